This is an optimization exercise on Yosys and OpenROAD, whose aim is a short achievable clock period and few clock cycles, not a production implementation. At most, simulation tests tie the RTL to the original design; equivalence was not proved. The runs stand in the order in which they began. Some may have run side by side, so a run need not build on the results above it, and the first need not be the original design. Not every run is shown, and edits may drop behaviour that the tests do not exercise. No functional check of the RTL was part of runs 2, 4 and 5.

### flow/run.sh
#!/bin/bash
# synth_recipe.tcl (not shown) runs the flow's synth.tcl, then flattens the netlist and writes it again
# the make line also repeats each setting of config.mk as NAME=value (left out here)
make -C /OpenROAD-flow-scripts/flow DESIGN_CONFIG=/design/flow/config.mk WORK_HOME=/design/flow/orfs CLKGATE_MAP_FILE= SYNTH_SCRIPT=/design/flow/synth_recipe.tcl finish
### flow/config.mk
export PLATFORM = sky130hd
export DESIGN_NAME = ulsoc_core
export DESIGN_NICKNAME = ulsoc_core
export VERILOG_FILES = /design/flow/design.v
export SDC_FILE = /design/flow/constraint.sdc
export NUM_CORES = 8
export LEC_CHECK = 0
export CAP_MARGIN = 30
export CORE_MARGIN = 2
export CORE_UTILIZATION = 50
export SLEW_MARGIN = 30
### flow/constraint.sdc
create_clock -name core_clock -period 9.0 [get_ports {clk}]
set_input_delay 1.8000 -clock core_clock [delete_from_list [all_inputs] [get_ports {clk}]]
set_output_delay 1.8000 -clock core_clock [all_outputs]
set_load 0.01 [all_outputs]
### flow/design.v
module ifu_fetch
(
    input       wire    [32-1:0]     pc_i,
    input       wire    [32-1:0]      rd_data_i,
    input       wire                        busy_,
    output      wire    [32-1:0]      inst_o,  
    output      wire    [32-1:0]     pc_o,
    output      wire                        wait_
);
assign inst_o = rd_data_i;
assign pc_o = pc_i;
assign wait_ = busy_;
endmodule
module ifu_reg
(
    input       wire    [32-1:0]      inst_i,  
    input       wire                        clk,
    input       wire                        reset,
    input       wire    [32-1:0]     pc_i,
    input       wire                        flush,
    input       wire                        stall,
    input       wire    [32-1:0]     jmp_addr,
    output      reg     [32-1:0]     pc_o,
    output      reg     [32-1:0]      inst_o,
    output      reg     [32-1:0]     pc_next_o
);
always @(posedge clk or negedge reset) begin
    if(reset == 1'b0)begin
        pc_o <= 0;
        pc_next_o <= 0;
        inst_o <= 32'b0000_0000_0000_0000_0000_0000_0001_0011;
    end
    else if(flush == 1'b1)begin
        pc_o <= jmp_addr;
        pc_next_o <= jmp_addr;
        inst_o <= 32'b0000_0000_0000_0000_0000_0000_0001_0011;
    end
    else if(stall == 1'b1)begin
        pc_o <= pc_o;
        pc_next_o <= pc_o;
        inst_o <= inst_o;
    end
    else begin
        pc_o <= pc_i;
        pc_next_o <= pc_i + 4;
        inst_o <= inst_i;
    end
end
endmodule
module ifu
(
    input       wire                        clk,
    input       wire                        reset,
    input       wire                        flush,
    input       wire                        stall,
    input       wire    [32-1:0]     jmp_addr_i,
    input       wire    [32-1:0]      rd_data_i,
    input       wire                        busy_,
    output      wire    [32-1:0]      inst_o, 
    output      wire    [32-1:0]     pc_o,
    output      wire    [32-1:0]     fetch_addr_o,
    output      wire                        wait_
);
wire [32-1:0] pc;
wire [32-1:0] pc_next;
wire [32-1:0]  inst;
assign fetch_addr_o = pc_next;
ifu_fetch ifu_fetch
(
    .pc_i(pc_next),
    .rd_data_i(rd_data_i),
    .busy_(busy_),
    .inst_o(inst),  
    .pc_o(pc),
    .wait_(wait_)
);
ifu_reg ifu_reg
(
    .clk(clk),
    .reset(reset),
    .inst_i(inst),  
    .pc_i(pc),
    .flush(flush),
    .stall(stall),
    .jmp_addr(jmp_addr_i),
    .pc_o(pc_o),
    .inst_o(inst_o),
    .pc_next_o(pc_next)
);
endmodule
module idu_dec
(
    input       wire    [32-1:0]      inst_i, 
    input       wire    [32-1:0]     pc_i,  
    input      wire     [32-1:0]    rd_data_0,
    input      wire     [32-1:0]    rd_data_1,
    output     reg      [4:0]                    rd_addr_0,
    output     reg      [4:0]                    rd_addr_1,
    output     reg     [32-1:0]         op_1_o,
    output     reg     [32-1:0]         op_2_o,
    output     reg     [32-1:0]         jmp_1_o,
    output     reg     [32-1:0]         jmp_2_o,
    output     wire     [32-1:0]         inst_o, 
    output     wire    [32-1:0]         pc_o,  
    output     reg                             jmp_o,
    output     reg                             wr_en_,
    output     wire     [4:0]                  wb_addr_o, 
    output     reg                             mem_rw,  
    output     reg                             mem_req_
);
wire [6:0] opcode = inst_i[6:0];
wire [4:0] rd = inst_i[11:7];
wire [2:0] funct3 = inst_i[14:12];
wire [4:0] rs1 = inst_i[19:15];
wire [4:0] rs2 = inst_i[24:20];
wire [7:0] funct7 = inst_i[31:25];
assign wb_addr_o = rd;
assign pc_o = pc_i;
assign inst_o = inst_i;
always @(*) begin
    rd_addr_0 = 0;
    rd_addr_1 = 0;
    op_1_o = 0;
    op_2_o = 0;
    jmp_o = 1'b0;
    jmp_1_o = 0;
    jmp_2_o = 0;
    wr_en_ = 1'b1;
    mem_rw = 1'b0;
    mem_req_ = 1'b1;
    case(opcode)
        7'b0010011:begin  
            case(funct3)
                3'b000,3'b010,3'b011,3'b100,3'b110,3'b111,3'b001,3'b101,3'b101:begin
                    rd_addr_0 = rs1;
                    rd_addr_1 = 0;
                    op_1_o = rd_data_0;
                    op_2_o = {{20{inst_i[31]}}, inst_i[31:20]};
                    jmp_o = 1'b0;
                    jmp_1_o = 0;
                    jmp_2_o = 0;
                    wr_en_ = 1'b0;
                end
                default:begin
                    rd_addr_0 = 0;
                    rd_addr_1 = 0;
                    op_1_o = 0;
                    op_2_o = 0;
                    jmp_o = 1'b0;
                    jmp_1_o = 0;
                    jmp_2_o = 0;
                    wr_en_ = 1'b1;
                end
            endcase
        end
        7'b0110011:begin
            case(funct3) 
                3'b000,3'b000,3'b001,3'b010,3'b011,3'b100,3'b101,3'b101,3'b110,3'b111:begin
                    rd_addr_0 = rs1;
                    rd_addr_1 = rs2;
                    op_1_o = rd_data_0;
                    op_2_o = rd_data_1;
                    jmp_o = 1'b0;
                    jmp_1_o = 0;
                    jmp_2_o = 0;
                    wr_en_ = 1'b0;
                end
                default:begin
                    rd_addr_0 = 0;
                    rd_addr_1 = 0;
                    op_1_o = 0;
                    op_2_o = 0;
                    jmp_o = 1'b0;
                    jmp_1_o = 0;
                    jmp_2_o = 0;
                    wr_en_ = 1'b1;
                end
            endcase
        end
        7'b0110111:begin
            rd_addr_0 = rs1;
            rd_addr_1 = 0;
            op_1_o = {inst_i[31:12], 12'b0};
            op_2_o = 0;
            jmp_o = 1'b0;
            jmp_1_o = 0;
            jmp_2_o = 0;
            wr_en_ = 1'b0;
        end
        7'b0010111:begin
            rd_addr_0 = 0;
            rd_addr_1 = 0;
            op_1_o = pc_i;
            op_2_o = {inst_i[31:12], 12'b0};
            wr_en_ = 1'b0;
        end
        7'b1101111:begin  
            rd_addr_0 = 0;
            rd_addr_1 = 0;
            op_1_o = pc_i;
            op_2_o = 4;
            jmp_o = 1'b1;
            jmp_1_o = pc_i;
            jmp_2_o = {{12{inst_i[31]}}, inst_i[19:12], inst_i[20], inst_i[30:21], 1'b0};
            wr_en_ = 1'b0;
        end
        7'b1100111:begin
            rd_addr_0 = rs1;
            rd_addr_1 = 0;
            op_1_o = pc_i;
            op_2_o = 4;
            jmp_o = 1'b1;
            jmp_1_o = rd_data_0;
            jmp_2_o = {{20{inst_i[31]}}, inst_i[31:20]};
            wr_en_ = 1'b0;
        end
        7'b1100011:begin  
            case (funct3)
                3'b000,3'b001,3'b100,3'b101,3'b110,3'b111:begin
                    rd_addr_0 = rs1;
                    rd_addr_1 = rs2;
                    op_1_o = rd_data_0;
                    op_2_o = rd_data_1;
                    jmp_o = 1'b1;
                    jmp_1_o = pc_i;
                    jmp_2_o = {{20{inst_i[31]}}, inst_i[7], inst_i[30:25], inst_i[11:8], 1'b0};
                    wr_en_ = 1'b1;
                end
                default:begin
                    rd_addr_0 = 0;
                    rd_addr_1 = 0;
                    op_1_o = 0;
                    op_2_o = 0;
                    jmp_o = 1'b0;
                    jmp_1_o = 0;
                    jmp_2_o = 0;
                    wr_en_ = 1'b1;
                end
            endcase
        end
        7'b0000011:begin
            case(funct3)
                3'b000,3'b001,3'b010,3'b100,3'b101:begin
                    rd_addr_0 = rs1;
                    rd_addr_1 = 0;
                    op_1_o = rd_data_0;
                    op_2_o = {{20{inst_i[31]}}, inst_i[31:20]};
                    jmp_o = 1'b0;
                    jmp_1_o = 0;
                    jmp_2_o = 0;
                    wr_en_ = 1'b0;
                end
                default:begin
                    rd_addr_0 = 0;
                    rd_addr_1 = 0;
                    op_1_o = 0;
                    op_2_o = 0;
                    jmp_o = 1'b0;
                    jmp_1_o = 0;
                    jmp_2_o = 0;
                    wr_en_ = 1'b1;
                end
            endcase
        end
        7'b0100011:begin
            case(funct3)
                3'b000,3'b001,3'b010:begin
                    rd_addr_0 = rs1;
                    rd_addr_1 = rs2;
                    op_1_o = rd_data_0;
                    op_2_o = {{20{inst_i[31]}}, inst_i[31:25], inst_i[11:7]};
                    jmp_o = 1'b0;
                    jmp_1_o = rd_data_1;
                    jmp_2_o = 0;
                    wr_en_ = 1'b1;
                end
                default:begin
                    rd_addr_0 = 0;
                    rd_addr_1 = 0;
                    op_1_o = 0;
                    op_2_o = 0;
                    jmp_o = 1'b0;
                    jmp_1_o = 0;
                    jmp_2_o = 0;
                    wr_en_ = 1'b1;
                end
            endcase
        end
        7'b0001111:begin
            case(funct3)
                3'b000:begin
                    rd_addr_0 = rs1;
                    rd_addr_1 = rs2;
                    op_1_o = inst_i;
                    op_2_o = 32'h4;
                end
            endcase
        end
        default:begin
            rd_addr_0 = 0;
            rd_addr_1 = 0;
            op_1_o = 0;
            op_2_o = 0;
            jmp_o = 1'b0;
            jmp_1_o = 0;
            jmp_2_o = 0;
            wr_en_ = 1'b1;
        end
    endcase
end
endmodule
module idu_reg
(
    input      wire    [32-1:0]         op_1_i,
    input      wire    [32-1:0]         op_2_i,
    input      wire    [32-1:0]         jmp_1_i,
    input      wire    [32-1:0]         jmp_2_i,
    input      wire    [32-1:0]          inst_i, 
    input      wire    [32-1:0]         pc_i,  
    input      wire                            jmp_i,
    input      wire    [4:0]                   wb_addr_i, 
    input      wire                            dec_wr_en_,
    output     reg     [32-1:0]         op_1_o,
    output     reg     [32-1:0]         op_2_o,
    output     reg     [32-1:0]         jmp_1_o,
    output     reg     [32-1:0]         jmp_2_o,
    output     reg     [32-1:0]          inst_o, 
    output     reg     [32-1:0]         pc_o,  
    output     reg                             jmp_o,
    output     reg      [4:0]                  wb_addr_o, 
    output     reg                             wr_en_,
    input      wire                            clk,
    input      wire                            reset,
    input      wire                            flush,
    input      wire                            stall
);
always @(posedge clk or negedge reset) begin
    if(reset == 1'b0)begin
        inst_o <= 32'b0000_0000_0000_0000_0000_0000_0001_0011;
        op_1_o <= 0;
        op_2_o <= 0;
        jmp_1_o <= 0;
        jmp_2_o <= 0;
        pc_o <= 0;
        jmp_o <= 0;
        wb_addr_o <= 0;
        wr_en_ <= 1'b1;
    end
    else if(flush == 1'b1)begin
        inst_o <= 32'b0000_0000_0000_0000_0000_0000_0001_0011;
        op_1_o <= 0;
        op_2_o <= 0;
        jmp_1_o <= 0;
        jmp_2_o <= 0;
        pc_o <= pc_o;
        jmp_o <= 0;
        wb_addr_o <= wb_addr_o;
        wr_en_ <= 1'b1;
    end
    else if (stall == 1'b1)begin
        op_1_o <= op_1_o;
        op_2_o <= op_2_o;
        jmp_1_o <= jmp_1_o;
        jmp_2_o <= jmp_2_o;
        inst_o <= inst_o;
        pc_o <= pc_o;
        jmp_o <= jmp_o;
        wb_addr_o <= wb_addr_o;
        wr_en_ <= wr_en_;
    end
    else begin
        op_1_o <= op_1_i;
        op_2_o <= op_2_i;
        jmp_1_o <= jmp_1_i;
        jmp_2_o <= jmp_2_i;
        inst_o <= inst_i;
        pc_o <= pc_i;
        jmp_o <= jmp_i;
        wb_addr_o <= wb_addr_i;
        wr_en_ <= dec_wr_en_;
    end
end
endmodule
module idu  
(
    input       wire                        clk,
    input       wire                        reset,
    input       wire                        flush,
    input       wire                        stall,  
    input       wire    [32-1:0]      inst_i, 
    input       wire    [32-1:0]     pc_i,
    output     wire     [32-1:0]         op_1_o,
    output     wire     [32-1:0]         op_2_o,
    output     wire     [32-1:0]         jmp_1_o,
    output     wire     [32-1:0]         jmp_2_o,
    output     wire     [32-1:0]          inst_o, 
    output     wire     [32-1:0]         pc_o,  
    output     wire                             jmp_o,
    output     wire                             wr_en_,
    output     wire     [4:0]                   wb_addr_o, 
    input      wire     [32-1:0]    rd_data_0,
    input      wire     [32-1:0]    rd_data_1,
    output     wire      [4:0]                   rd_addr_0,
    output     wire      [4:0]                   rd_addr_1,
    output     wire                              mem_rw,
    output     wire                              mem_req_
);
wire    [32-1:0]         op_1;
wire    [32-1:0]         op_2;
wire    [32-1:0]         jmp_1;
wire    [32-1:0]         jmp_2;
wire    [32-1:0]          inst; 
wire    [32-1:0]         pc;  
wire                            jmp;
wire    [4:0]                   wb_addr; 
wire                            dec_wr_en_;
idu_reg idu_reg
(
    .op_1_i(op_1),
    .op_2_i(op_2),
    .jmp_1_i(jmp_1),
    .jmp_2_i(jmp_2),
    .inst_i(inst), 
    .pc_i(pc),  
    .jmp_i(jmp),
    .wb_addr_i(wb_addr), 
    .dec_wr_en_(dec_wr_en_),
    .op_1_o(op_1_o),
    .op_2_o(op_2_o),
    .jmp_1_o(jmp_1_o),
    .jmp_2_o(jmp_2_o),
    .inst_o(inst_o), 
    .pc_o(pc_o),  
    .jmp_o(jmp_o),
    .wb_addr_o(wb_addr_o), 
    .wr_en_(wr_en_),
    .clk(clk),
    .reset(reset),
    .flush(flush),
    .stall(stall)
);
idu_dec idu_dec
(
    .inst_i(inst_i), 
    .pc_i(pc_i),  
    .rd_data_0(rd_data_0),
    .rd_data_1(rd_data_1),
    .rd_addr_0(rd_addr_0),
    .rd_addr_1(rd_addr_1),
    .op_1_o(op_1),
    .op_2_o(op_2),
    .jmp_1_o(jmp_1),
    .jmp_2_o(jmp_2),
    .inst_o(inst), 
    .pc_o(pc),  
    .jmp_o(jmp),
    .wr_en_(dec_wr_en_),
    .wb_addr_o(wb_addr), 
    .mem_rw(mem_rw),  
    .mem_req_(mem_req_)
);
endmodule
module regs_32I
(
    input       wire            [4:0]                    rd_addr_0,
    input       wire            [4:0]                    rd_addr_1,
    input       wire            [4:0]                    wr_addr,
    input       wire            [32-1:0]    wr_data,
    input       wire                                     reset,
    input       wire                                     clk,
    input       wire                                     wr_en_,
    output      wire            [32-1:0]    rd_data_0,
    output      wire            [32-1:0]    rd_data_1
);
reg [32-1:0] regs [0:32-1];
assign rd_data_0 = (rd_addr_0 == wr_addr && wr_en_ == 1'b0 && wr_addr != 0) ? wr_data:
                    (rd_addr_0 == 0)?0:regs[rd_addr_0];
assign rd_data_1 = (rd_addr_1 == wr_addr && wr_en_ == 1'b0 && wr_addr != 0) ? wr_data:
                    (rd_addr_1 == 0)?0:regs[rd_addr_1];
integer i;
always @(posedge clk or negedge reset) begin
    if(reset == 1'b0)begin
        for(i = 0;i < 32 ;i = i+1)begin
            regs[i] <= 0;
        end
    end
    else if(wr_en_ == 1'b0 && wr_addr != 0)begin
            regs[wr_addr] <= wr_data;
    end
end
endmodule
module exu_alu
(
    input      wire    [32-1:0]         op_1_i,
    input      wire    [32-1:0]         op_2_i,
    input      wire    [32-1:0]         jmp_1_i,
    input      wire    [32-1:0]         jmp_2_i,
    input      wire    [32-1:0]          inst_i,
    input      wire    [32-1:0]         pc_i,
    input      wire                            wr_en_,
    input      wire     [4:0]                  wb_addr_i,
    output     reg      [32-1:0]        jmp_addr_o,
    output     reg                             jmp_o,
    input      wire    [32-1:0]         mem_rd_data_i,
    output     reg                             mem_we_o,
    output     reg     [3:0]                   mem_wstrb_o,
    output     reg     [32-1:0]         mem_wr_data_o,
    output     wire    [32-1:0]         mem_addr_o,
    output      wire            [4:0]                    wr_addr_o,
    output      wire            [32-1:0]    wr_data_o,
    output      wire                                     reg_wr_en_
);
wire [6:0] opcode = inst_i[6:0];
wire [2:0] funct3 = inst_i[14:12];
wire [6:0] funct7 = inst_i[31:25];
wire  [32-1:0] ops_sll = op_1_i << op_2_i[4:0];
wire  [32-1:0] ops_srl = op_1_i >> op_2_i[4:0];
wire  [32-1:0] ops_sra = ($signed(op_1_i)) >>> op_2_i[4:0];
wire  [32-1:0] ops_add = op_1_i + op_2_i;
wire  [32-1:0] ops_sub = op_1_i - op_2_i;
wire  [32-1:0] ops_and = op_1_i & op_2_i;
wire  [32-1:0] ops_or  = op_1_i | op_2_i;
wire  [32-1:0] ops_xor = op_1_i ^ op_2_i;
wire                  ops_ge  = $signed(op_1_i) >= $signed(op_2_i);
wire                  ops_geu = op_1_i >= op_2_i;
wire                  ops_eq  = op_1_i == op_2_i;
wire  [32-1:0] jmps_add = jmp_1_i + jmp_2_i;
wire  [7:0]  ld_byte = mem_rd_data_i >> {ops_add[1:0], 3'b000};
wire  [15:0] ld_half = ops_add[1] ? mem_rd_data_i[31:16] : mem_rd_data_i[15:0];
reg    [32-1:0]  wb_data;
assign      mem_addr_o = ops_add;
assign      reg_wr_en_ = wr_en_;
assign      wr_addr_o  = wb_addr_i;
assign      wr_data_o  = wb_data;
always @(*) begin
    wb_data = ops_add;
    jmp_o = 1'b0;
    jmp_addr_o = jmps_add;
    mem_we_o = 1'b0;
    mem_wstrb_o = 4'b0000;
    mem_wr_data_o = jmp_1_i;
    case(opcode)
        7'b0010011:begin
            case(funct3)
                3'b000:  wb_data = ops_add;
                3'b010:  wb_data = {31'b0, ~ops_ge};
                3'b011: wb_data = {31'b0, ~ops_geu};
                3'b100:  wb_data = ops_xor;
                3'b110:   wb_data = ops_or;
                3'b111:  wb_data = ops_and;
                3'b001:  wb_data = ops_sll;
                default:      wb_data = (funct7 == 0) ? ops_srl : ops_sra;
            endcase
        end
        7'b0110011:begin
            case(funct3)
                3'b000:   wb_data = (funct7 == 0) ? ops_add : ops_sub;
                3'b010:   wb_data = {31'b0, ~ops_ge};
                3'b011:  wb_data = {31'b0, ~ops_geu};
                3'b100:   wb_data = ops_xor;
                3'b110:    wb_data = ops_or;
                3'b111:   wb_data = ops_and;
                3'b001:   wb_data = ops_sll;
                default:      wb_data = (funct7 == 0) ? ops_srl : ops_sra;
            endcase
        end
        7'b0110111, 7'b0010111:begin
            wb_data = ops_add;
        end
        7'b1101111:begin  
            jmp_o = 1'b1;
            wb_data = ops_add;
        end
        7'b1100111:begin
            jmp_o = 1'b1;
            wb_data = ops_add;
            jmp_addr_o = {jmps_add[31:1], 1'b0};
        end
        7'b1100011:begin
            case (funct3)
                3'b000:  jmp_o = ops_eq;
                3'b001:  jmp_o = ~ops_eq;
                3'b100:  jmp_o = ~ops_ge;
                3'b101:  jmp_o = ops_ge;
                3'b110: jmp_o = ~ops_geu;
                3'b111: jmp_o = ops_geu;
                default:     jmp_o = 1'b0;
            endcase
        end
        7'b0000011:begin
            case(funct3)
                3'b000:  wb_data = {{24{ld_byte[7]}}, ld_byte};
                3'b100: wb_data = {24'b0, ld_byte};
                3'b001:  wb_data = {{16{ld_half[15]}}, ld_half};
                3'b101: wb_data = {16'b0, ld_half};
                default:    wb_data = mem_rd_data_i;
            endcase
        end
        7'b0100011:begin
            case(funct3)
                3'b000:begin
                    mem_we_o = 1'b1;
                    mem_wstrb_o = 4'b0001 << ops_add[1:0];
                    mem_wr_data_o = {4{jmp_1_i[7:0]}};
                end
                3'b001:begin
                    mem_we_o = 1'b1;
                    mem_wstrb_o = ops_add[1] ? 4'b1100 : 4'b0011;
                    mem_wr_data_o = {2{jmp_1_i[15:0]}};
                end
                3'b010:begin
                    mem_we_o = 1'b1;
                    mem_wstrb_o = 4'b1111;
                end
                default:begin
                end
            endcase
        end
        default:begin
        end
    endcase
end
endmodule
module ulsoc_core
(
    input       wire                        clk,
    input       wire                        rst_n,
    output      wire    [32-1:0]     imem_addr,
    input       wire    [32-1:0]      imem_rdata,
    output      wire    [32-1:0]     dmem_addr,
    input       wire    [32-1:0]     dmem_rdata,
    output      wire                        dmem_we,
    output      wire    [3:0]               dmem_wstrb,
    output      wire    [32-1:0]     dmem_wdata,
    output      wire                        wb_valid,
    output      wire    [4:0]               wb_rd,
    output      wire    [32-1:0] wb_data
);
wire                        flush;
wire    [32-1:0]     jmp_addr;
wire    [32-1:0]      if_inst;
wire    [32-1:0]     if_pc;
wire    [32-1:0]     id_op_1;
wire    [32-1:0]     id_op_2;
wire    [32-1:0]     id_jmp_1;
wire    [32-1:0]     id_jmp_2;
wire    [32-1:0]      id_inst;
wire    [32-1:0]     id_pc;
wire                        id_jmp;
wire                        id_wr_en_;
wire    [4:0]               id_wb_addr;
wire    [32-1:0] rd_data_0;
wire    [32-1:0] rd_data_1;
wire    [4:0]               rd_addr_0;
wire    [4:0]               rd_addr_1;
wire    [4:0]               wr_addr;
wire    [32-1:0] wr_data;
wire                        wr_en_;
ifu ifu
(
    .clk(clk),
    .reset(rst_n),
    .flush(flush),
    .stall(1'b0),
    .jmp_addr_i(jmp_addr),
    .rd_data_i(imem_rdata),
    .busy_(1'b1),
    .inst_o(if_inst),
    .pc_o(if_pc),
    .fetch_addr_o(imem_addr),
    .wait_()
);
idu idu
(
    .clk(clk),
    .reset(rst_n),
    .flush(flush),
    .stall(1'b0),
    .inst_i(if_inst),
    .pc_i(if_pc),
    .op_1_o(id_op_1),
    .op_2_o(id_op_2),
    .jmp_1_o(id_jmp_1),
    .jmp_2_o(id_jmp_2),
    .inst_o(id_inst),
    .pc_o(id_pc),
    .jmp_o(id_jmp),
    .wr_en_(id_wr_en_),
    .wb_addr_o(id_wb_addr),
    .rd_data_0(rd_data_0),
    .rd_data_1(rd_data_1),
    .rd_addr_0(rd_addr_0),
    .rd_addr_1(rd_addr_1),
    .mem_rw(),
    .mem_req_()
);
regs_32I regs_32I
(
    .rd_addr_0(rd_addr_0),
    .rd_addr_1(rd_addr_1),
    .wr_addr(wr_addr),
    .wr_data(wr_data),
    .reset(rst_n),
    .clk(clk),
    .wr_en_(wr_en_),
    .rd_data_0(rd_data_0),
    .rd_data_1(rd_data_1)
);
exu_alu exu_alu
(
    .op_1_i(id_op_1),
    .op_2_i(id_op_2),
    .jmp_1_i(id_jmp_1),
    .jmp_2_i(id_jmp_2),
    .inst_i(id_inst),
    .pc_i(id_pc),
    .wr_en_(id_wr_en_),
    .wb_addr_i(id_wb_addr),
    .jmp_addr_o(jmp_addr),
    .jmp_o(flush),
    .mem_rd_data_i(dmem_rdata),
    .mem_we_o(dmem_we),
    .mem_wstrb_o(dmem_wstrb),
    .mem_wr_data_o(dmem_wdata),
    .mem_addr_o(dmem_addr),
    .wr_addr_o(wr_addr),
    .wr_data_o(wr_data),
    .reg_wr_en_(wr_en_)
);
assign wb_valid = (wr_en_ == 1'b0) && (wr_addr != 0);
assign wb_rd    = wr_addr;
assign wb_data  = wr_data;
endmodule
==> run notes, run 1 <==
OUTCOME
-------------------------------------------------------------------------------------
Run status .............................................................  no timing/DRC/antenna violations

YOSYS
-------------------------------------------------------------------------------------
Number of enable flip-flop cells after synthesis .......................            0
Sequential fraction of the synthesis area ..............................        42.9%
Post-synth cell types ..................................................           98
Async set-or-reset flop fraction in the synthesized netlist ............         100%
Yosys warning total ....................................................            6
Post-synthesis cell area ...............................................  0.0716 mm^2
Post-synth top flop .................................................... sky130_fd_sc_hd__dfrtp_1
Number of register bits inferred by synthesis ..........................        1,228
Gate Count Post-Synth ..................................................        8,191
Average cell area after synthesis ......................................    8.74 um^2

CLOCK TREE
-------------------------------------------------------------------------------------
# resized after CTS ....................................................            0
TritonCTS Sinks ........................................................        1,228
Clock transition at path regs ..........................................      0.07 ns
Post-CTS Hold Fix Bufs .................................................            0
Clock buffer depth .....................................................            3
TritonCTS clock tree ...................................................        built
Root Buffer Master ..................................................... sky130_fd_sc_hd__clkbuf_16
Clk Latency, worst-skew pair ...........................................      0.83 ns
Number of buffers inserted during clock tree synthesis .................          136
# Post-CTS Setup Buffers ...............................................            0
Total number of H-tree levels ..........................................            4

HOLD PATH
-------------------------------------------------------------------------------------
Hold Crit Depth ........................................................            2
Hold Startpoint ........................................................ regs_32I.regs[25][23]
Hold endpoint .......................................................... regs_32I.regs[25][23]
Hold Path Class ........................................................ register to register

ROUTE
-------------------------------------------------------------------------------------
Routed Antenna Nets ....................................................            0
Total wire length after detailed routing ...............................   435,000 um
Count of routing violations after the opening detailed-route iteration .       16,811
Average vias per placed instance .......................................         7.83
Routed vias ............................................................       79,596
Number of iterations in the first detailed-routing pass ................           14
Routed WL per cell .....................................................      42.8 um
Number of design rule violations left after detail routing .............            0

STA
-------------------------------------------------------------------------------------
Number of failing hold endpoints at the final stage ....................            0
Layout Skew ............................................................    0.0898 ns
Max Clk Rate ...........................................................      120 MHz
Number of pins exceeding their max-slew limit in the final report ......            0
Final setup violation count ............................................            0
Fin crit share .........................................................        92.4%
Pin slew with the least headroom to its limit ..........................      1.27 ns
RSZ-0062 raised after global routing ...................................        false
Slew margin rel. .......................................................        15.3%
Summed negative setup slack over all endpoints .........................         0 ns
Tmin final .............................................................      8.31 ns

FLOORPLANNING
-------------------------------------------------------------------------------------
Std-Cell Rows ..........................................................          138
Initial Util ...........................................................        50.4%
Full die area ..........................................................   0.146 mm^2
Core region area .......................................................   0.142 mm^2
Num ports ..............................................................          205
Die Wd .................................................................       382 um
Overall die height .....................................................       382 um

PLACE
-------------------------------------------------------------------------------------
Placer's final routability congestion estimate .........................         1.09
IO Port Bufs ...........................................................          204
DP HPWL ................................................................   281,000 um

SETUP PATH
-------------------------------------------------------------------------------------
CP arrival .............................................................      6.51 ns
Worst reg-to-reg setup slack ...........................................      1.97 ns
Kind of critical path .................................................. register to primary output
Worst reg-to-reg path cell count .......................................           16
Startpoint type of the worst setup path ................................     register
Required arrival time at the worst endpoint ............................      7.20 ns
Endpoint of the lowest-slack register-to-register path ................. idu.idu_reg.op_2_o[7]
Critical path capture point type ....................................... primary output
Reg-to-Reg Start ....................................................... idu.idu_reg.op_2_o[0]
Largest fanout on the critical path ....................................           34

LAYOUT
-------------------------------------------------------------------------------------
Layout cell share with drive strength beyond 1 .........................        11.8%
Final net count ........................................................        8,327
Area growth from synthesis to layout ...................................        14.5%
Layout Utilization .....................................................        57.7%
Leading cell types in the layout, fill and taps excluded ............... 1,396 x sky130_fd_sc_hd__nand2_1, 1,209 x sky130_fd_sc_hd__dfrtp_1, 1,123 x sky130_fd_sc_hd__o21ai_0
Most common cell after layout, fill and taps aside ..................... sky130_fd_sc_hd__nand2_1

GLOBAL ROUTING
-------------------------------------------------------------------------------------
Number of antenna violations at the first check in global routing ......           50
Number of global-route vias before repair ..............................       72,398
Global-route wire length before repair .................................   591,000 um
Overall fraction of global-route tracks in use .........................        58.1%
Pin count of the biggest net entering global routing ...................          159
Total global routing overflow ..........................................            0

RUN
-------------------------------------------------------------------------------------
# Max-Cap Violations ...................................................            0

==> synth_stat cells (all sizes together) (19+ instances only) <==
master   instances  share of area (%)
nand2         1430                7.5
dfrtp         1221                 43
o21ai         1145                8.0
a22oi          567                5.9
clkbuf         565                3.0
nor2           366                1.9
a21oi          345                2.4
inv            181               0.95
buf            179                1.2
a221oi         165                2.0
nor3           143                1.1
nand3          137               0.96
mux2i          130                1.8
nand4          130                1.1
ha             129                2.3
mux2           115                1.8
a22o           114                1.4
xnor2           71               0.87
and2            70               0.61
nand2b          64               0.56
a211oi          60               0.72
mux4            60                1.9
a222oi          54               0.75
a31oi           53               0.46
o22ai           47               0.41
and3            46               0.40
o211ai          43               0.46
nor4            33               0.31
o221ai          33               0.40
o21a            31               0.33
or3             30               0.27
a21o            29               0.30
nor2b           27               0.24
xor2            25               0.31
a2111oi         24               0.31
a32oi           24               0.29
o31ai           19               0.20
==> through the flow <==
step / area, um^2 / hold slack, ns / cells / setup WS, ns
2_1_floorplan: 71600 / 0.461 / 8191 / 2.66
3_3_place_gp: 76600 / 0.480 / 9868 / 1.41
3_5_place_dp: 76800 / 0.489 / 9875 / 1.45
4_1_cts: 81600 / 0.502 / 10123 / 0.931
5_1_grt: 81900 / 0.523 / 10135 / 0.460
6_report: 82000 / 0.508 / 10172 / 0.685
==> cell type report <==
cell class / count / area (um^2)
Multi-Input combinational cell: 6036 / 38300
Clock buffer: 194 / 3920
Fill cell: 12903 / 60000
Timing Repair Buffer: 544 / 4890
Sequential cell: 1228 / 30800
Antenna cell: 43 / 108
Tap cell: 1890 / 2360
Inverter: 183 / 687
Clock inverter: 54 / 887
==> layer usage <==
| layer | vias up | global-route usage, % | wire length [um] |
|---|---|---|---|
| met1 | 37900 | 65.8 | 141000 |
| met5 | - | 4.23 | 1250 |
| met3 | 3190 | 32.5 | 74500 |
| li1 | 30009 | - | - |
| met2 | 8441 | 76.4 | 164000 |
| met4 | 56 | 52.9 | 53800 |
==> cells by family (layout without fill, tap and decap cells) <==
| group | after synthesis | after routing | share of synthesized area [%] |
|---|---|---|---|
| xor+xnor | 96 | 96 | 1.17 |
| mux | 305 | 305 | 5.51 |
| flops | 1228 | 1228 | 42.9 |
| buf+inv | 927 | 975 | 5.17 |
| fa+ha+maj | 132 | 132 | 2.34 |
| simple gates | 2554 | 2554 | 15.9 |
| compound gates | 2949 | 2949 | 27.0 |
| other cells | 0 | 43 | 0 |
==> worst max-delay path by stage <==
stage	startpoint	to	slack [ns]	cells past startpoint
6_report	idu.idu_reg.op_2_o[0]	wb_data[24]	0.69	15
5_1_grt	idu.idu_reg.op_2_o[0]	wb_data[24]	0.46	15
4_1_cts	idu.idu_reg.op_2_o[0]	wb_data[25]	0.93	14
3_5_place_dp	dmem_rdata[31]	wb_data[25]	1.45	12
3_3_place_gp	dmem_rdata[31]	wb_data[25]	1.41	12
2_1_floorplan	idu.idu_reg.op_2_o[2]	wb_data[31]	2.66	19
==> registers in the layout, indices dropped and copies added, names as in the netlist <==
signal,count
idu.idu_reg.inst_o,17
idu.idu_reg.jmp_1_o,32
idu.idu_reg.jmp_2_o,21
idu.idu_reg.op_1_o,32
idu.idu_reg.op_2_o,32
idu.idu_reg.wb_addr_o,5
idu.idu_reg.wr_en_,1
ifu.ifu_reg.inst_o,32
ifu.ifu_reg.pc_next_o,32
ifu.ifu_reg.pc_o,32
regs_32I.regs,992
==> critical path, cell delays in order (launching register included) <==
cell	delay, ns
sky130_fd_sc_hd__dfrtp_4	0.69
sky130_fd_sc_hd__buf_4	0.48
sky130_fd_sc_hd__ha_1	0.26
sky130_fd_sc_hd__inv_1	0.06
sky130_fd_sc_hd__fa_1	0.39
sky130_fd_sc_hd__nor3b_1	0.16
sky130_fd_sc_hd__nor3_1	0.43
sky130_fd_sc_hd__nor2b_1	0.14
sky130_fd_sc_hd__o21ai_0	0.73
sky130_fd_sc_hd__nand4b_1	0.38
sky130_fd_sc_hd__and2_1	0.32
sky130_fd_sc_hd__a221oi_1	0.28
sky130_fd_sc_hd__o21a_1	0.26
sky130_fd_sc_hd__buf_4	0.39
sky130_fd_sc_hd__inv_1	0.13
sky130_fd_sc_hd__clkdlybuf4s50_1	0.62
Power of run 1 is not shown: the default activity estimate is doubtful for this run.
==> run 2, diff against run 1 <==
==> flow/design.v (replaced) <==
module ulsoc_core
(
    input  wire         clk,
    input  wire         rst_n,
    output wire [31:0]  imem_addr,
    input  wire [31:0]  imem_rdata,
    output wire [31:0]  dmem_addr,
    input  wire [31:0]  dmem_rdata,
    output wire         dmem_we,
    output wire [3:0]   dmem_wstrb,
    output wire [31:0]  dmem_wdata,
    output wire         wb_valid,
    output wire [4:0]   wb_rd,
    output wire [31:0]  wb_data
);
reg         exr_q;           
reg  [31:0] exr_pc_q;
reg         dr_q;            
reg  [31:0] dr_pc_q;
reg  [31:0] fpc_q;           
reg         d_v;
reg  [31:0] d_inst;
reg  [31:0] d_pc;
reg         d_pred;
reg         ex_v;
reg         ex_wr;           
reg  [4:0]  ex_rd;
reg         ex_early;        
reg  [31:0] ex_a;
reg  [31:0] ex_b;
reg         ex_fa;           
reg         ex_fb;           
reg  [31:0] ex_addr;
reg         ex_st;
reg  [3:0]  ex_wstrb;
reg  [1:0]  ex_sz;           
reg         ex_ld;
reg         ex_ldu;
reg         ex_br;
reg  [2:0]  ex_f3;
reg         ex_sub;          
reg         ex_op;           
reg         ex_pred;
reg  [31:0] ex_alt;
reg         wb_v;
reg  [4:0]  wb_rd_q;
reg  [31:0] wb_d;
reg  [31:0] rf [1:31];
wire [31:0] fpc = exr_q ? exr_pc_q : (dr_q ? dr_pc_q : fpc_q);
assign imem_addr = fpc;
wire [31:0] fi     = imem_rdata;
wire        f_jal  = (fi[6:0] == 7'b1101111);
wire        f_bbk  = (fi[6:0] == 7'b1100011) && fi[31];
wire [31:0] f_immj = {{12{fi[31]}}, fi[19:12], fi[20], fi[30:21], 1'b0};
wire [31:0] f_immb = {{20{fi[31]}}, fi[7], fi[30:25], fi[11:8], 1'b0};
wire [31:0] f_tj   = fpc + f_immj;
wire [31:0] f_tb   = fpc + f_immb;
wire [31:0] f_seq  = fpc + 32'd4;
wire [6:0]  d_opc = d_inst[6:0];
wire [4:0]  d_rd  = d_inst[11:7];
wire [2:0]  d_f3  = d_inst[14:12];
wire [4:0]  d_rs1 = d_inst[19:15];
wire [4:0]  d_rs2 = d_inst[24:20];
wire d_lui   = (d_opc == 7'b0110111);
wire d_auipc = (d_opc == 7'b0010111);
wire d_jal   = (d_opc == 7'b1101111);
wire d_jalr  = (d_opc == 7'b1100111);
wire d_br    = (d_opc == 7'b1100011);
wire d_load  = (d_opc == 7'b0000011);
wire d_store = (d_opc == 7'b0100011);
wire d_opimm = (d_opc == 7'b0010011);
wire d_opr   = (d_opc == 7'b0110011);
wire [31:0] d_immi = {{20{d_inst[31]}}, d_inst[31:20]};
wire [31:0] d_imms = {{20{d_inst[31]}}, d_inst[31:25], d_inst[11:7]};
wire [31:0] d_immb = {{20{d_inst[31]}}, d_inst[7], d_inst[30:25], d_inst[11:8], 1'b0};
wire [31:0] d_immu = {d_inst[31:12], 12'b0};
wire ex_hit1 = ex_v && ex_wr && (ex_rd == d_rs1);
wire ex_hit2 = ex_v && ex_wr && (ex_rd == d_rs2);
wire wb_hit1 = wb_v && (wb_rd_q == d_rs1);
wire wb_hit2 = wb_v && (wb_rd_q == d_rs2);
wire [31:0] rf1 = (d_rs1 == 5'd0) ? 32'd0 : rf[d_rs1];
wire [31:0] rf2 = (d_rs2 == 5'd0) ? 32'd0 : rf[d_rs2];
wire [31:0] d_v1 = (ex_hit1 && ex_early) ? ex_a : (wb_hit1 ? wb_d : rf1);
wire [31:0] d_v2 = (ex_hit2 && ex_early) ? ex_a : (wb_hit2 ? wb_d : rf2);
wire d_fa = ex_hit1 && !ex_early;
wire d_fb = ex_hit2 && !ex_early;
wire d_uses_addr = d_load || d_store || d_jalr;
wire d_stall     = d_v && d_uses_addr && d_fa;
wire [31:0] d_aimm = d_store ? d_imms : d_immi;
wire [31:0] d_sum  = d_v1 + d_aimm;
wire [31:0] d_pc4   = d_pc + 32'd4;
wire [31:0] d_tb    = d_pc + d_immb;
wire [31:0] d_auipv = d_pc + d_immu;
wire d_jr = d_v && d_jalr && !d_stall;       
reg  [3:0]  d_wstrb;
always @(*) begin
    case (d_f3[1:0])
        2'd0:    d_wstrb = 4'b0001 << d_sum[1:0];
        2'd1:    d_wstrb = d_sum[1] ? 4'b1100 : 4'b0011;
        default: d_wstrb = 4'b1111;
    endcase
end
wire [31:0] a = ex_fa ? wb_d : ex_a;
wire [31:0] b = ex_fb ? wb_d : ex_b;
wire [31:0] r_add = a + b;
wire [31:0] r_sub = a - b;
wire        c_eq  = (a == b);
wire        c_lt  = ($signed(a) < $signed(b));
wire        c_ltu = (a < b);
wire [31:0] r_sll = a << b[4:0];
wire [31:0] r_srl = a >> b[4:0];
wire [31:0] r_sra = $signed(a) >>> b[4:0];
reg         taken;
always @(*) begin
    case (ex_f3)
        3'd0:    taken = c_eq;
        3'd1:    taken = !c_eq;
        3'd4:    taken = c_lt;
        3'd5:    taken = !c_lt;
        3'd6:    taken = c_ltu;
        default: taken = !c_ltu;
    endcase
end
wire ex_mis = ex_v && ex_br && (taken != ex_pred);
wire [31:0] ld_sh = dmem_rdata >> {ex_addr[1:0], 3'b000};
reg  [31:0] ld_val;
always @(*) begin
    case (ex_sz)
        2'd0:    ld_val = {{24{ld_sh[7] & !ex_ldu}}, ld_sh[7:0]};
        2'd1:    ld_val = {{16{ld_sh[15] & !ex_ldu}}, ld_sh[15:0]};
        default: ld_val = dmem_rdata;
    endcase
end
reg  [31:0] alu;
always @(*) begin
    case (ex_f3)
        3'd0:    alu = ex_sub ? r_sub : r_add;
        3'd1:    alu = r_sll;
        3'd2:    alu = {31'd0, c_lt};
        3'd3:    alu = {31'd0, c_ltu};
        3'd4:    alu = a ^ b;
        3'd5:    alu = ex_sub ? r_sra : r_srl;
        3'd6:    alu = a | b;
        default: alu = a & b;
    endcase
end
wire [31:0] ex_res = ex_ld ? ld_val : (ex_op ? alu : ex_a);
assign dmem_addr  = ex_addr;
assign dmem_we    = ex_v && ex_st;
assign dmem_wstrb = ex_wstrb;
assign dmem_wdata = (ex_sz == 2'd0) ? {4{b[7:0]}} :
                    (ex_sz == 2'd1) ? {2{b[15:0]}} : b;
assign wb_valid = wb_v;
assign wb_rd    = wb_rd_q;
assign wb_data  = wb_d;
integer i;
always @(posedge clk or negedge rst_n) begin
    if (!rst_n) begin
        exr_q   <= 1'b0;
        exr_pc_q <= 32'd0;
        dr_q    <= 1'b0;
        dr_pc_q <= 32'd0;
        fpc_q   <= 32'd0;
        d_v     <= 1'b0;
        d_inst  <= 32'h00000013;
        d_pc    <= 32'd0;
        d_pred  <= 1'b0;
        ex_v    <= 1'b0;
        ex_wr   <= 1'b0;
        ex_rd   <= 5'd0;
        ex_early <= 1'b0;
        ex_a    <= 32'd0;
        ex_b    <= 32'd0;
        ex_fa   <= 1'b0;
        ex_fb   <= 1'b0;
        ex_addr <= 32'd0;
        ex_st   <= 1'b0;
        ex_wstrb <= 4'd0;
        ex_sz   <= 2'd0;
        ex_ld   <= 1'b0;
        ex_ldu  <= 1'b0;
        ex_br   <= 1'b0;
        ex_f3   <= 3'd0;
        ex_sub  <= 1'b0;
        ex_op   <= 1'b0;
        ex_pred <= 1'b0;
        ex_alt  <= 32'd0;
        wb_v    <= 1'b0;
        wb_rd_q <= 5'd0;
        wb_d    <= 32'd0;
        for (i = 1; i < 32; i = i + 1) rf[i] <= 32'd0;
    end
    else begin
        exr_q    <= ex_mis;
        exr_pc_q <= ex_alt;
        dr_q     <= d_jr && !ex_mis;
        dr_pc_q  <= {d_sum[31:1], 1'b0};
        if (d_stall)
            fpc_q <= fpc;
        else if (f_jal)
            fpc_q <= f_tj;
        else if (f_bbk)
            fpc_q <= f_tb;
        else
            fpc_q <= f_seq;
        if (ex_mis)
            d_v <= 1'b0;
        else if (!d_stall)
            d_v <= !d_jr;
        if (!d_stall) begin
            d_inst <= fi;
            d_pc   <= fpc;
            d_pred <= f_jal || f_bbk;
        end
        ex_v     <= d_v && !d_stall && !ex_mis;
        ex_wr    <= (d_rd != 5'd0) && !d_br && !d_store;
        ex_rd    <= d_rd;
        ex_early <= d_lui || d_auipc || d_jal || d_jalr;
        ex_a     <= d_lui ? d_immu : d_auipc ? d_auipv : (d_jal || d_jalr) ? d_pc4 : d_v1;
        ex_b     <= d_opimm ? d_immi : d_v2;
        ex_fa    <= d_fa && (d_opimm || d_opr || d_br);
        ex_fb    <= d_fb && (d_opr || d_br || d_store);
        ex_addr  <= d_sum;
        ex_st    <= d_store;
        ex_wstrb <= d_wstrb;
        ex_sz    <= d_f3[1:0];
        ex_ld    <= d_load;
        ex_ldu   <= d_f3[2];
        ex_br    <= d_br;
        ex_f3    <= d_f3;
        ex_sub   <= d_inst[30] && (d_opr || (d_opimm && d_f3 == 3'd5));
        ex_op    <= d_opimm || d_opr;
        ex_pred  <= d_pred;
        ex_alt   <= d_pred ? d_pc4 : d_tb;
        wb_v    <= ex_v && ex_wr;
        wb_rd_q <= ex_rd;
        wb_d    <= ex_res;
        if (wb_v)
            rf[wb_rd_q] <= wb_d;
    end
end
endmodule
--- a/flow/config.mk
+++ b/flow/config.mk
@@ -7,2 +7,3 @@
 export LEC_CHECK = 0
+export ABC_CLOCK_PERIOD_IN_PS = 2500
 export CAP_MARGIN = 30
@@ -10,2 +11,3 @@
 export CORE_UTILIZATION = 50
+export SETUP_SLACK_MARGIN = 5
 export SLEW_MARGIN = 30
==> run notes, run 2 <==
PLACE
-------------------------------------------------------------------------------------
DP HPWL ................................................................   269,000 um   was 281,000 um
IO Port Bufs ...........................................................          204   unchanged
Placed cell areas ......................................................  0.0847 mm^2   was 0.0768 mm^2
Placer's final routability congestion estimate .........................         1.05   was 1.09
Number of placed instances, taps included ..............................       10,005   was 9,875

YOSYS
-------------------------------------------------------------------------------------
Post-synth top area share ..............................................        41.2%   was 42.7%
Average cell area after synthesis ......................................    9.77 um^2   was 8.74 um^2
Commonest cells in the synthesized netlist ............................. 1,310 x sky130_fd_sc_hd__dfrtp_1, 1,024 x sky130_fd_sc_hd__mux2_2, 828 x sky130_fd_sc_hd__a22oi_1   was 1,430 x sky130_fd_sc_hd__nand2_1, 1,221 x sky130_fd_sc_hd__dfrtp_1, 1,125 x sky130_fd_sc_hd__o21ai_0
Async set-or-reset flop fraction in the synthesized netlist ............         100%   unchanged
Gate Count Post-Synth ..................................................        8,151   was 8,191
Top-count cell post-synth .............................................. sky130_fd_sc_hd__dfrtp_1   was sky130_fd_sc_hd__nand2_1
Sequential fraction of the synthesis area ..............................        41.3%   was 42.9%
Post-synth top flop .................................................... sky130_fd_sc_hd__dfrtp_1   unchanged
Leading cell types by total area after synthesis ....................... sky130_fd_sc_hd__dfrtp_1 41%, sky130_fd_sc_hd__mux2_2 14%, sky130_fd_sc_hd__a22oi_1 7.8%   was sky130_fd_sc_hd__dfrtp_1 43%, sky130_fd_sc_hd__o21ai_0 7.9%, sky130_fd_sc_hd__nand2_1 7.5%
Number of register bits inferred by synthesis ..........................        1,313   was 1,228
Post-synth cell types ..................................................           96   was 98
Post-synthesis cell type with the largest combined area ................ sky130_fd_sc_hd__dfrtp_1   unchanged
Number of enable flip-flop cells after synthesis .......................            0   unchanged
Post-synthesis cell area ...............................................  0.0796 mm^2   was 0.0716 mm^2
Yosys warning total ....................................................            2   was 6

ROUTE
-------------------------------------------------------------------------------------
Routed vias ............................................................       81,996   was 79,596
Average vias per placed instance .......................................         7.62   was 7.83
Routed Antenna Nets ....................................................            0   unchanged
Routed WL per cell .....................................................      40.8 um   was 42.8 um
Number of design rule violations left after detail routing .............            0   unchanged
Number of iterations in the first detailed-routing pass ................           14   unchanged
Count of routing violations after the opening detailed-route iteration .       17,949   was 16,811
Total wire length after detailed routing ...............................   438,000 um   was 435,000 um

CLOCK TREE
-------------------------------------------------------------------------------------
Clock buffer depth .....................................................            3   unchanged
Clock transition at path regs ..........................................      0.06 ns   was 0.07 ns
Post-CTS Hold Fix Bufs .................................................            0   unchanged
Root Buffer Master ..................................................... sky130_fd_sc_hd__clkbuf_16   unchanged
TritonCTS clock tree ...................................................        built   unchanged
Clk Latency, worst-skew pair ...........................................      0.83 ns   about the same
Total number of H-tree levels ..........................................            4   unchanged
TritonCTS Sinks ........................................................        1,313   was 1,228
Number of buffers inserted during clock tree synthesis .................          148   was 136

GLOBAL ROUTING
-------------------------------------------------------------------------------------
Met1 Track Usage GR ....................................................        66.6%   was 65.8%
Number of global-route vias before repair ..............................       77,398   was 72,398
Met3 usage .............................................................        24.6%   was 32.5%
Number of antenna violations at the first check in global routing ......           30   was 50
Overall fraction of global-route tracks in use .........................        52.4%   was 58.1%
Global-route wire length before repair .................................   603,000 um   was 591,000 um
Pin count of the biggest net entering global routing ...................          174   was 159
Met2 capacity usage during global routing ..............................        70.2%   was 76.4%
GRT Max-Usage Layer ....................................................         met2   unchanged
Total global routing overflow ..........................................            0   unchanged

STA
-------------------------------------------------------------------------------------
Number of pins exceeding their max-slew limit in the final report ......            0   unchanged
Number of failing hold endpoints at the final stage ....................            0   unchanged
Max Clk Rate ...........................................................      186 MHz   was 120 MHz
Layout Skew ............................................................    0.0457 ns   was 0.0898 ns
Fin crit share .........................................................        59.6%   was 92.4%
RSZ-0062 raised after global routing ...................................         true   was false
Post-route worst hold slack ............................................     0.347 ns   was 0.508 ns
Slew margin rel. .......................................................        22.3%   was 15.3%
Tmin final .............................................................      5.37 ns   was 8.31 ns
Pin slew with the least headroom to its limit ..........................      1.17 ns   was 1.27 ns
Summed negative setup slack over all endpoints .........................         0 ns   unchanged
Final setup violation count ............................................            0   unchanged

LAYOUT
-------------------------------------------------------------------------------------
Final net count ........................................................        8,848   was 8,327
Area growth from synthesis to layout ...................................        24.2%   was 14.5%
Leading cell types in the layout, fill and taps excluded ............... 1,290 x sky130_fd_sc_hd__dfrtp_1, 1,017 x sky130_fd_sc_hd__mux2_2, 813 x sky130_fd_sc_hd__a22oi_1   was 1,396 x sky130_fd_sc_hd__nand2_1, 1,209 x sky130_fd_sc_hd__dfrtp_1, 1,123 x sky130_fd_sc_hd__o21ai_0
Finished layout cell area ..............................................  0.0989 mm^2   was 0.0820 mm^2
Most common cell after layout, fill and taps aside ..................... sky130_fd_sc_hd__dfrtp_1   was sky130_fd_sc_hd__nand2_1
Largest register FFs ...................................................          992   unchanged
Layout cell share with drive strength beyond 1 .........................        31.8%   was 11.8%
Register with the highest flop count ...................................           rf   was regs_32I.regs
Non-filler instance count after layout .................................       10,759   was 10,172

OUTCOME
-------------------------------------------------------------------------------------
Run status .............................................................  no timing/DRC/antenna violations   unchanged

FLOORPLANNING
-------------------------------------------------------------------------------------
Std-Cell Rows ..........................................................          146   was 138
Core region area .......................................................   0.158 mm^2   was 0.142 mm^2
Num ports ..............................................................          205   unchanged
Full die area ..........................................................   0.162 mm^2   was 0.146 mm^2
Overall die height .....................................................       403 um   was 382 um
Die Wd .................................................................       403 um   was 382 um
Initial Util ...........................................................        50.3%   was 50.4%

SETUP PATH
-------------------------------------------------------------------------------------
Kind of critical path .................................................. register to register   was register to primary output
Critical path capture point type .......................................     register   was primary output
Required arrival time at the worst endpoint ............................      9.72 ns   was 7.20 ns
Worst reg-to-reg path cell count .......................................           19   was 16
Startpoint type of the worst setup path ................................     register   unchanged
Reg-to-Reg Start .......................................................   d_inst[18]   was idu.idu_reg.op_2_o[0]
Largest fanout on the critical path ....................................           11   was 34
Launch point of the critical path ......................................   d_inst[18]   was idu.idu_reg.op_2_o[0]
CP arrival .............................................................      6.08 ns   was 6.51 ns

HOLD PATH
-------------------------------------------------------------------------------------
Hold Path Class ........................................................ register to register   unchanged
Hold Startpoint ........................................................   ex_alt[13]   was regs_32I.regs[25][23]
Hold Crit Depth ........................................................            0   was 2

RUN
-------------------------------------------------------------------------------------
# Max-Cap Violations ...................................................            0   unchanged

## run 2: cell types whose count changed after synthesis, sizes merged, moves of 76 or more
cell    before   now
nand2     1430   709
a221oi     165    44
ha         129   222
a22o       114    25
a22oi      567   828
a21oi      345   542
mux2       115  1024
mux2i      130   206
nor2       366   458
o21ai     1145   448
dfrtp     1221  1310
## run 2: worst paths after layout
path                                      to  slack, ns
worst min-delay path            exr_pc_q[13]       0.35
max in group asynchronous            wb_d[2]       5.94
worst min register to register  exr_pc_q[13]       0.35
worst max-delay path             dr_pc_q[31]       3.63
worst max register to register   dr_pc_q[31]       3.63
min in group asynchronous         rf[22][15]       0.91
## run 2: layout make-up
cell class | instances | area (um^2)
antenna | 17 | 42.5
clock buffer | 205 | 4270
clock inverter | 62 | 830
fill | 13106 | 59300
inverter | 173 | 736
multi-input combinational | 5982 | 47700
sequential | 1313 | 32900
tap | 2072 | 2590
timing repair buffer | 934 | 9860
timing repair inverter | 1 | 8.76
## run 2: kinds of logic (layout without fill, tap and decap cells)
kind of cell	after synthesis	in the layout	synth area share, %
buffers and inverters	857	1375	4.29
XOR/XNOR	189	189	2.08
AO/OA/AOI/OAI	2480	2480	20.9
adder cells (fa/ha/maj)	229	229	3.66
multiplexers	1233	1233	17.2
other	0	17	0
flip-flops	1313	1313	41.3
AND/OR/NAND/NOR	1850	1851	10.6
## run 2: worst max-delay path, stage by stage, from the launching register on
cell and delay (ns):
sky130_fd_sc_hd__dfrtp_4 0.49, sky130_fd_sc_hd__buf_6 0.17, sky130_fd_sc_hd__nand3b_1 0.17, sky130_fd_sc_hd__buf_4 0.16, sky130_fd_sc_hd__nor2_4 0.04, sky130_fd_sc_hd__buf_4 0.19
sky130_fd_sc_hd__buf_4 0.23, sky130_fd_sc_hd__a2111oi_0 0.41, sky130_fd_sc_hd__nand3_1 0.14, sky130_fd_sc_hd__or4_1 0.66, sky130_fd_sc_hd__a32oi_2 0.37, sky130_fd_sc_hd__o21ai_1 0.18
sky130_fd_sc_hd__ha_1 0.41, sky130_fd_sc_hd__a21o_1 0.25, sky130_fd_sc_hd__a21oi_1 0.24, sky130_fd_sc_hd__o21ai_0 0.30, sky130_fd_sc_hd__o31a_1 0.40, sky130_fd_sc_hd__a21o_1 0.17
sky130_fd_sc_hd__a21oi_2 0.13, sky130_fd_sc_hd__xnor2_1 0.14
## run 2: per-stage QoR
step	util (%)	setup slack (ns)
finish	62.5	3.63
floorplan	-	4.58
detailed placement	53.5	1.77
global placement	53.4	1.89
global route	62.5	3.60
CTS	60.8	3.88
## run 2: metal layers
metal,vias up,part of all wire (%)
li1,31208,-
met5,-,0.091
met1,40237,36
met2,7876,39
met4,34,9.3
met3,2641,16
## run 2: what timing repair did
| action | in CTS | in global routing |
|---|---|---|
| setup buffers | 337 | 104 |
| cloned | 23 | 1 |
| pin swaps | 244 | 233 |
| gates resized for setup | 973 | 388 |
| endpoints found under the setup margin | 214 | 174 |
Power of run 2 is not shown: the default activity estimate is doubtful for this run.
==> run 3, diff against run 2 <==
==> flow/design.v (replaced) <==
module fe_pre
(
    input  wire [31:0] fi,           
    input  wire [8:0]  pc_lo,        
    output wire [8:0]  lo_j,
    output wire        cj,
    output wire [8:0]  lo_b,
    output wire        cb,
    output wire        pj,           
    output wire        pb            
);
wire sg = fi[31];
assign {cj, lo_j} = {1'b0, pc_lo} + {1'b0, fi[28:21], 1'b0};
assign {cb, lo_b} = {1'b0, pc_lo} + {1'b0, fi[28:25], fi[11:8], 1'b0};
wire jnear = (fi[19:12] == {8{sg}}) && (fi[20] == sg) && (fi[30:29] == {2{sg}});
wire bnear = (fi[7] == sg) && (fi[30:29] == {2{sg}});
assign pj = (fi[6:0] == 7'b1101111) && jnear;
assign pb = (fi[6:0] == 7'b1100011) && sg && bnear;
endmodule
module rs_sel
(
    input  wire [4:0]  rs,
    input  wire [4:0]  n_rd,         
    input  wire        n_wr,
    input  wire        n_early,      
    input  wire [4:0]  w_rd,         
    input  wire        w_wr,
    input  wire [31:1] ok,           
    output wire [31:1] sel_rf,
    output wire        sel_wb,
    output wire        sel_ee,
    output wire        fa            
);
wire hn = n_wr && (n_rd == rs);
wire hw = w_wr && (w_rd == rs);
wire [31:0] oh = 32'd1 << rs;
assign sel_rf = oh[31:1] & ok & {31{!hn && !hw}};
assign sel_wb = hw && !hn;
assign sel_ee = hn && n_early;
assign fa     = hn && !n_early;
endmodule
module rf_rd
(
    input  wire [31:1]   sel,
    input  wire          sel_wb,
    input  wire          sel_ee,
    input  wire [991:0]  rf,         
    input  wire [31:0]   wbd,
    input  wire [31:0]   eev,
    output reg  [31:0]   v
);
integer k;
always @(*) begin
    v = ({32{sel_wb}} & wbd) | ({32{sel_ee}} & eev);
    for (k = 1; k < 32; k = k + 1)
        v = v | ({32{sel[k]}} & rf[32*(k-1) +: 32]);
end
endmodule
module alu
(
    input  wire [31:0] a,
    input  wire [31:0] b,
    input  wire        s_add, s_sub, s_sll, s_slt, s_sltu, s_xor, s_srl, s_sra, s_or, s_and,
    output wire [31:0] r
);
wire [31:0] r_add = a + b;
wire [31:0] r_sub = a - b;
wire        lt    = $signed(a) < $signed(b);
wire        ltu   = a < b;
wire [31:0] r_sll = a << b[4:0];
wire [31:0] r_srl = a >> b[4:0];
wire [31:0] r_sra = $signed(a) >>> b[4:0];
assign r = ({32{s_add}} & r_add) |
           ({32{s_sub}} & r_sub) |
           ({32{s_sll}} & r_sll) |
           ({32{s_srl}} & r_srl) |
           ({32{s_sra}} & r_sra) |
           ({32{s_xor}} & (a ^ b)) |
           ({32{s_or}}  & (a | b)) |
           ({32{s_and}} & (a & b)) |
           {31'd0, (s_slt && lt) || (s_sltu && ltu)};
endmodule
module brc
(
    input  wire [31:0] a,
    input  wire [31:0] b,
    input  wire        m_eq1, m_eq0, m_lt1, m_lt0, m_ltu1, m_ltu0,
    output wire        mis
);
wire eq  = (a == b);
wire lt  = $signed(a) < $signed(b);
wire ltu = a < b;
assign mis = (m_eq1 && eq) || (m_eq0 && !eq) ||
             (m_lt1 && lt) || (m_lt0 && !lt) ||
             (m_ltu1 && ltu) || (m_ltu0 && !ltu);
endmodule
module ldal
(
    input  wire [31:0] d,
    input  wire [3:0]  s_b,
    input  wire [1:0]  s_h,
    input  wire        s_w,
    input  wire        s_sx,
    output wire [31:0] v
);
wire [7:0]  bb = ({8{s_b[0]}} & d[7:0])   | ({8{s_b[1]}} & d[15:8]) |
                 ({8{s_b[2]}} & d[23:16]) | ({8{s_b[3]}} & d[31:24]);
wire [15:0] hh = ({16{s_h[0]}} & d[15:0]) | ({16{s_h[1]}} & d[31:16]);
wire        bs = s_sx && bb[7];
wire        hs = s_sx && hh[15];
assign v = ({32{s_w}} & d) | {{24{bs}}, bb} | {{16{hs}}, hh};
endmodule
module ulsoc_core
(
    input  wire         clk,
    input  wire         rst_n,
    output wire [31:0]  imem_addr,
    input  wire [31:0]  imem_rdata,
    output wire [31:0]  dmem_addr,
    input  wire [31:0]  dmem_rdata,
    output wire         dmem_we,
    output wire [3:0]   dmem_wstrb,
    output wire [31:0]  dmem_wdata,
    output wire         wb_valid,
    output wire [4:0]   wb_rd,
    output wire [31:0]  wb_data
);
reg          s_exr, s_dr, s_sq, s_j, s_b, s_h0, s_hp, s_hm;
reg  [31:0]  exr_pc;
reg  [31:0]  dr_pc;
reg  [31:0]  seq_q;
reg  [8:0]   lo_j, lo_b;
reg  [31:9]  hi_q, hip_q, him_q;
reg          d_v;
reg  [31:0]  d_inst;
reg  [31:0]  d_pc;
reg          d_pred;
reg  [31:1]  d_rf1, d_rf2;       
reg          d_wb1, d_wb2;       
reg          d_ee1, d_ee2;       
reg          d_fa1, d_fa2;       
reg          ex_v;
reg          ex_wr;              
reg  [4:0]   ex_rd;
reg  [31:0]  ex_a;
reg  [31:0]  ex_b;
reg  [31:0]  ex_addr;
reg          ex_st;
reg  [3:0]   ex_wstrb;
reg  [1:0]   ex_sz;              
reg  [31:0]  ex_alt;             
reg          m_eq1, m_eq0, m_lt1, m_lt0, m_ltu1, m_ltu0;
reg          s_add, s_sub, s_sll, s_slt, s_sltu, s_xor, s_srl, s_sra, s_or, s_and, s_pass;
reg  [3:0]   s_lb;               
reg  [1:0]   s_lh;               
reg          s_lw;
reg          s_lsx;              
reg          wb_v;
reg  [4:0]   wb_rd_q;
reg  [31:0]  wb_d;
reg  [31:0]  rf [1:31];
reg  [31:1]  rf_ok;
wire [31:0] fpc;
assign fpc[8:0]  = ({9{s_exr}} & exr_pc[8:0]) | ({9{s_dr}} & dr_pc[8:0]) |
                   ({9{s_sq}} & seq_q[8:0])   | ({9{s_j}} & lo_j) | ({9{s_b}} & lo_b);
assign fpc[31:9] = ({23{s_exr}} & exr_pc[31:9]) | ({23{s_dr}} & dr_pc[31:9]) |
                   ({23{s_sq}} & seq_q[31:9])   | ({23{s_h0}} & hi_q) |
                   ({23{s_hp}} & hip_q)         | ({23{s_hm}} & him_q);
assign imem_addr = fpc;
wire [31:0] fi = imem_rdata;
wire [8:0]  f_lo_j, f_lo_b;
wire        f_cj, f_cb, f_pj, f_pb;
fe_pre u_fe_pre (.fi(fi), .pc_lo(fpc[8:0]), .lo_j(f_lo_j), .cj(f_cj), .lo_b(f_lo_b), .cb(f_cb),
                 .pj(f_pj), .pb(f_pb));
wire [6:0]  d_opc = d_inst[6:0];
wire [4:0]  d_rd  = d_inst[11:7];
wire [2:0]  d_f3  = d_inst[14:12];
wire d_lui   = (d_opc == 7'b0110111);
wire d_auipc = (d_opc == 7'b0010111);
wire d_jal   = (d_opc == 7'b1101111);
wire d_jalr  = (d_opc == 7'b1100111);
wire d_br    = (d_opc == 7'b1100011);
wire d_load  = (d_opc == 7'b0000011);
wire d_store = (d_opc == 7'b0100011);
wire d_opimm = (d_opc == 7'b0010011);
wire d_opr   = (d_opc == 7'b0110011);
wire d_op    = d_opimm || d_opr;
wire d_early = d_lui || d_auipc || d_jal || d_jalr;
wire d_wr    = (d_rd != 5'd0) && !d_br && !d_store;
wire [31:0] d_immi = {{20{d_inst[31]}}, d_inst[31:20]};
wire [31:0] d_imms = {{20{d_inst[31]}}, d_inst[31:25], d_inst[11:7]};
wire [31:0] d_immb = {{20{d_inst[31]}}, d_inst[7], d_inst[30:25], d_inst[11:8], 1'b0};
wire [31:0] d_immj = {{12{d_inst[31]}}, d_inst[19:12], d_inst[20], d_inst[30:21], 1'b0};
wire [31:0] d_immu = {d_inst[31:12], 12'b0};
wire [991:0] rf_bus;
genvar gi;
generate
    for (gi = 1; gi < 32; gi = gi + 1) begin : rfb
        assign rf_bus[32*(gi-1) +: 32] = rf[gi];
    end
endgenerate
wire [31:0] d_v1, d_v2;
rf_rd u_rd1 (.sel(d_rf1), .sel_wb(d_wb1), .sel_ee(d_ee1), .rf(rf_bus), .wbd(wb_d), .eev(ex_a), .v(d_v1));
rf_rd u_rd2 (.sel(d_rf2), .sel_wb(d_wb2), .sel_ee(d_ee2), .rf(rf_bus), .wbd(wb_d), .eev(ex_a), .v(d_v2));
wire d_stall = d_v && (d_load || d_store || d_jalr) && d_fa1;
wire d_redir = d_v && (d_stall || d_jalr || (d_jal && !d_pred));
wire [31:0] d_sum = d_v1 + (d_store ? d_imms : d_immi);
wire [31:0] d_pc4 = d_pc + 32'd4;
reg  [3:0]  d_wstrb;
always @(*) begin
    case (d_f3[1:0])
        2'd0:    d_wstrb = 4'b0001 << d_sum[1:0];
        2'd1:    d_wstrb = d_sum[1] ? 4'b1100 : 4'b0011;
        default: d_wstrb = 4'b1111;
    endcase
end
wire [31:0] d_aval = d_lui ? d_immu : d_auipc ? (d_pc + d_immu) : (d_jal || d_jalr) ? d_pc4 : d_v1;
wire [31:0] d_bval = d_opimm ? d_immi : d_v2;
wire [31:0] alu_r, ld_v;
wire        ex_mis_c;
alu u_alu (.a(ex_a), .b(ex_b), .s_add(s_add), .s_sub(s_sub), .s_sll(s_sll), .s_slt(s_slt),
           .s_sltu(s_sltu), .s_xor(s_xor), .s_srl(s_srl), .s_sra(s_sra), .s_or(s_or),
           .s_and(s_and), .r(alu_r));
brc u_brc (.a(ex_a), .b(ex_b), .m_eq1(m_eq1), .m_eq0(m_eq0), .m_lt1(m_lt1), .m_lt0(m_lt0),
           .m_ltu1(m_ltu1), .m_ltu0(m_ltu0), .mis(ex_mis_c));
ldal u_ldal (.d(dmem_rdata), .s_b(s_lb), .s_h(s_lh), .s_w(s_lw), .s_sx(s_lsx), .v(ld_v));
wire        ex_mis = ex_v && ex_mis_c;
wire [31:0] ex_res = alu_r | ld_v | ({32{s_pass}} & ex_a);
assign dmem_addr  = ex_addr;
assign dmem_we    = ex_v && ex_st;
assign dmem_wstrb = ex_wstrb;
assign dmem_wdata = (ex_sz == 2'd0) ? {4{ex_b[7:0]}} :
                    (ex_sz == 2'd1) ? {2{ex_b[15:0]}} : ex_b;
assign wb_valid = wb_v;
assign wb_rd    = wb_rd_q;
assign wb_data  = wb_d;
wire [31:1] rf_ok_nx = rf_ok | ({31{wb_v}} & (31'd1 << (wb_rd_q - 5'd1)));
wire [31:1] f_rf1, f_rf2;
wire        f_wb1, f_wb2, f_ee1, f_ee2, f_fa1, f_fa2;
rs_sel u_rs1 (.rs(fi[19:15]), .n_rd(d_rd), .n_wr(d_v && d_wr), .n_early(d_early),
              .w_rd(ex_rd), .w_wr(ex_v && ex_wr), .ok(rf_ok_nx),
              .sel_rf(f_rf1), .sel_wb(f_wb1), .sel_ee(f_ee1), .fa(f_fa1));
rs_sel u_rs2 (.rs(fi[24:20]), .n_rd(d_rd), .n_wr(d_v && d_wr), .n_early(d_early),
              .w_rd(ex_rd), .w_wr(ex_v && ex_wr), .ok(rf_ok_nx),
              .sel_rf(f_rf2), .sel_wb(f_wb2), .sel_ee(f_ee2), .fa(f_fa2));
wire f_go = !ex_mis && !d_redir;     
always @(posedge clk or negedge rst_n) begin
    if (!rst_n) begin
        s_exr <= 1'b0;
        s_dr  <= 1'b0;
        s_sq  <= 1'b0;
        s_j   <= 1'b0;
        s_b   <= 1'b0;
        s_h0  <= 1'b0;
        s_hp  <= 1'b0;
        s_hm  <= 1'b0;
        d_v   <= 1'b0;
        ex_v  <= 1'b0;
        wb_v  <= 1'b0;
        rf_ok <= 31'd0;
    end
    else begin
        s_exr <= ex_mis;
        s_dr  <= !ex_mis && d_redir;
        s_sq  <= f_go && !f_pj && !f_pb;
        s_j   <= f_go && f_pj;
        s_b   <= f_go && f_pb;
        s_h0  <= f_go && ((f_pj && (f_cj == f_immsg)) || (f_pb && f_cb));
        s_hp  <= f_go && f_pj && f_cj && !f_immsg;
        s_hm  <= f_go && ((f_pj && !f_cj && f_immsg) || (f_pb && !f_cb));
        d_v   <= f_go;
        ex_v  <= d_v && !d_stall && !ex_mis;
        wb_v  <= ex_v && ex_wr;
        rf_ok <= rf_ok_nx;
    end
end
wire f_immsg = fi[31];
wire d_go    = d_v && !d_stall;      
wire [31:0] d_tgt = d_stall ? d_pc : d_jalr ? {d_sum[31:1], 1'b0} : (d_pc + d_immj);
always @(posedge clk) begin
    exr_pc <= ex_alt;
    dr_pc  <= d_tgt;
    seq_q  <= fpc + 32'd4;
    lo_j   <= f_lo_j;
    lo_b   <= f_lo_b;
    hi_q   <= fpc[31:9];
    hip_q  <= fpc[31:9] + 23'd1;
    him_q  <= fpc[31:9] - 23'd1;
    d_inst <= fi;
    d_pc   <= fpc;
    d_pred <= f_pj || f_pb;
    d_rf1  <= f_rf1;
    d_rf2  <= f_rf2;
    d_wb1  <= f_wb1;
    d_wb2  <= f_wb2;
    d_ee1  <= f_ee1;
    d_ee2  <= f_ee2;
    d_fa1  <= f_fa1;
    d_fa2  <= f_fa2;
    ex_wr    <= d_wr;
    ex_rd    <= d_rd;
    ex_a     <= (d_fa1 && (d_op || d_br)) ? ex_res : d_aval;
    ex_b     <= (d_fa2 && (d_opr || d_br || d_store)) ? ex_res : d_bval;
    ex_addr  <= d_sum;
    ex_st    <= d_store;
    ex_wstrb <= d_wstrb;
    ex_sz    <= d_f3[1:0];
    ex_alt   <= d_pred ? d_pc4 : (d_pc + d_immb);
    m_eq1  <= d_go && d_br && (d_f3[2:1] == 2'd0) && !(d_pred ^ d_f3[0]);
    m_eq0  <= d_go && d_br && (d_f3[2:1] == 2'd0) &&  (d_pred ^ d_f3[0]);
    m_lt1  <= d_go && d_br && (d_f3[2:1] == 2'd2) && !(d_pred ^ d_f3[0]);
    m_lt0  <= d_go && d_br && (d_f3[2:1] == 2'd2) &&  (d_pred ^ d_f3[0]);
    m_ltu1 <= d_go && d_br && (d_f3[2:1] == 2'd3) && !(d_pred ^ d_f3[0]);
    m_ltu0 <= d_go && d_br && (d_f3[2:1] == 2'd3) &&  (d_pred ^ d_f3[0]);
    s_add  <= d_op && d_f3 == 3'd0 && !(d_opr && d_inst[30]);
    s_sub  <= d_opr && d_f3 == 3'd0 && d_inst[30];
    s_sll  <= d_op && d_f3 == 3'd1;
    s_slt  <= d_op && d_f3 == 3'd2;
    s_sltu <= d_op && d_f3 == 3'd3;
    s_xor  <= d_op && d_f3 == 3'd4;
    s_srl  <= d_op && d_f3 == 3'd5 && !d_inst[30];
    s_sra  <= d_op && d_f3 == 3'd5 && d_inst[30];
    s_or   <= d_op && d_f3 == 3'd6;
    s_and  <= d_op && d_f3 == 3'd7;
    s_pass <= d_early;
    s_lb   <= {4{d_load && d_f3[1:0] == 2'd0}} & (4'b0001 << d_sum[1:0]);
    s_lh   <= {2{d_load && d_f3[1:0] == 2'd1}} & (d_sum[1] ? 2'b10 : 2'b01);
    s_lw   <= d_load && d_f3[1:0] == 2'd2;
    s_lsx  <= !d_f3[2];
    wb_rd_q <= ex_rd;
    wb_d    <= ex_res;
    if (wb_v)
        rf[wb_rd_q] <= wb_d;
end
endmodule
--- a/flow/config.mk
+++ b/flow/config.mk
@@ -7,3 +7,2 @@
 export LEC_CHECK = 0
-export ABC_CLOCK_PERIOD_IN_PS = 2500
 export CAP_MARGIN = 30
@@ -13 +12,2 @@
 export SLEW_MARGIN = 30
+export SYNTH_HIERARCHICAL = 1
==> run notes, run 3 <==
OUTCOME
-------------------------------------------------------------------------------------
Run status .............................................................  no timing/DRC/antenna violations   unchanged

LAYOUT
-------------------------------------------------------------------------------------
Layout Utilization .....................................................        59.7%   was 62.5%
Area growth from synthesis to layout ...................................        18.6%   was 24.2%
Layout cell share with drive strength beyond 1 .........................        18.5%   was 31.8%
Largest register FFs ...................................................          992   unchanged
Register with the highest flop count ...................................           rf   unchanged
Most common cell after layout, fill and taps aside ..................... sky130_fd_sc_hd__a22oi_1   was sky130_fd_sc_hd__dfrtp_1
Leading cell types in the layout, fill and taps excluded ............... 998 x sky130_fd_sc_hd__a22oi_1, 992 x sky130_fd_sc_hd__edfxtp_1, 452 x sky130_fd_sc_hd__nand2_1   was 1,290 x sky130_fd_sc_hd__dfrtp_1, 1,017 x sky130_fd_sc_hd__mux2_2, 813 x sky130_fd_sc_hd__a22oi_1
Fillers ................................................................       12,266   was 13,106
Final net count ........................................................        7,384   was 8,848
Finished layout cell area ..............................................  0.0894 mm^2   was 0.0989 mm^2

STA
-------------------------------------------------------------------------------------
Final setup violation count ............................................            0   unchanged
Slew margin rel. .......................................................        17.3%   was 22.3%
Number of failing hold endpoints at the final stage ....................            0   unchanged
RSZ-0062 raised after global routing ...................................         true   unchanged
Tmin final .............................................................      4.26 ns   was 5.37 ns
Fin crit share .........................................................        47.3%   was 59.6%
Number of pins exceeding their max-slew limit in the final report ......            0   unchanged
Summed negative setup slack over all endpoints .........................         0 ns   unchanged
Post-route worst hold slack ............................................     0.321 ns   was 0.347 ns
Pin slew with the least headroom to its limit ..........................      1.23 ns   was 1.17 ns
Max Clk Rate ...........................................................      235 MHz   was 186 MHz
Layout Skew ............................................................    0.0474 ns   was 0.0457 ns

YOSYS
-------------------------------------------------------------------------------------
Post-synth top area share ..............................................        39.5%   was 41.2%
Post-synth top flop .................................................... sky130_fd_sc_hd__edfxtp_1   was sky130_fd_sc_hd__dfrtp_1
Yosys warning total ....................................................            8   was 2
Number of enable flip-flop cells after synthesis .......................          992   was 0
Average cell area after synthesis ......................................    11.2 um^2   was 9.77 um^2
Sequential fraction of the synthesis area ..............................        54.0%   was 41.3%
Async set-or-reset flop fraction in the synthesized netlist ............        2.75%   was 100%
Top-count cell post-synth .............................................. sky130_fd_sc_hd__a22oi_1   was sky130_fd_sc_hd__dfrtp_1
Post-synth cell types ..................................................          115   was 96
Gate Count Post-Synth ..................................................        6,745   was 8,151
Commonest cells in the synthesized netlist ............................. 1,051 x sky130_fd_sc_hd__a22oi_1, 992 x sky130_fd_sc_hd__edfxtp_1, 493 x sky130_fd_sc_hd__dfxtp_1   was 1,310 x sky130_fd_sc_hd__dfrtp_1, 1,024 x sky130_fd_sc_hd__mux2_2, 828 x sky130_fd_sc_hd__a22oi_1
Number of register bits inferred by synthesis ..........................        1,527   was 1,313
Post-synthesis cell area ...............................................  0.0754 mm^2   was 0.0796 mm^2
Leading cell types by total area after synthesis ....................... sky130_fd_sc_hd__edfxtp_1 40%, sky130_fd_sc_hd__dfxtp_1 13%, sky130_fd_sc_hd__a22oi_1 10%   was sky130_fd_sc_hd__dfrtp_1 41%, sky130_fd_sc_hd__mux2_2 14%, sky130_fd_sc_hd__a22oi_1 7.8%
Post-synthesis cell type with the largest combined area ................ sky130_fd_sc_hd__edfxtp_1   was sky130_fd_sc_hd__dfrtp_1

GLOBAL ROUTING
-------------------------------------------------------------------------------------
Overall fraction of global-route tracks in use .........................        45.2%   was 52.4%
Met2 capacity usage during global routing ..............................        66.2%   was 70.2%
Number of antenna violations at the first check in global routing ......           18   was 30
Met3 usage .............................................................        15.1%   was 24.6%
Pin count of the biggest net entering global routing ...................           68   was 174
Global-route wire length before repair .................................   486,000 um   was 603,000 um
Met1 Track Usage GR ....................................................        57.2%   was 66.6%
Number of global-route vias before repair ..............................       62,410   was 77,398
GRT Max-Usage Layer ....................................................         met2   unchanged
Total global routing overflow ..........................................            0   unchanged

ROUTE
-------------------------------------------------------------------------------------
Routed vias ............................................................       67,346   was 81,996
Total wire length after detailed routing ...............................   359,000 um   was 438,000 um
Average vias per placed instance .......................................         7.30   was 7.62
Routed Antenna Nets ....................................................            0   unchanged
Count of routing violations after the opening detailed-route iteration .       12,195   was 17,949
Routed WL per cell .....................................................      38.9 um   was 40.8 um
Number of design rule violations left after detail routing .............            0   unchanged
Number of iterations in the first detailed-routing pass ................           10   was 14

CLOCK TREE
-------------------------------------------------------------------------------------
Clock transition at path regs ..........................................      0.06 ns   about the same
Number of buffers inserted during clock tree synthesis .................          158   was 148
Clk Latency, worst-skew pair ...........................................      0.83 ns   about the same
Total number of H-tree levels ..........................................            4   unchanged
Root Buffer Master ..................................................... sky130_fd_sc_hd__clkbuf_16   unchanged
TritonCTS Sinks ........................................................        1,527   was 1,313
TritonCTS clock tree ...................................................        built   unchanged
Post-CTS Hold Fix Bufs .................................................            0   unchanged
Clock buffer depth .....................................................            3   unchanged

SETUP PATH
-------------------------------------------------------------------------------------
Kind of critical path .................................................. register to register   unchanged
Required arrival time at the worst endpoint ............................      9.69 ns   was 9.72 ns
Largest fanout on the critical path ....................................           32   was 11
Reg-to-Reg Start .......................................................    d_rf1[31]   was d_inst[18]
CP arrival .............................................................      4.95 ns   was 6.08 ns
Critical path capture point type .......................................     register   unchanged
Launch point of the critical path ......................................    d_rf1[31]   was d_inst[18]
Startpoint type of the worst setup path ................................     register   unchanged

FLOORPLANNING
-------------------------------------------------------------------------------------
Overall die height .....................................................       392 um   was 403 um
Num ports ..............................................................          205   unchanged
Core region area .......................................................   0.150 mm^2   was 0.158 mm^2
Die Wd .................................................................       392 um   was 403 um
Std-Cell Rows ..........................................................          142   was 146
Full die area ..........................................................   0.154 mm^2   was 0.162 mm^2
Initial Util ...........................................................        50.3%   about the same

RUN
-------------------------------------------------------------------------------------
# Max-Cap Violations ...................................................            0   unchanged

PLACE
-------------------------------------------------------------------------------------
Placed cell areas ......................................................  0.0797 mm^2   was 0.0847 mm^2
IO Port Bufs ...........................................................          204   unchanged
DP HPWL ................................................................   221,000 um   was 269,000 um
Placer's final routability congestion estimate .........................         1.04   was 1.05

HOLD PATH
-------------------------------------------------------------------------------------
Hold Path Class ........................................................ register to register   unchanged
Hold Startpoint ........................................................   ex_alt[19]   was ex_alt[13]

==> run 3: cell count changes after synthesis, moves of 223 or more <==
cell | before | now
sky130_fd_sc_hd__dfrtp_1 | 1310 | 42
sky130_fd_sc_hd__edfxtp_1 | 0 | 992
sky130_fd_sc_hd__mux2_2 | 1024 | 41
sky130_fd_sc_hd__dfxtp_1 | 0 | 493
sky130_fd_sc_hd__clkbuf_1 | 493 | 192
sky130_fd_sc_hd__nand2_1 | 709 | 484
sky130_fd_sc_hd__a21oi_1 | 540 | 317
sky130_fd_sc_hd__a22oi_1 | 828 | 1051
==> run 3: worst paths after layout <==
kind / endpoint / slack [ns] / cells after the start
max: dr_pc[28] / 4.74 / 14
min: exr_pc[19] / 0.32 / 0
max reg2reg: dr_pc[28] / 4.74 / 14
min reg2reg: exr_pc[19] / 0.32 / 0
max in group asynchronous: s_exr / 7.42 / 2
min in group asynchronous: s_h0 / 1.09 / 2
==> run 3: repair_timing <==
| action | 4_1_cts | 5_1_grt |
|---|---|---|
| pin swaps | 106 | 96 |
| setup buffers | 112 | 79 |
| setup endpoints to repair | 195 | 113 |
| resized for setup | 483 | 277 |
| gates cloned | 5 | 9 |
| endpoints found under the hold margin | 0 | 0 |
==> run 3: cells by family (layout without fill, tap and decap cells) <==
kind of cell | count (synthesis) | in the layout | synth area share (%)
multiplexers | 144 | 144 | 2.45
adder cells (fa/ha/maj) | 238 | 238 | 4.03
XOR/XNOR | 241 | 241 | 2.80
AND/OR/NAND/NOR | 1746 | 1746 | 11.8
flip-flops | 1527 | 1527 | 54.0
AO/OA/AOI/OAI | 2190 | 2190 | 20.8
other | 0 | 5 | 0
buffers and inverters | 659 | 1124 | 4.16
==> run 3: cell type report <==
class	instances	area, um^2	area share [%]
sequential	1527	41000	45.8
multi-input combinational	4559	33600	37.6
timing repair buffer	631	6190	6.92
clock buffer	218	4480	5.01
tap	2016	2520	2.82
clock inverter	72	832	0.930
inverter	203	779	0.872
antenna	5	12.5	0.0140
==> run 3: per-layer routing <==
metal  share of wire, %  wire length (um)
met1                 36            128000
met2                 42            150000
met3                 14             51500
met4                8.1             29000
met5              0.075               270
==> run 3: stage by stage <==
stage          cells  worst slack [ns]
5_1_grt         9226              4.70
3_3_place_gp    8731              3.83
2_1_floorplan   6745              5.03
6_report        9231              4.74
3_5_place_dp    8731              3.80
4_1_cts         9138              4.81
==> run 3: worst max-delay path, cell delays in order (launching register included) <==
cell	delay, ns
sky130_fd_sc_hd__dfxtp_2	0.32
sky130_fd_sc_hd__buf_8	0.22
sky130_fd_sc_hd__a22oi_1	0.24
sky130_fd_sc_hd__nand4_1	0.22
sky130_fd_sc_hd__nor4_4	0.61
sky130_fd_sc_hd__nand2_2	0.17
sky130_fd_sc_hd__ha_4	0.34
sky130_fd_sc_hd__nand4_1	0.09
sky130_fd_sc_hd__a211o_1	0.37
sky130_fd_sc_hd__a32oi_4	0.36
sky130_fd_sc_hd__a211oi_4	0.15
sky130_fd_sc_hd__or3_1	0.40
sky130_fd_sc_hd__o21ai_2	0.16
sky130_fd_sc_hd__xnor2_2	0.11
sky130_fd_sc_hd__a221o_1	0.31
==> run 3: modules after synthesis (local to each module, per instance) <==
module | times used | flops+latches | cells inside | area [um^2]
ulsoc_core | 1 | 1527 | 3352 | 52200
alu | 1 | 0 | 1273 | 8470
rf_rd | 2 | 0 | 803 | 5560
brc | 1 | 0 | 125 | 908
rs_sel | 2 | 0 | 110 | 773
fe_pre | 1 | 0 | 88 | 653
ldal | 1 | 0 | 81 | 484
Testbench counts for the RTL of run 3, summed over its fixed seeds: cycles 74,608.
Power of run 3 is not shown: the default activity estimate is doubtful for this run.
==> run 4, diff against run 3 <==
--- a/flow/design.v
+++ b/flow/design.v
@@ -11,9 +11,169 @@
 );
-wire sg = fi[31];
-assign {cj, lo_j} = {1'b0, pc_lo} + {1'b0, fi[28:21], 1'b0};
-assign {cb, lo_b} = {1'b0, pc_lo} + {1'b0, fi[28:25], fi[11:8], 1'b0};
-wire jnear = (fi[19:12] == {8{sg}}) && (fi[20] == sg) && (fi[30:29] == {2{sg}});
-wire bnear = (fi[7] == sg) && (fi[30:29] == {2{sg}});
-assign pj = (fi[6:0] == 7'b1101111) && jnear;
-assign pb = (fi[6:0] == 7'b1100011) && sg && bnear;
+ksa #(9, 0) u_j (.a(pc_lo), .b({fi[28:21], 1'b0}), .s(lo_j), .co(cj));
+ksa #(9, 0) u_b (.a(pc_lo), .b({fi[28:25], fi[11:8], 1'b0}), .s(lo_b), .co(cb));
+fe_dec u_dec (.fi(fi), .pj(pj), .pb(pb));
+endmodule
+module fe_dec
+(
+    input  wire [31:0] fi,
+    output wire        pj,
+    output wire        pb
+);
+assign pj = (fi[6:0] == 7'b1101111);
+assign pb = (fi[6:0] == 7'b1100011) && fi[31];
+endmodule
+module fq_mux
+(
+    input  wire        pj, pb, cj, cb, sg,
+    input  wire [8:0]  lo_j, lo_b,
+    input  wire [31:0] seq,
+    input  wire [31:9] hi, hip, him,
+    output wire [31:0] fq
+);
+wire sq = !pj && !pb;
+wire h0 = (pj && (cj == sg)) || (pb && cb);
+wire hp = pj && cj && !sg;
+wire hm = (pj && !cj && sg) || (pb && !cb);
+assign fq[8:0]  = ({9{pj}} & lo_j) | ({9{pb}} & lo_b) | ({9{sq}} & seq[8:0]);
+assign fq[31:9] = ({23{h0}} & hi) | ({23{hp}} & hip) | ({23{hm}} & him) | ({23{sq}} & seq[31:9]);
+endmodule
+module inc4
+(
+    input  wire [31:0] a,
+    output wire [31:0] s
+);
+assign s = {a[31:2] + 30'd1, a[1:0]};
+endmodule
+module c_inv   (input wire a, output wire y);                 assign y = ~a;                    endmodule
+module c_nand2 (input wire a, input wire b, output wire y);   assign y = ~(a & b);              endmodule
+module c_nor2  (input wire a, input wire b, output wire y);   assign y = ~(a | b);              endmodule
+module c_xor2  (input wire a, input wire b, output wire y);   assign y = a ^ b;                 endmodule
+module c_xnor2 (input wire a, input wire b, output wire y);   assign y = ~(a ^ b);              endmodule
+module c_nand2b(input wire a, input wire b, output wire y);   assign y = ~(a & ~b);             endmodule
+module c_nor2b (input wire a, input wire b, output wire y);   assign y = ~(a | ~b);             endmodule
+module c_aoi21 (input wire a1, input wire a2, input wire b1, output wire y); assign y = ~((a1 & a2) | b1); endmodule
+module c_oai21 (input wire a1, input wire a2, input wire b1, output wire y); assign y = ~((a1 | a2) & b1); endmodule
+module ksa #(parameter W = 32, parameter SUB = 0)
+(
+    input  wire [W-1:0] a,
+    input  wire [W-1:0] b,
+    output wire [W-1:0] s,
+    output wire         co
+);
+localparam L = $clog2(W);
+wire [W-1:0] g [0:L];
+wire [W-1:0] t [0:L];
+wire [W-1:0] p;                  
+genvar l, i;
+generate
+    for (i = 0; i < W; i = i + 1) begin : l0
+        if (SUB) begin : sb
+            c_xnor2 ux (.a(a[i]), .b(b[i]), .y(p[i]));
+            if (i == 0) begin : ci
+                c_nor2b ug (.a(a[i]), .b(b[i]), .y(g[0][i]));
+            end
+            else begin : nci
+                c_nand2b ug (.a(a[i]), .b(b[i]), .y(g[0][i]));
+            end
+            c_nor2b ut (.a(a[i]), .b(b[i]), .y(t[0][i]));
+        end
+        else begin : ad
+            c_xor2  ux (.a(a[i]), .b(b[i]), .y(p[i]));
+            c_nand2 ug (.a(a[i]), .b(b[i]), .y(g[0][i]));
+            c_nor2  ut (.a(a[i]), .b(b[i]), .y(t[0][i]));
+        end
+    end
+    for (l = 1; l <= L; l = l + 1) begin : lv
+        localparam D = 1 << (l - 1);
+        for (i = 0; i < W; i = i + 1) begin : bt
+            if (i >= D) begin : m
+                if (l % 2 == 1) begin : odd
+                    c_oai21 ug (.a1(t[l-1][i]), .a2(g[l-1][i-D]), .b1(g[l-1][i]), .y(g[l][i]));
+                    c_nor2  ut (.a(t[l-1][i]), .b(t[l-1][i-D]), .y(t[l][i]));
+                end
+                else begin : even
+                    c_aoi21 ug (.a1(t[l-1][i]), .a2(g[l-1][i-D]), .b1(g[l-1][i]), .y(g[l][i]));
+                    c_nand2 ut (.a(t[l-1][i]), .b(t[l-1][i-D]), .y(t[l][i]));
+                end
+            end
+            else begin : pass
+                c_inv ug (.a(g[l-1][i]), .y(g[l][i]));
+                assign t[l][i] = 1'b0;
+            end
+        end
+    end
+    if (L % 2 == 1) begin : sp
+        for (i = 1; i < W; i = i + 1) begin : s_
+            c_xor2 us (.a(p[i]), .b(g[L][i-1]), .y(s[i]));
+        end
+        assign co = g[L][W-1];
+    end
+    else begin : sn
+        for (i = 1; i < W; i = i + 1) begin : s_
+            c_xnor2 us (.a(p[i]), .b(g[L][i-1]), .y(s[i]));
+        end
+        c_inv uco (.a(g[L][W-1]), .y(co));
+    end
+    if (SUB) begin : s0s
+        c_inv us0 (.a(p[0]), .y(s[0]));
+    end
+    else begin : s0a
+        assign s[0] = p[0];
+    end
+endgenerate
+endmodule
+module c_aoi22 (input wire a1, input wire a2, input wire b1, input wire b2, output wire y);
+    assign y = ~((a1 & a2) | (b1 & b2));
+endmodule
+module c_nand4 (input wire a, input wire b, input wire c, input wire d, output wire y);
+    assign y = ~(a & b & c & d);
+endmodule
+module c_nand3 (input wire a, input wire b, input wire c, output wire y);
+    assign y = ~(a & b & c);
+endmodule
+module aomux #(parameter N = 33)
+(
+    input  wire [N-1:0]    sel,
+    input  wire [32*N-1:0] d,
+    output wire [31:0]     y
+);
+localparam N1 = (N + 1) / 2;         
+localparam N2 = (N1 + 3) / 4;        
+localparam N3 = (N2 + 1) / 2;        
+genvar j, k;
+generate
+    for (j = 0; j < 32; j = j + 1) begin : bit_
+        wire [4*N2-1:0] l1;
+        wire [2*N3-1:0] l2;
+        wire [2:0]      l3;
+        for (k = 0; k < 4 * N2; k = k + 1) begin : a1
+            if (2 * k + 1 < N) begin : two
+                c_aoi22 u (.a1(sel[2*k]), .a2(d[32*(2*k)+j]), .b1(sel[2*k+1]), .b2(d[32*(2*k+1)+j]), .y(l1[k]));
+            end
+            else if (2 * k < N) begin : one
+                c_nand2 u (.a(sel[2*k]), .b(d[32*(2*k)+j]), .y(l1[k]));
+            end
+            else begin : none
+                assign l1[k] = 1'b1;
+            end
+        end
+        for (k = 0; k < 2 * N3; k = k + 1) begin : a2
+            if (k < N2) begin : g
+                c_nand4 u (.a(l1[4*k]), .b(l1[4*k+1]), .c(l1[4*k+2]), .d(l1[4*k+3]), .y(l2[k]));
+            end
+            else begin : none
+                assign l2[k] = 1'b0;
+            end
+        end
+        for (k = 0; k < 3; k = k + 1) begin : a3
+            if (k < N3) begin : g
+                c_nor2 u (.a(l2[2*k]), .b(l2[2*k+1]), .y(l3[k]));
+            end
+            else begin : none
+                assign l3[k] = 1'b1;
+            end
+        end
+        c_nand3 u4 (.a(l3[0]), .b(l3[1]), .c(l3[2]), .y(y[j]));
+    end
+endgenerate
 endmodule
@@ -33,6 +193,15 @@
 );
+wire [31:1] n_oh = {31{n_wr}} & (31'd1 << (n_rd - 5'd1));
+wire [31:1] w_oh = {31{w_wr}} & (31'd1 << (w_rd - 5'd1));
+wire [31:1] m    = ok & ~n_oh & ~w_oh;
+wire [3:0]  q0 = 4'd1 << rs[1:0];
+wire [7:0]  q1 = 8'd1 << rs[4:2];
+genvar k;
+generate
+    for (k = 1; k < 32; k = k + 1) begin : dk
+        assign sel_rf[k] = q0[k % 4] & q1[k / 4] & m[k];
+    end
+endgenerate
 wire hn = n_wr && (n_rd == rs);
 wire hw = w_wr && (w_rd == rs);
-wire [31:0] oh = 32'd1 << rs;
-assign sel_rf = oh[31:1] & ok & {31{!hn && !hw}};
 assign sel_wb = hw && !hn;
@@ -41,2 +210,27 @@
 endmodule
+module add32
+(
+    input  wire [31:0] a,
+    input  wire [31:0] b,
+    output wire [31:0] s
+);
+ksa #(32, 0) u_k (.a(a), .b(b), .s(s), .co());
+endmodule
+module addc
+(
+    input  wire [31:0] a,
+    input  wire [31:0] b,
+    output wire [31:0] s
+);
+assign s = a + b;
+endmodule
+module incdec23
+(
+    input  wire [22:0] a,
+    output wire [22:0] p,
+    output wire [22:0] m
+);
+assign p = a + 23'd1;
+assign m = a - 23'd1;
+endmodule
 module rf_rd
@@ -49,12 +243,36 @@
     input  wire [31:0]   eev,
-    output reg  [31:0]   v
+    output wire [31:0]   v
 );
-integer k;
-always @(*) begin
-    v = ({32{sel_wb}} & wbd) | ({32{sel_ee}} & eev);
-    for (k = 1; k < 32; k = k + 1)
-        v = v | ({32{sel[k]}} & rf[32*(k-1) +: 32]);
-end
+aomux #(33) u_m (.sel({sel_ee, sel_wb, sel}), .d({eev, wbd, rf}), .y(v));
 endmodule
-module alu
+module shf
+(
+    input  wire [31:0] a,
+    input  wire [4:0]  shn,          
+    output wire [31:0] sll,
+    output wire [31:0] srl,
+    output wire [31:0] sra
+);
+wire [4:0] sh = ~shn;
+assign sll = a << sh;
+assign srl = a >> sh;
+assign sra = $signed(a) >>> sh;
+endmodule
+module cmp
+(
+    input  wire [31:0] a,
+    input  wire [31:0] b,
+    output wire        lt,
+    output wire        ltu,
+    output wire        eq
+);
+wire [31:0] du, ds;
+wire        geu, ges;
+ksa #(32, 1) u_u (.a(a), .b(b), .s(du), .co(geu));
+ksa #(32, 1) u_s (.a({~a[31], a[30:0]}), .b({~b[31], b[30:0]}), .s(ds), .co(ges));
+c_inv u_iu (.a(geu), .y(ltu));
+c_inv u_is (.a(ges), .y(lt));
+eqc u_eq (.a(a), .b(b), .eq(eq));
+endmodule
+module eqc
 (
@@ -62,13 +280,18 @@
     input  wire [31:0] b,
-    input  wire        s_add, s_sub, s_sll, s_slt, s_sltu, s_xor, s_srl, s_sra, s_or, s_and,
+    output wire        eq
+);
+assign eq = (a == b);
+endmodule
+module rmux
+(
+    input  wire [31:0] a,
+    input  wire [31:0] b,
+    input  wire [31:0] r_add, r_sub, r_sll, r_srl, r_sra,
+    input  wire        lt, ltu,
+    input  wire        s_add, s_sub, s_sll, s_slt, s_sltu, s_xor, s_srl, s_sra, s_or, s_and, s_pass,
+    input  wire [31:0] ld_v,         
     output wire [31:0] r
 );
-wire [31:0] r_add = a + b;
-wire [31:0] r_sub = a - b;
-wire        lt    = $signed(a) < $signed(b);
-wire        ltu   = a < b;
-wire [31:0] r_sll = a << b[4:0];
-wire [31:0] r_srl = a >> b[4:0];
-wire [31:0] r_sra = $signed(a) >>> b[4:0];
-assign r = ({32{s_add}} & r_add) |
+assign r = ld_v |
+           ({32{s_add}} & r_add) |
            ({32{s_sub}} & r_sub) |
@@ -80,5 +303,6 @@
            ({32{s_and}} & (a & b)) |
+           ({32{s_pass}} & a) |
            {31'd0, (s_slt && lt) || (s_sltu && ltu)};
 endmodule
-module brc
+module alu
 (
@@ -86,2 +310,36 @@
     input  wire [31:0] b,
+    input  wire [4:0]  shn,
+    input  wire [31:0] ld_v,
+    input  wire        lt, ltu,
+    input  wire        s_add, s_sub, s_sll, s_slt, s_sltu, s_xor, s_srl, s_sra, s_or, s_and, s_pass,
+    output wire [31:0] r
+);
+wire [31:0] r_add, r_sub, r_sll, r_srl, r_sra;
+ksa #(32, 0) u_add (.a(a), .b(b), .s(r_add), .co());
+ksa #(32, 1) u_sub (.a(a), .b(b), .s(r_sub), .co());
+shf u_shf (.a(a), .shn(shn), .sll(r_sll), .srl(r_srl), .sra(r_sra));
+rmux u_rmux (.a(a), .b(b), .r_add(r_add), .r_sub(r_sub), .r_sll(r_sll), .r_srl(r_srl), .r_sra(r_sra),
+             .lt(lt), .ltu(ltu), .s_add(s_add), .s_sub(s_sub), .s_sll(s_sll), .s_slt(s_slt),
+             .s_sltu(s_sltu), .s_xor(s_xor), .s_srl(s_srl), .s_sra(s_sra), .s_or(s_or),
+             .s_and(s_and), .s_pass(s_pass), .ld_v(ld_v), .r(r));
+endmodule
+module exfin
+(
+    input  wire [31:0] r,
+    input  wire        fa,
+    input  wire        fbw,          
+    input  wire        fbh,          
+    input  wire        fbb,          
+    input  wire [31:0] d_a,
+    input  wire [31:0] d_b,
+    output wire [31:0] a_nx,
+    output wire [31:0] b_nx
+);
+assign a_nx = fa ? r : d_a;
+assign b_nx = ({32{fbw}} & r) | ({32{fbh}} & {2{r[15:0]}}) | ({32{fbb}} & {4{r[7:0]}}) |
+              ({32{!(fbw || fbh || fbb)}} & d_b);
+endmodule
+module brc
+(
+    input  wire        eq, lt, ltu,
     input  wire        m_eq1, m_eq0, m_lt1, m_lt0, m_ltu1, m_ltu0,
@@ -89,5 +347,2 @@
 );
-wire eq  = (a == b);
-wire lt  = $signed(a) < $signed(b);
-wire ltu = a < b;
 assign mis = (m_eq1 && eq) || (m_eq0 && !eq) ||
@@ -127,8 +382,6 @@
 );
-reg          s_exr, s_dr, s_sq, s_j, s_b, s_h0, s_hp, s_hm;
+reg          s_exr, s_dr, s_fq;
 reg  [31:0]  exr_pc;
 reg  [31:0]  dr_pc;
-reg  [31:0]  seq_q;
-reg  [8:0]   lo_j, lo_b;
-reg  [31:9]  hi_q, hip_q, him_q;
+reg  [31:0]  fq;
 reg          d_v;
@@ -141,2 +394,5 @@
 reg          d_fa1, d_fa2;       
+reg          d_lui, d_auipc, d_jal, d_jalr, d_br, d_load, d_store, d_opimm, d_opr;
+reg          d_wr, d_early;
+reg  [31:0]  d_aimm;             
 reg          ex_v;
@@ -149,3 +405,3 @@
 reg  [3:0]   ex_wstrb;
-reg  [1:0]   ex_sz;              
+reg  [4:0]   ex_shn;             
 reg  [31:0]  ex_alt;             
@@ -162,8 +418,3 @@
 reg  [31:1]  rf_ok;
-wire [31:0] fpc;
-assign fpc[8:0]  = ({9{s_exr}} & exr_pc[8:0]) | ({9{s_dr}} & dr_pc[8:0]) |
-                   ({9{s_sq}} & seq_q[8:0])   | ({9{s_j}} & lo_j) | ({9{s_b}} & lo_b);
-assign fpc[31:9] = ({23{s_exr}} & exr_pc[31:9]) | ({23{s_dr}} & dr_pc[31:9]) |
-                   ({23{s_sq}} & seq_q[31:9])   | ({23{s_h0}} & hi_q) |
-                   ({23{s_hp}} & hip_q)         | ({23{s_hm}} & him_q);
+wire [31:0] fpc = ({32{s_exr}} & exr_pc) | ({32{s_dr}} & dr_pc) | ({32{s_fq}} & fq);
 assign imem_addr = fpc;
@@ -174,19 +425,23 @@
                  .pj(f_pj), .pb(f_pb));
-wire [6:0]  d_opc = d_inst[6:0];
+wire        f_immsg = fi[31];
+wire [31:0] f_seq, f_fq;
+wire [22:0] f_hip, f_him;
+inc4     u_seq (.a(fpc), .s(f_seq));
+incdec23 u_hid (.a(fpc[31:9]), .p(f_hip), .m(f_him));
+fq_mux   u_fq  (.pj(f_pj), .pb(f_pb), .cj(f_cj), .cb(f_cb), .sg(f_immsg), .lo_j(f_lo_j), .lo_b(f_lo_b),
+                .seq(f_seq), .hi(fpc[31:9]), .hip(f_hip), .him(f_him), .fq(f_fq));
+wire [6:0] f_opc   = fi[6:0];
+wire       f_lui   = (f_opc == 7'b0110111);
+wire       f_auipc = (f_opc == 7'b0010111);
+wire       f_jal   = (f_opc == 7'b1101111);
+wire       f_jalr  = (f_opc == 7'b1100111);
+wire       f_br    = (f_opc == 7'b1100011);
+wire       f_load  = (f_opc == 7'b0000011);
+wire       f_store = (f_opc == 7'b0100011);
+wire       f_opimm = (f_opc == 7'b0010011);
+wire       f_opr   = (f_opc == 7'b0110011);
 wire [4:0]  d_rd  = d_inst[11:7];
 wire [2:0]  d_f3  = d_inst[14:12];
-wire d_lui   = (d_opc == 7'b0110111);
-wire d_auipc = (d_opc == 7'b0010111);
-wire d_jal   = (d_opc == 7'b1101111);
-wire d_jalr  = (d_opc == 7'b1100111);
-wire d_br    = (d_opc == 7'b1100011);
-wire d_load  = (d_opc == 7'b0000011);
-wire d_store = (d_opc == 7'b0100011);
-wire d_opimm = (d_opc == 7'b0010011);
-wire d_opr   = (d_opc == 7'b0110011);
-wire d_op    = d_opimm || d_opr;
-wire d_early = d_lui || d_auipc || d_jal || d_jalr;
-wire d_wr    = (d_rd != 5'd0) && !d_br && !d_store;
+wire        d_op  = d_opimm || d_opr;
 wire [31:0] d_immi = {{20{d_inst[31]}}, d_inst[31:20]};
-wire [31:0] d_imms = {{20{d_inst[31]}}, d_inst[31:25], d_inst[11:7]};
 wire [31:0] d_immb = {{20{d_inst[31]}}, d_inst[7], d_inst[30:25], d_inst[11:8], 1'b0};
@@ -205,5 +460,14 @@
 wire d_stall = d_v && (d_load || d_store || d_jalr) && d_fa1;
-wire d_redir = d_v && (d_stall || d_jalr || (d_jal && !d_pred));
-wire [31:0] d_sum = d_v1 + (d_store ? d_imms : d_immi);
-wire [31:0] d_pc4 = d_pc + 32'd4;
+wire d_jnear = (d_inst[19:12] == {8{d_inst[31]}}) && (d_inst[20] == d_inst[31]) &&
+               (d_inst[30:29] == {2{d_inst[31]}});
+wire d_bnear = (d_inst[7] == d_inst[31]) && (d_inst[30:29] == {2{d_inst[31]}});
+wire d_far   = d_pred && (d_jal ? !d_jnear : !d_bnear);
+wire d_redir = d_v && (d_stall || d_jalr || d_far);
+wire [31:0] d_sum;
+add32 u_dsum (.a(d_v1), .b(d_aimm), .s(d_sum));
+wire [31:0] d_pc4, d_auipv, d_tb, d_tj;
+addc u_pc4 (.a(d_pc), .b(32'd4),  .s(d_pc4));
+addc u_aui (.a(d_pc), .b(d_immu), .s(d_auipv));
+addc u_tb  (.a(d_pc), .b(d_immb), .s(d_tb));
+addc u_tj  (.a(d_pc), .b(d_immj), .s(d_tj));
 reg  [3:0]  d_wstrb;
@@ -216,14 +480,23 @@
 end
-wire [31:0] d_aval = d_lui ? d_immu : d_auipc ? (d_pc + d_immu) : (d_jal || d_jalr) ? d_pc4 : d_v1;
-wire [31:0] d_bval = d_opimm ? d_immi : d_v2;
-wire [31:0] alu_r, ld_v;
-wire        ex_mis_c;
-alu u_alu (.a(ex_a), .b(ex_b), .s_add(s_add), .s_sub(s_sub), .s_sll(s_sll), .s_slt(s_slt),
-           .s_sltu(s_sltu), .s_xor(s_xor), .s_srl(s_srl), .s_sra(s_sra), .s_or(s_or),
-           .s_and(s_and), .r(alu_r));
-brc u_brc (.a(ex_a), .b(ex_b), .m_eq1(m_eq1), .m_eq0(m_eq0), .m_lt1(m_lt1), .m_lt0(m_lt0),
-           .m_ltu1(m_ltu1), .m_ltu0(m_ltu0), .mis(ex_mis_c));
+wire [31:0] d_aval = d_lui ? d_immu : d_auipc ? d_auipv : (d_jal || d_jalr) ? d_pc4 : d_v1;
+wire [31:0] d_bval = d_opimm ? d_immi :
+                     !d_store ? d_v2 :
+                     (d_f3[1:0] == 2'd0) ? {4{d_v2[7:0]}} :
+                     (d_f3[1:0] == 2'd1) ? {2{d_v2[15:0]}} : d_v2;
+wire        c_lt, c_ltu, c_eq, ex_mis_c;
+wire [31:0] ld_v, ex_res, ex_a_nx, ex_b_nx;
+cmp  u_cmp (.a(ex_a), .b(ex_b), .lt(c_lt), .ltu(c_ltu), .eq(c_eq));
 ldal u_ldal (.d(dmem_rdata), .s_b(s_lb), .s_h(s_lh), .s_w(s_lw), .s_sx(s_lsx), .v(ld_v));
+alu  u_alu (.a(ex_a), .b(ex_b), .shn(ex_shn), .ld_v(ld_v), .lt(c_lt), .ltu(c_ltu),
+            .s_add(s_add), .s_sub(s_sub), .s_sll(s_sll), .s_slt(s_slt), .s_sltu(s_sltu),
+            .s_xor(s_xor), .s_srl(s_srl), .s_sra(s_sra), .s_or(s_or), .s_and(s_and),
+            .s_pass(s_pass), .r(ex_res));
+brc  u_brc (.eq(c_eq), .lt(c_lt), .ltu(c_ltu), .m_eq1(m_eq1), .m_eq0(m_eq0), .m_lt1(m_lt1),
+            .m_lt0(m_lt0), .m_ltu1(m_ltu1), .m_ltu0(m_ltu0), .mis(ex_mis_c));
+wire d_fbx = d_fa2 && d_store;
+exfin u_exfin (.r(ex_res), .fa(d_fa1 && (d_op || d_br)),
+               .fbw(d_fa2 && (d_opr || d_br || (d_store && d_f3[1:0] == 2'd2))),
+               .fbh(d_fbx && d_f3[1:0] == 2'd1), .fbb(d_fbx && d_f3[1:0] == 2'd0),
+               .d_a(d_aval), .d_b(d_bval), .a_nx(ex_a_nx), .b_nx(ex_b_nx));
 wire        ex_mis = ex_v && ex_mis_c;
-wire [31:0] ex_res = alu_r | ld_v | ({32{s_pass}} & ex_a);
 assign dmem_addr  = ex_addr;
@@ -231,4 +504,3 @@
 assign dmem_wstrb = ex_wstrb;
-assign dmem_wdata = (ex_sz == 2'd0) ? {4{ex_b[7:0]}} :
-                    (ex_sz == 2'd1) ? {2{ex_b[15:0]}} : ex_b;
+assign dmem_wdata = ex_b;
 assign wb_valid = wb_v;
@@ -250,8 +522,3 @@
         s_dr  <= 1'b0;
-        s_sq  <= 1'b0;
-        s_j   <= 1'b0;
-        s_b   <= 1'b0;
-        s_h0  <= 1'b0;
-        s_hp  <= 1'b0;
-        s_hm  <= 1'b0;
+        s_fq  <= 1'b0;
         d_v   <= 1'b0;
@@ -264,8 +531,3 @@
         s_dr  <= !ex_mis && d_redir;
-        s_sq  <= f_go && !f_pj && !f_pb;
-        s_j   <= f_go && f_pj;
-        s_b   <= f_go && f_pb;
-        s_h0  <= f_go && ((f_pj && (f_cj == f_immsg)) || (f_pb && f_cb));
-        s_hp  <= f_go && f_pj && f_cj && !f_immsg;
-        s_hm  <= f_go && ((f_pj && !f_cj && f_immsg) || (f_pb && !f_cb));
+        s_fq  <= f_go;
         d_v   <= f_go;
@@ -276,5 +538,4 @@
 end
-wire f_immsg = fi[31];
-wire d_go    = d_v && !d_stall;      
-wire [31:0] d_tgt = d_stall ? d_pc : d_jalr ? {d_sum[31:1], 1'b0} : (d_pc + d_immj);
+wire d_go = d_v && !d_stall;         
+wire [31:0] d_tgt = d_stall ? d_pc : d_jalr ? {d_sum[31:1], 1'b0} : d_jal ? d_tj : d_tb;
 always @(posedge clk) begin
@@ -282,23 +543,30 @@
     dr_pc  <= d_tgt;
-    seq_q  <= fpc + 32'd4;
-    lo_j   <= f_lo_j;
-    lo_b   <= f_lo_b;
-    hi_q   <= fpc[31:9];
-    hip_q  <= fpc[31:9] + 23'd1;
-    him_q  <= fpc[31:9] - 23'd1;
-    d_inst <= fi;
-    d_pc   <= fpc;
-    d_pred <= f_pj || f_pb;
-    d_rf1  <= f_rf1;
-    d_rf2  <= f_rf2;
-    d_wb1  <= f_wb1;
-    d_wb2  <= f_wb2;
-    d_ee1  <= f_ee1;
-    d_ee2  <= f_ee2;
-    d_fa1  <= f_fa1;
-    d_fa2  <= f_fa2;
+    fq     <= f_fq;
+    d_inst  <= fi;
+    d_pc    <= fpc;
+    d_pred  <= f_pj || f_pb;
+    d_rf1   <= f_rf1;
+    d_rf2   <= f_rf2;
+    d_wb1   <= f_wb1;
+    d_wb2   <= f_wb2;
+    d_ee1   <= f_ee1;
+    d_ee2   <= f_ee2;
+    d_fa1   <= f_fa1;
+    d_fa2   <= f_fa2;
+    d_lui   <= f_lui;
+    d_auipc <= f_auipc;
+    d_jal   <= f_jal;
+    d_jalr  <= f_jalr;
+    d_br    <= f_br;
+    d_load  <= f_load;
+    d_store <= f_store;
+    d_opimm <= f_opimm;
+    d_opr   <= f_opr;
+    d_wr    <= (fi[11:7] != 5'd0) && !f_br && !f_store;
+    d_early <= f_lui || f_auipc || f_jal || f_jalr;
+    d_aimm  <= {{20{fi[31]}}, fi[31:25], f_store ? fi[11:7] : fi[24:20]};
     ex_wr    <= d_wr;
     ex_rd    <= d_rd;
-    ex_a     <= (d_fa1 && (d_op || d_br)) ? ex_res : d_aval;
-    ex_b     <= (d_fa2 && (d_opr || d_br || d_store)) ? ex_res : d_bval;
+    ex_a     <= ex_a_nx;
+    ex_b     <= ex_b_nx;
     ex_addr  <= d_sum;
@@ -306,4 +574,4 @@
     ex_wstrb <= d_wstrb;
-    ex_sz    <= d_f3[1:0];
-    ex_alt   <= d_pred ? d_pc4 : (d_pc + d_immb);
+    ex_shn   <= ~ex_b_nx[4:0];
+    ex_alt   <= d_pred ? d_pc4 : d_tb;
     m_eq1  <= d_go && d_br && (d_f3[2:1] == 2'd0) && !(d_pred ^ d_f3[0]);
==> flow/flow/run.sh (new file) <==
#!/bin/bash
# Own layout flow: the standard synthesis unchanged, then the standard ORFS
# steps (floorplan to finish) with three repair settings changed:
#  - timing and design repair may resize a cell to any size of its function,
#    not only to sizes with the same footprint (MATCH_CELL_FOOTPRINT=0);
#  - the port buffers are sky130_fd_sc_hd__buf_4;
set -euo pipefail
bash standard.sh synth > synth.log 2>&1
bash standard.sh MATCH_CELL_FOOTPRINT=0 \
    "BUFFER_PORTS_ARGS=-buffer_cell sky130_fd_sc_hd__buf_4" \
    SETUP_SLACK_MARGIN=6 finish > layout.log 2>&1
test -s out/final.def
==> flow/standard.sh (new file) <==
#!/bin/bash
# synth_recipe.tcl (not shown) runs the flow's synth.tcl, then flattens the netlist and writes it again
# the make line also repeats each setting of config.mk as NAME=value (left out here)
make -C /OpenROAD-flow-scripts/flow DESIGN_CONFIG=/design/flow/config.mk WORK_HOME=/design/flow/orfs CLKGATE_MAP_FILE= SYNTH_SCRIPT=/design/flow/synth_recipe.tcl "${@:-finish}"
--- a/flow/config.mk
+++ b/flow/config.mk
@@ -10,3 +10,2 @@
 export CORE_UTILIZATION = 50
-export SETUP_SLACK_MARGIN = 5
 export SLEW_MARGIN = 30
removed: flow/run.sh
==> run notes, run 4 <==
OUTCOME
-------------------------------------------------------------------------------------
Run status .............................................................  no timing/DRC/antenna violations   unchanged

STA
-------------------------------------------------------------------------------------
Summed negative setup slack over all endpoints .........................         0 ns   unchanged
Fin crit share .........................................................        44.5%   was 47.3%
Max Clk Rate ...........................................................      250 MHz   was 235 MHz
Tmin final .............................................................      4.00 ns   was 4.26 ns
Number of pins exceeding their max-slew limit in the final report ......            0   unchanged
Final setup violation count ............................................            0   unchanged
RSZ-0062 raised after global routing ...................................         true   unchanged
Layout Skew ............................................................    0.0807 ns   was 0.0474 ns
Number of failing hold endpoints at the final stage ....................            0   unchanged
Slew margin rel. .......................................................        30.7%   was 17.3%
Pin slew with the least headroom to its limit ..........................      1.03 ns   was 1.23 ns

ROUTE
-------------------------------------------------------------------------------------
Count of routing violations after the opening detailed-route iteration .       13,677   was 12,195
Routed vias ............................................................       85,966   was 67,346
Routed Antenna Nets ....................................................            0   unchanged
Number of iterations in the first detailed-routing pass ................           15   was 10
Routed WL per cell .....................................................      36.5 um   was 38.9 um
Total wire length after detailed routing ...............................   450,000 um   was 359,000 um
Number of design rule violations left after detail routing .............            0   unchanged
Average vias per placed instance .......................................         6.97   was 7.30

CLOCK TREE
-------------------------------------------------------------------------------------
Number of buffers inserted during clock tree synthesis .................          161   was 158
Root Buffer Master ..................................................... sky130_fd_sc_hd__clkbuf_16   unchanged
Clock transition at path regs ..........................................      0.06 ns   about the same
Total number of H-tree levels ..........................................            4   unchanged
Clock buffer depth .....................................................            3   unchanged
Post-CTS Hold Fix Bufs .................................................            0   unchanged
Clk Latency, worst-skew pair ...........................................      0.87 ns   was 0.83 ns
TritonCTS clock tree ...................................................        built   unchanged
TritonCTS Sinks ........................................................        1,472   was 1,527

PLACE
-------------------------------------------------------------------------------------
Placer's final routability congestion estimate .........................         1.07   was 1.04
IO Port Bufs ...........................................................          204   unchanged
Placed cell areas ......................................................  0.0983 mm^2   was 0.0797 mm^2
DP HPWL ................................................................   264,000 um   was 221,000 um
Number of placed instances, taps included ..............................       11,273   was 8,731

FLOORPLANNING
-------------------------------------------------------------------------------------
Overall die height .....................................................       433 um   was 392 um
Initial Util ...........................................................        50.3%   about the same
Full die area ..........................................................   0.187 mm^2   was 0.154 mm^2
Num ports ..............................................................          205   unchanged
Die Wd .................................................................       433 um   was 392 um
Core region area .......................................................   0.183 mm^2   was 0.150 mm^2
Std-Cell Rows ..........................................................          157   was 142

SETUP PATH
-------------------------------------------------------------------------------------
CP arrival .............................................................      2.20 ns   was 4.95 ns
Required arrival time at the worst endpoint ............................      7.20 ns   was 9.69 ns
Kind of critical path .................................................. register to primary output   was register to register
Critical path capture point type ....................................... primary output   was register
Startpoint type of the worst setup path ................................     register   unchanged
Largest fanout on the critical path ....................................           32   unchanged

LAYOUT
-------------------------------------------------------------------------------------
Final net count ........................................................        9,970   was 7,384
Non-filler instance count after layout .................................       12,326   was 9,231
Register with the highest flop count ...................................           rf   unchanged
Most common cell after layout, fill and taps aside ..................... sky130_fd_sc_hd__a22oi_2   was sky130_fd_sc_hd__a22oi_1
Finished layout cell area ..............................................   0.119 mm^2   was 0.0894 mm^2
Largest register FFs ...................................................          992   unchanged
Leading cell types in the layout, fill and taps excluded ............... 1,037 x sky130_fd_sc_hd__a22oi_2, 992 x sky130_fd_sc_hd__edfxtp_1, 687 x sky130_fd_sc_hd__buf_4   was 998 x sky130_fd_sc_hd__a22oi_1, 992 x sky130_fd_sc_hd__edfxtp_1, 452 x sky130_fd_sc_hd__nand2_1
Layout cell share with drive strength beyond 1 .........................        42.3%   was 18.5%
Area growth from synthesis to layout ...................................        29.2%   was 18.6%

RUN
-------------------------------------------------------------------------------------
# Max-Cap Violations ...................................................            0   unchanged

YOSYS
-------------------------------------------------------------------------------------
Average cell area after synthesis ......................................    11.0 um^2   was 11.2 um^2
Post-synthesis cell area ...............................................  0.0920 mm^2   was 0.0754 mm^2
Gate Count Post-Synth ..................................................        8,372   was 6,745
Yosys warning total ....................................................           10   was 8

GLOBAL ROUTING
-------------------------------------------------------------------------------------
Global-route wire length before repair .................................   611,000 um   was 486,000 um
Total global routing overflow ..........................................            0   unchanged
Number of antenna violations at the first check in global routing ......           49   was 18
Number of global-route vias before repair ..............................       79,586   was 62,410
Pin count of the biggest net entering global routing ...................           70   was 68
Overall fraction of global-route tracks in use .........................        46.3%   was 45.2%

HOLD PATH
-------------------------------------------------------------------------------------
Hold Path Class ........................................................ register to register   unchanged

run 4: final timing paths:
check / startpoint / to / slack [ns] / cells past startpoint
min in group asynchronous: rst_n / rf_ok[29] / 0.92 / 1
max: s_exr / imem_addr[10] / 5.00 / 4
min reg2reg: ex_alt[26] / exr_pc[26] / 0.32 / 0
max in group asynchronous: rst_n / wb_v / 7.66 / 1
min: ex_alt[26] / exr_pc[26] / 0.32 / 0
max reg2reg: ex_shn[0] / ex_b[25] / 5.51 / 14
run 4: worst max-delay path, stage by stage (launching register included):
cell and delay [ns]:
sky130_fd_sc_hd__dfrtp_1 0.41, sky130_fd_sc_hd__buf_12 0.18, sky130_fd_sc_hd__a222oi_1 0.45, sky130_fd_sc_hd__inv_2 0.13, sky130_fd_sc_hd__buf_4 0.17
run 4: final cells by class:
class | count | area [um^2]
Antenna cell | 26 | 65.1
Fill cell | 14218 | 64100
Tap cell | 2464 | 3080
Clock buffer | 212 | 4500
Timing Repair inverter | 1 | 7.51
Multi-Input combinational cell | 6592 | 55800
Timing Repair Buffer | 1155 | 12900
Sequential cell | 1472 | 40300
Clock inverter | 82 | 991
Inverter | 322 | 1230
run 4: per-stage QoR:
stage          util, %  hold WS [ns]  setup slack (ns)
2_1_floorplan        -         0.310              5.69
3_3_place_gp      53.7         0.310              4.29
3_5_place_dp      53.8         0.314              4.24
4_1_cts           63.1         0.320              5.03
5_1_grt           64.9         0.329              4.94
6_report          65.0         0.321              5.00
run 4: timing repair:
action | 4_1_cts | 5_1_grt
gates cloned | 69 | 4
endpoints found under the hold margin | 0 | 0
setup endpoints to repair | 356 | 304
pin swaps | 305 | 260
setup buffers | 539 | 121
resized for setup | 1523 | 555
run 4: per-layer routing:
metal | up-vias | wire length, um | track usage [%]
met5 | - | 692 | 2.00
li1 | 34970 | - | -
met2 | 6712 | 179000 | 64.0
met3 | 1899 | 62900 | 17.4
met4 | 30 | 38600 | 31.1
met1 | 42355 | 169000 | 59.7
Power of run 4 is not shown: the default activity estimate is doubtful for this run.
==> run 5, diff against run 4 <==
--- a/flow/design.v
+++ b/flow/design.v
@@ -32,8 +32,19 @@
 );
-wire sq = !pj && !pb;
-wire h0 = (pj && (cj == sg)) || (pb && cb);
-wire hp = pj && cj && !sg;
-wire hm = (pj && !cj && sg) || (pb && !cb);
-assign fq[8:0]  = ({9{pj}} & lo_j) | ({9{pb}} & lo_b) | ({9{sq}} & seq[8:0]);
-assign fq[31:9] = ({23{h0}} & hi) | ({23{hp}} & hip) | ({23{hm}} & him) | ({23{sq}} & seq[31:9]);
+wire sq, h0, hp, hm;
+fq_sel u_sel (.pj(pj), .pb(pb), .cj(cj), .cb(cb), .sg(sg), .sq(sq), .h0(h0), .hp(hp), .hm(hm));
+wire [31:0] lo, hh;
+ao3x32 u_lo (.s0(pj), .s1(pb), .s2(sq), .d0({23'd0, lo_j}), .d1({23'd0, lo_b}), .d2(seq), .y(lo));
+ao4x32 u_hi (.s0(h0), .s1(hp), .s2(hm), .s3(sq), .d0({hi, 9'd0}), .d1({hip, 9'd0}), .d2({him, 9'd0}),
+             .d3(seq), .y(hh));
+assign fq = {hh[31:9], lo[8:0]};
+endmodule
+module fq_sel
+(
+    input  wire pj, pb, cj, cb, sg,
+    output wire sq, h0, hp, hm
+);
+assign sq = !pj && !pb;
+assign h0 = (pj && (cj == sg)) || (pb && cb);
+assign hp = pj && cj && !sg;
+assign hm = (pj && !cj && sg) || (pb && !cb);
 endmodule
@@ -46,2 +57,11 @@
 endmodule
+module fo_mux
+(
+    input  wire        s,
+    input  wire [31:0] a,            
+    input  wire [31:0] b,
+    output wire [31:0] y
+);
+assign y = s ? a : b;
+endmodule
 module c_inv   (input wire a, output wire y);                 assign y = ~a;                    endmodule
@@ -179,2 +199,34 @@
 endmodule
+module ao3x32
+(
+    input  wire        s0, s1, s2,
+    input  wire [31:0] d0, d1, d2,
+    output wire [31:0] y
+);
+genvar j;
+generate
+    for (j = 0; j < 32; j = j + 1) begin : b
+        wire x01, x2;
+        c_aoi22 u0 (.a1(s0), .a2(d0[j]), .b1(s1), .b2(d1[j]), .y(x01));
+        c_nand2 u1 (.a(s2), .b(d2[j]), .y(x2));
+        c_nand2 u2 (.a(x01), .b(x2), .y(y[j]));
+    end
+endgenerate
+endmodule
+module ao4x32
+(
+    input  wire        s0, s1, s2, s3,
+    input  wire [31:0] d0, d1, d2, d3,
+    output wire [31:0] y
+);
+genvar j;
+generate
+    for (j = 0; j < 32; j = j + 1) begin : b
+        wire x01, x23;
+        c_aoi22 u0 (.a1(s0), .a2(d0[j]), .b1(s1), .b2(d1[j]), .y(x01));
+        c_aoi22 u1 (.a1(s2), .a2(d2[j]), .b1(s3), .b2(d3[j]), .y(x23));
+        c_nand2 u2 (.a(x01), .b(x23), .y(y[j]));
+    end
+endgenerate
+endmodule
 module rs_sel
@@ -284,59 +336,2 @@
 endmodule
-module rmux
-(
-    input  wire [31:0] a,
-    input  wire [31:0] b,
-    input  wire [31:0] r_add, r_sub, r_sll, r_srl, r_sra,
-    input  wire        lt, ltu,
-    input  wire        s_add, s_sub, s_sll, s_slt, s_sltu, s_xor, s_srl, s_sra, s_or, s_and, s_pass,
-    input  wire [31:0] ld_v,         
-    output wire [31:0] r
-);
-assign r = ld_v |
-           ({32{s_add}} & r_add) |
-           ({32{s_sub}} & r_sub) |
-           ({32{s_sll}} & r_sll) |
-           ({32{s_srl}} & r_srl) |
-           ({32{s_sra}} & r_sra) |
-           ({32{s_xor}} & (a ^ b)) |
-           ({32{s_or}}  & (a | b)) |
-           ({32{s_and}} & (a & b)) |
-           ({32{s_pass}} & a) |
-           {31'd0, (s_slt && lt) || (s_sltu && ltu)};
-endmodule
-module alu
-(
-    input  wire [31:0] a,
-    input  wire [31:0] b,
-    input  wire [4:0]  shn,
-    input  wire [31:0] ld_v,
-    input  wire        lt, ltu,
-    input  wire        s_add, s_sub, s_sll, s_slt, s_sltu, s_xor, s_srl, s_sra, s_or, s_and, s_pass,
-    output wire [31:0] r
-);
-wire [31:0] r_add, r_sub, r_sll, r_srl, r_sra;
-ksa #(32, 0) u_add (.a(a), .b(b), .s(r_add), .co());
-ksa #(32, 1) u_sub (.a(a), .b(b), .s(r_sub), .co());
-shf u_shf (.a(a), .shn(shn), .sll(r_sll), .srl(r_srl), .sra(r_sra));
-rmux u_rmux (.a(a), .b(b), .r_add(r_add), .r_sub(r_sub), .r_sll(r_sll), .r_srl(r_srl), .r_sra(r_sra),
-             .lt(lt), .ltu(ltu), .s_add(s_add), .s_sub(s_sub), .s_sll(s_sll), .s_slt(s_slt),
-             .s_sltu(s_sltu), .s_xor(s_xor), .s_srl(s_srl), .s_sra(s_sra), .s_or(s_or),
-             .s_and(s_and), .s_pass(s_pass), .ld_v(ld_v), .r(r));
-endmodule
-module exfin
-(
-    input  wire [31:0] r,
-    input  wire        fa,
-    input  wire        fbw,          
-    input  wire        fbh,          
-    input  wire        fbb,          
-    input  wire [31:0] d_a,
-    input  wire [31:0] d_b,
-    output wire [31:0] a_nx,
-    output wire [31:0] b_nx
-);
-assign a_nx = fa ? r : d_a;
-assign b_nx = ({32{fbw}} & r) | ({32{fbh}} & {2{r[15:0]}}) | ({32{fbb}} & {4{r[7:0]}}) |
-              ({32{!(fbw || fbh || fbb)}} & d_b);
-endmodule
 module brc
@@ -367,2 +362,53 @@
 endmodule
+module alu_ops
+(
+    input  wire [31:0] a,
+    input  wire [31:0] b,
+    input  wire [4:0]  shn,
+    output wire [31:0] r_add, r_sub, r_sll, r_srl, r_sra, r_xor, r_or, r_and
+);
+ksa #(32, 0) u_add (.a(a), .b(b), .s(r_add), .co());
+ksa #(32, 1) u_sub (.a(a), .b(b), .s(r_sub), .co());
+shf u_shf (.a(a), .shn(shn), .sll(r_sll), .srl(r_srl), .sra(r_sra));
+lgc u_lgc (.a(a), .b(b), .x(r_xor), .o(r_or), .n(r_and));
+endmodule
+module lgc
+(
+    input  wire [31:0] a,
+    input  wire [31:0] b,
+    output wire [31:0] x, o, n
+);
+assign x = a ^ b;
+assign o = a | b;
+assign n = a & b;
+endmodule
+module exsel
+(
+    input  wire [32*11-1:0] ops,     
+    input  wire [10:0]      s,       
+    input  wire [31:0]      ld_v,    
+    input  wire             fa,
+    input  wire             fbw,     
+    input  wire             fbh,     
+    input  wire             fbb,     
+    input  wire [31:0]      d_a,
+    input  wire [31:0]      d_b,
+    output wire [31:0]      r,
+    output wire [31:0]      a_nx,
+    output wire [31:0]      b_nx
+);
+wire [32*11-1:0] ops_h, ops_b;
+genvar k;
+generate
+    for (k = 0; k < 11; k = k + 1) begin : rp
+        assign ops_h[32*k +: 32] = {2{ops[32*k +: 16]}};
+        assign ops_b[32*k +: 32] = {4{ops[32*k +: 8]}};
+    end
+endgenerate
+wire nfb = !(fbw || fbh || fbb);
+aomux #(12) u_r (.sel({1'b1, s}), .d({ld_v, ops}), .y(r));
+aomux #(13) u_a (.sel({!fa, fa, {11{fa}} & s}), .d({d_a, ld_v, ops}), .y(a_nx));
+aomux #(37) u_b (.sel({nfb, fbb, fbh, fbw, {11{fbb}} & s, {11{fbh}} & s, {11{fbw}} & s}),
+                 .d({d_b, {4{ld_v[7:0]}}, {2{ld_v[15:0]}}, ld_v, ops_b, ops_h, ops}), .y(b_nx));
+endmodule
 module ulsoc_core
@@ -382,6 +428,3 @@
 );
-reg          s_exr, s_dr, s_fq;
-reg  [31:0]  exr_pc;
-reg  [31:0]  dr_pc;
-reg  [31:0]  fq;
+reg  [31:0]  fpc;                
 reg          d_v;
@@ -389,2 +432,3 @@
 reg  [31:0]  d_pc;
+reg  [31:0]  d_pc4;
 reg          d_pred;
@@ -407,2 +451,3 @@
 reg  [31:0]  ex_alt;             
+reg          ex_jalr;            
 reg          m_eq1, m_eq0, m_lt1, m_lt0, m_ltu1, m_ltu0;
@@ -418,3 +463,2 @@
 reg  [31:1]  rf_ok;
-wire [31:0] fpc = ({32{s_exr}} & exr_pc) | ({32{s_dr}} & dr_pc) | ({32{s_fq}} & fq);
 assign imem_addr = fpc;
@@ -464,10 +508,11 @@
 wire d_far   = d_pred && (d_jal ? !d_jnear : !d_bnear);
-wire d_redir = d_v && (d_stall || d_jalr || d_far);
+wire d_redir = d_v && (d_stall || d_far);
 wire [31:0] d_sum;
 add32 u_dsum (.a(d_v1), .b(d_aimm), .s(d_sum));
-wire [31:0] d_pc4, d_auipv, d_tb, d_tj;
-addc u_pc4 (.a(d_pc), .b(32'd4),  .s(d_pc4));
-addc u_aui (.a(d_pc), .b(d_immu), .s(d_auipv));
-addc u_tb  (.a(d_pc), .b(d_immb), .s(d_tb));
-addc u_tj  (.a(d_pc), .b(d_immj), .s(d_tj));
+wire [31:0] d_auipv, d_tb, d_tj;
+wire [19:0] d_auih;
+ksa #(20, 0) u_aui (.a(d_pc[31:12]), .b(d_inst[31:12]), .s(d_auih), .co());
+assign d_auipv = {d_auih, d_pc[11:0]};
+ksa #(32, 0) u_tb  (.a(d_pc), .b(d_immb), .s(d_tb), .co());
+ksa #(32, 0) u_tj  (.a(d_pc), .b(d_immj), .s(d_tj), .co());
 reg  [3:0]  d_wstrb;
@@ -489,13 +534,15 @@
 ldal u_ldal (.d(dmem_rdata), .s_b(s_lb), .s_h(s_lh), .s_w(s_lw), .s_sx(s_lsx), .v(ld_v));
-alu  u_alu (.a(ex_a), .b(ex_b), .shn(ex_shn), .ld_v(ld_v), .lt(c_lt), .ltu(c_ltu),
-            .s_add(s_add), .s_sub(s_sub), .s_sll(s_sll), .s_slt(s_slt), .s_sltu(s_sltu),
-            .s_xor(s_xor), .s_srl(s_srl), .s_sra(s_sra), .s_or(s_or), .s_and(s_and),
-            .s_pass(s_pass), .r(ex_res));
 brc  u_brc (.eq(c_eq), .lt(c_lt), .ltu(c_ltu), .m_eq1(m_eq1), .m_eq0(m_eq0), .m_lt1(m_lt1),
             .m_lt0(m_lt0), .m_ltu1(m_ltu1), .m_ltu0(m_ltu0), .mis(ex_mis_c));
+wire [31:0] r_add, r_sub, r_sll, r_srl, r_sra, r_xor, r_or, r_and;
+alu_ops u_ops (.a(ex_a), .b(ex_b), .shn(ex_shn), .r_add(r_add), .r_sub(r_sub), .r_sll(r_sll),
+               .r_srl(r_srl), .r_sra(r_sra), .r_xor(r_xor), .r_or(r_or), .r_and(r_and));
 wire d_fbx = d_fa2 && d_store;
-exfin u_exfin (.r(ex_res), .fa(d_fa1 && (d_op || d_br)),
+exsel u_exsel (.ops({{31'd0, c_ltu}, {31'd0, c_lt}, ex_a, r_and, r_or, r_xor, r_sra, r_srl, r_sll,
+                     r_sub, r_add}),
+               .s({s_sltu, s_slt, s_pass, s_and, s_or, s_xor, s_sra, s_srl, s_sll, s_sub, s_add}),
+               .ld_v(ld_v), .fa(d_fa1 && (d_op || d_br)),
                .fbw(d_fa2 && (d_opr || d_br || (d_store && d_f3[1:0] == 2'd2))),
                .fbh(d_fbx && d_f3[1:0] == 2'd1), .fbb(d_fbx && d_f3[1:0] == 2'd0),
-               .d_a(d_aval), .d_b(d_bval), .a_nx(ex_a_nx), .b_nx(ex_b_nx));
+               .d_a(d_aval), .d_b(d_bval), .r(ex_res), .a_nx(ex_a_nx), .b_nx(ex_b_nx));
 wire        ex_mis = ex_v && ex_mis_c;
@@ -517,8 +564,10 @@
               .sel_rf(f_rf2), .sel_wb(f_wb2), .sel_ee(f_ee2), .fa(f_fa2));
-wire f_go = !ex_mis && !d_redir;     
+wire ex_redir = ex_v && (ex_mis_c || ex_jalr);   
+wire f_go = !ex_redir && !d_redir;   
+wire [31:0] fpc_o, fpc_n;
+fo_mux  u_fo (.s(d_redir), .a(d_tgt), .b(f_fq), .y(fpc_o));
+fo_mux  u_fn (.s(ex_redir), .a(ex_tgt), .b(fpc_o), .y(fpc_n));
 always @(posedge clk or negedge rst_n) begin
     if (!rst_n) begin
-        s_exr <= 1'b0;
-        s_dr  <= 1'b0;
-        s_fq  <= 1'b0;
+        fpc   <= 32'd0;
         d_v   <= 1'b0;
@@ -529,7 +578,5 @@
     else begin
-        s_exr <= ex_mis;
-        s_dr  <= !ex_mis && d_redir;
-        s_fq  <= f_go;
+        fpc   <= fpc_n;
         d_v   <= f_go;
-        ex_v  <= d_v && !d_stall && !ex_mis;
+        ex_v  <= d_v && !d_stall && !ex_redir;
         wb_v  <= ex_v && ex_wr;
@@ -539,9 +586,8 @@
 wire d_go = d_v && !d_stall;         
-wire [31:0] d_tgt = d_stall ? d_pc : d_jalr ? {d_sum[31:1], 1'b0} : d_jal ? d_tj : d_tb;
+wire [31:0] d_tgt = d_stall ? d_pc : d_jal ? d_tj : d_tb;
+wire [31:0] ex_tgt = ex_jalr ? {ex_addr[31:1], 1'b0} : ex_alt;
 always @(posedge clk) begin
-    exr_pc <= ex_alt;
-    dr_pc  <= d_tgt;
-    fq     <= f_fq;
     d_inst  <= fi;
     d_pc    <= fpc;
+    d_pc4   <= f_seq;
     d_pred  <= f_pj || f_pb;
@@ -576,2 +622,3 @@
     ex_alt   <= d_pred ? d_pc4 : d_tb;
+    ex_jalr  <= d_jalr;
     m_eq1  <= d_go && d_br && (d_f3[2:1] == 2'd0) && !(d_pred ^ d_f3[0]);
==> run notes, run 5 <==
SETUP PATH
-------------------------------------------------------------------------------------
Critical path capture point type ....................................... primary output   unchanged
Largest fanout on the critical path ....................................            2   was 32
Required arrival time at the worst endpoint ............................      7.20 ns   about the same
Worst reg-to-reg setup slack ...........................................      5.56 ns   was 5.51 ns
Kind of critical path .................................................. register to primary output   unchanged
Startpoint type of the worst setup path ................................     register   unchanged
CP arrival .............................................................      1.81 ns   was 2.20 ns

HOLD PATH
-------------------------------------------------------------------------------------
Hold Path Class ........................................................ register to register   unchanged

STA
-------------------------------------------------------------------------------------
Pin slew with the least headroom to its limit ..........................      1.19 ns   was 1.03 ns
Final setup violation count ............................................            0   unchanged
Layout Skew ............................................................    0.0549 ns   was 0.0807 ns
Tmin final .............................................................      3.61 ns   was 4.00 ns
Number of failing hold endpoints at the final stage ....................            0   unchanged
Fin crit share .........................................................        40.1%   was 44.5%
Number of pins exceeding their max-slew limit in the final report ......            0   unchanged
RSZ-0062 raised after global routing ...................................         true   unchanged
Slew margin rel. .......................................................        20.9%   was 30.7%
Max Clk Rate ...........................................................      277 MHz   was 250 MHz
Summed negative setup slack over all endpoints .........................         0 ns   unchanged

FLOORPLANNING
-------------------------------------------------------------------------------------
Overall die height .....................................................       455 um   was 433 um
Die Wd .................................................................       455 um   was 433 um
Num ports ..............................................................          205   unchanged
Initial Util ...........................................................        50.3%   about the same
Full die area ..........................................................   0.207 mm^2   was 0.187 mm^2
Core region area .......................................................   0.202 mm^2   was 0.183 mm^2
Std-Cell Rows ..........................................................          165   was 157

CLOCK TREE
-------------------------------------------------------------------------------------
Post-CTS Hold Fix Bufs .................................................            0   unchanged
TritonCTS clock tree ...................................................        built   unchanged
Total number of H-tree levels ..........................................            4   unchanged
Clock buffer depth .....................................................            3   unchanged
Root Buffer Master ..................................................... sky130_fd_sc_hd__clkbuf_16   unchanged
Clk Latency, worst-skew pair ...........................................      0.88 ns   was 0.87 ns
TritonCTS Sinks ........................................................        1,439   was 1,472
Clock transition at path regs ..........................................      0.06 ns   about the same
Number of buffers inserted during clock tree synthesis .................          161   unchanged

ROUTE
-------------------------------------------------------------------------------------
Count of routing violations after the opening detailed-route iteration .       17,347   was 13,677
Average vias per placed instance .......................................         7.14   was 6.97
Total wire length after detailed routing ...............................   568,000 um   was 450,000 um
Routed Antenna Nets ....................................................            0   unchanged
Routed WL per cell .....................................................      39.7 um   was 36.5 um
Routed vias ............................................................      102,142   was 85,966
Number of iterations in the first detailed-routing pass ................            9   was 15
Number of design rule violations left after detail routing .............            0   unchanged

GLOBAL ROUTING
-------------------------------------------------------------------------------------
Total global routing overflow ..........................................            0   unchanged
Global-route wire length before repair .................................   743,000 um   was 611,000 um
Overall fraction of global-route tracks in use .........................        51.4%   was 46.3%
Number of antenna violations at the first check in global routing ......           51   was 49
Pin count of the biggest net entering global routing ...................           67   was 70
Number of global-route vias before repair ..............................       92,477   was 79,586

YOSYS
-------------------------------------------------------------------------------------
Average cell area after synthesis ......................................    10.8 um^2   was 11.0 um^2
Post-synthesis cell area ...............................................   0.102 mm^2   was 0.0920 mm^2
Yosys warning total ....................................................           11   was 10
Gate Count Post-Synth ..................................................        9,412   was 8,372

RUN
-------------------------------------------------------------------------------------
# Max-Cap Violations ...................................................            0   unchanged

LAYOUT
-------------------------------------------------------------------------------------
Register with the highest flop count ...................................           rf   unchanged
Area of the multi-input gates ..........................................  0.0687 mm^2   was 0.0558 mm^2
Fillers ................................................................       15,661   was 14,218
Leading cell types in the layout, fill and taps excluded ............... 2,046 x sky130_fd_sc_hd__a22oi_2, 992 x sky130_fd_sc_hd__edfxtp_1, 886 x sky130_fd_sc_hd__conb_1   was 1,037 x sky130_fd_sc_hd__a22oi_2, 992 x sky130_fd_sc_hd__edfxtp_1, 687 x sky130_fd_sc_hd__buf_4
Final net count ........................................................       11,605   was 9,970
Most common cell after layout, fill and taps aside ..................... sky130_fd_sc_hd__a22oi_2   unchanged
Sequential cell area ...................................................  0.0398 mm^2   was 0.0403 mm^2
Layout cell share with drive strength beyond 1 .........................        46.5%   was 42.3%
Area growth from synthesis to layout ...................................        30.4%   was 29.2%
Largest register FFs ...................................................          992   unchanged

PLACE
-------------------------------------------------------------------------------------
Placer's final routability congestion estimate .........................         1.05   was 1.07
DP HPWL ................................................................   337,000 um   was 264,000 um
IO Port Bufs ...........................................................          204   unchanged

OUTCOME
-------------------------------------------------------------------------------------
Run status .............................................................  no timing/DRC/antenna violations   unchanged

run 5: metrics by stage:
| stage | instance area (um^2) | util [%] | hold slack [ns] | setup slack, ns | cells |
|---|---|---|---|---|---|
| 2_1_floorplan | 105000 | - | 0.324 | 5.31 | 10287 |
| 3_3_place_gp | 111000 | 55.2 | 0.374 | 4.18 | 13274 |
| 3_5_place_dp | 112000 | 55.3 | 0.378 | 4.17 | 13278 |
| 4_1_cts | 126000 | 62.5 | 0.394 | 5.57 | 13970 |
| 5_1_grt | 133000 | 65.6 | 0.406 | 5.41 | 14281 |
| 6_report | 133000 | 65.6 | 0.392 | 5.39 | 14309 |
run 5: path summary, 6_finish.rpt:
kind,endpoint,depth (start not counted),start
max,wb_data[11],2,wb_d[11]
min,s_pass,0,d_early
max reg2reg,ex_a[13],13,d_rf1[13]
min reg2reg,s_pass,0,d_early
max in group asynchronous,fpc[2],2,rst_n
min in group asynchronous,fpc[29],1,rst_n
run 5: repair_timing:
item	in CTS	in global routing
buffers inserted	326	279
resized for setup	1371	795
endpoints found under the setup margin	330	303
gates cloned	70	24
pin swaps	112	408
run 5: worst max-delay path, stage by stage (launching register included):
cell and delay, ns:
sky130_fd_sc_hd__dfxtp_4 0.59, sky130_fd_sc_hd__buf_12 0.21, sky130_fd_sc_hd__buf_6 0.12
run 5: cell type report:
type	instances	area share (%)
multi-input combinational	8317	51.8
sequential	1439	30.0
timing repair buffer	1202	10.5
clock buffer	200	3.21
tap	2672	2.52
inverter	347	1.00
clock inverter	96	0.881
antenna	36	0.0679
run 5: layer usage:
metal,track usage [%],routed length (um),vias up
met5,1.01,1160,-
met4,34.7,52900,54
met3,25.9,96400,2678
met2,71.4,223000,9236
met1,61.7,194000,49908
li1,-,-,40266
Power of run 5 is not shown: the default activity estimate is doubtful for this run.
==> run 6, diff against run 5 <==
--- a/flow/design.v
+++ b/flow/design.v
@@ -82,3 +82,3 @@
 );
-localparam L = $clog2(W);
+localparam L = (W <= 2) ? 1 : (W <= 4) ? 2 : (W <= 8) ? 3 : (W <= 16) ? 4 : (W <= 32) ? 5 : 6;
 wire [W-1:0] g [0:L];
==> run notes, run 6 <==
ROUTE
----------------------------------------------------------------------------------------
Number of design rule violations left after detail routing ................            0   unchanged
Number of iterations in the first detailed-routing pass ...................            9   unchanged
Routed Antenna Nets .......................................................            0   unchanged
Count of routing violations after the opening detailed-route iteration ....       17,347   unchanged
Total wire length after detailed routing ..................................   568,000 um   unchanged
Routed vias ...............................................................      102,142   unchanged
Routed WL per cell ........................................................      39.7 um   unchanged
Average vias per placed instance ..........................................         7.14   unchanged

SETUP PATH
----------------------------------------------------------------------------------------
Number of logic stages on the critical path including buffering ...........            2   unchanged
Buf/Inv on CP .............................................................            2   unchanged
Endpoint of the lowest-slack register-to-register path ....................     ex_a[13]   unchanged
CP arrival ................................................................      1.81 ns   about the same
Startpoint type of the worst setup path ...................................     register   unchanged
Worst reg-to-reg path cell count ..........................................           13   unchanged
Required arrival time at the worst endpoint ...............................      7.20 ns   about the same
Worst reg-to-reg setup slack ..............................................      5.56 ns   about the same
Critical path capture point type .......................................... primary output   unchanged
Critical path, cell by cell ............................................... buf_12, buf_6   unchanged
Category of cells accounting for the largest share of critical-path delay .   flip-flops   unchanged
Largest fanout on the critical path .......................................            2   unchanged
Max incr delay on CP ......................................................      0.59 ns   about the same
Reg-to-Reg Start ..........................................................    d_rf1[13]   unchanged
Kind of critical path ..................................................... register to primary output   unchanged
Standard cell with the maximum stage delay on the critical path ........... sky130_fd_sc_hd__dfxtp_4   unchanged

STA
----------------------------------------------------------------------------------------
Summed negative setup slack over all endpoints ............................         0 ns   unchanged
Slew margin rel. ..........................................................        20.9%   unchanged
RSZ-0062 raised after global routing ......................................         true   unchanged
Pin slew with the least headroom to its limit .............................      1.19 ns   unchanged
Number of failing hold endpoints at the final stage .......................            0   unchanged
Max Clk Rate ..............................................................      277 MHz   unchanged
Number of pins exceeding their max-slew limit in the final report .........            0   unchanged
Final setup violation count ...............................................            0   unchanged
Layout Skew ...............................................................    0.0549 ns   unchanged
Tmin final ................................................................      3.61 ns   unchanged
Fin crit share ............................................................        40.1%   unchanged

FLOORPLANNING
----------------------------------------------------------------------------------------
Full die area .............................................................   0.207 mm^2   unchanged
Overall die height ........................................................       455 um   unchanged
Num ports .................................................................          205   unchanged
Std-Cell Rows .............................................................          165   unchanged
Die Wd ....................................................................       455 um   unchanged
Initial Util ..............................................................        50.3%   unchanged
Core region area ..........................................................   0.202 mm^2   unchanged

GLOBAL ROUTING
----------------------------------------------------------------------------------------
Total global routing overflow .............................................            0   unchanged
Number of global-route vias before repair .................................       92,477   unchanged
Overall fraction of global-route tracks in use ............................        51.4%   unchanged
Global-route wire length before repair ....................................   743,000 um   unchanged
Number of antenna violations at the first check in global routing .........           51   unchanged
Pin count of the biggest net entering global routing ......................           67   unchanged

CLOCK TREE
----------------------------------------------------------------------------------------
TritonCTS Sinks ...........................................................        1,439   unchanged
Number of buffers inserted during clock tree synthesis ....................          161   unchanged
Clk Latency, worst-skew pair ..............................................      0.88 ns   about the same
Total number of H-tree levels .............................................            4   unchanged
TritonCTS clock tree ......................................................        built   unchanged
Root Buffer Master ........................................................ sky130_fd_sc_hd__clkbuf_16   unchanged
Clock buffer depth ........................................................            3   unchanged
Clock transition at path regs .............................................      0.06 ns   about the same

LAYOUT
----------------------------------------------------------------------------------------
Leading cell types in the layout, fill and taps excluded .................. 2,046 x sky130_fd_sc_hd__a22oi_2, 992 x sky130_fd_sc_hd__edfxtp_1, 886 x sky130_fd_sc_hd__conb_1   unchanged
Layout Utilization ........................................................        65.6%   unchanged
Layout cell share with drive strength beyond 1 ............................        46.5%   unchanged
Area of the multi-input gates .............................................  0.0687 mm^2   unchanged
Register with the highest flop count ......................................           rf   unchanged
Fillers ...................................................................       15,661   unchanged
Largest register FFs ......................................................          992   unchanged
Final net count ...........................................................       11,605   unchanged
Most common cell after layout, fill and taps aside ........................ sky130_fd_sc_hd__a22oi_2   unchanged
Sequential cell area ......................................................  0.0398 mm^2   unchanged
Non-filler instance count after layout ....................................       14,309   unchanged
Area growth from synthesis to layout ......................................        30.4%   unchanged

HOLD PATH
----------------------------------------------------------------------------------------
Hold Startpoint ...........................................................      d_early   unchanged
Hold endpoint .............................................................       s_pass   unchanged
Hold Path Class ........................................................... register to register   unchanged
Hold Crit Depth ...........................................................            0   unchanged

PLACE
----------------------------------------------------------------------------------------
DP HPWL ...................................................................   337,000 um   unchanged
IO Port Bufs ..............................................................          204   unchanged
Number of placed instances, taps included .................................       13,278   unchanged
Placer's final routability congestion estimate ............................         1.05   unchanged

YOSYS
----------------------------------------------------------------------------------------
Gate Count Post-Synth .....................................................        9,412   unchanged
Yosys warning total .......................................................           11   unchanged
Average cell area after synthesis .........................................    10.8 um^2   unchanged
Post-synthesis cell area ..................................................   0.102 mm^2   unchanged

OUTCOME
----------------------------------------------------------------------------------------
Run status ................................................................  no timing/DRC/antenna violations   unchanged

RUN
----------------------------------------------------------------------------------------
# Max-Cap Violations ......................................................            0   unchanged

-- run 6: cell counts in the layout (fill, tap and decap cells not counted) --
Identical to the previous run, type by type.
-- run 6: cell type report --
cell class                 count  area share (%)
sequential                  1439            30.0
timing repair buffer        1202            10.5
inverter                     347            1.00
tap                         2672            2.52
antenna                       36          0.0679
clock inverter                96           0.881
multi-input combinational   8317            51.8
clock buffer                 200            3.21
-- run 6: worst max path at each step --
| stage | startpoint | end | slack, ns |
|---|---|---|---|
| floorplan | imem_rdata[22] | fpc[10] | 5.31 |
| global placement | ex_shn[0] | ex_shn[1] | 4.18 |
| detailed placement | ex_shn[0] | ex_shn[1] | 4.17 |
| CTS | wb_d[18] | wb_data[18] | 5.57 |
| global route | wb_d[11] | wb_data[11] | 5.41 |
| finish | wb_d[11] | wb_data[11] | 5.39 |
-- run 6: stage by stage --
| step | area, um^2 | worst slack (ns) | hold slack, ns |
|---|---|---|---|
| 6_report | 133000 | 5.39 | 0.392 |
| 5_1_grt | 133000 | 5.41 | 0.406 |
| 4_1_cts | 126000 | 5.57 | 0.394 |
| 3_5_place_dp | 112000 | 4.17 | 0.378 |
| 3_3_place_gp | 111000 | 4.18 | 0.374 |
| 2_1_floorplan | 105000 | 5.31 | 0.324 |
-- run 6: repair_timing --
| item | CTS | global route |
|---|---|---|
| hold buffers | 0 | 0 |
| cloned | 70 | 24 |
| gates resized for setup | 1371 | 795 |
| pin swaps | 112 | 408 |
| buffers inserted | 326 | 279 |
| endpoints found under the setup margin | 330 | 303 |
-- run 6: routing by layer --
metal / up-vias / wire length (um) / track usage (%)
li1: 40266 / - / -
met5: - / 1160 / 1.01
met3: 2678 / 96400 / 25.9
met2: 9236 / 223000 / 71.4
met4: 54 / 52900 / 34.7
met1: 49908 / 194000 / 61.7
Testbench counts for the RTL of run 6, summed over its fixed seeds: cycles 75,378.
Power of run 6 is not shown: the default activity estimate is doubtful for this run.
## Run 7: large edit since run 6, in outline
flow/design.v: 650 -> 5006 lines; modules unchanged: 27
  fe_pre: edited, 15 -> 16 lines
  fe_dec: edited, 9 -> 10 lines
  nf_mux: new, 35 lines
  nf_sel: new, 17 lines
  bht_rd: new, 8 lines
  aomuxb: new, 61 lines
  aomux: edited, 46 -> 15 lines
  rs_sel: edited, 31 -> 37 lines
  rf_rd: edited, 12 -> 14 lines
  exsel: edited, 29 -> 4236 lines, shown in part
  ulsoc_core: edited, 237 -> 312 lines
  removed: fq_mux, fq_sel
==> module fe_pre, changes in run 7 <==
@@ -8,2 +8,3 @@
     output wire        cb,
+    input  wire        flip,         
     output wire        pj,           
@@ -13,3 +14,3 @@
 ksa #(9, 0) u_b (.a(pc_lo), .b({fi[28:25], fi[11:8], 1'b0}), .s(lo_b), .co(cb));
-fe_dec u_dec (.fi(fi), .pj(pj), .pb(pb));
+fe_dec u_dec (.fi(fi), .flip(flip), .pj(pj), .pb(pb));
 endmodule
==> module fe_dec as of run 7 <==
module fe_dec
(
    input  wire [31:0] fi,
    input  wire        flip,
    output wire        pj,
    output wire        pb
);
assign pj = fi[6] && fi[5] && !fi[4] && fi[3];
assign pb = fi[6] && fi[5] && !fi[4] && !fi[3] && !fi[2] && (fi[31] ^ flip);
endmodule
==> module nf_mux as of run 7 <==
module nf_mux
(
    input  wire        ex_r, d_r,    
    input  wire        pj, pb, cj, cb, sg,
    input  wire [31:0] ex_t, d_t,    
    input  wire [8:0]  lo_j, lo_b,
    input  wire [31:0] seq,
    input  wire [31:9] hi, hip, him,
    output wire [31:0] y
);
wire [31:0] hi_x  = {hi, 9'd0};
wire [31:0] hip_x = {hip, 9'd0};
wire [31:0] him_x = {him, 9'd0};
genvar j, q;
generate
    for (q = 0; q < 8; q = q + 1) begin : sl
        wire se, sd, sj, sb, ss, h0, hp, hm;
        nf_sel u_sel (.ex_r(ex_r), .d_r(d_r), .pj(pj), .pb(pb), .cj(cj), .cb(cb), .sg(sg),
                      .se(se), .sd(sd), .sj(sj), .sb(sb), .ss(ss), .h0(h0), .hp(hp), .hm(hm));
        for (j = 4 * q; j < 4 * q + 4; j = j + 1) begin : b
            wire x0, x1, x2;
            c_aoi22 u0 (.a1(se), .a2(ex_t[j]), .b1(sd), .b2(d_t[j]), .y(x0));
            if (j < 9) begin : lo
                c_aoi22 u1 (.a1(sj), .a2(lo_j[j]), .b1(sb), .b2(lo_b[j]), .y(x1));
                c_nand2 u2 (.a(ss), .b(seq[j]), .y(x2));
            end
            else begin : hi_
                c_aoi22 u1 (.a1(h0), .a2(hi_x[j]), .b1(hp), .b2(hip_x[j]), .y(x1));
                c_aoi22 u2 (.a1(hm), .a2(him_x[j]), .b1(ss), .b2(seq[j]), .y(x2));
            end
            c_nand3 u3 (.a(x0), .b(x1), .c(x2), .y(y[j]));
        end
    end
endgenerate
endmodule
==> module nf_sel as of run 7 <==
module nf_sel
(
    input  wire ex_r, d_r, pj, pb, cj, cb, sg,
    output wire se, sd, sj, sb, ss, h0, hp, hm
);
wire f = !ex_r && !d_r;
wire p = pj || pb;
wire c = pj ? cj : cb;
assign se = ex_r;
assign sd = !ex_r && d_r;
assign sj = f && pj;
assign sb = f && pb;
assign ss = f && !p;
assign h0 = f && p && (c == sg);
assign hp = f && p && c && !sg;
assign hm = f && p && !c && sg;
endmodule
==> module bht_rd as of run 7 <==
module bht_rd #(parameter N = 64, parameter B = 6)
(
    input  wire [N-1:0]         flip_bits,
    input  wire [B-1:0]         idx,
    output wire                 flip
);
assign flip = flip_bits[idx];
endmodule
==> module aomuxb as of run 7 <==
module aomuxb #(parameter N = 16)
(
    input  wire [32*N-1:0] sel,
    input  wire [32*N-1:0] d,
    output wire [31:0]     y
);
localparam N1 = (N + 1) / 2;         
localparam N2 = (N1 + 3) / 4;        
localparam N3 = (N2 + 1) / 2;        
genvar j, k;
generate
    for (j = 0; j < 32; j = j + 1) begin : bit_
        wire [N1-1:0] l1;
        wire [N2-1:0] l2;
        wire [N3-1:0] l3;
        for (k = 0; k < N1; k = k + 1) begin : a1
            if (2 * k + 1 < N) begin : two
                c_aoi22 u (.a1(sel[32*(2*k)+j]), .a2(d[32*(2*k)+j]), .b1(sel[32*(2*k+1)+j]), .b2(d[32*(2*k+1)+j]), .y(l1[k]));
            end
            else begin : one
                c_nand2 u (.a(sel[32*(2*k)+j]), .b(d[32*(2*k)+j]), .y(l1[k]));
            end
        end
        for (k = 0; k < N2; k = k + 1) begin : a2
            localparam G = (N1 - 4 * k) < 4 ? (N1 - 4 * k) : 4;
            if (G == 4) begin : g4
                c_nand4 u (.a(l1[4*k]), .b(l1[4*k+1]), .c(l1[4*k+2]), .d(l1[4*k+3]), .y(l2[k]));
            end
            else if (G == 3) begin : g3
                c_nand3 u (.a(l1[4*k]), .b(l1[4*k+1]), .c(l1[4*k+2]), .y(l2[k]));
            end
            else if (G == 2) begin : g2
                c_nand2 u (.a(l1[4*k]), .b(l1[4*k+1]), .y(l2[k]));
            end
            else begin : g1
                c_inv u (.a(l1[4*k]), .y(l2[k]));
            end
        end
        for (k = 0; k < N3; k = k + 1) begin : a3
            if (2 * k + 1 < N2) begin : two
                c_nor2 u (.a(l2[2*k]), .b(l2[2*k+1]), .y(l3[k]));
            end
            else begin : one
                c_inv u (.a(l2[2*k]), .y(l3[k]));
            end
        end
        if (N3 == 4) begin : f4
            c_nand4 u4 (.a(l3[0]), .b(l3[1]), .c(l3[2]), .d(l3[3]), .y(y[j]));
        end
        else if (N3 == 3) begin : f3
            c_nand3 u4 (.a(l3[0]), .b(l3[1]), .c(l3[2]), .y(y[j]));
        end
        else if (N3 == 2) begin : f2
            c_nand2 u4 (.a(l3[0]), .b(l3[1]), .y(y[j]));
        end
        else begin : f1
            c_inv u4 (.a(l3[0]), .y(y[j]));
        end
    end
endgenerate
endmodule
==> module aomux as of run 7 <==
module aomux #(parameter N = 33)
(
    input  wire [N-1:0]    sel,
    input  wire [32*N-1:0] d,
    output wire [31:0]     y
);
wire [32*N-1:0] sel32;
genvar k;
generate
    for (k = 0; k < N; k = k + 1) begin : s
        assign sel32[32*k +: 32] = {32{sel[k]}};
    end
endgenerate
aomuxb #(N) u (.sel(sel32), .d(d), .y(y));
endmodule
==> module rs_sel, changes in run 7 <==
@@ -8,2 +8,4 @@
     input  wire        w_wr,
+    input  wire [4:0]  x_rd,         
+    input  wire        x_wr,
     input  wire [31:1] ok,           
@@ -11,2 +13,3 @@
     output wire        sel_wb,
+    output wire        sel_w2,
     output wire        sel_ee,
@@ -16,3 +19,4 @@
 wire [31:1] w_oh = {31{w_wr}} & (31'd1 << (w_rd - 5'd1));
-wire [31:1] m    = ok & ~n_oh & ~w_oh;
+wire [31:1] x_oh = {31{x_wr}} & (31'd1 << (x_rd - 5'd1));
+wire [31:1] m    = ok & ~n_oh & ~w_oh & ~x_oh;
 wire [3:0]  q0 = 4'd1 << rs[1:0];
@@ -27,3 +31,5 @@
 wire hw = w_wr && (w_rd == rs);
+wire hx = x_wr && (x_rd == rs);
 assign sel_wb = hw && !hn;
+assign sel_w2 = hx && !hw && !hn;
 assign sel_ee = hn && n_early;
==> module rf_rd as of run 7 <==
module rf_rd
(
    input  wire [31:1]   sel,
    input  wire          sel_wb,
    input  wire          sel_w2,
    input  wire          sel_ee,
    input  wire [991:0]  rf,         
    input  wire [31:0]   wbd,
    input  wire [31:0]   w2d,
    input  wire [31:0]   eev,
    output wire [31:0]   v
);
aomux #(34) u_m (.sel({sel_ee, sel_wb, sel_w2, sel}), .d({eev, wbd, w2d, rf}), .y(v));
endmodule
==> module exsel, changes in run 7, first 45 of 4261 lines <==
@@ -2,28 +2,4235 @@
 (
-    input  wire [32*11-1:0] ops,     
-    input  wire [10:0]      s,       
-    input  wire [31:0]      ld_v,    
-    input  wire             fa,
-    input  wire             fbw,     
-    input  wire             fbh,     
-    input  wire             fbb,     
-    input  wire [31:0]      d_a,
-    input  wire [31:0]      d_b,
-    output wire [31:0]      r,
-    output wire [31:0]      a_nx,
-    output wire [31:0]      b_nx
+    input  wire [31:0] r_add, r_sub, r_sll, r_srl, r_sra, r_xor, r_or, r_and, r_pass,
+    input  wire        lt, ltu,
+    input  wire        s_add, s_sub, s_sll, s_srl, s_sra, s_xor, s_or, s_and, s_pass, s_slt, s_sltu, lq0, lq1, lq2, lq3, lh0, lh1, lw, sx7, sx15b, sx15, sx23, sx31b, sx31,
+    input  wire [31:0] dm,       
+    input  wire        fa, fb, fsw, fsh, fsb,
+    input  wire [31:0] d_a, d_b, d_s,
+    output wire [31:0] r, a_nx, b_nx, s_nx
 );
-wire [32*11-1:0] ops_h, ops_b;
-genvar k;
-generate
-    for (k = 0; k < 11; k = k + 1) begin : rp
-        assign ops_h[32*k +: 32] = {2{ops[32*k +: 16]}};
-        assign ops_b[32*k +: 32] = {4{ops[32*k +: 8]}};
-    end
-endgenerate
-wire nfb = !(fbw || fbh || fbb);
-aomux #(12) u_r (.sel({1'b1, s}), .d({ld_v, ops}), .y(r));
-aomux #(13) u_a (.sel({!fa, fa, {11{fa}} & s}), .d({d_a, ld_v, ops}), .y(a_nx));
-aomux #(37) u_b (.sel({nfb, fbb, fbh, fbw, {11{fbb}} & s, {11{fbh}} & s, {11{fbw}} & s}),
-                 .d({d_b, {4{ld_v[7:0]}}, {2{ld_v[15:0]}}, ld_v, ops_b, ops_h, ops}), .y(b_nx));
+wire nfa = !fa;
+wire nfb = !fb;
+wire nfs = !(fsw || fsh || fsb);
+wire a_s_add = fa && s_add;
+wire a_s_sub = fa && s_sub;
+wire a_s_sll = fa && s_sll;
+wire a_s_srl = fa && s_srl;
+wire a_s_sra = fa && s_sra;
+wire a_s_xor = fa && s_xor;
+wire a_s_or = fa && s_or;
==> module ulsoc_core as of run 7 <==
module ulsoc_core
(
    input  wire         clk,
    input  wire         rst_n,
    output wire [31:0]  imem_addr,
    input  wire [31:0]  imem_rdata,
    output wire [31:0]  dmem_addr,
    input  wire [31:0]  dmem_rdata,
    output wire         dmem_we,
    output wire [3:0]   dmem_wstrb,
    output wire [31:0]  dmem_wdata,
    output wire         wb_valid,
    output wire [4:0]   wb_rd,
    output wire [31:0]  wb_data
);
reg  [31:0]  fpc;                
reg  [31:0]  fpc_n_q;            
reg          d_v;
reg  [31:0]  d_inst;
reg  [31:0]  d_pc;
reg  [31:0]  d_pc4;
reg          d_pred;
reg  [31:1]  d_rf1, d_rf2;       
reg          d_wb1, d_wb2;       
reg          d_x1, d_x2;         
reg          d_ee1, d_ee2;       
reg          d_fa1, d_fa2;       
reg          d_lui, d_auipc, d_jal, d_jalr, d_br, d_load, d_store, d_opimm, d_opr;
reg          d_wr, d_early;
reg  [31:0]  d_aimm;             
reg          ex_v;
reg          ex_wr;              
reg  [4:0]   ex_rd;
reg  [31:0]  ex_a;
reg  [31:0]  ex_b;
reg  [31:0]  ex_addr;
reg          ex_we;              
reg  [31:0]  ex_wd;              
reg  [3:0]   ex_wstrb;
reg  [4:0]   ex_shn;             
reg  [31:0]  ex_alt;             
reg          ex_jalr;            
reg          m_eq1, m_eq0, m_lt1, m_lt0, m_ltu1, m_ltu0;
reg          s_add, s_sub, s_sll, s_slt, s_sltu, s_xor, s_srl, s_sra, s_or, s_and, s_pass;
reg          lq0, lq1, lq2, lq3, lh0, lh1, lw;    
reg          sx7, sx15b, sx15, sx23, sx31b, sx31;
reg          wb_v;
reg  [4:0]   wb_rd_q;
reg  [31:0]  wb_d;
reg          w2_v;
reg  [4:0]   w2_rd;
reg  [31:0]  w2_d;
localparam BN = 64;
localparam BB = 6;
reg  [1:0]   bht [0:BN-1];
reg  [BB-1:0] d_bidx, ex_bidx, bu_idx;
reg  [BB-1:0] f_bidx;
reg           f_flip;
reg          ex_br, ex_pred, ex_sg, bu_we, bu_mis, bu_pred, bu_sg;
wire         bu_agree = (bu_pred ^ bu_mis) == bu_sg;    
reg  [31:0]  rf [1:31];
reg  [31:1]  rf_ok;
assign imem_addr = ~fpc_n_q;
wire [31:0] fi = imem_rdata;
wire [8:0]  f_lo_j, f_lo_b;
wire        f_cj, f_cb, f_pj, f_pb;
wire [BN-1:0] bht_flip;
genvar bi;
generate
    for (bi = 0; bi < BN; bi = bi + 1) begin : bhf
        assign bht_flip[bi] = bht[bi][1];
    end
endgenerate
wire        f_flip_n;
bht_rd #(BN, BB) u_bhr (.flip_bits(bht_flip), .idx(fpc[BB+1:2]), .flip(f_flip_n));
fe_pre u_fe_pre (.fi(fi), .pc_lo(fpc[8:0]), .flip(f_flip), .lo_j(f_lo_j), .cj(f_cj), .lo_b(f_lo_b), .cb(f_cb),
                 .pj(f_pj), .pb(f_pb));
wire        f_immsg = fi[31];
wire [31:0] f_seq;
wire [22:0] f_hip, f_him;
inc4     u_seq (.a(fpc), .s(f_seq));
incdec23 u_hid (.a(fpc[31:9]), .p(f_hip), .m(f_him));
wire [6:0] f_opc   = fi[6:0];
wire       f_lui   = (f_opc == 7'b0110111);
wire       f_auipc = (f_opc == 7'b0010111);
wire       f_jal   = (f_opc == 7'b1101111);
wire       f_jalr  = (f_opc == 7'b1100111);
wire       f_br    = (f_opc == 7'b1100011);
wire       f_load  = (f_opc == 7'b0000011);
wire       f_store = (f_opc == 7'b0100011);
wire       f_opimm = (f_opc == 7'b0010011);
wire       f_opr   = (f_opc == 7'b0110011);
wire [4:0]  d_rd  = d_inst[11:7];
wire [2:0]  d_f3  = d_inst[14:12];
wire        d_op  = d_opimm || d_opr;
wire [31:0] d_immi = {{20{d_inst[31]}}, d_inst[31:20]};
wire [31:0] d_immb = {{20{d_inst[31]}}, d_inst[7], d_inst[30:25], d_inst[11:8], 1'b0};
wire [31:0] d_immj = {{12{d_inst[31]}}, d_inst[19:12], d_inst[20], d_inst[30:21], 1'b0};
wire [31:0] d_immu = {d_inst[31:12], 12'b0};
wire [991:0] rf_bus;
genvar gi;
generate
    for (gi = 1; gi < 32; gi = gi + 1) begin : rfb
        assign rf_bus[32*(gi-1) +: 32] = rf[gi];
    end
endgenerate
wire [31:0] d_v1, d_v2;
rf_rd u_rd1 (.sel(d_rf1), .sel_wb(d_wb1), .sel_w2(d_x1), .sel_ee(d_ee1), .rf(rf_bus), .wbd(wb_d),
             .w2d(w2_d), .eev(ex_a), .v(d_v1));
rf_rd u_rd2 (.sel(d_rf2), .sel_wb(d_wb2), .sel_w2(d_x2), .sel_ee(d_ee2), .rf(rf_bus), .wbd(wb_d),
             .w2d(w2_d), .eev(ex_a), .v(d_v2));
wire d_stall = d_v && (d_load || d_store || d_jalr) && d_fa1;
wire d_jnear = (d_inst[19:12] == {8{d_inst[31]}}) && (d_inst[20] == d_inst[31]) &&
               (d_inst[30:29] == {2{d_inst[31]}});
wire d_bnear = (d_inst[7] == d_inst[31]) && (d_inst[30:29] == {2{d_inst[31]}});
wire d_far   = d_pred && (d_jal ? !d_jnear : !d_bnear);
wire d_redir = d_v && (d_stall || d_far);
wire [31:0] d_sum;
add32 u_dsum (.a(d_v1), .b(d_aimm), .s(d_sum));
wire [31:0] d_auipv, d_tb, d_tj;
wire [19:0] d_auih;
ksa #(20, 0) u_aui (.a(d_pc[31:12]), .b(d_inst[31:12]), .s(d_auih), .co());
assign d_auipv = {d_auih, d_pc[11:0]};
ksa #(32, 0) u_tb  (.a(d_pc), .b(d_immb), .s(d_tb), .co());
ksa #(32, 0) u_tj  (.a(d_pc), .b(d_immj), .s(d_tj), .co());
reg  [3:0]  d_wstrb;
always @(*) begin
    case (d_f3[1:0])
        2'd0:    d_wstrb = 4'b0001 << d_sum[1:0];
        2'd1:    d_wstrb = d_sum[1] ? 4'b1100 : 4'b0011;
        default: d_wstrb = 4'b1111;
    endcase
end
wire [31:0] d_aval = d_lui ? d_immu : d_auipc ? d_auipv : (d_jal || d_jalr) ? d_pc4 : d_v1;
wire [3:0]  d_lb  = {4{d_load && d_f3[1:0] == 2'd0}} & (4'b0001 << d_sum[1:0]);
wire [1:0]  d_lh  = {2{d_load && d_f3[1:0] == 2'd1}} & (d_sum[1] ? 2'b10 : 2'b01);
wire        d_lw  = d_load && d_f3[1:0] == 2'd2;
wire        d_lsx = !d_f3[2];
wire [31:0] d_bval = d_opimm ? d_immi : d_v2;
wire [31:0] d_sval = (d_f3[1:0] == 2'd0) ? {4{d_v2[7:0]}} :
                     (d_f3[1:0] == 2'd1) ? {2{d_v2[15:0]}} : d_v2;
wire        c_lt, c_ltu, c_eq, ex_mis_c;
wire [31:0] ex_res, ex_a_nx, ex_b_nx;
cmp  u_cmp (.a(ex_a), .b(ex_b), .lt(c_lt), .ltu(c_ltu), .eq(c_eq));
brc  u_brc (.eq(c_eq), .lt(c_lt), .ltu(c_ltu), .m_eq1(m_eq1), .m_eq0(m_eq0), .m_lt1(m_lt1),
            .m_lt0(m_lt0), .m_ltu1(m_ltu1), .m_ltu0(m_ltu0), .mis(ex_mis_c));
wire [31:0] r_add, r_sub, r_sll, r_srl, r_sra, r_xor, r_or, r_and;
alu_ops u_ops (.a(ex_a), .b(ex_b), .shn(ex_shn), .r_add(r_add), .r_sub(r_sub), .r_sll(r_sll),
               .r_srl(r_srl), .r_sra(r_sra), .r_xor(r_xor), .r_or(r_or), .r_and(r_and));
wire d_fsx = d_fa2 && d_store;
wire [31:0] ex_s_nx;
exsel u_exsel (.r_add(r_add), .r_sub(r_sub), .r_sll(r_sll), .r_srl(r_srl), .r_sra(r_sra),
               .r_xor(r_xor), .r_or(r_or), .r_and(r_and), .r_pass(ex_a), .lt(c_lt), .ltu(c_ltu),
               .s_add(s_add), .s_sub(s_sub), .s_sll(s_sll), .s_srl(s_srl), .s_sra(s_sra),
               .s_xor(s_xor), .s_or(s_or), .s_and(s_and), .s_pass(s_pass), .s_slt(s_slt),
               .s_sltu(s_sltu),
               .lq0(lq0), .lq1(lq1), .lq2(lq2), .lq3(lq3), .lh0(lh0), .lh1(lh1), .lw(lw),
               .sx7(sx7), .sx15b(sx15b), .sx15(sx15), .sx23(sx23), .sx31b(sx31b), .sx31(sx31),
               .dm(dmem_rdata),
               .fa(d_fa1 && (d_op || d_br)), .fb(d_fa2 && (d_opr || d_br)),
               .fsw(d_fsx && d_f3[1:0] == 2'd2), .fsh(d_fsx && d_f3[1:0] == 2'd1),
               .fsb(d_fsx && d_f3[1:0] == 2'd0),
               .d_a(d_aval), .d_b(d_bval), .d_s(d_sval),
               .r(ex_res), .a_nx(ex_a_nx), .b_nx(ex_b_nx), .s_nx(ex_s_nx));
wire        ex_mis = ex_v && ex_mis_c;
assign dmem_addr  = ex_addr;
assign dmem_we    = ex_we;
assign dmem_wstrb = ex_wstrb;
assign dmem_wdata = ex_wd;
assign wb_valid = wb_v;
assign wb_rd    = wb_rd_q;
assign wb_data  = wb_d;
wire [31:1] rf_ok_nx = rf_ok | ({31{w2_v}} & (31'd1 << (w2_rd - 5'd1)));
wire [31:1] f_rf1, f_rf2;
wire        f_wb1, f_wb2, f_x1, f_x2, f_ee1, f_ee2, f_fa1, f_fa2;
rs_sel u_rs1 (.rs(fi[19:15]), .n_rd(d_rd), .n_wr(d_v && d_wr), .n_early(d_early),
              .w_rd(ex_rd), .w_wr(ex_v && ex_wr), .x_rd(wb_rd_q), .x_wr(wb_v), .ok(rf_ok_nx),
              .sel_rf(f_rf1), .sel_wb(f_wb1), .sel_w2(f_x1), .sel_ee(f_ee1), .fa(f_fa1));
rs_sel u_rs2 (.rs(fi[24:20]), .n_rd(d_rd), .n_wr(d_v && d_wr), .n_early(d_early),
              .w_rd(ex_rd), .w_wr(ex_v && ex_wr), .x_rd(wb_rd_q), .x_wr(wb_v), .ok(rf_ok_nx),
              .sel_rf(f_rf2), .sel_wb(f_wb2), .sel_w2(f_x2), .sel_ee(f_ee2), .fa(f_fa2));
wire ex_redir = ex_v && (ex_mis_c || ex_jalr);   
wire f_go = !ex_redir && !d_redir;   
wire [31:0] d_tgt = d_stall ? d_pc : d_jal ? d_tj : d_tb;
wire [31:0] ex_tgt = ex_jalr ? {ex_addr[31:1], 1'b0} : ex_alt;
wire [31:0] fpc_n;
nf_mux u_nf (.ex_r(ex_redir), .d_r(d_redir), .pj(f_pj), .pb(f_pb), .cj(f_cj), .cb(f_cb),
             .sg(f_immsg), .ex_t(ex_tgt), .d_t(d_tgt), .lo_j(f_lo_j), .lo_b(f_lo_b),
             .seq(f_seq), .hi(fpc[31:9]), .hip(f_hip), .him(f_him), .y(fpc_n));
integer bk;
always @(posedge clk or negedge rst_n) begin
    if (!rst_n) begin
        fpc   <= 32'd0;
        f_bidx <= {BB{1'b0}};
        f_flip <= 1'b0;
        fpc_n_q <= 32'hffffffff;
        ex_we <= 1'b0;
        w2_v  <= 1'b0;
        bu_we <= 1'b0;
        for (bk = 0; bk < BN; bk = bk + 1) bht[bk] <= 2'd1;
        d_v   <= 1'b0;
        ex_v  <= 1'b0;
        wb_v  <= 1'b0;
        rf_ok <= 31'd0;
    end
    else begin
        fpc   <= fpc_n;
        f_bidx <= fpc[BB+1:2];
        f_flip <= f_flip_n;
        fpc_n_q <= ~fpc_n;
        ex_we <= d_v && !d_stall && !ex_redir && d_store;
        w2_v  <= wb_v;
        bu_we <= ex_v && ex_br;
        for (bk = 0; bk < BN; bk = bk + 1) begin
            if (bu_we && bu_idx == bk) begin
                if (bu_agree && bht[bk] != 2'd0)
                    bht[bk] <= bht[bk] - 2'd1;
                else if (!bu_agree && bht[bk] != 2'd3)
                    bht[bk] <= bht[bk] + 2'd1;
            end
        end
        d_v   <= f_go;
        ex_v  <= d_v && !d_stall && !ex_redir;
        wb_v  <= ex_v && ex_wr;
        rf_ok <= rf_ok_nx;
    end
end
wire d_go = d_v && !d_stall;         
always @(posedge clk) begin
    d_inst  <= fi;
    d_pc    <= fpc;
    d_pc4   <= f_seq;
    d_bidx  <= f_bidx;
    d_pred  <= f_pj || f_pb;
    d_rf1   <= f_rf1;
    d_rf2   <= f_rf2;
    d_wb1   <= f_wb1;
    d_wb2   <= f_wb2;
    d_x1    <= f_x1;
    d_x2    <= f_x2;
    d_ee1   <= f_ee1;
    d_ee2   <= f_ee2;
    d_fa1   <= f_fa1;
    d_fa2   <= f_fa2;
    d_lui   <= f_lui;
    d_auipc <= f_auipc;
    d_jal   <= f_jal;
    d_jalr  <= f_jalr;
    d_br    <= f_br;
    d_load  <= f_load;
    d_store <= f_store;
    d_opimm <= f_opimm;
    d_opr   <= f_opr;
    d_wr    <= (fi[11:7] != 5'd0) && !f_br && !f_store;
    d_early <= f_lui || f_auipc || f_jal || f_jalr;
    d_aimm  <= {{20{fi[31]}}, fi[31:25], f_store ? fi[11:7] : fi[24:20]};
    ex_wr    <= d_wr;
    ex_rd    <= d_rd;
    ex_a     <= ex_a_nx;
    ex_b     <= ex_b_nx;
    ex_addr  <= d_sum;
    ex_wd    <= ex_s_nx;
    ex_wstrb <= d_wstrb;
    ex_shn   <= ~ex_b_nx[4:0];
    ex_alt   <= d_pred ? d_pc4 : d_tb;
    ex_jalr  <= d_jalr;
    ex_br    <= d_br;
    ex_pred  <= d_pred;
    ex_sg    <= d_inst[31];
    ex_bidx  <= d_bidx;
    bu_idx   <= ex_bidx;
    bu_mis   <= ex_mis_c;
    bu_pred  <= ex_pred;
    bu_sg    <= ex_sg;
    m_eq1  <= d_go && d_br && (d_f3[2:1] == 2'd0) && !(d_pred ^ d_f3[0]);
    m_eq0  <= d_go && d_br && (d_f3[2:1] == 2'd0) &&  (d_pred ^ d_f3[0]);
    m_lt1  <= d_go && d_br && (d_f3[2:1] == 2'd2) && !(d_pred ^ d_f3[0]);
    m_lt0  <= d_go && d_br && (d_f3[2:1] == 2'd2) &&  (d_pred ^ d_f3[0]);
    m_ltu1 <= d_go && d_br && (d_f3[2:1] == 2'd3) && !(d_pred ^ d_f3[0]);
    m_ltu0 <= d_go && d_br && (d_f3[2:1] == 2'd3) &&  (d_pred ^ d_f3[0]);
    s_add  <= d_op && d_f3 == 3'd0 && !(d_opr && d_inst[30]);
    s_sub  <= d_opr && d_f3 == 3'd0 && d_inst[30];
    s_sll  <= d_op && d_f3 == 3'd1;
    s_slt  <= d_op && d_f3 == 3'd2;
    s_sltu <= d_op && d_f3 == 3'd3;
    s_xor  <= d_op && d_f3 == 3'd4;
    s_srl  <= d_op && d_f3 == 3'd5 && !d_inst[30];
    s_sra  <= d_op && d_f3 == 3'd5 && d_inst[30];
    s_or   <= d_op && d_f3 == 3'd6;
    s_and  <= d_op && d_f3 == 3'd7;
    s_pass <= d_early;
    lq0    <= d_lw || d_lb[0] || d_lh[0];
    lq1    <= d_lb[1];
    lq2    <= d_lb[2] || d_lh[1];
    lq3    <= d_lb[3];
    lh0    <= d_lw || d_lh[0];
    lh1    <= d_lh[1];
    lw     <= d_lw;
    sx7    <= d_lsx && d_lb[0];
    sx15b  <= d_lsx && d_lb[1];
    sx15   <= d_lsx && (d_lb[1] || d_lh[0]);
    sx23   <= d_lsx && d_lb[2];
    sx31b  <= d_lsx && d_lb[3];
    sx31   <= d_lsx && (d_lb[3] || d_lh[1]);
    wb_rd_q <= ex_rd;
    wb_d    <= ex_res;
    w2_rd   <= wb_rd_q;
    w2_d    <= wb_d;
    if (w2_v)
        rf[w2_rd] <= w2_d;
end
endmodule
==> run notes, run 7 <==
YOSYS
-------------------------------------------------------------------------------------
Average cell area after synthesis ......................................    10.7 um^2   was 10.8 um^2
Yosys warning total ....................................................           12   was 11
Post-synthesis cell area ...............................................   0.119 mm^2   was 0.102 mm^2
Gate Count Post-Synth ..................................................       11,131   was 9,412

HOLD PATH
-------------------------------------------------------------------------------------
Hold endpoint ..........................................................   ex_bidx[4]   was s_pass
Hold Startpoint ........................................................    d_bidx[4]   was d_early
Hold Path Class ........................................................ register to register   unchanged
Hold Crit Depth ........................................................            0   unchanged

STA
-------------------------------------------------------------------------------------
RSZ-0062 raised after global routing ...................................         true   unchanged
Summed negative setup slack over all endpoints .........................         0 ns   unchanged
Final setup violation count ............................................            0   unchanged
Tmin final .............................................................      3.79 ns   was 3.61 ns
Fin crit share .........................................................        42.1%   was 40.1%
Layout Skew ............................................................     0.101 ns   was 0.0549 ns
Pin slew with the least headroom to its limit ..........................      1.15 ns   was 1.19 ns
Number of pins exceeding their max-slew limit in the final report ......            0   unchanged
Number of failing hold endpoints at the final stage ....................            0   unchanged
Max Clk Rate ...........................................................      264 MHz   was 277 MHz
Slew margin rel. .......................................................        22.4%   was 20.9%

CLOCK TREE
-------------------------------------------------------------------------------------
Post-CTS Hold Fix Bufs .................................................            0   unchanged
TritonCTS Sinks ........................................................        1,708   was 1,439
Clock transition at path regs ..........................................      0.07 ns   was 0.06 ns
TritonCTS clock tree ...................................................        built   unchanged
Number of buffers inserted during clock tree synthesis .................          187   was 161
Clk Latency, worst-skew pair ...........................................      0.93 ns   was 0.88 ns
Total number of H-tree levels ..........................................            4   unchanged
Clock buffer depth .....................................................            3   unchanged
Root Buffer Master ..................................................... sky130_fd_sc_hd__clkbuf_16   unchanged

ROUTE
-------------------------------------------------------------------------------------
Highest signal layer in the routed design ..............................         met5   unchanged
Routed vias ............................................................      116,752   was 102,142
Routed WL per cell .....................................................      41.0 um   was 39.7 um
Routed Antenna Nets ....................................................            0   unchanged
Total wire length after detailed routing ...............................   639,000 um   was 568,000 um
Average vias per placed instance .......................................         7.49   was 7.14
WL met3 ................................................................    99,500 um   was 96,400 um
Met1 Wirelength ........................................................   223,000 um   was 194,000 um
Number of iterations in the first detailed-routing pass ................           15   was 9
Routed wl met2 .........................................................   253,000 um   was 223,000 um
Number of design rule violations left after detail routing .............            0   unchanged
Count of routing violations after the opening detailed-route iteration .       19,023   was 17,347

SETUP PATH
-------------------------------------------------------------------------------------
Startpoint type of the worst setup path ................................     register   unchanged
Kind of critical path .................................................. register to register   was register to primary output
Largest fanout on the critical path ....................................            8   was 2
Worst reg-to-reg path cell count .......................................           12   was 13
Worst reg-to-reg setup slack ...........................................      5.21 ns   was 5.56 ns
Required arrival time at the worst endpoint ............................      9.77 ns   was 7.20 ns
Reg-to-Reg Start .......................................................    ex_shn[0]   was d_rf1[13]
Critical path capture point type .......................................     register   was primary output
Endpoint of the lowest-slack register-to-register path .................    ex_wd[19]   was ex_a[13]
CP arrival .............................................................      4.56 ns   was 1.81 ns

RUN
-------------------------------------------------------------------------------------
# Max-Cap Violations ...................................................            0   unchanged

FLOORPLANNING
-------------------------------------------------------------------------------------
Initial Util ...........................................................        50.2%   was 50.3%
Core region area .......................................................   0.237 mm^2   was 0.202 mm^2
Overall die height .....................................................       492 um   was 455 um
Full die area ..........................................................   0.242 mm^2   was 0.207 mm^2
Die Wd .................................................................       492 um   was 455 um
Std-Cell Rows ..........................................................          179   was 165
Num ports ..............................................................          205   unchanged

LAYOUT
-------------------------------------------------------------------------------------
Leading cell types in the layout, fill and taps excluded ............... 2,537 x sky130_fd_sc_hd__a22oi_2, 992 x sky130_fd_sc_hd__edfxtp_1, 712 x sky130_fd_sc_hd__nand2_1   was 2,046 x sky130_fd_sc_hd__a22oi_2, 992 x sky130_fd_sc_hd__edfxtp_1, 886 x sky130_fd_sc_hd__conb_1
Biggest regs ........................................................... rf (992), bht (128)
Area growth from synthesis to layout ...................................        24.2%   was 30.4%
Final net count ........................................................       12,366   was 11,605
Fillers ................................................................       18,767   was 15,661
Largest register FFs ...................................................          992   unchanged
Most common cell after layout, fill and taps aside ..................... sky130_fd_sc_hd__a22oi_2   unchanged
Layout cell share with drive strength beyond 1 .........................        49.3%   was 46.5%
Register with the highest flop count ...................................           rf   unchanged

GLOBAL ROUTING
-------------------------------------------------------------------------------------
Number of antenna violations at the first check in global routing ......           53   was 51
Number of global-route vias before repair ..............................      107,632   was 92,477
Global-route wire length before repair .................................   864,000 um   was 743,000 um
Overall fraction of global-route tracks in use .........................        50.5%   was 51.4%
Pin count of the biggest net entering global routing ...................          153   was 67
Total global routing overflow ..........................................            0   unchanged

PLACE
-------------------------------------------------------------------------------------
Placer's final routability congestion estimate .........................         1.09   was 1.05
IO Port Bufs ...........................................................          204   unchanged
DP HPWL ................................................................   406,000 um   was 337,000 um

OUTCOME
-------------------------------------------------------------------------------------
Run status .............................................................  no timing/DRC/antenna violations   unchanged

run 7: worst max-delay path: stages, from the launching register on:
cell and delay (ns):
sky130_fd_sc_hd__dfxtp_4 0.38, sky130_fd_sc_hd__buf_12 0.10, sky130_fd_sc_hd__buf_12 0.10, sky130_fd_sc_hd__buf_16 0.14, sky130_fd_sc_hd__mux4_2 0.64, sky130_fd_sc_hd__nor2_2 0.16
sky130_fd_sc_hd__nor3_2 0.06, sky130_fd_sc_hd__a21oi_1 0.13, sky130_fd_sc_hd__o211ai_1 0.25, sky130_fd_sc_hd__a22oi_2 0.25, sky130_fd_sc_hd__nand4_1 0.88, sky130_fd_sc_hd__nor2_2 0.42
sky130_fd_sc_hd__nand3_1 0.11
run 7: metrics by stage:
| stage | cell area, um^2 | utilization (%) | setup slack [ns] | hold WS (ns) | cells |
|---|---|---|---|---|---|
| after floorplan | 119000 | - | 5.22 | 0.310 | 11137 |
| after global placement | 126000 | 53.2 | 3.69 | 0.310 | 14573 |
| after detailed placement | 126000 | 53.3 | 3.58 | 0.313 | 14578 |
| after CTS | 144000 | 60.5 | 5.51 | 0.295 | 15333 |
| after global routing | 148000 | 62.3 | 5.37 | 0.310 | 15562 |
| final | 148000 | 62.3 | 5.21 | 0.291 | 15590 |
run 7: what timing repair did:
item / 4_1_cts / 5_1_grt
hold endpoints to repair: 0 / 0
buffers inserted: 358 / 210
pin swaps: 397 / 442
gates resized for setup: 1773 / 501
endpoints found under the setup margin: 408 / 370
cloned: 54 / 7
run 7: area by class of cell:
class | instances | area [um^2] | area share, %
diodes | 40 | 100 | 0.0678
clock buffers | 235 | 5050 | 3.42
clock inverters | 108 | 1220 | 0.827
inverters | 734 | 2800 | 1.90
multi-input cells | 8433 | 75800 | 51.3
flip-flops and latches | 1708 | 46200 | 31.3
well taps | 3167 | 3960 | 2.68
repair buffers | 1165 | 12700 | 8.57
run 7: layer usage:
layer  global-route usage (%)  vias to the layer above
li1                         -                    45613
met2                     69.2                    10123
met1                     60.5                    57891
met4                     36.6                       42
met3                     24.7                     3083
met5                     4.52                        -
run 7: worst max path at each step:
| stage | cells after the start | slack [ns] | from | end |
|---|---|---|---|---|
| 6_report | 12 | 5.21 | ex_shn[0] | ex_wd[19] |
| 3_5_place_dp | 16 | 3.58 | ex_a[7] | fpc_n_q[18] |
| 4_1_cts | 2 | 5.51 | fpc_n_q[4] | imem_addr[4] |
| 5_1_grt | 12 | 5.37 | ex_shn[0] | ex_wd[19] |
| 2_1_floorplan | 7 | 5.22 | imem_rdata[4] | fpc_n_q[12] |
| 3_3_place_gp | 16 | 3.69 | ex_a[7] | fpc_n_q[22] |
Testbench counts for the RTL of run 7, summed over its fixed seeds: cycles 74,458.
Power of run 7 is not shown: the default activity estimate is doubtful for this run.
==> run 8, diff against run 7 <==
==> flow/design.v (replaced) <==
module fe_pre
(
    input  wire [31:0] fi,           
    input  wire [8:0]  pc_lo,        
    output wire [8:0]  lo_j,
    output wire        cj,
    output wire [8:0]  lo_b,
    output wire        cb,
    input  wire        flip,         
    output wire        pj,           
    output wire        pb            
);
ksa #(9, 0) u_j (.a(pc_lo), .b({fi[28:21], 1'b0}), .s(lo_j), .co(cj));
ksa #(9, 0) u_b (.a(pc_lo), .b({fi[28:25], fi[11:8], 1'b0}), .s(lo_b), .co(cb));
fe_dec u_dec (.fi(fi), .flip(flip), .pj(pj), .pb(pb));
endmodule
module fe_dec
(
    input  wire [31:0] fi,
    input  wire        flip,
    output wire        pj,
    output wire        pb
);
assign pj = fi[6] && fi[5] && !fi[4] && fi[3];
assign pb = fi[6] && fi[5] && !fi[4] && !fi[3] && !fi[2] && (fi[31] ^ flip);
endmodule
module fq_mux
(
    input  wire        pj, pb, cj, cb, sg,
    input  wire [8:0]  lo_j, lo_b,
    input  wire [31:0] seq,
    input  wire [31:9] hi, hip, him,
    output wire [31:0] fq
);
wire sq, h0, hp, hm;
fq_sel u_sel (.pj(pj), .pb(pb), .cj(cj), .cb(cb), .sg(sg), .sq(sq), .h0(h0), .hp(hp), .hm(hm));
wire [31:0] lo, hh;
ao3x32 u_lo (.s0(pj), .s1(pb), .s2(sq), .d0({23'd0, lo_j}), .d1({23'd0, lo_b}), .d2(seq), .y(lo));
ao4x32 u_hi (.s0(h0), .s1(hp), .s2(hm), .s3(sq), .d0({hi, 9'd0}), .d1({hip, 9'd0}), .d2({him, 9'd0}),
             .d3(seq), .y(hh));
assign fq = {hh[31:9], lo[8:0]};
endmodule
module fq_sel
(
    input  wire pj, pb, cj, cb, sg,
    output wire sq, h0, hp, hm
);
assign sq = !pj && !pb;
assign h0 = (pj && (cj == sg)) || (pb && (cb == sg));
assign hp = (pj && cj && !sg) || (pb && cb && !sg);
assign hm = (pj && !cj && sg) || (pb && !cb && sg);
endmodule
module inc4
(
    input  wire [31:0] a,
    output wire [31:0] s
);
assign s = {a[31:2] + 30'd1, a[1:0]};
endmodule
module fo_mux
(
    input  wire        s,
    input  wire [31:0] a,            
    input  wire [31:0] b,
    output wire [31:0] y
);
assign y = s ? a : b;
endmodule
module bht_rd #(parameter N = 64, parameter B = 6)
(
    input  wire [N-1:0]         flip_bits,
    input  wire [B-1:0]         idx,
    output wire                 flip
);
assign flip = flip_bits[idx];
endmodule
module c_inv   (input wire a, output wire y);                 assign y = ~a;                    endmodule
module c_nand2 (input wire a, input wire b, output wire y);   assign y = ~(a & b);              endmodule
module c_nor2  (input wire a, input wire b, output wire y);   assign y = ~(a | b);              endmodule
module c_xor2  (input wire a, input wire b, output wire y);   assign y = a ^ b;                 endmodule
module c_xnor2 (input wire a, input wire b, output wire y);   assign y = ~(a ^ b);              endmodule
module c_nand2b(input wire a, input wire b, output wire y);   assign y = ~(a & ~b);             endmodule
module c_nor2b (input wire a, input wire b, output wire y);   assign y = ~(a | ~b);             endmodule
module c_aoi21 (input wire a1, input wire a2, input wire b1, output wire y); assign y = ~((a1 & a2) | b1); endmodule
module c_oai21 (input wire a1, input wire a2, input wire b1, output wire y); assign y = ~((a1 | a2) & b1); endmodule
module ksa #(parameter W = 32, parameter SUB = 0)
(
    input  wire [W-1:0] a,
    input  wire [W-1:0] b,
    output wire [W-1:0] s,
    output wire         co
);
localparam L = (W <= 2) ? 1 : (W <= 4) ? 2 : (W <= 8) ? 3 : (W <= 16) ? 4 : (W <= 32) ? 5 : 6;
wire [W-1:0] g [0:L];
wire [W-1:0] t [0:L];
wire [W-1:0] p;                  
genvar l, i;
generate
    for (i = 0; i < W; i = i + 1) begin : l0
        if (SUB) begin : sb
            c_xnor2 ux (.a(a[i]), .b(b[i]), .y(p[i]));
            if (i == 0) begin : ci
                c_nor2b ug (.a(a[i]), .b(b[i]), .y(g[0][i]));
            end
            else begin : nci
                c_nand2b ug (.a(a[i]), .b(b[i]), .y(g[0][i]));
            end
            c_nor2b ut (.a(a[i]), .b(b[i]), .y(t[0][i]));
        end
        else begin : ad
            c_xor2  ux (.a(a[i]), .b(b[i]), .y(p[i]));
            c_nand2 ug (.a(a[i]), .b(b[i]), .y(g[0][i]));
            c_nor2  ut (.a(a[i]), .b(b[i]), .y(t[0][i]));
        end
    end
    for (l = 1; l <= L; l = l + 1) begin : lv
        localparam D = 1 << (l - 1);
        for (i = 0; i < W; i = i + 1) begin : bt
            if (i >= D) begin : m
                if (l % 2 == 1) begin : odd
                    c_oai21 ug (.a1(t[l-1][i]), .a2(g[l-1][i-D]), .b1(g[l-1][i]), .y(g[l][i]));
                    c_nor2  ut (.a(t[l-1][i]), .b(t[l-1][i-D]), .y(t[l][i]));
                end
                else begin : even
                    c_aoi21 ug (.a1(t[l-1][i]), .a2(g[l-1][i-D]), .b1(g[l-1][i]), .y(g[l][i]));
                    c_nand2 ut (.a(t[l-1][i]), .b(t[l-1][i-D]), .y(t[l][i]));
                end
            end
            else begin : pass
                c_inv ug (.a(g[l-1][i]), .y(g[l][i]));
                assign t[l][i] = 1'b0;
            end
        end
    end
    if (L % 2 == 1) begin : sp
        for (i = 1; i < W; i = i + 1) begin : s_
            c_xor2 us (.a(p[i]), .b(g[L][i-1]), .y(s[i]));
        end
        assign co = g[L][W-1];
    end
    else begin : sn
        for (i = 1; i < W; i = i + 1) begin : s_
            c_xnor2 us (.a(p[i]), .b(g[L][i-1]), .y(s[i]));
        end
        c_inv uco (.a(g[L][W-1]), .y(co));
    end
    if (SUB) begin : s0s
        c_inv us0 (.a(p[0]), .y(s[0]));
    end
    else begin : s0a
        assign s[0] = p[0];
    end
endgenerate
endmodule
module c_aoi22 (input wire a1, input wire a2, input wire b1, input wire b2, output wire y);
    assign y = ~((a1 & a2) | (b1 & b2));
endmodule
module c_nand4 (input wire a, input wire b, input wire c, input wire d, output wire y);
    assign y = ~(a & b & c & d);
endmodule
module c_nand3 (input wire a, input wire b, input wire c, output wire y);
    assign y = ~(a & b & c);
endmodule
module ao3x32
(
    input  wire        s0, s1, s2,
    input  wire [31:0] d0, d1, d2,
    output wire [31:0] y
);
genvar j;
generate
    for (j = 0; j < 32; j = j + 1) begin : b
        wire x01, x2;
        c_aoi22 u0 (.a1(s0), .a2(d0[j]), .b1(s1), .b2(d1[j]), .y(x01));
        c_nand2 u1 (.a(s2), .b(d2[j]), .y(x2));
        c_nand2 u2 (.a(x01), .b(x2), .y(y[j]));
    end
endgenerate
endmodule
module ao4x32
(
    input  wire        s0, s1, s2, s3,
    input  wire [31:0] d0, d1, d2, d3,
    output wire [31:0] y
);
genvar j;
generate
    for (j = 0; j < 32; j = j + 1) begin : b
        wire x01, x23;
        c_aoi22 u0 (.a1(s0), .a2(d0[j]), .b1(s1), .b2(d1[j]), .y(x01));
        c_aoi22 u1 (.a1(s2), .a2(d2[j]), .b1(s3), .b2(d3[j]), .y(x23));
        c_nand2 u2 (.a(x01), .b(x23), .y(y[j]));
    end
endgenerate
endmodule
module aomuxb #(parameter N = 16)
(
    input  wire [32*N-1:0] sel,
    input  wire [32*N-1:0] d,
    output wire [31:0]     y
);
localparam N1 = (N + 1) / 2;         
localparam N2 = (N1 + 3) / 4;        
localparam N3 = (N2 + 1) / 2;        
genvar j, k;
generate
    for (j = 0; j < 32; j = j + 1) begin : bit_
        wire [N1-1:0] l1;
        wire [N2-1:0] l2;
        wire [N3-1:0] l3;
        for (k = 0; k < N1; k = k + 1) begin : a1
            if (2 * k + 1 < N) begin : two
                c_aoi22 u (.a1(sel[32*(2*k)+j]), .a2(d[32*(2*k)+j]), .b1(sel[32*(2*k+1)+j]), .b2(d[32*(2*k+1)+j]), .y(l1[k]));
            end
            else begin : one
                c_nand2 u (.a(sel[32*(2*k)+j]), .b(d[32*(2*k)+j]), .y(l1[k]));
            end
        end
        for (k = 0; k < N2; k = k + 1) begin : a2
            localparam G = (N1 - 4 * k) < 4 ? (N1 - 4 * k) : 4;
            if (G == 4) begin : g4
                c_nand4 u (.a(l1[4*k]), .b(l1[4*k+1]), .c(l1[4*k+2]), .d(l1[4*k+3]), .y(l2[k]));
            end
            else if (G == 3) begin : g3
                c_nand3 u (.a(l1[4*k]), .b(l1[4*k+1]), .c(l1[4*k+2]), .y(l2[k]));
            end
            else if (G == 2) begin : g2
                c_nand2 u (.a(l1[4*k]), .b(l1[4*k+1]), .y(l2[k]));
            end
            else begin : g1
                c_inv u (.a(l1[4*k]), .y(l2[k]));
            end
        end
        for (k = 0; k < N3; k = k + 1) begin : a3
            if (2 * k + 1 < N2) begin : two
                c_nor2 u (.a(l2[2*k]), .b(l2[2*k+1]), .y(l3[k]));
            end
            else begin : one
                c_inv u (.a(l2[2*k]), .y(l3[k]));
            end
        end
        if (N3 == 4) begin : f4
            c_nand4 u4 (.a(l3[0]), .b(l3[1]), .c(l3[2]), .d(l3[3]), .y(y[j]));
        end
        else if (N3 == 3) begin : f3
            c_nand3 u4 (.a(l3[0]), .b(l3[1]), .c(l3[2]), .y(y[j]));
        end
        else if (N3 == 2) begin : f2
            c_nand2 u4 (.a(l3[0]), .b(l3[1]), .y(y[j]));
        end
        else begin : f1
            c_inv u4 (.a(l3[0]), .y(y[j]));
        end
    end
endgenerate
endmodule
module aomux #(parameter N = 33)
(
    input  wire [N-1:0]    sel,
    input  wire [32*N-1:0] d,
    output wire [31:0]     y
);
wire [32*N-1:0] sel32;
genvar k;
generate
    for (k = 0; k < N; k = k + 1) begin : s
        assign sel32[32*k +: 32] = {32{sel[k]}};
    end
endgenerate
aomuxb #(N) u (.sel(sel32), .d(d), .y(y));
endmodule
module rs_sel
(
    input  wire [4:0]  rs,
    input  wire [4:0]  n_rd,         
    input  wire        n_wr,
    input  wire        n_early,      
    input  wire [4:0]  w_rd,         
    input  wire        w_wr,
    input  wire [4:0]  x_rd,         
    input  wire        x_wr,
    input  wire [31:1] ok,           
    output wire [31:1] sel_rf,
    output wire        sel_wb,
    output wire        sel_w2,
    output wire        sel_ee,
    output wire        fa            
);
wire [31:1] n_oh = {31{n_wr}} & (31'd1 << (n_rd - 5'd1));
wire [31:1] w_oh = {31{w_wr}} & (31'd1 << (w_rd - 5'd1));
wire [31:1] x_oh = {31{x_wr}} & (31'd1 << (x_rd - 5'd1));
wire [31:1] m    = ok & ~n_oh & ~w_oh & ~x_oh;
wire [3:0]  q0 = 4'd1 << rs[1:0];
wire [7:0]  q1 = 8'd1 << rs[4:2];
genvar k;
generate
    for (k = 1; k < 32; k = k + 1) begin : dk
        assign sel_rf[k] = q0[k % 4] & q1[k / 4] & m[k];
    end
endgenerate
wire hn = n_wr && (n_rd == rs);
wire hw = w_wr && (w_rd == rs);
wire hx = x_wr && (x_rd == rs);
assign sel_wb = hw && !hn;
assign sel_w2 = hx && !hw && !hn;
assign sel_ee = hn && n_early;
assign fa     = hn && !n_early;
endmodule
module add32
(
    input  wire [31:0] a,
    input  wire [31:0] b,
    output wire [31:0] s
);
ksa #(32, 0) u_k (.a(a), .b(b), .s(s), .co());
endmodule
module addc
(
    input  wire [31:0] a,
    input  wire [31:0] b,
    output wire [31:0] s
);
assign s = a + b;
endmodule
module incdec23
(
    input  wire [22:0] a,
    output wire [22:0] p,
    output wire [22:0] m
);
assign p = a + 23'd1;
assign m = a - 23'd1;
endmodule
module rf_rd
(
    input  wire [31:1]   sel,
    input  wire          sel_wb,
    input  wire          sel_w2,
    input  wire          sel_ee,
    input  wire [991:0]  rf,         
    input  wire [31:0]   wbd,
    input  wire [31:0]   w2d,
    input  wire [31:0]   eev,
    output wire [31:0]   v
);
aomux #(34) u_m (.sel({sel_ee, sel_wb, sel_w2, sel}), .d({eev, wbd, w2d, rf}), .y(v));
endmodule
module shf
(
    input  wire [31:0] a,
    input  wire [4:0]  shn,          
    output wire [31:0] sll,
    output wire [31:0] srl,
    output wire [31:0] sra
);
wire [4:0] sh = ~shn;
assign sll = a << sh;
assign srl = a >> sh;
assign sra = $signed(a) >>> sh;
endmodule
module cmp
(
    input  wire [31:0] a,
    input  wire [31:0] b,
    output wire        lt,
    output wire        ltu,
    output wire        eq
);
wire [31:0] du, ds;
wire        geu, ges;
ksa #(32, 1) u_u (.a(a), .b(b), .s(du), .co(geu));
ksa #(32, 1) u_s (.a({~a[31], a[30:0]}), .b({~b[31], b[30:0]}), .s(ds), .co(ges));
c_inv u_iu (.a(geu), .y(ltu));
c_inv u_is (.a(ges), .y(lt));
eqc u_eq (.a(a), .b(b), .eq(eq));
endmodule
module eqc
(
    input  wire [31:0] a,
    input  wire [31:0] b,
    output wire        eq
);
assign eq = (a == b);
endmodule
module brc
(
    input  wire        eq, lt, ltu,
    input  wire        m_eq1, m_eq0, m_lt1, m_lt0, m_ltu1, m_ltu0,
    output wire        mis
);
assign mis = (m_eq1 && eq) || (m_eq0 && !eq) ||
             (m_lt1 && lt) || (m_lt0 && !lt) ||
             (m_ltu1 && ltu) || (m_ltu0 && !ltu);
endmodule
module ldal
(
    input  wire [31:0] d,
    input  wire [3:0]  s_b,
    input  wire [1:0]  s_h,
    input  wire        s_w,
    input  wire        s_sx,
    output wire [31:0] v
);
wire [7:0]  bb = ({8{s_b[0]}} & d[7:0])   | ({8{s_b[1]}} & d[15:8]) |
                 ({8{s_b[2]}} & d[23:16]) | ({8{s_b[3]}} & d[31:24]);
wire [15:0] hh = ({16{s_h[0]}} & d[15:0]) | ({16{s_h[1]}} & d[31:16]);
wire        bs = s_sx && bb[7];
wire        hs = s_sx && hh[15];
assign v = ({32{s_w}} & d) | {{24{bs}}, bb} | {{16{hs}}, hh};
endmodule
module alu_ops
(
    input  wire [31:0] a,
    input  wire [31:0] b,
    input  wire [4:0]  shn,
    output wire [31:0] r_add, r_sub, r_sll, r_srl, r_sra, r_xor, r_or, r_and
);
ksa #(32, 0) u_add (.a(a), .b(b), .s(r_add), .co());
ksa #(32, 1) u_sub (.a(a), .b(b), .s(r_sub), .co());
shf u_shf (.a(a), .shn(shn), .sll(r_sll), .srl(r_srl), .sra(r_sra));
lgc u_lgc (.a(a), .b(b), .x(r_xor), .o(r_or), .n(r_and));
endmodule
module lgc
(
    input  wire [31:0] a,
    input  wire [31:0] b,
    output wire [31:0] x, o, n
);
assign x = a ^ b;
assign o = a | b;
assign n = a & b;
endmodule
module exsel
(
    input  wire [32*11-1:0] ops,     
    input  wire [10:0]      s,       
    input  wire [31:0]      ld_v,    
    input  wire             fa,
    input  wire             fbw,     
    input  wire             fbh,     
    input  wire             fbb,     
    input  wire [31:0]      d_a,
    input  wire [31:0]      d_b,
    output wire [31:0]      r,
    output wire [31:0]      a_nx,
    output wire [31:0]      b_nx
);
wire [32*11-1:0] ops_h, ops_b;
genvar k;
generate
    for (k = 0; k < 11; k = k + 1) begin : rp
        assign ops_h[32*k +: 32] = {2{ops[32*k +: 16]}};
        assign ops_b[32*k +: 32] = {4{ops[32*k +: 8]}};
    end
endgenerate
wire nfb = !(fbw || fbh || fbb);
aomux #(12) u_r (.sel({1'b1, s}), .d({ld_v, ops}), .y(r));
aomux #(13) u_a (.sel({!fa, fa, {11{fa}} & s}), .d({d_a, ld_v, ops}), .y(a_nx));
aomux #(37) u_b (.sel({nfb, fbb, fbh, fbw, {11{fbb}} & s, {11{fbh}} & s, {11{fbw}} & s}),
                 .d({d_b, {4{ld_v[7:0]}}, {2{ld_v[15:0]}}, ld_v, ops_b, ops_h, ops}), .y(b_nx));
endmodule
module ulsoc_core
(
    input  wire         clk,
    input  wire         rst_n,
    output wire [31:0]  imem_addr,
    input  wire [31:0]  imem_rdata,
    output wire [31:0]  dmem_addr,
    input  wire [31:0]  dmem_rdata,
    output wire         dmem_we,
    output wire [3:0]   dmem_wstrb,
    output wire [31:0]  dmem_wdata,
    output wire         wb_valid,
    output wire [4:0]   wb_rd,
    output wire [31:0]  wb_data
);
reg  [31:0]  fpc;                
reg          d_v;
reg  [31:0]  d_inst;
reg  [31:0]  d_pc;
reg  [31:0]  d_pc4;
reg          d_pred;
reg  [31:1]  d_rf1, d_rf2;       
reg          d_wb1, d_wb2;       
reg          d_x1, d_x2;         
reg          d_ee1, d_ee2;       
reg          d_fa1, d_fa2;       
reg          d_lui, d_auipc, d_jal, d_jalr, d_br, d_load, d_store, d_opimm, d_opr;
reg          d_wr, d_early;
reg  [31:0]  d_aimm;             
reg          ex_v;
reg          ex_wr;              
reg  [4:0]   ex_rd;
reg  [31:0]  ex_a;
reg  [31:0]  ex_b;
reg  [31:0]  ex_addr;
reg          ex_we;              
reg  [3:0]   ex_wstrb;
reg  [4:0]   ex_shn;             
reg  [31:0]  ex_alt;             
reg          ex_jalr;            
reg          m_eq1, m_eq0, m_lt1, m_lt0, m_ltu1, m_ltu0;
reg          s_add, s_sub, s_sll, s_slt, s_sltu, s_xor, s_srl, s_sra, s_or, s_and, s_pass;
reg  [3:0]   s_lb;               
reg  [1:0]   s_lh;               
reg          s_lw;
reg          s_lsx;              
reg          wb_v;
reg  [4:0]   wb_rd_q;
reg  [31:0]  wb_d;
reg          w2_v;
reg  [4:0]   w2_rd;
reg  [31:0]  w2_d;
localparam BN = 64;
localparam BB = 6;
reg  [1:0]   bht [0:BN-1];
reg  [BB-1:0] d_bidx, ex_bidx, bu_idx;
reg  [BB-1:0] f_bidx;
reg           f_flip;
reg          ex_br, ex_pred, ex_sg, bu_we, bu_mis, bu_pred, bu_sg;
wire         bu_agree = (bu_pred ^ bu_mis) == bu_sg;    
reg  [31:0]  rf [1:31];
reg  [31:1]  rf_ok;
assign imem_addr = fpc;
wire [31:0] fi = imem_rdata;
wire [8:0]  f_lo_j, f_lo_b;
wire        f_cj, f_cb, f_pj, f_pb;
wire [BN-1:0] bht_flip;
genvar bi;
generate
    for (bi = 0; bi < BN; bi = bi + 1) begin : bhf
        assign bht_flip[bi] = bht[bi][1];
    end
endgenerate
wire        f_flip_n;
bht_rd #(BN, BB) u_bhr (.flip_bits(bht_flip), .idx(fpc[BB+1:2]), .flip(f_flip_n));
fe_pre u_fe_pre (.fi(fi), .pc_lo(fpc[8:0]), .flip(f_flip), .lo_j(f_lo_j), .cj(f_cj), .lo_b(f_lo_b), .cb(f_cb),
                 .pj(f_pj), .pb(f_pb));
wire        f_immsg = fi[31];
wire [31:0] f_seq, f_fq;
wire [22:0] f_hip, f_him;
inc4     u_seq (.a(fpc), .s(f_seq));
incdec23 u_hid (.a(fpc[31:9]), .p(f_hip), .m(f_him));
fq_mux   u_fq  (.pj(f_pj), .pb(f_pb), .cj(f_cj), .cb(f_cb), .sg(f_immsg), .lo_j(f_lo_j), .lo_b(f_lo_b),
                .seq(f_seq), .hi(fpc[31:9]), .hip(f_hip), .him(f_him), .fq(f_fq));
wire [6:0] f_opc   = fi[6:0];
wire       f_lui   = (f_opc == 7'b0110111);
wire       f_auipc = (f_opc == 7'b0010111);
wire       f_jal   = (f_opc == 7'b1101111);
wire       f_jalr  = (f_opc == 7'b1100111);
wire       f_br    = (f_opc == 7'b1100011);
wire       f_load  = (f_opc == 7'b0000011);
wire       f_store = (f_opc == 7'b0100011);
wire       f_opimm = (f_opc == 7'b0010011);
wire       f_opr   = (f_opc == 7'b0110011);
wire [4:0]  d_rd  = d_inst[11:7];
wire [2:0]  d_f3  = d_inst[14:12];
wire        d_op  = d_opimm || d_opr;
wire [31:0] d_immi = {{20{d_inst[31]}}, d_inst[31:20]};
wire [31:0] d_immb = {{20{d_inst[31]}}, d_inst[7], d_inst[30:25], d_inst[11:8], 1'b0};
wire [31:0] d_immj = {{12{d_inst[31]}}, d_inst[19:12], d_inst[20], d_inst[30:21], 1'b0};
wire [31:0] d_immu = {d_inst[31:12], 12'b0};
wire [991:0] rf_bus;
genvar gi;
generate
    for (gi = 1; gi < 32; gi = gi + 1) begin : rfb
        assign rf_bus[32*(gi-1) +: 32] = rf[gi];
    end
endgenerate
wire [31:0] d_v1, d_v2;
rf_rd u_rd1 (.sel(d_rf1), .sel_wb(d_wb1), .sel_w2(d_x1), .sel_ee(d_ee1), .rf(rf_bus), .wbd(wb_d),
             .w2d(w2_d), .eev(ex_a), .v(d_v1));
rf_rd u_rd2 (.sel(d_rf2), .sel_wb(d_wb2), .sel_w2(d_x2), .sel_ee(d_ee2), .rf(rf_bus), .wbd(wb_d),
             .w2d(w2_d), .eev(ex_a), .v(d_v2));
wire d_stall = d_v && (d_load || d_store || d_jalr) && d_fa1;
wire d_jnear = (d_inst[19:12] == {8{d_inst[31]}}) && (d_inst[20] == d_inst[31]) &&
               (d_inst[30:29] == {2{d_inst[31]}});
wire d_bnear = (d_inst[7] == d_inst[31]) && (d_inst[30:29] == {2{d_inst[31]}});
wire d_far   = d_pred && (d_jal ? !d_jnear : !d_bnear);
wire d_redir = d_v && (d_stall || d_far);
wire [31:0] d_sum;
add32 u_dsum (.a(d_v1), .b(d_aimm), .s(d_sum));
wire [31:0] d_auipv, d_tb, d_tj;
wire [19:0] d_auih;
ksa #(20, 0) u_aui (.a(d_pc[31:12]), .b(d_inst[31:12]), .s(d_auih), .co());
assign d_auipv = {d_auih, d_pc[11:0]};
ksa #(32, 0) u_tb  (.a(d_pc), .b(d_immb), .s(d_tb), .co());
ksa #(32, 0) u_tj  (.a(d_pc), .b(d_immj), .s(d_tj), .co());
reg  [3:0]  d_wstrb;
always @(*) begin
    case (d_f3[1:0])
        2'd0:    d_wstrb = 4'b0001 << d_sum[1:0];
        2'd1:    d_wstrb = d_sum[1] ? 4'b1100 : 4'b0011;
        default: d_wstrb = 4'b1111;
    endcase
end
wire [31:0] d_aval = d_lui ? d_immu : d_auipc ? d_auipv : (d_jal || d_jalr) ? d_pc4 : d_v1;
wire [31:0] d_bval = d_opimm ? d_immi :
                     !d_store ? d_v2 :
                     (d_f3[1:0] == 2'd0) ? {4{d_v2[7:0]}} :
                     (d_f3[1:0] == 2'd1) ? {2{d_v2[15:0]}} : d_v2;
wire        c_lt, c_ltu, c_eq, ex_mis_c;
wire [31:0] ld_v, ex_res, ex_a_nx, ex_b_nx;
cmp  u_cmp (.a(ex_a), .b(ex_b), .lt(c_lt), .ltu(c_ltu), .eq(c_eq));
ldal u_ldal (.d(dmem_rdata), .s_b(s_lb), .s_h(s_lh), .s_w(s_lw), .s_sx(s_lsx), .v(ld_v));
brc  u_brc (.eq(c_eq), .lt(c_lt), .ltu(c_ltu), .m_eq1(m_eq1), .m_eq0(m_eq0), .m_lt1(m_lt1),
            .m_lt0(m_lt0), .m_ltu1(m_ltu1), .m_ltu0(m_ltu0), .mis(ex_mis_c));
wire [31:0] r_add, r_sub, r_sll, r_srl, r_sra, r_xor, r_or, r_and;
alu_ops u_ops (.a(ex_a), .b(ex_b), .shn(ex_shn), .r_add(r_add), .r_sub(r_sub), .r_sll(r_sll),
               .r_srl(r_srl), .r_sra(r_sra), .r_xor(r_xor), .r_or(r_or), .r_and(r_and));
wire d_fbx = d_fa2 && d_store;
exsel u_exsel (.ops({{31'd0, c_ltu}, {31'd0, c_lt}, ex_a, r_and, r_or, r_xor, r_sra, r_srl, r_sll,
                     r_sub, r_add}),
               .s({s_sltu, s_slt, s_pass, s_and, s_or, s_xor, s_sra, s_srl, s_sll, s_sub, s_add}),
               .ld_v(ld_v), .fa(d_fa1 && (d_op || d_br)),
               .fbw(d_fa2 && (d_opr || d_br || (d_store && d_f3[1:0] == 2'd2))),
               .fbh(d_fbx && d_f3[1:0] == 2'd1), .fbb(d_fbx && d_f3[1:0] == 2'd0),
               .d_a(d_aval), .d_b(d_bval), .r(ex_res), .a_nx(ex_a_nx), .b_nx(ex_b_nx));
wire        ex_mis = ex_v && ex_mis_c;
assign dmem_addr  = ex_addr;
assign dmem_we    = ex_we;
assign dmem_wstrb = ex_wstrb;
assign dmem_wdata = ex_b;
assign wb_valid = wb_v;
assign wb_rd    = wb_rd_q;
assign wb_data  = wb_d;
wire [31:1] rf_ok_nx = rf_ok | ({31{w2_v}} & (31'd1 << (w2_rd - 5'd1)));
wire [31:1] f_rf1, f_rf2;
wire        f_wb1, f_wb2, f_x1, f_x2, f_ee1, f_ee2, f_fa1, f_fa2;
rs_sel u_rs1 (.rs(fi[19:15]), .n_rd(d_rd), .n_wr(d_v && d_wr), .n_early(d_early),
              .w_rd(ex_rd), .w_wr(ex_v && ex_wr), .x_rd(wb_rd_q), .x_wr(wb_v), .ok(rf_ok_nx),
              .sel_rf(f_rf1), .sel_wb(f_wb1), .sel_w2(f_x1), .sel_ee(f_ee1), .fa(f_fa1));
rs_sel u_rs2 (.rs(fi[24:20]), .n_rd(d_rd), .n_wr(d_v && d_wr), .n_early(d_early),
              .w_rd(ex_rd), .w_wr(ex_v && ex_wr), .x_rd(wb_rd_q), .x_wr(wb_v), .ok(rf_ok_nx),
              .sel_rf(f_rf2), .sel_wb(f_wb2), .sel_w2(f_x2), .sel_ee(f_ee2), .fa(f_fa2));
wire ex_redir = ex_v && (ex_mis_c || ex_jalr);   
wire f_go = !ex_redir && !d_redir;   
wire [31:0] fpc_o, fpc_n;
fo_mux  u_fo (.s(d_redir), .a(d_tgt), .b(f_fq), .y(fpc_o));
fo_mux  u_fn (.s(ex_redir), .a(ex_tgt), .b(fpc_o), .y(fpc_n));
integer bk;
always @(posedge clk or negedge rst_n) begin
    if (!rst_n) begin
        fpc   <= 32'd0;
        ex_we <= 1'b0;
        w2_v  <= 1'b0;
        f_bidx <= {BB{1'b0}};
        f_flip <= 1'b0;
        bu_we <= 1'b0;
        for (bk = 0; bk < BN; bk = bk + 1) bht[bk] <= 2'd1;
        d_v   <= 1'b0;
        ex_v  <= 1'b0;
        wb_v  <= 1'b0;
        rf_ok <= 31'd0;
    end
    else begin
        fpc   <= fpc_n;
        ex_we <= d_v && !d_stall && !ex_redir && d_store;
        w2_v  <= wb_v;
        f_bidx <= fpc[BB+1:2];
        f_flip <= f_flip_n;
        bu_we <= ex_v && ex_br;
        for (bk = 0; bk < BN; bk = bk + 1) begin
            if (bu_we && bu_idx == bk) begin
                if (bu_agree && bht[bk] != 2'd0)
                    bht[bk] <= bht[bk] - 2'd1;
                else if (!bu_agree && bht[bk] != 2'd3)
                    bht[bk] <= bht[bk] + 2'd1;
            end
        end
        d_v   <= f_go;
        ex_v  <= d_v && !d_stall && !ex_redir;
        wb_v  <= ex_v && ex_wr;
        rf_ok <= rf_ok_nx;
    end
end
wire d_go = d_v && !d_stall;         
wire [31:0] d_tgt = d_stall ? d_pc : d_jal ? d_tj : d_tb;
wire [31:0] ex_tgt = ex_jalr ? {ex_addr[31:1], 1'b0} : ex_alt;
always @(posedge clk) begin
    d_inst  <= fi;
    d_pc    <= fpc;
    d_pc4   <= f_seq;
    d_bidx  <= f_bidx;
    d_pred  <= f_pj || f_pb;
    d_rf1   <= f_rf1;
    d_rf2   <= f_rf2;
    d_wb1   <= f_wb1;
    d_wb2   <= f_wb2;
    d_x1    <= f_x1;
    d_x2    <= f_x2;
    d_ee1   <= f_ee1;
    d_ee2   <= f_ee2;
    d_fa1   <= f_fa1;
    d_fa2   <= f_fa2;
    d_lui   <= f_lui;
    d_auipc <= f_auipc;
    d_jal   <= f_jal;
    d_jalr  <= f_jalr;
    d_br    <= f_br;
    d_load  <= f_load;
    d_store <= f_store;
    d_opimm <= f_opimm;
    d_opr   <= f_opr;
    d_wr    <= (fi[11:7] != 5'd0) && !f_br && !f_store;
    d_early <= f_lui || f_auipc || f_jal || f_jalr;
    d_aimm  <= {{20{fi[31]}}, fi[31:25], f_store ? fi[11:7] : fi[24:20]};
    ex_wr    <= d_wr;
    ex_rd    <= d_rd;
    ex_a     <= ex_a_nx;
    ex_b     <= ex_b_nx;
    ex_addr  <= d_sum;
    ex_wstrb <= d_wstrb;
    ex_shn   <= ~ex_b_nx[4:0];
    ex_alt   <= d_pred ? d_pc4 : d_tb;
    ex_jalr  <= d_jalr;
    ex_br    <= d_br;
    ex_pred  <= d_pred;
    ex_sg    <= d_inst[31];
    ex_bidx  <= d_bidx;
    bu_idx   <= ex_bidx;
    bu_mis   <= ex_mis_c;
    bu_pred  <= ex_pred;
    bu_sg    <= ex_sg;
    m_eq1  <= d_go && d_br && (d_f3[2:1] == 2'd0) && !(d_pred ^ d_f3[0]);
    m_eq0  <= d_go && d_br && (d_f3[2:1] == 2'd0) &&  (d_pred ^ d_f3[0]);
    m_lt1  <= d_go && d_br && (d_f3[2:1] == 2'd2) && !(d_pred ^ d_f3[0]);
    m_lt0  <= d_go && d_br && (d_f3[2:1] == 2'd2) &&  (d_pred ^ d_f3[0]);
    m_ltu1 <= d_go && d_br && (d_f3[2:1] == 2'd3) && !(d_pred ^ d_f3[0]);
    m_ltu0 <= d_go && d_br && (d_f3[2:1] == 2'd3) &&  (d_pred ^ d_f3[0]);
    s_add  <= d_op && d_f3 == 3'd0 && !(d_opr && d_inst[30]);
    s_sub  <= d_opr && d_f3 == 3'd0 && d_inst[30];
    s_sll  <= d_op && d_f3 == 3'd1;
    s_slt  <= d_op && d_f3 == 3'd2;
    s_sltu <= d_op && d_f3 == 3'd3;
    s_xor  <= d_op && d_f3 == 3'd4;
    s_srl  <= d_op && d_f3 == 3'd5 && !d_inst[30];
    s_sra  <= d_op && d_f3 == 3'd5 && d_inst[30];
    s_or   <= d_op && d_f3 == 3'd6;
    s_and  <= d_op && d_f3 == 3'd7;
    s_pass <= d_early;
    s_lb   <= {4{d_load && d_f3[1:0] == 2'd0}} & (4'b0001 << d_sum[1:0]);
    s_lh   <= {2{d_load && d_f3[1:0] == 2'd1}} & (d_sum[1] ? 2'b10 : 2'b01);
    s_lw   <= d_load && d_f3[1:0] == 2'd2;
    s_lsx  <= !d_f3[2];
    wb_rd_q <= ex_rd;
    wb_d    <= ex_res;
    w2_rd   <= wb_rd_q;
    w2_d    <= wb_d;
    if (w2_v)
        rf[w2_rd] <= w2_d;
end
endmodule
==> run notes, run 8 <==
HOLD PATH
----------------------------------------------------------------------------------------
Hold Path Class ........................................................... register to register   unchanged
Hold Startpoint ...........................................................    d_bidx[5]   was d_bidx[4]

GLOBAL ROUTING
----------------------------------------------------------------------------------------
Total global routing overflow .............................................            0   unchanged
Pin count of the biggest net entering global routing ......................          124   was 153
Number of global-route vias before repair .................................       96,948   was 107,632
Met2 capacity usage during global routing .................................        66.0%   was 69.2%
Number of antenna violations at the first check in global routing .........           27   was 53
Global-route wire length before repair ....................................   742,000 um   was 864,000 um
Met1 Track Usage GR .......................................................        56.9%   was 60.5%
GRT Max-Usage Layer .......................................................         met2   unchanged
Overall fraction of global-route tracks in use ............................        45.1%   was 50.5%
Met3 usage ................................................................        14.2%   was 24.7%

SETUP PATH
----------------------------------------------------------------------------------------
Largest fanout on the critical path .......................................            2   was 8
CP arrival ................................................................      1.62 ns   was 4.56 ns
Standard cell with the maximum stage delay on the critical path ........... sky130_fd_sc_hd__dfrtp_4   was sky130_fd_sc_hd__nand4_1
Max incr delay on CP ......................................................      0.56 ns   was 0.88 ns
Critical path capture point type .......................................... primary output   was register
Startpoint type of the worst setup path ...................................     register   unchanged
Category of cells accounting for the largest share of critical-path delay .   flip-flops   was simple AND/OR/NAND/NOR gates
Buf/Inv on CP .............................................................            1   was 3
Launch point of the critical path .........................................      fpc[29]   was ex_shn[0]
Kind of critical path ..................................................... register to primary output   was register to register
Critical path, cell by cell ...............................................        buf_6   was buf_12, buf_12, buf_16, mux4_2, nor2_2, nor3_2, a21oi_1, o211ai_1, a22oi_2, nand4_1, nor2_2, nand3_1
Required arrival time at the worst endpoint ...............................      7.20 ns   was 9.77 ns
Reg-to-Reg Start ..........................................................    d_rf1[23]   was ex_shn[0]

FLOORPLANNING
----------------------------------------------------------------------------------------
Num ports .................................................................          205   unchanged
Die Wd ....................................................................       477 um   was 492 um
Std-Cell Rows .............................................................          173   was 179
Full die area .............................................................   0.227 mm^2   was 0.242 mm^2
Core region area ..........................................................   0.222 mm^2   was 0.237 mm^2
Overall die height ........................................................       477 um   was 492 um
Initial Util ..............................................................        50.3%   was 50.2%

CLOCK TREE
----------------------------------------------------------------------------------------
Clock transition at path regs .............................................      0.07 ns   about the same
Post-CTS Hold Fix Bufs ....................................................            0   unchanged
Root Buffer Master ........................................................ sky130_fd_sc_hd__clkbuf_16   unchanged
Total number of H-tree levels .............................................            4   unchanged
Clock buffer depth ........................................................            3   unchanged
Number of buffers inserted during clock tree synthesis ....................          182   was 187
Clk Latency, worst-skew pair ..............................................      0.92 ns   was 0.93 ns
TritonCTS Sinks ...........................................................        1,639   was 1,708
TritonCTS clock tree ......................................................        built   unchanged

LAYOUT
----------------------------------------------------------------------------------------
Most common cell after layout, fill and taps aside ........................ sky130_fd_sc_hd__a22oi_2   unchanged
Biggest regs .............................................................. rf (992), bht (128)   unchanged
Register with the highest flop count ......................................           rf   unchanged
Non-filler instance count after layout ....................................       14,820   was 15,590
Leading cell types in the layout, fill and taps excluded .................. 2,107 x sky130_fd_sc_hd__a22oi_2, 992 x sky130_fd_sc_hd__edfxtp_1, 727 x sky130_fd_sc_hd__nor2_1   was 2,537 x sky130_fd_sc_hd__a22oi_2, 992 x sky130_fd_sc_hd__edfxtp_1, 712 x sky130_fd_sc_hd__nand2_1
Largest register FFs ......................................................          992   unchanged
Final net count ...........................................................       11,812   was 12,366
Layout cell share with drive strength beyond 1 ............................        45.5%   was 49.3%
Area growth from synthesis to layout ......................................        23.9%   was 24.2%

STA
----------------------------------------------------------------------------------------
Layout Skew ...............................................................    0.0829 ns   was 0.101 ns
RSZ-0062 raised after global routing ......................................         true   unchanged
Number of failing hold endpoints at the final stage .......................            0   unchanged
Tmin final ................................................................      3.42 ns   was 3.79 ns
Post-route worst hold slack ...............................................     0.322 ns   was 0.291 ns
Fin crit share ............................................................        38.0%   was 42.1%
Summed negative setup slack over all endpoints ............................         0 ns   unchanged
Max Clk Rate ..............................................................      293 MHz   was 264 MHz
Final setup violation count ...............................................            0   unchanged
Number of pins exceeding their max-slew limit in the final report .........            0   unchanged
Slew margin rel. ..........................................................        16.0%   was 22.4%
Pin slew with the least headroom to its limit .............................      1.26 ns   was 1.15 ns

YOSYS
----------------------------------------------------------------------------------------
Yosys warning total .......................................................           12   unchanged
Post-synthesis cell area ..................................................   0.112 mm^2   was 0.119 mm^2
Average cell area after synthesis .........................................    10.8 um^2   was 10.7 um^2
Gate Count Post-Synth .....................................................       10,393   was 11,131

ROUTE
----------------------------------------------------------------------------------------
Total wire length after detailed routing ..................................   543,000 um   was 639,000 um
Routed WL per cell ........................................................      36.7 um   was 41.0 um
Number of iterations in the first detailed-routing pass ...................           10   was 15
Count of routing violations after the opening detailed-route iteration ....       14,711   was 19,023
Number of design rule violations left after detail routing ................            0   unchanged
Average vias per placed instance ..........................................         7.01   was 7.49
Routed vias ...............................................................      103,894   was 116,752
Routed Antenna Nets .......................................................            0   unchanged

OUTCOME
----------------------------------------------------------------------------------------
Run status ................................................................  no timing/DRC/antenna violations   unchanged

PLACE
----------------------------------------------------------------------------------------
DP HPWL ...................................................................   354,000 um   was 406,000 um
IO Port Bufs ..............................................................          204   unchanged
Number of placed instances, taps included .................................       13,936   was 14,578
Placer's final routability congestion estimate ............................         1.09   about the same

RUN
----------------------------------------------------------------------------------------
# Max-Cap Violations ......................................................            0   unchanged

[run 8: cell types whose count changed in the layout (fill, tap and decap cells not counted), moves of 83 or more]
cell,previous run,this run
sky130_fd_sc_hd__o21ai_0,152,42
sky130_fd_sc_hd__o31ai_1,3,86
sky130_fd_sc_hd__a22oi_2,2537,2107
sky130_fd_sc_hd__conb_1,8,342
sky130_fd_sc_hd__nand4_1,598,475
sky130_fd_sc_hd__o21ai_1,419,332
[run 8: routing by layer]
layer | vias to the layer above | share of wire, %
li1 | 42567 | -
met1 | 51623 | 37
met2 | 7587 | 42
met3 | 2101 | 12
met4 | 16 | 8.5
met5 | - | 0.062
[run 8: area by class of cell]
type | instances | area [um^2]
fillers | 18147 | 83700
multi-input cells | 8154 | 70500
flip-flops and latches | 1639 | 44600
repair buffers | 1053 | 11100
clock buffers | 233 | 4910
well taps | 2975 | 3720
inverters | 643 | 2470
clock inverters | 102 | 1200
diodes | 19 | 47.5
repair inverters | 2 | 36.3
[run 8: worst paths after layout]
| path | cells after the start | slack (ns) | end |
|---|---|---|---|
| min in group asynchronous | 1 | 0.90 | f_bidx[0] |
| worst max-delay path | 1 | 5.58 | imem_addr[29] |
| worst min register to register | 0 | 0.32 | ex_bidx[5] |
| max in group asynchronous | 2 | 6.70 | fpc[21] |
| worst min-delay path | 0 | 0.32 | ex_bidx[5] |
| worst max register to register | 13 | 5.67 | ex_a[17] |
[run 8: metrics by stage]
step	setup WS, ns	utilization (%)	instance area [um^2]
2_1_floorplan	4.97	-	113000
3_5_place_dp	4.08	53.9	120000
3_3_place_gp	4.49	53.8	120000
6_report	5.58	62.3	139000
4_1_cts	5.57	59.6	132000
5_1_grt	5.56	62.3	139000
[run 8: repair_timing]
action,in CTS,in global routing
pin swaps,72,325
gates resized for setup,1198,846
setup buffers,233,257
setup endpoints to repair,369,344
cloned,25,14
Testbench counts for the RTL of run 8, summed over its fixed seeds: cycles 74,458.
Power of run 8 is not shown: the default activity estimate is doubtful for this run.
==> run 9, diff against run 8 <==
--- a/flow/design.v
+++ b/flow/design.v
@@ -579,3 +579,6 @@
 wire d_far   = d_pred && (d_jal ? !d_jnear : !d_bnear);
-wire d_redir = d_v && (d_stall || d_far);
+wire d_jrf   = d_jalr && d_ee1;
+wire [31:0] d_jrs;
+ksa #(32, 0) u_jrs (.a(ex_a), .b(d_immi), .s(d_jrs), .co());
+wire d_redir = d_v && (d_stall || d_far || d_jrf);
 wire [31:0] d_sum;
@@ -677,3 +680,3 @@
 wire d_go = d_v && !d_stall;         
-wire [31:0] d_tgt = d_stall ? d_pc : d_jal ? d_tj : d_tb;
+wire [31:0] d_tgt = d_stall ? d_pc : d_jrf ? {d_jrs[31:1], 1'b0} : d_jal ? d_tj : d_tb;
 wire [31:0] ex_tgt = ex_jalr ? {ex_addr[31:1], 1'b0} : ex_alt;
@@ -715,3 +718,3 @@
     ex_alt   <= d_pred ? d_pc4 : d_tb;
-    ex_jalr  <= d_jalr;
+    ex_jalr  <= d_jalr && !d_jrf;
     ex_br    <= d_br;
==> run notes, run 9 <==
OUTCOME
-------------------------------------------------------------------------------------
Run status ............................................................. finished with violations   was no timing/DRC/antenna violations
List of failed layout checks ........................................... antenna rules

LAYOUT
-------------------------------------------------------------------------------------
Final net count ........................................................       12,283   was 11,812
Finished layout cell area ..............................................   0.141 mm^2   was 0.139 mm^2
Leading cell types in the layout, fill and taps excluded ............... 2,106 x sky130_fd_sc_hd__a22oi_2, 992 x sky130_fd_sc_hd__edfxtp_1, 842 x sky130_fd_sc_hd__nand2_1   was 2,107 x sky130_fd_sc_hd__a22oi_2, 992 x sky130_fd_sc_hd__edfxtp_1, 727 x sky130_fd_sc_hd__nor2_1
Fillers ................................................................       18,519   was 18,147
Register with the highest flop count ...................................           rf   unchanged
Area of the multi-input gates ..........................................  0.0726 mm^2   was 0.0705 mm^2
Most common cell after layout, fill and taps aside ..................... sky130_fd_sc_hd__a22oi_2   unchanged
Area growth from synthesis to layout ...................................        23.9%   about the same
Layout cell share with drive strength beyond 1 .........................        44.8%   was 45.5%
Sequential cell area ...................................................  0.0445 mm^2   was 0.0446 mm^2
Biggest regs ........................................................... rf (992), bht (128)   unchanged
Largest register FFs ...................................................          992   unchanged

PLACE
-------------------------------------------------------------------------------------
IO Port Bufs ...........................................................          204   unchanged
Placer's final routability congestion estimate .........................         1.08   was 1.09
DP HPWL ................................................................   370,000 um   was 354,000 um
Placed cell areas ......................................................   0.122 mm^2   was 0.120 mm^2

STA
-------------------------------------------------------------------------------------
Tmin final .............................................................      3.44 ns   was 3.42 ns
Number of pins exceeding their max-slew limit in the final report ......            0   unchanged
Max Clk Rate ...........................................................      291 MHz   was 293 MHz
Number of failing hold endpoints at the final stage ....................            0   unchanged
Pin slew with the least headroom to its limit ..........................      1.24 ns   was 1.26 ns
Slew margin rel. .......................................................        16.7%   was 16.0%
Summed negative setup slack over all endpoints .........................         0 ns   unchanged
Fin crit share .........................................................        38.2%   was 38.0%
Final setup violation count ............................................            0   unchanged
RSZ-0062 raised after global routing ...................................         true   unchanged
Layout Skew ............................................................    0.0966 ns   was 0.0829 ns

SETUP PATH
-------------------------------------------------------------------------------------
Required arrival time at the worst endpoint ............................      7.20 ns   about the same
Kind of critical path .................................................. register to primary output   unchanged
Largest fanout on the critical path ....................................            2   unchanged
Critical path capture point type ....................................... primary output   unchanged
CP arrival .............................................................      1.64 ns   was 1.62 ns
Startpoint type of the worst setup path ................................     register   unchanged

FLOORPLANNING
-------------------------------------------------------------------------------------
Overall die height .....................................................       481 um   was 477 um
Std-Cell Rows ..........................................................          175   was 173
Full die area ..........................................................   0.231 mm^2   was 0.227 mm^2
Core region area .......................................................   0.227 mm^2   was 0.222 mm^2
Num ports ..............................................................          205   unchanged
Initial Util ...........................................................        50.1%   was 50.3%
Die Wd .................................................................       481 um   was 477 um

ROUTE
-------------------------------------------------------------------------------------
Number of iterations in the first detailed-routing pass ................           17   was 10
WL met3 ................................................................    83,900 um   was 66,400 um
Routed Antenna Nets ....................................................            1   was 0
Highest signal layer in the routed design ..............................         met5   unchanged
Routed wl met2 .........................................................   233,000 um   was 230,000 um
Number of design rule violations left after detail routing .............            0   unchanged
Count of routing violations after the opening detailed-route iteration .       17,175   was 14,711
Met1 Wirelength ........................................................   214,000 um   was 200,000 um
Total wire length after detailed routing ...............................   584,000 um   was 543,000 um
Routed vias ............................................................      109,002   was 103,894
Average vias per placed instance .......................................         7.10   was 7.01
Routed WL per cell .....................................................      38.0 um   was 36.7 um

YOSYS
-------------------------------------------------------------------------------------
Post-synthesis cell area ...............................................   0.114 mm^2   was 0.112 mm^2
Average cell area after synthesis ......................................    10.5 um^2   was 10.8 um^2
Gate Count Post-Synth ..................................................       10,850   was 10,393
Yosys warning total ....................................................           12   unchanged

GLOBAL ROUTING
-------------------------------------------------------------------------------------
Total global routing overflow ..........................................            0   unchanged
Number of antenna violations at the first check in global routing ......           31   was 27
Global-route wire length before repair .................................   785,000 um   was 742,000 um
Overall fraction of global-route tracks in use .........................        47.8%   was 45.1%
Number of global-route vias before repair ..............................      100,855   was 96,948
Pin count of the biggest net entering global routing ...................          150   was 124

CLOCK TREE
-------------------------------------------------------------------------------------
Post-CTS Hold Fix Bufs .................................................            0   unchanged
Total number of H-tree levels ..........................................            4   unchanged
Number of buffers inserted during clock tree synthesis .................          179   was 182
Root Buffer Master ..................................................... sky130_fd_sc_hd__clkbuf_16   unchanged
Clock buffer depth .....................................................            3   unchanged
Clk Latency, worst-skew pair ...........................................      0.91 ns   was 0.92 ns
TritonCTS Sinks ........................................................        1,639   unchanged
Clock transition at path regs ..........................................      0.06 ns   was 0.07 ns
TritonCTS clock tree ...................................................        built   unchanged

RUN
-------------------------------------------------------------------------------------
# Max-Cap Violations ...................................................            0   unchanged

HOLD PATH
-------------------------------------------------------------------------------------
Hold Path Class ........................................................ register to register   unchanged

==> run 9: cell types whose count changed in the layout (fill, tap and decap cells not counted), moves of 43 or more <==
cell / change
sky130_fd_sc_hd__nand2_1: +143
sky130_fd_sc_hd__o21ai_0: +120
sky130_fd_sc_hd__nor2_1: +95
sky130_fd_sc_hd__o21ai_1: +79
sky130_fd_sc_hd__xor2_1: +71
sky130_fd_sc_hd__nor2_2: +56
sky130_fd_sc_hd__o31ai_1: -55
sky130_fd_sc_hd__a21oi_2: +54
sky130_fd_sc_hd__o211ai_1: -50
sky130_fd_sc_hd__a211oi_1: -44
sky130_fd_sc_hd__nand3_1: +43
==> run 9: path summary, 6_finish.rpt <==
path | startpoint | to | slack [ns] | cells past startpoint
setup / recovery | ex_b[28] | dmem_wdata[28] | 5.56 | 2
hold / removal | ex_bidx[1] | bu_idx[1] | 0.33 | 0
setup reg to reg | ex_b[23] | fpc[7] | 5.59 | 14
hold reg to reg | ex_bidx[1] | bu_idx[1] | 0.33 | 0
max in group asynchronous | rst_n | fpc[25] | 6.78 | 3
min in group asynchronous | rst_n | bht[3][1] | 0.81 | 1
==> run 9: layout make-up <==
class                      instances  area share, %
tap                             3009           2.67
inverter                         637           1.71
multi-input combinational       8650           51.5
timing repair buffer            1039           8.02
antenna                           32         0.0568
clock buffer                     235           3.47
clock inverter                   102          0.955
sequential                      1639           31.6
==> run 9: repair_timing <==
item / in CTS / in global routing
pin swaps: 137 / 271
gates cloned: 37 / 18
gates resized for setup: 1201 / 731
setup buffers: 278 / 179
setup endpoints to repair: 337 / 298
==> run 9: per-layer routing <==
layer  up-vias  GRT usage, %
li1      43983             -
met1     54060          60.6
met2      8622          66.4
met3      2301          18.7
met4        36          32.8
met5         -         0.456
==> run 9: metrics by stage <==
step	setup slack (ns)	instances	hold slack (ns)	utilization, %
after global routing	5.58	15319	0.331	62.1
after floorplan	4.97	11189	0.310	-
final	5.56	15343	0.326	62.1
after detailed placement	4.30	14459	0.312	53.9
after global placement	4.25	14453	0.311	53.8
after CTS	5.57	15111	0.326	59.9
==> run 9: critical path: stages (launching register included) <==
cell and delay, ns:
sky130_fd_sc_hd__dfxtp_4 0.48, sky130_fd_sc_hd__buf_12 0.15, sky130_fd_sc_hd__buf_6 0.09
Testbench counts for the RTL of run 9, summed over its fixed seeds: cycles 73,674.
Power of run 9 is not shown: the default activity estimate is doubtful for this run.
==> run 10, diff against run 9 <==
--- a/flow/design.v
+++ b/flow/design.v
@@ -76,2 +76,32 @@
 endmodule
+module fn_mux
+(
+    input  wire        ex_v, ex_jalr,
+    input  wire        eq, lt, ltu,
+    input  wire        m_eq1, m_eq0, m_lt1, m_lt0, m_ltu1, m_ltu0,
+    input  wire [31:0] ex_t,         
+    input  wire [31:0] other,        
+    output wire [31:0] y
+);
+genvar q;
+generate
+    for (q = 0; q < 8; q = q + 1) begin : sl
+        wire mis;
+        brc u_brc (.eq(eq), .lt(lt), .ltu(ltu), .m_eq1(m_eq1), .m_eq0(m_eq0), .m_lt1(m_lt1),
+                   .m_lt0(m_lt0), .m_ltu1(m_ltu1), .m_ltu0(m_ltu0), .mis(mis));
+        fn_sel u_s (.ex_v(ex_v), .ex_jalr(ex_jalr), .mis(mis), .a(ex_t[4*q +: 4]),
+                    .b(other[4*q +: 4]), .y(y[4*q +: 4]));
+    end
+endgenerate
+endmodule
+module fn_sel
+(
+    input  wire       ex_v, ex_jalr, mis,
+    input  wire [3:0] a,
+    input  wire [3:0] b,
+    output wire [3:0] y
+);
+wire s = ex_v && (mis || ex_jalr);
+assign y = s ? a : b;
+endmodule
 module c_inv   (input wire a, output wire y);                 assign y = ~a;                    endmodule
@@ -640,5 +670,9 @@
 wire f_go = !ex_redir && !d_redir;   
+wire [31:0] d_tgt = d_stall ? d_pc : d_jrf ? {d_jrs[31:1], 1'b0} : d_jal ? d_tj : d_tb;
+wire [31:0] ex_tgt = ex_jalr ? {ex_addr[31:1], 1'b0} : ex_alt;
 wire [31:0] fpc_o, fpc_n;
 fo_mux  u_fo (.s(d_redir), .a(d_tgt), .b(f_fq), .y(fpc_o));
-fo_mux  u_fn (.s(ex_redir), .a(ex_tgt), .b(fpc_o), .y(fpc_n));
+fn_mux  u_fn (.ex_v(ex_v), .ex_jalr(ex_jalr), .eq(c_eq), .lt(c_lt), .ltu(c_ltu),
+              .m_eq1(m_eq1), .m_eq0(m_eq0), .m_lt1(m_lt1), .m_lt0(m_lt0), .m_ltu1(m_ltu1),
+              .m_ltu0(m_ltu0), .ex_t(ex_tgt), .other(fpc_o), .y(fpc_n));
 integer bk;
@@ -680,4 +714,2 @@
 wire d_go = d_v && !d_stall;         
-wire [31:0] d_tgt = d_stall ? d_pc : d_jrf ? {d_jrs[31:1], 1'b0} : d_jal ? d_tj : d_tb;
-wire [31:0] ex_tgt = ex_jalr ? {ex_addr[31:1], 1'b0} : ex_alt;
 always @(posedge clk) begin
==> flow/flow/run.sh (replaced) <==
#!/bin/bash
# Own layout flow: the standard synthesis unchanged, then the standard ORFS
# steps (floorplan to finish) with four repair settings changed:
#  - timing and design repair may resize a cell to any size of its function,
#    not only to sizes with the same footprint (MATCH_CELL_FOOTPRINT=0);
#  - the port buffers are sky130_fd_sc_hd__buf_4;
#  - antenna repair after detailed routing may take up to 10 rounds, not 5.
# Each make run's full output goes to a log file here; ORFS keeps its per-step
# logs under orfs/logs.
set -euo pipefail
bash standard.sh synth > synth.log 2>&1
bash standard.sh MATCH_CELL_FOOTPRINT=0 \
    "BUFFER_PORTS_ARGS=-buffer_cell sky130_fd_sc_hd__buf_4" \
    SETUP_SLACK_MARGIN=6 MAX_REPAIR_ANTENNAS_ITER_DRT=10 finish > layout.log 2>&1
test -s out/final.def
==> run notes, run 10 <==
STA
----------------------------------------------------------------------------------------
Number of pins exceeding their max-slew limit in the final report .........            0   unchanged
Layout Skew ...............................................................     0.127 ns   was 0.0966 ns
Setup ws final ............................................................      5.61 ns   was 5.56 ns
Fin crit share ............................................................        37.7%   was 38.2%
Slew margin rel. ..........................................................        25.7%   was 16.7%
Summed negative setup slack over all endpoints ............................         0 ns   unchanged
Max Clk Rate ..............................................................      295 MHz   was 291 MHz
Tmin final ................................................................      3.39 ns   was 3.44 ns
Number of failing hold endpoints at the final stage .......................            0   unchanged
Pin slew with the least headroom to its limit .............................      1.11 ns   was 1.24 ns
Final setup violation count ...............................................            0   unchanged
RSZ-0062 raised after global routing ......................................         true   unchanged

CLOCK TREE
----------------------------------------------------------------------------------------
TritonCTS clock tree ......................................................        built   unchanged
Post-CTS Hold Fix Bufs ....................................................            0   unchanged
Clock transition at path regs .............................................      0.06 ns   about the same
Clk Latency, worst-skew pair ..............................................      0.94 ns   was 0.91 ns
Clock buffer depth ........................................................            3   unchanged
Number of buffers inserted during clock tree synthesis ....................          182   was 179
Root Buffer Master ........................................................ sky130_fd_sc_hd__clkbuf_16   unchanged
TritonCTS Sinks ...........................................................        1,639   unchanged
Total number of H-tree levels .............................................            4   unchanged

PLACE
----------------------------------------------------------------------------------------
Placer's final routability congestion estimate ............................         1.10   was 1.08
Pre-CTS setup slack .......................................................      4.30 ns   about the same
IO Port Bufs ..............................................................          204   unchanged
DP HPWL ...................................................................   381,000 um   was 370,000 um

ROUTE
----------------------------------------------------------------------------------------
Routed WL per cell ........................................................      38.6 um   was 38.0 um
Routed Antenna Nets .......................................................            0   was 1
Number of design rule violations left after detail routing ................            0   unchanged
Number of iterations in the first detailed-routing pass ...................           17   unchanged
Average vias per placed instance ..........................................         7.17   was 7.10
Count of routing violations after the opening detailed-route iteration ....       17,427   was 17,175
Routed vias ...............................................................      111,381   was 109,002
Total wire length after detailed routing ..................................   600,000 um   was 584,000 um

LAYOUT
----------------------------------------------------------------------------------------
Fillers ...................................................................       18,242   was 18,519
Largest register FFs ......................................................          992   unchanged
Area growth from synthesis to layout ......................................        25.9%   was 23.9%
Layout Utilization ........................................................        63.2%   was 62.1%
Biggest regs .............................................................. rf (992), bht (128)   unchanged
Register with the highest flop count ......................................           rf   unchanged
Final net count ...........................................................       12,472   was 12,283
Leading cell types in the layout, fill and taps excluded .................. 2,109 x sky130_fd_sc_hd__a22oi_2, 992 x sky130_fd_sc_hd__edfxtp_1, 832 x sky130_fd_sc_hd__nand2_1   was 2,106 x sky130_fd_sc_hd__a22oi_2, 992 x sky130_fd_sc_hd__edfxtp_1, 842 x sky130_fd_sc_hd__nand2_1
Most common cell after layout, fill and taps aside ........................ sky130_fd_sc_hd__a22oi_2   unchanged
Layout cell share with drive strength beyond 1 ............................        46.2%   was 44.8%

GLOBAL ROUTING
----------------------------------------------------------------------------------------
Pin count of the biggest net entering global routing ......................          126   was 150
Number of global-route vias before repair .................................      102,111   was 100,855
Overall fraction of global-route tracks in use ............................        48.8%   was 47.8%
Global-route wire length before repair ....................................   801,000 um   was 785,000 um
Total global routing overflow .............................................            0   unchanged
Number of antenna violations at the first check in global routing .........           55   was 31

FLOORPLANNING
----------------------------------------------------------------------------------------
Core region area ..........................................................   0.227 mm^2   about the same
Num ports .................................................................          205   unchanged
Std-Cell Rows .............................................................          175   unchanged
Die Wd ....................................................................       481 um   about the same
Overall die height ........................................................       481 um   about the same
Full die area .............................................................   0.232 mm^2   was 0.231 mm^2
Initial Util ..............................................................        50.2%   was 50.1%

YOSYS
----------------------------------------------------------------------------------------
Post-synthesis cell area ..................................................   0.114 mm^2   about the same
Average cell area after synthesis .........................................    10.5 um^2   about the same
Yosys warning total .......................................................           12   unchanged
Gate Count Post-Synth .....................................................       10,889   was 10,850

HOLD PATH
----------------------------------------------------------------------------------------
Hold endpoint .............................................................    bu_idx[5]   was bu_idx[1]
Hold Startpoint ...........................................................   ex_bidx[5]   was ex_bidx[1]
Hold Path Class ........................................................... register to register   unchanged
Hold Crit Depth ...........................................................            0   unchanged

OUTCOME
----------------------------------------------------------------------------------------
Run status ................................................................  no timing/DRC/antenna violations   was finished with violations

RUN
----------------------------------------------------------------------------------------
# Max-Cap Violations ......................................................            0   unchanged

SETUP PATH
----------------------------------------------------------------------------------------
Launch point of the critical path .........................................        ex_we   was ex_b[28]
Critical path capture point type .......................................... primary output   unchanged
CP arrival ................................................................      1.59 ns   was 1.64 ns
Largest fanout on the critical path .......................................            1   was 2
Worst reg-to-reg path cell count ..........................................           11   was 14
Worst reg-to-reg setup slack ..............................................      5.64 ns   was 5.59 ns
Endpoint of the lowest-slack register-to-register path ....................     wb_d[19]   was fpc[7]
Category of cells accounting for the largest share of critical-path delay .   flip-flops   unchanged
Startpoint type of the worst setup path ...................................     register   unchanged
Required arrival time at the worst endpoint ...............................      7.20 ns   about the same
Critical path, cell by cell ...............................................        buf_6   was buf_12, buf_6
Max incr delay on CP ......................................................      0.54 ns   was 0.48 ns
Buf/Inv on CP .............................................................            1   was 2
Reg-to-Reg Start ..........................................................    ex_shn[0]   was ex_b[23]
Kind of critical path ..................................................... register to primary output   unchanged
Standard cell with the maximum stage delay on the critical path ........... sky130_fd_sc_hd__dfrtp_2   was sky130_fd_sc_hd__dfxtp_4

run 10: what timing repair did:
action,4_1_cts,5_1_grt
pin swaps,236,425
setup endpoints to repair,324,310
resized for setup,1450,890
setup buffers,358,210
cloned,49,27
run 10: routing by layer:
layer	track usage [%]	vias up	routed length, um
li1	-	44494	-
met1	59.5	55092	212000
met2	68.0	9059	241000
met3	21.0	2688	89500
met4	35.8	48	56300
met5	2.63	-	997
run 10: cell type report:
class | count | area, um^2 | area share [%]
Tap cell | 3009 | 3760 | 2.62
Timing Repair Buffer | 1174 | 12900 | 9.02
Sequential cell | 1639 | 44500 | 31.0
Clock buffer | 246 | 4970 | 3.46
Multi-Input combinational cell | 8701 | 73700 | 51.4
Inverter | 637 | 2430 | 1.70
Antenna cell | 48 | 120 | 0.0837
Clock inverter | 85 | 1030 | 0.721
run 10: metrics by stage:
| stage | cells | hold WS, ns | area [um^2] |
|---|---|---|---|
| after global placement | 14508 | 0.312 | 122000 |
| after floorplan | 11228 | 0.310 | 116000 |
| after global routing | 15511 | 0.336 | 143000 |
| after CTS | 15253 | 0.325 | 137000 |
| final | 15539 | 0.326 | 143000 |
| after detailed placement | 14515 | 0.312 | 123000 |
run 10: how the worst max path moves through the flow:
stage,slack [ns],endpoint,cells after the start
finish,5.61,dmem_we,1
global route,5.53,ex_b[20],14
CTS,5.57,dmem_we,1
detailed placement,4.30,fpc[23],9
global placement,4.35,fpc[23],9
floorplan,4.97,fpc[11],8
Testbench counts for the RTL of run 10, summed over its fixed seeds: cycles 73,674.
Power of run 10 is not shown: the default activity estimate is doubtful for this run.
==> run 11, diff against run 10 <==
--- a/flow/design.v
+++ b/flow/design.v
@@ -78,6 +78,10 @@
 (
-    input  wire        ex_v, ex_jalr,
+    input  wire        ex_v, ex_jalr, ex_dres,
     input  wire        eq, lt, ltu,
     input  wire        m_eq1, m_eq0, m_lt1, m_lt0, m_ltu1, m_ltu0,
+    input  wire        dres,
+    input  wire        d_eq, d_lt, d_ltu,
+    input  wire        dm_eq1, dm_eq0, dm_lt1, dm_lt0, dm_ltu1, dm_ltu0,
     input  wire [31:0] ex_t,         
+    input  wire [31:0] d_t,          
     input  wire [31:0] other,        
@@ -88,7 +92,10 @@
     for (q = 0; q < 8; q = q + 1) begin : sl
-        wire mis;
+        wire mis, dmis;
         brc u_brc (.eq(eq), .lt(lt), .ltu(ltu), .m_eq1(m_eq1), .m_eq0(m_eq0), .m_lt1(m_lt1),
                    .m_lt0(m_lt0), .m_ltu1(m_ltu1), .m_ltu0(m_ltu0), .mis(mis));
-        fn_sel u_s (.ex_v(ex_v), .ex_jalr(ex_jalr), .mis(mis), .a(ex_t[4*q +: 4]),
-                    .b(other[4*q +: 4]), .y(y[4*q +: 4]));
+        brc u_dbrc (.eq(d_eq), .lt(d_lt), .ltu(d_ltu), .m_eq1(dm_eq1), .m_eq0(dm_eq0), .m_lt1(dm_lt1),
+                    .m_lt0(dm_lt0), .m_ltu1(dm_ltu1), .m_ltu0(dm_ltu0), .mis(dmis));
+        fn_sel u_s (.ex_v(ex_v), .ex_jalr(ex_jalr), .ex_dres(ex_dres), .mis(mis), .dres(dres),
+                    .dmis(dmis), .a(ex_t[4*q +: 4]), .d(d_t[4*q +: 4]), .b(other[4*q +: 4]),
+                    .y(y[4*q +: 4]));
     end
@@ -98,4 +105,5 @@
 (
-    input  wire       ex_v, ex_jalr, mis,
+    input  wire       ex_v, ex_jalr, ex_dres, mis, dres, dmis,
     input  wire [3:0] a,
+    input  wire [3:0] d,
     input  wire [3:0] b,
@@ -103,4 +111,5 @@
 );
-wire s = ex_v && (mis || ex_jalr);
-assign y = s ? a : b;
+wire se = ex_v && ((mis && !ex_dres) || ex_jalr);
+wire sd = dres && dmis;
+assign y = se ? a : sd ? d : b;
 endmodule
@@ -531,2 +540,3 @@
 reg          ex_jalr;            
+reg          ex_dres;            
 reg          m_eq1, m_eq0, m_lt1, m_lt0, m_ltu1, m_ltu0;
@@ -668,4 +678,20 @@
               .sel_rf(f_rf2), .sel_wb(f_wb2), .sel_w2(f_x2), .sel_ee(f_ee2), .fa(f_fa2));
-wire ex_redir = ex_v && (ex_mis_c || ex_jalr);   
-wire f_go = !ex_redir && !d_redir;   
+wire ex_redir = ex_v && ((ex_mis_c && !ex_dres) || ex_jalr);   
+wire dres = d_v && d_br && !d_far && ex_v && s_lw && (d_fa1 || d_fa2);
+wire [31:0] dr_a = d_fa1 ? dmem_rdata : d_v1;
+wire [31:0] dr_b = d_fa2 ? dmem_rdata : d_v2;
+wire        dc_lt, dc_ltu, dc_eq, dc_mis;
+cmp u_dcmp (.a(dr_a), .b(dr_b), .lt(dc_lt), .ltu(dc_ltu), .eq(dc_eq));
+wire dm_x   = d_pred ^ d_f3[0];
+wire dm_eq1 = (d_f3[2:1] == 2'd0) && !dm_x;
+wire dm_eq0 = (d_f3[2:1] == 2'd0) &&  dm_x;
+wire dm_lt1 = (d_f3[2:1] == 2'd2) && !dm_x;
+wire dm_lt0 = (d_f3[2:1] == 2'd2) &&  dm_x;
+wire dm_ltu1 = (d_f3[2:1] == 2'd3) && !dm_x;
+wire dm_ltu0 = (d_f3[2:1] == 2'd3) &&  dm_x;
+brc  u_dbrc (.eq(dc_eq), .lt(dc_lt), .ltu(dc_ltu), .m_eq1(dm_eq1), .m_eq0(dm_eq0), .m_lt1(dm_lt1),
+             .m_lt0(dm_lt0), .m_ltu1(dm_ltu1), .m_ltu0(dm_ltu0), .mis(dc_mis));
+wire d_bmis = dres && dc_mis;        
+wire [31:0] d_balt = d_pred ? d_pc4 : d_tb;
+wire f_go = !ex_redir && !d_redir && !d_bmis;   
 wire [31:0] d_tgt = d_stall ? d_pc : d_jrf ? {d_jrs[31:1], 1'b0} : d_jal ? d_tj : d_tb;
@@ -674,5 +700,8 @@
 fo_mux  u_fo (.s(d_redir), .a(d_tgt), .b(f_fq), .y(fpc_o));
-fn_mux  u_fn (.ex_v(ex_v), .ex_jalr(ex_jalr), .eq(c_eq), .lt(c_lt), .ltu(c_ltu),
+fn_mux  u_fn (.ex_v(ex_v), .ex_jalr(ex_jalr), .ex_dres(ex_dres), .eq(c_eq), .lt(c_lt), .ltu(c_ltu),
               .m_eq1(m_eq1), .m_eq0(m_eq0), .m_lt1(m_lt1), .m_lt0(m_lt0), .m_ltu1(m_ltu1),
-              .m_ltu0(m_ltu0), .ex_t(ex_tgt), .other(fpc_o), .y(fpc_n));
+              .m_ltu0(m_ltu0), .dres(dres), .d_eq(dc_eq), .d_lt(dc_lt), .d_ltu(dc_ltu),
+              .dm_eq1(dm_eq1), .dm_eq0(dm_eq0), .dm_lt1(dm_lt1), .dm_lt0(dm_lt0),
+              .dm_ltu1(dm_ltu1), .dm_ltu0(dm_ltu0), .ex_t(ex_tgt), .d_t(d_balt),
+              .other(fpc_o), .y(fpc_n));
 integer bk;
@@ -751,2 +780,3 @@
     ex_jalr  <= d_jalr && !d_jrf;
+    ex_dres  <= d_bmis;
     ex_br    <= d_br;
==> run notes, run 11 <==
OUTCOME
----------------------------------------------------------------------------------------
Run status ................................................................  no timing/DRC/antenna violations   unchanged

STA
----------------------------------------------------------------------------------------
Max Clk Rate ..............................................................      223 MHz   was 295 MHz
Summed negative setup slack over all endpoints ............................         0 ns   unchanged
Final setup violation count ...............................................            0   unchanged
Layout Skew ...............................................................     0.129 ns   was 0.127 ns
Tmin final ................................................................      4.49 ns   was 3.39 ns
Pin slew with the least headroom to its limit .............................      1.15 ns   was 1.11 ns
Number of pins exceeding their max-slew limit in the final report .........            0   unchanged
Number of failing hold endpoints at the final stage .......................            0   unchanged
Fin crit share ............................................................        49.9%   was 37.7%
RSZ-0062 raised after global routing ......................................         true   unchanged
Slew margin rel. ..........................................................        23.6%   was 25.7%

CLOCK TREE
----------------------------------------------------------------------------------------
Clock buffer depth ........................................................            3   unchanged
Total number of H-tree levels .............................................            4   unchanged
TritonCTS clock tree ......................................................        built   unchanged
Root Buffer Master ........................................................ sky130_fd_sc_hd__clkbuf_16   unchanged
Number of buffers inserted during clock tree synthesis ....................          179   was 182
Clk Latency, worst-skew pair ..............................................      0.92 ns   was 0.94 ns
Clock transition at path regs .............................................      0.07 ns   was 0.06 ns
Post-CTS Hold Fix Bufs ....................................................            0   unchanged
TritonCTS Sinks ...........................................................        1,640   was 1,639

GLOBAL ROUTING
----------------------------------------------------------------------------------------
Global-route wire length before repair ....................................   827,000 um   was 801,000 um
Number of antenna violations at the first check in global routing .........           53   was 55
Number of global-route vias before repair .................................      105,270   was 102,111
Total global routing overflow .............................................            0   unchanged
Overall fraction of global-route tracks in use ............................        48.9%   was 48.8%
Pin count of the biggest net entering global routing ......................          149   was 126

PLACE
----------------------------------------------------------------------------------------
DP HPWL ...................................................................   387,000 um   was 381,000 um
IO Port Bufs ..............................................................          204   unchanged
Placer's final routability congestion estimate ............................         1.08   was 1.10

YOSYS
----------------------------------------------------------------------------------------
Gate Count Post-Synth .....................................................       11,436   was 10,889
Average cell area after synthesis .........................................    10.3 um^2   was 10.5 um^2
Post-synthesis cell area ..................................................   0.118 mm^2   was 0.114 mm^2
Yosys warning total .......................................................           12   unchanged

FLOORPLANNING
----------------------------------------------------------------------------------------
Initial Util ..............................................................        50.1%   was 50.2%
Std-Cell Rows .............................................................          178   was 175
Full die area .............................................................   0.239 mm^2   was 0.232 mm^2
Overall die height ........................................................       489 um   was 481 um
Die Wd ....................................................................       489 um   was 481 um
Core region area ..........................................................   0.235 mm^2   was 0.227 mm^2
Num ports .................................................................          205   unchanged

SETUP PATH
----------------------------------------------------------------------------------------
Critical path, cell by cell ............................................... buf_12, a22oi_2, nand4_1, nor2_2, nand3_4, mux2_4, buf_4, nor2b_4, nor2_2, nand2_1, nor2_1, nand2_1, o21ai_4, inv_6, mux2i_1, nand3_1, nand2_2, mux2_1, mux2_4   was buf_6
Number of logic stages on the critical path including buffering ...........           19   was 1
Reg-to-Reg Start ..........................................................    d_rf2[21]   was ex_shn[0]
Worst reg-to-reg path cell count ..........................................           19   was 11
Category of cells accounting for the largest share of critical-path delay . simple AND/OR/NAND/NOR gates   was flip-flops
Endpoint of the lowest-slack register-to-register path ....................      fpc[16]   was wb_d[19]
Max incr delay on CP ......................................................      0.47 ns   was 0.54 ns
Worst reg-to-reg setup slack ..............................................      4.51 ns   was 5.64 ns
Standard cell with the maximum stage delay on the critical path ........... sky130_fd_sc_hd__nand4_1   was sky130_fd_sc_hd__dfrtp_2
Critical path capture point type ..........................................     register   was primary output
CP arrival ................................................................      5.25 ns   was 1.59 ns
Startpoint type of the worst setup path ...................................     register   unchanged
Kind of critical path ..................................................... register to register   was register to primary output
Buf/Inv on CP .............................................................            3   was 1
Largest fanout on the critical path .......................................           16   was 1
Required arrival time at the worst endpoint ...............................      9.76 ns   was 7.20 ns

RUN
----------------------------------------------------------------------------------------
# Max-Cap Violations ......................................................            0   unchanged

ROUTE
----------------------------------------------------------------------------------------
Number of iterations in the first detailed-routing pass ...................           12   was 17
Routed WL per cell ........................................................      37.8 um   was 38.6 um
Routed vias ...............................................................      114,086   was 111,381
Average vias per placed instance ..........................................         7.06   was 7.17
Total wire length after detailed routing ..................................   611,000 um   was 600,000 um
Routed Antenna Nets .......................................................            0   unchanged
Count of routing violations after the opening detailed-route iteration ....       17,959   was 17,427
Number of design rule violations left after detail routing ................            0   unchanged

HOLD PATH
----------------------------------------------------------------------------------------
Hold endpoint .............................................................    bu_idx[2]   was bu_idx[5]
Hold Path Class ........................................................... register to register   unchanged
Hold Crit Depth ...........................................................            0   unchanged
Hold Startpoint ...........................................................   ex_bidx[2]   was ex_bidx[5]

LAYOUT
----------------------------------------------------------------------------------------
Area growth from synthesis to layout ......................................        24.6%   was 25.9%
Most common cell after layout, fill and taps aside ........................ sky130_fd_sc_hd__a22oi_2   unchanged
Layout cell share with drive strength beyond 1 ............................        43.9%   was 46.2%
Biggest regs .............................................................. rf (992), bht (128)   unchanged
Register with the highest flop count ......................................           rf   unchanged
Final net count ...........................................................       12,952   was 12,472
Largest register FFs ......................................................          992   unchanged
Leading cell types in the layout, fill and taps excluded .................. 2,109 x sky130_fd_sc_hd__a22oi_2, 992 x sky130_fd_sc_hd__edfxtp_1, 945 x sky130_fd_sc_hd__nand2_1   was 2,109 x sky130_fd_sc_hd__a22oi_2, 992 x sky130_fd_sc_hd__edfxtp_1, 832 x sky130_fd_sc_hd__nand2_1

[run 11: routing by layer]
metal / share of wire (%) / track usage (%) / up-vias
met5: 0.17 / 1.23 / -
met4: 9.1 / 34.1 / 59
met3: 15 / 20.6 / 2524
met2: 39 / 67.2 / 9264
met1: 37 / 61.5 / 56144
li1: - / - / 46095
[run 11: timing repair]
action / CTS / global route
setup buffers: 318 / 169
pin swaps: 232 / 264
resized for setup: 1516 / 525
gates cloned: 68 / 7
setup endpoints to repair: 397 / 349
[run 11: final cells by class]
class	instances	area, um^2
antenna	35	87.6
clock buffer	225	4830
clock inverter	111	1470
fill	19001	88100
inverter	656	2480
multi-input combinational	9223	76700
sequential	1640	44500
tap	3150	3940
timing repair buffer	1114	12400
timing repair inverter	1	7.51
[run 11: worst max path at each step]
stage / startpoint / endpoint / slack (ns)
final: d_rf2[21] / fpc[16] / 4.51
after CTS: d_rf2[17] / fpc[25] / 4.80
after global placement: d_rf1[13] / fpc[28] / 3.58
after global routing: d_rf2[19] / fpc[26] / 4.48
after floorplan: imem_rdata[4] / fpc[15] / 4.77
after detailed placement: d_rf1[13] / fpc[18] / 3.55
[run 11: per-stage QoR]
stage | cells | instance area (um^2) | utilization [%] | setup slack [ns] | hold slack, ns
after floorplan | 11775 | 119000 | - | 4.77 | 0.310
after global placement | 15209 | 126000 | 53.9 | 3.58 | 0.310
after detailed placement | 15219 | 127000 | 54.1 | 3.55 | 0.312
after CTS | 15941 | 143000 | 60.8 | 4.80 | 0.326
after global routing | 16135 | 146000 | 62.4 | 4.48 | 0.330
final | 16155 | 146000 | 62.4 | 4.51 | 0.326
Testbench counts for the RTL of run 11, summed over its fixed seeds: cycles 72,663.
Power of run 11 is not shown: the default activity estimate is doubtful for this run.
==> run 12, diff against run 11 <==
--- a/flow/design.v
+++ b/flow/design.v
@@ -81,4 +81,4 @@
     input  wire        m_eq1, m_eq0, m_lt1, m_lt0, m_ltu1, m_ltu0,
-    input  wire        dres,
-    input  wire        d_eq, d_lt, d_ltu,
+    input  wire        ares,         
+    input  wire        a_eq, a_lt, a_ltu,
     input  wire        dm_eq1, dm_eq0, dm_lt1, dm_lt0, dm_ltu1, dm_ltu0,
@@ -92,9 +92,9 @@
     for (q = 0; q < 8; q = q + 1) begin : sl
-        wire mis, dmis;
+        wire mis, amis;
         brc u_brc (.eq(eq), .lt(lt), .ltu(ltu), .m_eq1(m_eq1), .m_eq0(m_eq0), .m_lt1(m_lt1),
                    .m_lt0(m_lt0), .m_ltu1(m_ltu1), .m_ltu0(m_ltu0), .mis(mis));
-        brc u_dbrc (.eq(d_eq), .lt(d_lt), .ltu(d_ltu), .m_eq1(dm_eq1), .m_eq0(dm_eq0), .m_lt1(dm_lt1),
-                    .m_lt0(dm_lt0), .m_ltu1(dm_ltu1), .m_ltu0(dm_ltu0), .mis(dmis));
-        fn_sel u_s (.ex_v(ex_v), .ex_jalr(ex_jalr), .ex_dres(ex_dres), .mis(mis), .dres(dres),
-                    .dmis(dmis), .a(ex_t[4*q +: 4]), .d(d_t[4*q +: 4]), .b(other[4*q +: 4]),
+        brc u_abrc (.eq(a_eq), .lt(a_lt), .ltu(a_ltu), .m_eq1(dm_eq1), .m_eq0(dm_eq0), .m_lt1(dm_lt1),
+                    .m_lt0(dm_lt0), .m_ltu1(dm_ltu1), .m_ltu0(dm_ltu0), .mis(amis));
+        fn_sel u_s (.ex_v(ex_v), .ex_jalr(ex_jalr), .ex_dres(ex_dres), .mis(mis), .ares(ares),
+                    .amis(amis), .a(ex_t[4*q +: 4]), .d(d_t[4*q +: 4]), .b(other[4*q +: 4]),
                     .y(y[4*q +: 4]));
@@ -105,3 +105,3 @@
 (
-    input  wire       ex_v, ex_jalr, ex_dres, mis, dres, dmis,
+    input  wire       ex_v, ex_jalr, ex_dres, mis, ares, amis,
     input  wire [3:0] a,
@@ -112,3 +112,3 @@
 wire se = ex_v && ((mis && !ex_dres) || ex_jalr);
-wire sd = dres && dmis;
+wire sd = ares && amis;
 assign y = se ? a : sd ? d : b;
@@ -500,2 +500,18 @@
 endmodule
+module zsg
+(
+    input  wire [31:0] a,
+    input  wire [31:0] b,
+    input  wire [31:0] r_add,
+    input  wire [31:0] r_sub,
+    input  wire        eq,           
+    input  wire        s_add, s_sub, s_and,
+    output wire        z,
+    output wire        sg
+);
+wire z_add = ((a ^ b) == {a[30:0] | b[30:0], 1'b0});
+wire z_and = ((a & b) == 32'd0);
+assign z  = (s_add && z_add) || (s_sub && eq) || (s_and && z_and);
+assign sg = (s_add && r_add[31]) || (s_sub && r_sub[31]) || (s_and && a[31] && b[31]);
+endmodule
 module ulsoc_core
@@ -679,7 +695,2 @@
 wire ex_redir = ex_v && ((ex_mis_c && !ex_dres) || ex_jalr);   
-wire dres = d_v && d_br && !d_far && ex_v && s_lw && (d_fa1 || d_fa2);
-wire [31:0] dr_a = d_fa1 ? dmem_rdata : d_v1;
-wire [31:0] dr_b = d_fa2 ? dmem_rdata : d_v2;
-wire        dc_lt, dc_ltu, dc_eq, dc_mis;
-cmp u_dcmp (.a(dr_a), .b(dr_b), .lt(dc_lt), .ltu(dc_ltu), .eq(dc_eq));
 wire dm_x   = d_pred ^ d_f3[0];
@@ -691,6 +702,17 @@
 wire dm_ltu0 = (d_f3[2:1] == 2'd3) &&  dm_x;
-brc  u_dbrc (.eq(dc_eq), .lt(dc_lt), .ltu(dc_ltu), .m_eq1(dm_eq1), .m_eq0(dm_eq0), .m_lt1(dm_lt1),
-             .m_lt0(dm_lt0), .m_ltu1(dm_ltu1), .m_ltu0(dm_ltu0), .mis(dc_mis));
-wire d_bmis = dres && dc_mis;        
 wire [31:0] d_balt = d_pred ? d_pc4 : d_tb;
+wire ex_zs = ex_v && (s_add || s_sub || s_and);
+wire ares1 = d_fa1 && (d_inst[24:20] == 5'd0);      
+wire ares2 = d_fa2 && (d_inst[19:15] == 5'd0);      
+wire ares  = d_v && d_br && !d_far && ex_zs && (ares1 || ares2);
+wire r_z, r_sg;
+zsg  u_zsg (.a(ex_a), .b(ex_b), .r_add(r_add), .r_sub(r_sub), .eq(c_eq), .s_add(s_add),
+            .s_sub(s_sub), .s_and(s_and), .z(r_z), .sg(r_sg));
+wire az_eq  = r_z;
+wire az_lt  = ares1 ? r_sg : (!r_sg && !r_z);
+wire az_ltu = ares1 ? 1'b0 : !r_z;
+wire        da_mis;
+brc  u_abrc (.eq(az_eq), .lt(az_lt), .ltu(az_ltu), .m_eq1(dm_eq1), .m_eq0(dm_eq0), .m_lt1(dm_lt1),
+             .m_lt0(dm_lt0), .m_ltu1(dm_ltu1), .m_ltu0(dm_ltu0), .mis(da_mis));
+wire d_bmis = ares && da_mis;       
 wire f_go = !ex_redir && !d_redir && !d_bmis;   
@@ -702,5 +724,6 @@
               .m_eq1(m_eq1), .m_eq0(m_eq0), .m_lt1(m_lt1), .m_lt0(m_lt0), .m_ltu1(m_ltu1),
-              .m_ltu0(m_ltu0), .dres(dres), .d_eq(dc_eq), .d_lt(dc_lt), .d_ltu(dc_ltu),
+              .m_ltu0(m_ltu0),
               .dm_eq1(dm_eq1), .dm_eq0(dm_eq0), .dm_lt1(dm_lt1), .dm_lt0(dm_lt0),
-              .dm_ltu1(dm_ltu1), .dm_ltu0(dm_ltu0), .ex_t(ex_tgt), .d_t(d_balt),
+              .dm_ltu1(dm_ltu1), .dm_ltu0(dm_ltu0), .ares(ares), .a_eq(az_eq), .a_lt(az_lt),
+              .a_ltu(az_ltu), .ex_t(ex_tgt), .d_t(d_balt),
               .other(fpc_o), .y(fpc_n));
==> run notes, run 12 <==
OUTCOME
-------------------------------------------------------------------------------------
Run status .............................................................  no timing/DRC/antenna violations   unchanged

GLOBAL ROUTING
-------------------------------------------------------------------------------------
Met2 capacity usage during global routing ..............................        67.8%   was 67.2%
Global-route wire length before repair .................................   820,000 um   was 827,000 um
Total global routing overflow ..........................................            0   unchanged
Met3 usage .............................................................        20.2%   was 20.6%
Number of global-route vias before repair ..............................      104,045   was 105,270
Overall fraction of global-route tracks in use .........................        49.0%   was 48.9%
Number of antenna violations at the first check in global routing ......           43   was 53
Met1 Track Usage GR ....................................................        61.6%   was 61.5%
Pin count of the biggest net entering global routing ...................          159   was 149
GRT Max-Usage Layer ....................................................         met2   unchanged

STA
-------------------------------------------------------------------------------------
Number of failing hold endpoints at the final stage ....................            0   unchanged
Fin crit share .........................................................        49.7%   was 49.9%
RSZ-0062 raised after global routing ...................................         true   unchanged
Max Clk Rate ...........................................................      223 MHz   about the same
Final setup violation count ............................................            0   unchanged
Slew margin rel. .......................................................        21.5%   was 23.6%
Tmin final .............................................................      4.48 ns   was 4.49 ns
Number of pins exceeding their max-slew limit in the final report ......            0   unchanged
Pin slew with the least headroom to its limit ..........................      1.17 ns   was 1.15 ns
Summed negative setup slack over all endpoints .........................         0 ns   unchanged
Layout Skew ............................................................     0.137 ns   was 0.129 ns

CLOCK TREE
-------------------------------------------------------------------------------------
Clk Latency, worst-skew pair ...........................................      0.95 ns   was 0.92 ns
Number of buffers inserted during clock tree synthesis .................          181   was 179
Root Buffer Master ..................................................... sky130_fd_sc_hd__clkbuf_16   unchanged
Total number of H-tree levels ..........................................            4   unchanged
Clock buffer depth .....................................................            3   unchanged
TritonCTS Sinks ........................................................        1,640   unchanged
Clock transition at path regs ..........................................      0.07 ns   about the same
TritonCTS clock tree ...................................................        built   unchanged
Post-CTS Hold Fix Bufs .................................................            0   unchanged

SETUP PATH
-------------------------------------------------------------------------------------
Reg-to-Reg Start .......................................................      ex_a[5]   was d_rf2[21]
Worst reg-to-reg setup slack ...........................................      4.52 ns   was 4.51 ns
Required arrival time at the worst endpoint ............................      9.72 ns   was 9.76 ns
Endpoint of the lowest-slack register-to-register path .................       fpc[3]   was fpc[16]
Worst reg-to-reg path cell count .......................................           14   was 19
Kind of critical path .................................................. register to register   unchanged
Critical path capture point type .......................................     register   unchanged
CP arrival .............................................................      5.19 ns   was 5.25 ns
Startpoint type of the worst setup path ................................     register   unchanged
Largest fanout on the critical path ....................................           10   was 16

YOSYS
-------------------------------------------------------------------------------------
Average cell area after synthesis ......................................    10.3 um^2   about the same
Yosys warning total ....................................................           12   unchanged
Post-synthesis cell area ...............................................   0.116 mm^2   was 0.118 mm^2
Gate Count Post-Synth ..................................................       11,265   was 11,436

HOLD PATH
-------------------------------------------------------------------------------------
Hold Crit Depth ........................................................            0   unchanged
Hold Path Class ........................................................ register to register   unchanged
Hold endpoint ..........................................................    bu_idx[2]   unchanged
Hold Startpoint ........................................................   ex_bidx[2]   unchanged

ROUTE
-------------------------------------------------------------------------------------
Total wire length after detailed routing ...............................   612,000 um   was 611,000 um
Routed vias ............................................................      113,490   was 114,086
Count of routing violations after the opening detailed-route iteration .       18,421   was 17,959
Routed Antenna Nets ....................................................            0   unchanged
Average vias per placed instance .......................................         7.15   was 7.06
Number of design rule violations left after detail routing .............            0   unchanged
Number of iterations in the first detailed-routing pass ................           10   was 12
Routed WL per cell .....................................................      38.5 um   was 37.8 um

FLOORPLANNING
-------------------------------------------------------------------------------------
Die Wd .................................................................       486 um   was 489 um
Initial Util ...........................................................        50.4%   was 50.1%
Overall die height .....................................................       486 um   was 489 um
Core region area .......................................................   0.230 mm^2   was 0.235 mm^2
Num ports ..............................................................          205   unchanged
Full die area ..........................................................   0.236 mm^2   was 0.239 mm^2
Std-Cell Rows ..........................................................          176   was 178

LAYOUT
-------------------------------------------------------------------------------------
Layout cell share with drive strength beyond 1 .........................        43.8%   was 43.9%
Most common cell after layout, fill and taps aside ..................... sky130_fd_sc_hd__a22oi_2   unchanged
Register with the highest flop count ...................................           rf   unchanged
Biggest regs ........................................................... rf (992), bht (128)   unchanged
Largest register FFs ...................................................          992   unchanged
Area of the multi-input gates ..........................................  0.0749 mm^2   was 0.0767 mm^2
Sequential cell area ...................................................  0.0445 mm^2   about the same
Fillers ................................................................       18,603   was 19,001
Area growth from synthesis to layout ...................................        24.4%   was 24.6%
Leading cell types in the layout, fill and taps excluded ............... 2,112 x sky130_fd_sc_hd__a22oi_2, 992 x sky130_fd_sc_hd__edfxtp_1, 912 x sky130_fd_sc_hd__nand2_1   was 2,109 x sky130_fd_sc_hd__a22oi_2, 992 x sky130_fd_sc_hd__edfxtp_1, 945 x sky130_fd_sc_hd__nand2_1
Final net count ........................................................       12,861   was 12,952

RUN
-------------------------------------------------------------------------------------
# Max-Cap Violations ...................................................            0   unchanged

PLACE
-------------------------------------------------------------------------------------
Placer's final routability congestion estimate .........................         1.07   was 1.08
DP HPWL ................................................................   395,000 um   was 387,000 um
IO Port Bufs ...........................................................          204   unchanged

## run 12: worst max-delay path by stage
| stage | from | end | depth (start not counted) |
|---|---|---|---|
| after floorplan | imem_rdata[4] | fpc[15] | 9 |
| after global placement | ex_a[28] | fpc[30] | 14 |
| after detailed placement | ex_a[28] | fpc[0] | 14 |
| after CTS | ex_b[29] | fpc[2] | 14 |
| after global routing | ex_b[29] | fpc[9] | 15 |
| final | ex_a[5] | fpc[3] | 14 |
## run 12: critical path: stages (launching register included)
cell and delay [ns]:
sky130_fd_sc_hd__dfxtp_4 0.50, sky130_fd_sc_hd__inv_1 0.08, sky130_fd_sc_hd__ha_1 0.34, sky130_fd_sc_hd__xor2_2 0.22, sky130_fd_sc_hd__nand4_1 0.15, sky130_fd_sc_hd__nor4_2 0.38, sky130_fd_sc_hd__nand4_1 0.68, sky130_fd_sc_hd__nand3_4 0.41
sky130_fd_sc_hd__nor2_4 0.06, sky130_fd_sc_hd__mux2_4 0.37, sky130_fd_sc_hd__mux2i_1 0.19, sky130_fd_sc_hd__nand3_1 0.15, sky130_fd_sc_hd__nand2_4 0.16, sky130_fd_sc_hd__mux2_4 0.32, sky130_fd_sc_hd__mux2_4 0.26
## run 12: layout make-up
| class | instances | area share [%] |
|---|---|---|
| Antenna cell | 25 | 0.0433 |
| Clock buffer | 232 | 3.41 |
| Clock inverter | 108 | 0.857 |
| Inverter | 717 | 1.90 |
| Multi-Input combinational cell | 8996 | 51.8 |
| Sequential cell | 1640 | 30.8 |
| Tap cell | 3026 | 2.62 |
| Timing Repair Buffer | 1125 | 8.49 |
## run 12: timing repair
action | in CTS | in global routing
setup buffers | 323 | 203
cloned | 37 | 23
endpoints found under the hold margin | 0 | 0
resized for setup | 1382 | 656
pin swaps | 164 | 294
setup endpoints to repair | 383 | 326
## run 12: per-stage QoR
stage	instance area, um^2	std cells	util [%]	hold slack [ns]	setup slack [ns]
after global placement	125000	14909	54.1	0.310	3.44
final	144000	15869	62.7	0.301	4.52
after detailed placement	125000	14914	54.2	0.312	3.34
after floorplan	118000	11604	-	0.310	4.77
after CTS	139000	15614	60.5	0.291	4.82
after global routing	144000	15845	62.7	0.313	4.55
## run 12: metal layers
| metal | vias to the layer above | share of wire [%] |
|---|---|---|
| met1 | 55785 | 36 |
| met3 | 2495 | 15 |
| met4 | 32 | 9.0 |
| li1 | 45500 | - |
| met5 | - | 0.090 |
| met2 | 9678 | 40 |
Testbench counts for the RTL of run 12, summed over its fixed seeds: cycles 72,258.
Power of run 12 is not shown: the default activity estimate is doubtful for this run.
==> run 13, diff against run 12 <==
--- a/flow/design.v
+++ b/flow/design.v
@@ -81,2 +81,4 @@
     input  wire        m_eq1, m_eq0, m_lt1, m_lt0, m_ltu1, m_ltu0,
+    input  wire        dres,         
+    input  wire        d_eq, d_lt, d_ltu,
     input  wire        ares,         
@@ -92,9 +94,11 @@
     for (q = 0; q < 8; q = q + 1) begin : sl
-        wire mis, amis;
+        wire mis, dmis, amis;
         brc u_brc (.eq(eq), .lt(lt), .ltu(ltu), .m_eq1(m_eq1), .m_eq0(m_eq0), .m_lt1(m_lt1),
                    .m_lt0(m_lt0), .m_ltu1(m_ltu1), .m_ltu0(m_ltu0), .mis(mis));
+        brc u_dbrc (.eq(d_eq), .lt(d_lt), .ltu(d_ltu), .m_eq1(dm_eq1), .m_eq0(dm_eq0), .m_lt1(dm_lt1),
+                    .m_lt0(dm_lt0), .m_ltu1(dm_ltu1), .m_ltu0(dm_ltu0), .mis(dmis));
         brc u_abrc (.eq(a_eq), .lt(a_lt), .ltu(a_ltu), .m_eq1(dm_eq1), .m_eq0(dm_eq0), .m_lt1(dm_lt1),
                     .m_lt0(dm_lt0), .m_ltu1(dm_ltu1), .m_ltu0(dm_ltu0), .mis(amis));
-        fn_sel u_s (.ex_v(ex_v), .ex_jalr(ex_jalr), .ex_dres(ex_dres), .mis(mis), .ares(ares),
-                    .amis(amis), .a(ex_t[4*q +: 4]), .d(d_t[4*q +: 4]), .b(other[4*q +: 4]),
+        fn_sel u_s (.ex_v(ex_v), .ex_jalr(ex_jalr), .ex_dres(ex_dres), .mis(mis), .dres(dres),
+                    .dmis(dmis), .ares(ares), .amis(amis), .a(ex_t[4*q +: 4]), .d(d_t[4*q +: 4]), .b(other[4*q +: 4]),
                     .y(y[4*q +: 4]));
@@ -105,3 +109,3 @@
 (
-    input  wire       ex_v, ex_jalr, ex_dres, mis, ares, amis,
+    input  wire       ex_v, ex_jalr, ex_dres, mis, dres, dmis, ares, amis,
     input  wire [3:0] a,
@@ -112,3 +116,3 @@
 wire se = ex_v && ((mis && !ex_dres) || ex_jalr);
-wire sd = ares && amis;
+wire sd = (dres && dmis) || (ares && amis);
 assign y = se ? a : sd ? d : b;
@@ -703,2 +707,14 @@
 wire [31:0] d_balt = d_pred ? d_pc4 : d_tb;
+wire dq1 = d_wb1 || d_x1 || (d_inst[19:15] == 5'd0);
+wire dq2 = d_wb2 || d_x2 || (d_inst[24:20] == 5'd0);
+wire dres = d_v && d_br && !d_far && ex_v && s_lw &&
+            ((d_fa1 && (d_fa2 || dq2)) || (d_fa2 && (d_fa1 || dq1)));
+wire [31:0] dq_v1 = ({32{d_wb1}} & wb_d) | ({32{d_x1}} & w2_d);
+wire [31:0] dq_v2 = ({32{d_wb2}} & wb_d) | ({32{d_x2}} & w2_d);
+wire [31:0] dr_a = d_fa1 ? dmem_rdata : dq_v1;
+wire [31:0] dr_b = d_fa2 ? dmem_rdata : dq_v2;
+wire        dc_lt, dc_ltu, dc_eq, dc_mis;
+cmp  u_dcmp (.a(dr_a), .b(dr_b), .lt(dc_lt), .ltu(dc_ltu), .eq(dc_eq));
+brc  u_dbrc (.eq(dc_eq), .lt(dc_lt), .ltu(dc_ltu), .m_eq1(dm_eq1), .m_eq0(dm_eq0), .m_lt1(dm_lt1),
+             .m_lt0(dm_lt0), .m_ltu1(dm_ltu1), .m_ltu0(dm_ltu0), .mis(dc_mis));
 wire ex_zs = ex_v && (s_add || s_sub || s_and);
@@ -706,3 +722,3 @@
 wire ares2 = d_fa2 && (d_inst[19:15] == 5'd0);      
-wire ares  = d_v && d_br && !d_far && ex_zs && (ares1 || ares2);
+wire ares  = d_v && d_br && !d_far && ex_zs && (ares1 || ares2) && !dres;
 wire r_z, r_sg;
@@ -716,3 +732,3 @@
              .m_lt0(dm_lt0), .m_ltu1(dm_ltu1), .m_ltu0(dm_ltu0), .mis(da_mis));
-wire d_bmis = ares && da_mis;       
+wire d_bmis = (dres && dc_mis) || (ares && da_mis);        
 wire f_go = !ex_redir && !d_redir && !d_bmis;   
@@ -724,3 +740,3 @@
               .m_eq1(m_eq1), .m_eq0(m_eq0), .m_lt1(m_lt1), .m_lt0(m_lt0), .m_ltu1(m_ltu1),
-              .m_ltu0(m_ltu0),
+              .m_ltu0(m_ltu0), .dres(dres), .d_eq(dc_eq), .d_lt(dc_lt), .d_ltu(dc_ltu),
               .dm_eq1(dm_eq1), .dm_eq0(dm_eq0), .dm_lt1(dm_lt1), .dm_lt0(dm_lt0),
==> run notes, run 13 <==
LAYOUT
----------------------------------------------------------------------------------------
Area growth from synthesis to layout ......................................        24.1%   was 24.4%
Largest register FFs ......................................................          992   unchanged
Final net count ...........................................................       13,505   was 12,861
Leading cell types in the layout, fill and taps excluded .................. 2,119 x sky130_fd_sc_hd__a22oi_2, 1,008 x sky130_fd_sc_hd__nand2_1, 992 x sky130_fd_sc_hd__edfxtp_1   was 2,112 x sky130_fd_sc_hd__a22oi_2, 992 x sky130_fd_sc_hd__edfxtp_1, 912 x sky130_fd_sc_hd__nand2_1
Biggest regs .............................................................. rf (992), bht (128)   unchanged
Most common cell after layout, fill and taps aside ........................ sky130_fd_sc_hd__a22oi_2   unchanged
Register with the highest flop count ......................................           rf   unchanged
Layout cell share with drive strength beyond 1 ............................        41.9%   was 43.8%

SETUP PATH
----------------------------------------------------------------------------------------
Largest fanout on the critical path .......................................           24   was 10
Launch point of the critical path .........................................    d_inst[7]   was ex_a[5]
Worst reg-to-reg setup slack ..............................................      4.86 ns   was 4.52 ns
Critical path capture point type ..........................................     register   unchanged
Buf/Inv on CP .............................................................            2   was 1
Worst reg-to-reg path cell count ..........................................           15   was 14
Endpoint of the lowest-slack register-to-register path ....................      fpc[16]   was fpc[3]
Reg-to-Reg Start ..........................................................    d_inst[7]   was ex_a[5]
Critical path, cell by cell ............................................... buf_4, nor2_1, nor2_1, nand2_1, nor2_2, a21oi_2, inv_1, xor2_1, mux2i_1, nor2_1, a21oi_2, o21ai_1, mux2_4, mux2_4, mux2_4   was inv_1, ha_1, xor2_2, nand4_1, nor4_2, nand4_1, nand3_4, nor2_4, mux2_4, mux2i_1, nand3_1, nand2_4, mux2_4, mux2_4
CP arrival ................................................................      4.91 ns   was 5.19 ns
Kind of critical path ..................................................... register to register   unchanged
Number of logic stages on the critical path including buffering ...........           15   was 14
Max incr delay on CP ......................................................      0.81 ns   was 0.68 ns
Startpoint type of the worst setup path ...................................     register   unchanged
Worst setup endpoint ......................................................      fpc[16]   was fpc[3]
Required arrival time at the worst endpoint ...............................      9.77 ns   was 9.72 ns
Category of cells accounting for the largest share of critical-path delay . simple AND/OR/NAND/NOR gates   unchanged
Standard cell with the maximum stage delay on the critical path ........... sky130_fd_sc_hd__xor2_1   was sky130_fd_sc_hd__nand4_1

GLOBAL ROUTING
----------------------------------------------------------------------------------------
Total global routing overflow .............................................            0   unchanged
Number of antenna violations at the first check in global routing .........           69   was 43
Global-route wire length before repair ....................................   897,000 um   was 820,000 um
Pin count of the biggest net entering global routing ......................          137   was 159
Overall fraction of global-route tracks in use ............................        52.4%   was 49.0%
Number of global-route vias before repair .................................      110,564   was 104,045

ROUTE
----------------------------------------------------------------------------------------
Average vias per placed instance ..........................................         7.24   was 7.15
Number of iterations in the first detailed-routing pass ...................           31   was 10
Routed vias ...............................................................      120,709   was 113,490
Number of design rule violations left after detail routing ................            0   unchanged
Count of routing violations after the opening detailed-route iteration ....       19,292   was 18,421
Total wire length after detailed routing ..................................   665,000 um   was 612,000 um
Routed WL per cell ........................................................      39.9 um   was 38.5 um
Routed Antenna Nets .......................................................            0   unchanged

STA
----------------------------------------------------------------------------------------
RSZ-0062 raised after global routing ......................................         true   unchanged
Slew margin rel. ..........................................................        19.8%   was 21.5%
Number of pins exceeding their max-slew limit in the final report .........            0   unchanged
Number of failing hold endpoints at the final stage .......................            0   unchanged
Post-route worst hold slack ...............................................     0.315 ns   was 0.301 ns
Layout Skew ...............................................................     0.113 ns   was 0.137 ns
Pin slew with the least headroom to its limit .............................      1.19 ns   was 1.17 ns
Final setup violation count ...............................................            0   unchanged
Summed negative setup slack over all endpoints ............................         0 ns   unchanged
Tmin final ................................................................      4.14 ns   was 4.48 ns
Setup ws final ............................................................      4.86 ns   was 4.52 ns
Fin crit share ............................................................        46.0%   was 49.7%
Max Clk Rate ..............................................................      242 MHz   was 223 MHz

CLOCK TREE
----------------------------------------------------------------------------------------
Total number of H-tree levels .............................................            4   unchanged
Clock transition at path regs .............................................      0.07 ns   about the same
Number of buffers inserted during clock tree synthesis ....................          181   unchanged
TritonCTS clock tree ......................................................        built   unchanged
Clk Latency, worst-skew pair ..............................................      0.94 ns   was 0.95 ns
TritonCTS Sinks ...........................................................        1,640   unchanged
Clock buffer depth ........................................................            3   unchanged
Root Buffer Master ........................................................ sky130_fd_sc_hd__clkbuf_16   unchanged
Post-CTS Hold Fix Bufs ....................................................            0   unchanged

FLOORPLANNING
----------------------------------------------------------------------------------------
Full die area .............................................................   0.243 mm^2   was 0.236 mm^2
Die Wd ....................................................................       493 um   was 486 um
Num ports .................................................................          205   unchanged
Initial Util ..............................................................        50.3%   was 50.4%
Overall die height ........................................................       493 um   was 486 um
Std-Cell Rows .............................................................          179   was 176
Core region area ..........................................................   0.238 mm^2   was 0.230 mm^2

OUTCOME
----------------------------------------------------------------------------------------
Run status ................................................................  no timing/DRC/antenna violations   unchanged

PLACE
----------------------------------------------------------------------------------------
DP HPWL ...................................................................   416,000 um   was 395,000 um
Placer's final routability congestion estimate ............................         1.08   was 1.07
Pre-CTS setup slack .......................................................      3.30 ns   was 3.34 ns
IO Port Bufs ..............................................................          204   unchanged

YOSYS
----------------------------------------------------------------------------------------
Post-synthesis cell area ..................................................   0.120 mm^2   was 0.116 mm^2
Yosys warning total .......................................................           12   unchanged
Average cell area after synthesis .........................................    10.1 um^2   was 10.3 um^2
Gate Count Post-Synth .....................................................       11,814   was 11,265

HOLD PATH
----------------------------------------------------------------------------------------
Hold Path Class ........................................................... register to register   unchanged

RUN
----------------------------------------------------------------------------------------
# Max-Cap Violations ......................................................            0   unchanged

-- run 13: through the flow --
step / cells / utilization, % / cell area, um^2
after detailed placement: 15573 / 54.3 / 129000
after global placement: 15569 / 54.2 / 129000
after global routing: 16644 / 62.4 / 148000
final: 16683 / 62.4 / 148000
after CTS: 16448 / 60.9 / 145000
after floorplan: 12153 / - / 122000
-- run 13: area by class of cell --
cell class,count,area [um^2]
fill,19449,89400
multi-input combinational,9516,77400
sequential,1640,44600
timing repair buffer,1254,13200
clock buffer,241,4990
tap,3167,3960
inverter,711,2700
clock inverter,102,1440
antenna,51,128
timing repair inverter,1,6.26
-- run 13: worst min path at each step --
stage | end | slack [ns] | cells after the start | from
4_1_cts | d_bidx[5] | 0.30 | 0 | f_bidx[5]
6_report | d_bidx[5] | 0.31 | 0 | f_bidx[5]
3_3_place_gp | bu_idx[5] | 0.31 | 0 | ex_bidx[5]
2_1_floorplan | bu_idx[0] | 0.31 | 0 | ex_bidx[0]
3_5_place_dp | bu_idx[5] | 0.31 | 0 | ex_bidx[5]
5_1_grt | d_bidx[5] | 0.32 | 0 | f_bidx[5]
-- run 13: routing by layer --
metal / share of wire [%] / GRT usage (%)
met1: 34 / 61.2
met2: 39 / 71.6
met3: 16 / 27.4
met4: 10 / 40.4
met5: 0.28 / 3.29
-- run 13: what timing repair did --
item	in CTS	in global routing
gates resized for setup	1200	436
cloned	27	5
pin swaps	207	256
endpoints found under the setup margin	393	373
buffers inserted	505	177
Testbench counts for the RTL of run 13, summed over its fixed seeds: cycles 71,248.
Power of run 13 is not shown: the default activity estimate is doubtful for this run.
==> run 14, diff against run 13 <==
--- a/flow/design.v
+++ b/flow/design.v
@@ -81,7 +81,4 @@
     input  wire        m_eq1, m_eq0, m_lt1, m_lt0, m_ltu1, m_ltu0,
-    input  wire        dres,         
-    input  wire        d_eq, d_lt, d_ltu,
-    input  wire        ares,         
-    input  wire        a_eq, a_lt, a_ltu,
-    input  wire        dm_eq1, dm_eq0, dm_lt1, dm_lt0, dm_ltu1, dm_ltu0,
+    input  wire [3:0]  ak,           
+    input  wire        a_z, a_sg,    
     input  wire [31:0] ex_t,         
@@ -94,12 +91,8 @@
     for (q = 0; q < 8; q = q + 1) begin : sl
-        wire mis, dmis, amis;
+        wire mis, amis;
         brc u_brc (.eq(eq), .lt(lt), .ltu(ltu), .m_eq1(m_eq1), .m_eq0(m_eq0), .m_lt1(m_lt1),
                    .m_lt0(m_lt0), .m_ltu1(m_ltu1), .m_ltu0(m_ltu0), .mis(mis));
-        brc u_dbrc (.eq(d_eq), .lt(d_lt), .ltu(d_ltu), .m_eq1(dm_eq1), .m_eq0(dm_eq0), .m_lt1(dm_lt1),
-                    .m_lt0(dm_lt0), .m_ltu1(dm_ltu1), .m_ltu0(dm_ltu0), .mis(dmis));
-        brc u_abrc (.eq(a_eq), .lt(a_lt), .ltu(a_ltu), .m_eq1(dm_eq1), .m_eq0(dm_eq0), .m_lt1(dm_lt1),
-                    .m_lt0(dm_lt0), .m_ltu1(dm_ltu1), .m_ltu0(dm_ltu0), .mis(amis));
-        fn_sel u_s (.ex_v(ex_v), .ex_jalr(ex_jalr), .ex_dres(ex_dres), .mis(mis), .dres(dres),
-                    .dmis(dmis), .ares(ares), .amis(amis), .a(ex_t[4*q +: 4]), .d(d_t[4*q +: 4]), .b(other[4*q +: 4]),
-                    .y(y[4*q +: 4]));
+        amis_m u_amis (.k(ak), .z(a_z), .sg(a_sg), .mis(amis));
+        fn_sel u_s (.ex_v(ex_v), .ex_jalr(ex_jalr), .ex_dres(ex_dres), .mis(mis), .amis(amis),
+                    .a(ex_t[4*q +: 4]), .d(d_t[4*q +: 4]), .b(other[4*q +: 4]), .y(y[4*q +: 4]));
     end
@@ -109,3 +102,3 @@
 (
-    input  wire       ex_v, ex_jalr, ex_dres, mis, dres, dmis, ares, amis,
+    input  wire       ex_v, ex_jalr, ex_dres, mis, amis,
     input  wire [3:0] a,
@@ -116,4 +109,12 @@
 wire se = ex_v && ((mis && !ex_dres) || ex_jalr);
-wire sd = (dres && dmis) || (ares && amis);
-assign y = se ? a : sd ? d : b;
+assign y = se ? a : amis ? d : b;
+endmodule
+module amis_m
+(
+    input  wire [3:0] k,
+    input  wire       z,
+    input  wire       sg,
+    output wire       mis
+);
+assign mis = k[{z, sg}];
 endmodule
@@ -515,6 +516,53 @@
 );
-wire z_add = ((a ^ b) == {a[30:0] | b[30:0], 1'b0});
-wire z_and = ((a & b) == 32'd0);
+wire [31:0] t_add, t_and;            
+genvar i;
+generate
+    for (i = 0; i < 32; i = i + 1) begin : b_
+        wire x;
+        c_xor2 ux (.a(a[i]), .b(b[i]), .y(x));
+        if (i == 0) begin : f
+            c_inv ut (.a(x), .y(t_add[i]));
+        end
+        else begin : n
+            wire on;
+            c_nor2 uo (.a(a[i-1]), .b(b[i-1]), .y(on));
+            c_xor2 ut (.a(x), .b(on), .y(t_add[i]));
+        end
+        c_nand2 un (.a(a[i]), .b(b[i]), .y(t_and[i]));
+    end
+endgenerate
+wire z_add, z_and;
+all32 u_za (.t(t_add), .y(z_add));
+all32 u_zn (.t(t_and), .y(z_and));
+zcomb u_c (.z_add(z_add), .z_and(z_and), .eq(eq), .s31_add(r_add[31]), .s31_sub(r_sub[31]),
+           .a31(a[31]), .b31(b[31]), .s_add(s_add), .s_sub(s_sub), .s_and(s_and), .z(z), .sg(sg));
+endmodule
+module all32
+(
+    input  wire [31:0] t,
+    output wire        y
+);
+wire [7:0] l1;
+wire [3:0] l2;
+wire       l3;
+genvar k;
+generate
+    for (k = 0; k < 8; k = k + 1) begin : a1
+        c_nand4 u (.a(t[4*k]), .b(t[4*k+1]), .c(t[4*k+2]), .d(t[4*k+3]), .y(l1[k]));
+    end
+    for (k = 0; k < 4; k = k + 1) begin : a2
+        c_nor2 u (.a(l1[2*k]), .b(l1[2*k+1]), .y(l2[k]));
+    end
+endgenerate
+c_nand4 u3 (.a(l2[0]), .b(l2[1]), .c(l2[2]), .d(l2[3]), .y(l3));
+c_inv u4 (.a(l3), .y(y));
+endmodule
+module zcomb
+(
+    input  wire z_add, z_and, eq, s31_add, s31_sub, a31, b31, s_add, s_sub, s_and,
+    output wire z,
+    output wire sg
+);
 assign z  = (s_add && z_add) || (s_sub && eq) || (s_and && z_and);
-assign sg = (s_add && r_add[31]) || (s_sub && r_sub[31]) || (s_and && a[31] && b[31]);
+assign sg = (s_add && s31_add) || (s_sub && s31_sub) || (s_and && a31 && b31);
 endmodule
@@ -699,22 +747,3 @@
 wire ex_redir = ex_v && ((ex_mis_c && !ex_dres) || ex_jalr);   
-wire dm_x   = d_pred ^ d_f3[0];
-wire dm_eq1 = (d_f3[2:1] == 2'd0) && !dm_x;
-wire dm_eq0 = (d_f3[2:1] == 2'd0) &&  dm_x;
-wire dm_lt1 = (d_f3[2:1] == 2'd2) && !dm_x;
-wire dm_lt0 = (d_f3[2:1] == 2'd2) &&  dm_x;
-wire dm_ltu1 = (d_f3[2:1] == 2'd3) && !dm_x;
-wire dm_ltu0 = (d_f3[2:1] == 2'd3) &&  dm_x;
 wire [31:0] d_balt = d_pred ? d_pc4 : d_tb;
-wire dq1 = d_wb1 || d_x1 || (d_inst[19:15] == 5'd0);
-wire dq2 = d_wb2 || d_x2 || (d_inst[24:20] == 5'd0);
-wire dres = d_v && d_br && !d_far && ex_v && s_lw &&
-            ((d_fa1 && (d_fa2 || dq2)) || (d_fa2 && (d_fa1 || dq1)));
-wire [31:0] dq_v1 = ({32{d_wb1}} & wb_d) | ({32{d_x1}} & w2_d);
-wire [31:0] dq_v2 = ({32{d_wb2}} & wb_d) | ({32{d_x2}} & w2_d);
-wire [31:0] dr_a = d_fa1 ? dmem_rdata : dq_v1;
-wire [31:0] dr_b = d_fa2 ? dmem_rdata : dq_v2;
-wire        dc_lt, dc_ltu, dc_eq, dc_mis;
-cmp  u_dcmp (.a(dr_a), .b(dr_b), .lt(dc_lt), .ltu(dc_ltu), .eq(dc_eq));
-brc  u_dbrc (.eq(dc_eq), .lt(dc_lt), .ltu(dc_ltu), .m_eq1(dm_eq1), .m_eq0(dm_eq0), .m_lt1(dm_lt1),
-             .m_lt0(dm_lt0), .m_ltu1(dm_ltu1), .m_ltu0(dm_ltu0), .mis(dc_mis));
 wire ex_zs = ex_v && (s_add || s_sub || s_and);
@@ -722,3 +751,3 @@
 wire ares2 = d_fa2 && (d_inst[19:15] == 5'd0);      
-wire ares  = d_v && d_br && !d_far && ex_zs && (ares1 || ares2) && !dres;
+wire ares  = d_v && d_br && !d_far && ex_zs && (ares1 || ares2);
 wire r_z, r_sg;
@@ -726,9 +755,27 @@
             .s_sub(s_sub), .s_and(s_and), .z(r_z), .sg(r_sg));
-wire az_eq  = r_z;
-wire az_lt  = ares1 ? r_sg : (!r_sg && !r_z);
-wire az_ltu = ares1 ? 1'b0 : !r_z;
+function automatic amis_k(input [2:0] f3, input side1, input pred, input zz, input ss);
+    reg eq, lt, ltu, tk;
+    begin
+        eq  = zz;
+        lt  = side1 ? ss : (!ss && !zz);
+        ltu = side1 ? 1'b0 : !zz;
+        case (f3)
+            3'd0:    tk = eq;
+            3'd1:    tk = !eq;
+            3'd4:    tk = lt;
+            3'd5:    tk = !lt;
+            3'd6:    tk = ltu;
+            default: tk = !ltu;
+        endcase
+        amis_k = tk ^ pred;
+    end
+endfunction
+wire [3:0] ak;                       
+assign ak[0] = ares && amis_k(d_f3, ares1, d_pred, 1'b0, 1'b0);
+assign ak[1] = ares && amis_k(d_f3, ares1, d_pred, 1'b0, 1'b1);
+assign ak[2] = ares && amis_k(d_f3, ares1, d_pred, 1'b1, 1'b0);
+assign ak[3] = ares && amis_k(d_f3, ares1, d_pred, 1'b1, 1'b1);
 wire        da_mis;
-brc  u_abrc (.eq(az_eq), .lt(az_lt), .ltu(az_ltu), .m_eq1(dm_eq1), .m_eq0(dm_eq0), .m_lt1(dm_lt1),
-             .m_lt0(dm_lt0), .m_ltu1(dm_ltu1), .m_ltu0(dm_ltu0), .mis(da_mis));
-wire d_bmis = (dres && dc_mis) || (ares && da_mis);        
+amis_m u_amis (.k(ak), .z(r_z), .sg(r_sg), .mis(da_mis));
+wire d_bmis = da_mis;                
 wire f_go = !ex_redir && !d_redir && !d_bmis;   
@@ -740,6 +787,3 @@
               .m_eq1(m_eq1), .m_eq0(m_eq0), .m_lt1(m_lt1), .m_lt0(m_lt0), .m_ltu1(m_ltu1),
-              .m_ltu0(m_ltu0), .dres(dres), .d_eq(dc_eq), .d_lt(dc_lt), .d_ltu(dc_ltu),
-              .dm_eq1(dm_eq1), .dm_eq0(dm_eq0), .dm_lt1(dm_lt1), .dm_lt0(dm_lt0),
-              .dm_ltu1(dm_ltu1), .dm_ltu0(dm_ltu0), .ares(ares), .a_eq(az_eq), .a_lt(az_lt),
-              .a_ltu(az_ltu), .ex_t(ex_tgt), .d_t(d_balt),
+              .m_ltu0(m_ltu0), .ak(ak), .a_z(r_z), .a_sg(r_sg), .ex_t(ex_tgt), .d_t(d_balt),
               .other(fpc_o), .y(fpc_n));
==> run notes, run 14 <==
OUTCOME
----------------------------------------------------------------------------------------
Run status ................................................................  no timing/DRC/antenna violations   unchanged

FLOORPLANNING
----------------------------------------------------------------------------------------
Overall die height ........................................................       484 um   was 493 um
Num ports .................................................................          205   unchanged
Initial Util ..............................................................        50.2%   was 50.3%
Core region area ..........................................................   0.230 mm^2   was 0.238 mm^2
Die Wd ....................................................................       484 um   was 493 um
Full die area .............................................................   0.235 mm^2   was 0.243 mm^2
Std-Cell Rows .............................................................          176   was 179

SETUP PATH
----------------------------------------------------------------------------------------
Buf/Inv on CP .............................................................            6   was 2
Category of cells accounting for the largest share of critical-path delay . multiplexers   was simple AND/OR/NAND/NOR gates
CP arrival ................................................................      4.43 ns   was 4.91 ns
Standard cell with the maximum stage delay on the critical path ........... sky130_fd_sc_hd__a222oi_1   was sky130_fd_sc_hd__xor2_1
Critical path, cell by cell ............................................... buf_12, buf_4, nor2_4, xor2_1, nand4_1, nor2_2, nand4_1, inv_1, a222oi_1, buf_4, clkinvlp_4, buf_12, mux4_2, mux2_2, mux2_4   was buf_4, nor2_1, nor2_1, nand2_1, nor2_2, a21oi_2, inv_1, xor2_1, mux2i_1, nor2_1, a21oi_2, o21ai_1, mux2_4, mux2_4, mux2_4
Kind of critical path ..................................................... register to register   unchanged
Critical path capture point type ..........................................     register   unchanged
Required arrival time at the worst endpoint ...............................      9.70 ns   was 9.77 ns
Startpoint type of the worst setup path ...................................     register   unchanged
Largest fanout on the critical path .......................................            9   was 24
Max incr delay on CP ......................................................      0.48 ns   was 0.81 ns

CLOCK TREE
----------------------------------------------------------------------------------------
Total number of H-tree levels .............................................            4   unchanged
TritonCTS clock tree ......................................................        built   unchanged
Number of buffers inserted during clock tree synthesis ....................          181   unchanged
Clk Latency, worst-skew pair ..............................................      0.92 ns   was 0.94 ns
Clock buffer depth ........................................................            3   unchanged
Root Buffer Master ........................................................ sky130_fd_sc_hd__clkbuf_16   unchanged
Post-CTS Hold Fix Bufs ....................................................            0   unchanged
TritonCTS Sinks ...........................................................        1,640   unchanged
Clock transition at path regs .............................................      0.07 ns   about the same

PLACE
----------------------------------------------------------------------------------------
DP HPWL ...................................................................   385,000 um   was 416,000 um
IO Port Bufs ..............................................................          204   unchanged
Placer's final routability congestion estimate ............................         1.07   was 1.08

LAYOUT
----------------------------------------------------------------------------------------
Register with the highest flop count ......................................           rf   unchanged
Most common cell after layout, fill and taps aside ........................ sky130_fd_sc_hd__a22oi_2   unchanged
Final net count ...........................................................       12,744   was 13,505
Biggest regs .............................................................. rf (992), bht (128)   unchanged
Area growth from synthesis to layout ......................................        24.6%   was 24.1%
Largest register FFs ......................................................          992   unchanged
Leading cell types in the layout, fill and taps excluded .................. 2,110 x sky130_fd_sc_hd__a22oi_2, 992 x sky130_fd_sc_hd__edfxtp_1, 977 x sky130_fd_sc_hd__nand2_1   was 2,119 x sky130_fd_sc_hd__a22oi_2, 1,008 x sky130_fd_sc_hd__nand2_1, 992 x sky130_fd_sc_hd__edfxtp_1
Layout cell share with drive strength beyond 1 ............................        44.3%   was 41.9%
Layout Utilization ........................................................        62.6%   was 62.4%

STA
----------------------------------------------------------------------------------------
Max Clk Rate ..............................................................      268 MHz   was 242 MHz
Tmin final ................................................................      3.73 ns   was 4.14 ns
Slew margin rel. ..........................................................        16.2%   was 19.8%
Number of pins exceeding their max-slew limit in the final report .........            0   unchanged
Summed negative setup slack over all endpoints ............................         0 ns   unchanged
RSZ-0062 raised after global routing ......................................         true   unchanged
Final setup violation count ...............................................            0   unchanged
Number of failing hold endpoints at the final stage .......................            0   unchanged
Post-route worst hold slack ...............................................     0.285 ns   was 0.315 ns
Pin slew with the least headroom to its limit .............................      1.26 ns   was 1.19 ns
Layout Skew ...............................................................     0.125 ns   was 0.113 ns
Fin crit share ............................................................        41.5%   was 46.0%

GLOBAL ROUTING
----------------------------------------------------------------------------------------
Global-route wire length before repair ....................................   821,000 um   was 897,000 um
Number of global-route vias before repair .................................      104,731   was 110,564
Pin count of the biggest net entering global routing ......................          227   was 137
Overall fraction of global-route tracks in use ............................        49.2%   was 52.4%
Total global routing overflow .............................................            0   unchanged
Number of antenna violations at the first check in global routing .........           46   was 69

RUN
----------------------------------------------------------------------------------------
# Max-Cap Violations ......................................................            0   unchanged

ROUTE
----------------------------------------------------------------------------------------
Number of iterations in the first detailed-routing pass ...................           15   was 31
Average vias per placed instance ..........................................         7.20   was 7.24
Routed WL per cell ........................................................      38.6 um   was 39.9 um
Routed Antenna Nets .......................................................            0   unchanged
Routed vias ...............................................................      113,866   was 120,709
Count of routing violations after the opening detailed-route iteration ....       19,742   was 19,292
Total wire length after detailed routing ..................................   610,000 um   was 665,000 um
Number of design rule violations left after detail routing ................            0   unchanged

YOSYS
----------------------------------------------------------------------------------------
Gate Count Post-Synth .....................................................       11,200   was 11,814
Average cell area after synthesis .........................................    10.3 um^2   was 10.1 um^2
Yosys warning total .......................................................           12   unchanged
Post-synthesis cell area ..................................................   0.115 mm^2   was 0.120 mm^2

HOLD PATH
----------------------------------------------------------------------------------------
Hold Path Class ........................................................... register to register   unchanged

run 14: final cells by class:
cell class,count,area (um^2)
fill,18790,86000
multi-input combinational,8993,74300
sequential,1640,44600
timing repair buffer,1138,12300
clock buffer,238,4950
tap,3026,3790
inverter,653,2460
clock inverter,102,1330
antenna,19,47.5
run 14: layer usage:
metal,vias up,track usage (%),wire length [um],part of all wire [%]
li1,45401,-,-,-
met2,9832,67.1,238000,39
met3,2777,21.8,95900,16
met5,-,0.306,650,0.11
met1,55814,61.9,219000,36
met4,42,33.6,55700,9.1
run 14: stage by stage:
step,instances,worst slack [ns],instance area (um^2)
after floorplan,11539,4.78,117000
after global placement,14823,3.97,124000
after detailed placement,14829,4.01,124000
after CTS,15601,5.39,139000
after global routing,15794,5.29,144000
final,15809,5.27,144000
run 14: path summary, 6_finish.rpt:
kind,startpoint,endpoint,slack [ns],cells after the start
setup / recovery,ex_b[1],fpc[3],5.27,15
min in group asynchronous,rst_n,bht[24][1],0.95,1
setup reg to reg,ex_b[1],fpc[3],5.27,15
max in group asynchronous,rst_n,fpc[26],6.56,2
hold reg to reg,d_bidx[4],ex_bidx[4],0.28,0
hold / removal,d_bidx[4],ex_bidx[4],0.28,0
run 14: repair_timing:
action,4_1_cts,5_1_grt
setup endpoints to repair,325,311
gates resized for setup,1348,614
pin swaps,171,264
setup buffers,376,170
gates cloned,56,18
Testbench counts for the RTL of run 14, summed over its fixed seeds: cycles 72,258.
Power of run 14 is not shown: the default activity estimate is doubtful for this run.
==> run 15, diff against run 14 <==
--- a/flow/design.v
+++ b/flow/design.v
@@ -565,4 +565,14 @@
 );
-assign z  = (s_add && z_add) || (s_sub && eq) || (s_and && z_and);
-assign sg = (s_add && s31_add) || (s_sub && s31_sub) || (s_and && a31 && b31);
+wire n1, n2, n3, m1, m2, m3, ab;
+c_nand2 u1 (.a(s_add), .b(z_add), .y(n1));
+c_nand2 u2 (.a(s_sub), .b(eq), .y(n2));
+c_nand2 u3 (.a(s_and), .b(z_and), .y(n3));
+c_nand3 u4 (.a(n1), .b(n2), .c(n3), .y(z));
+c_nand2 u5 (.a(s_add), .b(s31_add), .y(m1));
+c_nand2 u6 (.a(s_sub), .b(s31_sub), .y(m2));
+c_nand2 u7 (.a(a31), .b(b31), .y(ab));
+c_nor2b u8 (.a(ab), .b(s_and), .y(m3));      
+wire m3n;
+c_inv u9 (.a(m3), .y(m3n));
+c_nand3 u10 (.a(m1), .b(m2), .c(m3n), .y(sg));
 endmodule
==> run notes, run 15 <==
OUTCOME
----------------------------------------------------------------------------------------
Run status ................................................................  no timing/DRC/antenna violations   unchanged

CLOCK TREE
----------------------------------------------------------------------------------------
Clock buffer depth ........................................................            3   unchanged
TritonCTS Sinks ...........................................................        1,640   unchanged
TritonCTS clock tree ......................................................        built   unchanged
Clk Latency, worst-skew pair ..............................................      0.92 ns   about the same
Root Buffer Master ........................................................ sky130_fd_sc_hd__clkbuf_16   unchanged
Number of buffers inserted during clock tree synthesis ....................          180   was 181
Post-CTS Hold Fix Bufs ....................................................            0   unchanged
Total number of H-tree levels .............................................            4   unchanged
Clock transition at path regs .............................................      0.06 ns   was 0.07 ns

STA
----------------------------------------------------------------------------------------
Fin crit share ............................................................        40.9%   was 41.5%
Tmin final ................................................................      3.68 ns   was 3.73 ns
Layout Skew ...............................................................     0.109 ns   was 0.125 ns
Setup ws final ............................................................      5.32 ns   was 5.27 ns
Max Clk Rate ..............................................................      271 MHz   was 268 MHz
Slew margin rel. ..........................................................        23.7%   was 16.2%
Number of pins exceeding their max-slew limit in the final report .........            0   unchanged
Number of failing hold endpoints at the final stage .......................            0   unchanged
Final setup violation count ...............................................            0   unchanged
Summed negative setup slack over all endpoints ............................         0 ns   unchanged
RSZ-0062 raised after global routing ......................................         true   unchanged
Pin slew with the least headroom to its limit .............................      1.14 ns   was 1.26 ns

LAYOUT
----------------------------------------------------------------------------------------
Leading cell types in the layout, fill and taps excluded .................. 2,111 x sky130_fd_sc_hd__a22oi_2, 992 x sky130_fd_sc_hd__edfxtp_1, 984 x sky130_fd_sc_hd__nand2_1   was 2,110 x sky130_fd_sc_hd__a22oi_2, 992 x sky130_fd_sc_hd__edfxtp_1, 977 x sky130_fd_sc_hd__nand2_1
Finished layout cell area .................................................   0.144 mm^2   about the same
Layout Utilization ........................................................        62.5%   was 62.6%
Most common cell after layout, fill and taps aside ........................ sky130_fd_sc_hd__a22oi_2   unchanged
Area growth from synthesis to layout ......................................        24.4%   was 24.6%
Final net count ...........................................................       12,771   was 12,744
Biggest regs .............................................................. rf (992), bht (128)   unchanged
Layout cell share with drive strength beyond 1 ............................        43.8%   was 44.3%
Fillers ...................................................................       18,758   was 18,790
Largest register FFs ......................................................          992   unchanged
Register with the highest flop count ......................................           rf   unchanged

SETUP PATH
----------------------------------------------------------------------------------------
Buf/Inv on CP .............................................................            3   was 6
Category of cells accounting for the largest share of critical-path delay . multiplexers   unchanged
Largest fanout on the critical path .......................................           16   was 9
Critical path's most frequent cell ........................................ sky130_fd_sc_hd__mux2_4
Critical path, cell by cell ............................................... buf_6, xor2_1, nor4_1, nand4_1, nor2_1, buf_4, nand2_4, nand3_4, buf_12, mux4_2, mux2_4, mux2_4   was buf_12, buf_4, nor2_4, xor2_1, nand4_1, nor2_2, nand4_1, inv_1, a222oi_1, buf_4, clkinvlp_4, buf_12, mux4_2, mux2_2, mux2_4
Standard cell with the maximum stage delay on the critical path ........... sky130_fd_sc_hd__dfxtp_4   was sky130_fd_sc_hd__a222oi_1
Startpoint type of the worst setup path ...................................     register   unchanged
CP arrival ................................................................      4.42 ns   was 4.43 ns
Max incr delay on CP ......................................................      0.47 ns   was 0.48 ns
Critical path capture point type ..........................................     register   unchanged
Required arrival time at the worst endpoint ...............................      9.73 ns   was 9.70 ns
Kind of critical path ..................................................... register to register   unchanged

ROUTE
----------------------------------------------------------------------------------------
Routed WL per cell ........................................................      38.6 um   about the same
Number of iterations in the first detailed-routing pass ...................           17   was 15
Number of design rule violations left after detail routing ................            0   unchanged
Total wire length after detailed routing ..................................   611,000 um   was 610,000 um
Average vias per placed instance ..........................................         7.21   was 7.20
Count of routing violations after the opening detailed-route iteration ....       19,546   was 19,742
Routed vias ...............................................................      114,252   was 113,866
Routed Antenna Nets .......................................................            0   unchanged

PLACE
----------------------------------------------------------------------------------------
Placed cell areas .........................................................   0.124 mm^2   about the same
Placer's final routability congestion estimate ............................         1.08   was 1.07
DP HPWL ...................................................................   379,000 um   was 385,000 um
Pre-CTS setup slack .......................................................      3.99 ns   was 4.01 ns
IO Port Bufs ..............................................................          204   unchanged

FLOORPLANNING
----------------------------------------------------------------------------------------
Num ports .................................................................          205   unchanged
Full die area .............................................................   0.235 mm^2   about the same
Std-Cell Rows .............................................................          176   unchanged
Core region area ..........................................................   0.230 mm^2   unchanged
Overall die height ........................................................       484 um   about the same
Initial Util ..............................................................        50.2%   about the same
Die Wd ....................................................................       484 um   about the same

YOSYS
----------------------------------------------------------------------------------------
Post-synthesis cell area ..................................................   0.115 mm^2   about the same
Gate Count Post-Synth .....................................................       11,205   was 11,200
Average cell area after synthesis .........................................    10.3 um^2   about the same
Yosys warning total .......................................................           12   unchanged

GLOBAL ROUTING
----------------------------------------------------------------------------------------
Pin count of the biggest net entering global routing ......................          158   was 227
Global-route wire length before repair ....................................   819,000 um   was 821,000 um
Overall fraction of global-route tracks in use ............................        49.1%   was 49.2%
Number of global-route vias before repair .................................      104,064   was 104,731
Total global routing overflow .............................................            0   unchanged
Number of antenna violations at the first check in global routing .........           45   was 46

HOLD PATH
----------------------------------------------------------------------------------------
Hold Path Class ........................................................... register to register   unchanged

RUN
----------------------------------------------------------------------------------------
# Max-Cap Violations ......................................................            0   unchanged

## run 15: cell count changes in the layout (fill, tap and decap cells not counted), moves of 18 or more
cell                      before  now
sky130_fd_sc_hd__buf_8        38   20
sky130_fd_sc_hd__o21ai_1     425  446
sky130_fd_sc_hd__xor2_1      486  509
sky130_fd_sc_hd__buf_6       225  279
sky130_fd_sc_hd__xor2_2       61   27
## run 15: final cells by class
| cell class | instances | area, um^2 | area share [%] |
|---|---|---|---|
| multi-input cells | 8999 | 74100 | 51.6 |
| flip-flops and latches | 1640 | 44600 | 31.1 |
| repair buffers | 1160 | 12400 | 8.62 |
| clock buffers | 238 | 4940 | 3.44 |
| well taps | 3026 | 3790 | 2.64 |
| inverters | 653 | 2470 | 1.72 |
| clock inverters | 94 | 1230 | 0.858 |
| diodes | 26 | 65.1 | 0.0453 |
## run 15: per-layer routing
layer	wire, um	global-route usage, %	vias to the layer above
met5	823	0.898	-
met4	56800	34.8	36
met3	94600	21.2	2689
met2	239000	66.9	9712
met1	219000	61.6	56323
li1	-	-	45492
## run 15: per-stage QoR
stage | std cells | hold slack, ns
floorplan | 11544 | 0.310
global placement | 14807 | 0.313
detailed placement | 14813 | 0.312
CTS | 15585 | 0.326
global route | 15815 | 0.328
finish | 15836 | 0.326
## run 15: worst paths after layout
path                            from          to  slack, ns  depth (start not counted)
min reg2reg                d_bidx[0]  ex_bidx[0]       0.33                          0
min in group asynchronous      rst_n   rf_ok[31]       0.86                          1
max                         ex_a[10]     fpc[17]       5.32                         12
min                        d_bidx[0]  ex_bidx[0]       0.33                          0
max in group asynchronous      rst_n      fpc[7]       6.81                          2
max reg2reg                 ex_a[10]     fpc[17]       5.32                         12
## run 15: repair_timing
action                                  4_1_cts  5_1_grt
endpoints found under the hold margin         0        0
cloned                                       52       21
buffers inserted                            388      202
endpoints found under the setup margin      353      314
resized for setup                          1271      622
pin swaps                                   137      295
Testbench counts for the RTL of run 15, summed over its fixed seeds: cycles 72,258.
Power of run 15 is not shown: the default activity estimate is doubtful for this run.
==> run 16, diff against run 15 <==
--- a/flow/design.v
+++ b/flow/design.v
@@ -510,5 +510,3 @@
     input  wire [31:0] r_add,
-    input  wire [31:0] r_sub,
-    input  wire        eq,           
-    input  wire        s_add, s_sub, s_and,
+    input  wire        s_add, s_and,
     output wire        z,
@@ -536,4 +534,4 @@
 all32 u_zn (.t(t_and), .y(z_and));
-zcomb u_c (.z_add(z_add), .z_and(z_and), .eq(eq), .s31_add(r_add[31]), .s31_sub(r_sub[31]),
-           .a31(a[31]), .b31(b[31]), .s_add(s_add), .s_sub(s_sub), .s_and(s_and), .z(z), .sg(sg));
+zcomb u_c (.z_add(z_add), .z_and(z_and), .s31_add(r_add[31]), .a31(a[31]), .b31(b[31]),
+           .s_add(s_add), .s_and(s_and), .z(z), .sg(sg));
 endmodule
@@ -561,3 +559,3 @@
 (
-    input  wire z_add, z_and, eq, s31_add, s31_sub, a31, b31, s_add, s_sub, s_and,
+    input  wire z_add, z_and, s31_add, a31, b31, s_add, s_and,
     output wire z,
@@ -565,14 +563,11 @@
 );
-wire n1, n2, n3, m1, m2, m3, ab;
+wire n1, n3, m1, ab, m3, m3n;
 c_nand2 u1 (.a(s_add), .b(z_add), .y(n1));
-c_nand2 u2 (.a(s_sub), .b(eq), .y(n2));
 c_nand2 u3 (.a(s_and), .b(z_and), .y(n3));
-c_nand3 u4 (.a(n1), .b(n2), .c(n3), .y(z));
+c_nand2 u4 (.a(n1), .b(n3), .y(z));
 c_nand2 u5 (.a(s_add), .b(s31_add), .y(m1));
-c_nand2 u6 (.a(s_sub), .b(s31_sub), .y(m2));
 c_nand2 u7 (.a(a31), .b(b31), .y(ab));
 c_nor2b u8 (.a(ab), .b(s_and), .y(m3));      
-wire m3n;
-c_inv u9 (.a(m3), .y(m3n));
-c_nand3 u10 (.a(m1), .b(m2), .c(m3n), .y(sg));
+c_inv   u9 (.a(m3), .y(m3n));
+c_nand2 u10 (.a(m1), .b(m3n), .y(sg));
 endmodule
@@ -758,3 +753,3 @@
 wire [31:0] d_balt = d_pred ? d_pc4 : d_tb;
-wire ex_zs = ex_v && (s_add || s_sub || s_and);
+wire ex_zs = ex_v && (s_add || s_and);
 wire ares1 = d_fa1 && (d_inst[24:20] == 5'd0);      
@@ -763,4 +758,3 @@
 wire r_z, r_sg;
-zsg  u_zsg (.a(ex_a), .b(ex_b), .r_add(r_add), .r_sub(r_sub), .eq(c_eq), .s_add(s_add),
-            .s_sub(s_sub), .s_and(s_and), .z(r_z), .sg(r_sg));
+zsg  u_zsg (.a(ex_a), .b(ex_b), .r_add(r_add), .s_add(s_add), .s_and(s_and), .z(r_z), .sg(r_sg));
 function automatic amis_k(input [2:0] f3, input side1, input pred, input zz, input ss);
==> run notes, run 16 <==
CLOCK TREE
----------------------------------------------------------------------------------------
Clock transition at path regs .............................................      0.07 ns   was 0.06 ns
TritonCTS Sinks ...........................................................        1,640   unchanged
Clock buffer depth ........................................................            3   unchanged
Total number of H-tree levels .............................................            4   unchanged
Root Buffer Master ........................................................ sky130_fd_sc_hd__clkbuf_16   unchanged
Clk Latency, worst-skew pair ..............................................      0.93 ns   was 0.92 ns
Number of buffers inserted during clock tree synthesis ....................          183   was 180
Post-CTS Hold Fix Bufs ....................................................            0   unchanged
TritonCTS clock tree ......................................................        built   unchanged

GLOBAL ROUTING
----------------------------------------------------------------------------------------
Total global routing overflow .............................................            0   unchanged
Number of global-route vias before repair .................................      104,867   was 104,064
Pin count of the biggest net entering global routing ......................          138   was 158
Global-route wire length before repair ....................................   817,000 um   was 819,000 um
Overall fraction of global-route tracks in use ............................        48.8%   was 49.1%
Number of antenna violations at the first check in global routing .........           51   was 45

ROUTE
----------------------------------------------------------------------------------------
Routed vias ...............................................................      113,374   was 114,252
Routed Antenna Nets .......................................................            0   unchanged
Number of iterations in the first detailed-routing pass ...................           14   was 17
Average vias per placed instance ..........................................         7.15   was 7.21
Number of design rule violations left after detail routing ................            0   unchanged
Count of routing violations after the opening detailed-route iteration ....       19,037   was 19,546
Routed WL per cell ........................................................      38.3 um   was 38.6 um
Total wire length after detailed routing ..................................   607,000 um   was 611,000 um

STA
----------------------------------------------------------------------------------------
Slew margin rel. ..........................................................        22.0%   was 23.7%
Final setup violation count ...............................................            0   unchanged
Max Clk Rate ..............................................................      272 MHz   was 271 MHz
Number of failing hold endpoints at the final stage .......................            0   unchanged
Tmin final ................................................................      3.68 ns   about the same
Fin crit share ............................................................        40.9%   about the same
Summed negative setup slack over all endpoints ............................         0 ns   unchanged
Number of pins exceeding their max-slew limit in the final report .........            0   unchanged
Pin slew with the least headroom to its limit .............................      1.16 ns   was 1.14 ns
RSZ-0062 raised after global routing ......................................         true   unchanged
Layout Skew ...............................................................     0.122 ns   was 0.109 ns

SETUP PATH
----------------------------------------------------------------------------------------
Required arrival time at the worst endpoint ...............................      9.63 ns   was 9.73 ns
Largest fanout on the critical path .......................................            7   was 16
Startpoint type of the worst setup path ...................................     register   unchanged
Critical path, cell by cell ............................................... buf_12, buf_8, buf_16, mux4_2, nor2_4, nor3_2, a21oi_2, o211ai_1, buf_4, a22oi_2, nand4_1, nor2_4, clkinvlp_4   was buf_6, xor2_1, nor4_1, nand4_1, nor2_1, buf_4, nand2_4, nand3_4, buf_12, mux4_2, mux2_4, mux2_4
Kind of critical path ..................................................... register to register   unchanged
CP arrival ................................................................      4.31 ns   was 4.42 ns
Critical path capture point type ..........................................     register   unchanged
Buf/Inv on CP .............................................................            5   was 3
Standard cell with the maximum stage delay on the critical path ........... sky130_fd_sc_hd__mux4_2   was sky130_fd_sc_hd__dfxtp_4
Category of cells accounting for the largest share of critical-path delay . buffers and inverters   was multiplexers
Max incr delay on CP ......................................................      0.54 ns   was 0.47 ns
Critical path's most frequent cell ........................................ sky130_fd_sc_hd__nor2_4   was sky130_fd_sc_hd__mux2_4

RUN
----------------------------------------------------------------------------------------
# Max-Cap Violations ......................................................            0   unchanged

LAYOUT
----------------------------------------------------------------------------------------
Layout cell share with drive strength beyond 1 ............................        45.1%   was 43.8%
Register with the highest flop count ......................................           rf   unchanged
Most common cell after layout, fill and taps aside ........................ sky130_fd_sc_hd__a22oi_2   unchanged
Leading cell types in the layout, fill and taps excluded .................. 2,109 x sky130_fd_sc_hd__a22oi_2, 992 x sky130_fd_sc_hd__edfxtp_1, 968 x sky130_fd_sc_hd__nand2_1   was 2,111 x sky130_fd_sc_hd__a22oi_2, 992 x sky130_fd_sc_hd__edfxtp_1, 984 x sky130_fd_sc_hd__nand2_1
Fillers ...................................................................       18,608   was 18,758
Biggest regs .............................................................. rf (992), bht (128)   unchanged
Layout Utilization ........................................................        63.0%   was 62.5%
Area of the multi-input gates .............................................  0.0749 mm^2   was 0.0741 mm^2
Finished layout cell area .................................................   0.145 mm^2   was 0.144 mm^2
Final net count ...........................................................       12,779   was 12,771
Area growth from synthesis to layout ......................................        25.4%   was 24.4%
Largest register FFs ......................................................          992   unchanged
Sequential cell area ......................................................  0.0446 mm^2   about the same

FLOORPLANNING
----------------------------------------------------------------------------------------
Overall die height ........................................................       484 um   about the same
Full die area .............................................................   0.235 mm^2   about the same
Std-Cell Rows .............................................................          176   unchanged
Num ports .................................................................          205   unchanged
Die Wd ....................................................................       484 um   about the same
Core region area ..........................................................   0.230 mm^2   unchanged
Initial Util ..............................................................        50.2%   about the same

YOSYS
----------------------------------------------------------------------------------------
Post-synthesis cell area ..................................................   0.115 mm^2   about the same
Average cell area after synthesis .........................................    10.3 um^2   about the same
Gate Count Post-Synth .....................................................       11,204   was 11,205
Yosys warning total .......................................................           12   unchanged

PLACE
----------------------------------------------------------------------------------------
IO Port Bufs ..............................................................          204   unchanged
Placed cell areas .........................................................   0.124 mm^2   about the same
DP HPWL ...................................................................   387,000 um   was 379,000 um
Placer's final routability congestion estimate ............................         1.09   was 1.08

HOLD PATH
----------------------------------------------------------------------------------------
Hold Path Class ........................................................... register to register   unchanged

OUTCOME
----------------------------------------------------------------------------------------
Run status ................................................................  no timing/DRC/antenna violations   unchanged

[run 16: path summary, 6_finish.rpt]
check,endpoint,start,cells past startpoint,slack [ns]
max in group asynchronous,bht[58][1],rst_n,2,6.82
worst min-delay path,ex_wr,d_wr,0,0.28
worst max-delay path,wb_d[19],ex_a[15],13,5.32
worst min register to register,ex_wr,d_wr,0,0.28
min in group asynchronous,rf_ok[9],rst_n,1,0.84
worst max register to register,wb_d[19],ex_a[15],13,5.32
[run 16: what timing repair did]
item | in CTS | in global routing
resized for setup | 1428 | 749
cloned | 54 | 16
pin swaps | 189 | 381
endpoints found under the setup margin | 407 | 317
buffers inserted | 321 | 243
[run 16: per-layer routing]
layer / vias to the layer above / routed length, um / global-route usage, %
li1: 45512 / - / -
met4: 32 / 55300 / 34.6
met5: - / 513 / 1.16
met2: 9191 / 243000 / 68.1
met3: 2520 / 90700 / 20.2
met1: 56119 / 218000 / 60.6
[run 16: final cells by class]
class / count / area share [%]
clock buffer: 233 / 3.44
inverter: 653 / 1.71
antenna: 23 / 0.0398
tap: 3026 / 2.62
clock inverter: 114 / 1.00
sequential: 1640 / 30.8
timing repair buffer: 1166 / 8.64
multi-input combinational: 8998 / 51.8
[run 16: metrics by stage]
step | worst slack, ns | hold WS (ns) | instances
2_1_floorplan | 4.78 | 0.310 | 11543
3_3_place_gp | 4.06 | 0.310 | 14842
3_5_place_dp | 4.02 | 0.314 | 14846
4_1_cts | 5.44 | 0.287 | 15568
5_1_grt | 5.36 | 0.288 | 15836
6_report | 5.32 | 0.278 | 15853
Testbench counts for the RTL of run 16, summed over its fixed seeds: cycles 72,258.
Power of run 16 is not shown: the default activity estimate is doubtful for this run.
==> run 17, diff against run 16 <==
--- a/flow/design.v
+++ b/flow/design.v
@@ -756,3 +756,3 @@
 wire ares2 = d_fa2 && (d_inst[19:15] == 5'd0);      
-wire ares  = d_v && d_br && !d_far && ex_zs && (ares1 || ares2);
+wire ares  = d_v && d_br && ex_zs && (ares1 || ares2);
 wire r_z, r_sg;
==> run notes, run 17 <==
FLOORPLANNING
-------------------------------------------------------------------------------------
Std-Cell Rows ..........................................................          176   unchanged
Num ports ..............................................................          205   unchanged
Die Wd .................................................................       485 um   was 484 um
Full die area ..........................................................   0.235 mm^2   about the same
Core region area .......................................................   0.230 mm^2   about the same
Overall die height .....................................................       485 um   was 484 um
Initial Util ...........................................................        50.3%   was 50.2%

LAYOUT
-------------------------------------------------------------------------------------
Layout Utilization .....................................................        62.5%   was 63.0%
Fillers ................................................................       18,461   was 18,608
Area growth from synthesis to layout ...................................        24.4%   was 25.4%
Register with the highest flop count ...................................           rf   unchanged
Layout cell share with drive strength beyond 1 .........................        44.1%   was 45.1%
Most common cell after layout, fill and taps aside ..................... sky130_fd_sc_hd__a22oi_2   unchanged
Final net count ........................................................       12,797   was 12,779
Biggest regs ........................................................... rf (992), bht (128)   unchanged
Leading cell types in the layout, fill and taps excluded ............... 2,109 x sky130_fd_sc_hd__a22oi_2, 992 x sky130_fd_sc_hd__edfxtp_1, 944 x sky130_fd_sc_hd__nand2_1   was 2,109 x sky130_fd_sc_hd__a22oi_2, 992 x sky130_fd_sc_hd__edfxtp_1, 968 x sky130_fd_sc_hd__nand2_1
Largest register FFs ...................................................          992   unchanged

GLOBAL ROUTING
-------------------------------------------------------------------------------------
Number of global-route vias before repair ..............................      104,901   was 104,867
Total global routing overflow ..........................................            0   unchanged
Global-route wire length before repair .................................   819,000 um   was 817,000 um
Number of antenna violations at the first check in global routing ......           52   was 51
Pin count of the biggest net entering global routing ...................          110   was 138
Overall fraction of global-route tracks in use .........................        48.8%   about the same

HOLD PATH
-------------------------------------------------------------------------------------
Hold Path Class ........................................................ register to register   unchanged

CLOCK TREE
-------------------------------------------------------------------------------------
Number of buffers inserted during clock tree synthesis .................          178   was 183
TritonCTS clock tree ...................................................        built   unchanged
TritonCTS Sinks ........................................................        1,640   unchanged
Total number of H-tree levels ..........................................            4   unchanged
Root Buffer Master ..................................................... sky130_fd_sc_hd__clkbuf_16   unchanged
Clock buffer depth .....................................................            3   unchanged
Clock transition at path regs ..........................................      0.07 ns   about the same
Clk Latency, worst-skew pair ...........................................      0.93 ns   about the same
Post-CTS Hold Fix Bufs .................................................            0   unchanged

SETUP PATH
-------------------------------------------------------------------------------------
Required arrival time at the worst endpoint ............................      9.82 ns   was 9.63 ns
CP arrival .............................................................      4.50 ns   was 4.31 ns
Largest fanout on the critical path ....................................           13   was 7
Max incr delay on CP ...................................................      0.56 ns   was 0.54 ns
Critical path capture point type .......................................     register   unchanged
Critical path, cell by cell ............................................ buf_8, nor2_1, nor2_1, nand2_1, nor2_1, a21oi_2, o21ai_1, xor2_2, a21oi_1, o21ai_0, mux2_4, mux2_2, mux2_4   was buf_12, buf_8, buf_16, mux4_2, nor2_4, nor3_2, a21oi_2, o211ai_1, buf_4, a22oi_2, nand4_1, nor2_4, clkinvlp_4
Startpoint type of the worst setup path ................................     register   unchanged
Standard cell with the maximum stage delay on the critical path ........ sky130_fd_sc_hd__xor2_2   was sky130_fd_sc_hd__mux4_2
Critical path's most frequent cell ..................................... sky130_fd_sc_hd__nor2_1   was sky130_fd_sc_hd__nor2_4
Kind of critical path .................................................. register to register   unchanged

STA
-------------------------------------------------------------------------------------
Number of failing hold endpoints at the final stage ....................            0   unchanged
Number of pins exceeding their max-slew limit in the final report ......            0   unchanged
Summed negative setup slack over all endpoints .........................         0 ns   unchanged
Pin slew with the least headroom to its limit ..........................      1.28 ns   was 1.16 ns
Final setup violation count ............................................            0   unchanged
Fin crit share .........................................................        40.9%   about the same
Slew margin rel. .......................................................        14.4%   was 22.0%
Layout Skew ............................................................     0.123 ns   was 0.122 ns
RSZ-0062 raised after global routing ...................................         true   unchanged
Post-route worst hold slack ............................................     0.317 ns   was 0.278 ns
Max Clk Rate ...........................................................      272 MHz   about the same
Tmin final .............................................................      3.68 ns   about the same

YOSYS
-------------------------------------------------------------------------------------
Average cell area after synthesis ......................................    10.3 um^2   about the same
Post-synthesis cell area ...............................................   0.116 mm^2   was 0.115 mm^2
Yosys warning total ....................................................           12   unchanged
Gate Count Post-Synth ..................................................       11,216   was 11,204

RUN
-------------------------------------------------------------------------------------
# Max-Cap Violations ...................................................            0   unchanged

ROUTE
-------------------------------------------------------------------------------------
Routed Antenna Nets ....................................................            0   unchanged
Routed WL per cell .....................................................      38.0 um   was 38.3 um
Number of design rule violations left after detail routing .............            0   unchanged
Total wire length after detailed routing ...............................   603,000 um   was 607,000 um
Number of iterations in the first detailed-routing pass ................            9   was 14
Count of routing violations after the opening detailed-route iteration .       17,856   was 19,037
Routed vias ............................................................      113,147   was 113,374
Average vias per placed instance .......................................         7.13   was 7.15

PLACE
-------------------------------------------------------------------------------------
Placer's final routability congestion estimate .........................         1.07   was 1.09
DP HPWL ................................................................   393,000 um   was 387,000 um
IO Port Bufs ...........................................................          204   unchanged

OUTCOME
-------------------------------------------------------------------------------------
Run status .............................................................  no timing/DRC/antenna violations   unchanged

## run 17: final cells by class
| cell class | count | area (um^2) | share of cell area (%) |
|---|---|---|---|
| sequential | 1640 | 44600 | 31.0 |
| tap | 3026 | 3790 | 2.63 |
| clock buffer | 246 | 4970 | 3.46 |
| inverter | 648 | 2470 | 1.72 |
| multi-input combinational | 9011 | 74600 | 51.9 |
| timing repair buffer | 1181 | 12200 | 8.47 |
| antenna | 38 | 95.1 | 0.0661 |
| clock inverter | 89 | 1140 | 0.790 |
## run 17: worst paths after layout
path,startpoint,endpoint,slack (ns),depth (start not counted)
max,ex_a[7],fpc[26],5.32,13
min,ex_sg,bu_sg,0.32,0
max reg2reg,ex_a[7],fpc[26],5.32,13
min reg2reg,ex_sg,bu_sg,0.32,0
max in group asynchronous,rst_n,wb_v,6.60,2
min in group asynchronous,rst_n,bht[57][1],0.97,1
## run 17: stage by stage
step / setup slack (ns) / instance area, um^2 / cells
finish: 5.32 / 144000 / 15879
floorplan: 4.78 / 117000 / 11555
global placement: 3.87 / 124000 / 14865
global route: 5.34 / 144000 / 15844
CTS: 5.51 / 139000 / 15643
detailed placement: 3.93 / 124000 / 14869
## run 17: layer usage
layer / vias up / global-route usage (%) / part of all wire, %
met1: 55591 / 59.3 / 35
met3: 2726 / 19.6 / 14
met5: - / 1.29 / 0.093
met4: 32 / 35.4 / 9.3
li1: 45470 / - / -
met2: 9328 / 69.6 / 41
## run 17: what timing repair did
item,CTS,global route
setup buffers,408,192
gates cloned,31,6
pin swaps,150,332
gates resized for setup,1363,645
setup endpoints to repair,358,313
endpoints found under the hold margin,0,0
## run 17: worst max-delay path: cells and delay by family (launching register included)
family / cells / cell delay [ns]
muxes: 3 / 0.48
AOI/OAI and AO/OA: 4 / 0.87
xor gates and xnor gates: 1 / 0.56
buffers and inverters: 1 / 0.31
DFF: 1 / 0.47
and+or+nand+nor: 4 / 0.81
Testbench counts for the RTL of run 17, summed over its fixed seeds: cycles 72,258.
Power of run 17 is not shown: the default activity estimate is doubtful for this run.

[separate check: timing with driven ports]
In the flow no input, the clock included, has a driving cell. The finished layouts below were timed again as built, in two steps. Step 1, drivers: a clkbuf_16 drives clk and a buf_2 each remaining input, both assumed. Step 2 also shifts input and output timing later by t, the mid clock arrival at the registers, as if the neighbouring blocks saw the same clock. Three values: ideal ports, drivers, drivers and shift; two values: the first two.
run | t, ns | setup WS [ns] | worst hold slack (ns) | slew at the worst register clock pin (ns)
run 1 | 0.878 | 0.685 / 0.596 / 1.474 | 0.508 / 0.508 / 0.508 | 0.07 / 0.07
run 2 | 0.891 | 3.634 / 3.634 / 3.634 | 0.347 / 0.347 / 0.347 | 0.07 / 0.07
run 3 | 0.897 | 4.743 / 4.743 / 4.402 | 0.321 / 0.321 / 0.321 | 0.07 / 0.07
run 4 | 0.930 | 4.996 / 4.898 / 4.896 | 0.321 / 0.321 / 0.321 | 0.07 / 0.07
run 5 | 0.953 | 5.393 / 5.294 / 4.803 | 0.392 / 0.392 / 0.392 | 0.07 / 0.07
run 6 | 0.953 | 5.393 / 5.294 / 4.803 | 0.392 / 0.392 / 0.392 | 0.07 / 0.07
run 7 | 0.980 | 5.210 / 5.210 / 4.719 | 0.291 / 0.291 / 0.291 | 0.09 / 0.09
run 8 | 0.960 | 5.583 / 5.501 / 4.758 | 0.322 / 0.322 / 0.322 | 0.07 / 0.07
run 9 | 0.964 | 5.562 / 5.463 / 4.812 | 0.326 / 0.326 / 0.326 | 0.07 / 0.07
run 10 | 0.975 | 5.611 / 5.505 / 4.748 | 0.326 / 0.326 / 0.326 | 0.07 / 0.07
run 11 | 0.962 | 4.513 / 4.513 / 3.947 | 0.326 / 0.326 / 0.326 | 0.12 / 0.12
run 12 | 0.980 | 4.523 / 4.523 / 4.115 | 0.301 / 0.301 / 0.301 | 0.08 / 0.08
run 13 | 0.974 | 4.861 / 4.571 / 3.597 | 0.315 / 0.315 / 0.315 | 0.08 / 0.08
run 14 | 0.950 | 5.268 / 5.268 / 4.446 | 0.285 / 0.285 / 0.285 | 0.07 / 0.07
run 15 | 0.962 | 5.316 / 5.316 / 4.484 | 0.326 / 0.326 / 0.326 | 0.08 / 0.08
run 16 | 0.970 | 5.320 / 5.285 / 4.315 | 0.278 / 0.278 / 0.278 | 0.07 / 0.07
run 17 | 0.962 | 5.321 / 5.321 / 4.431 | 0.317 / 0.317 / 0.317 | 0.08 / 0.08
For run 13, which loses most, drivers alone change the setup slack by -0.290 ns; drivers and shift together by -1.264 ns.
